This is an optimization exercise on Yosys and OpenROAD, whose aim is small area, a short achievable clock period and few clock cycles per item, not a production implementation. Where RTL was checked, it was by simulation tests only, not by an equivalence proof against the original. Order is by start time. A run may have started before the one above it ended, and the first run may already hold edits. Some runs may be left out. An edit can pass the tests and still lose a function that they never use. The RTL of runs 2 and 9 to 12 was laid out without a check of its function. The clock cells of runs 15 to 19 come from the design's own scripts or RTL, not from TritonCTS. The clock port is modelled as an ideal driver, which makes a skipped or thinned clock tree look cheaper than it is; a real chip needs a root buffer or a tree.

==> flow/design.v <==
`timescale 1ns / 1ps
module fixedPointSquareroot(
    input [22:0] Y,
    output wire [23:0] result
);
    wire [23:0] Y_new = {1'b1, Y};  
    wire [5:0] Y_cap = Y[22:17];
    reg [8:0] R_LUT [0:63];
    reg [27:0] M_LUT [0:63];
    initial begin
        $readmemb("lutR.mem", R_LUT);
        $readmemb("lutM.mem", M_LUT);
    end
    wire [8:0] R = R_LUT[Y_cap];
    wire [27:0] M = M_LUT[Y_cap];
    wire [31:0] product = R * Y_new;
    wire [23:0] A_raw = product[31:8] - 24'h800000;
    wire [23:0] A = A_raw[23] ? (~A_raw + 1'b1) : A_raw;  
    wire [6:0] A2 = A[15:9];
    wire [6:0] A3 = A[8:2];
    wire [23:0] A2_square = (A2 * A2) >> 5;
    wire [23:0] A2_cube = (A2 * A2 * A2) >> 19;
    wire [23:0] A2_A3_prod = (A2 * A3) >> 12;
    wire [23:0] term1 = 24'h800000;
    wire [23:0] term2 = A_raw[23] ? (A >> 1) : ({2'b0, A[23:1]});
    wire [23:0] term3 = A2_square >> 3;
    wire [23:0] term4 = A2_A3_prod >> 2;
    wire [23:0] term5 = A2_cube >> 4;
    wire [23:0] B = A_raw[23]
        ? (term1 - term2 - term3 - term4 - term5)
        : (term1 + term2 - term3 - term4 + term5);
    wire [50:0] prod = M * B;
    assign result = prod[50:27];
endmodule
`timescale 1ns / 1ps
module SquareRoot(
    input clk,
    input rst,
    input in_valid,
    input [31:0] floating_point_in,
    output out_valid,
    output reg [31:0] result
);
    reg [31:0] x_q;
    reg        v_q;
    always @(posedge clk) begin
        if (rst) v_q <= 1'b0;
        else     v_q <= in_valid;
        x_q <= floating_point_in;
    end
    assign out_valid = v_q;
    wire sign = x_q[31];
    wire [7:0] exponent = x_q[30:23];
    wire [22:0] mantissa = x_q[22:0];
    wire is_nan = (exponent == 8'hFF) && (mantissa != 0);
    wire is_pos_inf = (sign == 1'b0) && (exponent == 8'hFF) && (mantissa == 0);
    wire is_neg_inf = (sign == 1'b1) && (exponent == 8'hFF) && (mantissa == 0);
    wire is_zero = (exponent == 8'h00) && (mantissa == 0);
    wire [8:0] exp_sum = {1'b0, exponent} + 9'd127;
    wire [7:0] sqrt_exponent = exp_sum[8:1];
    wire [23:0] fixed_sqrt_result;
    fixedPointSquareroot sqrt_inst (
        .Y(mantissa),
        .result(fixed_sqrt_result)
    );
    parameter ROOT2 = 24'hB504F3;  
    reg [23:0] sqrt_mantissa;
    reg [46:0] product;
    always @* begin
        sqrt_mantissa = fixed_sqrt_result;
        product = 47'd0;
        if (exponent[0] == 0) begin
            product = (sqrt_mantissa * ROOT2);
            sqrt_mantissa = product[46:23] + 1'b1;
        end
        if (is_nan) begin
            result = 32'h7FC00000;
        end else if (is_pos_inf) begin
            result = 32'h7F800000;
        end else if (is_neg_inf) begin
            result = 32'h7FC00000;
        end else if (is_zero) begin
            result = 32'h00000000;
        end else if (sign == 1) begin
            result = 32'h7FC00000;
        end else begin
            result = {1'b0, sqrt_exponent, sqrt_mantissa[22:0]};
        end
    end
endmodule
==> flow/lutM.mem <==
1000000000000000000000000000
1000000100000011000010100010
1000001000001100010100100100
1000001100011100000110011000
1000010000110010101001010001
1000010100001000001010100100
1000010111100001110001110101
1000011100001010100001101110
1000011111101110001101110111
1000100011010110011101110010
1000100111000011011011010110
1000101010110101010000111001
1000101110101100001001010001
1000110010101000001111110110
1000110101010011010011110010
1000111001011000100010001111
1000111101100011100000001001
1001000000011000110001100110
1001000100101101110010100111
1001000111101001111110010010
1001001010101001000010110010
1001001111001101001110100010
1001010010010011110110010110
1001010101011101101000011110
1001011000101010101010010100
1001011011111011000001100010
1001011111001110110011111110
1001100010100110000111101100
1001100110000001000011000000
1001101001011111101100011110
1001101101000010001010111011
1001110000101000100101011101
1001110100010011000011011101
1001111000000001101100101000
1001111001111010100111111001
1001111101101111110000111111
1010000001101001011001111100
1010000011100111111101001001
1010000111101000100110110001
1010001001101010101111100011
1010001101110010101111001101
1010001111111000101000100111
1010010100001000010101001011
1010010110010010001011000010
1010011010101001111100111100
1010011100110111111011111001
1010100001011000001101010100
1010100011101010100010111010
1010100101111110011000100011
1010101010101010101010101010
1010101101000011001010100100
1010101111011101010001011000
1010110001111001000000111011
1010110100010110011011000110
1010111001010110010110111100
1010111011111000111100100101
1010111110011101010100110011
1011000001000011100001101100
1011000011101011100101011011
1011000110010101100010010000
1011001001000001011010011011
1011001011101111010000010101
1011001110011111000110010111
1011010001010000111111000000
==> flow/lutR.mem <==
100000000
011111100
011111000
011110100
011110000
011101101
011101010
011100110
011100011
011100000
011011101
011011010
011010111
011010100
011010010
011001111
011001100
011001010
011000111
011000101
011000011
011000000
010111110
010111100
010111010
010111000
010110110
010110100
010110010
010110000
010101110
010101100
010101010
010101000
010100111
010100101
010100011
010100010
010100000
010011111
010011101
010011100
010011010
010011001
010010111
010010110
010010100
010010011
010010010
010010000
010001111
010001110
010001101
010001100
010001010
010001001
010001000
010000111
010000110
010000101
010000100
010000011
010000010
010000001
==> flow/run.sh <==
#!/bin/bash
# synth_recipe.tcl (not shown) runs the flow's synth.tcl, then flattens the netlist and writes it again
# the make line also repeats each setting of config.mk as NAME=value (left out here)
make -C /OpenROAD-flow-scripts/flow DESIGN_CONFIG=/design/flow/config.mk WORK_HOME=/design/flow/orfs CLKGATE_MAP_FILE= SYNTH_SCRIPT=/design/flow/synth_recipe.tcl finish
==> flow/config.mk <==
export PLATFORM = sky130hd
export DESIGN_NAME = SquareRoot
export DESIGN_NICKNAME = SquareRoot
export VERILOG_FILES = /design/flow/design.v
export SDC_FILE = /design/flow/constraint.sdc
export NUM_CORES = 4
export LEC_CHECK = 0
export CAP_MARGIN = 20
export CORE_MARGIN = 2
export CORE_UTILIZATION = 40
export SLEW_MARGIN = 20
==> flow/constraint.sdc <==
create_clock -name core_clock -period 35.0 [get_ports {clk}]
set_input_delay 7.0000 -clock core_clock [delete_from_list [all_inputs] [get_ports {clk}]]
set_output_delay 7.0000 -clock core_clock [all_outputs]
set_load 0.01 [all_outputs]
==> notes.md, run 1 <==
PortBufs - 66
H-tree depth - 3
GP Congestion - 0.9483
Hold/Removal Path Class - in2reg
Die H - 346.4 um
clock transition at the registers of the reported paths - 0.07 ns
Detail Route Antenna Nets - 0
DR WL/cell - 19.64 um
clk sinks - 68
Most used DFF post-synth - dfxtp_1
Ys Warns - 2
WHS Endpoint - x_q[4]$_DFF_P_
Slew HR - 0.2662
CP Capture Type - output pin
DR vias/cell - 5.353
crit path time final - 33.80 ns
Final #Nets - 7114
kind of critical path - reg2out
commonest non-fill, non-tap cells in the layout - inv_1, fa_1, nand2_1
num rows - 125
1st-iter DRT viols - 2871
register area - 1415 um^2
Place WS - -0.5907 ns
total stage count of the critical path - 101
Max-cap violations - 0
number of synthesized flops with an enable pin - 0
layout cells sized above 1 - 0.06733
library cells used by synthesis - 99
Core ar. - 116200 um^2
vias post-DR - 38.29k
maximum clock frequency - 29.59 MHz
GR Overflow Total - 0
Slew Limit Fails - 0
synthesized cell area - 46890 um^2
Worst setup SP type - flip-flop
CP max-delay cell - dfxtp_1
Hold Worst Slack - 7.053 ns
min-delay src - floating_point_in[4]
number of global-route vias before repair - 40.07k
endpoints failing setup - 0
Yosys reg bits - 68
Largest delay share family, worst path - adder cells
Overall Global Routing Usage - 0.2379
syn_area_per_cell - 8.313 um^2
Area growth syn-to-layout - 8.394%
critical path arrival - 26.80 ns
Initial Utilization - 0.4036
async set-reset flop share out of synthesis - 0
status - timing/DRC/antenna clean
grt met3 use - 0.03303
Worst Tran Pin Value - 1.099 ns
# IOs - 68
synthesized instance count - 5641
drt total wl - 140.5 mm
Worst path most repeated cell - fa_1
final hold viol count - 0
met1 GRT Util - 0.3480
DRT Pass-1 Iters - 6
commonest non-fill, non-tap cell in the layout - inv_1
GR Util met2 - 0.3700
CP bufs+invs - 21
die area - 120000 um^2
Hold Path Depth - 1
largest net degree at the start of global routing - 87
first-pass GRT wire length - 226.8 mm
Filler cells - 11.57k
Setup TNS Final - 0 ns
critical path data required time - 28.00 ns
busiest layer in global routing - met2
CP Max Fanout - 16
TritonCTS clock tree - done
Final period util - 0.9657
Num CTS Buffers - 9
clock root buffer - clkbuf_16
setup ws final - 1.201 ns
clock tree buffer depth - 2
post-DP HPWL - 114.0 mm
initial antenna violation count - 3
DIE WIDTH - 346.4 um
sequential area share after synthesis - 0.02903
DRC Markers - 0
worst stage delay on the critical path - 0.67 ns
Multi-input gate area - 40740 um^2
-- routing by layer --
metal	wire length, um	part of all wire
met1	65160	0.46
met2	61670	0.44
met3	10270	0.073
met4	3370	0.024
met5	0	0
-- layout make-up --
| class | instances | area share |
|---|---|---|
| Antenna cell | 1 | 0.00004923 |
| Clock buffer | 12 | 0.005046 |
| Clock inverter | 4 | 0.0006400 |
| Inverter | 1224 | 0.09039 |
| Multi-Input combinational cell | 4098 | 0.8014 |
| Sequential cell | 68 | 0.02784 |
| Tap cell | 1524 | 0.03751 |
| Timing Repair Buffer | 223 | 0.03709 |
-- Yosys cell counts (13+ instances only) --
library cell / instances / area, um^2
xnor2_1: 127 / 1112
or2_2: 18 / 112.6
a211oi_1: 50 / 375.4
and3_1: 28 / 175.2
inv_1: 1220 / 4579
clkbuf_1: 219 / 822.0
nor2_1: 243 / 912.1
and2_1: 324 / 2027
nor3_1: 52 / 260.3
mux2i_1: 26 / 260.3
nand3_1: 60 / 300.3
o21bai_1: 28 / 210.2
xor2_1: 86 / 753.2
a221oi_1: 15 / 131.4
fa_1: 881 / 17640
o21a_1: 18 / 135.1
buf_1: 18 / 67.56
nor2b_1: 32 / 200.2
nand4_1: 28 / 175.2
a21o_1: 80 / 600.6
o211ai_1: 27 / 202.7
a21oi_1: 220 / 1101
buf_2: 13 / 65.06
dfxtp_1: 68 / 1361
a31oi_1: 28 / 175.2
ha_1: 574 / 7182
nand2b_1: 31 / 193.9
nand2_1: 712 / 2673
or3_1: 16 / 100.1
o21ai_0: 147 / 735.7
-- per-stage QoR --
stage	instances	area, um^2	util
2_1_floorplan	5641	46900	-
6_report	7154	50830	0.4374
5_1_grt	7153	50830	0.4374
4_1_cts	7124	50010	0.4304
3_5_place_dp	7104	49580	0.4267
3_3_place_gp	7104	49580	0.4267
-- logic make-up after synthesis --
family	Yosys count	synth area share
other	1	0.00007997
flip-flops	68	0.02903
adder cells (fa/ha/maj)	1455	0.5292
AO/OA/AOI/OAI	773	0.1085
XOR/XNOR	215	0.04047
buffers and inverters	1475	0.1185
multiplexers	40	0.009712
AND/OR/NAND/NOR	1614	0.1644
-- worst max-delay path by stage --
stage	start	end	slack [ns]
5_1_grt	sqrt_inst.R[4]$_DFF_P_	result[15]	-0.05
4_1_cts	sqrt_inst.R[2]$_DFF_P_	result[22]	0.06
2_1_floorplan	sqrt_inst.R[0]$_DFF_P_	result[22]	2.17
6_report	x_q[0]$_DFF_P_	result[21]	1.20
3_3_place_gp	sqrt_inst.R[4]$_DFF_P_	result[22]	-0.39
3_5_place_dp	sqrt_inst.R[4]$_DFF_P_	result[22]	-0.59
-- sequential cells by signal, summed over array words and instances (netlist names) --
name         flops
sqrt_inst.M     26
sqrt_inst.R      9
v_q              1
x_q             32
-- what timing repair did --
action                     CTS  global route
gates resized for setup     35           138
hold buffers                 0             0
setup endpoints to repair   16            21
setup buffers                4            28
pin swaps                    5            19
gates cloned                 0             0
Testbench counts, summed over its fixed seeds: cycles 16,008, items 16,000.
Power of run 1 is left out: the tool's default activity adds up to more than one toggle a clock period on the data nets, which glitch-free logic cannot reach.
## Run 2: large edit since run 1, in outline
flow/design.v: 90 -> 2163 lines; modules unchanged: 0
  sqrt_s1: new, 437 lines, not shown
  sqrt_s2: new, 9 lines
  sqrt_s3: new, 1333 lines, shown in part
  sqrt_s4: new, 322 lines, not shown
  SquareRoot: edited, 55 -> 60 lines
  removed: fixedPointSquareroot
==> module sqrt_s2 as of run 2 <==
module sqrt_s2(input [17:0] ar, output [17:0] d);
wire neg = ar[17];
wire [17:0] aabs = neg ? (18'd0 - ar) : ar;
wire [6:0] a2 = aabs[15:9];
wire [13:0] sq = a2 * a2;
wire [5:0] t3 = sq[13:8];
wire [17:0] sd = {ar[17], ar[17:1]} + {17'd0, neg & ar[0]};
assign d = sd - {12'd0, t3};
endmodule
==> module sqrt_s3 as of run 2, first 50 of 1333 lines <==
module sqrt_s3(input [5:0] idx, input [17:0] d, output [21:0] g);
wire [25:0] mp;
wire [63:0] mp_t0 = 64'h759127edc0059950;
assign mp[0] = mp_t0[idx];
wire [63:0] mp_t1 = 64'h55338e8866fee782;
assign mp[1] = mp_t1[idx];
wire [63:0] mp_t2 = 64'h62e45319adc6a5e4;
assign mp[2] = mp_t2[idx];
wire [63:0] mp_t3 = 64'h165ab53fec818888;
assign mp[3] = mp_t3[idx];
wire [63:0] mp_t4 = 64'h7d58f05de5d87f58;
assign mp[4] = mp_t4[idx];
wire [63:0] mp_t5 = 64'h03d7b2de4e366be6;
assign mp[5] = mp_t5[idx];
wire [63:0] mp_t6 = 64'h86286db59e0277d0;
assign mp[6] = mp_t6[idx];
wire [63:0] mp_t7 = 64'hd866a9c55d7ce42a;
assign mp[7] = mp_t7[idx];
wire [63:0] mp_t8 = 64'hc5c055e6a868230c;
assign mp[8] = mp_t8[idx];
wire [63:0] mp_t9 = 64'h90a77bb261a83730;
assign mp[9] = mp_t9[idx];
wire [63:0] mp_t10 = 64'hb1e93438044e4e44;
assign mp[10] = mp_t10[idx];
wire [63:0] mp_t11 = 64'h8e82b3eea5cf80d0;
assign mp[11] = mp_t11[idx];
wire [63:0] mp_t12 = 64'h7f1c303b32fd4c42;
assign mp[12] = mp_t12[idx];
wire [63:0] mp_t13 = 64'h6667a9ad6f414792;
assign mp[13] = mp_t13[idx];
wire [63:0] mp_t14 = 64'h696920282ca41b0c;
assign mp[14] = mp_t14[idx];
wire [63:0] mp_t15 = 64'h659bd6dca7beb1ac;
assign mp[15] = mp_t15[idx];
wire [63:0] mp_t16 = 64'hc9f96b0522c2ca18;
assign mp[16] = mp_t16[idx];
wire [63:0] mp_t17 = 64'h2493b3fc8b1d3950;
assign mp[17] = mp_t17[idx];
wire [63:0] mp_t18 = 64'hb6ddc3fc66a9c740;
assign mp[18] = mp_t18[idx];
wire [63:0] mp_t19 = 64'h6d8a9a601e783f40;
assign mp[19] = mp_t19[idx];
wire [63:0] mp_t20 = 64'h492d2f4954ad55ea;
assign mp[20] = mp_t20[idx];
wire [63:0] mp_t21 = 64'h71ce338e6731998c;
assign mp[21] = mp_t21[idx];
wire [63:0] mp_t22 = 64'h81f03c0f87c1e1f0;
assign mp[22] = mp_t22[idx];
wire [63:0] mp_t23 = 64'h01ffc00ff801fe00;
assign mp[23] = mp_t23[idx];
==> module SquareRoot as of run 2 <==
module SquareRoot(
    input clk,
    input rst,
    input in_valid,
    input [31:0] floating_point_in,
    output out_valid,
    output [31:0] result
);
    reg [0:0] v;
    always @(posedge clk) begin
        if (rst) v <= 1'd0;
        else v <= in_valid;
    end
    assign out_valid = v[0];
    wire [31:0] x_x = floating_point_in;
    reg [31:0] x_x_q;
    always @(posedge clk) begin
        x_x_q <= x_x;
    end
    wire sign = x_x_q[31];
    wire [7:0] expo = x_x_q[30:23];
    wire [22:0] mant = x_x_q[22:0];
    wire e_ff = (expo == 8'hFF);
    wire m_z = (mant == 23'd0);
    wire e_z = (expo == 8'h00);
    wire is_zero = e_z & m_z;
    wire kill = e_ff | is_zero | sign;
    wire qnan = e_ff ? (~m_z | sign) : ~is_zero;
    wire [8:0] exp_sum = {1'b0, expo} + 9'd127;
    wire [7:0] eo = kill ? (is_zero ? 8'h00 : 8'hFF) : exp_sum[8:1];
    wire [17:0] ar0;
    sqrt_s1 u1(.m(mant), .ar(ar0));
    wire [7:0] eo_a = eo;
    wire [0:0] k_a = kill;
    wire [0:0] qn_a = qnan;
    wire [0:0] e0_a = expo[0];
    wire [17:0] ar_a = ar0;
    wire [5:0] ix_a = mant[22:17];
    wire [17:0] d0;
    sqrt_s2 u2(.ar(ar_a), .d(d0));
    wire [7:0] eo_b = eo_a;
    wire [0:0] k_b = k_a;
    wire [0:0] qn_b = qn_a;
    wire [0:0] e0_b = e0_a;
    wire [17:0] d_b = d0;
    wire [5:0] ix_b = ix_a;
    wire [21:0] g0;
    sqrt_s3 u3(.idx(ix_b), .d(d_b), .g(g0));
    wire [7:0] eo_c = eo_b;
    wire [0:0] k_c = k_b;
    wire [0:0] qn_c = qn_b;
    wire [0:0] e0_c = e0_b;
    wire [21:0] g_c = g0;
    wire [22:0] me0;
    sqrt_s4 u4(.g(g_c), .me(me0));
    wire [22:0] mf = e0_c ? {1'b0, g_c} : me0;
    wire [30:0] res0 = {eo_c, k_c ? {qn_c, 22'd0} : mf};
    wire [30:0] res_o = res0;
    assign result = {1'b0, res_o};
endmodule
removed: flow/lutM.mem
removed: flow/lutR.mem
==> run 2 against run 1 <==
  * Global-route usage is 1.5 points higher
  * Non-clock buffer count is 32 lower
  * Sequential share of layout area fell by 0.78 points
  * Synthesized cell count shrank 33%
  * Worst hold slack improved by 0.041 ns
  * Cell count decreased by 32%
  * Still clean
  * Area after synthesis decreased by 34%
  * Critical path depth grew 4
==> notes.md, run 2 <==
CP Capture Type - output pin
synth cell count leaders - inv_1, fa_1, nand2_1
kind of critical path - reg2out
Final period util - 0.9628
Worst setup SP type - flip-flop
# IOs - 68
number of global-route vias before repair - 27.51k
WHS Endpoint - x_x_q[10]$_DFF_P_
H-tree depth - 2
DR vias/cell - 5.425
sequential area share after synthesis - 0.02139
async set-reset flop share out of synthesis - 0
critical path arrival - 26.70 ns
synthesized instance count - 3797
Hold Worst Slack - 7.094 ns
1st-iter DRT viols - 2444
status - timing/DRC/antenna clean
largest net degree at the start of global routing - 57
commonest non-fill, non-tap cells in the layout - inv_1, fa_1, nand2_1
clock transition at the registers of the reported paths - 0.09 ns
Core ar. - 76200 um^2
Final #Nets - 4742
Hold/Removal Path Class - in2reg
CP Max Fanout - 21
placed cell areas - 32990 um^2
synthesized cell area - 30890 um^2
endpoints failing setup - 0
hold_buf cts - 0
Worst Tran Pin Value - 0.9719 ns
Place WS - 0.3660 ns
CP max-delay cell - xnor2_4
Max-cap violations - 0
Initial Utilization - 0.4054
die area - 79460 um^2
Synth area leader - fa_1
clk sinks - 33
worst stage delay on the critical path - 0.68 ns
Most used DFF post-synth - dfxtp_1
TritonCTS clock tree - done
max reg flops - 32
vias post-DR - 26.39k
register with the most flip-flops - x_x_q
post-DP HPWL - 77.80 mm
Multi-input gate area - 26660 um^2
maximum clock frequency - 29.67 MHz
Detail Route Antenna Nets - 0
setup ws final - 1.301 ns
PortBufs - 66
crit path time final - 33.70 ns
Finished Cell Area - 33510 um^2
clock tree buffer depth - 2
library cells used by synthesis - 107
drt total wl - 98.78 mm
num rows - 101
syn_area_per_cell - 8.136 um^2
top post-synthesis cells by area - fa_1, ha_1, inv_1
Filler cells - 7648
GR Overflow Total - 0
Slew Limit Fails - 0
GP Congestion - 0.9972
layout cells sized above 1 - 0.06468
Die H - 281.9 um
Area growth syn-to-layout - 8.485%
Diodes inserted - 0
DIE WIDTH - 281.9 um
Num CTS Buffers - 5
most common cell in the netlist - inv_1
min-delay src - floating_point_in[10]
Synth top area share - 0.4012
Worst path most repeated cell - fa_1
Slew HR - 0.3513
register area - 673.1 um^2
number of synthesized flops with an enable pin - 0
Util after Layout - 0.4398
DRT Pass-1 Iters - 8
first-pass GRT wire length - 155.8 mm
DR WL/cell - 20.31 um
Overall Global Routing Usage - 0.2528
final hold viol count - 0
critical path data required time - 28.00 ns
DRC Markers - 0
Yosys reg bits - 33
Ys Warns - 1
Hold Path Depth - 1
commonest non-fill, non-tap cell in the layout - inv_1
initial antenna violation count - 0
clock root buffer - clkbuf_16
==> run 2: worst max path at each step <==
stage	end	cells after the start	slack [ns]	start
final	result[17]	105	1.30	x_x_q[17]$_DFF_P_
after global routing	result[17]	109	-0.05	x_x_q[17]$_DFF_P_
after CTS	result[22]	110	0.33	x_x_q[18]$_DFF_P_
after detailed placement	result[22]	110	0.37	x_x_q[18]$_DFF_P_
after global placement	result[22]	110	0.73	x_x_q[18]$_DFF_P_
after floorplan	result[17]	103	2.93	x_x_q[19]$_DFF_P_
==> run 2: what timing repair did <==
action	4_1_cts	5_1_grt
endpoints found under the setup margin	2	23
gates resized for setup	1	29
pin swaps	0	3
setup buffers	0	22
==> run 2: routing by layer <==
layer / GRT usage / wire [um] / share of wire
met5: 0 / 0 / 0
met4: 0.09233 / 4287 / 0.043
met2: 0.4055 / 44260 / 0.45
met1: 0.3400 / 41310 / 0.42
met3: 0.04765 / 8918 / 0.090
==> run 2: logic make-up (layout without fill, tap and decap cells) <==
family | after synthesis | in the layout | share of synthesized area
AND/OR/NAND/NOR | 1124 | 1124 | 0.1665
buffers and inverters | 975 | 1012 | 0.1209
adder cells (fa/ha/maj) | 877 | 877 | 0.5054
AO/OA/AOI/OAI | 634 | 634 | 0.1363
XOR/XNOR | 126 | 126 | 0.03840
flip-flops | 33 | 33 | 0.02139
multiplexers | 27 | 27 | 0.01098
other | 1 | 1 | 0.0001214
==> run 2: critical path: cells and delay by family, from the launching register on <==
kind	cells	cell delay [ns]
adders and majority gates	26	10.63
AOI/OAI and AO/OA	33	7.33
buffers and inverters	22	3.58
and+or+nand+nor	19	3.24
xor gates and xnor gates	5	1.26
DFF	1	0.30
==> run 2: area by class of cell <==
cell class                      count  share of cell area
Timing Repair Buffer              191             0.04828
Clock buffer                        5            0.003734
Inverter                          813             0.09173
Clock inverter                      3            0.002053
Multi-Input combinational cell   2789              0.7957
Sequential cell                    33             0.02009
Tap cell                         1030             0.03846
==> run 2: through the flow <==
step	setup TNS (ns)	instances
2_1_floorplan	0	3797
3_3_place_gp	0	4833
3_5_place_dp	0	4833
4_1_cts	0	4841
5_1_grt	-0.05444	4864
6_report	0	4864
Power of run 2 is left out for the same reason.
--- run 3: outline of the changes from run 2 ---
flow/design.v: 2163 -> 2245 lines; modules unchanged: 1
  sqrt_fa: new, 4 lines
  sqrt_ha: new, 4 lines
  sqrt_s1: edited, 437 -> 445 lines, not shown
  sqrt_s3: edited, 1333 -> 1339 lines, shown in part
  sqrt_s4: edited, 322 -> 338 lines, not shown
  SquareRoot: edited, 60 -> 104 lines
==> module sqrt_fa as of run 3 <==
module sqrt_fa(input a, input b, input c, output s, output co);
    assign s = a ^ b ^ c;
    assign co = (a & b) | (a & c) | (b & c);
endmodule
==> module sqrt_ha as of run 3 <==
module sqrt_ha(input a, input b, output s, output co);
    assign s = a ^ b;
    assign co = a & b;
endmodule
==> module sqrt_s3 as of run 3, first 50 of 1339 lines <==
module sqrt_s3(input [5:0] idx, input [17:0] d, output [21:0] g);
wire [25:0] mp;
wire [63:0] mp_t0 = 64'h759127edc0059950;
assign mp[0] = mp_t0[idx];
wire [63:0] mp_t1 = 64'h55338e8866fee782;
assign mp[1] = mp_t1[idx];
wire [63:0] mp_t2 = 64'h62e45319adc6a5e4;
assign mp[2] = mp_t2[idx];
wire [63:0] mp_t3 = 64'h165ab53fec818888;
assign mp[3] = mp_t3[idx];
wire [63:0] mp_t4 = 64'h7d58f05de5d87f58;
assign mp[4] = mp_t4[idx];
wire [63:0] mp_t5 = 64'h03d7b2de4e366be6;
assign mp[5] = mp_t5[idx];
wire [63:0] mp_t6 = 64'h86286db59e0277d0;
assign mp[6] = mp_t6[idx];
wire [63:0] mp_t7 = 64'hd866a9c55d7ce42a;
assign mp[7] = mp_t7[idx];
wire [63:0] mp_t8 = 64'hc5c055e6a868230c;
assign mp[8] = mp_t8[idx];
wire [63:0] mp_t9 = 64'h90a77bb261a83730;
assign mp[9] = mp_t9[idx];
wire [63:0] mp_t10 = 64'hb1e93438044e4e44;
assign mp[10] = mp_t10[idx];
wire [63:0] mp_t11 = 64'h8e82b3eea5cf80d0;
assign mp[11] = mp_t11[idx];
wire [63:0] mp_t12 = 64'h7f1c303b32fd4c42;
assign mp[12] = mp_t12[idx];
wire [63:0] mp_t13 = 64'h6667a9ad6f414792;
assign mp[13] = mp_t13[idx];
wire [63:0] mp_t14 = 64'h696920282ca41b0c;
assign mp[14] = mp_t14[idx];
wire [63:0] mp_t15 = 64'h659bd6dca7beb1ac;
assign mp[15] = mp_t15[idx];
wire [63:0] mp_t16 = 64'hc9f96b0522c2ca18;
assign mp[16] = mp_t16[idx];
wire [63:0] mp_t17 = 64'h2493b3fc8b1d3950;
assign mp[17] = mp_t17[idx];
wire [63:0] mp_t18 = 64'hb6ddc3fc66a9c740;
assign mp[18] = mp_t18[idx];
wire [63:0] mp_t19 = 64'h6d8a9a601e783f40;
assign mp[19] = mp_t19[idx];
wire [63:0] mp_t20 = 64'h492d2f4954ad55ea;
assign mp[20] = mp_t20[idx];
wire [63:0] mp_t21 = 64'h71ce338e6731998c;
assign mp[21] = mp_t21[idx];
wire [63:0] mp_t22 = 64'h81f03c0f87c1e1f0;
assign mp[22] = mp_t22[idx];
wire [63:0] mp_t23 = 64'h01ffc00ff801fe00;
assign mp[23] = mp_t23[idx];
==> module SquareRoot as of run 3 <==
module SquareRoot(
    input clk,
    input rst,
    input in_valid,
    input [31:0] floating_point_in,
    output out_valid,
    output [31:0] result
);
    reg [4:0] v;
    always @(posedge clk) begin
        if (rst) v <= 5'd0;
        else v <= {v[3:0], in_valid};
    end
    assign out_valid = v[4];
    wire [31:0] x_x = floating_point_in;
    reg [31:0] x_x_q;
    always @(posedge clk) begin
        x_x_q <= x_x;
    end
    wire sign = x_x_q[31];
    wire [7:0] expo = x_x_q[30:23];
    wire [22:0] mant = x_x_q[22:0];
    wire e_ff = (expo == 8'hFF);
    wire m_z = (mant == 23'd0);
    wire e_z = (expo == 8'h00);
    wire is_zero = e_z & m_z;
    wire kill = e_ff | is_zero | sign;
    wire qnan = e_ff ? (~m_z | sign) : ~is_zero;
    wire [8:0] exp_sum = {1'b0, expo} + 9'd127;
    wire [7:0] eo = kill ? (is_zero ? 8'h00 : 8'hFF) : exp_sum[8:1];
    wire [17:0] ar0;
    sqrt_s1 u1(.m(mant), .ar(ar0));
    wire [7:0] eo_a = eo;
    wire [0:0] k_a = kill;
    wire [0:0] qn_a = qnan;
    wire [0:0] e0_a = expo[0];
    wire [17:0] ar_a = ar0;
    wire [5:0] ix_a = mant[22:17];
    reg [7:0] eo_a_q;
    reg [0:0] k_a_q;
    reg [0:0] qn_a_q;
    reg [0:0] e0_a_q;
    reg [17:0] ar_a_q;
    reg [5:0] ix_a_q;
    always @(posedge clk) begin
        eo_a_q <= eo_a;
        k_a_q <= k_a;
        qn_a_q <= qn_a;
        e0_a_q <= e0_a;
        ar_a_q <= ar_a;
        ix_a_q <= ix_a;
    end
    wire [17:0] d0;
    sqrt_s2 u2(.ar(ar_a_q), .d(d0));
    wire [7:0] eo_b = eo_a_q;
    wire [0:0] k_b = k_a_q;
    wire [0:0] qn_b = qn_a_q;
    wire [0:0] e0_b = e0_a_q;
    wire [17:0] d_b = d0;
    wire [5:0] ix_b = ix_a_q;
    reg [7:0] eo_b_q;
    reg [0:0] k_b_q;
    reg [0:0] qn_b_q;
    reg [0:0] e0_b_q;
    reg [17:0] d_b_q;
    reg [5:0] ix_b_q;
    always @(posedge clk) begin
        eo_b_q <= eo_b;
        k_b_q <= k_b;
        qn_b_q <= qn_b;
        e0_b_q <= e0_b;
        d_b_q <= d_b;
        ix_b_q <= ix_b;
    end
    wire [21:0] g0;
    sqrt_s3 u3(.idx(ix_b_q), .d(d_b_q), .g(g0));
    wire [7:0] eo_c = eo_b_q;
    wire [0:0] k_c = k_b_q;
    wire [0:0] qn_c = qn_b_q;
    wire [0:0] e0_c = e0_b_q;
    wire [21:0] g_c = g0;
    reg [7:0] eo_c_q;
    reg [0:0] k_c_q;
    reg [0:0] qn_c_q;
    reg [0:0] e0_c_q;
    reg [21:0] g_c_q;
    always @(posedge clk) begin
        eo_c_q <= eo_c;
        k_c_q <= k_c;
        qn_c_q <= qn_c;
        e0_c_q <= e0_c;
        g_c_q <= g_c;
    end
    wire [22:0] me0;
    sqrt_s4 u4(.g(g_c_q), .me(me0));
    wire [22:0] mf = e0_c_q ? {1'b0, g_c_q} : me0;
    wire [30:0] res0 = {eo_c_q, k_c_q ? {qn_c_q, 22'd0} : mf};
    wire [30:0] res_o = res0;
    reg [30:0] res_o_q;
    always @(posedge clk) begin
        res_o_q <= res_o;
    end
    assign result = {1'b0, res_o_q};
endmodule
--- a/flow/config.mk
+++ b/flow/config.mk
@@ -10,2 +10,4 @@
 export CORE_UTILIZATION = 40
 export SLEW_MARGIN = 20
+export SYNTH_HIERARCHICAL = 1
+export SYNTH_MINIMUM_KEEP_SIZE = 0
==> run 3 against run 2 <==
  * Cell area is 0.49% higher
  * Cell count is 10% lower
  * First-iteration DRC count is 27% lower
  * Non-clock buffer count is 64 lower
  * Flip-flop and latch count is 138 higher
  * Area after synthesis is 2.3% higher
  * Worst setup slack better by 18 ns
  * Synthesized cell count is 11% lower
  * Critical path depth is 64 lower
  * Fmax is 120% higher
  * Worst hold slack worse by 6.8 ns
  * Wire length is 13% lower
  * Critical endpoint is now g_c_q[19]$_DFF_P_
==> notes.md, run 3 <==
# IOs - 68
sequential area share after synthesis - 0.1084
initial antenna violation count - 0
register-to-register setup slack - 19.63 ns
GP Congestion - 0.9236
Synth top area share - 0.4144
GR Overflow Total - 0
Max-cap violations - 0
Reg2Reg Depth - 41
CP max-delay cell - ha_1
clock transition at the registers of the reported paths - 0.08 ns
Setup TNS Final - 0 ns
synthesized instance count - 3374
CP endpoint - g_c_q[19]$_DFF_P_
reg-to-reg startpoint - ix_b_q[1]$_DFF_P_
post-DP HPWL - 64.42 mm
num rows - 103
CP Capture Type - flip-flop
Slew HR - 0.3975
Clock Latency Late Sink - 0.49 ns
layout cells sized above 1 - 0.05197
1st-iter DRT viols - 1787
clock tree buffer depth - 2
Worst path most repeated cell - fa_1
Hold/Removal Path Class - reg2reg
Slew Limit Fails - 0
Worst setup SP type - flip-flop
most common cell in the netlist - nand2_1
clock root buffer - clkbuf_16
Diodes inserted - 0
maximum clock frequency - 65.07 MHz
Post-CTS Setup Bufs - 0
Finished Cell Area - 33680 um^2
synthesized cell area - 31590 um^2
number of synthesized flops with an enable pin - 0
Final #Nets - 4246
Detail Route Antenna Nets - 0
commonest non-fill, non-tap cell in the layout - nand2_1
worst reg2reg path endpoint - g_c_q[19]$_DFF_P_
setup repair after global routing missed its margin - false
DR vias/cell - 5.508
syn_area_per_cell - 9.363 um^2
CP Max Fanout - 25
commonest non-fill, non-tap cells in the layout - nand2_1, fa_1, inv_1
top post-synthesis cells by area - fa_1, dfxtp_1, ha_1
critical path data required time - 35.40 ns
Synth area leader - fa_1
Ys Warns - 7
Yosys reg bits - 171
Overall Global Routing Usage - 0.2169
synth cell count leaders - nand2_1, fa_1, inv_1
worst stage delay on the critical path - 0.93 ns
register with the most flip-flops - x_x_q
vias post-DR - 24.12k
Final period util - 0.4391
Die H - 285.0 um
DR WL/cell - 19.54 um
drt total wl - 85.57 mm
Area growth syn-to-layout - 6.606%
PortBufs - 66
Most used DFF post-synth - dfxtp_1
async set-reset flop share out of synthesis - 0
Initial Utilization - 0.4018
die area - 81240 um^2
status - timing/DRC/antenna clean
endpoints failing setup - 0
DRC Markers - 0
Num CTS Buffers - 17
final hold viol count - 0
TritonCTS clock tree - done
largest net degree at the start of global routing - 82
DIE WIDTH - 285.0 um
library cells used by synthesis - 106
max reg flops - 32
number of global-route vias before repair - 25.65k
worst setup path start - ix_b_q[1]$_DFF_P_
H-tree depth - 4
crit path time final - 15.37 ns
Core ar. - 78610 um^2
DRT Pass-1 Iters - 6
# resized after CTS - 0
kind of critical path - reg2reg
placed cell areas - 33110 um^2
critical path arrival - 15.77 ns
Worst Tran Pin Value - 0.9024 ns
first-pass GRT wire length - 140.2 mm
skew final - 0.02513 ns
clk sinks - 171
hold_buf cts - 0
run 3: cell types whose count changed in the layout (fill, tap and decap cells not counted), moves of 12 or more:
cell	change
a21o_1	-53
and2_1	-89
buf_4	-60
clkbuf_16	+12
dfxtp_1	+137
fa_1	+35
ha_1	-16
inv_1	-541
mux2i_1	+13
nand2_1	+256
nor2_1	-147
o21ai_0	-19
xnor2_2	-14
run 3: cells by family (layout without fill, tap and decap cells):
logic type / count (synthesis) / in the layout / share of synthesized area
xor gates and xnor gates: 97 / 97 / 0.02689
buffers and inverters: 456 / 411 / 0.05961
DFF: 171 / 171 / 0.1084
adders and majority gates: 894 / 894 / 0.5094
other: 1 / 1 / 0.0001187
muxes: 36 / 36 / 0.01382
and+or+nand+nor: 1134 / 1134 / 0.1566
AOI/OAI and AO/OA: 585 / 585 / 0.1252
run 3: modules after synthesis, one instance, submodules excluded:
module,copies in the design,cells inside
sqrt_s4,1,341
sqrt_fa,641,1
sqrt_ha,9,1
sqrt_s2,1,261
sqrt_s1,1,587
SquareRoot,1,276
sqrt_s3,1,1259
run 3: worst min-delay path by stage:
| stage | cells past startpoint | from | slack, ns | endpoint |
|---|---|---|---|---|
| 6_report | 0 | qn_b_q$_DFF_P_ | 0.33 | qn_c_q$_DFF_P_ |
| 5_1_grt | 0 | qn_b_q$_DFF_P_ | 0.33 | qn_c_q$_DFF_P_ |
| 4_1_cts | 0 | eo_b_q[1]$_DFF_P_ | 0.32 | eo_c_q[1]$_DFF_P_ |
| 3_5_place_dp | 0 | eo_a_q[3]$_DFF_P_ | 0.31 | eo_b_q[3]$_DFF_P_ |
| 3_3_place_gp | 0 | e0_a_q$_DFF_P_ | 0.31 | e0_b_q$_DFF_P_ |
| 2_1_floorplan | 0 | e0_a_q$_DFF_P_ | 0.31 | e0_b_q$_DFF_P_ |
run 3: per-stage QoR:
step                hold slack, ns  cells    util  setup slack (ns)
CTS                         0.3243   4379  0.4283             19.75
global route                0.3278   4379  0.4284             19.03
global placement            0.3103   4349  0.4212             19.92
floorplan                   0.3096   3374       -             21.13
detailed placement          0.3121   4349  0.4212             19.79
finish                      0.3261   4379  0.4284             19.63
run 3: area by class of cell:
type | count | area [um^2]
fillers | 7696 | 44940
clock buffers | 20 | 456.7
flip-flops and latches | 171 | 3430
inverters | 254 | 953.4
multi-input cells | 2747 | 26300
well taps | 1050 | 1314
repair buffers | 127 | 1119
clock inverters | 10 | 101.3
run 3: worst max-delay path: cells and delay by family, from the launching register on:
family                     cells  cell delay [ns]
adders and majority gates     26            11.16
xor gates and xnor gates       1             0.15
and+or+nand+nor                4             1.11
DFF                            1             0.31
AOI/OAI and AO/OA              6             1.01
buffers and inverters          3             0.72
muxes                          1             0.78
run 3: per-layer routing:
metal  up-vias  routed length, um  global-route usage
met5         -                  0                   0
met3       126               5055             0.03160
met2       840              41880              0.3703
li1      10990                  -                   -
met4         0               2021             0.05929
met1     12170              36610              0.2880
Testbench counts for the RTL of run 3, summed over its fixed seeds: cycles 16,040, items 16,000.
Power of run 3 is left out for the same reason.
## Run 4: large edit since run 3, in outline
flow/design.v: 2245 -> 3006 lines; modules unchanged: 2
  sqrt_gc: new, 3 lines
  sqrt_bc: new, 4 lines
  sqrt_s1: edited, 445 -> 520 lines, not shown
  sqrt_s2: edited, 9 -> 216 lines, not shown
  sqrt_mpt: new, 54 lines
  sqrt_s3: edited, 1339 -> 1507 lines, shown in part
  sqrt_s4: edited, 338 -> 586 lines, not shown
  SquareRoot: edited, 104 -> 106 lines
==> module sqrt_gc as of run 4 <==
module sqrt_gc(input gh, input ph, input gl, output g);
    assign g = gh | (ph & gl);
endmodule
==> module sqrt_bc as of run 4 <==
module sqrt_bc(input gh, input ph, input gl, input pl, output g, output p);
    assign g = gh | (ph & gl);
    assign p = ph & pl;
endmodule
==> module sqrt_mpt as of run 4 <==
module sqrt_mpt(input [5:0] idx, output [25:0] mp);
wire [63:0] mp_t0 = 64'h759127edc0059950;
assign mp[0] = mp_t0[idx];
wire [63:0] mp_t1 = 64'h55338e8866fee782;
assign mp[1] = mp_t1[idx];
wire [63:0] mp_t2 = 64'h62e45319adc6a5e4;
assign mp[2] = mp_t2[idx];
wire [63:0] mp_t3 = 64'h165ab53fec818888;
assign mp[3] = mp_t3[idx];
wire [63:0] mp_t4 = 64'h7d58f05de5d87f58;
assign mp[4] = mp_t4[idx];
wire [63:0] mp_t5 = 64'h03d7b2de4e366be6;
assign mp[5] = mp_t5[idx];
wire [63:0] mp_t6 = 64'h86286db59e0277d0;
assign mp[6] = mp_t6[idx];
wire [63:0] mp_t7 = 64'hd866a9c55d7ce42a;
assign mp[7] = mp_t7[idx];
wire [63:0] mp_t8 = 64'hc5c055e6a868230c;
assign mp[8] = mp_t8[idx];
wire [63:0] mp_t9 = 64'h90a77bb261a83730;
assign mp[9] = mp_t9[idx];
wire [63:0] mp_t10 = 64'hb1e93438044e4e44;
assign mp[10] = mp_t10[idx];
wire [63:0] mp_t11 = 64'h8e82b3eea5cf80d0;
assign mp[11] = mp_t11[idx];
wire [63:0] mp_t12 = 64'h7f1c303b32fd4c42;
assign mp[12] = mp_t12[idx];
wire [63:0] mp_t13 = 64'h6667a9ad6f414792;
assign mp[13] = mp_t13[idx];
wire [63:0] mp_t14 = 64'h696920282ca41b0c;
assign mp[14] = mp_t14[idx];
wire [63:0] mp_t15 = 64'h659bd6dca7beb1ac;
assign mp[15] = mp_t15[idx];
wire [63:0] mp_t16 = 64'hc9f96b0522c2ca18;
assign mp[16] = mp_t16[idx];
wire [63:0] mp_t17 = 64'h2493b3fc8b1d3950;
assign mp[17] = mp_t17[idx];
wire [63:0] mp_t18 = 64'hb6ddc3fc66a9c740;
assign mp[18] = mp_t18[idx];
wire [63:0] mp_t19 = 64'h6d8a9a601e783f40;
assign mp[19] = mp_t19[idx];
wire [63:0] mp_t20 = 64'h492d2f4954ad55ea;
assign mp[20] = mp_t20[idx];
wire [63:0] mp_t21 = 64'h71ce338e6731998c;
assign mp[21] = mp_t21[idx];
wire [63:0] mp_t22 = 64'h81f03c0f87c1e1f0;
assign mp[22] = mp_t22[idx];
wire [63:0] mp_t23 = 64'h01ffc00ff801fe00;
assign mp[23] = mp_t23[idx];
wire [63:0] mp_t24 = 64'hfe00000ffffe0000;
assign mp[24] = mp_t24[idx];
wire [63:0] mp_t25 = 64'hfffffff000000000;
assign mp[25] = mp_t25[idx];
endmodule
==> module sqrt_s3 as of run 4, first 52 of 1507 lines <==
module sqrt_s3(input [25:0] mp, input [17:0] d, output [21:0] g);
wire pp3_0_8 = ~(mp[8] & d[0]);
wire pp3_0_9 = ~(mp[9] & d[0]);
wire pp3_0_10 = ~(mp[10] & d[0]);
wire pp3_0_11 = ~(mp[11] & d[0]);
wire pp3_0_12 = ~(mp[12] & d[0]);
wire pp3_0_13 = ~(mp[13] & d[0]);
wire pp3_0_14 = ~(mp[14] & d[0]);
wire pp3_0_15 = ~(mp[15] & d[0]);
wire pp3_0_16 = ~(mp[16] & d[0]);
wire pp3_0_17 = ~(mp[17] & d[0]);
wire pp3_0_18 = ~(mp[18] & d[0]);
wire pp3_0_19 = ~(mp[19] & d[0]);
wire pp3_0_20 = ~(mp[20] & d[0]);
wire pp3_0_21 = ~(mp[21] & d[0]);
wire pp3_0_22 = ~(mp[22] & d[0]);
wire pp3_0_23 = ~(mp[23] & d[0]);
wire pp3_0_24 = ~(mp[24] & d[0]);
wire pp3_0_25 = ~(mp[25] & d[0]);
wire pp3_1_7 = ~(mp[7] & d[1]);
wire pp3_1_8 = ~(mp[8] & d[1]);
wire pp3_1_9 = ~(mp[9] & d[1]);
wire pp3_1_10 = ~(mp[10] & d[1]);
wire pp3_1_11 = ~(mp[11] & d[1]);
wire pp3_1_12 = ~(mp[12] & d[1]);
wire pp3_1_13 = ~(mp[13] & d[1]);
wire pp3_1_14 = ~(mp[14] & d[1]);
wire pp3_1_15 = ~(mp[15] & d[1]);
wire pp3_1_16 = ~(mp[16] & d[1]);
wire pp3_1_17 = ~(mp[17] & d[1]);
wire pp3_1_18 = ~(mp[18] & d[1]);
wire pp3_1_19 = ~(mp[19] & d[1]);
wire pp3_1_20 = ~(mp[20] & d[1]);
wire pp3_1_21 = ~(mp[21] & d[1]);
wire pp3_1_22 = ~(mp[22] & d[1]);
wire pp3_1_23 = ~(mp[23] & d[1]);
wire pp3_1_24 = ~(mp[24] & d[1]);
wire pp3_1_25 = ~(mp[25] & d[1]);
wire pp3_2_6 = ~(mp[6] & d[2]);
wire pp3_2_7 = ~(mp[7] & d[2]);
wire pp3_2_8 = ~(mp[8] & d[2]);
wire pp3_2_9 = ~(mp[9] & d[2]);
wire pp3_2_10 = ~(mp[10] & d[2]);
wire pp3_2_11 = ~(mp[11] & d[2]);
wire pp3_2_12 = ~(mp[12] & d[2]);
wire pp3_2_13 = ~(mp[13] & d[2]);
wire pp3_2_14 = ~(mp[14] & d[2]);
wire pp3_2_15 = ~(mp[15] & d[2]);
wire pp3_2_16 = ~(mp[16] & d[2]);
wire pp3_2_17 = ~(mp[17] & d[2]);
wire pp3_2_18 = ~(mp[18] & d[2]);
wire pp3_2_19 = ~(mp[19] & d[2]);
==> module SquareRoot, changes in run 4 <==
@@ -53,4 +53,6 @@
     wire [17:0] d0;
     sqrt_s2 u2(.ar(ar_a_q), .d(d0));
+    wire [25:0] mp0;
+    sqrt_mpt ut(.idx(ix_a_q), .mp(mp0));
     wire [7:0] eo_b = eo_a_q;
     wire [0:0] k_b = k_a_q;
@@ -58,5 +60,5 @@
     wire [0:0] e0_b = e0_a_q;
     wire [17:0] d_b = d0;
-    wire [5:0] ix_b = ix_a_q;
+    wire [25:0] mp_b = mp0;
     reg [7:0] eo_b_q;
     reg [0:0] k_b_q;
@@ -64,5 +66,5 @@
     reg [0:0] e0_b_q;
     reg [17:0] d_b_q;
-    reg [5:0] ix_b_q;
+    reg [25:0] mp_b_q;
     always @(posedge clk) begin
         eo_b_q <= eo_b;
@@ -71,8 +73,8 @@
         e0_b_q <= e0_b;
         d_b_q <= d_b;
-        ix_b_q <= ix_b;
+        mp_b_q <= mp_b;
     end
     wire [21:0] g0;
-    sqrt_s3 u3(.idx(ix_b_q), .d(d_b_q), .g(g0));
+    sqrt_s3 u3(.mp(mp_b_q), .d(d_b_q), .g(g0));
     wire [7:0] eo_c = eo_b_q;
     wire [0:0] k_c = k_b_q;
==> run 4 against run 3 <==
  * Still clean
  * Cell count down 5.8%
  * Register-to-register slack better by 7.9 ns
  * Flip-flop and latch count up 20
  * Global-route usage down 1.0 points
  * Core utilization up 0.26 points
  * Synthesized cell count down 7.2%
  * Critical endpoint is now result[27]
  * Largest cell class unchanged
  * Highest routed layer unchanged
==> notes.md, run 4 <==
Synth area leader - fa_1
busiest layer in global routing - met2
worst stage delay on the critical path - 0.54 ns
sequential area share after synthesis - 0.1241
endpoints failing setup - 0
Num CTS Buffers - 17
maximum clock frequency - 119.6 MHz
worst reg2reg path endpoint - ar_a_q[15]$_DFF_P_
CP bufs+invs - 1
Post-CTS Setup Bufs - 0
drt total wl - 78.63 mm
Util after Layout - 0.4310
clock tree buffer depth - 2
number of global-route vias before repair - 23.20k
TritonCTS clock tree - done
first-pass GRT wire length - 128.1 mm
max reg flops - 32
# IOs - 68
number of synthesized flops with an enable pin - 0
register-to-register setup slack - 27.51 ns
synthesized cell area - 30820 um^2
layout cells sized above 1 - 0.03846
setup repair after global routing missed its margin - false
# resized after CTS - 0
Ys Warns - 7
register with the most flip-flops - x_x_q
DRT Pass-1 Iters - 6
Largest delay share family, worst path - buffers and inverters
commonest non-fill, non-tap cell in the layout - fa_1
CP max-delay cell - clkdlybuf4s50_1
Worst Tran Pin Value - 1.146 ns
GP Congestion - 0.8782
CP cell instances - clkdlybuf4s50_1
Final #Nets - 3973
Slew Limit Fails - 0
critical path data required time - 28.00 ns
post-DP HPWL - 56.21 mm
synthesized instance count - 3131
largest net degree at the start of global routing - 78
kind of critical path - reg2out
library cells used by synthesis - 96
Hold Path Depth - 0
Worst setup SP type - flip-flop
Reg2Reg Depth - 19
most common cell in the netlist - fa_1
grt met3 use - 0.03580
final hold viol count - 0
Slew HR - 0.2351
Area growth syn-to-layout - 6.386%
die area - 79280 um^2
Die H - 281.6 um
GR Util met2 - 0.3391
Initial Utilization - 0.4051
async set-reset flop share out of synthesis - 0
Detail Route Antenna Nets - 0
min-delay src - eo_c_q[0]$_DFF_P_
Diodes inserted - 0
top post-synthesis cells by area - fa_1, dfxtp_1, ha_1
Most used DFF post-synth - dfxtp_1
skew final - 0.02289 ns
Final period util - 0.2388
clock transition at the registers of the reported paths - 0.10 ns
Clock Latency Late Sink - 0.49 ns
Yosys reg bits - 191
DR vias/cell - 5.355
DRC Markers - 0
DIE WIDTH - 281.6 um
num rows - 101
1st-iter DRT viols - 1643
syn_area_per_cell - 9.843 um^2
Core ar. - 76080 um^2
H-tree depth - 4
Hold/Removal Path Class - reg2reg
reg-to-reg startpoint - x_x_q[18]$_DFF_P_
Overall Global Routing Usage - 0.2068
hold_buf cts - 0
commonest non-fill, non-tap cells in the layout - fa_1, nand2_1, inv_1
Setup TNS Final - 0 ns
status - timing/DRC/antenna clean
PortBufs - 66
synth cell count leaders - fa_1, nand2_1, inv_1
initial antenna violation count - 0
CP Max Fanout - 1
clk sinks - 191
WHS Endpoint - res_o_q[23]$_DFF_P_
Synth top area share - 0.4105
GR Overflow Total - 0
critical path arrival - 1.36 ns
crit path time final - 8.359 ns
vias post-DR - 22.09k
Max-cap violations - 0
met1 GRT Util - 0.2809
DR WL/cell - 19.07 um
CP Capture Type - output pin
clock root buffer - clkbuf_16
[run 4: cell type report]
type / count / area (um^2)
fillers: 7391 / 43290
multi-input cells: 2437 / 24810
flip-flops and latches: 191 / 3835
well taps: 1030 / 1289
inverters: 323 / 1212
repair buffers: 111 / 998.5
clock buffers: 17 / 425.4
clock inverters: 15 / 217.7
[run 4: layer usage]
layer  wire [um]  part of all wire  up-vias
li1            -                 -     9927
met1       33740              0.43    11170
met2       37870              0.48      844
met3        5065             0.064      144
met4        1948             0.025        0
met5           0                 0        -
[run 4: through the flow]
step | cells | hold WS [ns] | cell area (um^2) | worst slack, ns
2_1_floorplan | 3134 | 0.3096 | 30830 | 27.67
3_3_place_gp | 4092 | 0.3108 | 32140 | 27.17
3_5_place_dp | 4092 | 0.3121 | 32140 | 27.16
4_1_cts | 4124 | 0.3186 | 32780 | 26.58
5_1_grt | 4124 | 0.3336 | 32790 | 26.57
6_report | 4124 | 0.3242 | 32790 | 26.64
[run 4: per-module statistics from Yosys (local to each module, per instance)]
module | area (um^2) | flip-flops and latches | cells | copies in the design
SquareRoot | 4521 | 191 | 296 | 1
sqrt_s3 | 3570 | 0 | 745 | 1
sqrt_s1 | 2587 | 0 | 401 | 1
sqrt_mpt | 2557 | 0 | 394 | 1
sqrt_s4 | 1425 | 0 | 202 | 1
sqrt_s2 | 972.2 | 0 | 124 | 1
sqrt_fa | 20.02 | 0 | 1 | 632
sqrt_bc | 13.76 | 0 | 2 | 105
sqrt_ha | 12.51 | 0 | 1 | 27
sqrt_gc | 7.507 | 0 | 1 | 100
[run 4: worst max-delay path by stage]
stage                                startpoint         end  slack (ns)  depth (start not counted)
final                       res_o_q[27]$_DFF_P_  result[27]       26.64                          1
after global routing        res_o_q[27]$_DFF_P_  result[27]       26.57                          1
after CTS                   res_o_q[27]$_DFF_P_  result[27]       26.58                          1
after detailed placement  res_o_q[9]$_SDFF_PP0_   result[9]       27.16                          1
after global placement      res_o_q[29]$_DFF_P_  result[29]       27.17                          1
after floorplan                 v[4]$_SDFF_PP0_   out_valid       27.67                          0
[run 4: kinds of logic after synthesis]
logic type | synth area share
simple gates | 0.1426
fa+ha+maj | 0.5019
buf+inv | 0.07170
compound gates | 0.1135
flops | 0.1241
xor+xnor | 0.03073
mux | 0.01510
other cells | 0.0003654
Testbench counts for the RTL of run 4, summed over its fixed seeds: cycles 16,040, items 16,000.
Power of run 4 is left out for the same reason.
==> run 5: too many edits to list; what changed since run 4 <==
flow/design.v: 3006 -> 2641 lines; modules unchanged: 5
  sqrt_bp: new, 3 lines
  sqrt_s1: edited, 520 -> 505 lines, not shown
  sqrt_s2: edited, 216 -> 198 lines
  sqrt_s3: edited, 1507 -> 1237 lines, not shown
  sqrt_s4: edited, 586 -> 538 lines, not shown
  SquareRoot: edited, 106 -> 89 lines
==> module sqrt_bp as of run 5 <==
module sqrt_bp(input on, input tw, input ng, input a, input b, output p);
    assign p = ((on & a) | (tw & b)) ^ ng;
endmodule
==> module sqrt_s2 as of run 5 <==
module sqrt_s2(input [17:0] ar, output [17:0] d);
wire neg = ar[17];
wire az = (ar[8:0] == 9'd0);
wire [6:0] a2 = (ar[15:9] ^ {7{neg}}) + {6'd0, neg & az};
wire [5:0] t3;
wire sq_0_1 = a2[0] & a2[1];
wire sq_0_2 = a2[0] & a2[2];
wire sq_0_3 = a2[0] & a2[3];
wire sq_0_4 = a2[0] & a2[4];
wire sq_0_5 = a2[0] & a2[5];
wire sq_0_6 = a2[0] & a2[6];
wire sq_1_2 = a2[1] & a2[2];
wire sq_1_3 = a2[1] & a2[3];
wire sq_1_4 = a2[1] & a2[4];
wire sq_1_5 = a2[1] & a2[5];
wire sq_1_6 = a2[1] & a2[6];
wire sq_2_3 = a2[2] & a2[3];
wire sq_2_4 = a2[2] & a2[4];
wire sq_2_5 = a2[2] & a2[5];
wire sq_2_6 = a2[2] & a2[6];
wire sq_3_4 = a2[3] & a2[4];
wire sq_3_5 = a2[3] & a2[5];
wire sq_3_6 = a2[3] & a2[6];
wire sq_4_5 = a2[4] & a2[5];
wire sq_4_6 = a2[4] & a2[6];
wire sq_5_6 = a2[5] & a2[6];
wire t2q_1, t2q_2;
sqrt_ha t2q_1_c(.a(sq_0_5), .b(sq_1_4), .s(t2q_1), .co(t2q_2));
wire t2q_3, t2q_4;
sqrt_ha t2q_3_c(.a(sq_0_6), .b(sq_1_5), .s(t2q_3), .co(t2q_4));
wire t2q_5, t2q_6;
sqrt_fa t2q_5_c(.a(sq_1_6), .b(sq_2_5), .c(sq_3_4), .s(t2q_5), .co(t2q_6));
wire t2q_7, t2q_8;
sqrt_ha t2q_7_c(.a(sq_0_3), .b(sq_1_2), .s(t2q_7), .co(t2q_8));
wire t2q_9, t2q_10;
sqrt_ha t2q_9_c(.a(sq_0_4), .b(sq_1_3), .s(t2q_9), .co(t2q_10));
wire t2q_11, t2q_12;
sqrt_fa t2q_11_c(.a(sq_2_3), .b(a2[3]), .c(t2q_1), .s(t2q_11), .co(t2q_12));
wire t2q_13, t2q_14;
sqrt_fa t2q_13_c(.a(sq_2_4), .b(t2q_3), .c(t2q_2), .s(t2q_13), .co(t2q_14));
wire t2q_15, t2q_16;
sqrt_fa t2q_15_c(.a(a2[4]), .b(t2q_5), .c(t2q_4), .s(t2q_15), .co(t2q_16));
wire t2q_17, t2q_18;
sqrt_fa t2q_17_c(.a(sq_2_6), .b(sq_3_5), .c(t2q_6), .s(t2q_17), .co(t2q_18));
wire t2q_19, t2q_20;
sqrt_fa t2q_19_c(.a(sq_3_6), .b(sq_4_5), .c(a2[5]), .s(t2q_19), .co(t2q_20));
wire t2q_21 = sq_0_1 & a2[1];
wire t2q_22 = sq_0_1 ^ a2[1];
wire t2q_23 = a2[2] & t2q_7;
wire t2q_24 = a2[2] ^ t2q_7;
wire t2q_25 = t2q_9 & t2q_8;
wire t2q_26 = t2q_9 ^ t2q_8;
wire t2q_27 = t2q_11 & t2q_10;
wire t2q_28 = t2q_11 ^ t2q_10;
wire t2q_29 = t2q_13 & t2q_12;
wire t2q_30 = t2q_13 ^ t2q_12;
wire t2q_31 = t2q_15 & t2q_14;
wire t2q_32 = t2q_15 ^ t2q_14;
wire t2q_33 = t2q_17 & t2q_16;
wire t2q_34 = t2q_17 ^ t2q_16;
wire t2q_35 = t2q_19 & t2q_18;
wire t2q_36 = t2q_19 ^ t2q_18;
wire t2q_37 = sq_4_6 & t2q_20;
wire t2q_38 = sq_4_6 ^ t2q_20;
wire t2q_39 = sq_5_6 & a2[6];
wire t2q_40 = sq_5_6 ^ a2[6];
wire t2q_41 = sq_0_2 & t2q_21;
wire t2q_42 = sq_0_2 & t2q_22;
wire t2q_43, t2q_44;
sqrt_bc t2q_43_c(.gh(t2q_25), .ph(t2q_26), .gl(t2q_23), .pl(t2q_24), .g(t2q_43), .p(t2q_44));
wire t2q_45, t2q_46;
sqrt_bc t2q_45_c(.gh(t2q_29), .ph(t2q_30), .gl(t2q_27), .pl(t2q_28), .g(t2q_45), .p(t2q_46));
wire t2q_47, t2q_48;
sqrt_bc t2q_47_c(.gh(t2q_45), .ph(t2q_46), .gl(t2q_43), .pl(t2q_44), .g(t2q_47), .p(t2q_48));
wire t2q_49;
sqrt_gc t2q_49_c(.gh(t2q_47), .ph(t2q_48), .gl(t2q_41), .g(t2q_49));
wire t2q_50;
sqrt_gc t2q_50_c(.gh(t2q_31), .ph(t2q_32), .gl(t2q_49), .g(t2q_50));
wire t2q_51, t2q_52;
sqrt_bc t2q_51_c(.gh(t2q_35), .ph(t2q_36), .gl(t2q_33), .pl(t2q_34), .g(t2q_51), .p(t2q_52));
wire t2q_53, t2q_54;
sqrt_bc t2q_53_c(.gh(t2q_39), .ph(t2q_40), .gl(t2q_37), .pl(t2q_38), .g(t2q_53), .p(t2q_54));
wire t2q_55;
sqrt_gc t2q_55_c(.gh(t2q_51), .ph(t2q_52), .gl(t2q_50), .g(t2q_55));
wire t2q_56;
sqrt_gc t2q_56_c(.gh(t2q_53), .ph(t2q_54), .gl(t2q_55), .g(t2q_56));
wire t2q_57;
sqrt_gc t2q_57_c(.gh(t2q_33), .ph(t2q_34), .gl(t2q_50), .g(t2q_57));
wire t2q_58;
sqrt_gc t2q_58_c(.gh(t2q_37), .ph(t2q_38), .gl(t2q_55), .g(t2q_58));
assign t3 = {t2q_56, (t2q_40 ^ t2q_58), (t2q_38 ^ t2q_55), (t2q_36 ^ t2q_57), (t2q_34 ^ t2q_50), (t2q_32 ^ t2q_49)};
wire nb = neg & ar[0];
wire t2d_1, t2d_2;
sqrt_ha t2d_1_c(.a(ar[1]), .b(nb), .s(t2d_1), .co(t2d_2));
wire t2d_3, t2d_4;
sqrt_fa t2d_3_c(.a(ar[2]), .b(~t3[1]), .c(t2d_2), .s(t2d_3), .co(t2d_4));
wire t2d_5, t2d_6;
sqrt_ha t2d_5_c(.a(ar[3]), .b(~t3[2]), .s(t2d_5), .co(t2d_6));
wire t2d_7, t2d_8;
sqrt_ha t2d_7_c(.a(ar[4]), .b(~t3[3]), .s(t2d_7), .co(t2d_8));
wire t2d_9, t2d_10;
sqrt_ha t2d_9_c(.a(ar[5]), .b(~t3[4]), .s(t2d_9), .co(t2d_10));
wire t2d_11, t2d_12;
sqrt_ha t2d_11_c(.a(ar[6]), .b(~t3[5]), .s(t2d_11), .co(t2d_12));
wire t2d_13 = t2d_1 & t3[0];
wire t2d_14 = t2d_1 ^ t3[0];
wire t2d_15 = t2d_3 & ~t3[0];
wire t2d_16 = t2d_3 ^ ~t3[0];
wire t2d_17 = t2d_5 & t2d_4;
wire t2d_18 = t2d_5 ^ t2d_4;
wire t2d_19 = t2d_7 & t2d_6;
wire t2d_20 = t2d_7 ^ t2d_6;
wire t2d_21 = t2d_9 & t2d_8;
wire t2d_22 = t2d_9 ^ t2d_8;
wire t2d_23 = t2d_11 & t2d_10;
wire t2d_24 = t2d_11 ^ t2d_10;
wire t2d_25 = ~ar[7] & t2d_12;
wire t2d_26 = ~ar[7] ^ t2d_12;
wire t2d_27 = ~ar[8] & ar[7];
wire t2d_28 = ~ar[8] ^ ar[7];
wire t2d_29 = ~ar[9] & ar[8];
wire t2d_30 = ~ar[9] ^ ar[8];
wire t2d_31 = ~ar[10] & ar[9];
wire t2d_32 = ~ar[10] ^ ar[9];
wire t2d_33 = ~ar[11] & ar[10];
wire t2d_34 = ~ar[11] ^ ar[10];
wire t2d_35 = ~ar[12] & ar[11];
wire t2d_36 = ~ar[12] ^ ar[11];
wire t2d_37 = ~ar[13] & ar[12];
wire t2d_38 = ~ar[13] ^ ar[12];
wire t2d_39 = ~ar[14] & ar[13];
wire t2d_40 = ~ar[14] ^ ar[13];
wire t2d_41 = ~ar[15] & ar[14];
wire t2d_42 = ~ar[15] ^ ar[14];
wire t2d_43 = ~ar[16] & ar[15];
wire t2d_44 = ~ar[16] ^ ar[15];
wire t2d_45 = ~ar[17] & ar[16];
wire t2d_46 = ~ar[17] ^ ar[16];
wire t2d_47 = ~ar[17] & ar[17];
wire t2d_48 = ~ar[17] ^ ar[17];
wire t2d_49, t2d_50;
sqrt_bc t2d_49_c(.gh(t2d_17), .ph(t2d_18), .gl(t2d_15), .pl(t2d_16), .g(t2d_49), .p(t2d_50));
wire t2d_51, t2d_52;
sqrt_bc t2d_51_c(.gh(t2d_21), .ph(t2d_22), .gl(t2d_19), .pl(t2d_20), .g(t2d_51), .p(t2d_52));
wire t2d_53, t2d_54;
sqrt_bc t2d_53_c(.gh(t2d_25), .ph(t2d_26), .gl(t2d_23), .pl(t2d_24), .g(t2d_53), .p(t2d_54));
wire t2d_55, t2d_56;
sqrt_bc t2d_55_c(.gh(t2d_29), .ph(t2d_30), .gl(t2d_27), .pl(t2d_28), .g(t2d_55), .p(t2d_56));
wire t2d_57, t2d_58;
sqrt_bc t2d_57_c(.gh(t2d_33), .ph(t2d_34), .gl(t2d_31), .pl(t2d_32), .g(t2d_57), .p(t2d_58));
wire t2d_59, t2d_60;
sqrt_bc t2d_59_c(.gh(t2d_37), .ph(t2d_38), .gl(t2d_35), .pl(t2d_36), .g(t2d_59), .p(t2d_60));
wire t2d_61, t2d_62;
sqrt_bc t2d_61_c(.gh(t2d_41), .ph(t2d_42), .gl(t2d_39), .pl(t2d_40), .g(t2d_61), .p(t2d_62));
wire t2d_63, t2d_64;
sqrt_bc t2d_63_c(.gh(t2d_45), .ph(t2d_46), .gl(t2d_43), .pl(t2d_44), .g(t2d_63), .p(t2d_64));
wire t2d_65;
sqrt_gc t2d_65_c(.gh(t2d_49), .ph(t2d_50), .gl(t2d_13), .g(t2d_65));
wire t2d_66, t2d_67;
sqrt_bc t2d_66_c(.gh(t2d_53), .ph(t2d_54), .gl(t2d_51), .pl(t2d_52), .g(t2d_66), .p(t2d_67));
wire t2d_68, t2d_69;
sqrt_bc t2d_68_c(.gh(t2d_57), .ph(t2d_58), .gl(t2d_55), .pl(t2d_56), .g(t2d_68), .p(t2d_69));
wire t2d_70, t2d_71;
sqrt_bc t2d_70_c(.gh(t2d_61), .ph(t2d_62), .gl(t2d_59), .pl(t2d_60), .g(t2d_70), .p(t2d_71));
wire t2d_72;
sqrt_gc t2d_72_c(.gh(t2d_66), .ph(t2d_67), .gl(t2d_65), .g(t2d_72));
wire t2d_73, t2d_74;
sqrt_bc t2d_73_c(.gh(t2d_70), .ph(t2d_71), .gl(t2d_68), .pl(t2d_69), .g(t2d_73), .p(t2d_74));
wire t2d_75;
sqrt_gc t2d_75_c(.gh(t2d_73), .ph(t2d_74), .gl(t2d_72), .g(t2d_75));
wire t2d_76;
sqrt_gc t2d_76_c(.gh(t2d_68), .ph(t2d_69), .gl(t2d_72), .g(t2d_76));
wire t2d_77;
sqrt_gc t2d_77_c(.gh(t2d_51), .ph(t2d_52), .gl(t2d_65), .g(t2d_77));
wire t2d_78;
sqrt_gc t2d_78_c(.gh(t2d_55), .ph(t2d_56), .gl(t2d_72), .g(t2d_78));
wire t2d_79;
sqrt_gc t2d_79_c(.gh(t2d_59), .ph(t2d_60), .gl(t2d_76), .g(t2d_79));
wire t2d_80;
sqrt_gc t2d_80_c(.gh(t2d_63), .ph(t2d_64), .gl(t2d_75), .g(t2d_80));
wire t2d_81;
sqrt_gc t2d_81_c(.gh(t2d_15), .ph(t2d_16), .gl(t2d_13), .g(t2d_81));
wire t2d_82;
sqrt_gc t2d_82_c(.gh(t2d_19), .ph(t2d_20), .gl(t2d_65), .g(t2d_82));
wire t2d_83;
sqrt_gc t2d_83_c(.gh(t2d_23), .ph(t2d_24), .gl(t2d_77), .g(t2d_83));
wire t2d_84;
sqrt_gc t2d_84_c(.gh(t2d_27), .ph(t2d_28), .gl(t2d_72), .g(t2d_84));
wire t2d_85;
sqrt_gc t2d_85_c(.gh(t2d_31), .ph(t2d_32), .gl(t2d_78), .g(t2d_85));
wire t2d_86;
sqrt_gc t2d_86_c(.gh(t2d_35), .ph(t2d_36), .gl(t2d_76), .g(t2d_86));
wire t2d_87;
sqrt_gc t2d_87_c(.gh(t2d_39), .ph(t2d_40), .gl(t2d_79), .g(t2d_87));
wire t2d_88;
sqrt_gc t2d_88_c(.gh(t2d_43), .ph(t2d_44), .gl(t2d_75), .g(t2d_88));
assign d = {(t2d_48 ^ t2d_80), (t2d_46 ^ t2d_88), (t2d_44 ^ t2d_75), (t2d_42 ^ t2d_87), (t2d_40 ^ t2d_79), (t2d_38 ^ t2d_86), (t2d_36 ^ t2d_76), (t2d_34 ^ t2d_85), (t2d_32 ^ t2d_78), (t2d_30 ^ t2d_84), (t2d_28 ^ t2d_72), (t2d_26 ^ t2d_83), (t2d_24 ^ t2d_77), (t2d_22 ^ t2d_82), (t2d_20 ^ t2d_65), (t2d_18 ^ t2d_81), (t2d_16 ^ t2d_13), t2d_14};
endmodule
==> module SquareRoot as of run 5 <==
module SquareRoot(
    input clk,
    input rst,
    input in_valid,
    input [31:0] floating_point_in,
    output out_valid,
    output [31:0] result
);
    reg [4:0] v;
    always @(posedge clk) begin
        if (rst) v <= 5'd0;
        else v <= {v[3:0], in_valid};
    end
    assign out_valid = v[4];
    wire [31:0] x_x = floating_point_in;
    reg [31:0] x_x_q;
    always @(posedge clk) begin
        x_x_q <= x_x;
    end
    wire sign = x_x_q[31];
    wire [7:0] expo = x_x_q[30:23];
    wire [22:0] mant = x_x_q[22:0];
    wire e_ff = (expo == 8'hFF);
    wire m_z = (mant == 23'd0);
    wire e_z = (expo == 8'h00);
    wire is_zero = e_z & m_z;
    wire kill = e_ff | is_zero | sign;
    wire qnan = e_ff ? (~m_z | sign) : ~is_zero;
    wire [8:0] exp_sum = {1'b0, expo} + 9'd127;
    wire [7:0] eo = kill ? (is_zero ? 8'h00 : 8'hFF) : exp_sum[8:1];
    wire [17:0] ar0;
    sqrt_s1 u1(.m(mant), .ar(ar0));
    wire [7:0] eo_a = eo;
    wire [0:0] e0_a = kill ? qnan : expo[0];
    wire [17:0] ar_a = ar0;
    wire [5:0] ix_a = mant[22:17];
    reg [7:0] eo_a_q;
    reg [0:0] e0_a_q;
    reg [17:0] ar_a_q;
    reg [5:0] ix_a_q;
    always @(posedge clk) begin
        eo_a_q <= eo_a;
        e0_a_q <= e0_a;
        ar_a_q <= ar_a;
        ix_a_q <= ix_a;
    end
    wire [17:0] d0;
    sqrt_s2 u2(.ar(ar_a_q), .d(d0));
    wire [25:0] mp0;
    sqrt_mpt ut(.idx(ix_a_q), .mp(mp0));
    wire [7:0] eo_b = eo_a_q;
    wire [0:0] e0_b = e0_a_q;
    wire [17:0] d_b = d0;
    wire [25:0] mp_b = mp0;
    reg [7:0] eo_b_q;
    reg [0:0] e0_b_q;
    reg [17:0] d_b_q;
    reg [25:0] mp_b_q;
    always @(posedge clk) begin
        eo_b_q <= eo_b;
        e0_b_q <= e0_b;
        d_b_q <= d_b;
        mp_b_q <= mp_b;
    end
    wire [21:0] g0;
    sqrt_s3 u3(.mp(mp_b_q), .d(d_b_q), .g(g0));
    wire [7:0] eo_c = eo_b_q;
    wire [0:0] e0_c = e0_b_q;
    wire [21:0] g_c = g0;
    reg [7:0] eo_c_q;
    reg [0:0] e0_c_q;
    reg [21:0] g_c_q;
    always @(posedge clk) begin
        eo_c_q <= eo_c;
        e0_c_q <= e0_c;
        g_c_q <= g_c;
    end
    wire [22:0] me0;
    sqrt_s4 u4(.g(g_c_q), .me(me0));
    wire [22:0] mf = e0_c_q ? {1'b0, g_c_q} : me0;
    wire kf = (eo_c_q == 8'h00) | (eo_c_q == 8'hFF);
    wire [30:0] res0 = {eo_c_q, kf ? {e0_c_q, 22'd0} : mf};
    wire [30:0] res_o = res0;
    reg [30:0] res_o_q;
    always @(posedge clk) begin
        res_o_q <= res_o;
    end
    assign result = {1'b0, res_o_q};
endmodule
==> run 5 against run 4 <==
  * Still clean
  * Register-to-register slack got worse by 0.16 ns
  * Cell count decreased by 5.4%
  * First-iteration DRC count decreased by 6.1%
  * Flip-flop and latch count decreased by 6
  * Non-clock buffer count increased by 36
  * Global-route usage increased by 1.2 points
  * Sequential share of layout area decreased by 0.42 points
  * Worst setup slack improved by 0.033 ns
  * Area after synthesis decreased by 2.3%
  * Wire length increased by 6.9%
  * Worst hold slack improved by 0.0016 ns
  * Critical path type unchanged
==> notes.md, run 5 <==
status - timing/DRC/antenna clean
CP Max Fanout - 1
synth cell count leaders - fa_1, xnor2_1, ha_1
Detail Route Antenna Nets - 0
Worst Tran Pin Value - 0.9279 ns
largest net degree at the start of global routing - 76
Ys Warns - 7
# IOs - 68
num rows - 100
crit path time final - 8.326 ns
max reg flops - 32
register-to-register setup slack - 27.35 ns
critical path data required time - 28.00 ns
syn_area_per_cell - 10.65 um^2
kind of critical path - reg2out
DIE WIDTH - 278.3 um
Setup TNS Final - 0 ns
worst stage delay on the critical path - 0.55 ns
Place WS - 26.96 ns
most common cell in the netlist - fa_1
CP Capture Type - output pin
Synth area leader - fa_1
first-pass GRT wire length - 134.6 mm
# resized after CTS - 0
CP cell instances - clkdlybuf4s50_1
Num CTS Buffers - 17
register with the most flip-flops - x_x_q
Diodes inserted - 0
Most used DFF post-synth - dfxtp_1
Hold Worst Slack - 0.3258 ns
initial antenna violation count - 1
vias post-DR - 22.57k
GR Overflow Total - 0
PortBufs - 66
final cell count without fillers - 3900
Overall Global Routing Usage - 0.2190
worst setup path start - res_o_q[22]$_DFF_P_
Reg2Reg Depth - 28
Largest delay share family, worst path - buffers and inverters
sequential area share after synthesis - 0.1230
library cells used by synthesis - 100
clock tree buffer depth - 2
Post-CTS Setup Bufs - 0
Core ar. - 74450 um^2
1st-iter DRT viols - 1542
endpoints failing setup - 0
synthesized instance count - 2827
Die H - 278.3 um
setup repair after global routing missed its margin - false
maximum clock frequency - 120.1 MHz
die area - 77460 um^2
DRC Markers - 0
DR vias/cell - 5.787
async set-reset flop share out of synthesis - 0
hold_buf cts - 0
Final period util - 0.2379
Hold/Removal Path Class - reg2reg
CP max-delay cell - clkdlybuf4s50_1
Clock Latency Late Sink - 0.46 ns
clock transition at the registers of the reported paths - 0.07 ns
TritonCTS clock tree - done
commonest non-fill, non-tap cell in the layout - fa_1
commonest non-fill, non-tap cells in the layout - fa_1, xnor2_1, ha_1
layout cells sized above 1 - 0.1488
H-tree depth - 4
Synth top area share - 0.2980
GP Congestion - 0.8788
final hold viol count - 0
setup ws final - 26.67 ns
drt total wl - 84.03 mm
Worst setup SP type - flip-flop
Yosys reg bits - 185
placed cells - 3865
Final #Nets - 3649
DR WL/cell - 21.54 um
skew final - 0.01417 ns
Initial Utilization - 0.4043
clock root buffer - clkbuf_16
synthesized cell area - 30100 um^2
reg-to-reg startpoint - ar_a_q[17]$_DFF_P_
number of global-route vias before repair - 24.41k
number of synthesized flops with an enable pin - 0
DRT Pass-1 Iters - 6
Hold Path Depth - 0
Max-cap violations - 0
WHS Endpoint - eo_c_q[5]$_DFF_P_
worst reg2reg path endpoint - d_b_q[14]$_DFF_P_
Slew Limit Fails - 0
CP bufs+invs - 1
Filler cells - 6927
Area growth syn-to-layout - 9.635%
Multi-input gate area - 25310 um^2
Slew HR - 0.3790
top post-synthesis cells by area - fa_1, dfxtp_1, ha_1
critical path arrival - 1.33 ns
register area - 3721 um^2
post-DP HPWL - 59.67 mm
min-delay src - eo_b_q[5]$_DFF_P_
clk sinks - 185
run 5: cell count changes after synthesis, moves of 9 or more:
| cell | delta |
|---|---|
| fa_1 | -184 |
| ha_1 | +23 |
| nand2_1 | -421 |
| a21o_1 | -10 |
| and2_1 | -37 |
| o21ai_0 | +16 |
| xnor2_1 | +244 |
| buf_2 | -83 |
| inv_1 | -103 |
| clkbuf_1 | -11 |
| a22oi_2 | +244 |
| o21ai_1 | -10 |
| o31ai_2 | +9 |
run 5: cells by family after synthesis:
kind of cell	share of synthesized area
compound gates	0.2209
fa+ha+maj	0.4010
simple gates	0.08842
xor+xnor	0.1040
buf+inv	0.04635
flops	0.1230
mux	0.01605
other cells	0.0002495
run 5: modules after synthesis, one instance, submodules excluded, a selection:
module	flip-flops and latches	cells	times used
sqrt_bp	0	2	243
sqrt_gc	0	1	93
SquareRoot	185	292	1
sqrt_ha	0	1	47
sqrt_fa	0	1	448
sqrt_s1	0	386	1
sqrt_s3	0	156	1
sqrt_mpt	0	394	1
run 5: area by class of cell:
type                    count  share of cell area
multi-input cells        2346              0.7670
flip-flops and latches    185              0.1128
repair buffers            147             0.04087
well taps                 969             0.03674
inverters                 221             0.02514
clock buffers              18             0.01300
clock inverters            14            0.004512
run 5: worst max path at each step:
stage                              endpoint  cells after the start  slack [ns]
after floorplan           g_c_q[21]$_DFF_P_                     23       25.61
after global placement    g_c_q[21]$_DFF_P_                     23       27.08
after detailed placement  g_c_q[21]$_DFF_P_                     23       26.96
after CTS                         result[0]                      1       26.63
after global routing              result[0]                      1       26.60
final                            result[22]                      1       26.67
run 5: routing by layer:
metal / wire (um) / GRT usage / vias to the layer above
met2: 41180 / 0.3781 / 838
li1: - / - / 10030
met3: 5095 / 0.03643 / 151
met1: 35680 / 0.2827 / 11550
met5: 13 / 0 / -
met4: 2055 / 0.05974 / 2
run 5: per-stage QoR:
| stage | cell area, um^2 | utilization |
|---|---|---|
| CTS | 32920 | 0.4421 |
| floorplan | 30160 | - |
| detailed placement | 32340 | 0.4344 |
| global placement | 32310 | 0.4340 |
| finish | 33000 | 0.4433 |
| global route | 33000 | 0.4433 |
Testbench counts for the RTL of run 5, summed over its fixed seeds: cycles 16,040, items 16,000.
Power of run 5 is left out for the same reason.
==> run 6: changes to the inputs <==
--- a/flow/design.v
+++ b/flow/design.v
@@ -780,12 +780,4 @@
 wire on0 = d[0] ^ 1'b0;
 wire tw0 = (d[1] & ~d[0] & ~1'b0) | (~d[1] & d[0] & 1'b0);
-wire bp0_0;
-sqrt_bp bp0_0_c(.on(on0), .tw(tw0), .ng(ng0), .a(mx[1]), .b(mx[0]), .p(bp0_0));
-wire bp0_1;
-sqrt_bp bp0_1_c(.on(on0), .tw(tw0), .ng(ng0), .a(mx[2]), .b(mx[1]), .p(bp0_1));
-wire bp0_2;
-sqrt_bp bp0_2_c(.on(on0), .tw(tw0), .ng(ng0), .a(mx[3]), .b(mx[2]), .p(bp0_2));
-wire bp0_3;
-sqrt_bp bp0_3_c(.on(on0), .tw(tw0), .ng(ng0), .a(mx[4]), .b(mx[3]), .p(bp0_3));
 wire bp0_4;
 sqrt_bp bp0_4_c(.on(on0), .tw(tw0), .ng(ng0), .a(mx[5]), .b(mx[4]), .p(bp0_4));
@@ -837,8 +829,4 @@
 wire on1 = d[2] ^ d[1];
 wire tw1 = (d[3] & ~d[2] & ~d[1]) | (~d[3] & d[2] & d[1]);
-wire bp1_0;
-sqrt_bp bp1_0_c(.on(on1), .tw(tw1), .ng(ng1), .a(mx[1]), .b(mx[0]), .p(bp1_0));
-wire bp1_1;
-sqrt_bp bp1_1_c(.on(on1), .tw(tw1), .ng(ng1), .a(mx[2]), .b(mx[1]), .p(bp1_1));
 wire bp1_2;
 sqrt_bp bp1_2_c(.on(on1), .tw(tw1), .ng(ng1), .a(mx[3]), .b(mx[2]), .p(bp1_2));
@@ -1627,5 +1615,5 @@
 sqrt_ha t3_329_c(.a(bp0_4), .b(bp1_2), .s(t3_329), .co(t3_330));
 wire t3_331, t3_332;
-sqrt_ha t3_331_c(.a(bp0_5), .b(bp1_3), .s(t3_331), .co(t3_332));
+sqrt_fa t3_331_c(.a(bp0_5), .b(bp1_3), .c(bp2_1), .s(t3_331), .co(t3_332));
 wire t3_333, t3_334;
 sqrt_fa t3_333_c(.a(bp2_2), .b(bp3_0), .c(ng3), .s(t3_333), .co(t3_334));
@@ -1706,309 +1694,293 @@
 sqrt_fa t3_407_c(.a(d[16]), .b(mp[20]), .c(t3_328), .s(t3_407), .co(t3_408));
 wire t3_409, t3_410;
-sqrt_ha t3_409_c(.a(bp0_2), .b(bp1_0), .s(t3_409), .co(t3_410));
+sqrt_ha t3_409_c(.a(bp2_0), .b(ng2), .s(t3_409), .co(t3_410));
 wire t3_411, t3_412;
-sqrt_ha t3_411_c(.a(bp0_3), .b(bp1_1), .s(t3_411), .co(t3_412));
+assign t3_411 = ~t3_331 ^ ~t3_330;
+assign t3_412 = ~t3_331 & ~t3_330;
 wire t3_413, t3_414;
-sqrt_fa t3_413_c(.a(bp2_0), .b(ng2), .c(t3_329), .s(t3_413), .co(t3_414));
+sqrt_fa t3_413_c(.a(t3_191), .b(t3_333), .c(t3_332), .s(t3_413), .co(t3_414));
 wire t3_415, t3_416;
-sqrt_fa t3_415_c(.a(bp2_1), .b(t3_331), .c(t3_330), .s(t3_415), .co(t3_416));
+sqrt_fa t3_415_c(.a(t3_192), .b(t3_335), .c(t3_334), .s(t3_415), .co(t3_416));
 wire t3_417, t3_418;
-sqrt_fa t3_417_c(.a(t3_191), .b(t3_333), .c(t3_332), .s(t3_417), .co(t3_418));
+sqrt_fa t3_417_c(.a(t3_194), .b(t3_337), .c(t3_336), .s(t3_417), .co(t3_418));
 wire t3_419, t3_420;
-sqrt_fa t3_419_c(.a(t3_192), .b(t3_335), .c(t3_334), .s(t3_419), .co(t3_420));
+sqrt_fa t3_419_c(.a(t3_198), .b(t3_339), .c(t3_338), .s(t3_419), .co(t3_420));
 wire t3_421, t3_422;
-sqrt_fa t3_421_c(.a(t3_194), .b(t3_337), .c(t3_336), .s(t3_421), .co(t3_422));
+sqrt_fa t3_421_c(.a(t3_202), .b(t3_341), .c(t3_340), .s(t3_421), .co(t3_422));
 wire t3_423, t3_424;
-sqrt_fa t3_423_c(.a(t3_198), .b(t3_339), .c(t3_338), .s(t3_423), .co(t3_424));
+sqrt_fa t3_423_c(.a(t3_206), .b(t3_343), .c(t3_342), .s(t3_423), .co(t3_424));
 wire t3_425, t3_426;
-sqrt_fa t3_425_c(.a(t3_202), .b(t3_341), .c(t3_340), .s(t3_425), .co(t3_426));
+sqrt_fa t3_425_c(.a(t3_210), .b(t3_345), .c(t3_344), .s(t3_425), .co(t3_426));
 wire t3_427, t3_428;
-sqrt_fa t3_427_c(.a(t3_206), .b(t3_343), .c(t3_342), .s(t3_427), .co(t3_428));
+sqrt_fa t3_427_c(.a(t3_214), .b(t3_347), .c(t3_346), .s(t3_427), .co(t3_428));
 wire t3_429, t3_430;
-sqrt_fa t3_429_c(.a(t3_210), .b(t3_345), .c(t3_344), .s(t3_429), .co(t3_430));
+sqrt_fa t3_429_c(.a(t3_218), .b(t3_349), .c(t3_348), .s(t3_429), .co(t3_430));
 wire t3_431, t3_432;
-sqrt_fa t3_431_c(.a(t3_214), .b(t3_347), .c(t3_346), .s(t3_431), .co(t3_432));
+sqrt_fa t3_431_c(.a(t3_222), .b(t3_351), .c(t3_350), .s(t3_431), .co(t3_432));
 wire t3_433, t3_434;
-sqrt_fa t3_433_c(.a(t3_218), .b(t3_349), .c(t3_348), .s(t3_433), .co(t3_434));
+sqrt_fa t3_433_c(.a(t3_226), .b(t3_353), .c(t3_352), .s(t3_433), .co(t3_434));
 wire t3_435, t3_436;
-sqrt_fa t3_435_c(.a(t3_222), .b(t3_351), .c(t3_350), .s(t3_435), .co(t3_436));
+sqrt_fa t3_435_c(.a(t3_230), .b(t3_355), .c(t3_354), .s(t3_435), .co(t3_436));
 wire t3_437, t3_438;
-sqrt_fa t3_437_c(.a(t3_226), .b(t3_353), .c(t3_352), .s(t3_437), .co(t3_438));
+sqrt_fa t3_437_c(.a(t3_234), .b(t3_357), .c(t3_356), .s(t3_437), .co(t3_438));
 wire t3_439, t3_440;
-sqrt_fa t3_439_c(.a(t3_230), .b(t3_355), .c(t3_354), .s(t3_439), .co(t3_440));
+sqrt_fa t3_439_c(.a(t3_238), .b(t3_359), .c(t3_358), .s(t3_439), .co(t3_440));
 wire t3_441, t3_442;
-sqrt_fa t3_441_c(.a(t3_234), .b(t3_357), .c(t3_356), .s(t3_441), .co(t3_442));
+sqrt_fa t3_441_c(.a(t3_242), .b(t3_361), .c(t3_360), .s(t3_441), .co(t3_442));
 wire t3_443, t3_444;
-sqrt_fa t3_443_c(.a(t3_238), .b(t3_359), .c(t3_358), .s(t3_443), .co(t3_444));
+sqrt_fa t3_443_c(.a(t3_246), .b(t3_363), .c(t3_362), .s(t3_443), .co(t3_444));
 wire t3_445, t3_446;
-sqrt_fa t3_445_c(.a(t3_242), .b(t3_361), .c(t3_360), .s(t3_445), .co(t3_446));
+sqrt_fa t3_445_c(.a(t3_250), .b(t3_365), .c(t3_364), .s(t3_445), .co(t3_446));
 wire t3_447, t3_448;
-sqrt_fa t3_447_c(.a(t3_246), .b(t3_363), .c(t3_362), .s(t3_447), .co(t3_448));
+sqrt_fa t3_447_c(.a(t3_254), .b(t3_367), .c(t3_366), .s(t3_447), .co(t3_448));
 wire t3_449, t3_450;
-sqrt_fa t3_449_c(.a(t3_250), .b(t3_365), .c(t3_364), .s(t3_449), .co(t3_450));
+sqrt_fa t3_449_c(.a(t3_258), .b(t3_369), .c(t3_368), .s(t3_449), .co(t3_450));
 wire t3_451, t3_452;
-sqrt_fa t3_451_c(.a(t3_254), .b(t3_367), .c(t3_366), .s(t3_451), .co(t3_452));
+sqrt_fa t3_451_c(.a(t3_262), .b(t3_371), .c(t3_370), .s(t3_451), .co(t3_452));
 wire t3_453, t3_454;
-sqrt_fa t3_453_c(.a(t3_258), .b(t3_369), .c(t3_368), .s(t3_453), .co(t3_454));
+sqrt_fa t3_453_c(.a(t3_266), .b(t3_373), .c(t3_372), .s(t3_453), .co(t3_454));
 wire t3_455, t3_456;
-sqrt_fa t3_455_c(.a(t3_262), .b(t3_371), .c(t3_370), .s(t3_455), .co(t3_456));
+sqrt_fa t3_455_c(.a(t3_270), .b(t3_375), .c(t3_374), .s(t3_455), .co(t3_456));
 wire t3_457, t3_458;
-sqrt_fa t3_457_c(.a(t3_266), .b(t3_373), .c(t3_372), .s(t3_457), .co(t3_458));
+sqrt_fa t3_457_c(.a(~t3_277), .b(t3_377), .c(t3_376), .s(t3_457), .co(t3_458));
 wire t3_459, t3_460;
-sqrt_fa t3_459_c(.a(t3_270), .b(t3_375), .c(t3_374), .s(t3_459), .co(t3_460));
+sqrt_fa t3_459_c(.a(~t3_278), .b(t3_379), .c(t3_378), .s(t3_459), .co(t3_460));
 wire t3_461, t3_462;
-sqrt_fa t3_461_c(.a(~t3_277), .b(t3_377), .c(t3_376), .s(t3_461), .co(t3_462));
+sqrt_fa t3_461_c(.a(t3_282), .b(t3_381), .c(t3_380), .s(t3_461), .co(t3_462));
 wire t3_463, t3_464;
-sqrt_fa t3_463_c(.a(~t3_278), .b(t3_379), .c(t3_378), .s(t3_463), .co(t3_464));
+sqrt_fa t3_463_c(.a(t3_286), .b(t3_383), .c(t3_382), .s(t3_463), .co(t3_464));
 wire t3_465, t3_466;
-sqrt_fa t3_465_c(.a(t3_282), .b(t3_381), .c(t3_380), .s(t3_465), .co(t3_466));
+sqrt_fa t3_465_c(.a(t3_290), .b(t3_385), .c(t3_384), .s(t3_465), .co(t3_466));
 wire t3_467, t3_468;
-sqrt_fa t3_467_c(.a(t3_286), .b(t3_383), .c(t3_382), .s(t3_467), .co(t3_468));
+sqrt_fa t3_467_c(.a(t3_294), .b(t3_387), .c(t3_386), .s(t3_467), .co(t3_468));
 wire t3_469, t3_470;
-sqrt_fa t3_469_c(.a(t3_290), .b(t3_385), .c(t3_384), .s(t3_469), .co(t3_470));
+sqrt_fa t3_469_c(.a(t3_298), .b(t3_389), .c(t3_388), .s(t3_469), .co(t3_470));
 wire t3_471, t3_472;
-sqrt_fa t3_471_c(.a(t3_294), .b(t3_387), .c(t3_386), .s(t3_471), .co(t3_472));
+sqrt_fa t3_471_c(.a(t3_302), .b(t3_391), .c(t3_390), .s(t3_471), .co(t3_472));
 wire t3_473, t3_474;
-sqrt_fa t3_473_c(.a(t3_298), .b(t3_389), .c(t3_388), .s(t3_473), .co(t3_474));
+sqrt_fa t3_473_c(.a(~t3_307), .b(t3_393), .c(t3_392), .s(t3_473), .co(t3_474));
 wire t3_475, t3_476;
-sqrt_fa t3_475_c(.a(t3_302), .b(t3_391), .c(t3_390), .s(t3_475), .co(t3_476));
+sqrt_fa t3_475_c(.a(~t3_308), .b(t3_395), .c(t3_394), .s(t3_475), .co(t3_476));
 wire t3_477, t3_478;
-sqrt_fa t3_477_c(.a(~t3_307), .b(t3_393), .c(t3_392), .s(t3_477), .co(t3_478));
+sqrt_fa t3_477_c(.a(~t3_317), .b(t3_397), .c(t3_396), .s(t3_477), .co(t3_478));
 wire t3_479, t3_480;
-sqrt_fa t3_479_c(.a(~t3_308), .b(t3_395), .c(t3_394), .s(t3_479), .co(t3_480));
+sqrt_fa t3_479_c(.a(~t3_318), .b(t3_399), .c(t3_398), .s(t3_479), .co(t3_480));
 wire t3_481, t3_482;
-sqrt_fa t3_481_c(.a(~t3_317), .b(t3_397), .c(t3_396), .s(t3_481), .co(t3_482));
+sqrt_fa t3_481_c(.a(~mp[17]), .b(t3_401), .c(t3_400), .s(t3_481), .co(t3_482));
 wire t3_483, t3_484;
-sqrt_fa t3_483_c(.a(~t3_318), .b(t3_399), .c(t3_398), .s(t3_483), .co(t3_484));
+sqrt_fa t3_483_c(.a(~ng7), .b(t3_403), .c(t3_402), .s(t3_483), .co(t3_484));
 wire t3_485, t3_486;
-sqrt_fa t3_485_c(.a(~mp[17]), .b(t3_401), .c(t3_400), .s(t3_485), .co(t3_486));
+sqrt_fa t3_485_c(.a(t3_326), .b(~t3_405), .c(t3_404), .s(t3_485), .co(t3_486));
 wire t3_487, t3_488;
-sqrt_fa t3_487_c(.a(~ng7), .b(t3_403), .c(t3_402), .s(t3_487), .co(t3_488));
+sqrt_fa t3_487_c(.a(ng8), .b(~t3_407), .c(t3_406), .s(t3_487), .co(t3_488));
 wire t3_489, t3_490;
-sqrt_fa t3_489_c(.a(t3_326), .b(~t3_405), .c(t3_404), .s(t3_489), .co(t3_490));
-wire t3_491, t3_492;
-sqrt_fa t3_491_c(.a(ng8), .b(~t3_407), .c(t3_406), .s(t3_491), .co(t3_492));
-wire t3_493, t3_494;
-sqrt_fa t3_493_c(.a(~d[17]), .b(mp[21]), .c(t3_408), .s(t3_493), .co(t3_494));
-wire t3_495 = bp0_0 & ng0;
-wire t3_496 = bp0_0 ^ ng0;
-wire t3_497 = ng1 & t3_409;
-wire t3_498 = ng1 ^ t3_409;
-wire t3_499 = t3_411 & t3_410;
-wire t3_500 = t3_411 ^ t3_410;
-wire t3_501 = t3_413 & t3_412;
-wire t3_502 = t3_413 ^ t3_412;
-wire t3_503 = t3_415 & t3_414;
-wire t3_504 = t3_415 ^ t3_414;
-wire t3_505 = t3_417 & t3_416;
-wire t3_506 = t3_417 ^ t3_416;
-wire t3_507 = t3_419 & t3_418;
-wire t3_508 = t3_419 ^ t3_418;
-wire t3_509 = t3_421 & t3_420;
-wire t3_510 = t3_421 ^ t3_420;
-wire t3_511 = t3_423 & t3_422;
-wire t3_512 = t3_423 ^ t3_422;
-wire t3_513 = t3_425 & t3_424;
-wire t3_514 = t3_425 ^ t3_424;
-wire t3_515 = t3_427 & t3_426;
-wire t3_516 = t3_427 ^ t3_426;
-wire t3_517 = t3_429 & t3_428;
-wire t3_518 = t3_429 ^ t3_428;
-wire t3_519 = t3_431 & t3_430;
-wire t3_520 = t3_431 ^ t3_430;
-wire t3_521 = t3_433 & t3_432;
-wire t3_522 = t3_433 ^ t3_432;
-wire t3_523 = t3_435 & t3_434;
-wire t3_524 = t3_435 ^ t3_434;
-wire t3_525 = t3_437 & t3_436;
-wire t3_526 = t3_437 ^ t3_436;
-wire t3_527 = t3_439 & t3_438;
-wire t3_528 = t3_439 ^ t3_438;
-wire t3_529 = t3_441 & t3_440;
-wire t3_530 = t3_441 ^ t3_440;
-wire t3_531 = t3_443 & t3_442;
-wire t3_532 = t3_443 ^ t3_442;
-wire t3_533 = t3_445 & t3_444;
-wire t3_534 = t3_445 ^ t3_444;
-wire t3_535 = t3_447 & t3_446;
-wire t3_536 = t3_447 ^ t3_446;
-wire t3_537 = t3_449 & t3_448;
-wire t3_538 = t3_449 ^ t3_448;
-wire t3_539 = t3_451 & t3_450;
-wire t3_540 = t3_451 ^ t3_450;
-wire t3_541 = t3_453 & t3_452;
-wire t3_542 = t3_453 ^ t3_452;
-wire t3_543 = t3_455 & t3_454;
-wire t3_544 = t3_455 ^ t3_454;
-wire t3_545 = t3_457 & t3_456;
-wire t3_546 = t3_457 ^ t3_456;
-wire t3_547 = t3_459 & t3_458;
-wire t3_548 = t3_459 ^ t3_458;
-wire t3_549 = t3_461 & t3_460;
-wire t3_550 = t3_461 ^ t3_460;
-wire t3_551 = t3_463 & t3_462;
-wire t3_552 = t3_463 ^ t3_462;
-wire t3_553 = t3_465 & t3_464;
-wire t3_554 = t3_465 ^ t3_464;
-wire t3_555 = t3_467 & t3_466;
-wire t3_556 = t3_467 ^ t3_466;
-wire t3_557 = t3_469 & t3_468;
-wire t3_558 = t3_469 ^ t3_468;
-wire t3_559 = t3_471 & t3_470;
-wire t3_560 = t3_471 ^ t3_470;
-wire t3_561 = t3_473 & t3_472;
-wire t3_562 = t3_473 ^ t3_472;
-wire t3_563 = t3_475 & t3_474;
-wire t3_564 = t3_475 ^ t3_474;
-wire t3_565 = t3_477 & t3_476;
-wire t3_566 = t3_477 ^ t3_476;
-wire t3_567 = t3_479 & t3_478;
-wire t3_568 = t3_479 ^ t3_478;
-wire t3_569 = t3_481 & t3_480;
-wire t3_570 = t3_481 ^ t3_480;
-wire t3_571 = t3_483 & t3_482;
-wire t3_572 = t3_483 ^ t3_482;
-wire t3_573 = t3_485 & t3_484;
-wire t3_574 = t3_485 ^ t3_484;
-wire t3_575 = t3_487 & t3_486;
-wire t3_576 = t3_487 ^ t3_486;
-wire t3_577 = t3_489 & t3_488;
-wire t3_578 = t3_489 ^ t3_488;
-wire t3_579 = ~t3_491 & t3_490;
-wire t3_580 = ~t3_491 ^ t3_490;
-wire t3_581 = t3_493 & ~t3_492;
-wire t3_582 = t3_493 ^ ~t3_492;
-wire t3_583 = ~mp[22] & t3_494;
-wire t3_584 = ~mp[22] ^ t3_494;
-wire t3_585 = ~mp[23] & mp[22];
-wire t3_586 = ~mp[23] ^ mp[22];
-wire t3_587 = ~mp[24] & mp[23];
-wire t3_588 = ~mp[24] ^ mp[23];
-wire t3_589 = ~mp[25] & mp[24];
-wire t3_590 = ~mp[25] ^ mp[24];
-wire t3_591 = bp0_1 & t3_495;
+sqrt_fa t3_489_c(.a(~d[17]), .b(mp[21]), .c(t3_408), .s(t3_489), .co(t3_490));
+wire t3_491 = t3_329 & t3_409;
+wire t3_492 = t3_329 ^ t3_409;
+wire t3_493 = ~t3_411 & t3_410;
+wire t3_494 = ~t3_411 ^ t3_410;
+wire t3_495 = t3_413 & ~t3_412;
+wire t3_496 = t3_413 ^ ~t3_412;
+wire t3_497 = t3_415 & t3_414;
+wire t3_498 = t3_415 ^ t3_414;
+wire t3_499 = t3_417 & t3_416;
+wire t3_500 = t3_417 ^ t3_416;
+wire t3_501 = t3_419 & t3_418;
+wire t3_502 = t3_419 ^ t3_418;
+wire t3_503 = t3_421 & t3_420;
+wire t3_504 = t3_421 ^ t3_420;
+wire t3_505 = t3_423 & t3_422;
+wire t3_506 = t3_423 ^ t3_422;
+wire t3_507 = t3_425 & t3_424;
+wire t3_508 = t3_425 ^ t3_424;
+wire t3_509 = t3_427 & t3_426;
+wire t3_510 = t3_427 ^ t3_426;
+wire t3_511 = t3_429 & t3_428;
+wire t3_512 = t3_429 ^ t3_428;
+wire t3_513 = t3_431 & t3_430;
+wire t3_514 = t3_431 ^ t3_430;
+wire t3_515 = t3_433 & t3_432;
+wire t3_516 = t3_433 ^ t3_432;
+wire t3_517 = t3_435 & t3_434;
+wire t3_518 = t3_435 ^ t3_434;
+wire t3_519 = t3_437 & t3_436;
+wire t3_520 = t3_437 ^ t3_436;
+wire t3_521 = t3_439 & t3_438;
+wire t3_522 = t3_439 ^ t3_438;
+wire t3_523 = t3_441 & t3_440;
+wire t3_524 = t3_441 ^ t3_440;
+wire t3_525 = t3_443 & t3_442;
+wire t3_526 = t3_443 ^ t3_442;
+wire t3_527 = t3_445 & t3_444;
+wire t3_528 = t3_445 ^ t3_444;
+wire t3_529 = t3_447 & t3_446;
+wire t3_530 = t3_447 ^ t3_446;
+wire t3_531 = t3_449 & t3_448;
+wire t3_532 = t3_449 ^ t3_448;
+wire t3_533 = t3_451 & t3_450;
+wire t3_534 = t3_451 ^ t3_450;
+wire t3_535 = t3_453 & t3_452;
+wire t3_536 = t3_453 ^ t3_452;
+wire t3_537 = t3_455 & t3_454;
+wire t3_538 = t3_455 ^ t3_454;
+wire t3_539 = t3_457 & t3_456;
+wire t3_540 = t3_457 ^ t3_456;
+wire t3_541 = t3_459 & t3_458;
+wire t3_542 = t3_459 ^ t3_458;
+wire t3_543 = t3_461 & t3_460;
+wire t3_544 = t3_461 ^ t3_460;
+wire t3_545 = t3_463 & t3_462;
+wire t3_546 = t3_463 ^ t3_462;
+wire t3_547 = t3_465 & t3_464;
+wire t3_548 = t3_465 ^ t3_464;
+wire t3_549 = t3_467 & t3_466;
+wire t3_550 = t3_467 ^ t3_466;
+wire t3_551 = t3_469 & t3_468;
+wire t3_552 = t3_469 ^ t3_468;
+wire t3_553 = t3_471 & t3_470;
+wire t3_554 = t3_471 ^ t3_470;
+wire t3_555 = t3_473 & t3_472;
+wire t3_556 = t3_473 ^ t3_472;
+wire t3_557 = t3_475 & t3_474;
+wire t3_558 = t3_475 ^ t3_474;
+wire t3_559 = t3_477 & t3_476;
+wire t3_560 = t3_477 ^ t3_476;
+wire t3_561 = t3_479 & t3_478;
+wire t3_562 = t3_479 ^ t3_478;
+wire t3_563 = t3_481 & t3_480;
+wire t3_564 = t3_481 ^ t3_480;
+wire t3_565 = t3_483 & t3_482;
+wire t3_566 = t3_483 ^ t3_482;
+wire t3_567 = t3_485 & t3_484;
+wire t3_568 = t3_485 ^ t3_484;
+wire t3_569 = ~t3_487 & t3_486;
+wire t3_570 = ~t3_487 ^ t3_486;
+wire t3_571 = t3_489 & ~t3_488;
+wire t3_572 = t3_489 ^ ~t3_488;
+wire t3_573 = ~mp[22] & t3_490;
+wire t3_574 = ~mp[22] ^ t3_490;
+wire t3_575 = ~mp[23] & mp[22];
+wire t3_576 = ~mp[23] ^ mp[22];
+wire t3_577 = ~mp[24] & mp[23];
+wire t3_578 = ~mp[24] ^ mp[23];
+wire t3_579 = ~mp[25] & mp[24];
+wire t3_580 = ~mp[25] ^ mp[24];
+wire t3_581;
+sqrt_gc t3_581_c(.gh(t3_493), .ph(t3_494), .gl(t3_491), .g(t3_581));
+wire t3_582, t3_583;
+sqrt_bc t3_582_c(.gh(t3_497), .ph(t3_498), .gl(t3_495), .pl(t3_496), .g(t3_582), .p(t3_583));
+wire t3_584, t3_585;
+sqrt_bc t3_584_c(.gh(t3_501), .ph(t3_502), .gl(t3_499), .pl(t3_500), .g(t3_584), .p(t3_585));
+wire t3_586, t3_587;
+sqrt_bc t3_586_c(.gh(t3_505), .ph(t3_506), .gl(t3_503), .pl(t3_504), .g(t3_586), .p(t3_587));
+wire t3_588, t3_589;
+sqrt_bc t3_588_c(.gh(t3_509), .ph(t3_510), .gl(t3_507), .pl(t3_508), .g(t3_588), .p(t3_589));
+wire t3_590, t3_591;
+sqrt_bc t3_590_c(.gh(t3_513), .ph(t3_514), .gl(t3_511), .pl(t3_512), .g(t3_590), .p(t3_591));
 wire t3_592, t3_593;
-sqrt_bc t3_592_c(.gh(t3_499), .ph(t3_500), .gl(t3_497), .pl(t3_498), .g(t3_592), .p(t3_593));
+sqrt_bc t3_592_c(.gh(t3_517), .ph(t3_518), .gl(t3_515), .pl(t3_516), .g(t3_592), .p(t3_593));
 wire t3_594, t3_595;
-sqrt_bc t3_594_c(.gh(t3_503), .ph(t3_504), .gl(t3_501), .pl(t3_502), .g(t3_594), .p(t3_595));
+sqrt_bc t3_594_c(.gh(t3_521), .ph(t3_522), .gl(t3_519), .pl(t3_520), .g(t3_594), .p(t3_595));
 wire t3_596, t3_597;
-sqrt_bc t3_596_c(.gh(t3_507), .ph(t3_508), .gl(t3_505), .pl(t3_506), .g(t3_596), .p(t3_597));
+sqrt_bc t3_596_c(.gh(t3_525), .ph(t3_526), .gl(t3_523), .pl(t3_524), .g(t3_596), .p(t3_597));
 wire t3_598, t3_599;
-sqrt_bc t3_598_c(.gh(t3_511), .ph(t3_512), .gl(t3_509), .pl(t3_510), .g(t3_598), .p(t3_599));
+sqrt_bc t3_598_c(.gh(t3_529), .ph(t3_530), .gl(t3_527), .pl(t3_528), .g(t3_598), .p(t3_599));
 wire t3_600, t3_601;
-sqrt_bc t3_600_c(.gh(t3_515), .ph(t3_516), .gl(t3_513), .pl(t3_514), .g(t3_600), .p(t3_601));
-wire t3_602, t3_603;
-sqrt_bc t3_602_c(.gh(t3_519), .ph(t3_520), .gl(t3_517), .pl(t3_518), .g(t3_602), .p(t3_603));
-wire t3_604, t3_605;
-sqrt_bc t3_604_c(.gh(t3_523), .ph(t3_524), .gl(t3_521), .pl(t3_522), .g(t3_604), .p(t3_605));
-wire t3_606, t3_607;
-sqrt_bc t3_606_c(.gh(t3_527), .ph(t3_528), .gl(t3_525), .pl(t3_526), .g(t3_606), .p(t3_607));
-wire t3_608, t3_609;
-sqrt_bc t3_608_c(.gh(t3_531), .ph(t3_532), .gl(t3_529), .pl(t3_530), .g(t3_608), .p(t3_609));
-wire t3_610, t3_611;
-sqrt_bc t3_610_c(.gh(t3_535), .ph(t3_536), .gl(t3_533), .pl(t3_534), .g(t3_610), .p(t3_611));
-wire t3_612, t3_613;
-sqrt_bc t3_612_c(.gh(t3_539), .ph(t3_540), .gl(t3_537), .pl(t3_538), .g(t3_612), .p(t3_613));
+sqrt_bc t3_600_c(.gh(t3_533), .ph(t3_534), .gl(t3_531), .pl(t3_532), .g(t3_600), .p(t3_601));
+wire t3_602;
+sqrt_gc t3_602_c(.gh(t3_582), .ph(t3_583), .gl(t3_581), .g(t3_602));
+wire t3_603, t3_604;
+sqrt_bc t3_603_c(.gh(t3_586), .ph(t3_587), .gl(t3_584), .pl(t3_585), .g(t3_603), .p(t3_604));
+wire t3_605, t3_606;
+sqrt_bc t3_605_c(.gh(t3_590), .ph(t3_591), .gl(t3_588), .pl(t3_589), .g(t3_605), .p(t3_606));
+wire t3_607, t3_608;
+sqrt_bc t3_607_c(.gh(t3_594), .ph(t3_595), .gl(t3_592), .pl(t3_593), .g(t3_607), .p(t3_608));
+wire t3_609, t3_610;
+sqrt_bc t3_609_c(.gh(t3_598), .ph(t3_599), .gl(t3_596), .pl(t3_597), .g(t3_609), .p(t3_610));
+wire t3_611, t3_612;
+sqrt_bc t3_611_c(.gh(t3_535), .ph(t3_536), .gl(t3_600), .pl(t3_601), .g(t3_611), .p(t3_612));
+wire t3_613;
+sqrt_gc t3_613_c(.gh(t3_603), .ph(t3_604), .gl(t3_602), .g(t3_613));
 wire t3_614, t3_615;
-sqrt_bc t3_614_c(.gh(t3_543), .ph(t3_544), .gl(t3_541), .pl(t3_542), .g(t3_614), .p(t3_615));
-wire t3_616;
-sqrt_gc t3_616_c(.gh(t3_592), .ph(t3_593), .gl(t3_591), .g(t3_616));
-wire t3_617, t3_618;
-sqrt_bc t3_617_c(.gh(t3_596), .ph(t3_597), .gl(t3_594), .pl(t3_595), .g(t3_617), .p(t3_618));
-wire t3_619, t3_620;
-sqrt_bc t3_619_c(.gh(t3_600), .ph(t3_601), .gl(t3_598), .pl(t3_599), .g(t3_619), .p(t3_620));
+sqrt_bc t3_614_c(.gh(t3_607), .ph(t3_608), .gl(t3_605), .pl(t3_606), .g(t3_614), .p(t3_615));
+wire t3_616, t3_617;
+sqrt_bc t3_616_c(.gh(t3_611), .ph(t3_612), .gl(t3_609), .pl(t3_610), .g(t3_616), .p(t3_617));
+wire t3_618;
+sqrt_gc t3_618_c(.gh(t3_614), .ph(t3_615), .gl(t3_613), .g(t3_618));
+wire t3_619;
+sqrt_gc t3_619_c(.gh(t3_616), .ph(t3_617), .gl(t3_618), .g(t3_619));
+wire t3_620;
+sqrt_gc t3_620_c(.gh(t3_537), .ph(t3_538), .gl(t3_619), .g(t3_620));
 wire t3_621, t3_622;
-sqrt_bc t3_621_c(.gh(t3_604), .ph(t3_605), .gl(t3_602), .pl(t3_603), .g(t3_621), .p(t3_622));
+sqrt_bc t3_621_c(.gh(t3_541), .ph(t3_542), .gl(t3_539), .pl(t3_540), .g(t3_621), .p(t3_622));
 wire t3_623, t3_624;
-sqrt_bc t3_623_c(.gh(t3_608), .ph(t3_609), .gl(t3_606), .pl(t3_607), .g(t3_623), .p(t3_624));
+sqrt_bc t3_623_c(.gh(t3_545), .ph(t3_546), .gl(t3_543), .pl(t3_544), .g(t3_623), .p(t3_624));
 wire t3_625, t3_626;
-sqrt_bc t3_625_c(.gh(t3_612), .ph(t3_613), .gl(t3_610), .pl(t3_611), .g(t3_625), .p(t3_626));
+sqrt_bc t3_625_c(.gh(t3_549), .ph(t3_550), .gl(t3_547), .pl(t3_548), .g(t3_625), .p(t3_626));
 wire t3_627, t3_628;
-sqrt_bc t3_627_c(.gh(t3_545), .ph(t3_546), .gl(t3_614), .pl(t3_615), .g(t3_627), .p(t3_628));
-wire t3_629;
-sqrt_gc t3_629_c(.gh(t3_617), .ph(t3_618), .gl(t3_616), .g(t3_629));
-wire t3_630, t3_631;
-sqrt_bc t3_630_c(.gh(t3_621), .ph(t3_622), .gl(t3_619), .pl(t3_620), .g(t3_630), .p(t3_631));
-wire t3_632, t3_633;
-sqrt_bc t3_632_c(.gh(t3_625), .ph(t3_626), .gl(t3_623), .pl(t3_624), .g(t3_632), .p(t3_633));
-wire t3_634;
-sqrt_gc t3_634_c(.gh(t3_630), .ph(t3_631), .gl(t3_629), .g(t3_634));
+sqrt_bc t3_627_c(.gh(t3_553), .ph(t3_554), .gl(t3_551), .pl(t3_552), .g(t3_627), .p(t3_628));
+wire t3_629, t3_630;
+sqrt_bc t3_629_c(.gh(t3_557), .ph(t3_558), .gl(t3_555), .pl(t3_556), .g(t3_629), .p(t3_630));
+wire t3_631, t3_632;
+sqrt_bc t3_631_c(.gh(t3_561), .ph(t3_562), .gl(t3_559), .pl(t3_560), .g(t3_631), .p(t3_632));
+wire t3_633, t3_634;
+sqrt_bc t3_633_c(.gh(t3_565), .ph(t3_566), .gl(t3_563), .pl(t3_564), .g(t3_633), .p(t3_634));
 wire t3_635, t3_636;
-sqrt_bc t3_635_c(.gh(t3_627), .ph(t3_628), .gl(t3_632), .pl(t3_633), .g(t3_635), .p(t3_636));
-wire t3_637;
-sqrt_gc t3_637_c(.gh(t3_635), .ph(t3_636), .gl(t3_634), .g(t3_637));
-wire t3_638;
-sqrt_gc t3_638_c(.gh(t3_547), .ph(t3_548), .gl(t3_637), .g(t3_638));
+sqrt_bc t3_635_c(.gh(t3_569), .ph(t3_570), .gl(t3_567), .pl(t3_568), .g(t3_635), .p(t3_636));
+wire t3_637, t3_638;
+sqrt_bc t3_637_c(.gh(t3_573), .ph(t3_574), .gl(t3_571), .pl(t3_572), .g(t3_637), .p(t3_638));
 wire t3_639, t3_640;
-sqrt_bc t3_639_c(.gh(t3_551), .ph(t3_552), .gl(t3_549), .pl(t3_550), .g(t3_639), .p(t3_640));
-wire t3_641, t3_642;
-sqrt_bc t3_641_c(.gh(t3_555), .ph(t3_556), .gl(t3_553), .pl(t3_554), .g(t3_641), .p(t3_642));
-wire t3_643, t3_644;
-sqrt_bc t3_643_c(.gh(t3_559), .ph(t3_560), .gl(t3_557), .pl(t3_558), .g(t3_643), .p(t3_644));
-wire t3_645, t3_646;
-sqrt_bc t3_645_c(.gh(t3_563), .ph(t3_564), .gl(t3_561), .pl(t3_562), .g(t3_645), .p(t3_646));
-wire t3_647, t3_648;
-sqrt_bc t3_647_c(.gh(t3_567), .ph(t3_568), .gl(t3_565), .pl(t3_566), .g(t3_647), .p(t3_648));
-wire t3_649, t3_650;
-sqrt_bc t3_649_c(.gh(t3_571), .ph(t3_572), .gl(t3_569), .pl(t3_570), .g(t3_649), .p(t3_650));
+sqrt_bc t3_639_c(.gh(t3_577), .ph(t3_578), .gl(t3_575), .pl(t3_576), .g(t3_639), .p(t3_640));
+wire t3_641;
+sqrt_gc t3_641_c(.gh(t3_621), .ph(t3_622), .gl(t3_620), .g(t3_641));
+wire t3_642, t3_643;
+sqrt_bc t3_642_c(.gh(t3_625), .ph(t3_626), .gl(t3_623), .pl(t3_624), .g(t3_642), .p(t3_643));
+wire t3_644, t3_645;
+sqrt_bc t3_644_c(.gh(t3_629), .ph(t3_630), .gl(t3_627), .pl(t3_628), .g(t3_644), .p(t3_645));
+wire t3_646, t3_647;
+sqrt_bc t3_646_c(.gh(t3_633), .ph(t3_634), .gl(t3_631), .pl(t3_632), .g(t3_646), .p(t3_647));
+wire t3_648, t3_649;
+sqrt_bc t3_648_c(.gh(t3_637), .ph(t3_638), .gl(t3_635), .pl(t3_636), .g(t3_648), .p(t3_649));
+wire t3_650;
+sqrt_gc t3_650_c(.gh(t3_642), .ph(t3_643), .gl(t3_641), .g(t3_650));
 wire t3_651, t3_652;
-sqrt_bc t3_651_c(.gh(t3_575), .ph(t3_576), .gl(t3_573), .pl(t3_574), .g(t3_651), .p(t3_652));
-wire t3_653, t3_654;
-sqrt_bc t3_653_c(.gh(t3_579), .ph(t3_580), .gl(t3_577), .pl(t3_578), .g(t3_653), .p(t3_654));
-wire t3_655, t3_656;
-sqrt_bc t3_655_c(.gh(t3_583), .ph(t3_584), .gl(t3_581), .pl(t3_582), .g(t3_655), .p(t3_656));
-wire t3_657, t3_658;
-sqrt_bc t3_657_c(.gh(t3_587), .ph(t3_588), .gl(t3_585), .pl(t3_586), .g(t3_657), .p(t3_658));
+sqrt_bc t3_651_c(.gh(t3_646), .ph(t3_647), .gl(t3_644), .pl(t3_645), .g(t3_651), .p(t3_652));
+wire t3_653;
+sqrt_gc t3_653_c(.gh(t3_651), .ph(t3_652), .gl(t3_650), .g(t3_653));
+wire t3_654;
+sqrt_gc t3_654_c(.gh(t3_644), .ph(t3_645), .gl(t3_650), .g(t3_654));
+wire t3_655;
+sqrt_gc t3_655_c(.gh(t3_648), .ph(t3_649), .gl(t3_653), .g(t3_655));
+wire t3_656;
+sqrt_gc t3_656_c(.gh(t3_623), .ph(t3_624), .gl(t3_641), .g(t3_656));
+wire t3_657;
+sqrt_gc t3_657_c(.gh(t3_627), .ph(t3_628), .gl(t3_650), .g(t3_657));
+wire t3_658;
+sqrt_gc t3_658_c(.gh(t3_631), .ph(t3_632), .gl(t3_654), .g(t3_658));
 wire t3_659;
-sqrt_gc t3_659_c(.gh(t3_639), .ph(t3_640), .gl(t3_638), .g(t3_659));
-wire t3_660, t3_661;
-sqrt_bc t3_660_c(.gh(t3_643), .ph(t3_644), .gl(t3_641), .pl(t3_642), .g(t3_660), .p(t3_661));
-wire t3_662, t3_663;
-sqrt_bc t3_662_c(.gh(t3_647), .ph(t3_648), .gl(t3_645), .pl(t3_646), .g(t3_662), .p(t3_663));
-wire t3_664, t3_665;
-sqrt_bc t3_664_c(.gh(t3_651), .ph(t3_652), .gl(t3_649), .pl(t3_650), .g(t3_664), .p(t3_665));
-wire t3_666, t3_667;
-sqrt_bc t3_666_c(.gh(t3_655), .ph(t3_656), .gl(t3_653), .pl(t3_654), .g(t3_666), .p(t3_667));
+sqrt_gc t3_659_c(.gh(t3_635), .ph(t3_636), .gl(t3_653), .g(t3_659));
+wire t3_660;
+sqrt_gc t3_660_c(.gh(t3_639), .ph(t3_640), .gl(t3_655), .g(t3_660));
+wire t3_661;
+sqrt_gc t3_661_c(.gh(t3_539), .ph(t3_540), .gl(t3_620), .g(t3_661));
+wire t3_662;
+sqrt_gc t3_662_c(.gh(t3_543), .ph(t3_544), .gl(t3_641), .g(t3_662));
+wire t3_663;
+sqrt_gc t3_663_c(.gh(t3_547), .ph(t3_548), .gl(t3_656), .g(t3_663));
+wire t3_664;
+sqrt_gc t3_664_c(.gh(t3_551), .ph(t3_552), .gl(t3_650), .g(t3_664));
+wire t3_665;
+sqrt_gc t3_665_c(.gh(t3_555), .ph(t3_556), .gl(t3_657), .g(t3_665));
+wire t3_666;
+sqrt_gc t3_666_c(.gh(t3_559), .ph(t3_560), .gl(t3_654), .g(t3_666));
+wire t3_667;
+sqrt_gc t3_667_c(.gh(t3_563), .ph(t3_564), .gl(t3_658), .g(t3_667));
 wire t3_668;
-sqrt_gc t3_668_c(.gh(t3_660), .ph(t3_661), .gl(t3_659), .g(t3_668));
-wire t3_669, t3_670;
-sqrt_bc t3_669_c(.gh(t3_664), .ph(t3_665), .gl(t3_662), .pl(t3_663), .g(t3_669), .p(t3_670));
-wire t3_671;
-sqrt_gc t3_671_c(.gh(t3_669), .ph(t3_670), .gl(t3_668), .g(t3_671));
-wire t3_672;
-sqrt_gc t3_672_c(.gh(t3_662), .ph(t3_663), .gl(t3_668), .g(t3_672));
-wire t3_673;
-sqrt_gc t3_673_c(.gh(t3_666), .ph(t3_667), .gl(t3_671), .g(t3_673));
-wire t3_674;
-sqrt_gc t3_674_c(.gh(t3_641), .ph(t3_642), .gl(t3_659), .g(t3_674));
-wire t3_675;
-sqrt_gc t3_675_c(.gh(t3_645), .ph(t3_646), .gl(t3_668), .g(t3_675));
-wire t3_676;
-sqrt_gc t3_676_c(.gh(t3_649), .ph(t3_650), .gl(t3_672), .g(t3_676));
-wire t3_677;
-sqrt_gc t3_677_c(.gh(t3_653), .ph(t3_654), .gl(t3_671), .g(t3_677));
-wire t3_678;
-sqrt_gc t3_678_c(.gh(t3_657), .ph(t3_658), .gl(t3_673), .g(t3_678));
-wire t3_679;
-sqrt_gc t3_679_c(.gh(t3_549), .ph(t3_550), .gl(t3_638), .g(t3_679));
-wire t3_680;
-sqrt_gc t3_680_c(.gh(t3_553), .ph(t3_554), .gl(t3_659), .g(t3_680));
-wire t3_681;
-sqrt_gc t3_681_c(.gh(t3_557), .ph(t3_558), .gl(t3_674), .g(t3_681));
-wire t3_682;
-sqrt_gc t3_682_c(.gh(t3_561), .ph(t3_562), .gl(t3_668), .g(t3_682));
-wire t3_683;
-sqrt_gc t3_683_c(.gh(t3_565), .ph(t3_566), .gl(t3_675), .g(t3_683));
-wire t3_684;
-sqrt_gc t3_684_c(.gh(t3_569), .ph(t3_570), .gl(t3_672), .g(t3_684));
-wire t3_685;
-sqrt_gc t3_685_c(.gh(t3_573), .ph(t3_574), .gl(t3_676), .g(t3_685));
-wire t3_686;
-sqrt_gc t3_686_c(.gh(t3_577), .ph(t3_578), .gl(t3_671), .g(t3_686));
-wire t3_687;
-sqrt_gc t3_687_c(.gh(t3_581), .ph(t3_582), .gl(t3_677), .g(t3_687));
-wire t3_688;
-sqrt_gc t3_688_c(.gh(t3_585), .ph(t3_586), .gl(t3_673), .g(t3_688));
-assign g = {(t3_590 ^ t3_678), (t3_588 ^ t3_688), (t3_586 ^ t3_673), (t3_584 ^ t3_687), (t3_582 ^ t3_677), (t3_580 ^ t3_686), (t3_578 ^ t3_671), (t3_576 ^ t3_685), (t3_574 ^ t3_676), (t3_572 ^ t3_684), (t3_570 ^ t3_672), (t3_568 ^ t3_683), (t3_566 ^ t3_675), (t3_564 ^ t3_682), (t3_562 ^ t3_668), (t3_560 ^ t3_681), (t3_558 ^ t3_674), (t3_556 ^ t3_680), (t3_554 ^ t3_659), (t3_552 ^ t3_679), (t3_550 ^ t3_638), (t3_548 ^ t3_637)};
+sqrt_gc t3_668_c(.gh(t3_567), .ph(t3_568), .gl(t3_653), .g(t3_668));
+wire t3_669;
+sqrt_gc t3_669_c(.gh(t3_571), .ph(t3_572), .gl(t3_659), .g(t3_669));
+wire t3_670;
+sqrt_gc t3_670_c(.gh(t3_575), .ph(t3_576), .gl(t3_655), .g(t3_670));
+assign g = {(t3_580 ^ t3_660), (t3_578 ^ t3_670), (t3_576 ^ t3_655), (t3_574 ^ t3_669), (t3_572 ^ t3_659), (t3_570 ^ t3_668), (t3_568 ^ t3_653), (t3_566 ^ t3_667), (t3_564 ^ t3_658), (t3_562 ^ t3_666), (t3_560 ^ t3_654), (t3_558 ^ t3_665), (t3_556 ^ t3_657), (t3_554 ^ t3_664), (t3_552 ^ t3_650), (t3_550 ^ t3_663), (t3_548 ^ t3_656), (t3_546 ^ t3_662), (t3_544 ^ t3_641), (t3_542 ^ t3_661), (t3_540 ^ t3_620), (t3_538 ^ t3_619)};
 endmodule
 module sqrt_s4(input [21:0] g, output [22:0] me);
==> flow/flow/run.sh (new file) <==
#!/bin/bash
# The standard layout, except that the port buffers use buf_1 instead of the
# clkdlybuf4s50_1 that buffer_ports picks by default (smaller and faster).
set -euo pipefail
export BUFFER_PORTS_ARGS="-buffer_cell sky130_fd_sc_hd__buf_1"
bash standard.sh synth > synth.log 2>&1
bash standard.sh > layout.log 2>&1
==> flow/standard.sh (new file) <==
#!/bin/bash
# synth_recipe.tcl (not shown) runs the flow's synth.tcl, then flattens the netlist and writes it again
# the make line also repeats each setting of config.mk as NAME=value (left out here)
make -C /OpenROAD-flow-scripts/flow DESIGN_CONFIG=/design/flow/config.mk WORK_HOME=/design/flow/orfs CLKGATE_MAP_FILE= SYNTH_SCRIPT=/design/flow/synth_recipe.tcl "${@:-finish}"
removed: flow/run.sh
==> run 6 against run 5 <==
  * Still clean
  * Via count fell by 1.8%
  * Worst setup slack improved by 0.37 ns
  * Register-to-register slack improved by 0.27 ns
  * Clock-buffer cell count fell by 1
  * Fmax up 4.7%
  * Critical endpoint is now result[9]
==> notes.md, run 6 <==
status - timing/DRC/antenna clean
Filler cells - 7032
number of synthesized flops with an enable pin - 0
clock tree buffer depth - 2
Synth area leader - fa_1
critical path arrival - 0.95 ns
synth cell count leaders - fa_1, xnor2_1, ha_1
kind of critical path - reg2out
vias post-DR - 22.16k
worst reg2reg path endpoint - d_b_q[14]$_DFF_P_
async set-reset flop share out of synthesis - 0
register-to-register setup slack - 27.62 ns
CP bufs+invs - 1
synthesized cell area - 29870 um^2
skew final - 0.01720 ns
layout cells sized above 1 - 0.1474
DR vias/cell - 5.723
total stage count of the critical path - 1
H-tree depth - 4
number of global-route vias before repair - 24.42k
max reg flops - 32
die area - 76880 um^2
DIE WIDTH - 277.3 um
TritonCTS clock tree - done
Die H - 277.3 um
Final period util - 0.2272
Diodes inserted - 0
sequential area share after synthesis - 0.1240
first-pass GRT wire length - 135.7 mm
PortBufs - 66
reg-to-reg startpoint - ar_a_q[17]$_DFF_P_
largest net degree at the start of global routing - 76
Area growth syn-to-layout - 8.202%
library cells used by synthesis - 100
post-DP HPWL - 59.60 mm
# IOs - 68
setup repair after global routing missed its margin - false
Ys Warns - 7
Synth top area share - 0.2996
Initial Utilization - 0.4026
Reg2Reg Depth - 28
final hold viol count - 0
endpoints failing setup - 0
crit path time final - 7.954 ns
Final #Nets - 3616
Multi-input gate area - 25040 um^2
clock transition at the registers of the reported paths - 0.08 ns
Detail Route Antenna Nets - 0
DRC Markers - 0
initial antenna violation count - 1
Core ar. - 74200 um^2
synthesized instance count - 2807
register with the most flip-flops - x_x_q
Num CTS Buffers - 17
top post-synthesis cells by area - fa_1, dfxtp_1, ha_1
CP endpoint - result[9]
CP Max Fanout - 1
worst stage delay on the critical path - 0.34 ns
maximum clock frequency - 125.7 MHz
GR Overflow Total - 0
hold_buf cts - 0
CP max-delay cell - dfxtp_1
CP Capture Type - output pin
drt total wl - 83.65 mm
CP cell instances - buf_1
Most used DFF post-synth - dfxtp_1
Slew HR - 0.3845
num rows - 100
1st-iter DRT viols - 1490
commonest non-fill, non-tap cells in the layout - fa_1, xnor2_1, ha_1
clock root buffer - clkbuf_16
DR WL/cell - 21.60 um
Clock Latency Late Sink - 0.47 ns
Slew Limit Fails - 0
commonest non-fill, non-tap cell in the layout - fa_1
Setup TNS Final - 0 ns
clk sinks - 185
GP Congestion - 0.8726
worst setup path start - res_o_q[9]$_SDFF_PP0_
most common cell in the netlist - fa_1
syn_area_per_cell - 10.64 um^2
Yosys reg bits - 185
DRT Pass-1 Iters - 5
Largest delay share family, worst path - flip-flops
Worst Tran Pin Value - 0.9220 ns
Overall Global Routing Usage - 0.2214
Worst setup SP type - flip-flop
critical path data required time - 28.00 ns
Post-CTS Setup Bufs - 0
Max-cap violations - 0
# resized after CTS - 0
Hold/Removal Path Class - reg2reg
register area - 3725 um^2
## run 6: modules after synthesis (local to each module, per instance), a selection
module    cell area [um^2]  cells  copies in the design  flip-flops and latches
sqrt_bp              21.27      2                   237                       0
sqrt_mpt              2557    394                     1                       0
sqrt_s1               2649    386                     1                       0
sqrt_s4               1425    202                     1                       0
sqrt_bc              13.76      2                    97                       0
sqrt_fa              20.02      1                   447                       0
sqrt_s3               1255    158                     1                       0
sqrt_ha              12.51      1                    45                       0
sqrt_gc              7.507      1                    94                       0
sqrt_s2              943.4    121                     1                       0
## run 6: cell families after synthesis
| logic type | share of synthesized area |
|---|---|
| AND/OR/NAND/NOR | 0.08826 |
| multiplexers | 0.01617 |
| XOR/XNOR | 0.1030 |
| buffers and inverters | 0.04721 |
| adder cells (fa/ha/maj) | 0.4018 |
| flip-flops | 0.1240 |
| AO/OA/AOI/OAI | 0.2193 |
| other | 0.0002514 |
## run 6: layout make-up
cell class | count | share of cell area
multi-input combinational | 2320 | 0.7747
sequential | 185 | 0.1152
timing repair buffer | 141 | 0.02632
clock inverter | 15 | 0.006891
clock buffer | 17 | 0.01316
tap | 969 | 0.03751
inverter | 225 | 0.02613
## run 6: worst min path at each step
| stage | end | start | slack [ns] | depth (start not counted) |
|---|---|---|---|---|
| global route | eo_c_q[4]$_DFF_P_ | eo_b_q[4]$_DFF_P_ | 0.33 | 0 |
| detailed placement | eo_b_q[1]$_DFF_P_ | eo_a_q[1]$_DFF_P_ | 0.31 | 0 |
| finish | eo_c_q[1]$_DFF_P_ | eo_b_q[1]$_DFF_P_ | 0.33 | 0 |
| floorplan | e0_b_q$_DFF_P_ | e0_a_q$_DFF_P_ | 0.31 | 0 |
| CTS | eo_b_q[1]$_DFF_P_ | eo_a_q[1]$_DFF_P_ | 0.33 | 0 |
| global placement | e0_c_q$_DFF_P_ | e0_b_q$_DFF_P_ | 0.31 | 0 |
## run 6: metrics by stage
| stage | util | instance area, um^2 | hold WS, ns | cells | setup slack [ns] |
|---|---|---|---|---|---|
| 5_1_grt | 0.4356 | 32320 | 0.3350 | 3872 | 26.99 |
| 3_5_place_dp | 0.4261 | 31610 | 0.3128 | 3838 | 27.29 |
| 6_report | 0.4356 | 32320 | 0.3307 | 3872 | 27.05 |
| 2_1_floorplan | - | 29930 | 0.3096 | 2822 | 25.79 |
| 3_3_place_gp | 0.4261 | 31610 | 0.3096 | 3838 | 27.41 |
| 4_1_cts | 0.4348 | 32260 | 0.3310 | 3870 | 27.01 |
## run 6: routing by layer
metal,up-vias,track usage,share of wire
met2,671,0.3898,0.50
met4,2,0.06480,0.026
met5,-,0,0.00012
met1,11420,0.2817,0.42
met3,150,0.03125,0.050
li1,9922,-,-
Testbench counts for the RTL of run 6, summed over its fixed seeds: cycles 16,040, items 16,000.
Power of run 6 is left out for the same reason.
--- run 7: outline of the changes from run 6 ---
flow/design.v: 2613 -> 2876 lines; modules unchanged: 10
  sqrt_s3: edited, 1209 -> 1472 lines, shown in part
==> module sqrt_s3 as of run 7, first 52 of 1472 lines <==
module sqrt_s3(input [25:0] mp, input [17:0] d, output [21:0] g);
wire pp3_0_8 = ~(mp[8] & d[0]);
wire pp3_0_9 = ~(mp[9] & d[0]);
wire pp3_0_10 = ~(mp[10] & d[0]);
wire pp3_0_11 = ~(mp[11] & d[0]);
wire pp3_0_12 = ~(mp[12] & d[0]);
wire pp3_0_13 = ~(mp[13] & d[0]);
wire pp3_0_14 = ~(mp[14] & d[0]);
wire pp3_0_15 = ~(mp[15] & d[0]);
wire pp3_0_16 = ~(mp[16] & d[0]);
wire pp3_0_17 = ~(mp[17] & d[0]);
wire pp3_0_18 = ~(mp[18] & d[0]);
wire pp3_0_19 = ~(mp[19] & d[0]);
wire pp3_0_20 = ~(mp[20] & d[0]);
wire pp3_0_21 = ~(mp[21] & d[0]);
wire pp3_0_22 = ~(mp[22] & d[0]);
wire pp3_0_23 = ~(mp[23] & d[0]);
wire pp3_0_24 = ~(mp[24] & d[0]);
wire pp3_0_25 = ~(mp[25] & d[0]);
wire pp3_1_7 = ~(mp[7] & d[1]);
wire pp3_1_8 = ~(mp[8] & d[1]);
wire pp3_1_9 = ~(mp[9] & d[1]);
wire pp3_1_10 = ~(mp[10] & d[1]);
wire pp3_1_11 = ~(mp[11] & d[1]);
wire pp3_1_12 = ~(mp[12] & d[1]);
wire pp3_1_13 = ~(mp[13] & d[1]);
wire pp3_1_14 = ~(mp[14] & d[1]);
wire pp3_1_15 = ~(mp[15] & d[1]);
wire pp3_1_16 = ~(mp[16] & d[1]);
wire pp3_1_17 = ~(mp[17] & d[1]);
wire pp3_1_18 = ~(mp[18] & d[1]);
wire pp3_1_19 = ~(mp[19] & d[1]);
wire pp3_1_20 = ~(mp[20] & d[1]);
wire pp3_1_21 = ~(mp[21] & d[1]);
wire pp3_1_22 = ~(mp[22] & d[1]);
wire pp3_1_23 = ~(mp[23] & d[1]);
wire pp3_1_24 = ~(mp[24] & d[1]);
wire pp3_1_25 = ~(mp[25] & d[1]);
wire pp3_2_6 = ~(mp[6] & d[2]);
wire pp3_2_7 = ~(mp[7] & d[2]);
wire pp3_2_8 = ~(mp[8] & d[2]);
wire pp3_2_9 = ~(mp[9] & d[2]);
wire pp3_2_10 = ~(mp[10] & d[2]);
wire pp3_2_11 = ~(mp[11] & d[2]);
wire pp3_2_12 = ~(mp[12] & d[2]);
wire pp3_2_13 = ~(mp[13] & d[2]);
wire pp3_2_14 = ~(mp[14] & d[2]);
wire pp3_2_15 = ~(mp[15] & d[2]);
wire pp3_2_16 = ~(mp[16] & d[2]);
wire pp3_2_17 = ~(mp[17] & d[2]);
wire pp3_2_18 = ~(mp[18] & d[2]);
wire pp3_2_19 = ~(mp[19] & d[2]);
==> run 7 against run 6 <==
  * Critical path type unchanged
  * Global-route usage fell by 1.7 points
  * Flip-flop and latch count unchanged
  * Non-clock buffer count down 19
  * Clock-buffer cell count stayed put
  * First-iteration DRC count is 1.7% higher
  * Still clean on timing, DRC and antenna
==> notes.md, run 7 <==
Synth area leader - fa_1
commonest non-fill, non-tap cell in the layout - fa_1
synth cell count leaders - fa_1, nand2_1, inv_1
# IOs - 68
synthesized cell area - 30590 um^2
number of synthesized flops with an enable pin - 0
Die H - 280.5 um
die area - 78700 um^2
post-DP HPWL - 55.37 mm
Slew Limit Fails - 0
most common cell in the netlist - fa_1
clock transition at the registers of the reported paths - 0.09 ns
Initial Utilization - 0.4034
Diodes inserted - 0
critical path arrival - 0.97 ns
Clock Latency Late Sink - 0.50 ns
kind of critical path - reg2out
endpoints failing setup - 0
DRC Markers - 0
GP Congestion - 0.9053
hold_buf cts - 0
CP cell instances - buf_1
# resized after CTS - 0
Hold/Removal Path Class - reg2reg
critical path data required time - 28.00 ns
CP Capture Type - output pin
Slew HR - 0.2762
sequential area share after synthesis - 0.1211
PortBufs - 66
Post-CTS Setup Bufs - 0
num rows - 101
setup repair after global routing missed its margin - false
Most used DFF post-synth - dfxtp_1
CP Max Fanout - 1
initial antenna violation count - 0
async set-reset flop share out of synthesis - 0
Max-cap violations - 0
DIE WIDTH - 280.5 um
top post-synthesis cells by area - fa_1, dfxtp_1, ha_1
Core ar. - 75820 um^2
min-delay src - eo_b_q[7]$_DFF_P_
number of global-route vias before repair - 23.20k
CP max-delay cell - dfxtp_1
DR vias/cell - 5.435
Synth top area share - 0.4136
register with the most flip-flops - x_x_q
clk sinks - 185
vias post-DR - 21.96k
Final period util - 0.2278
max reg flops - 32
TritonCTS clock tree - done
first-pass GRT wire length - 126.5 mm
skew final - 0.02113 ns
library cells used by synthesis - 98
layout cells sized above 1 - 0.04082
largest net degree at the start of global routing - 84
crit path time final - 7.972 ns
Yosys reg bits - 185
maximum clock frequency - 125.4 MHz
syn_area_per_cell - 9.883 um^2
GR Overflow Total - 0
reg-to-reg startpoint - x_x_q[18]$_DFF_P_
Area growth syn-to-layout - 4.970%
synthesized instance count - 3095
placed cell areas - 31440 um^2
Overall Global Routing Usage - 0.2048
Worst setup SP type - flip-flop
clock tree buffer depth - 2
Final #Nets - 3944
Num CTS Buffers - 17
Ys Warns - 7
Setup TNS Final - 0 ns
drt total wl - 76.90 mm
H-tree depth - 4
worst setup path start - res_o_q[27]$_DFF_P_
DRT Pass-1 Iters - 6
Detail Route Antenna Nets - 0
worst stage delay on the critical path - 0.32 ns
commonest non-fill, non-tap cells in the layout - fa_1, nand2_1, inv_1
CP bufs+invs - 1
final hold viol count - 0
status - timing/DRC/antenna clean
Finished Cell Area - 32110 um^2
1st-iter DRT viols - 1515
DR WL/cell - 19.04 um
Largest delay share family, worst path - flip-flops
clock root buffer - clkbuf_16
Worst Tran Pin Value - 1.084 ns
## run 7: cell types whose count changed in the layout (fill, tap and decap cells not counted), sizes merged, moves of 17 or more
| cell | delta |
|---|---|
| xnor2 | -237 |
| and2 | +28 |
| inv | +100 |
| o211ai | +17 |
| nand2 | +411 |
| buf | -19 |
| a22oi | -237 |
| o21ai | -32 |
| fa | +185 |
## run 7: kinds of logic after synthesis
logic type                 Yosys count  share of synthesized area
and+or+nand+nor                    926                     0.1402
xor gates and xnor gates           104                    0.03096
other                                1                  0.0001226
muxes                               36                    0.01280
buffers and inverters              511                    0.07391
adders and majority gates          860                     0.5069
DFF                                185                     0.1211
AOI/OAI and AO/OA                  472                     0.1140
## run 7: path summary, 6_finish.rpt
check                       endpoint  slack, ns  depth (start not counted)
setup / recovery          result[27]      27.03                          1
hold / removal     eo_c_q[7]$_DFF_P_       0.33                          0
setup reg to reg  ar_a_q[14]$_DFF_P_      27.58                         23
hold reg to reg    eo_c_q[7]$_DFF_P_       0.33                          0
## run 7: final cells by class
class                      instances  area (um^2)
timing repair buffer             122        668.1
clock buffer                      17        425.4
multi-input combinational       2399        24620
fill                            7377        43710
clock inverter                    15        239.0
sequential                       185         3712
inverter                         324         1216
tap                              978         1224
## run 7: per-module statistics from Yosys (local to each module, per instance)
module      flops+latches  cells inside  cell area [um^2]
sqrt_s1                 0           402              2651
SquareRoot            185           292              4447
sqrt_s4                 0           202              1425
sqrt_bc                 0             2             13.76
sqrt_fa                 0             1             20.02
sqrt_ha                 0             1             12.51
sqrt_gc                 0             1             7.507
sqrt_s2                 0           121             962.2
sqrt_mpt                0           394              2557
sqrt_s3                 0           745              3570
## run 7: metrics by stage
stage	hold WS, ns	utilization	std cells	worst slack (ns)
after detailed placement	0.3121	0.4147	4008	27.55
after floorplan	0.3096	-	3095	27.67
after global routing	0.3342	0.4235	4040	26.96
after CTS	0.3281	0.4235	4040	26.98
after global placement	0.3108	0.4147	4008	27.55
final	0.3321	0.4235	4040	27.03
## run 7: per-layer routing
metal,vias to the layer above,share of wire,track usage
met3,138,0.069,0.03672
met1,11160,0.42,0.2690
met2,789,0.49,0.3430
met4,0,0.025,0.06417
li1,9871,-,-
met5,-,0,0
Testbench counts for the RTL of run 7, summed over its fixed seeds: cycles 16,040, items 16,000.
Power of run 7 is left out for the same reason.
## Run 8: large edit since run 7, in outline
flow/design.v: 2876 -> 2764 lines; modules unchanged: 6
  sqrt_s1: edited, 505 -> 498 lines
  sqrt_s2: edited, 198 -> 192 lines, not shown
  sqrt_s3: edited, 1472 -> 1392 lines, shown in part
  sqrt_s4: edited, 538 -> 519 lines, not shown
  SquareRoot: edited, 89 -> 89 lines
==> module sqrt_s1, changes in run 8 <==
@@ -221,10 +221,8 @@
 wire t1_65, t1_66;
 sqrt_fa t1_65_c(.a(pp1_2_3), .b(pp1_3_2), .c(pp1_4_1), .s(t1_65), .co(t1_66));
-wire t1_67, t1_68;
-assign t1_67 = ~pp1_5_0 ^ ~t1_1;
-assign t1_68 = ~pp1_5_0 & ~t1_1;
-wire t1_69, t1_70;
-assign t1_69 = ~pp1_5_1 ^ ~pp1_6_0;
-assign t1_70 = ~pp1_5_1 & ~pp1_6_0;
+wire t1_67 = pp1_5_0 ^ t1_1;
+wire t1_68 = pp1_5_0 | t1_1;
+wire t1_69 = pp1_5_1 ^ pp1_6_0;
+wire t1_70 = pp1_5_1 | pp1_6_0;
 wire t1_71, t1_72;
 sqrt_fa t1_71_c(.a(t1_3), .b(t1_5), .c(t1_2), .s(t1_71), .co(t1_72));
@@ -269,7 +267,6 @@
 wire t1_111, t1_112;
 sqrt_fa t1_111_c(.a(t1_45), .b(t1_40), .c(t1_42), .s(t1_111), .co(t1_112));
-wire t1_113, t1_114;
-assign t1_113 = ~t1_47 ^ ~t1_49;
-assign t1_114 = ~t1_47 & ~t1_49;
+wire t1_113 = t1_47 ^ t1_49;
+wire t1_114 = t1_47 | t1_49;
 wire t1_115, t1_116;
 sqrt_fa t1_115_c(.a(t1_51), .b(t1_44), .c(t1_46), .s(t1_115), .co(t1_116));
@@ -290,16 +287,14 @@
 wire t1_131, t1_132;
 sqrt_ha t1_131_c(.a(pp1_0_2), .b(pp1_1_1), .s(t1_131), .co(t1_132));
-wire t1_133, t1_134;
-assign t1_133 = ~pp1_2_1 ^ ~pp1_3_0;
-assign t1_134 = ~pp1_2_1 & ~pp1_3_0;
-wire t1_135, t1_136;
-assign t1_135 = ~t1_61 ^ ~t1_63;
-assign t1_136 = ~t1_61 & ~t1_63;
+wire t1_133 = pp1_2_1 ^ pp1_3_0;
+wire t1_134 = pp1_2_1 | pp1_3_0;
+wire t1_135 = t1_61 ^ t1_63;
+wire t1_136 = t1_61 | t1_63;
 wire t1_137, t1_138;
 sqrt_fa t1_137_c(.a(t1_65), .b(t1_62), .c(t1_64), .s(t1_137), .co(t1_138));
 wire t1_139, t1_140;
-sqrt_fa t1_139_c(.a(~t1_69), .b(t1_71), .c(t1_66), .s(t1_139), .co(t1_140));
+sqrt_fa t1_139_c(.a(t1_71), .b(t1_66), .c(t1_68), .s(t1_139), .co(t1_140));
 wire t1_141, t1_142;
-sqrt_fa t1_141_c(.a(t1_73), .b(t1_75), .c(t1_72), .s(t1_141), .co(t1_142));
+sqrt_fa t1_141_c(.a(t1_73), .b(t1_75), .c(t1_70), .s(t1_141), .co(t1_142));
 wire t1_143, t1_144;
 sqrt_fa t1_143_c(.a(t1_77), .b(t1_79), .c(t1_74), .s(t1_143), .co(t1_144));
@@ -323,5 +318,5 @@
 sqrt_fa t1_161_c(.a(t1_115), .b(t1_110), .c(t1_112), .s(t1_161), .co(t1_162));
 wire t1_163, t1_164;
-sqrt_fa t1_163_c(.a(t1_117), .b(t1_119), .c(t1_116), .s(t1_163), .co(t1_164));
+sqrt_fa t1_163_c(.a(t1_117), .b(t1_119), .c(t1_114), .s(t1_163), .co(t1_164));
 wire t1_165, t1_166;
 sqrt_fa t1_165_c(.a(t1_121), .b(t1_123), .c(t1_118), .s(t1_165), .co(t1_166));
@@ -334,17 +329,16 @@
 wire t1_173, t1_174;
 sqrt_ha t1_173_c(.a(pp1_0_1), .b(pp1_1_0), .s(t1_173), .co(t1_174));
-wire t1_175, t1_176;
-assign t1_175 = ~pp1_2_0 ^ ~t1_131;
-assign t1_176 = ~pp1_2_0 & ~t1_131;
+wire t1_175 = pp1_2_0 ^ t1_131;
+wire t1_176 = pp1_2_0 | t1_131;
 wire t1_177, t1_178;
 sqrt_fa t1_177_c(.a(t1_59), .b(~t1_133), .c(t1_132), .s(t1_177), .co(t1_178));
 wire t1_179, t1_180;
-sqrt_fa t1_179_c(.a(~t1_60), .b(t1_135), .c(t1_134), .s(t1_179), .co(t1_180));
+sqrt_fa t1_179_c(.a(t1_60), .b(~t1_135), .c(t1_134), .s(t1_179), .co(t1_180));
 wire t1_181, t1_182;
-sqrt_fa t1_181_c(.a(t1_67), .b(~t1_137), .c(t1_136), .s(t1_181), .co(t1_182));
+sqrt_fa t1_181_c(.a(~t1_67), .b(t1_137), .c(t1_136), .s(t1_181), .co(t1_182));
 wire t1_183, t1_184;
-sqrt_fa t1_183_c(.a(~t1_68), .b(t1_139), .c(t1_138), .s(t1_183), .co(t1_184));
+sqrt_fa t1_183_c(.a(~t1_69), .b(t1_139), .c(t1_138), .s(t1_183), .co(t1_184));
 wire t1_185, t1_186;
-sqrt_fa t1_185_c(.a(~t1_70), .b(t1_141), .c(t1_140), .s(t1_185), .co(t1_186));
+sqrt_fa t1_185_c(.a(t1_72), .b(t1_141), .c(t1_140), .s(t1_185), .co(t1_186));
 wire t1_187, t1_188;
 sqrt_fa t1_187_c(.a(t1_76), .b(t1_143), .c(t1_142), .s(t1_187), .co(t1_188));
@@ -368,5 +362,5 @@
 sqrt_fa t1_205_c(.a(~t1_113), .b(t1_161), .c(t1_160), .s(t1_205), .co(t1_206));
 wire t1_207, t1_208;
-sqrt_fa t1_207_c(.a(~t1_114), .b(t1_163), .c(t1_162), .s(t1_207), .co(t1_208));
+sqrt_fa t1_207_c(.a(t1_116), .b(t1_163), .c(t1_162), .s(t1_207), .co(t1_208));
 wire t1_209, t1_210;
 sqrt_fa t1_209_c(.a(t1_120), .b(t1_165), .c(t1_164), .s(t1_209), .co(t1_210));
@@ -379,19 +373,18 @@
 wire t1_217, t1_218;
 sqrt_fa t1_217_c(.a(yl[15]), .b(c1[6]), .c(t1_172), .s(t1_217), .co(t1_218));
-wire t1_219, t1_220;
-assign t1_219 = ~yl[16] ^ ~c1[7];
-assign t1_220 = ~yl[16] & ~c1[7];
+wire t1_219 = yl[16] ^ c1[7];
+wire t1_220 = yl[16] | c1[7];
 wire t1_221 = ~t1_175 & t1_174;
-wire t1_222 = ~t1_175 ^ t1_174;
-wire t1_223 = t1_177 & ~t1_176;
-wire t1_224 = t1_177 ^ ~t1_176;
-wire t1_225 = ~t1_179 & t1_178;
-wire t1_226 = ~t1_179 ^ t1_178;
-wire t1_227 = ~t1_181 & ~t1_180;
-wire t1_228 = ~t1_181 ^ ~t1_180;
-wire t1_229 = t1_183 & ~t1_182;
-wire t1_230 = t1_183 ^ ~t1_182;
+wire t1_222 = ~t1_175 | t1_174;
+wire t1_223 = t1_177 & t1_176;
+wire t1_224 = t1_177 | t1_176;
+wire t1_225 = t1_179 & t1_178;
+wire t1_226 = t1_179 | t1_178;
+wire t1_227 = t1_181 & t1_180;
+wire t1_228 = t1_181 | t1_180;
+wire t1_229 = t1_183 & t1_182;
+wire t1_230 = t1_183 | t1_182;
 wire t1_231 = t1_185 & t1_184;
-wire t1_232 = t1_185 ^ t1_184;
+wire t1_232 = t1_185 | t1_184;
 wire t1_233 = t1_187 & t1_186;
 wire t1_234 = t1_187 ^ t1_186;
@@ -428,6 +421,6 @@
 wire t1_265 = ~t1_219 & t1_218;
 wire t1_266 = ~t1_219 ^ t1_218;
-wire t1_267 = ~c1[8] & ~t1_220;
-wire t1_268 = ~c1[8] ^ ~t1_220;
+wire t1_267 = ~c1[8] & t1_220;
+wire t1_268 = ~c1[8] ^ t1_220;
 wire t1_269;
 sqrt_gc t1_269_c(.gh(t1_173), .ph(~t1_173), .gl(pp1_0_0), .g(t1_269));
==> module sqrt_s3 as of run 8, first 52 of 1392 lines <==
module sqrt_s3(input [25:0] mp, input [16:0] d, output [21:0] g);
wire pp3_0_8 = ~(mp[8] & d[0]);
wire pp3_0_9 = ~(mp[9] & d[0]);
wire pp3_0_10 = ~(mp[10] & d[0]);
wire pp3_0_11 = ~(mp[11] & d[0]);
wire pp3_0_12 = ~(mp[12] & d[0]);
wire pp3_0_13 = ~(mp[13] & d[0]);
wire pp3_0_14 = ~(mp[14] & d[0]);
wire pp3_0_15 = ~(mp[15] & d[0]);
wire pp3_0_16 = ~(mp[16] & d[0]);
wire pp3_0_17 = ~(mp[17] & d[0]);
wire pp3_0_18 = ~(mp[18] & d[0]);
wire pp3_0_19 = ~(mp[19] & d[0]);
wire pp3_0_20 = ~(mp[20] & d[0]);
wire pp3_0_21 = ~(mp[21] & d[0]);
wire pp3_0_22 = ~(mp[22] & d[0]);
wire pp3_0_23 = ~(mp[23] & d[0]);
wire pp3_0_24 = ~(mp[24] & d[0]);
wire pp3_0_25 = ~(mp[25] & d[0]);
wire pp3_1_7 = ~(mp[7] & d[1]);
wire pp3_1_8 = ~(mp[8] & d[1]);
wire pp3_1_9 = ~(mp[9] & d[1]);
wire pp3_1_10 = ~(mp[10] & d[1]);
wire pp3_1_11 = ~(mp[11] & d[1]);
wire pp3_1_12 = ~(mp[12] & d[1]);
wire pp3_1_13 = ~(mp[13] & d[1]);
wire pp3_1_14 = ~(mp[14] & d[1]);
wire pp3_1_15 = ~(mp[15] & d[1]);
wire pp3_1_16 = ~(mp[16] & d[1]);
wire pp3_1_17 = ~(mp[17] & d[1]);
wire pp3_1_18 = ~(mp[18] & d[1]);
wire pp3_1_19 = ~(mp[19] & d[1]);
wire pp3_1_20 = ~(mp[20] & d[1]);
wire pp3_1_21 = ~(mp[21] & d[1]);
wire pp3_1_22 = ~(mp[22] & d[1]);
wire pp3_1_23 = ~(mp[23] & d[1]);
wire pp3_1_24 = ~(mp[24] & d[1]);
wire pp3_1_25 = ~(mp[25] & d[1]);
wire pp3_2_6 = ~(mp[6] & d[2]);
wire pp3_2_7 = ~(mp[7] & d[2]);
wire pp3_2_8 = ~(mp[8] & d[2]);
wire pp3_2_9 = ~(mp[9] & d[2]);
wire pp3_2_10 = ~(mp[10] & d[2]);
wire pp3_2_11 = ~(mp[11] & d[2]);
wire pp3_2_12 = ~(mp[12] & d[2]);
wire pp3_2_13 = ~(mp[13] & d[2]);
wire pp3_2_14 = ~(mp[14] & d[2]);
wire pp3_2_15 = ~(mp[15] & d[2]);
wire pp3_2_16 = ~(mp[16] & d[2]);
wire pp3_2_17 = ~(mp[17] & d[2]);
wire pp3_2_18 = ~(mp[18] & d[2]);
wire pp3_2_19 = ~(mp[19] & d[2]);
==> module SquareRoot, changes in run 8 <==
@@ -45,5 +45,5 @@
         ix_a_q <= ix_a;
     end
-    wire [17:0] d0;
+    wire [16:0] d0;
     sqrt_s2 u2(.ar(ar_a_q), .d(d0));
     wire [25:0] mp0;
@@ -51,9 +51,9 @@
     wire [7:0] eo_b = eo_a_q;
     wire [0:0] e0_b = e0_a_q;
-    wire [17:0] d_b = d0;
+    wire [16:0] d_b = d0;
     wire [25:0] mp_b = mp0;
     reg [7:0] eo_b_q;
     reg [0:0] e0_b_q;
-    reg [17:0] d_b_q;
+    reg [16:0] d_b_q;
     reg [25:0] mp_b_q;
     always @(posedge clk) begin
==> run 8 against run 7 <==
  * Synthesized cell count decreased by 4.2%
  * First-iteration DRC count increased by 16%
  * Sequential share of layout area increased by 0.41 points
  * Cell area decreased by 4.0%
  * Core utilization decreased by 0.094 points
  * Cell count decreased by 3.6%
  * Worst hold slack got worse by 0.0067 ns
  * Area after synthesis decreased by 3.8%
  * Via count decreased by 3.6%
  * Clock skew decreased by 0.0056 ns
  * Critical path depth unchanged
==> notes.md, run 8 <==
synthesized cell area - 29430 um^2
Core ar. - 72960 um^2
Initial Utilization - 0.4034
worst stage delay on the critical path - 0.32 ns
clock tree buffer depth - 2
Area growth syn-to-layout - 4.749%
crit path time final - 7.929 ns
Max-cap violations - 0
DR vias/cell - 5.435
clock root buffer - clkbuf_16
DRC Markers - 0
Yosys reg bits - 184
top post-synthesis cells by area - fa_1, dfxtp_1, ha_1
Filler cells - 7114
Detail Route Antenna Nets - 0
synthesized instance count - 2966
sequential area share after synthesis - 0.1252
Ys Warns - 7
library cells used by synthesis - 103
DR WL/cell - 19.09 um
setup repair after global routing missed its margin - false
TritonCTS clock tree - done
Diodes inserted - 0
CP Max Fanout - 1
critical path data required time - 28.00 ns
min-delay src - eo_a_q[7]$_DFF_P_
drt total wl - 74.36 mm
Slew Limit Fails - 0
maximum clock frequency - 126.1 MHz
worst reg2reg path endpoint - ar_a_q[14]$_DFF_P_
Hold Path Depth - 0
Die H - 275.2 um
clk sinks - 184
Reg2Reg Depth - 23
DIE WIDTH - 275.2 um
Worst setup SP type - flip-flop
async set-reset flop share out of synthesis - 0
GP Congestion - 0.8579
CP bufs+invs - 1
Overall Global Routing Usage - 0.2052
register with the most flip-flops - x_x_q
PortBufs - 66
status - timing/DRC/antenna clean
H-tree depth - 4
DRT Pass-1 Iters - 7
CP max-delay cell - dfxtp_1
max reg flops - 32
Synth area leader - fa_1
Final #Nets - 3741
number of global-route vias before repair - 22.51k
critical path arrival - 0.93 ns
Synth top area share - 0.4122
Final period util - 0.2266
total stage count of the critical path - 1
skew final - 0.01554 ns
commonest non-fill, non-tap cells in the layout - fa_1, nand2_1, inv_1
CP cell instances - buf_1
most common cell in the netlist - fa_1
layout cells sized above 1 - 0.04768
number of synthesized flops with an enable pin - 0
CP Capture Type - output pin
Clock Latency Late Sink - 0.47 ns
WHS Endpoint - eo_b_q[7]$_DFF_P_
# resized after CTS - 0
commonest non-fill, non-tap cell in the layout - fa_1
synth cell count leaders - fa_1, nand2_1, inv_1
largest net degree at the start of global routing - 86
final hold viol count - 0
final cell count without fillers - 3895
register-to-register setup slack - 27.74 ns
syn_area_per_cell - 9.922 um^2
Worst Tran Pin Value - 1.120 ns
Hold/Removal Path Class - reg2reg
Largest delay share family, worst path - flip-flops
Most used DFF post-synth - dfxtp_1
die area - 75760 um^2
Slew HR - 0.2524
# IOs - 68
Num CTS Buffers - 17
initial antenna violation count - 1
post-DP HPWL - 54.78 mm
vias post-DR - 21.17k
placed cells - 3863
first-pass GRT wire length - 121.9 mm
kind of critical path - reg2out
reg-to-reg startpoint - x_x_q[18]$_DFF_P_
Setup TNS Final - 0 ns
hold_buf cts - 0
GR Overflow Total - 0
Post-CTS Setup Bufs - 0
endpoints failing setup - 0
num rows - 99
1st-iter DRT viols - 1755
clock transition at the registers of the reported paths - 0.07 ns
run 8: changes by cell type after synthesis, moves of 10 or more:
cell and change:
nor2b_1 +12, nand2b_1 +10, nand3_2 +10, inv_1 -102, o21ai_1 +12, and2_1 +25, ha_1 -51, or2_1 +18
fa_1 -26, o211ai_1 -14
run 8: per-module statistics from Yosys (local to each module, per instance):
module	copies in the design	cells inside	flip-flops and latches
SquareRoot	1	291	184
sqrt_ha	36	1	0
sqrt_fa	606	1	0
sqrt_bc	92	2	0
sqrt_mpt	1	394	0
sqrt_s4	1	147	0
sqrt_s1	1	386	0
sqrt_gc	93	1	0
sqrt_s3	1	703	0
sqrt_s2	1	126	0
run 8: worst max-delay path by stage:
stage                     startpoint         end  slack [ns]
2_1_floorplan        v[4]$_SDFF_PP0_   out_valid       27.67
3_3_place_gp     res_o_q[28]$_DFF_P_  result[28]       27.56
3_5_place_dp   res_o_q[5]$_SDFF_PP0_   result[5]       27.56
4_1_cts          res_o_q[28]$_DFF_P_  result[28]       27.02
5_1_grt          res_o_q[28]$_DFF_P_  result[28]       26.99
6_report       res_o_q[5]$_SDFF_PP0_   result[5]       27.07
run 8: cell families (layout without fill, tap and decap cells):
family,count (synthesis),count (layout),synth area share
AO/OA/AOI/OAI,461,461,0.1152
XOR/XNOR,105,105,0.03248
adder cells (fa/ha/maj),783,783,0.4875
buffers and inverters,400,370,0.06343
flip-flops,184,184,0.1252
multiplexers,36,36,0.01373
other,1,1,0.0001274
AND/OR/NAND/NOR,996,996,0.1624
run 8: layout make-up:
type	count	area [um^2]	area share
timing repair buffer	113	600.6	0.01948
multi-input combinational	2382	23880	0.7746
clock inverter	14	183.9	0.005966
sequential	184	3690	0.1197
tap	959	1200	0.03892
inverter	225	844.6	0.02740
clock buffer	18	429.2	0.01392
run 8: metrics by stage:
step / cell area (um^2) / utilization / setup WS [ns] / hold slack (ns)
after global routing: 30830 / 0.4225 / 26.99 / 0.3333
after floorplan: 29430 / - / 27.67 / 0.3096
after CTS: 30830 / 0.4225 / 27.02 / 0.3262
after global placement: 30210 / 0.4141 / 27.56 / 0.3105
final: 30830 / 0.4225 / 27.07 / 0.3254
after detailed placement: 30210 / 0.4141 / 27.56 / 0.3121
run 8: layer usage:
layer,global-route usage,up-vias,routed length [um]
met5,0,-,0
met3,0.03497,128,4806
met1,0.2760,10740,31890
li1,-,9503,-
met4,0.05263,0,1575
met2,0.3441,805,36100
Testbench counts for the RTL of run 8, summed over its fixed seeds: cycles 16,040, items 16,000.
Power of run 8 is left out for the same reason.
==> run 9: changes to the inputs <==
--- a/flow/design.v
+++ b/flow/design.v
@@ -240,7 +240,7 @@
 wire t1_65, t1_66;
 sqrt_fa t1_65_c(.a(pp1_2_3), .b(pp1_3_2), .c(pp1_4_1), .s(t1_65), .co(t1_66));
-wire t1_67 = pp1_5_0 ^ t1_1;
+wire t1_67 = ~(pp1_5_0 ^ t1_1);
 wire t1_68 = pp1_5_0 | t1_1;
-wire t1_69 = pp1_5_1 ^ pp1_6_0;
+wire t1_69 = ~(pp1_5_1 ^ pp1_6_0);
 wire t1_70 = pp1_5_1 | pp1_6_0;
 wire t1_71, t1_72;
@@ -286,5 +286,5 @@
 wire t1_111, t1_112;
 sqrt_fa t1_111_c(.a(t1_45), .b(t1_40), .c(t1_42), .s(t1_111), .co(t1_112));
-wire t1_113 = t1_47 ^ t1_49;
+wire t1_113 = ~(t1_47 ^ t1_49);
 wire t1_114 = t1_47 | t1_49;
 wire t1_115, t1_116;
@@ -306,12 +306,12 @@
 wire t1_131, t1_132;
 sqrt_ha t1_131_c(.a(pp1_0_2), .b(pp1_1_1), .s(t1_131), .co(t1_132));
-wire t1_133 = pp1_2_1 ^ pp1_3_0;
+wire t1_133 = ~(pp1_2_1 ^ pp1_3_0);
 wire t1_134 = pp1_2_1 | pp1_3_0;
-wire t1_135 = t1_61 ^ t1_63;
+wire t1_135 = ~(t1_61 ^ t1_63);
 wire t1_136 = t1_61 | t1_63;
 wire t1_137, t1_138;
-sqrt_fa t1_137_c(.a(t1_65), .b(t1_62), .c(t1_64), .s(t1_137), .co(t1_138));
+sqrt_fa t1_137_c(.a(t1_65), .b(t1_67), .c(t1_62), .s(t1_137), .co(t1_138));
 wire t1_139, t1_140;
-sqrt_fa t1_139_c(.a(t1_71), .b(t1_66), .c(t1_68), .s(t1_139), .co(t1_140));
+sqrt_fa t1_139_c(.a(t1_69), .b(t1_71), .c(t1_66), .s(t1_139), .co(t1_140));
 wire t1_141, t1_142;
 sqrt_fa t1_141_c(.a(t1_73), .b(t1_75), .c(t1_70), .s(t1_141), .co(t1_142));
@@ -335,5 +335,5 @@
 sqrt_fa t1_159_c(.a(t1_109), .b(t1_111), .c(t1_106), .s(t1_159), .co(t1_160));
 wire t1_161, t1_162;
-sqrt_fa t1_161_c(.a(t1_115), .b(t1_110), .c(t1_112), .s(t1_161), .co(t1_162));
+sqrt_fa t1_161_c(.a(t1_113), .b(t1_115), .c(t1_110), .s(t1_161), .co(t1_162));
 wire t1_163, t1_164;
 sqrt_fa t1_163_c(.a(t1_117), .b(t1_119), .c(t1_114), .s(t1_163), .co(t1_164));
@@ -348,14 +348,14 @@
 wire t1_173, t1_174;
 sqrt_ha t1_173_c(.a(pp1_0_1), .b(pp1_1_0), .s(t1_173), .co(t1_174));
-wire t1_175 = pp1_2_0 ^ t1_131;
+wire t1_175 = ~(pp1_2_0 ^ t1_131);
 wire t1_176 = pp1_2_0 | t1_131;
 wire t1_177, t1_178;
-sqrt_fa t1_177_c(.a(t1_59), .b(~t1_133), .c(t1_132), .s(t1_177), .co(t1_178));
+sqrt_fa t1_177_c(.a(t1_59), .b(t1_133), .c(t1_132), .s(t1_177), .co(t1_178));
 wire t1_179, t1_180;
-sqrt_fa t1_179_c(.a(t1_60), .b(~t1_135), .c(t1_134), .s(t1_179), .co(t1_180));
+sqrt_fa t1_179_c(.a(t1_60), .b(t1_135), .c(t1_134), .s(t1_179), .co(t1_180));
 wire t1_181, t1_182;
-sqrt_fa t1_181_c(.a(~t1_67), .b(t1_137), .c(t1_136), .s(t1_181), .co(t1_182));
+sqrt_fa t1_181_c(.a(t1_64), .b(t1_137), .c(t1_136), .s(t1_181), .co(t1_182));
 wire t1_183, t1_184;
-sqrt_fa t1_183_c(.a(~t1_69), .b(t1_139), .c(t1_138), .s(t1_183), .co(t1_184));
+sqrt_fa t1_183_c(.a(t1_68), .b(t1_139), .c(t1_138), .s(t1_183), .co(t1_184));
 wire t1_185, t1_186;
 sqrt_fa t1_185_c(.a(t1_72), .b(t1_141), .c(t1_140), .s(t1_185), .co(t1_186));
@@ -379,5 +379,5 @@
 sqrt_fa t1_203_c(.a(t1_108), .b(t1_159), .c(t1_158), .s(t1_203), .co(t1_204));
 wire t1_205, t1_206;
-sqrt_fa t1_205_c(.a(~t1_113), .b(t1_161), .c(t1_160), .s(t1_205), .co(t1_206));
+sqrt_fa t1_205_c(.a(t1_112), .b(t1_161), .c(t1_160), .s(t1_205), .co(t1_206));
 wire t1_207, t1_208;
 sqrt_fa t1_207_c(.a(t1_116), .b(t1_163), .c(t1_162), .s(t1_207), .co(t1_208));
@@ -392,8 +392,8 @@
 wire t1_217, t1_218;
 sqrt_fa t1_217_c(.a(yl[15]), .b(c1[6]), .c(t1_172), .s(t1_217), .co(t1_218));
-wire t1_219 = yl[16] ^ c1[7];
+wire t1_219 = ~(yl[16] ^ c1[7]);
 wire t1_220 = yl[16] | c1[7];
-wire t1_221 = ~t1_175 & t1_174;
-wire t1_222 = ~t1_175 | t1_174;
+wire t1_221 = t1_175 & t1_174;
+wire t1_222 = t1_175 | t1_174;
 wire t1_223 = t1_177 & t1_176;
 wire t1_224 = t1_177 | t1_176;
@@ -438,6 +438,6 @@
 wire t1_263 = t1_217 & t1_216;
 wire t1_264 = t1_217 ^ t1_216;
-wire t1_265 = ~t1_219 & t1_218;
-wire t1_266 = ~t1_219 ^ t1_218;
+wire t1_265 = t1_219 & t1_218;
+wire t1_266 = t1_219 ^ t1_218;
 wire t1_267 = ~c1[8] & t1_220;
 wire t1_268 = ~c1[8] ^ t1_220;
@@ -612,12 +612,12 @@
 wire t2d_3, t2d_4;
 sqrt_fa t2d_3_c(.a(ar[2]), .b(~t3[1]), .c(t2d_2), .s(t2d_3), .co(t2d_4));
-wire t2d_5, t2d_6;
-sqrt_ha t2d_5_c(.a(ar[3]), .b(~t3[2]), .s(t2d_5), .co(t2d_6));
-wire t2d_7, t2d_8;
-sqrt_ha t2d_7_c(.a(ar[4]), .b(~t3[3]), .s(t2d_7), .co(t2d_8));
-wire t2d_9, t2d_10;
-sqrt_ha t2d_9_c(.a(ar[5]), .b(~t3[4]), .s(t2d_9), .co(t2d_10));
-wire t2d_11, t2d_12;
-sqrt_ha t2d_11_c(.a(ar[6]), .b(~t3[5]), .s(t2d_11), .co(t2d_12));
+wire t2d_5 = ar[3] ^ ~t3[2];
+wire t2d_6 = ar[3] & ~t3[2];
+wire t2d_7 = ar[4] ^ ~t3[3];
+wire t2d_8 = ar[4] & ~t3[3];
+wire t2d_9 = ar[5] ^ ~t3[4];
+wire t2d_10 = ar[5] & ~t3[4];
+wire t2d_11 = ar[6] ^ ~t3[5];
+wire t2d_12 = ar[6] & ~t3[5];
 wire t2d_13 = t2d_1 & t3[0];
 wire t2d_14 = t2d_1 ^ t3[0];
@@ -1143,47 +1143,44 @@
 wire pp3_15_24 = ~(mp[24] & d[15]);
 wire pp3_15_25 = ~(mp[25] & d[15]);
-wire pp3_16_0 = ~(mp[0] & d[16]);
-wire pp3_16_1 = ~(mp[1] & d[16]);
-wire pp3_16_2 = ~(mp[2] & d[16]);
-wire pp3_16_3 = ~(mp[3] & d[16]);
-wire pp3_16_4 = ~(mp[4] & d[16]);
-wire pp3_16_5 = ~(mp[5] & d[16]);
-wire pp3_16_6 = ~(mp[6] & d[16]);
-wire pp3_16_7 = ~(mp[7] & d[16]);
-wire pp3_16_8 = ~(mp[8] & d[16]);
-wire pp3_16_9 = ~(mp[9] & d[16]);
-wire pp3_16_10 = ~(mp[10] & d[16]);
-wire pp3_16_11 = ~(mp[11] & d[16]);
-wire pp3_16_12 = ~(mp[12] & d[16]);
-wire pp3_16_13 = ~(mp[13] & d[16]);
-wire pp3_16_14 = ~(mp[14] & d[16]);
-wire pp3_16_15 = ~(mp[15] & d[16]);
-wire pp3_16_16 = ~(mp[16] & d[16]);
-wire pp3_16_17 = ~(mp[17] & d[16]);
-wire pp3_16_18 = ~(mp[18] & d[16]);
-wire pp3_16_19 = ~(mp[19] & d[16]);
-wire pp3_16_20 = ~(mp[20] & d[16]);
-wire pp3_16_21 = ~(mp[21] & d[16]);
-wire pp3_16_22 = ~(mp[22] & d[16]);
-wire pp3_16_23 = ~(mp[23] & d[16]);
-wire pp3_16_24 = ~(mp[24] & d[16]);
-wire pp3_16_25 = ~(mp[25] & d[16]);
-wire t3_1, t3_2;
-assign t3_1 = ~pp3_0_13 ^ ~pp3_1_12;
-assign t3_2 = ~pp3_0_13 & ~pp3_1_12;
+wire pp3_16_0 = mp[0] & d[16];
+wire pp3_16_1 = mp[1] & d[16];
+wire pp3_16_2 = mp[2] & d[16];
+wire pp3_16_3 = mp[3] & d[16];
+wire pp3_16_4 = mp[4] & d[16];
+wire pp3_16_5 = mp[5] & d[16];
+wire pp3_16_6 = mp[6] & d[16];
+wire pp3_16_7 = mp[7] & d[16];
+wire pp3_16_8 = mp[8] & d[16];
+wire pp3_16_9 = mp[9] & d[16];
+wire pp3_16_10 = mp[10] & d[16];
+wire pp3_16_11 = mp[11] & d[16];
+wire pp3_16_12 = mp[12] & d[16];
+wire pp3_16_13 = mp[13] & d[16];
+wire pp3_16_14 = mp[14] & d[16];
+wire pp3_16_15 = mp[15] & d[16];
+wire pp3_16_16 = mp[16] & d[16];
+wire pp3_16_17 = mp[17] & d[16];
+wire pp3_16_18 = mp[18] & d[16];
+wire pp3_16_19 = mp[19] & d[16];
+wire pp3_16_20 = mp[20] & d[16];
+wire pp3_16_21 = mp[21] & d[16];
+wire pp3_16_22 = mp[22] & d[16];
+wire pp3_16_23 = mp[23] & d[16];
+wire pp3_16_24 = mp[24] & d[16];
+wire pp3_16_25 = mp[25] & d[16];
+wire t3_1 = ~(~pp3_0_13 ^ ~pp3_1_12);
+wire t3_2 = ~(~pp3_0_13 & ~pp3_1_12);
 wire t3_3, t3_4;
 sqrt_fa t3_3_c(.a(pp3_0_14), .b(pp3_1_13), .c(pp3_2_12), .s(t3_3), .co(t3_4));
-wire t3_5, t3_6;
-assign t3_5 = ~pp3_3_11 ^ ~pp3_4_10;
-assign t3_6 = ~pp3_3_11 & ~pp3_4_10;
+wire t3_5 = ~(~pp3_3_11 ^ ~pp3_4_10);
+wire t3_6 = ~(~pp3_3_11 & ~pp3_4_10);
 wire t3_7, t3_8;
 sqrt_fa t3_7_c(.a(pp3_0_15), .b(pp3_1_14), .c(pp3_2_13), .s(t3_7), .co(t3_8));
 wire t3_9, t3_10;
 sqrt_fa t3_9_c(.a(pp3_3_12), .b(pp3_4_11), .c(pp3_5_10), .s(t3_9), .co(t3_10));
-wire t3_11, t3_12;
-assign t3_11 = ~pp3_6_9 ^ ~pp3_7_8;
-assign t3_12 = ~pp3_6_9 & ~pp3_7_8;
-wire t3_13, t3_14;
-sqrt_ha t3_13_c(.a(pp3_0_16), .b(pp3_1_15), .s(t3_13), .co(t3_14));
+wire t3_11 = ~(~pp3_6_9 ^ ~pp3_7_8);
+wire t3_12 = ~(~pp3_6_9 & ~pp3_7_8);
+wire t3_13 = ~(pp3_0_16 ^ pp3_1_15);
+wire t3_14 = ~(pp3_0_16 & pp3_1_15);
 wire t3_15, t3_16;
 sqrt_fa t3_15_c(.a(pp3_2_14), .b(pp3_3_13), .c(pp3_4_12), .s(t3_15), .co(t3_16));
@@ -1248,7 +1245,6 @@
 wire t3_75, t3_76;
 sqrt_fa t3_75_c(.a(pp3_9_14), .b(pp3_10_13), .c(pp3_11_12), .s(t3_75), .co(t3_76));
-wire t3_77, t3_78;
-assign t3_77 = ~pp3_12_11 ^ ~pp3_13_10;
-assign t3_78 = ~pp3_12_11 & ~pp3_13_10;
+wire t3_77 = ~(~pp3_12_11 ^ ~pp3_13_10);
+wire t3_78 = ~(~pp3_12_11 & ~pp3_13_10);
 wire t3_79, t3_80;
 sqrt_fa t3_79_c(.a(pp3_0_24), .b(pp3_1_23), .c(pp3_2_22), .s(t3_79), .co(t3_80));
@@ -1279,7 +1275,6 @@
 wire t3_105, t3_106;
 sqrt_fa t3_105_c(.a(pp3_10_16), .b(pp3_11_15), .c(pp3_12_14), .s(t3_105), .co(t3_106));
-wire t3_107, t3_108;
-assign t3_107 = ~pp3_13_13 ^ ~pp3_14_12;
-assign t3_108 = ~pp3_13_13 & ~pp3_14_12;
+wire t3_107 = ~(~pp3_13_13 ^ ~pp3_14_12);
+wire t3_108 = ~(~pp3_13_13 & ~pp3_14_12);
 wire t3_109, t3_110;
 sqrt_fa t3_109_c(.a(pp3_2_25), .b(pp3_3_24), .c(pp3_4_23), .s(t3_109), .co(t3_110));
@@ -1290,7 +1285,6 @@
 wire t3_115, t3_116;
 sqrt_fa t3_115_c(.a(pp3_11_16), .b(pp3_12_15), .c(pp3_13_14), .s(t3_115), .co(t3_116));
-wire t3_117, t3_118;
-assign t3_117 = ~pp3_14_13 ^ ~pp3_15_12;
-assign t3_118 = ~pp3_14_13 & ~pp3_15_12;
+wire t3_117 = ~(~pp3_14_13 ^ ~pp3_15_12);
+wire t3_118 = ~(~pp3_14_13 & ~pp3_15_12);
 wire t3_119, t3_120;
 sqrt_fa t3_119_c(.a(pp3_3_25), .b(pp3_4_24), .c(pp3_5_23), .s(t3_119), .co(t3_120));
@@ -1313,21 +1307,18 @@
 wire t3_137, t3_138;
 sqrt_fa t3_137_c(.a(pp3_6_25), .b(pp3_7_24), .c(pp3_8_23), .s(t3_137), .co(t3_138));
-wire t3_139, t3_140;
-assign t3_139 = ~pp3_0_8 ^ ~pp3_1_7;
-assign t3_140 = ~pp3_0_8 & ~pp3_1_7;
+wire t3_139 = ~(~pp3_0_8 ^ ~pp3_1_7);
+wire t3_140 = ~(~pp3_0_8 & ~pp3_1_7);
 wire t3_141, t3_142;
 sqrt_fa t3_141_c(.a(pp3_0_9), .b(pp3_1_8), .c(pp3_2_7), .s(t3_141), .co(t3_142));
 wire t3_143, t3_144;
 sqrt_fa t3_143_c(.a(pp3_0_10), .b(pp3_1_9), .c(pp3_2_8), .s(t3_143), .co(t3_144));
-wire t3_145, t3_146;
-assign t3_145 = ~pp3_3_7 ^ ~pp3_4_6;
-assign t3_146 = ~pp3_3_7 & ~pp3_4_6;
+wire t3_145 = ~(~pp3_3_7 ^ ~pp3_4_6);
+wire t3_146 = ~(~pp3_3_7 & ~pp3_4_6);
 wire t3_147, t3_148;
 sqrt_fa t3_147_c(.a(pp3_0_11), .b(pp3_1_10), .c(pp3_2_9), .s(t3_147), .co(t3_148));
 wire t3_149, t3_150;
 sqrt_fa t3_149_c(.a(pp3_3_8), .b(pp3_4_7), .c(pp3_5_6), .s(t3_149), .co(t3_150));
-wire t3_151, t3_152;
-assign t3_151 = ~pp3_6_5 ^ ~pp3_7_4;
-assign t3_152 = ~pp3_6_5 & ~pp3_7_4;
+wire t3_151 = ~(~pp3_6_5 ^ ~pp3_7_4);
+wire t3_152 = ~(~pp3_6_5 & ~pp3_7_4);
 wire t3_153, t3_154;
 sqrt_fa t3_153_c(.a(pp3_0_12), .b(pp3_1_11), .c(pp3_2_10), .s(t3_153), .co(t3_154));
@@ -1336,7 +1327,6 @@
 wire t3_157, t3_158;
 sqrt_fa t3_157_c(.a(pp3_6_6), .b(pp3_7_5), .c(pp3_8_4), .s(t3_157), .co(t3_158));
-wire t3_159, t3_160;
-assign t3_159 = ~pp3_9_3 ^ ~pp3_10_2;
-assign t3_160 = ~pp3_9_3 & ~pp3_10_2;
+wire t3_159 = ~(~pp3_9_3 ^ ~pp3_10_2);
+wire t3_160 = ~(~pp3_9_3 & ~pp3_10_2);
 wire t3_161, t3_162;
 sqrt_fa t3_161_c(.a(pp3_2_11), .b(pp3_3_10), .c(pp3_4_9), .s(t3_161), .co(t3_162));
@@ -1354,5 +1344,5 @@
 sqrt_fa t3_173_c(.a(pp3_11_3), .b(pp3_12_2), .c(pp3_13_1), .s(t3_173), .co(t3_174));
 wire t3_175, t3_176;
-sqrt_fa t3_175_c(.a(pp3_14_0), .b(t3_3), .c(~t3_5), .s(t3_175), .co(t3_176));
+sqrt_fa t3_175_c(.a(pp3_14_0), .b(t3_3), .c(t3_5), .s(t3_175), .co(t3_176));
 wire t3_177, t3_178;
 sqrt_fa t3_177_c(.a(pp3_8_7), .b(pp3_9_6), .c(pp3_10_5), .s(t3_177), .co(t3_178));
@@ -1362,19 +1352,19 @@
 sqrt_fa t3_181_c(.a(pp3_14_1), .b(pp3_15_0), .c(t3_7), .s(t3_181), .co(t3_182));
 wire t3_183, t3_184;
-sqrt_fa t3_183_c(.a(t3_9), .b(~t3_11), .c(t3_4), .s(t3_183), .co(t3_184));
+sqrt_fa t3_183_c(.a(t3_9), .b(t3_11), .c(t3_4), .s(t3_183), .co(t3_184));
 wire t3_185, t3_186;
 sqrt_fa t3_185_c(.a(pp3_11_5), .b(pp3_12_4), .c(pp3_13_3), .s(t3_185), .co(t3_186));
 wire t3_187, t3_188;
-sqrt_fa t3_187_c(.a(pp3_14_2), .b(pp3_15_1), .c(t3_13), .s(t3_187), .co(t3_188));
+sqrt_fa t3_187_c(.a(pp3_14_2), .b(pp3_15_1), .c(pp3_16_0), .s(t3_187), .co(t3_188));
 wire t3_189, t3_190;
 sqrt_fa t3_189_c(.a(t3_15), .b(t3_17), .c(t3_19), .s(t3_189), .co(t3_190));
 wire t3_191, t3_192;
-sqrt_fa t3_191_c(.a(~pp3_16_0), .b(t3_8), .c(t3_10), .s(t3_191), .co(t3_192));
+sqrt_fa t3_191_c(.a(t3_8), .b(t3_10), .c(t3_12), .s(t3_191), .co(t3_192));
 wire t3_193, t3_194;
 sqrt_fa t3_193_c(.a(pp3_12_5), .b(pp3_13_4), .c(pp3_14_3), .s(t3_193), .co(t3_194));
 wire t3_195, t3_196;
-sqrt_fa t3_195_c(.a(pp3_15_2), .b(t3_21), .c(t3_23), .s(t3_195), .co(t3_196));
+sqrt_fa t3_195_c(.a(pp3_15_2), .b(pp3_16_1), .c(t3_21), .s(t3_195), .co(t3_196));
 wire t3_197, t3_198;
-sqrt_fa t3_197_c(.a(t3_25), .b(t3_27), .c(t3_14), .s(t3_197), .co(t3_198));
+sqrt_fa t3_197_c(.a(t3_23), .b(t3_25), .c(t3_27), .s(t3_197), .co(t3_198));
 wire t3_199, t3_200;
 sqrt_fa t3_199_c(.a(t3_16), .b(t3_18), .c(t3_20), .s(t3_199), .co(t3_200));
@@ -1382,105 +1372,105 @@
 sqrt_fa t3_201_c(.a(pp3_12_6), .b(pp3_13_5), .c(pp3_14_4), .s(t3_201), .co(t3_202));
 wire t3_203, t3_204;
-sqrt_fa t3_203_c(.a(pp3_15_3), .b(t3_29), .c(t3_31), .s(t3_203), .co(t3_204));
+sqrt_fa t3_203_c(.a(pp3_15_3), .b(pp3_16_2), .c(t3_29), .s(t3_203), .co(t3_204));
 wire t3_205, t3_206;
-sqrt_fa t3_205_c(.a(t3_33), .b(t3_35), .c(t3_22), .s(t3_205), .co(t3_206));
+sqrt_fa t3_205_c(.a(t3_31), .b(t3_33), .c(t3_35), .s(t3_205), .co(t3_206));
 wire t3_207, t3_208;
-sqrt_fa t3_207_c(.a(t3_24), .b(t3_26), .c(t3_28), .s(t3_207), .co(t3_208));
+sqrt_fa t3_207_c(.a(t3_22), .b(t3_24), .c(t3_26), .s(t3_207), .co(t3_208));
 wire t3_209, t3_210;
 sqrt_fa t3_209_c(.a(pp3_12_7), .b(pp3_13_6), .c(pp3_14_5), .s(t3_209), .co(t3_210));
 wire t3_211, t3_212;
-sqrt_fa t3_211_c(.a(pp3_15_4), .b(t3_37), .c(t3_39), .s(t3_211), .co(t3_212));
+sqrt_fa t3_211_c(.a(pp3_15_4), .b(pp3_16_3), .c(t3_37), .s(t3_211), .co(t3_212));
 wire t3_213, t3_214;
-sqrt_fa t3_213_c(.a(t3_41), .b(t3_43), .c(t3_30), .s(t3_213), .co(t3_214));
+sqrt_fa t3_213_c(.a(t3_39), .b(t3_41), .c(t3_43), .s(t3_213), .co(t3_214));
 wire t3_215, t3_216;
-sqrt_fa t3_215_c(.a(t3_32), .b(t3_34), .c(t3_36), .s(t3_215), .co(t3_216));
+sqrt_fa t3_215_c(.a(t3_30), .b(t3_32), .c(t3_34), .s(t3_215), .co(t3_216));
 wire t3_217, t3_218;
 sqrt_fa t3_217_c(.a(pp3_12_8), .b(pp3_13_7), .c(pp3_14_6), .s(t3_217), .co(t3_218));
 wire t3_219, t3_220;
-sqrt_fa t3_219_c(.a(pp3_15_5), .b(t3_45), .c(t3_47), .s(t3_219), .co(t3_220));
+sqrt_fa t3_219_c(.a(pp3_15_5), .b(pp3_16_4), .c(t3_45), .s(t3_219), .co(t3_220));
 wire t3_221, t3_222;
-sqrt_fa t3_221_c(.a(t3_49), .b(t3_51), .c(t3_38), .s(t3_221), .co(t3_222));
+sqrt_fa t3_221_c(.a(t3_47), .b(t3_49), .c(t3_51), .s(t3_221), .co(t3_222));
 wire t3_223, t3_224;
-sqrt_fa t3_223_c(.a(t3_40), .b(t3_42), .c(t3_44), .s(t3_223), .co(t3_224));
+sqrt_fa t3_223_c(.a(t3_38), .b(t3_40), .c(t3_42), .s(t3_223), .co(t3_224));
 wire t3_225, t3_226;
 sqrt_fa t3_225_c(.a(pp3_12_9), .b(pp3_13_8), .c(pp3_14_7), .s(t3_225), .co(t3_226));
 wire t3_227, t3_228;
-sqrt_fa t3_227_c(.a(pp3_15_6), .b(t3_53), .c(t3_55), .s(t3_227), .co(t3_228));
+sqrt_fa t3_227_c(.a(pp3_15_6), .b(pp3_16_5), .c(t3_53), .s(t3_227), .co(t3_228));
 wire t3_229, t3_230;
-sqrt_fa t3_229_c(.a(t3_57), .b(t3_59), .c(t3_46), .s(t3_229), .co(t3_230));
+sqrt_fa t3_229_c(.a(t3_55), .b(t3_57), .c(t3_59), .s(t3_229), .co(t3_230));
 wire t3_231, t3_232;
-sqrt_fa t3_231_c(.a(t3_48), .b(t3_50), .c(t3_52), .s(t3_231), .co(t3_232));
+sqrt_fa t3_231_c(.a(t3_46), .b(t3_48), .c(t3_50), .s(t3_231), .co(t3_232));
 wire t3_233, t3_234;
 sqrt_fa t3_233_c(.a(pp3_12_10), .b(pp3_13_9), .c(pp3_14_8), .s(t3_233), .co(t3_234));
 wire t3_235, t3_236;
-sqrt_fa t3_235_c(.a(pp3_15_7), .b(t3_61), .c(t3_63), .s(t3_235), .co(t3_236));
+sqrt_fa t3_235_c(.a(pp3_15_7), .b(pp3_16_6), .c(t3_61), .s(t3_235), .co(t3_236));
 wire t3_237, t3_238;
-sqrt_fa t3_237_c(.a(t3_65), .b(t3_67), .c(t3_54), .s(t3_237), .co(t3_238));
+sqrt_fa t3_237_c(.a(t3_63), .b(t3_65), .c(t3_67), .s(t3_237), .co(t3_238));
 wire t3_239, t3_240;
-sqrt_fa t3_239_c(.a(t3_56), .b(t3_58), .c(t3_60), .s(t3_239), .co(t3_240));
+sqrt_fa t3_239_c(.a(t3_54), .b(t3_56), .c(t3_58), .s(t3_239), .co(t3_240));
 wire t3_241, t3_242;
-sqrt_fa t3_241_c(.a(pp3_14_9), .b(pp3_15_8), .c(t3_69), .s(t3_241), .co(t3_242));
+sqrt_fa t3_241_c(.a(pp3_14_9), .b(pp3_15_8), .c(pp3_16_7), .s(t3_241), .co(t3_242));
 wire t3_243, t3_244;
-sqrt_fa t3_243_c(.a(t3_71), .b(t3_73), .c(t3_75), .s(t3_243), .co(t3_244));
+sqrt_fa t3_243_c(.a(t3_69), .b(t3_71), .c(t3_73), .s(t3_243), .co(t3_244));
 wire t3_245, t3_246;
-sqrt_fa t3_245_c(.a(pp3_16_7), .b(mp[0]), .c(t3_77), .s(t3_245), .co(t3_246));
+sqrt_fa t3_245_c(.a(t3_75), .b(t3_77), .c(t3_62), .s(t3_245), .co(t3_246));
 wire t3_247, t3_248;
-sqrt_fa t3_247_c(.a(t3_62), .b(t3_64), .c(t3_66), .s(t3_247), .co(t3_248));
+sqrt_fa t3_247_c(.a(t3_64), .b(t3_66), .c(t3_68), .s(t3_247), .co(t3_248));
 wire t3_249, t3_250;
-sqrt_fa t3_249_c(.a(pp3_15_9), .b(t3_79), .c(t3_81), .s(t3_249), .co(t3_250));
+sqrt_fa t3_249_c(.a(pp3_15_9), .b(pp3_16_8), .c(t3_79), .s(t3_249), .co(t3_250));
 wire t3_251, t3_252;
-sqrt_fa t3_251_c(.a(t3_83), .b(t3_85), .c(t3_87), .s(t3_251), .co(t3_252));
+sqrt_fa t3_251_c(.a(t3_81), .b(t3_83), .c(t3_85), .s(t3_251), .co(t3_252));
 wire t3_253, t3_254;
-sqrt_fa t3_253_c(.a(t3_70), .b(t3_72), .c(t3_74), .s(t3_253), .co(t3_254));
+sqrt_fa t3_253_c(.a(t3_87), .b(t3_70), .c(t3_72), .s(t3_253), .co(t3_254));
 wire t3_255, t3_256;
-sqrt_fa t3_255_c(.a(pp3_16_8), .b(mp[1]), .c(t3_78), .s(t3_255), .co(t3_256));
+sqrt_fa t3_255_c(.a(t3_74), .b(t3_76), .c(t3_78), .s(t3_255), .co(t3_256));
 wire t3_257, t3_258;
-sqrt_fa t3_257_c(.a(pp3_15_10), .b(t3_89), .c(t3_91), .s(t3_257), .co(t3_258));
+sqrt_fa t3_257_c(.a(pp3_15_10), .b(pp3_16_9), .c(t3_89), .s(t3_257), .co(t3_258));
 wire t3_259, t3_260;
-sqrt_fa t3_259_c(.a(t3_93), .b(t3_95), .c(t3_97), .s(t3_259), .co(t3_260));
+sqrt_fa t3_259_c(.a(t3_91), .b(t3_93), .c(t3_95), .s(t3_259), .co(t3_260));
 wire t3_261, t3_262;
-sqrt_fa t3_261_c(.a(t3_80), .b(t3_82), .c(t3_84), .s(t3_261), .co(t3_262));
+sqrt_fa t3_261_c(.a(t3_97), .b(t3_80), .c(t3_82), .s(t3_261), .co(t3_262));
 wire t3_263, t3_264;
-sqrt_fa t3_263_c(.a(pp3_16_9), .b(mp[2]), .c(~t3_86), .s(t3_263), .co(t3_264));
+sqrt_fa t3_263_c(.a(t3_84), .b(t3_86), .c(t3_88), .s(t3_263), .co(t3_264));
 wire t3_265, t3_266;
-sqrt_fa t3_265_c(.a(pp3_15_11), .b(t3_99), .c(t3_101), .s(t3_265), .co(t3_266));
+sqrt_fa t3_265_c(.a(pp3_15_11), .b(pp3_16_10), .c(t3_99), .s(t3_265), .co(t3_266));
 wire t3_267, t3_268;
-sqrt_fa t3_267_c(.a(pp3_16_10), .b(mp[3]), .c(t3_107), .s(t3_267), .co(t3_268));
+sqrt_fa t3_267_c(.a(t3_101), .b(t3_103), .c(t3_105), .s(t3_267), .co(t3_268));
 wire t3_269, t3_270;
-sqrt_fa t3_269_c(.a(t3_103), .b(t3_105), .c(t3_90), .s(t3_269), .co(t3_270));
+sqrt_fa t3_269_c(.a(t3_107), .b(t3_90), .c(t3_92), .s(t3_269), .co(t3_270));
 wire t3_271, t3_272;
-sqrt_fa t3_271_c(.a(t3_92), .b(t3_94), .c(t3_96), .s(t3_271), .co(t3_272));
+sqrt_fa t3_271_c(.a(t3_94), .b(t3_96), .c(t3_98), .s(t3_271), .co(t3_272));
 wire t3_273, t3_274;
-sqrt_fa t3_273_c(.a(pp3_16_11), .b(d[0]), .c(mp[4]), .s(t3_273), .co(t3_274));
+sqrt_fa t3_273_c(.a(pp3_16_11), .b(t3_109), .c(t3_111), .s(t3_273), .co(t3_274));
 wire t3_275, t3_276;
-sqrt_fa t3_275_c(.a(t3_109), .b(t3_111), .c(t3_113), .s(t3_275), .co(t3_276));
+sqrt_fa t3_275_c(.a(t3_113), .b(t3_115), .c(t3_117), .s(t3_275), .co(t3_276));
 wire t3_277, t3_278;
-sqrt_fa t3_277_c(.a(t3_115), .b(t3_100), .c(t3_102), .s(t3_277), .co(t3_278));
+sqrt_fa t3_277_c(.a(t3_100), .b(t3_102), .c(t3_104), .s(t3_277), .co(t3_278));
 wire t3_279, t3_280;
-sqrt_fa t3_279_c(.a(~t3_117), .b(t3_104), .c(t3_106), .s(t3_279), .co(t3_280));
+sqrt_fa t3_279_c(.a(d[0]), .b(mp[4]), .c(~t3_106), .s(t3_279), .co(t3_280));
 wire t3_281, t3_282;
-sqrt_fa t3_281_c(.a(pp3_16_12), .b(d[1]), .c(mp[5]), .s(t3_281), .co(t3_282));
+sqrt_fa t3_281_c(.a(pp3_15_13), .b(pp3_16_12), .c(t3_119), .s(t3_281), .co(t3_282));
 wire t3_283, t3_284;
-sqrt_fa t3_283_c(.a(pp3_15_13), .b(t3_119), .c(t3_121), .s(t3_283), .co(t3_284));
+sqrt_fa t3_283_c(.a(t3_121), .b(t3_123), .c(t3_125), .s(t3_283), .co(t3_284));
 wire t3_285, t3_286;
-sqrt_fa t3_285_c(.a(t3_123), .b(t3_125), .c(t3_110), .s(t3_285), .co(t3_286));
+sqrt_fa t3_285_c(.a(t3_110), .b(t3_112), .c(t3_114), .s(t3_285), .co(t3_286));
 wire t3_287, t3_288;
-sqrt_fa t3_287_c(.a(t3_112), .b(t3_114), .c(t3_116), .s(t3_287), .co(t3_288));
+sqrt_fa t3_287_c(.a(d[1]), .b(mp[5]), .c(~t3_116), .s(t3_287), .co(t3_288));
 wire t3_289, t3_290;
 sqrt_fa t3_289_c(.a(pp3_13_16), .b(pp3_14_15), .c(pp3_15_14), .s(t3_289), .co(t3_290));
 wire t3_291, t3_292;
-sqrt_fa t3_291_c(.a(pp3_16_13), .b(d[2]), .c(mp[6]), .s(t3_291), .co(t3_292));
+sqrt_fa t3_291_c(.a(pp3_16_13), .b(t3_127), .c(t3_129), .s(t3_291), .co(t3_292));
 wire t3_293, t3_294;
-sqrt_fa t3_293_c(.a(t3_127), .b(t3_129), .c(t3_131), .s(t3_293), .co(t3_294));
+sqrt_fa t3_293_c(.a(t3_131), .b(t3_120), .c(t3_122), .s(t3_293), .co(t3_294));
 wire t3_295, t3_296;
-sqrt_fa t3_295_c(.a(t3_120), .b(t3_122), .c(t3_124), .s(t3_295), .co(t3_296));
+sqrt_fa t3_295_c(.a(d[2]), .b(mp[6]), .c(~t3_124), .s(t3_295), .co(t3_296));
 wire t3_297, t3_298;
 sqrt_fa t3_297_c(.a(pp3_11_19), .b(pp3_12_18), .c(pp3_13_17), .s(t3_297), .co(t3_298));
 wire t3_299, t3_300;
-sqrt_fa t3_299_c(.a(pp3_16_14), .b(d[3]), .c(mp[7]), .s(t3_299), .co(t3_300));
+sqrt_fa t3_299_c(.a(pp3_14_16), .b(pp3_15_15), .c(pp3_16_14), .s(t3_299), .co(t3_300));
 wire t3_301, t3_302;
-sqrt_fa t3_301_c(.a(pp3_14_16), .b(pp3_15_15), .c(t3_133), .s(t3_301), .co(t3_302));
+sqrt_fa t3_301_c(.a(t3_133), .b(t3_135), .c(t3_128), .s(t3_301), .co(t3_302));
 wire t3_303, t3_304;
-sqrt_fa t3_303_c(.a(t3_135), .b(t3_128), .c(t3_130), .s(t3_303), .co(t3_304));
+sqrt_fa t3_303_c(.a(d[3]), .b(mp[7]), .c(~t3_130), .s(t3_303), .co(t3_304));
 wire t3_305, t3_306;
 sqrt_fa t3_305_c(.a(pp3_9_22), .b(pp3_10_21), .c(pp3_11_20), .s(t3_305), .co(t3_306));
@@ -1488,7 +1478,7 @@
 sqrt_fa t3_307_c(.a(pp3_12_19), .b(pp3_13_18), .c(pp3_14_17), .s(t3_307), .co(t3_308));
 wire t3_309, t3_310;
-sqrt_fa t3_309_c(.a(pp3_16_15), .b(d[4]), .c(mp[8]), .s(t3_309), .co(t3_310));
+sqrt_fa t3_309_c(.a(pp3_15_16), .b(pp3_16_15), .c(t3_137), .s(t3_309), .co(t3_310));
 wire t3_311, t3_312;
-sqrt_fa t3_311_c(.a(pp3_15_16), .b(t3_137), .c(t3_134), .s(t3_311), .co(t3_312));
+sqrt_fa t3_311_c(.a(d[4]), .b(mp[8]), .c(~t3_134), .s(t3_311), .co(t3_312));
 wire t3_313, t3_314;
 sqrt_fa t3_313_c(.a(pp3_7_25), .b(pp3_8_24), .c(pp3_9_23), .s(t3_313), .co(t3_314));
@@ -1498,5 +1488,5 @@
 sqrt_fa t3_317_c(.a(pp3_13_19), .b(pp3_14_18), .c(pp3_15_17), .s(t3_317), .co(t3_318));
 wire t3_319, t3_320;
-sqrt_fa t3_319_c(.a(pp3_16_16), .b(d[5]), .c(mp[9]), .s(t3_319), .co(t3_320));
+sqrt_fa t3_319_c(.a(~pp3_16_16), .b(d[5]), .c(mp[9]), .s(t3_319), .co(t3_320));
 wire t3_321, t3_322;
 sqrt_fa t3_321_c(.a(pp3_8_25), .b(pp3_9_24), .c(pp3_10_23), .s(t3_321), .co(t3_322));
@@ -1504,5 +1494,5 @@
 sqrt_fa t3_323_c(.a(pp3_11_22), .b(pp3_12_21), .c(pp3_13_20), .s(t3_323), .co(t3_324));
 wire t3_325, t3_326;
-sqrt_fa t3_325_c(.a(pp3_16_17), .b(d[6]), .c(mp[10]), .s(t3_325), .co(t3_326));
+sqrt_fa t3_325_c(.a(pp3_14_19), .b(pp3_15_18), .c(pp3_16_17), .s(t3_325), .co(t3_326));
 wire t3_327, t3_328;
 sqrt_fa t3_327_c(.a(pp3_9_25), .b(pp3_10_24), .c(pp3_11_23), .s(t3_327), .co(t3_328));
@@ -1511,16 +1501,14 @@
 wire t3_331, t3_332;
 sqrt_fa t3_331_c(.a(pp3_10_25), .b(pp3_11_24), .c(pp3_12_23), .s(t3_331), .co(t3_332));
-wire t3_333, t3_334;
-sqrt_ha t3_333_c(.a(pp3_2_6), .b(pp3_3_5), .s(t3_333), .co(t3_334));
-wire t3_335, t3_336;
-assign t3_335 = ~pp3_4_4 ^ ~pp3_5_3;
-assign t3_336 = ~pp3_4_4 & ~pp3_5_3;
+wire t3_333 = ~(pp3_2_6 ^ pp3_3_5);
+wire t3_334 = ~(pp3_2_6 & pp3_3_5);
+wire t3_335 = ~(~pp3_4_4 ^ ~pp3_5_3);
+wire t3_336 = ~(~pp3_4_4 & ~pp3_5_3);
 wire t3_337, t3_338;
 sqrt_fa t3_337_c(.a(pp3_3_6), .b(pp3_4_5), .c(pp3_5_4), .s(t3_337), .co(t3_338));
 wire t3_339, t3_340;
 sqrt_fa t3_339_c(.a(pp3_6_3), .b(pp3_7_2), .c(pp3_8_1), .s(t3_339), .co(t3_340));
-wire t3_341, t3_342;
-assign t3_341 = ~pp3_9_0 ^ ~t3_141;
-assign t3_342 = ~pp3_9_0 & ~t3_141;
+wire t3_341 = ~(~pp3_9_0 ^ ~t3_141);
+wire t3_342 = ~(~pp3_9_0 & ~t3_141);
 wire t3_343, t3_344;
 sqrt_fa t3_343_c(.a(pp3_5_5), .b(pp3_6_4), .c(pp3_7_3), .s(t3_343), .co(t3_344));
@@ -1528,5 +1516,5 @@
 sqrt_fa t3_345_c(.a(pp3_8_2), .b(pp3_9_1), .c(pp3_10_0), .s(t3_345), .co(t3_346));
 wire t3_347, t3_348;
-sqrt_fa t3_347_c(.a(t3_143), .b(~t3_145), .c(t3_142), .s(t3_347), .co(t3_348));
+sqrt_fa t3_347_c(.a(t3_143), .b(t3_145), .c(t3_142), .s(t3_347), .co(t3_348));
 wire t3_349, t3_350;
 sqrt_fa t3_349_c(.a(pp3_8_3), .b(pp3_9_2), .c(pp3_10_1), .s(t3_349), .co(t3_350));
@@ -1534,29 +1522,29 @@
 sqrt_fa t3_351_c(.a(pp3_11_0), .b(t3_147), .c(t3_149), .s(t3_351), .co(t3_352));
 wire t3_353, t3_354;
-sqrt_fa t3_353_c(.a(t3_151), .b(~t3_144), .c(t3_146), .s(t3_353), .co(t3_354));
+sqrt_fa t3_353_c(.a(t3_151), .b(t3_144), .c(t3_146), .s(t3_353), .co(t3_354));
 wire t3_355, t3_356;
 sqrt_fa t3_355_c(.a(pp3_11_1), .b(pp3_12_0), .c(t3_153), .s(t3_355), .co(t3_356));
 wire t3_357, t3_358;
-sqrt_fa t3_357_c(.a(t3_155), .b(t3_157), .c(t3_148), .s(t3_357), .co(t3_358));
+sqrt_fa t3_357_c(.a(t3_155), .b(t3_157), .c(t3_159), .s(t3_357), .co(t3_358));
 wire t3_359, t3_360;
-sqrt_fa t3_359_c(.a(t3_159), .b(~t3_150), .c(t3_152), .s(t3_359), .co(t3_360));
+sqrt_fa t3_359_c(.a(t3_148), .b(t3_150), .c(t3_152), .s(t3_359), .co(t3_360));
 wire t3_361, t3_362;
-sqrt_fa t3_361_c(.a(t3_161), .b(t3_163), .c(t3_165), .s(t3_361), .co(t3_362));
+sqrt_fa t3_361_c(.a(t3_1), .b(t3_161), .c(t3_163), .s(t3_361), .co(t3_362));
 wire t3_363, t3_364;
-sqrt_fa t3_363_c(.a(t3_167), .b(t3_154), .c(t3_156), .s(t3_363), .co(t3_364));
+sqrt_fa t3_363_c(.a(t3_165), .b(t3_167), .c(t3_154), .s(t3_363), .co(t3_364));
 wire t3_365, t3_366;
-sqrt_fa t3_365_c(.a(t3_1), .b(~t3_158), .c(t3_160), .s(t3_365), .co(t3_366));
+sqrt_fa t3_365_c(.a(t3_156), .b(t3_158), .c(t3_160), .s(t3_365), .co(t3_366));
 wire t3_367, t3_368;
-sqrt_fa t3_367_c(.a(t3_169), .b(t3_171), .c(t3_173), .s(t3_367), .co(t3_368));
+sqrt_fa t3_367_c(.a(t3_2), .b(t3_169), .c(t3_171), .s(t3_367), .co(t3_368));
 wire t3_369, t3_370;
-sqrt_fa t3_369_c(.a(t3_175), .b(t3_162), .c(t3_164), .s(t3_369), .co(t3_370));
+sqrt_fa t3_369_c(.a(t3_173), .b(t3_175), .c(t3_162), .s(t3_369), .co(t3_370));
 wire t3_371, t3_372;
-sqrt_fa t3_371_c(.a(~t3_2), .b(t3_166), .c(t3_168), .s(t3_371), .co(t3_372));
+sqrt_fa t3_371_c(.a(t3_164), .b(t3_166), .c(t3_168), .s(t3_371), .co(t3_372));
 wire t3_373, t3_374;
-sqrt_fa t3_373_c(.a(t3_177), .b(t3_179), .c(t3_181), .s(t3_373), .co(t3_374));
+sqrt_fa t3_373_c(.a(t3_6), .b(t3_177), .c(t3_179), .s(t3_373), .co(t3_374));
 wire t3_375, t3_376;
-sqrt_fa t3_375_c(.a(t3_183), .b(t3_170), .c(t3_172), .s(t3_375), .co(t3_376));
+sqrt_fa t3_375_c(.a(t3_181), .b(t3_183), .c(t3_170), .s(t3_375), .co(t3_376));
 wire t3_377, t3_378;
-sqrt_fa t3_377_c(.a(~t3_6), .b(t3_174), .c(t3_176), .s(t3_377), .co(t3_378));
+sqrt_fa t3_377_c(.a(t3_172), .b(t3_174), .c(t3_176), .s(t3_377), .co(t3_378));
 wire t3_379, t3_380;
 sqrt_fa t3_379_c(.a(t3_185), .b(t3_187), .c(t3_189), .s(t3_379), .co(t3_380));
@@ -1564,5 +1552,5 @@
 sqrt_fa t3_381_c(.a(t3_191), .b(t3_178), .c(t3_180), .s(t3_381), .co(t3_382));
 wire t3_383, t3_384;
-sqrt_fa t3_383_c(.a(~t3_12), .b(t3_182), .c(t3_184), .s(t3_383), .co(t3_384));
+sqrt_fa t3_383_c(.a(~t3_13), .b(t3_182), .c(t3_184), .s(t3_383), .co(t3_384));
 wire t3_385, t3_386;
 sqrt_fa t3_385_c(.a(t3_193), .b(t3_195), .c(t3_197), .s(t3_385), .co(t3_386));
@@ -1570,89 +1558,89 @@
 sqrt_fa t3_387_c(.a(t3_199), .b(t3_186), .c(t3_188), .s(t3_387), .co(t3_388));
 wire t3_389, t3_390;
-sqrt_fa t3_389_c(.a(~pp3_16_1), .b(t3_190), .c(t3_192), .s(t3_389), .co(t3_390));
+sqrt_fa t3_389_c(.a(~t3_14), .b(t3_190), .c(t3_192), .s(t3_389), .co(t3_390));
 wire t3_391, t3_392;
-sqrt_fa t3_391_c(.a(t3_201), .b(t3_203), .c(t3_205), .s(t3_391), .co(t3_392));
+sqrt_fa t3_391_c(.a(t3_28), .b(t3_201), .c(t3_203), .s(t3_391), .co(t3_392));
 wire t3_393, t3_394;
-sqrt_fa t3_393_c(.a(t3_207), .b(t3_194), .c(t3_196), .s(t3_393), .co(t3_394));
+sqrt_fa t3_393_c(.a(t3_205), .b(t3_207), .c(t3_194), .s(t3_393), .co(t3_394));
 wire t3_395, t3_396;
-sqrt_fa t3_395_c(.a(~pp3_16_2), .b(t3_198), .c(t3_200), .s(t3_395), .co(t3_396));
+sqrt_fa t3_395_c(.a(t3_196), .b(t3_198), .c(t3_200), .s(t3_395), .co(t3_396));
 wire t3_397, t3_398;
-sqrt_fa t3_397_c(.a(t3_209), .b(t3_211), .c(t3_213), .s(t3_397), .co(t3_398));
+sqrt_fa t3_397_c(.a(t3_36), .b(t3_209), .c(t3_211), .s(t3_397), .co(t3_398));
 wire t3_399, t3_400;
-sqrt_fa t3_399_c(.a(t3_215), .b(t3_202), .c(t3_204), .s(t3_399), .co(t3_400));
+sqrt_fa t3_399_c(.a(t3_213), .b(t3_215), .c(t3_202), .s(t3_399), .co(t3_400));
 wire t3_401, t3_402;
-sqrt_fa t3_401_c(.a(~pp3_16_3), .b(t3_206), .c(t3_208), .s(t3_401), .co(t3_402));
+sqrt_fa t3_401_c(.a(t3_204), .b(t3_206), .c(t3_208), .s(t3_401), .co(t3_402));
 wire t3_403, t3_404;
-sqrt_fa t3_403_c(.a(t3_217), .b(t3_219), .c(t3_221), .s(t3_403), .co(t3_404));
+sqrt_fa t3_403_c(.a(t3_44), .b(t3_217), .c(t3_219), .s(t3_403), .co(t3_404));
 wire t3_405, t3_406;
-sqrt_fa t3_405_c(.a(t3_223), .b(t3_210), .c(t3_212), .s(t3_405), .co(t3_406));
+sqrt_fa t3_405_c(.a(t3_221), .b(t3_223), .c(t3_210), .s(t3_405), .co(t3_406));
 wire t3_407, t3_408;
-sqrt_fa t3_407_c(.a(~pp3_16_4), .b(t3_214), .c(t3_216), .s(t3_407), .co(t3_408));
+sqrt_fa t3_407_c(.a(t3_212), .b(t3_214), .c(t3_216), .s(t3_407), .co(t3_408));
 wire t3_409, t3_410;
-sqrt_fa t3_409_c(.a(t3_225), .b(t3_227), .c(t3_229), .s(t3_409), .co(t3_410));
+sqrt_fa t3_409_c(.a(t3_52), .b(t3_225), .c(t3_227), .s(t3_409), .co(t3_410));
 wire t3_411, t3_412;
-sqrt_fa t3_411_c(.a(t3_231), .b(t3_218), .c(t3_220), .s(t3_411), .co(t3_412));
+sqrt_fa t3_411_c(.a(t3_229), .b(t3_231), .c(t3_218), .s(t3_411), .co(t3_412));
 wire t3_413, t3_414;
-sqrt_fa t3_413_c(.a(~pp3_16_5), .b(t3_222), .c(t3_224), .s(t3_413), .co(t3_414));
+sqrt_fa t3_413_c(.a(t3_220), .b(t3_222), .c(t3_224), .s(t3_413), .co(t3_414));
 wire t3_415, t3_416;
-sqrt_fa t3_415_c(.a(t3_233), .b(t3_235), .c(t3_237), .s(t3_415), .co(t3_416));
+sqrt_fa t3_415_c(.a(t3_60), .b(t3_233), .c(t3_235), .s(t3_415), .co(t3_416));
 wire t3_417, t3_418;
-sqrt_fa t3_417_c(.a(t3_239), .b(t3_226), .c(t3_228), .s(t3_417), .co(t3_418));
+sqrt_fa t3_417_c(.a(t3_237), .b(t3_239), .c(t3_226), .s(t3_417), .co(t3_418));
 wire t3_419, t3_420;
-sqrt_fa t3_419_c(.a(~pp3_16_6), .b(t3_230), .c(t3_232), .s(t3_419), .co(t3_420));
+sqrt_fa t3_419_c(.a(t3_228), .b(t3_230), .c(t3_232), .s(t3_419), .co(t3_420));
 wire t3_421, t3_422;
-sqrt_fa t3_421_c(.a(t3_68), .b(t3_241), .c(t3_243), .s(t3_421), .co(t3_422));
+sqrt_fa t3_421_c(.a(t3_241), .b(t3_243), .c(t3_245), .s(t3_421), .co(t3_422));
 wire t3_423, t3_424;
 sqrt_fa t3_423_c(.a(t3_247), .b(t3_234), .c(t3_236), .s(t3_423), .co(t3_424));
 wire t3_425, t3_426;
-sqrt_fa t3_425_c(.a(~t3_245), .b(t3_238), .c(t3_240), .s(t3_425), .co(t3_426));
+sqrt_fa t3_425_c(.a(~mp[0]), .b(t3_238), .c(t3_240), .s(t3_425), .co(t3_426));
 wire t3_427, t3_428;
-sqrt_fa t3_427_c(.a(t3_76), .b(t3_249), .c(t3_251), .s(t3_427), .co(t3_428));
+sqrt_fa t3_427_c(.a(t3_249), .b(t3_251), .c(t3_253), .s(t3_427), .co(t3_428));
 wire t3_429, t3_430;
-sqrt_fa t3_429_c(.a(t3_253), .b(t3_242), .c(t3_244), .s(t3_429), .co(t3_430));
+sqrt_fa t3_429_c(.a(t3_255), .b(t3_242), .c(t3_244), .s(t3_429), .co(t3_430));
 wire t3_431, t3_432;
-sqrt_fa t3_431_c(.a(t3_255), .b(t3_246), .c(~t3_248), .s(t3_431), .co(t3_432));
+sqrt_fa t3_431_c(.a(~mp[1]), .b(t3_246), .c(t3_248), .s(t3_431), .co(t3_432));
 wire t3_433, t3_434;
-sqrt_fa t3_433_c(.a(t3_88), .b(t3_257), .c(t3_259), .s(t3_433), .co(t3_434));
+sqrt_fa t3_433_c(.a(t3_257), .b(t3_259), .c(t3_261), .s(t3_433), .co(t3_434));
 wire t3_435, t3_436;
-sqrt_fa t3_435_c(.a(t3_261), .b(t3_250), .c(t3_252), .s(t3_435), .co(t3_436));
+sqrt_fa t3_435_c(.a(t3_263), .b(t3_250), .c(t3_252), .s(t3_435), .co(t3_436));
 wire t3_437, t3_438;
-sqrt_fa t3_437_c(.a(t3_263), .b(~t3_254), .c(t3_256), .s(t3_437), .co(t3_438));
+sqrt_fa t3_437_c(.a(~mp[2]), .b(t3_254), .c(t3_256), .s(t3_437), .co(t3_438));
 wire t3_439, t3_440;
-sqrt_fa t3_439_c(.a(t3_98), .b(t3_265), .c(t3_269), .s(t3_439), .co(t3_440));
+sqrt_fa t3_439_c(.a(t3_265), .b(t3_267), .c(t3_269), .s(t3_439), .co(t3_440));
 wire t3_441, t3_442;
 sqrt_fa t3_441_c(.a(t3_271), .b(t3_258), .c(t3_260), .s(t3_441), .co(t3_442));
 wire t3_443, t3_444;
-sqrt_fa t3_443_c(.a(t3_267), .b(~t3_262), .c(t3_264), .s(t3_443), .co(t3_444));
+sqrt_fa t3_443_c(.a(~mp[3]), .b(t3_262), .c(t3_264), .s(t3_443), .co(t3_444));
 wire t3_445, t3_446;
-sqrt_fa t3_445_c(.a(t3_275), .b(t3_277), .c(t3_279), .s(t3_445), .co(t3_446));
+sqrt_fa t3_445_c(.a(t3_108), .b(t3_273), .c(t3_275), .s(t3_445), .co(t3_446));
 wire t3_447, t3_448;
-sqrt_fa t3_447_c(.a(t3_108), .b(t3_273), .c(t3_268), .s(t3_447), .co(t3_448));
+sqrt_fa t3_447_c(.a(t3_277), .b(t3_266), .c(t3_268), .s(t3_447), .co(t3_448));
 wire t3_449, t3_450;
-sqrt_fa t3_449_c(.a(t3_266), .b(t3_270), .c(t3_272), .s(t3_449), .co(t3_450));
+sqrt_fa t3_449_c(.a(~t3_279), .b(t3_270), .c(t3_272), .s(t3_449), .co(t3_450));
 wire t3_451, t3_452;
-sqrt_fa t3_451_c(.a(t3_283), .b(t3_285), .c(t3_287), .s(t3_451), .co(t3_452));
+sqrt_fa t3_451_c(.a(t3_118), .b(t3_281), .c(t3_283), .s(t3_451), .co(t3_452));
 wire t3_453, t3_454;
-sqrt_fa t3_453_c(.a(t3_118), .b(t3_281), .c(t3_274), .s(t3_453), .co(t3_454));
+sqrt_fa t3_453_c(.a(t3_285), .b(t3_274), .c(t3_276), .s(t3_453), .co(t3_454));
 wire t3_455, t3_456;
-sqrt_fa t3_455_c(.a(t3_276), .b(t3_278), .c(t3_280), .s(t3_455), .co(t3_456));
+sqrt_fa t3_455_c(.a(t3_287), .b(~t3_278), .c(t3_280), .s(t3_455), .co(t3_456));
 wire t3_457, t3_458;
-sqrt_fa t3_457_c(.a(t3_126), .b(t3_289), .c(t3_293), .s(t3_457), .co(t3_458));
+sqrt_fa t3_457_c(.a(t3_126), .b(t3_289), .c(t3_291), .s(t3_457), .co(t3_458));
 wire t3_459, t3_460;
-sqrt_fa t3_459_c(.a(t3_295), .b(t3_284), .c(t3_286), .s(t3_459), .co(t3_460));
+sqrt_fa t3_459_c(.a(t3_293), .b(t3_282), .c(t3_284), .s(t3_459), .co(t3_460));
 wire t3_461, t3_462;
-sqrt_fa t3_461_c(.a(t3_291), .b(t3_282), .c(~t3_288), .s(t3_461), .co(t3_462));
+sqrt_fa t3_461_c(.a(t3_295), .b(~t3_286), .c(t3_288), .s(t3_461), .co(t3_462));
 wire t3_463, t3_464;
-sqrt_fa t3_463_c(.a(t3_132), .b(t3_297), .c(t3_301), .s(t3_463), .co(t3_464));
+sqrt_fa t3_463_c(.a(t3_132), .b(t3_297), .c(t3_299), .s(t3_463), .co(t3_464));
 wire t3_465, t3_466;
-sqrt_fa t3_465_c(.a(t3_303), .b(t3_290), .c(t3_294), .s(t3_465), .co(t3_466));
+sqrt_fa t3_465_c(.a(t3_301), .b(t3_290), .c(t3_292), .s(t3_465), .co(t3_466));
 wire t3_467, t3_468;
-sqrt_fa t3_467_c(.a(t3_299), .b(t3_292), .c(~t3_296), .s(t3_467), .co(t3_468));
+sqrt_fa t3_467_c(.a(t3_303), .b(~t3_294), .c(t3_296), .s(t3_467), .co(t3_468));
 wire t3_469, t3_470;
 sqrt_fa t3_469_c(.a(t3_136), .b(t3_305), .c(t3_307), .s(t3_469), .co(t3_470));
 wire t3_471, t3_472;
-sqrt_fa t3_471_c(.a(t3_311), .b(t3_298), .c(t3_302), .s(t3_471), .co(t3_472));
+sqrt_fa t3_471_c(.a(t3_309), .b(t3_298), .c(t3_300), .s(t3_471), .co(t3_472));
 wire t3_473, t3_474;
-sqrt_fa t3_473_c(.a(t3_309), .b(t3_300), .c(~t3_304), .s(t3_473), .co(t3_474));
+sqrt_fa t3_473_c(.a(t3_311), .b(~t3_302), .c(t3_304), .s(t3_473), .co(t3_474));
 wire t3_475, t3_476;
 sqrt_fa t3_475_c(.a(t3_138), .b(t3_313), .c(t3_315), .s(t3_475), .co(t3_476));
@@ -1660,33 +1648,33 @@
 sqrt_fa t3_477_c(.a(t3_317), .b(t3_306), .c(t3_308), .s(t3_477), .co(t3_478));
 wire t3_479, t3_480;
-sqrt_fa t3_479_c(.a(t3_319), .b(t3_310), .c(~t3_312), .s(t3_479), .co(t3_480));
+sqrt_fa t3_479_c(.a(t3_319), .b(~t3_310), .c(t3_312), .s(t3_479), .co(t3_480));
 wire t3_481, t3_482;
-sqrt_fa t3_481_c(.a(pp3_14_19), .b(pp3_15_18), .c(t3_321), .s(t3_481), .co(t3_482));
+sqrt_fa t3_481_c(.a(t3_321), .b(t3_323), .c(t3_325), .s(t3_481), .co(t3_482));
 wire t3_483, t3_484;
-sqrt_fa t3_483_c(.a(t3_323), .b(t3_314), .c(t3_316), .s(t3_483), .co(t3_484));
+sqrt_fa t3_483_c(.a(t3_314), .b(t3_316), .c(t3_318), .s(t3_483), .co(t3_484));
 wire t3_485, t3_486;
-sqrt_fa t3_485_c(.a(t3_325), .b(~t3_318), .c(t3_320), .s(t3_485), .co(t3_486));
+sqrt_fa t3_485_c(.a(d[6]), .b(mp[10]), .c(t3_320), .s(t3_485), .co(t3_486));
 wire t3_487, t3_488;
-sqrt_fa t3_487_c(.a(pp3_16_18), .b(d[7]), .c(mp[11]), .s(t3_487), .co(t3_488));
+sqrt_fa t3_487_c(.a(pp3_15_19), .b(pp3_16_18), .c(t3_327), .s(t3_487), .co(t3_488));
 wire t3_489, t3_490;
-sqrt_fa t3_489_c(.a(pp3_15_19), .b(t3_327), .c(t3_329), .s(t3_489), .co(t3_490));
+sqrt_fa t3_489_c(.a(t3_329), .b(t3_322), .c(t3_324), .s(t3_489), .co(t3_490));
 wire t3_491, t3_492;
-sqrt_fa t3_491_c(.a(t3_322), .b(t3_324), .c(~t3_326), .s(t3_491), .co(t3_492));
+sqrt_fa t3_491_c(.a(d[7]), .b(mp[11]), .c(~t3_326), .s(t3_491), .co(t3_492));
 wire t3_493, t3_494;
 sqrt_fa t3_493_c(.a(pp3_13_22), .b(pp3_14_21), .c(pp3_15_20), .s(t3_493), .co(t3_494));
 wire t3_495, t3_496;
-sqrt_fa t3_495_c(.a(pp3_16_19), .b(d[8]), .c(mp[12]), .s(t3_495), .co(t3_496));
+sqrt_fa t3_495_c(.a(pp3_16_19), .b(t3_331), .c(t3_328), .s(t3_495), .co(t3_496));
 wire t3_497, t3_498;
-sqrt_fa t3_497_c(.a(t3_331), .b(t3_328), .c(t3_330), .s(t3_497), .co(t3_498));
+sqrt_fa t3_497_c(.a(d[8]), .b(mp[12]), .c(~t3_330), .s(t3_497), .co(t3_498));
 wire t3_499, t3_500;
 sqrt_fa t3_499_c(.a(pp3_11_25), .b(pp3_12_24), .c(pp3_13_23), .s(t3_499), .co(t3_500));
 wire t3_501, t3_502;
-sqrt_fa t3_501_c(.a(pp3_16_20), .b(d[9]), .c(mp[13]), .s(t3_501), .co(t3_502));
+sqrt_fa t3_501_c(.a(pp3_14_22), .b(pp3_15_21), .c(pp3_16_20), .s(t3_501), .co(t3_502));
 wire t3_503, t3_504;
-sqrt_fa t3_503_c(.a(pp3_14_22), .b(pp3_15_21), .c(t3_332), .s(t3_503), .co(t3_504));
+sqrt_fa t3_503_c(.a(d[9]), .b(mp[13]), .c(~t3_332), .s(t3_503), .co(t3_504));
 wire t3_505, t3_506;
 sqrt_fa t3_505_c(.a(pp3_12_25), .b(pp3_13_24), .c(pp3_14_23), .s(t3_505), .co(t3_506));
 wire t3_507, t3_508;
-sqrt_fa t3_507_c(.a(pp3_16_21), .b(d[10]), .c(mp[14]), .s(t3_507), .co(t3_508));
+sqrt_fa t3_507_c(.a(pp3_15_22), .b(pp3_16_21), .c(~d[10]), .s(t3_507), .co(t3_508));
 wire t3_509, t3_510;
 sqrt_fa t3_509_c(.a(pp3_13_25), .b(pp3_14_24), .c(pp3_15_23), .s(t3_509), .co(t3_510));
@@ -1694,27 +1682,27 @@
 sqrt_fa t3_511_c(.a(pp3_6_2), .b(pp3_7_1), .c(pp3_8_0), .s(t3_511), .co(t3_512));
 wire t3_513, t3_514;
-sqrt_fa t3_513_c(.a(t3_337), .b(t3_339), .c(t3_334), .s(t3_513), .co(t3_514));
-wire t3_515, t3_516;
-sqrt_ha t3_515_c(.a(t3_140), .b(t3_341), .s(t3_515), .co(t3_516));
+sqrt_fa t3_513_c(.a(t3_140), .b(t3_337), .c(t3_339), .s(t3_513), .co(t3_514));
+wire t3_515 = ~(~t3_341 ^ ~t3_336);
+wire t3_516 = ~(~t3_341 & ~t3_336);
 wire t3_517, t3_518;
 sqrt_fa t3_517_c(.a(t3_343), .b(t3_345), .c(t3_347), .s(t3_517), .co(t3_518));
 wire t3_519, t3_520;
-sqrt_fa t3_519_c(.a(t3_338), .b(t3_340), .c(~t3_342), .s(t3_519), .co(t3_520));
+sqrt_fa t3_519_c(.a(t3_338), .b(t3_340), .c(t3_342), .s(t3_519), .co(t3_520));
 wire t3_521, t3_522;
-sqrt_fa t3_521_c(.a(t3_349), .b(t3_351), .c(t3_344), .s(t3_521), .co(t3_522));
+sqrt_fa t3_521_c(.a(t3_349), .b(t3_351), .c(t3_353), .s(t3_521), .co(t3_522));
 wire t3_523, t3_524;
-sqrt_fa t3_523_c(.a(~t3_353), .b(t3_346), .c(t3_348), .s(t3_523), .co(t3_524));
+sqrt_fa t3_523_c(.a(t3_344), .b(t3_346), .c(t3_348), .s(t3_523), .co(t3_524));
 wire t3_525, t3_526;
-sqrt_fa t3_525_c(.a(t3_355), .b(t3_357), .c(t3_350), .s(t3_525), .co(t3_526));
+sqrt_fa t3_525_c(.a(t3_355), .b(t3_357), .c(t3_359), .s(t3_525), .co(t3_526));
 wire t3_527, t3_528;
-sqrt_fa t3_527_c(.a(t3_359), .b(~t3_352), .c(t3_354), .s(t3_527), .co(t3_528));
+sqrt_fa t3_527_c(.a(t3_350), .b(t3_352), .c(t3_354), .s(t3_527), .co(t3_528));
 wire t3_529, t3_530;
-sqrt_fa t3_529_c(.a(t3_361), .b(t3_363), .c(t3_356), .s(t3_529), .co(t3_530));
+sqrt_fa t3_529_c(.a(t3_361), .b(t3_363), .c(t3_365), .s(t3_529), .co(t3_530));
 wire t3_531, t3_532;
-sqrt_fa t3_531_c(.a(t3_365), .b(~t3_358), .c(t3_360), .s(t3_531), .co(t3_532));
+sqrt_fa t3_531_c(.a(t3_356), .b(t3_358), .c(t3_360), .s(t3_531), .co(t3_532));
 wire t3_533, t3_534;
 sqrt_fa t3_533_c(.a(t3_367), .b(t3_369), .c(t3_371), .s(t3_533), .co(t3_534));
 wire t3_535, t3_536;
-sqrt_fa t3_535_c(.a(t3_362), .b(t3_364), .c(~t3_366), .s(t3_535), .co(t3_536));
+sqrt_fa t3_535_c(.a(t3_362), .b(t3_364), .c(t3_366), .s(t3_535), .co(t3_536));
 wire t3_537, t3_538;
 sqrt_fa t3_537_c(.a(t3_373), .b(t3_375), .c(t3_377), .s(t3_537), .co(t3_538));
@@ -1754,27 +1742,27 @@
 sqrt_fa t3_571_c(.a(t3_416), .b(t3_418), .c(t3_420), .s(t3_571), .co(t3_572));
 wire t3_573, t3_574;
-sqrt_fa t3_573_c(.a(t3_427), .b(t3_429), .c(t3_422), .s(t3_573), .co(t3_574));
+sqrt_fa t3_573_c(.a(t3_427), .b(t3_429), .c(t3_431), .s(t3_573), .co(t3_574));
 wire t3_575, t3_576;
-sqrt_fa t3_575_c(.a(~t3_431), .b(t3_424), .c(t3_426), .s(t3_575), .co(t3_576));
+sqrt_fa t3_575_c(.a(t3_422), .b(t3_424), .c(t3_426), .s(t3_575), .co(t3_576));
 wire t3_577, t3_578;
-sqrt_fa t3_577_c(.a(t3_433), .b(t3_435), .c(t3_428), .s(t3_577), .co(t3_578));
+sqrt_fa t3_577_c(.a(t3_433), .b(t3_435), .c(t3_437), .s(t3_577), .co(t3_578));
 wire t3_579, t3_580;
-sqrt_fa t3_579_c(.a(t3_437), .b(~t3_430), .c(t3_432), .s(t3_579), .co(t3_580));
+sqrt_fa t3_579_c(.a(t3_428), .b(t3_430), .c(t3_432), .s(t3_579), .co(t3_580));
 wire t3_581, t3_582;
-sqrt_fa t3_581_c(.a(t3_439), .b(t3_441), .c(t3_434), .s(t3_581), .co(t3_582));
+sqrt_fa t3_581_c(.a(t3_439), .b(t3_441), .c(t3_443), .s(t3_581), .co(t3_582));
 wire t3_583, t3_584;
-sqrt_fa t3_583_c(.a(t3_443), .b(~t3_436), .c(t3_438), .s(t3_583), .co(t3_584));
+sqrt_fa t3_583_c(.a(t3_434), .b(t3_436), .c(t3_438), .s(t3_583), .co(t3_584));
 wire t3_585, t3_586;
-sqrt_fa t3_585_c(.a(t3_445), .b(t3_449), .c(t3_440), .s(t3_585), .co(t3_586));
+sqrt_fa t3_585_c(.a(t3_445), .b(t3_447), .c(t3_449), .s(t3_585), .co(t3_586));
 wire t3_587, t3_588;
-sqrt_fa t3_587_c(.a(t3_447), .b(~t3_442), .c(t3_444), .s(t3_587), .co(t3_588));
+sqrt_fa t3_587_c(.a(t3_440), .b(t3_442), .c(t3_444), .s(t3_587), .co(t3_588));
 wire t3_589, t3_590;
-sqrt_fa t3_589_c(.a(t3_451), .b(t3_455), .c(t3_446), .s(t3_589), .co(t3_590));
+sqrt_fa t3_589_c(.a(t3_451), .b(t3_453), .c(t3_446), .s(t3_589), .co(t3_590));
 wire t3_591, t3_592;
-sqrt_fa t3_591_c(.a(t3_453), .b(t3_448), .c(~t3_450), .s(t3_591), .co(t3_592));
+sqrt_fa t3_591_c(.a(~t3_455), .b(t3_448), .c(t3_450), .s(t3_591), .co(t3_592));
 wire t3_593, t3_594;
 sqrt_fa t3_593_c(.a(t3_457), .b(t3_459), .c(t3_452), .s(t3_593), .co(t3_594));
 wire t3_595, t3_596;
-sqrt_fa t3_595_c(.a(t3_461), .b(t3_454), .c(~t3_456), .s(t3_595), .co(t3_596));
+sqrt_fa t3_595_c(.a(t3_461), .b(~t3_454), .c(t3_456), .s(t3_595), .co(t3_596));
 wire t3_597, t3_598;
 sqrt_fa t3_597_c(.a(t3_463), .b(t3_465), .c(t3_458), .s(t3_597), .co(t3_598));
@@ -1794,33 +1782,33 @@
 sqrt_fa t3_611_c(.a(t3_485), .b(~t3_478), .c(t3_480), .s(t3_611), .co(t3_612));
 wire t3_613, t3_614;
-sqrt_fa t3_613_c(.a(t3_489), .b(t3_491), .c(t3_482), .s(t3_613), .co(t3_614));
+sqrt_fa t3_613_c(.a(t3_487), .b(t3_489), .c(t3_482), .s(t3_613), .co(t3_614));
 wire t3_615, t3_616;
-sqrt_fa t3_615_c(.a(t3_487), .b(~t3_484), .c(t3_486), .s(t3_615), .co(t3_616));
+sqrt_fa t3_615_c(.a(t3_491), .b(~t3_484), .c(t3_486), .s(t3_615), .co(t3_616));
 wire t3_617, t3_618;
-sqrt_fa t3_617_c(.a(t3_493), .b(t3_497), .c(t3_490), .s(t3_617), .co(t3_618));
+sqrt_fa t3_617_c(.a(t3_493), .b(t3_495), .c(t3_488), .s(t3_617), .co(t3_618));
 wire t3_619, t3_620;
-sqrt_fa t3_619_c(.a(t3_495), .b(t3_488), .c(~t3_492), .s(t3_619), .co(t3_620));
+sqrt_fa t3_619_c(.a(t3_497), .b(~t3_490), .c(t3_492), .s(t3_619), .co(t3_620));
 wire t3_621, t3_622;
-sqrt_fa t3_621_c(.a(t3_499), .b(t3_503), .c(t3_494), .s(t3_621), .co(t3_622));
+sqrt_fa t3_621_c(.a(t3_499), .b(t3_501), .c(t3_494), .s(t3_621), .co(t3_622));
 wire t3_623, t3_624;
-sqrt_fa t3_623_c(.a(t3_501), .b(t3_496), .c(~t3_498), .s(t3_623), .co(t3_624));
+sqrt_fa t3_623_c(.a(t3_503), .b(~t3_496), .c(t3_498), .s(t3_623), .co(t3_624));
 wire t3_625, t3_626;
-sqrt_fa t3_625_c(.a(pp3_15_22), .b(t3_505), .c(t3_500), .s(t3_625), .co(t3_626));
+sqrt_fa t3_625_c(.a(t3_505), .b(t3_507), .c(t3_500), .s(t3_625), .co(t3_626));
 wire t3_627, t3_628;
-sqrt_fa t3_627_c(.a(t3_507), .b(t3_502), .c(~t3_504), .s(t3_627), .co(t3_628));
+sqrt_fa t3_627_c(.a(mp[14]), .b(~t3_502), .c(t3_504), .s(t3_627), .co(t3_628));
 wire t3_629, t3_630;
-sqrt_fa t3_629_c(.a(pp3_16_22), .b(d[11]), .c(mp[15]), .s(t3_629), .co(t3_630));
+sqrt_fa t3_629_c(.a(pp3_16_22), .b(t3_509), .c(t3_506), .s(t3_629), .co(t3_630));
 wire t3_631, t3_632;
-sqrt_fa t3_631_c(.a(t3_509), .b(t3_506), .c(~t3_508), .s(t3_631), .co(t3_632));
+sqrt_fa t3_631_c(.a(d[11]), .b(mp[15]), .c(~t3_508), .s(t3_631), .co(t3_632));
 wire t3_633, t3_634;
-sqrt_fa t3_633_c(.a(pp3_16_23), .b(d[12]), .c(mp[16]), .s(t3_633), .co(t3_634));
+sqrt_fa t3_633_c(.a(pp3_14_25), .b(pp3_15_24), .c(pp3_16_23), .s(t3_633), .co(t3_634));
 wire t3_635, t3_636;
-sqrt_fa t3_635_c(.a(pp3_14_25), .b(pp3_15_24), .c(t3_510), .s(t3_635), .co(t3_636));
+sqrt_fa t3_635_c(.a(d[12]), .b(mp[16]), .c(~t3_510), .s(t3_635), .co(t3_636));
 wire t3_637, t3_638;
-sqrt_fa t3_637_c(.a(pp3_16_24), .b(d[13]), .c(mp[17]), .s(t3_637), .co(t3_638));
-wire t3_639, t3_640;
-sqrt_ha t3_639_c(.a(t3_139), .b(t3_335), .s(t3_639), .co(t3_640));
+sqrt_fa t3_637_c(.a(pp3_15_25), .b(pp3_16_24), .c(~d[13]), .s(t3_637), .co(t3_638));
+wire t3_639 = ~(~t3_139 ^ ~t3_335);
+wire t3_640 = ~(~t3_139 & ~t3_335);
 wire t3_641, t3_642;
-sqrt_fa t3_641_c(.a(t3_336), .b(~t3_513), .c(t3_515), .s(t3_641), .co(t3_642));
+sqrt_fa t3_641_c(.a(t3_513), .b(t3_515), .c(t3_512), .s(t3_641), .co(t3_642));
 wire t3_643, t3_644;
 sqrt_fa t3_643_c(.a(t3_517), .b(t3_519), .c(t3_514), .s(t3_643), .co(t3_644));
@@ -1828,7 +1816,7 @@
 sqrt_fa t3_645_c(.a(t3_521), .b(t3_523), .c(t3_518), .s(t3_645), .co(t3_646));
 wire t3_647, t3_648;
-sqrt_fa t3_647_c(.a(t3_525), .b(t3_522), .c(t3_524), .s(t3_647), .co(t3_648));
+sqrt_fa t3_647_c(.a(t3_525), .b(t3_527), .c(t3_522), .s(t3_647), .co(t3_648));
 wire t3_649, t3_650;
-sqrt_fa t3_649_c(.a(t3_529), .b(~t3_531), .c(t3_526), .s(t3_649), .co(t3_650));
+sqrt_fa t3_649_c(.a(t3_529), .b(t3_531), .c(t3_526), .s(t3_649), .co(t3_650));
 wire t3_651, t3_652;
 sqrt_fa t3_651_c(.a(t3_533), .b(t3_535), .c(t3_530), .s(t3_651), .co(t3_652));
@@ -1854,13 +1842,13 @@
 sqrt_fa t3_671_c(.a(t3_573), .b(t3_575), .c(t3_570), .s(t3_671), .co(t3_672));
 wire t3_673, t3_674;
-sqrt_fa t3_673_c(.a(t3_577), .b(t3_574), .c(t3_576), .s(t3_673), .co(t3_674));
+sqrt_fa t3_673_c(.a(t3_577), .b(t3_579), .c(t3_574), .s(t3_673), .co(t3_674));
 wire t3_675, t3_676;
-sqrt_fa t3_675_c(.a(t3_581), .b(~t3_583), .c(t3_578), .s(t3_675), .co(t3_676));
+sqrt_fa t3_675_c(.a(t3_581), .b(t3_583), .c(t3_578), .s(t3_675), .co(t3_676));
 wire t3_677, t3_678;
-sqrt_fa t3_677_c(.a(t3_585), .b(~t3_587), .c(t3_582), .s(t3_677), .co(t3_678));
+sqrt_fa t3_677_c(.a(t3_585), .b(t3_587), .c(t3_582), .s(t3_677), .co(t3_678));
 wire t3_679, t3_680;
-sqrt_fa t3_679_c(.a(t3_589), .b(~t3_591), .c(t3_586), .s(t3_679), .co(t3_680));
+sqrt_fa t3_679_c(.a(t3_589), .b(t3_591), .c(t3_586), .s(t3_679), .co(t3_680));
 wire t3_681, t3_682;
-sqrt_fa t3_681_c(.a(t3_593), .b(~t3_595), .c(t3_590), .s(t3_681), .co(t3_682));
+sqrt_fa t3_681_c(.a(t3_593), .b(t3_590), .c(t3_592), .s(t3_681), .co(t3_682));
 wire t3_683, t3_684;
 sqrt_fa t3_683_c(.a(t3_597), .b(~t3_599), .c(t3_594), .s(t3_683), .co(t3_684));
@@ -1880,28 +1868,27 @@
 sqrt_fa t3_697_c(.a(t3_625), .b(~t3_627), .c(t3_622), .s(t3_697), .co(t3_698));
 wire t3_699, t3_700;
-sqrt_fa t3_699_c(.a(~t3_629), .b(t3_631), .c(t3_626), .s(t3_699), .co(t3_700));
+sqrt_fa t3_699_c(.a(t3_629), .b(~t3_631), .c(t3_626), .s(t3_699), .co(t3_700));
 wire t3_701, t3_702;
 sqrt_fa t3_701_c(.a(t3_633), .b(~t3_635), .c(t3_630), .s(t3_701), .co(t3_702));
 wire t3_703, t3_704;
-sqrt_fa t3_703_c(.a(~pp3_15_25), .b(t3_637), .c(t3_634), .s(t3_703), .co(t3_704));
+sqrt_fa t3_703_c(.a(~mp[17]), .b(t3_637), .c(t3_634), .s(t3_703), .co(t3_704));
 wire t3_705, t3_706;
-sqrt_fa t3_705_c(.a(pp3_16_25), .b(d[14]), .c(mp[18]), .s(t3_705), .co(t3_706));
-wire t3_707, t3_708;
-sqrt_ha t3_707_c(.a(d[15]), .b(mp[19]), .s(t3_707), .co(t3_708));
-wire t3_709, t3_710;
-assign t3_709 = ~t3_333 ^ ~t3_511;
-assign t3_710 = ~t3_333 & ~t3_511;
+sqrt_fa t3_705_c(.a(~pp3_16_25), .b(d[14]), .c(mp[18]), .s(t3_705), .co(t3_706));
+wire t3_707 = ~(d[15] ^ mp[19]);
+wire t3_708 = ~(d[15] & mp[19]);
+wire t3_709 = ~(~t3_511 ^ ~t3_639);
+wire t3_710 = ~(~t3_511 & ~t3_639);
 wire t3_711, t3_712;
-sqrt_fa t3_711_c(.a(~t3_512), .b(t3_641), .c(t3_640), .s(t3_711), .co(t3_712));
+sqrt_fa t3_711_c(.a(~t3_334), .b(t3_641), .c(t3_640), .s(t3_711), .co(t3_712));
 wire t3_713, t3_714;
-sqrt_fa t3_713_c(.a(t3_516), .b(~t3_643), .c(t3_642), .s(t3_713), .co(t3_714));
+sqrt_fa t3_713_c(.a(t3_516), .b(t3_643), .c(t3_642), .s(t3_713), .co(t3_714));
 wire t3_715, t3_716;
 sqrt_fa t3_715_c(.a(t3_520), .b(t3_645), .c(t3_644), .s(t3_715), .co(t3_716));
 wire t3_717, t3_718;
-sqrt_fa t3_717_c(.a(~t3_527), .b(t3_647), .c(t3_646), .s(t3_717), .co(t3_718));
+sqrt_fa t3_717_c(.a(t3_524), .b(t3_647), .c(t3_646), .s(t3_717), .co(t3_718));
 wire t3_719, t3_720;
-sqrt_fa t3_719_c(.a(~t3_528), .b(t3_649), .c(t3_648), .s(t3_719), .co(t3_720));
+sqrt_fa t3_719_c(.a(t3_528), .b(t3_649), .c(t3_648), .s(t3_719), .co(t3_720));
 wire t3_721, t3_722;
-sqrt_fa t3_721_c(.a(~t3_532), .b(t3_651), .c(t3_650), .s(t3_721), .co(t3_722));
+sqrt_fa t3_721_c(.a(t3_532), .b(t3_651), .c(t3_650), .s(t3_721), .co(t3_722));
 wire t3_723, t3_724;
 sqrt_fa t3_723_c(.a(t3_536), .b(t3_653), .c(t3_652), .s(t3_723), .co(t3_724));
@@ -1925,13 +1912,13 @@
 sqrt_fa t3_741_c(.a(t3_572), .b(t3_671), .c(t3_670), .s(t3_741), .co(t3_742));
 wire t3_743, t3_744;
-sqrt_fa t3_743_c(.a(~t3_579), .b(t3_673), .c(t3_672), .s(t3_743), .co(t3_744));
+sqrt_fa t3_743_c(.a(t3_576), .b(t3_673), .c(t3_672), .s(t3_743), .co(t3_744));
 wire t3_745, t3_746;
-sqrt_fa t3_745_c(.a(~t3_580), .b(t3_675), .c(t3_674), .s(t3_745), .co(t3_746));
+sqrt_fa t3_745_c(.a(t3_580), .b(t3_675), .c(t3_674), .s(t3_745), .co(t3_746));
 wire t3_747, t3_748;
-sqrt_fa t3_747_c(.a(~t3_584), .b(t3_677), .c(t3_676), .s(t3_747), .co(t3_748));
+sqrt_fa t3_747_c(.a(t3_584), .b(t3_677), .c(t3_676), .s(t3_747), .co(t3_748));
 wire t3_749, t3_750;
-sqrt_fa t3_749_c(.a(~t3_588), .b(t3_679), .c(t3_678), .s(t3_749), .co(t3_750));
+sqrt_fa t3_749_c(.a(t3_588), .b(t3_679), .c(t3_678), .s(t3_749), .co(t3_750));
 wire t3_751, t3_752;
-sqrt_fa t3_751_c(.a(~t3_592), .b(t3_681), .c(t3_680), .s(t3_751), .co(t3_752));
+sqrt_fa t3_751_c(.a(~t3_595), .b(t3_681), .c(t3_680), .s(t3_751), .co(t3_752));
 wire t3_753, t3_754;
 sqrt_fa t3_753_c(.a(~t3_596), .b(t3_683), .c(t3_682), .s(t3_753), .co(t3_754));
@@ -1953,21 +1940,21 @@
 sqrt_fa t3_769_c(.a(~t3_628), .b(t3_699), .c(t3_698), .s(t3_769), .co(t3_770));
 wire t3_771, t3_772;
-sqrt_fa t3_771_c(.a(t3_632), .b(~t3_701), .c(t3_700), .s(t3_771), .co(t3_772));
+sqrt_fa t3_771_c(.a(~t3_632), .b(t3_701), .c(t3_700), .s(t3_771), .co(t3_772));
 wire t3_773, t3_774;
 sqrt_fa t3_773_c(.a(~t3_636), .b(t3_703), .c(t3_702), .s(t3_773), .co(t3_774));
 wire t3_775, t3_776;
-sqrt_fa t3_775_c(.a(t3_638), .b(t3_705), .c(t3_704), .s(t3_775), .co(t3_776));
-wire t3_777 = t3_707 ^ t3_706;
-wire t3_778 = t3_707 | t3_706;
+sqrt_fa t3_775_c(.a(t3_638), .b(~t3_705), .c(t3_704), .s(t3_775), .co(t3_776));
+wire t3_777 = ~(~(~t3_707 ^ t3_706));
+wire t3_778 = ~(~t3_707 | t3_706);
 wire t3_779, t3_780;
-sqrt_fa t3_779_c(.a(~d[16]), .b(mp[20]), .c(t3_708), .s(t3_779), .co(t3_780));
-wire t3_781 = t3_639 & t3_709;
-wire t3_782 = t3_639 | t3_709;
-wire t3_783 = t3_711 & t3_710;
-wire t3_784 = t3_711 | t3_710;
-wire t3_785 = t3_713 & t3_712;
-wire t3_786 = t3_713 | t3_712;
-wire t3_787 = ~t3_715 & t3_714;
-wire t3_788 = ~t3_715 | t3_714;
+sqrt_fa t3_779_c(.a(d[16]), .b(~mp[20]), .c(t3_708), .s(t3_779), .co(t3_780));
+wire t3_781 = t3_333 & ~t3_709;
+wire t3_782 = t3_333 | ~t3_709;
+wire t3_783 = ~t3_711 & ~t3_710;
+wire t3_784 = ~t3_711 | ~t3_710;
+wire t3_785 = ~t3_713 & ~t3_712;
+wire t3_786 = ~t3_713 | ~t3_712;
+wire t3_787 = ~t3_715 & ~t3_714;
+wire t3_788 = ~t3_715 | ~t3_714;
 wire t3_789 = ~t3_717 & ~t3_716;
 wire t3_790 = ~t3_717 | ~t3_716;
@@ -2026,14 +2013,14 @@
 wire t3_843 = ~t3_771 & ~t3_770;
 wire t3_844 = ~t3_771 ^ ~t3_770;
-wire t3_845 = t3_773 & ~t3_772;
-wire t3_846 = t3_773 ^ ~t3_772;
-wire t3_847 = t3_775 & t3_774;
-wire t3_848 = t3_775 ^ t3_774;
-wire t3_849 = ~t3_777 & t3_776;
-wire t3_850 = ~t3_777 ^ t3_776;
-wire t3_851 = t3_779 & t3_778;
-wire t3_852 = t3_779 ^ t3_778;
-wire t3_853 = ~mp[21] & t3_780;
-wire t3_854 = ~mp[21] ^ t3_780;
+wire t3_845 = ~t3_773 & ~t3_772;
+wire t3_846 = ~t3_773 ^ ~t3_772;
+wire t3_847 = ~t3_775 & ~t3_774;
+wire t3_848 = ~t3_775 ^ ~t3_774;
+wire t3_849 = ~t3_777 & ~t3_776;
+wire t3_850 = ~t3_777 ^ ~t3_776;
+wire t3_851 = ~t3_779 & ~t3_778;
+wire t3_852 = ~t3_779 ^ ~t3_778;
+wire t3_853 = ~mp[21] & ~t3_780;
+wire t3_854 = ~mp[21] ^ ~t3_780;
 wire t3_855 = ~mp[22] & mp[21];
 wire t3_856 = ~mp[22] ^ mp[21];
@@ -2236,5 +2223,5 @@
 wire t4_79, t4_80;
 sqrt_fa t4_79_c(.a(g[1]), .b(t4_3), .c(t4_2), .s(t4_79), .co(t4_80));
-wire t4_81 = g[2] ^ gn[0];
+wire t4_81 = ~(g[2] ^ gn[0]);
 wire t4_82 = g[2] | gn[0];
 wire t4_83, t4_84;
@@ -2256,5 +2243,5 @@
 wire t4_99, t4_100;
 sqrt_fa t4_99_c(.a(t4_23), .b(t4_18), .c(t4_20), .s(t4_99), .co(t4_100));
-wire t4_101 = t4_25 ^ t4_27;
+wire t4_101 = ~(t4_25 ^ t4_27);
 wire t4_102 = t4_25 | t4_27;
 wire t4_103, t4_104;
@@ -2268,13 +2255,13 @@
 wire t4_111, t4_112;
 sqrt_fa t4_111_c(.a(t4_32), .b(t4_34), .c(g[2]), .s(t4_111), .co(t4_112));
-wire t4_113 = g[4] ^ t4_39;
+wire t4_113 = ~(g[4] ^ t4_39);
 wire t4_114 = g[4] | t4_39;
 wire t4_115, t4_116;
 sqrt_fa t4_115_c(.a(t4_41), .b(t4_36), .c(t4_38), .s(t4_115), .co(t4_116));
-wire t4_117 = g[5] ^ t4_43;
+wire t4_117 = ~(g[5] ^ t4_43);
 wire t4_118 = g[5] | t4_43;
 wire t4_119, t4_120;
 sqrt_fa t4_119_c(.a(t4_45), .b(t4_40), .c(t4_42), .s(t4_119), .co(t4_120));
-wire t4_121 = g[6] ^ t4_47;
+wire t4_121 = ~(g[6] ^ t4_47);
 wire t4_122 = g[6] | t4_47;
 wire t4_123, t4_124;
@@ -2290,5 +2277,5 @@
 wire t4_133, t4_134;
 sqrt_fa t4_133_c(.a(g[17]), .b(g[15]), .c(gn[13]), .s(t4_133), .co(t4_134));
-wire t4_135 = gn[11] ^ g[9];
+wire t4_135 = ~(gn[11] ^ g[9]);
 wire t4_136 = gn[11] | g[9];
 wire t4_137, t4_138;
@@ -2345,5 +2332,5 @@
 sqrt_fa t4_187_c(.a(t4_77), .b(t4_79), .c(t4_74), .s(t4_187), .co(t4_188));
 wire t4_189, t4_190;
-sqrt_fa t4_189_c(.a(t4_83), .b(t4_78), .c(t4_80), .s(t4_189), .co(t4_190));
+sqrt_fa t4_189_c(.a(t4_81), .b(t4_83), .c(t4_78), .s(t4_189), .co(t4_190));
 wire t4_191, t4_192;
 sqrt_fa t4_191_c(.a(t4_85), .b(t4_87), .c(t4_82), .s(t4_191), .co(t4_192));
@@ -2355,5 +2342,5 @@
 sqrt_fa t4_197_c(.a(t4_97), .b(t4_99), .c(t4_94), .s(t4_197), .co(t4_198));
 wire t4_199, t4_200;
-sqrt_fa t4_199_c(.a(t4_103), .b(t4_98), .c(t4_100), .s(t4_199), .co(t4_200));
+sqrt_fa t4_199_c(.a(t4_101), .b(t4_103), .c(t4_98), .s(t4_199), .co(t4_200));
 wire t4_201, t4_202;
 sqrt_fa t4_201_c(.a(t4_105), .b(t4_107), .c(t4_102), .s(t4_201), .co(t4_202));
@@ -2361,9 +2348,9 @@
 sqrt_fa t4_203_c(.a(t4_109), .b(t4_111), .c(t4_106), .s(t4_203), .co(t4_204));
 wire t4_205, t4_206;
-sqrt_fa t4_205_c(.a(t4_115), .b(t4_110), .c(t4_112), .s(t4_205), .co(t4_206));
+sqrt_fa t4_205_c(.a(t4_113), .b(t4_115), .c(t4_110), .s(t4_205), .co(t4_206));
 wire t4_207, t4_208;
-sqrt_fa t4_207_c(.a(t4_119), .b(t4_114), .c(t4_116), .s(t4_207), .co(t4_208));
+sqrt_fa t4_207_c(.a(t4_117), .b(t4_119), .c(t4_114), .s(t4_207), .co(t4_208));
 wire t4_209, t4_210;
-sqrt_fa t4_209_c(.a(t4_123), .b(t4_118), .c(t4_120), .s(t4_209), .co(t4_210));
+sqrt_fa t4_209_c(.a(t4_121), .b(t4_123), .c(t4_118), .s(t4_209), .co(t4_210));
 wire t4_211, t4_212;
 sqrt_fa t4_211_c(.a(t4_125), .b(t4_127), .c(t4_122), .s(t4_211), .co(t4_212));
@@ -2371,5 +2358,5 @@
 sqrt_fa t4_213_c(.a(t4_129), .b(t4_131), .c(t4_126), .s(t4_213), .co(t4_214));
 wire t4_215, t4_216;
-sqrt_fa t4_215_c(.a(t4_133), .b(t4_130), .c(t4_132), .s(t4_215), .co(t4_216));
+sqrt_fa t4_215_c(.a(t4_133), .b(t4_135), .c(t4_130), .s(t4_215), .co(t4_216));
 wire t4_217, t4_218;
 sqrt_fa t4_217_c(.a(t4_137), .b(t4_139), .c(t4_134), .s(t4_217), .co(t4_218));
@@ -2382,5 +2369,5 @@
 wire t4_225, t4_226;
 sqrt_fa t4_225_c(.a(g[14]), .b(t4_153), .c(t4_150), .s(t4_225), .co(t4_226));
-wire t4_227 = g[15] ^ t4_155;
+wire t4_227 = ~(g[15] ^ t4_155);
 wire t4_228 = g[15] | t4_155;
 wire t4_229, t4_230;
@@ -2421,5 +2408,5 @@
 sqrt_fa t4_263_c(.a(t4_76), .b(t4_187), .c(t4_186), .s(t4_263), .co(t4_264));
 wire t4_265, t4_266;
-sqrt_fa t4_265_c(.a(~t4_81), .b(t4_189), .c(t4_188), .s(t4_265), .co(t4_266));
+sqrt_fa t4_265_c(.a(t4_80), .b(t4_189), .c(t4_188), .s(t4_265), .co(t4_266));
 wire t4_267, t4_268;
 sqrt_fa t4_267_c(.a(t4_84), .b(t4_191), .c(t4_190), .s(t4_267), .co(t4_268));
@@ -2431,5 +2418,5 @@
 sqrt_fa t4_273_c(.a(t4_96), .b(t4_197), .c(t4_196), .s(t4_273), .co(t4_274));
 wire t4_275, t4_276;
-sqrt_fa t4_275_c(.a(~t4_101), .b(t4_199), .c(t4_198), .s(t4_275), .co(t4_276));
+sqrt_fa t4_275_c(.a(t4_100), .b(t4_199), .c(t4_198), .s(t4_275), .co(t4_276));
 wire t4_277, t4_278;
 sqrt_fa t4_277_c(.a(t4_104), .b(t4_201), .c(t4_200), .s(t4_277), .co(t4_278));
@@ -2437,9 +2424,9 @@
 sqrt_fa t4_279_c(.a(t4_108), .b(t4_203), .c(t4_202), .s(t4_279), .co(t4_280));
 wire t4_281, t4_282;
-sqrt_fa t4_281_c(.a(~t4_113), .b(t4_205), .c(t4_204), .s(t4_281), .co(t4_282));
+sqrt_fa t4_281_c(.a(t4_112), .b(t4_205), .c(t4_204), .s(t4_281), .co(t4_282));
 wire t4_283, t4_284;
-sqrt_fa t4_283_c(.a(~t4_117), .b(t4_207), .c(t4_206), .s(t4_283), .co(t4_284));
+sqrt_fa t4_283_c(.a(t4_116), .b(t4_207), .c(t4_206), .s(t4_283), .co(t4_284));
 wire t4_285, t4_286;
-sqrt_fa t4_285_c(.a(~t4_121), .b(t4_209), .c(t4_208), .s(t4_285), .co(t4_286));
+sqrt_fa t4_285_c(.a(t4_120), .b(t4_209), .c(t4_208), .s(t4_285), .co(t4_286));
 wire t4_287, t4_288;
 sqrt_fa t4_287_c(.a(t4_124), .b(t4_211), .c(t4_210), .s(t4_287), .co(t4_288));
@@ -2447,5 +2434,5 @@
 sqrt_fa t4_289_c(.a(t4_128), .b(t4_213), .c(t4_212), .s(t4_289), .co(t4_290));
 wire t4_291, t4_292;
-sqrt_fa t4_291_c(.a(~t4_135), .b(t4_215), .c(t4_214), .s(t4_291), .co(t4_292));
+sqrt_fa t4_291_c(.a(t4_132), .b(t4_215), .c(t4_214), .s(t4_291), .co(t4_292));
 wire t4_293, t4_294;
 sqrt_fa t4_293_c(.a(t4_136), .b(t4_217), .c(t4_216), .s(t4_293), .co(t4_294));
@@ -2459,10 +2446,10 @@
 sqrt_fa t4_301_c(.a(t4_152), .b(t4_225), .c(t4_224), .s(t4_301), .co(t4_302));
 wire t4_303, t4_304;
-sqrt_fa t4_303_c(.a(t4_154), .b(~t4_227), .c(t4_226), .s(t4_303), .co(t4_304));
+sqrt_fa t4_303_c(.a(t4_154), .b(t4_227), .c(t4_226), .s(t4_303), .co(t4_304));
 wire t4_305, t4_306;
 sqrt_fa t4_305_c(.a(t4_156), .b(t4_229), .c(t4_228), .s(t4_305), .co(t4_306));
-wire t4_307 = t4_231 ^ t4_230;
+wire t4_307 = ~(t4_231 ^ t4_230);
 wire t4_308 = t4_231 | t4_230;
-wire t4_309 = t4_233 ^ t4_232;
+wire t4_309 = ~(t4_233 ^ t4_232);
 wire t4_310 = t4_233 | t4_232;
 wire t4_311, t4_312;
@@ -2546,8 +2533,8 @@
 wire t4_389 = t4_305 & t4_304;
 wire t4_390 = t4_305 ^ t4_304;
-wire t4_391 = ~t4_307 & t4_306;
-wire t4_392 = ~t4_307 ^ t4_306;
-wire t4_393 = ~t4_309 & t4_308;
-wire t4_394 = ~t4_309 ^ t4_308;
+wire t4_391 = t4_307 & t4_306;
+wire t4_392 = t4_307 ^ t4_306;
+wire t4_393 = t4_309 & t4_308;
+wire t4_394 = t4_309 ^ t4_308;
 wire t4_395 = t4_311 & t4_310;
 wire t4_396 = t4_311 ^ t4_310;
--- a/flow/config.mk
+++ b/flow/config.mk
@@ -8,5 +8,7 @@
 export CAP_MARGIN = 20
 export CORE_MARGIN = 2
-export CORE_UTILIZATION = 40
+export CORE_UTILIZATION = 65
+export CTS_CLUSTER_DIAMETER = 100
+export CTS_CLUSTER_SIZE = 30
 export SLEW_MARGIN = 20
 export SYNTH_HIERARCHICAL = 1
==> run 9 against run 8 <==
  * Via count is 4.0% higher
  * Area after synthesis is 0.20% lower
  * Worst setup slack lost 0.037 ns
  * Flip-flop and latch count is the same
==> notes.md, run 9 <==
Clock Latency Late Sink - 0.49 ns
final hold viol count - 0
clk sinks - 184
register-to-register setup slack - 27.42 ns
largest net degree at the start of global routing - 103
worst setup path start - res_o_q[0]$_SDFF_PP0_
Initial Utilization - 0.6613
die area - 46900 um^2
synthesized cell area - 29370 um^2
Ys Warns - 7
synth cell count leaders - fa_1, nand2_1, inv_1
Slew Limit Fails - 0
CP bufs+invs - 1
vias post-DR - 22.01k
clock root buffer - clkbuf_16
Setup TNS Final - 0 ns
TritonCTS clock tree - done
most common cell in the netlist - fa_1
setup repair after global routing missed its margin - false
min-delay src - eo_b_q[2]$_DFF_P_
Yosys reg bits - 184
number of global-route vias before repair - 23.97k
DRT Pass-1 Iters - 5
DR WL/cell - 22.02 um
kind of critical path - reg2out
Hold/Removal Path Class - reg2reg
skew final - 0.01333 ns
drt total wl - 77.50 mm
# resized after CTS - 0
reg-to-reg startpoint - x_x_q[18]$_DFF_P_
DRC Markers - 0
Multi-input gate area - 23840 um^2
Diodes inserted - 0
Synth area leader - fa_1
Worst setup SP type - flip-flop
CP cell instances - buf_1
# IOs - 68
post-DP HPWL - 55.80 mm
CP max-delay cell - dfxtp_1
critical path data required time - 28.00 ns
Slew HR - 0.1883
crit path time final - 7.966 ns
top post-synthesis cells by area - fa_1, dfxtp_1, ha_1
clock transition at the registers of the reported paths - 0.08 ns
Overall Global Routing Usage - 0.3467
max reg flops - 32
critical path arrival - 0.97 ns
Detail Route Antenna Nets - 0
initial antenna violation count - 0
Final #Nets - 3733
1st-iter DRT viols - 2096
Core ar. - 44410 um^2
library cells used by synthesis - 106
worst reg2reg path endpoint - ar_a_q[14]$_DFF_P_
CP Max Fanout - 1
Synth top area share - 0.4130
Most used DFF post-synth - dfxtp_1
CP Capture Type - output pin
maximum clock frequency - 125.5 MHz
number of synthesized flops with an enable pin - 0
GR Overflow Total - 0
Area growth syn-to-layout - 3.191%
DR vias/cell - 6.253
layout cells sized above 1 - 0.04406
Filler cells - 3524
worst stage delay on the critical path - 0.33 ns
DIE WIDTH - 216.6 um
sequential area share after synthesis - 0.1254
synthesized instance count - 2961
CP endpoint - result[0]
num rows - 77
H-tree depth - 4
register area - 3689 um^2
syn_area_per_cell - 9.920 um^2
hold_buf cts - 0
Die H - 216.6 um
first-pass GRT wire length - 126.3 mm
Final period util - 0.2276
Reg2Reg Depth - 21
Post-CTS Setup Bufs - 0
commonest non-fill, non-tap cell in the layout - fa_1
PortBufs - 66
commonest non-fill, non-tap cells in the layout - fa_1, nand2_1, inv_1
register with the most flip-flops - x_x_q
clock tree buffer depth - 2
status - timing/DRC/antenna clean
total stage count of the critical path - 1
endpoints failing setup - 0
Worst Tran Pin Value - 1.216 ns
async set-reset flop share out of synthesis - 0
GP Congestion - 0.9216
Largest delay share family, worst path - flip-flops
Max-cap violations - 0
Num CTS Buffers - 17
==> run 9: logic make-up (layout without fill, tap and decap cells) <==
group	after synthesis	count (layout)	share of synthesized area
DFF	184	184	0.1254
buffers and inverters	399	366	0.06305
muxes	39	39	0.01538
adders and majority gates	783	783	0.4884
AOI/OAI and AO/OA	464	464	0.1154
xor gates and xnor gates	104	104	0.03246
other	1	1	0.0001277
and+or+nand+nor	987	987	0.1597
==> run 9: modules after synthesis, one instance, submodules excluded <==
module / cell area, um^2 / cells
sqrt_ha: 12.51 / 1
sqrt_mpt: 2557 / 394
sqrt_s2: 982.2 / 127
sqrt_fa: 20.02 / 1
sqrt_s3: 3362 / 709
sqrt_gc: 7.507 / 1
sqrt_s1: 2561 / 383
sqrt_s4: 1049 / 147
sqrt_bc: 13.76 / 2
SquareRoot: 4427 / 291
==> run 9: worst min path at each step <==
stage                             end  cells after the start  slack [ns]
floorplan              e0_b_q$_DFF_P_                      0        0.31
global placement    eo_c_q[4]$_DFF_P_                      0        0.31
detailed placement  eo_b_q[0]$_DFF_P_                      0        0.31
CTS                 eo_c_q[6]$_DFF_P_                      0        0.33
global route        eo_c_q[2]$_DFF_P_                      0        0.34
finish              eo_c_q[2]$_DFF_P_                      0        0.33
==> run 9: metrics by stage <==
step                      cells  hold WS, ns  setup WS [ns]    util  area (um^2)
final                      3520       0.3306          27.03  0.6824        30310
after global routing       3520       0.3351          26.98  0.6824        30310
after CTS                  3520       0.3316          26.99  0.6824        30310
after detailed placement   3488       0.3121          27.52  0.6679        29660
after global placement     3488       0.3123          27.56  0.6679        29660
after floorplan            2961       0.3096          27.67       -        29370
==> run 9: cell type report <==
cell class              count  area share
clock buffers              17     0.01404
clock inverters            15    0.007224
inverters                 230     0.02857
multi-input cells        2378      0.7865
flip-flops and latches    184      0.1217
well taps                 592     0.02444
repair buffers            104     0.01759
==> run 9: metal layers <==
layer  track usage  part of all wire  up-vias
li1              -                 -     9497
met1        0.4713              0.40    11120
met2        0.5600              0.47     1202
met3       0.06919             0.092      194
met4        0.1194             0.029        0
met5             0                 0        -
Power of run 9 is left out for the same reason.
==> run 10: changes to the inputs <==
--- a/flow/config.mk
+++ b/flow/config.mk
@@ -9,6 +9,4 @@
 export CORE_MARGIN = 2
 export CORE_UTILIZATION = 65
-export CTS_CLUSTER_DIAMETER = 100
-export CTS_CLUSTER_SIZE = 30
 export SLEW_MARGIN = 20
 export SYNTH_HIERARCHICAL = 1
==> run 10 against run 9 <==
  * Register-to-register slack about the same
  * Clock skew unchanged
  * First-iteration DRC count is the same
  * Via count unchanged
  * Core utilization unchanged
  * Sequential share of layout area unchanged
  * Global-route usage stayed put
  * Largest cell class unchanged
==> notes.md, run 10 <==
final hold viol count - 0
DR WL/cell - 22.02 um
met2 wire length - 36.80 mm
max reg flops - 32
top post-synthesis cells by area - fa_1, dfxtp_1, ha_1
M1 WL - 31.31 mm
Area growth syn-to-layout - 3.191%
number of global-route vias before repair - 23.97k
PortBufs - 66
Hold/Removal Path Class - reg2reg
Most used DFF post-synth - dfxtp_1
initial antenna violation count - 0
DRT Pass-1 Iters - 5
DRC Markers - 0
DR vias/cell - 6.253
Worst setup SP type - flip-flop
Synth top area share - 0.4130
# IOs - 68
crit path time final - 7.966 ns
Max-cap violations - 0
H-tree depth - 4
met3 wire length - 7.154 mm
clock transition at the registers of the reported paths - 0.08 ns
CP Capture Type - output pin
layout cells sized above 1 - 0.04406
most common cell in the netlist - fa_1
num rows - 77
library cells used by synthesis - 106
status - timing/DRC/antenna clean
sequential area share after synthesis - 0.1254
Die H - 216.6 um
maximum clock frequency - 125.5 MHz
Final period util - 0.2276
GR Overflow Total - 0
Largest delay share family, worst path - flip-flops
Synth area leader - fa_1
largest net degree at the start of global routing - 103
Post-CTS Setup Bufs - 0
critical path arrival - 0.97 ns
Yosys reg bits - 184
synth cell count leaders - fa_1, nand2_1, inv_1
kind of critical path - reg2out
GP Congestion - 0.9216
Worst Tran Pin Value - 1.216 ns
1st-iter DRT viols - 2096
syn_area_per_cell - 9.920 um^2
clk sinks - 184
TritonCTS clock tree - done
drt total wl - 77.50 mm
vias post-DR - 22.01k
Filler cells - 3524
Clock Latency Late Sink - 0.49 ns
commonest non-fill, non-tap cells in the layout - fa_1, nand2_1, inv_1
# resized after CTS - 0
clock root buffer - clkbuf_16
setup repair after global routing missed its margin - false
Detail Route Antenna Nets - 0
Slew Limit Fails - 0
Ys Warns - 7
Slew HR - 0.1883
Overall Global Routing Usage - 0.3467
synthesized cell area - 29370 um^2
clock tree buffer depth - 2
DIE WIDTH - 216.6 um
die area - 46900 um^2
first-pass GRT wire length - 126.3 mm
async set-reset flop share out of synthesis - 0
synthesized instance count - 2961
setup ws final - 27.03 ns
critical path data required time - 28.00 ns
Initial Utilization - 0.6613
CP bufs+invs - 1
endpoints failing setup - 0
hold_buf cts - 0
Num CTS Buffers - 17
Diodes inserted - 0
Final #Nets - 3733
Place WS - 27.52 ns
CP Max Fanout - 1
number of synthesized flops with an enable pin - 0
skew final - 0.01333 ns
CP max-delay cell - dfxtp_1
commonest non-fill, non-tap cell in the layout - fa_1
register with the most flip-flops - x_x_q
CP cell instances - buf_1
Top Layer Used - met4
worst stage delay on the critical path - 0.33 ns
Core ar. - 44410 um^2
post-DP HPWL - 55.80 mm
Setup TNS Final - 0 ns
run 10: metal layers:
layer  GRT usage  vias up
met4      0.1194        0
li1            -     9497
met2      0.5600     1202
met3     0.06919      194
met5           0        -
met1      0.4713    11120
run 10: cells by family (layout without fill, tap and decap cells):
kind of cell	Yosys count	in the layout	synth area share
other cells	1	1	0.0001277
mux	39	39	0.01538
fa+ha+maj	783	783	0.4884
buf+inv	399	366	0.06305
compound gates	464	464	0.1154
flops	184	184	0.1254
simple gates	987	987	0.1597
xor+xnor	104	104	0.03246
run 10: per-module statistics from Yosys, one instance, submodules excluded, a selection:
module      flip-flops and latches  cells inside  area [um^2]
SquareRoot                     184           291         4427
sqrt_s3                          0           709         3362
sqrt_s1                          0           383         2561
sqrt_mpt                         0           394         2557
sqrt_s4                          0           147         1049
sqrt_s2                          0           127        982.2
sqrt_fa                          0             1        20.02
sqrt_ha                          0             1        12.51
sqrt_gc                          0             1        7.507
run 10: final timing paths:
path / to / slack [ns] / cells past startpoint / start
max: result[0] / 27.03 / 1 / res_o_q[0]$_SDFF_PP0_
min: eo_c_q[2]$_DFF_P_ / 0.33 / 0 / eo_b_q[2]$_DFF_P_
max reg2reg: ar_a_q[14]$_DFF_P_ / 27.42 / 21 / x_x_q[18]$_DFF_P_
min reg2reg: eo_c_q[2]$_DFF_P_ / 0.33 / 0 / eo_b_q[2]$_DFF_P_
run 10: layout make-up:
class / instances / area, um^2 / area share
Clock buffer: 17 / 425.4 / 0.01404
Timing Repair Buffer: 104 / 533.0 / 0.01759
Multi-Input combinational cell: 2378 / 23840 / 0.7865
Tap cell: 592 / 740.7 / 0.02444
Inverter: 230 / 865.8 / 0.02857
Clock inverter: 15 / 219.0 / 0.007224
Sequential cell: 184 / 3689 / 0.1217
run 10: stage by stage:
stage / hold WS [ns] / area [um^2] / cells / utilization
floorplan: 0.3096 / 29370 / 2961 / -
CTS: 0.3316 / 30310 / 3520 / 0.6824
detailed placement: 0.3121 / 29660 / 3488 / 0.6679
finish: 0.3306 / 30310 / 3520 / 0.6824
global route: 0.3351 / 30310 / 3520 / 0.6824
global placement: 0.3123 / 29660 / 3488 / 0.6679
Power of run 10 is left out for the same reason.
==> run 11: changes to the inputs <==
--- a/flow/config.mk
+++ b/flow/config.mk
@@ -6,8 +6,8 @@
 export NUM_CORES = 4
 export LEC_CHECK = 0
-export CAP_MARGIN = 20
+export CAP_MARGIN = 0
 export CORE_MARGIN = 2
-export CORE_UTILIZATION = 65
-export SLEW_MARGIN = 20
+export CORE_UTILIZATION = 40
+export SLEW_MARGIN = 0
 export SYNTH_HIERARCHICAL = 1
 export SYNTH_MINIMUM_KEEP_SIZE = 0
==> run 11 against run 10 <==
  * Cell area grew 1.6%
  * Clock skew grew 0.0095 ns
  * Highest routed layer is now met5
  * Critical path depth is the same
  * Sequential share of layout area shrank 0.18 points
  * Die area grew 61%
  * Worst setup slack gained 0.024 ns
  * Still clean
==> notes.md, run 11 <==
register with the most flip-flops - x_x_q
Core ar. - 72830 um^2
maximum clock frequency - 125.9 MHz
Area growth syn-to-layout - 4.826%
busiest layer in global routing - met2
1st-iter DRT viols - 1470
placed cells - 3863
Slew HR - 0.1898
clock transition at the registers of the reported paths - 0.09 ns
Detail Route Antenna Nets - 0
total stage count of the critical path - 1
crit path time final - 7.942 ns
CP bufs+invs - 1
layout cells sized above 1 - 0.04666
number of synthesized flops with an enable pin - 0
largest net degree at the start of global routing - 86
grt met3 use - 0.03823
Clock Latency Late Sink - 0.48 ns
clk sinks - 184
CP Max Fanout - 1
reg-to-reg startpoint - ar_a_q[17]$_DFF_P_
CP cell instances - buf_1
Slew Limit Fails - 0
CP max-delay cell - dfxtp_1
final hold viol count - 0
async set-reset flop share out of synthesis - 0
vias post-DR - 21.04k
commonest non-fill, non-tap cell in the layout - fa_1
# IOs - 68
Overall Global Routing Usage - 0.2050
# resized after CTS - 0
Yosys reg bits - 184
DRC Markers - 0
Multi-input gate area - 23840 um^2
num rows - 99
kind of critical path - reg2out
Ys Warns - 7
Most used DFF post-synth - dfxtp_1
Reg2Reg Depth - 28
most common cell in the netlist - fa_1
PortBufs - 66
critical path data required time - 28.00 ns
setup ws final - 27.06 ns
drt total wl - 74.26 mm
Initial Utilization - 0.4033
clock tree buffer depth - 2
synth cell count leaders - fa_1, nand2_1, inv_1
met1 GRT Util - 0.2741
Filler cells - 7161
GP Congestion - 0.9135
hold_buf cts - 0
Post-CTS Setup Bufs - 0
min-delay src - eo_b_q[1]$_DFF_P_
TritonCTS clock tree - done
worst reg2reg path endpoint - d_b_q[14]$_DFF_P_
top post-synthesis cells by area - fa_1, dfxtp_1, ha_1
Hold/Removal Path Class - reg2reg
syn_area_per_cell - 9.920 um^2
GR Util met2 - 0.3399
Die H - 275.0 um
Largest delay share family, worst path - flip-flops
DIE WIDTH - 275.0 um
synthesized cell area - 29370 um^2
library cells used by synthesis - 106
DR WL/cell - 19.07 um
Final period util - 0.2269
DR vias/cell - 5.402
status - timing/DRC/antenna clean
register-to-register setup slack - 27.67 ns
Final #Nets - 3741
GR Overflow Total - 0
sequential area share after synthesis - 0.1254
final cell count without fillers - 3895
Worst setup SP type - flip-flop
setup repair after global routing missed its margin - false
initial antenna violation count - 1
Hold Path Depth - 0
Setup TNS Final - 0 ns
synthesized instance count - 2961
Num CTS Buffers - 17
WHS Endpoint - eo_c_q[1]$_DFF_P_
worst setup path start - v[4]$_SDFF_PP0_
die area - 75610 um^2
CP Capture Type - output pin
first-pass GRT wire length - 121.9 mm
Util after Layout - 0.4227
skew final - 0.02287 ns
Synth area leader - fa_1
clock root buffer - clkbuf_16
Max-cap violations - 0
Place WS - 27.54 ns
H-tree depth - 4
critical path arrival - 0.94 ns
Diodes inserted - 0
number of global-route vias before repair - 22.69k
DRT Pass-1 Iters - 5
Worst Tran Pin Value - 1.214 ns
post-DP HPWL - 54.54 mm
max reg flops - 32
worst stage delay on the critical path - 0.32 ns
commonest non-fill, non-tap cells in the layout - fa_1, nand2_1, inv_1
Synth top area share - 0.4130
register area - 3691 um^2
endpoints failing setup - 0
run 11: cell counts after synthesis:
Identical to the previous run, type by type.
run 11: routing by layer:
layer	up-vias	wire length, um
met1	10600	31930
met4	2	1730
li1	9503	-
met3	124	5074
met2	810	35510
met5	-	9
run 11: modules after synthesis, one instance, submodules excluded:
module / cells inside / cell area [um^2] / copies in the design / flops+latches
sqrt_s2: 127 / 982.2 / 1 / 0
sqrt_s3: 709 / 3362 / 1 / 0
sqrt_ha: 1 / 12.51 / 27 / 0
sqrt_fa: 1 / 20.02 / 606 / 0
sqrt_gc: 1 / 7.507 / 93 / 0
sqrt_mpt: 394 / 2557 / 1 / 0
sqrt_s4: 147 / 1049 / 1 / 0
sqrt_s1: 383 / 2561 / 1 / 0
sqrt_bc: 2 / 13.76 / 92 / 0
SquareRoot: 291 / 4427 / 1 / 184
run 11: cells by family after synthesis:
logic type	count (synthesis)	synth area share
simple gates	987	0.1597
fa+ha+maj	783	0.4884
compound gates	464	0.1154
buf+inv	399	0.06305
flops	184	0.1254
xor+xnor	104	0.03246
mux	39	0.01538
other cells	1	0.0001277
run 11: worst max-delay path by stage:
stage                 end  slack [ns]
6_report        out_valid       27.06
5_1_grt        result[20]       26.99
4_1_cts         out_valid       27.00
3_5_place_dp    out_valid       27.54
3_3_place_gp    out_valid       27.55
2_1_floorplan   out_valid       27.67
run 11: area by class of cell:
cell class / instances / area share
multi-input combinational: 2378 / 0.7743
sequential: 184 / 0.1199
tap: 959 / 0.03897
inverter: 230 / 0.02812
timing repair buffer: 112 / 0.01926
clock buffer: 18 / 0.01394
clock inverter: 14 / 0.005527
run 11: through the flow:
stage / hold WS [ns] / area [um^2]
3_5_place_dp: 0.3121 / 30190
3_3_place_gp: 0.3099 / 30190
4_1_cts: 0.3199 / 30790
2_1_floorplan: 0.3096 / 29370
5_1_grt: 0.3276 / 30790
6_report: 0.3169 / 30790
Power of run 11 is left out for the same reason.
==> run 12: changes to the inputs <==
--- a/flow/config.mk
+++ b/flow/config.mk
@@ -9,4 +9,5 @@
 export CORE_MARGIN = 2
 export CORE_UTILIZATION = 40
+export GPL_TIMING_DRIVEN = 0
 export SLEW_MARGIN = 0
 export SYNTH_HIERARCHICAL = 1
==> run 12 against run 11 <==
  * Still clean
  * Clock skew is 0.0033 ns lower
  * Critical path depth stayed put
  * Sequential share of layout area is 0.27 points lower
  * Via count is 4.2% higher
  * Synthesized cell count stayed put
  * Cell area is 2.1% higher
  * Non-clock buffer count is 123 higher
  * Largest cell class unchanged
  * Highest routed layer is now met4
==> notes.md, run 12 <==
DR vias/cell - 5.459
Final period util - 0.2264
top post-synthesis cells by area - fa_1, dfxtp_1, ha_1
GP Congestion - 0.9703
clock transition at the registers of the reported paths - 0.08 ns
largest family of logic cells by synthesized area - adder cells
maximum clock frequency - 126.2 MHz
num rows - 99
register with the most flip-flops - x_x_q
CP Capture Type - output pin
Most used DFF post-synth - dfxtp_1
met1 GRT Util - 0.3190
die area - 75610 um^2
Overall Global Routing Usage - 0.2319
Slew HR - 0.3991
H-tree depth - 4
async set-reset flop share out of synthesis - 0
Compound-Gate Fraction of Synth Area - 0.1154
busiest layer in global routing - met2
hold_buf cts - 0
Num CTS Buffers - 17
first-pass GRT wire length - 134.3 mm
CP Max Fanout - 1
Post-CTS Setup Bufs - 0
layout cells sized above 1 - 0.07486
# IOs - 68
commonest non-fill, non-tap cell in the layout - fa_1
clk sinks - 184
critical path data required time - 28.00 ns
TritonCTS clock tree - done
max reg flops - 32
Clock Latency Late Sink - 0.46 ns
DRT Pass-1 Iters - 6
Diodes inserted - 0
Slew Limit Fails - 0
commonest non-fill, non-tap cells in the layout - fa_1, nand2_1, inv_1
GR Util met2 - 0.3709
DIE WIDTH - 275.0 um
clock tree buffer depth - 2
Worst setup SP type - flip-flop
Post-Synth XOR/XNOR Area - 0.03246
status - timing/DRC/antenna clean
Largest delay share family, worst path - flip-flops
Synth area leader - fa_1
library cells used by synthesis - 106
kind of critical path - reg2out
Die H - 275.0 um
final hold viol count - 0
Core ar. - 72830 um^2
skew final - 0.01954 ns
vias post-DR - 21.94k
number of synthesized flops with an enable pin - 0
Final #Nets - 3864
setup repair after global routing missed its margin - false
worst stage delay on the critical path - 0.32 ns
Max-cap violations - 0
Area growth syn-to-layout - 7.029%
1st-iter DRT viols - 1804
synthesized instance count - 2961
proportion of synthesized area in mux cells - 0.01538
DRC Markers - 0
number of global-route vias before repair - 23.18k
critical path arrival - 0.92 ns
DR WL/cell - 21.06 um
Worst Tran Pin Value - 0.9013 ns
sequential area share after synthesis - 0.1254
Synth Area in Simple Gates - 0.1597
grt met3 use - 0.04609
adder-cell share of the synthesized area - 0.4884
clock root buffer - clkbuf_16
# resized after CTS - 0
PortBufs - 66
CP cell instances - buf_1
post-DP HPWL - 67.94 mm
synthesized cell area - 29370 um^2
Yosys reg bits - 184
Synth top area share - 0.4130
Initial Utilization - 0.4033
initial antenna violation count - 0
crit path time final - 7.924 ns
Detail Route Antenna Nets - 0
syn_area_per_cell - 9.920 um^2
drt total wl - 84.61 mm
Ys Warns - 7
Filler cells - 7225
synth cell count leaders - fa_1, nand2_1, inv_1
endpoints failing setup - 0
Setup TNS Final - 0 ns
largest net degree at the start of global routing - 20
CP bufs+invs - 1
Hold/Removal Path Class - reg2reg
GR Overflow Total - 0
most common cell in the netlist - fa_1
CP max-delay cell - dfxtp_1
[run 12: cell counts after synthesis]
Identical to the previous run, type by type.
[run 12: cell families (layout without fill, tap and decap cells)]
family,after synthesis,in the layout
AND/OR/NAND/NOR,987,987
adder cells (fa/ha/maj),783,783
AO/OA/AOI/OAI,464,464
buffers and inverters,399,497
flip-flops,184,184
XOR/XNOR,104,104
multiplexers,39,39
other,1,1
[run 12: final cells by class]
type                       instances  area (um^2)  area share
clock buffer                      18        439.2     0.01397
tap                              959         1200     0.03817
sequential                       184         3684      0.1172
multi-input combinational       2378        23840      0.7582
clock inverter                    14        177.7    0.005652
timing repair buffer              66        247.7    0.007881
buffer                           169        985.9     0.03136
inverter                         230        865.8     0.02754
[run 12: path summary, 6_finish.rpt]
kind	start	end	slack, ns	cells past startpoint
max	res_o_q[15]$_SDFF_PP0_	result[15]	27.08	1
min	e0_b_q$_DFF_P_	e0_c_q$_DFF_P_	0.33	0
max reg2reg	x_x_q[17]$_DFF_P_	ar_a_q[14]$_DFF_P_	27.63	24
min reg2reg	e0_b_q$_DFF_P_	e0_c_q$_DFF_P_	0.33	0
[run 12: metal layers]
metal,routed length [um],share of wire,vias to the layer above
met4,2448,0.029,0
met1,36140,0.43,11010
met2,39070,0.46,997
met3,6947,0.082,179
li1,-,-,9749
met5,0,0,-
[run 12: per-module statistics from Yosys, one instance, submodules excluded]
| module | area [um^2] | cells | times used |
|---|---|---|---|
| sqrt_s1 | 2561 | 383 | 1 |
| sqrt_gc | 7.507 | 1 | 93 |
| sqrt_bc | 13.76 | 2 | 92 |
| sqrt_fa | 20.02 | 1 | 606 |
| sqrt_s4 | 1049 | 147 | 1 |
| sqrt_ha | 12.51 | 1 | 27 |
| sqrt_s2 | 982.2 | 127 | 1 |
| sqrt_s3 | 3362 | 709 | 1 |
| SquareRoot | 4427 | 291 | 1 |
| sqrt_mpt | 2557 | 394 | 1 |
[run 12: metrics by stage]
step                cell area, um^2  hold slack, ns    util  std cells  setup WS [ns]
global route                  31440          0.3339  0.4316       4018          27.00
floorplan                     29370          0.3096       -       2961          27.67
global placement              30820          0.3105  0.4231       3986          27.55
finish                        31440          0.3267  0.4316       4018          27.08
detailed placement            30820          0.3121  0.4231       3986          27.55
CTS                           31440          0.3258  0.4316       4018          27.04
Power of run 12 is left out for the same reason.
==> run 13: changes to the inputs <==
--- a/flow/design.v
+++ b/flow/design.v
@@ -18,4 +18,19 @@
     assign p = ph & pl;
 endmodule
+module sqrt_g2_1(input a, input b, output y);
+    assign y = (~a & ~b);
+endmodule
+module sqrt_g2_2(input a, input b, output y);
+    assign y = (~a & b);
+endmodule
+module sqrt_g2_4(input a, input b, output y);
+    assign y = (a & ~b);
+endmodule
+module sqrt_g2_7(input a, input b, output y);
+    assign y = (~a & ~b) | (~a & b) | (a & ~b);
+endmodule
+module sqrt_g2_e(input a, input b, output y);
+    assign y = (~a & b) | (a & ~b) | (a & b);
+endmodule
 module sqrt_s1(input [22:0] m, output [17:0] ar);
 wire [5:0] idx = m[22:17];
@@ -241,7 +256,9 @@
 sqrt_fa t1_65_c(.a(pp1_2_3), .b(pp1_3_2), .c(pp1_4_1), .s(t1_65), .co(t1_66));
 wire t1_67 = ~(pp1_5_0 ^ t1_1);
-wire t1_68 = pp1_5_0 | t1_1;
+wire t1_68;
+sqrt_g2_e t1_68_c(.a(pp1_5_0), .b(t1_1), .y(t1_68));
 wire t1_69 = ~(pp1_5_1 ^ pp1_6_0);
-wire t1_70 = pp1_5_1 | pp1_6_0;
+wire t1_70;
+sqrt_g2_e t1_70_c(.a(pp1_5_1), .b(pp1_6_0), .y(t1_70));
 wire t1_71, t1_72;
 sqrt_fa t1_71_c(.a(t1_3), .b(t1_5), .c(t1_2), .s(t1_71), .co(t1_72));
@@ -287,5 +304,6 @@
 sqrt_fa t1_111_c(.a(t1_45), .b(t1_40), .c(t1_42), .s(t1_111), .co(t1_112));
 wire t1_113 = ~(t1_47 ^ t1_49);
-wire t1_114 = t1_47 | t1_49;
+wire t1_114;
+sqrt_g2_e t1_114_c(.a(t1_47), .b(t1_49), .y(t1_114));
 wire t1_115, t1_116;
 sqrt_fa t1_115_c(.a(t1_51), .b(t1_44), .c(t1_46), .s(t1_115), .co(t1_116));
@@ -307,7 +325,9 @@
 sqrt_ha t1_131_c(.a(pp1_0_2), .b(pp1_1_1), .s(t1_131), .co(t1_132));
 wire t1_133 = ~(pp1_2_1 ^ pp1_3_0);
-wire t1_134 = pp1_2_1 | pp1_3_0;
+wire t1_134;
+sqrt_g2_e t1_134_c(.a(pp1_2_1), .b(pp1_3_0), .y(t1_134));
 wire t1_135 = ~(t1_61 ^ t1_63);
-wire t1_136 = t1_61 | t1_63;
+wire t1_136;
+sqrt_g2_e t1_136_c(.a(t1_61), .b(t1_63), .y(t1_136));
 wire t1_137, t1_138;
 sqrt_fa t1_137_c(.a(t1_65), .b(t1_67), .c(t1_62), .s(t1_137), .co(t1_138));
@@ -349,5 +369,6 @@
 sqrt_ha t1_173_c(.a(pp1_0_1), .b(pp1_1_0), .s(t1_173), .co(t1_174));
 wire t1_175 = ~(pp1_2_0 ^ t1_131);
-wire t1_176 = pp1_2_0 | t1_131;
+wire t1_176;
+sqrt_g2_e t1_176_c(.a(pp1_2_0), .b(t1_131), .y(t1_176));
 wire t1_177, t1_178;
 sqrt_fa t1_177_c(.a(t1_59), .b(t1_133), .c(t1_132), .s(t1_177), .co(t1_178));
@@ -393,5 +414,6 @@
 sqrt_fa t1_217_c(.a(yl[15]), .b(c1[6]), .c(t1_172), .s(t1_217), .co(t1_218));
 wire t1_219 = ~(yl[16] ^ c1[7]);
-wire t1_220 = yl[16] | c1[7];
+wire t1_220;
+sqrt_g2_e t1_220_c(.a(yl[16]), .b(c1[7]), .y(t1_220));
 wire t1_221 = t1_175 & t1_174;
 wire t1_222 = t1_175 | t1_174;
@@ -440,6 +462,7 @@
 wire t1_265 = t1_219 & t1_218;
 wire t1_266 = t1_219 ^ t1_218;
-wire t1_267 = ~c1[8] & t1_220;
-wire t1_268 = ~c1[8] ^ t1_220;
+wire t1_267;
+sqrt_g2_2 t1_267_c(.a(c1[8]), .b(t1_220), .y(t1_267));
+wire t1_268 = ~(c1[8] ^ t1_220);
 wire t1_269;
 sqrt_gc t1_269_c(.gh(t1_173), .ph(~t1_173), .gl(pp1_0_0), .g(t1_269));
@@ -612,16 +635,21 @@
 wire t2d_3, t2d_4;
 sqrt_fa t2d_3_c(.a(ar[2]), .b(~t3[1]), .c(t2d_2), .s(t2d_3), .co(t2d_4));
-wire t2d_5 = ar[3] ^ ~t3[2];
-wire t2d_6 = ar[3] & ~t3[2];
-wire t2d_7 = ar[4] ^ ~t3[3];
-wire t2d_8 = ar[4] & ~t3[3];
-wire t2d_9 = ar[5] ^ ~t3[4];
-wire t2d_10 = ar[5] & ~t3[4];
-wire t2d_11 = ar[6] ^ ~t3[5];
-wire t2d_12 = ar[6] & ~t3[5];
+wire t2d_5 = ~(ar[3] ^ t3[2]);
+wire t2d_6;
+sqrt_g2_4 t2d_6_c(.a(ar[3]), .b(t3[2]), .y(t2d_6));
+wire t2d_7 = ~(ar[4] ^ t3[3]);
+wire t2d_8;
+sqrt_g2_4 t2d_8_c(.a(ar[4]), .b(t3[3]), .y(t2d_8));
+wire t2d_9 = ~(ar[5] ^ t3[4]);
+wire t2d_10;
+sqrt_g2_4 t2d_10_c(.a(ar[5]), .b(t3[4]), .y(t2d_10));
+wire t2d_11 = ~(ar[6] ^ t3[5]);
+wire t2d_12;
+sqrt_g2_4 t2d_12_c(.a(ar[6]), .b(t3[5]), .y(t2d_12));
 wire t2d_13 = t2d_1 & t3[0];
 wire t2d_14 = t2d_1 ^ t3[0];
-wire t2d_15 = t2d_3 & ~t3[0];
-wire t2d_16 = t2d_3 ^ ~t3[0];
+wire t2d_15;
+sqrt_g2_4 t2d_15_c(.a(t2d_3), .b(t3[0]), .y(t2d_15));
+wire t2d_16 = ~(t2d_3 ^ t3[0]);
 wire t2d_17 = t2d_5 & t2d_4;
 wire t2d_18 = t2d_5 ^ t2d_4;
@@ -632,26 +660,37 @@
 wire t2d_23 = t2d_11 & t2d_10;
 wire t2d_24 = t2d_11 ^ t2d_10;
-wire t2d_25 = ~ar[7] & t2d_12;
-wire t2d_26 = ~ar[7] ^ t2d_12;
-wire t2d_27 = ~ar[8] & ar[7];
-wire t2d_28 = ~ar[8] ^ ar[7];
-wire t2d_29 = ~ar[9] & ar[8];
-wire t2d_30 = ~ar[9] ^ ar[8];
-wire t2d_31 = ~ar[10] & ar[9];
-wire t2d_32 = ~ar[10] ^ ar[9];
-wire t2d_33 = ~ar[11] & ar[10];
-wire t2d_34 = ~ar[11] ^ ar[10];
-wire t2d_35 = ~ar[12] & ar[11];
-wire t2d_36 = ~ar[12] ^ ar[11];
-wire t2d_37 = ~ar[13] & ar[12];
-wire t2d_38 = ~ar[13] ^ ar[12];
-wire t2d_39 = ~ar[14] & ar[13];
-wire t2d_40 = ~ar[14] ^ ar[13];
-wire t2d_41 = ~ar[15] & ar[14];
-wire t2d_42 = ~ar[15] ^ ar[14];
-wire t2d_43 = ~ar[16] & ar[15];
-wire t2d_44 = ~ar[16] ^ ar[15];
-wire t2d_45 = ~ar[17] & ar[16];
-wire t2d_46 = ~ar[17] ^ ar[16];
+wire t2d_25;
+sqrt_g2_2 t2d_25_c(.a(ar[7]), .b(t2d_12), .y(t2d_25));
+wire t2d_26 = ~(ar[7] ^ t2d_12);
+wire t2d_27;
+sqrt_g2_2 t2d_27_c(.a(ar[8]), .b(ar[7]), .y(t2d_27));
+wire t2d_28 = ~(ar[8] ^ ar[7]);
+wire t2d_29;
+sqrt_g2_2 t2d_29_c(.a(ar[9]), .b(ar[8]), .y(t2d_29));
+wire t2d_30 = ~(ar[9] ^ ar[8]);
+wire t2d_31;
+sqrt_g2_2 t2d_31_c(.a(ar[10]), .b(ar[9]), .y(t2d_31));
+wire t2d_32 = ~(ar[10] ^ ar[9]);
+wire t2d_33;
+sqrt_g2_2 t2d_33_c(.a(ar[11]), .b(ar[10]), .y(t2d_33));
+wire t2d_34 = ~(ar[11] ^ ar[10]);
+wire t2d_35;
+sqrt_g2_2 t2d_35_c(.a(ar[12]), .b(ar[11]), .y(t2d_35));
+wire t2d_36 = ~(ar[12] ^ ar[11]);
+wire t2d_37;
+sqrt_g2_2 t2d_37_c(.a(ar[13]), .b(ar[12]), .y(t2d_37));
+wire t2d_38 = ~(ar[13] ^ ar[12]);
+wire t2d_39;
+sqrt_g2_2 t2d_39_c(.a(ar[14]), .b(ar[13]), .y(t2d_39));
+wire t2d_40 = ~(ar[14] ^ ar[13]);
+wire t2d_41;
+sqrt_g2_2 t2d_41_c(.a(ar[15]), .b(ar[14]), .y(t2d_41));
+wire t2d_42 = ~(ar[15] ^ ar[14]);
+wire t2d_43;
+sqrt_g2_2 t2d_43_c(.a(ar[16]), .b(ar[15]), .y(t2d_43));
+wire t2d_44 = ~(ar[16] ^ ar[15]);
+wire t2d_45;
+sqrt_g2_2 t2d_45_c(.a(ar[17]), .b(ar[16]), .y(t2d_45));
+wire t2d_46 = ~(ar[17] ^ ar[16]);
 wire t2d_47, t2d_48;
 sqrt_bc t2d_47_c(.gh(t2d_17), .ph(t2d_18), .gl(t2d_15), .pl(t2d_16), .g(t2d_47), .p(t2d_48));
@@ -1169,18 +1208,22 @@
 wire pp3_16_24 = mp[24] & d[16];
 wire pp3_16_25 = mp[25] & d[16];
-wire t3_1 = ~(~pp3_0_13 ^ ~pp3_1_12);
-wire t3_2 = ~(~pp3_0_13 & ~pp3_1_12);
+wire t3_1 = ~(pp3_0_13 ^ pp3_1_12);
+wire t3_2;
+sqrt_g2_e t3_2_c(.a(pp3_0_13), .b(pp3_1_12), .y(t3_2));
 wire t3_3, t3_4;
 sqrt_fa t3_3_c(.a(pp3_0_14), .b(pp3_1_13), .c(pp3_2_12), .s(t3_3), .co(t3_4));
-wire t3_5 = ~(~pp3_3_11 ^ ~pp3_4_10);
-wire t3_6 = ~(~pp3_3_11 & ~pp3_4_10);
+wire t3_5 = ~(pp3_3_11 ^ pp3_4_10);
+wire t3_6;
+sqrt_g2_e t3_6_c(.a(pp3_3_11), .b(pp3_4_10), .y(t3_6));
 wire t3_7, t3_8;
 sqrt_fa t3_7_c(.a(pp3_0_15), .b(pp3_1_14), .c(pp3_2_13), .s(t3_7), .co(t3_8));
 wire t3_9, t3_10;
 sqrt_fa t3_9_c(.a(pp3_3_12), .b(pp3_4_11), .c(pp3_5_10), .s(t3_9), .co(t3_10));
-wire t3_11 = ~(~pp3_6_9 ^ ~pp3_7_8);
-wire t3_12 = ~(~pp3_6_9 & ~pp3_7_8);
+wire t3_11 = ~(pp3_6_9 ^ pp3_7_8);
+wire t3_12;
+sqrt_g2_e t3_12_c(.a(pp3_6_9), .b(pp3_7_8), .y(t3_12));
 wire t3_13 = ~(pp3_0_16 ^ pp3_1_15);
-wire t3_14 = ~(pp3_0_16 & pp3_1_15);
+wire t3_14;
+sqrt_g2_7 t3_14_c(.a(pp3_0_16), .b(pp3_1_15), .y(t3_14));
 wire t3_15, t3_16;
 sqrt_fa t3_15_c(.a(pp3_2_14), .b(pp3_3_13), .c(pp3_4_12), .s(t3_15), .co(t3_16));
@@ -1245,6 +1288,7 @@
 wire t3_75, t3_76;
 sqrt_fa t3_75_c(.a(pp3_9_14), .b(pp3_10_13), .c(pp3_11_12), .s(t3_75), .co(t3_76));
-wire t3_77 = ~(~pp3_12_11 ^ ~pp3_13_10);
-wire t3_78 = ~(~pp3_12_11 & ~pp3_13_10);
+wire t3_77 = ~(pp3_12_11 ^ pp3_13_10);
+wire t3_78;
+sqrt_g2_e t3_78_c(.a(pp3_12_11), .b(pp3_13_10), .y(t3_78));
 wire t3_79, t3_80;
 sqrt_fa t3_79_c(.a(pp3_0_24), .b(pp3_1_23), .c(pp3_2_22), .s(t3_79), .co(t3_80));
@@ -1275,6 +1319,7 @@
 wire t3_105, t3_106;
 sqrt_fa t3_105_c(.a(pp3_10_16), .b(pp3_11_15), .c(pp3_12_14), .s(t3_105), .co(t3_106));
-wire t3_107 = ~(~pp3_13_13 ^ ~pp3_14_12);
-wire t3_108 = ~(~pp3_13_13 & ~pp3_14_12);
+wire t3_107 = ~(pp3_13_13 ^ pp3_14_12);
+wire t3_108;
+sqrt_g2_e t3_108_c(.a(pp3_13_13), .b(pp3_14_12), .y(t3_108));
 wire t3_109, t3_110;
 sqrt_fa t3_109_c(.a(pp3_2_25), .b(pp3_3_24), .c(pp3_4_23), .s(t3_109), .co(t3_110));
@@ -1285,6 +1330,7 @@
 wire t3_115, t3_116;
 sqrt_fa t3_115_c(.a(pp3_11_16), .b(pp3_12_15), .c(pp3_13_14), .s(t3_115), .co(t3_116));
-wire t3_117 = ~(~pp3_14_13 ^ ~pp3_15_12);
-wire t3_118 = ~(~pp3_14_13 & ~pp3_15_12);
+wire t3_117 = ~(pp3_14_13 ^ pp3_15_12);
+wire t3_118;
+sqrt_g2_e t3_118_c(.a(pp3_14_13), .b(pp3_15_12), .y(t3_118));
 wire t3_119, t3_120;
 sqrt_fa t3_119_c(.a(pp3_3_25), .b(pp3_4_24), .c(pp3_5_23), .s(t3_119), .co(t3_120));
@@ -1307,18 +1353,21 @@
 wire t3_137, t3_138;
 sqrt_fa t3_137_c(.a(pp3_6_25), .b(pp3_7_24), .c(pp3_8_23), .s(t3_137), .co(t3_138));
-wire t3_139 = ~(~pp3_0_8 ^ ~pp3_1_7);
-wire t3_140 = ~(~pp3_0_8 & ~pp3_1_7);
+wire t3_139 = ~(pp3_0_8 ^ pp3_1_7);
+wire t3_140;
+sqrt_g2_e t3_140_c(.a(pp3_0_8), .b(pp3_1_7), .y(t3_140));
 wire t3_141, t3_142;
 sqrt_fa t3_141_c(.a(pp3_0_9), .b(pp3_1_8), .c(pp3_2_7), .s(t3_141), .co(t3_142));
 wire t3_143, t3_144;
 sqrt_fa t3_143_c(.a(pp3_0_10), .b(pp3_1_9), .c(pp3_2_8), .s(t3_143), .co(t3_144));
-wire t3_145 = ~(~pp3_3_7 ^ ~pp3_4_6);
-wire t3_146 = ~(~pp3_3_7 & ~pp3_4_6);
+wire t3_145 = ~(pp3_3_7 ^ pp3_4_6);
+wire t3_146;
+sqrt_g2_e t3_146_c(.a(pp3_3_7), .b(pp3_4_6), .y(t3_146));
 wire t3_147, t3_148;
 sqrt_fa t3_147_c(.a(pp3_0_11), .b(pp3_1_10), .c(pp3_2_9), .s(t3_147), .co(t3_148));
 wire t3_149, t3_150;
 sqrt_fa t3_149_c(.a(pp3_3_8), .b(pp3_4_7), .c(pp3_5_6), .s(t3_149), .co(t3_150));
-wire t3_151 = ~(~pp3_6_5 ^ ~pp3_7_4);
-wire t3_152 = ~(~pp3_6_5 & ~pp3_7_4);
+wire t3_151 = ~(pp3_6_5 ^ pp3_7_4);
+wire t3_152;
+sqrt_g2_e t3_152_c(.a(pp3_6_5), .b(pp3_7_4), .y(t3_152));
 wire t3_153, t3_154;
 sqrt_fa t3_153_c(.a(pp3_0_12), .b(pp3_1_11), .c(pp3_2_10), .s(t3_153), .co(t3_154));
@@ -1327,6 +1376,7 @@
 wire t3_157, t3_158;
 sqrt_fa t3_157_c(.a(pp3_6_6), .b(pp3_7_5), .c(pp3_8_4), .s(t3_157), .co(t3_158));
-wire t3_159 = ~(~pp3_9_3 ^ ~pp3_10_2);
-wire t3_160 = ~(~pp3_9_3 & ~pp3_10_2);
+wire t3_159 = ~(pp3_9_3 ^ pp3_10_2);
+wire t3_160;
+sqrt_g2_e t3_160_c(.a(pp3_9_3), .b(pp3_10_2), .y(t3_160));
 wire t3_161, t3_162;
 sqrt_fa t3_161_c(.a(pp3_2_11), .b(pp3_3_10), .c(pp3_4_9), .s(t3_161), .co(t3_162));
@@ -1502,13 +1552,16 @@
 sqrt_fa t3_331_c(.a(pp3_10_25), .b(pp3_11_24), .c(pp3_12_23), .s(t3_331), .co(t3_332));
 wire t3_333 = ~(pp3_2_6 ^ pp3_3_5);
-wire t3_334 = ~(pp3_2_6 & pp3_3_5);
-wire t3_335 = ~(~pp3_4_4 ^ ~pp3_5_3);
-wire t3_336 = ~(~pp3_4_4 & ~pp3_5_3);
+wire t3_334;
+sqrt_g2_7 t3_334_c(.a(pp3_2_6), .b(pp3_3_5), .y(t3_334));
+wire t3_335 = ~(pp3_4_4 ^ pp3_5_3);
+wire t3_336;
+sqrt_g2_e t3_336_c(.a(pp3_4_4), .b(pp3_5_3), .y(t3_336));
 wire t3_337, t3_338;
 sqrt_fa t3_337_c(.a(pp3_3_6), .b(pp3_4_5), .c(pp3_5_4), .s(t3_337), .co(t3_338));
 wire t3_339, t3_340;
 sqrt_fa t3_339_c(.a(pp3_6_3), .b(pp3_7_2), .c(pp3_8_1), .s(t3_339), .co(t3_340));
-wire t3_341 = ~(~pp3_9_0 ^ ~t3_141);
-wire t3_342 = ~(~pp3_9_0 & ~t3_141);
+wire t3_341 = ~(pp3_9_0 ^ t3_141);
+wire t3_342;
+sqrt_g2_e t3_342_c(.a(pp3_9_0), .b(t3_141), .y(t3_342));
 wire t3_343, t3_344;
 sqrt_fa t3_343_c(.a(pp3_5_5), .b(pp3_6_4), .c(pp3_7_3), .s(t3_343), .co(t3_344));
@@ -1683,6 +1736,7 @@
 wire t3_513, t3_514;
 sqrt_fa t3_513_c(.a(t3_140), .b(t3_337), .c(t3_339), .s(t3_513), .co(t3_514));
-wire t3_515 = ~(~t3_341 ^ ~t3_336);
-wire t3_516 = ~(~t3_341 & ~t3_336);
+wire t3_515 = ~(t3_341 ^ t3_336);
+wire t3_516;
+sqrt_g2_e t3_516_c(.a(t3_341), .b(t3_336), .y(t3_516));
 wire t3_517, t3_518;
 sqrt_fa t3_517_c(.a(t3_343), .b(t3_345), .c(t3_347), .s(t3_517), .co(t3_518));
@@ -1807,6 +1861,7 @@
 wire t3_637, t3_638;
 sqrt_fa t3_637_c(.a(pp3_15_25), .b(pp3_16_24), .c(~d[13]), .s(t3_637), .co(t3_638));
-wire t3_639 = ~(~t3_139 ^ ~t3_335);
-wire t3_640 = ~(~t3_139 & ~t3_335);
+wire t3_639 = ~(t3_139 ^ t3_335);
+wire t3_640;
+sqrt_g2_e t3_640_c(.a(t3_139), .b(t3_335), .y(t3_640));
 wire t3_641, t3_642;
 sqrt_fa t3_641_c(.a(t3_513), .b(t3_515), .c(t3_512), .s(t3_641), .co(t3_642));
@@ -1876,7 +1931,9 @@
 sqrt_fa t3_705_c(.a(~pp3_16_25), .b(d[14]), .c(mp[18]), .s(t3_705), .co(t3_706));
 wire t3_707 = ~(d[15] ^ mp[19]);
-wire t3_708 = ~(d[15] & mp[19]);
-wire t3_709 = ~(~t3_511 ^ ~t3_639);
-wire t3_710 = ~(~t3_511 & ~t3_639);
+wire t3_708;
+sqrt_g2_7 t3_708_c(.a(d[15]), .b(mp[19]), .y(t3_708));
+wire t3_709 = ~(t3_511 ^ t3_639);
+wire t3_710;
+sqrt_g2_e t3_710_c(.a(t3_511), .b(t3_639), .y(t3_710));
 wire t3_711, t3_712;
 sqrt_fa t3_711_c(.a(~t3_334), .b(t3_641), .c(t3_640), .s(t3_711), .co(t3_712));
@@ -1945,6 +2002,7 @@
 wire t3_775, t3_776;
 sqrt_fa t3_775_c(.a(t3_638), .b(~t3_705), .c(t3_704), .s(t3_775), .co(t3_776));
-wire t3_777 = ~(~(~t3_707 ^ t3_706));
-wire t3_778 = ~(~t3_707 | t3_706);
+wire t3_777 = ~(t3_707 ^ t3_706);
+wire t3_778;
+sqrt_g2_4 t3_778_c(.a(t3_707), .b(t3_706), .y(t3_778));
 wire t3_779, t3_780;
 sqrt_fa t3_779_c(.a(d[16]), .b(~mp[20]), .c(t3_708), .s(t3_779), .co(t3_780));
@@ -1987,48 +2045,70 @@
 wire t3_817 = ~t3_745 & ~t3_744;
 wire t3_818 = ~t3_745 | ~t3_744;
-wire t3_819 = ~t3_747 & ~t3_746;
-wire t3_820 = ~t3_747 ^ ~t3_746;
-wire t3_821 = ~t3_749 & ~t3_748;
-wire t3_822 = ~t3_749 ^ ~t3_748;
-wire t3_823 = ~t3_751 & ~t3_750;
-wire t3_824 = ~t3_751 ^ ~t3_750;
-wire t3_825 = ~t3_753 & ~t3_752;
-wire t3_826 = ~t3_753 ^ ~t3_752;
-wire t3_827 = ~t3_755 & ~t3_754;
-wire t3_828 = ~t3_755 ^ ~t3_754;
-wire t3_829 = ~t3_757 & ~t3_756;
-wire t3_830 = ~t3_757 ^ ~t3_756;
-wire t3_831 = ~t3_759 & ~t3_758;
-wire t3_832 = ~t3_759 ^ ~t3_758;
-wire t3_833 = ~t3_761 & ~t3_760;
-wire t3_834 = ~t3_761 ^ ~t3_760;
-wire t3_835 = ~t3_763 & ~t3_762;
-wire t3_836 = ~t3_763 ^ ~t3_762;
-wire t3_837 = ~t3_765 & ~t3_764;
-wire t3_838 = ~t3_765 ^ ~t3_764;
-wire t3_839 = ~t3_767 & ~t3_766;
-wire t3_840 = ~t3_767 ^ ~t3_766;
-wire t3_841 = ~t3_769 & ~t3_768;
-wire t3_842 = ~t3_769 ^ ~t3_768;
-wire t3_843 = ~t3_771 & ~t3_770;
-wire t3_844 = ~t3_771 ^ ~t3_770;
-wire t3_845 = ~t3_773 & ~t3_772;
-wire t3_846 = ~t3_773 ^ ~t3_772;
-wire t3_847 = ~t3_775 & ~t3_774;
-wire t3_848 = ~t3_775 ^ ~t3_774;
-wire t3_849 = ~t3_777 & ~t3_776;
-wire t3_850 = ~t3_777 ^ ~t3_776;
-wire t3_851 = ~t3_779 & ~t3_778;
-wire t3_852 = ~t3_779 ^ ~t3_778;
-wire t3_853 = ~mp[21] & ~t3_780;
-wire t3_854 = ~mp[21] ^ ~t3_780;
-wire t3_855 = ~mp[22] & mp[21];
-wire t3_856 = ~mp[22] ^ mp[21];
-wire t3_857 = ~mp[23] & mp[22];
-wire t3_858 = ~mp[23] ^ mp[22];
-wire t3_859 = ~mp[24] & mp[23];
-wire t3_860 = ~mp[24] ^ mp[23];
-wire t3_861 = ~mp[25] & mp[24];
-wire t3_862 = ~mp[25] ^ mp[24];
+wire t3_819;
+sqrt_g2_1 t3_819_c(.a(t3_747), .b(t3_746), .y(t3_819));
+wire t3_820 = t3_747 ^ t3_746;
+wire t3_821;
+sqrt_g2_1 t3_821_c(.a(t3_749), .b(t3_748), .y(t3_821));
+wire t3_822 = t3_749 ^ t3_748;
+wire t3_823;
+sqrt_g2_1 t3_823_c(.a(t3_751), .b(t3_750), .y(t3_823));
+wire t3_824 = t3_751 ^ t3_750;
+wire t3_825;
+sqrt_g2_1 t3_825_c(.a(t3_753), .b(t3_752), .y(t3_825));
+wire t3_826 = t3_753 ^ t3_752;
+wire t3_827;
+sqrt_g2_1 t3_827_c(.a(t3_755), .b(t3_754), .y(t3_827));
+wire t3_828 = t3_755 ^ t3_754;
+wire t3_829;
+sqrt_g2_1 t3_829_c(.a(t3_757), .b(t3_756), .y(t3_829));
+wire t3_830 = t3_757 ^ t3_756;
+wire t3_831;
+sqrt_g2_1 t3_831_c(.a(t3_759), .b(t3_758), .y(t3_831));
+wire t3_832 = t3_759 ^ t3_758;
+wire t3_833;
+sqrt_g2_1 t3_833_c(.a(t3_761), .b(t3_760), .y(t3_833));
+wire t3_834 = t3_761 ^ t3_760;
+wire t3_835;
+sqrt_g2_1 t3_835_c(.a(t3_763), .b(t3_762), .y(t3_835));
+wire t3_836 = t3_763 ^ t3_762;
+wire t3_837;
+sqrt_g2_1 t3_837_c(.a(t3_765), .b(t3_764), .y(t3_837));
+wire t3_838 = t3_765 ^ t3_764;
+wire t3_839;
+sqrt_g2_1 t3_839_c(.a(t3_767), .b(t3_766), .y(t3_839));
+wire t3_840 = t3_767 ^ t3_766;
+wire t3_841;
+sqrt_g2_1 t3_841_c(.a(t3_769), .b(t3_768), .y(t3_841));
+wire t3_842 = t3_769 ^ t3_768;
+wire t3_843;
+sqrt_g2_1 t3_843_c(.a(t3_771), .b(t3_770), .y(t3_843));
+wire t3_844 = t3_771 ^ t3_770;
+wire t3_845;
+sqrt_g2_1 t3_845_c(.a(t3_773), .b(t3_772), .y(t3_845));
+wire t3_846 = t3_773 ^ t3_772;
+wire t3_847;
+sqrt_g2_1 t3_847_c(.a(t3_775), .b(t3_774), .y(t3_847));
+wire t3_848 = t3_775 ^ t3_774;
+wire t3_849;
+sqrt_g2_1 t3_849_c(.a(t3_777), .b(t3_776), .y(t3_849));
+wire t3_850 = t3_777 ^ t3_776;
+wire t3_851;
+sqrt_g2_1 t3_851_c(.a(t3_779), .b(t3_778), .y(t3_851));
+wire t3_852 = t3_779 ^ t3_778;
+wire t3_853;
+sqrt_g2_1 t3_853_c(.a(mp[21]), .b(t3_780), .y(t3_853));
+wire t3_854 = mp[21] ^ t3_780;
+wire t3_855;
+sqrt_g2_2 t3_855_c(.a(mp[22]), .b(mp[21]), .y(t3_855));
+wire t3_856 = ~(mp[22] ^ mp[21]);
+wire t3_857;
+sqrt_g2_2 t3_857_c(.a(mp[23]), .b(mp[22]), .y(t3_857));
+wire t3_858 = ~(mp[23] ^ mp[22]);
+wire t3_859;
+sqrt_g2_2 t3_859_c(.a(mp[24]), .b(mp[23]), .y(t3_859));
+wire t3_860 = ~(mp[24] ^ mp[23]);
+wire t3_861;
+sqrt_g2_2 t3_861_c(.a(mp[25]), .b(mp[24]), .y(t3_861));
+wire t3_862 = ~(mp[25] ^ mp[24]);
 wire t3_863;
 sqrt_gc t3_863_c(.gh(t3_783), .ph(t3_784), .gl(t3_781), .g(t3_863));
@@ -2224,5 +2304,6 @@
 sqrt_fa t4_79_c(.a(g[1]), .b(t4_3), .c(t4_2), .s(t4_79), .co(t4_80));
 wire t4_81 = ~(g[2] ^ gn[0]);
-wire t4_82 = g[2] | gn[0];
+wire t4_82;
+sqrt_g2_e t4_82_c(.a(g[2]), .b(gn[0]), .y(t4_82));
 wire t4_83, t4_84;
 sqrt_fa t4_83_c(.a(t4_5), .b(t4_7), .c(t4_4), .s(t4_83), .co(t4_84));
@@ -2244,5 +2325,6 @@
 sqrt_fa t4_99_c(.a(t4_23), .b(t4_18), .c(t4_20), .s(t4_99), .co(t4_100));
 wire t4_101 = ~(t4_25 ^ t4_27);
-wire t4_102 = t4_25 | t4_27;
+wire t4_102;
+sqrt_g2_e t4_102_c(.a(t4_25), .b(t4_27), .y(t4_102));
 wire t4_103, t4_104;
 sqrt_fa t4_103_c(.a(t4_29), .b(t4_22), .c(t4_24), .s(t4_103), .co(t4_104));
@@ -2256,13 +2338,16 @@
 sqrt_fa t4_111_c(.a(t4_32), .b(t4_34), .c(g[2]), .s(t4_111), .co(t4_112));
 wire t4_113 = ~(g[4] ^ t4_39);
-wire t4_114 = g[4] | t4_39;
+wire t4_114;
+sqrt_g2_e t4_114_c(.a(g[4]), .b(t4_39), .y(t4_114));
 wire t4_115, t4_116;
 sqrt_fa t4_115_c(.a(t4_41), .b(t4_36), .c(t4_38), .s(t4_115), .co(t4_116));
 wire t4_117 = ~(g[5] ^ t4_43);
-wire t4_118 = g[5] | t4_43;
+wire t4_118;
+sqrt_g2_e t4_118_c(.a(g[5]), .b(t4_43), .y(t4_118));
 wire t4_119, t4_120;
 sqrt_fa t4_119_c(.a(t4_45), .b(t4_40), .c(t4_42), .s(t4_119), .co(t4_120));
 wire t4_121 = ~(g[6] ^ t4_47);
-wire t4_122 = g[6] | t4_47;
+wire t4_122;
+sqrt_g2_e t4_122_c(.a(g[6]), .b(t4_47), .y(t4_122));
 wire t4_123, t4_124;
 sqrt_fa t4_123_c(.a(t4_49), .b(t4_44), .c(t4_46), .s(t4_123), .co(t4_124));
@@ -2278,5 +2363,6 @@
 sqrt_fa t4_133_c(.a(g[17]), .b(g[15]), .c(gn[13]), .s(t4_133), .co(t4_134));
 wire t4_135 = ~(gn[11] ^ g[9]);
-wire t4_136 = gn[11] | g[9];
+wire t4_136;
+sqrt_g2_e t4_136_c(.a(gn[11]), .b(g[9]), .y(t4_136));
 wire t4_137, t4_138;
 sqrt_fa t4_137_c(.a(g[18]), .b(g[16]), .c(gn[14]), .s(t4_137), .co(t4_138));
@@ -2370,5 +2456,6 @@
 sqrt_fa t4_225_c(.a(g[14]), .b(t4_153), .c(t4_150), .s(t4_225), .co(t4_226));
 wire t4_227 = ~(g[15] ^ t4_155);
-wire t4_228 = g[15] | t4_155;
+wire t4_228;
+sqrt_g2_e t4_228_c(.a(g[15]), .b(t4_155), .y(t4_228));
 wire t4_229, t4_230;
 sqrt_fa t4_229_c(.a(gn[20]), .b(gn[18]), .c(g[16]), .s(t4_229), .co(t4_230));
@@ -2450,7 +2537,9 @@
 sqrt_fa t4_305_c(.a(t4_156), .b(t4_229), .c(t4_228), .s(t4_305), .co(t4_306));
 wire t4_307 = ~(t4_231 ^ t4_230);
-wire t4_308 = t4_231 | t4_230;
+wire t4_308;
+sqrt_g2_e t4_308_c(.a(t4_231), .b(t4_230), .y(t4_308));
 wire t4_309 = ~(t4_233 ^ t4_232);
-wire t4_310 = t4_233 | t4_232;
+wire t4_310;
+sqrt_g2_e t4_310_c(.a(t4_233), .b(t4_232), .y(t4_310));
 wire t4_311, t4_312;
 sqrt_fa t4_311_c(.a(gn[21]), .b(g[19]), .c(t4_234), .s(t4_311), .co(t4_312));
--- a/flow/config.mk
+++ b/flow/config.mk
@@ -6,9 +6,8 @@
 export NUM_CORES = 4
 export LEC_CHECK = 0
-export CAP_MARGIN = 0
+export CAP_MARGIN = 20
 export CORE_MARGIN = 2
 export CORE_UTILIZATION = 40
-export GPL_TIMING_DRIVEN = 0
-export SLEW_MARGIN = 0
+export SLEW_MARGIN = 20
 export SYNTH_HIERARCHICAL = 1
 export SYNTH_MINIMUM_KEEP_SIZE = 0
==> run 13 against run 12 <==
  * Still clean
  * First-iteration DRC count shrank 8.5%
  * Die area down 1.0%
  * Wire length is 8.3% lower
  * Non-clock buffer count decreased by 128
  * Flip-flop and latch count unchanged
  * Register-to-register slack worse by 0.05 ns
  * Critical path depth stayed put
  * Cell area is 2.9% lower
  * Clock skew increased by 0.0094 ns
  * Highest routed layer is now met5
==> notes.md, run 13 <==
GR Util met2 - 0.3662
Slew HR - 0.2058
layout cells sized above 1 - 0.05036
maximum clock frequency - 125.8 MHz
TritonCTS clock tree - done
endpoints failing setup - 0
DR vias/cell - 5.521
Synth area leader - fa_1
synthesized instance count - 2940
sequential area share after synthesis - 0.1267
proportion of synthesized area in mux cells - 0.02049
crit path time final - 7.951 ns
CP max-delay cell - dfxtp_1
busiest layer in global routing - met2
max reg flops - 32
Core ar. - 71730 um^2
skew final - 0.02894 ns
Post-CTS Setup Bufs - 0
worst stage delay on the critical path - 0.32 ns
CP bufs+invs - 1
DR WL/cell - 20.16 um
async set-reset flop share out of synthesis - 0
adder-cell share of the synthesized area - 0.4638
most common cell in the netlist - fa_1
Yosys reg bits - 184
kind of critical path - reg2out
top post-synthesis cells by area - fa_1, dfxtp_1, nand2_1
register with the most flip-flops - x_x_q
vias post-DR - 21.26k
Slew Limit Fails - 0
clock root buffer - clkbuf_16
Compound-Gate Fraction of Synth Area - 0.1085
Overall Global Routing Usage - 0.2154
Worst Tran Pin Value - 1.190 ns
largest family of logic cells by synthesized area - adder cells
CP Max Fanout - 1
Hold Path Depth - 0
Worst setup SP type - flip-flop
largest net degree at the start of global routing - 71
total stage count of the critical path - 1
DIE WIDTH - 273.6 um
critical path arrival - 0.95 ns
Most used DFF post-synth - dfxtp_1
GR Overflow Total - 0
Hold/Removal Path Class - reg2reg
Largest delay share family, worst path - flip-flops
setup repair after global routing missed its margin - false
# IOs - 68
Max-cap violations - 0
Initial Utilization - 0.4053
CP cell instances - buf_1
hold_buf cts - 0
grt met3 use - 0.04368
post-DP HPWL - 56.72 mm
Synth top area share - 0.4173
initial antenna violation count - 2
synthesized cell area - 29070 um^2
Clock Latency Late Sink - 0.48 ns
num rows - 98
GP Congestion - 0.9012
1st-iter DRT viols - 1650
library cells used by synthesis - 96
Synth Area in Simple Gates - 0.1790
register-to-register setup slack - 27.58 ns
drt total wl - 77.62 mm
syn_area_per_cell - 9.888 um^2
clock tree buffer depth - 2
Final period util - 0.2272
Final #Nets - 3635
met1 GRT Util - 0.2766
die area - 74850 um^2
critical path data required time - 28.00 ns
H-tree depth - 4
Area growth syn-to-layout - 4.997%
commonest non-fill, non-tap cell in the layout - fa_1
synth cell count leaders - fa_1, nand2_1, a21o_1
clk sinks - 184
first-pass GRT wire length - 127.0 mm
final hold viol count - 0
status - timing/DRC/antenna clean
CP Capture Type - output pin
# resized after CTS - 0
Detail Route Antenna Nets - 0
number of synthesized flops with an enable pin - 0
commonest non-fill, non-tap cells in the layout - fa_1, nand2_1, a21o_1
Setup TNS Final - 0 ns
Reg2Reg Depth - 23
PortBufs - 66
clock transition at the registers of the reported paths - 0.07 ns
Die H - 273.6 um
Num CTS Buffers - 17
Ys Warns - 7
DRT Pass-1 Iters - 5
Post-Synth XOR/XNOR Area - 0.05414
number of global-route vias before repair - 23.37k
DRC Markers - 0
run 13: cell types whose count changed in the layout (fill, tap and decap cells not counted), moves of 24 or more:
cell      delta
clkbuf_1    -25
inv_1      -112
xnor2_1     +43
and2_1      -24
buf_4       +25
xor2_1      +28
buf_2      -104
nand2_1     +97
ha_1        -69
nand3_1     -49
or2_1       +32
run 13: cells by family (layout without fill, tap and decap cells):
logic type / after synthesis / after routing
AO/OA/AOI/OAI: 443 / 443
XOR/XNOR: 175 / 175
adder cells (fa/ha/maj): 714 / 714
buffers and inverters: 295 / 254
flip-flops: 184 / 184
multiplexers: 49 / 49
other: 1 / 2
AND/OR/NAND/NOR: 1079 / 1079
run 13: final timing paths:
path | start | endpoint
worst max-delay path | res_o_q[28]$_DFF_P_ | result[28]
worst min-delay path | eo_b_q[5]$_DFF_P_ | eo_c_q[5]$_DFF_P_
worst max register to register | x_x_q[17]$_DFF_P_ | ar_a_q[14]$_DFF_P_
worst min register to register | eo_b_q[5]$_DFF_P_ | eo_c_q[5]$_DFF_P_
run 13: layout make-up:
type	instances	area, um^2
Antenna cell	1	2.502
Clock inverter	14	202.7
Fill cell	6927	41210
Timing Repair Buffer	107	555.5
Multi-Input combinational cell	2461	24010
Tap cell	950	1189
Inverter	115	431.7
Sequential cell	184	3690
Clock buffer	18	439.2
run 13: per-layer routing:
metal  vias up  wire length (um)
li1       9375                 -
met5         -                24
met1     10840             31820
met3       152              5627
met2       883             38320
met4         4              1823
run 13: per-module statistics from Yosys, one instance, submodules excluded, a selection:
module / times used / flip-flops and latches / cell area (um^2) / cells
SquareRoot: 1 / 184 / 4427 / 291
sqrt_g2_7: 3 / 0 / 3.754 / 1
sqrt_g2_e: 31 / 0 / 6.256 / 1
sqrt_gc: 93 / 0 / 7.507 / 1
sqrt_ha: 27 / 0 / 12.51 / 1
sqrt_mpt: 1 / 0 / 2557 / 394
sqrt_s1: 1 / 0 / 2409 / 384
sqrt_s2: 1 / 0 / 905.9 / 117
sqrt_s3: 1 / 0 / 2889 / 653
sqrt_s4: 1 / 0 / 915.9 / 120
run 13: stage by stage:
stage          area, um^2  setup WS, ns  hold WS [ns]  std cells    util
2_1_floorplan       29070         27.67        0.3096       2940       -
6_report            30520         27.05        0.3256       3850  0.4255
4_1_cts             30520         27.00        0.3271       3849  0.4255
3_5_place_dp        29880         27.54        0.3121       3817  0.4165
5_1_grt             30520         26.99        0.3324       3849  0.4255
3_3_place_gp        29880         27.56        0.3107       3817  0.4165
Testbench counts for the RTL of run 13, summed over its fixed seeds: cycles 16,040, items 16,000.
Power of run 13 is left out for the same reason.
==> run 14: changes to the inputs <==
==> flow/flow/run.sh (replaced) <==
#!/bin/bash
# The standard layout, except: port buffers use buf_1 instead of the clkdlybuf4s50_1
# that buffer_ports picks by default (smaller and faster), and clock tree synthesis uses
# larger sink clusters (fewer, more heavily loaded leaf buffers) for a shorter insertion delay.
set -euo pipefail
export BUFFER_PORTS_ARGS="-buffer_cell sky130_fd_sc_hd__buf_1"
export CTS_ARGS="-sink_clustering_enable -repair_clock_nets -sink_clustering_size 64 -sink_clustering_max_diameter 300 -sink_buffer_max_cap_derate 1.0 -root_buf sky130_fd_sc_hd__clkbuf_16 -buf_list sky130_fd_sc_hd__clkbuf_16"
bash standard.sh synth > synth.log 2>&1
bash standard.sh > layout.log 2>&1
==> run 14 against run 13 <==
  * First-iteration DRC count down 1.6%
  * Clock skew down 0.0012 ns
  * Flip-flop and latch count unchanged
  * Via count down 0.14%
  * Clock-buffer cell count down 1
  * Non-clock buffer count unchanged
  * Die area unchanged
  * Core utilization about the same
  * Worst setup slack worse by 0.0011 ns
  * Fmax about the same
  * Area after synthesis unchanged
  * Cell count unchanged
  * Highest routed layer unchanged
==> notes.md, run 14 <==
status - timing/DRC/antenna clean
largest net degree at the start of global routing - 71
sequential area share after synthesis - 0.1267
TritonCTS clock tree - done
Max-cap violations - 0
maximum clock frequency - 125.8 MHz
Yosys reg bits - 184
CP cell instances - buf_1
Num CTS Buffers - 17
Finished Cell Area - 30510 um^2
Die H - 273.6 um
num rows - 98
hold_buf cts - 0
syn_area_per_cell - 9.888 um^2
Post-CTS Setup Bufs - 0
1st-iter DRT viols - 1624
skew final - 0.02769 ns
register-to-register setup slack - 27.61 ns
Filler cells - 6923
max reg flops - 32
clk sinks - 184
Slew Limit Fails - 0
post-DP HPWL - 56.72 mm
CP Max Fanout - 1
# IOs - 68
number of global-route vias before repair - 23.35k
DIE WIDTH - 273.6 um
placed cell areas - 29880 um^2
endpoints failing setup - 0
Final period util - 0.2272
number of synthesized flops with an enable pin - 0
library cells used by synthesis - 96
final hold viol count - 0
commonest non-fill, non-tap cells in the layout - fa_1, nand2_1, a21o_1
CP max-delay cell - dfxtp_1
Clock Latency Late Sink - 0.48 ns
clock tree buffer depth - 2
Setup TNS Final - 0 ns
clock transition at the registers of the reported paths - 0.07 ns
GR Overflow Total - 0
H-tree depth - 4
Detail Route Antenna Nets - 0
min-delay src - eo_b_q[5]$_DFF_P_
WHS Endpoint - eo_c_q[5]$_DFF_P_
initial antenna violation count - 2
Initial Utilization - 0.4053
commonest non-fill, non-tap cell in the layout - fa_1
DR WL/cell - 20.20 um
Synth area leader - fa_1
Synth top area share - 0.4173
synthesized cell area - 29070 um^2
Worst setup SP type - flip-flop
GP Congestion - 0.9012
critical path arrival - 0.95 ns
Hold/Removal Path Class - reg2reg
final cell count without fillers - 3850
Core ar. - 71730 um^2
PortBufs - 66
Final #Nets - 3635
CP bufs+invs - 1
# resized after CTS - 0
layout cells sized above 1 - 0.05002
synthesized instance count - 2940
worst reg2reg path endpoint - ar_a_q[14]$_DFF_P_
top post-synthesis cells by area - fa_1, dfxtp_1, nand2_1
DR vias/cell - 5.513
crit path time final - 7.952 ns
reg-to-reg startpoint - x_x_q[17]$_DFF_P_
Area growth syn-to-layout - 4.962%
die area - 74850 um^2
register with the most flip-flops - x_x_q
DRT Pass-1 Iters - 11
vias post-DR - 21.23k
drt total wl - 77.77 mm
placed cells - 3817
Worst Tran Pin Value - 1.204 ns
Largest delay share family, worst path - flip-flops
Slew HR - 0.1959
Hold Path Depth - 0
Reg2Reg Depth - 23
setup repair after global routing missed its margin - false
clock root buffer - clkbuf_16
critical path data required time - 28.00 ns
kind of critical path - reg2out
DRC Markers - 0
worst stage delay on the critical path - 0.32 ns
first-pass GRT wire length - 126.9 mm
Overall Global Routing Usage - 0.2153
synth cell count leaders - fa_1, nand2_1, a21o_1
async set-reset flop share out of synthesis - 0
CP Capture Type - output pin
Most used DFF post-synth - dfxtp_1
most common cell in the netlist - fa_1
Ys Warns - 7
setup ws final - 27.05 ns
Place WS - 27.54 ns
run 14: cell counts after synthesis:
No cell type changed its count.
run 14: how the worst max path moves through the flow:
| stage | startpoint | to | slack, ns | cells past startpoint |
|---|---|---|---|---|
| 3_3_place_gp | res_o_q[16]$_SDFF_PP0_ | result[16] | 27.56 | 1 |
| 5_1_grt | res_o_q[24]$_DFF_P_ | result[24] | 26.99 | 1 |
| 4_1_cts | res_o_q[12]$_SDFF_PP0_ | result[12] | 27.00 | 1 |
| 3_5_place_dp | res_o_q[26]$_DFF_P_ | result[26] | 27.54 | 1 |
| 6_report | res_o_q[28]$_DFF_P_ | result[28] | 27.05 | 1 |
| 2_1_floorplan | v[4]$_SDFF_PP0_ | out_valid | 27.67 | 0 |
run 14: worst register-to-register path: stages (launching register included):
cell and delay [ns]:
dfxtp_1 0.73, inv_1 0.23, ha_1 0.50, inv_1 0.13, ha_1 0.31, mux4_2 0.52
nor2_2 0.12, or2_1 0.46, nand2_1 0.15, fa_1 0.52, fa_1 0.44, fa_1 0.57
fa_1 0.42, or2_2 0.30, and2_1 0.17, and2_1 0.15, a21o_1 0.19, a21o_1 0.20
a21o_1 0.22, a21o_1 0.25, a21o_1 0.22, a21o_1 0.18, a21o_1 0.16, xor2_1 0.13
run 14: kinds of logic after synthesis:
logic type / synth area share
fa+ha+maj: 0.4638
xor+xnor: 0.05414
simple gates: 0.1790
compound gates: 0.1085
other cells: 0.0001290
buf+inv: 0.04726
mux: 0.02049
flops: 0.1267
run 14: final cells by class:
class,count,area (um^2),share of cell area
timing repair buffer,107,555.5,0.01821
antenna,1,2.502,0.00008201
clock buffer,17,425.4,0.01394
inverter,115,431.7,0.01415
multi-input combinational,2461,24010,0.7870
sequential,184,3690,0.1209
tap,950,1189,0.03895
clock inverter,15,206.4,0.006766
run 14: Yosys stat by module, one instance, submodules excluded, excerpt:
| module | times used | cells inside |
|---|---|---|
| SquareRoot | 1 | 291 |
| sqrt_s3 | 1 | 653 |
| sqrt_s1 | 1 | 384 |
| sqrt_s4 | 1 | 120 |
| sqrt_s2 | 1 | 117 |
| sqrt_fa | 606 | 1 |
| sqrt_bc | 92 | 2 |
| sqrt_g2_4 | 6 | 1 |
| sqrt_ha | 27 | 1 |
| sqrt_g2_e | 31 | 1 |
| sqrt_g2_1 | 18 | 1 |
run 14: metrics by stage:
stage               utilization  hold slack (ns)
floorplan                     -           0.3096
global placement         0.4165           0.3107
detailed placement       0.4165           0.3121
CTS                      0.4253           0.3271
global route             0.4254           0.3324
finish                   0.4254           0.3255
run 14: layer usage:
metal,wire [um],share of wire,global-route usage
met4,2094,0.027,0.06414
met1,31710,0.41,0.2768
met5,24,0.00031,0
met2,38190,0.49,0.3659
met3,5749,0.074,0.04351
Power of run 14 is left out for the same reason.
==> run 15: changes to the inputs <==
==> flow/flow/run.sh (replaced) <==
#!/bin/bash
# The standard layout, except:
#  - port buffers use buf_1 instead of the clkdlybuf4s50_1 that buffer_ports picks by default;
#  - the clock tree has two levels: the clock port drives four clkbuf_16, which drive sixteen
#    leaf clkbuf_16 near the register clusters (flow/mycts.tcl, sourced as ORFS's PRE_CTS_TCL hook,
#    stands in for TritonCTS). The rest of ORFS's CTS step (legalisation, repair) runs as usual.
set -euo pipefail
export BUFFER_PORTS_ARGS="-buffer_cell sky130_fd_sc_hd__buf_1"
export PRE_CTS_TCL="$(pwd)/flow/mycts.tcl"
bash standard.sh synth > synth.log 2>&1
bash standard.sh > layout.log 2>&1
==> flow/flow/mycts.tcl (new file) <==
# PRE_CTS hook: replaces TritonCTS with a two-level clock tree. The clock port drives four
# clkbuf_16; each drives the leaf clkbuf_16 of nearby register clusters (k-means on the placed
# register positions), so no single buffer has to span the die.
proc mycts_kmeans {xs ys k} {
  set n [llength $xs]
  set order [lsort -real -indices $xs]
  set cx {}; set cy {}
  for {set j 0} {$j < $k} {incr j} {
    set i [lindex $order [expr {int(($j + 0.5) * $n / $k)}]]
    lappend cx [lindex $xs $i]; lappend cy [lindex $ys $i]
  }
  set asg [lrepeat $n 0]
  for {set iter 0} {$iter < 100} {incr iter} {
    for {set i 0} {$i < $n} {incr i} {
      set best 0; set bd 1e30
      for {set j 0} {$j < $k} {incr j} {
        set d [expr {abs([lindex $xs $i] - [lindex $cx $j]) + abs([lindex $ys $i] - [lindex $cy $j])}]
        if {$d < $bd} { set bd $d; set best $j }
      }
      lset asg $i $best
    }
    for {set j 0} {$j < $k} {incr j} {
      set sx 0; set sy 0; set c 0
      for {set i 0} {$i < $n} {incr i} {
        if {[lindex $asg $i] == $j} { set sx [expr {$sx + [lindex $xs $i]}]; set sy [expr {$sy + [lindex $ys $i]}]; incr c }
      }
      if {$c > 0} { lset cx $j [expr {$sx / $c}]; lset cy $j [expr {$sy / $c}] }
    }
  }
  return [list $asg $cx $cy]
}

proc mycts_buffer {block master name innet x y} {
  set inst [odb::dbInst_create $block $master $name]
  set net [odb::dbNet_create $block "net_$name"]
  $net setSigType CLOCK
  [$inst findITerm A] connect $innet
  [$inst findITerm X] connect $net
  $inst setLocation [expr {int($x)}] [expr {int($y)}]
  $inst setPlacementStatus PLACED
  return $net
}

proc clock_tree_synthesis {args} {
  set n1 4
  set n2 16
  set block [ord::get_db_block]
  set clk [$block findNet clk]
  $clk setSigType CLOCK
  set master [[ord::get_db] findMaster sky130_fd_sc_hd__clkbuf_16]
  set sinks {}
  foreach it [$clk getITerms] {
    if {[$it isInputSignal]} { lappend sinks $it }
  }
  set xs {}; set ys {}
  foreach it $sinks {
    set bb [[$it getInst] getBBox]
    lappend xs [expr {([$bb xMin] + [$bb xMax]) / 2.0}]
    lappend ys [expr {([$bb yMin] + [$bb yMax]) / 2.0}]
  }
  lassign [mycts_kmeans $xs $ys $n2] asg2 cx2 cy2
  lassign [mycts_kmeans $cx2 $cy2 $n1] asg1 cx1 cy1
  puts "mycts: [llength $sinks] clock sinks, $n1 + $n2 buffers"
  for {set a 0} {$a < $n1} {incr a} {
    set net1 [mycts_buffer $block $master "clkbuf_my1_$a" $clk [lindex $cx1 $a] [lindex $cy1 $a]]
    for {set b 0} {$b < $n2} {incr b} {
      if {[lindex $asg1 $b] != $a} continue
      set net2 [mycts_buffer $block $master "clkbuf_my2_$b" $net1 [lindex $cx2 $b] [lindex $cy2 $b]]
      set c 0
      for {set i 0} {$i < [llength $sinks]} {incr i} {
        if {[lindex $asg2 $i] == $b} {
          set it [lindex $sinks $i]
          $it disconnect
          $it connect $net2
          incr c
        }
      }
      puts "mycts: leaf $b under $a drives $c sinks"
    }
  }
}
==> run 15 against run 14 <==
  * Area after synthesis is the same
  * Flip-flop and latch count is the same
  * Wire length shrank 0.40%
  * Sequential share of layout area grew 0.053 points
  * Cell area shrank 0.44%
  * Core utilization shrank 0.19 points
==> notes.md, run 15 <==
status - timing/DRC/antenna clean
DR vias/cell - 5.495
Ys Warns - 7
Worst setup SP type - flip-flop
register with the most flip-flops - x_x_q
num rows - 98
Die H - 273.6 um
most common cell in the netlist - fa_1
Diodes inserted - 0
Final #Nets - 3638
skew final - 0.05243 ns
commonest non-fill, non-tap cells in the layout - fa_1, nand2_1, a21o_1
Detail Route Antenna Nets - 0
largest net degree at the start of global routing - 71
first-pass GRT wire length - 126.5 mm
Initial Utilization - 0.4053
initial antenna violation count - 1
met3 wire length - 5.810 mm
critical path arrival - 0.81 ns
WHS Endpoint - eo_b_q[5]$_DFF_P_
Core ar. - 71730 um^2
CP max-delay cell - dfxtp_1
Final period util - 0.2231
Slew Limit Fails - 0
1st-iter DRT viols - 1634
Area growth syn-to-layout - 4.502%
final cell count without fillers - 3837
Reg2Reg Depth - 23
reg-to-reg startpoint - x_x_q[17]$_DFF_P_
drt total wl - 77.46 mm
CP Max Fanout - 1
number of global-route vias before repair - 23.36k
PortBufs - 66
register area - 3690 um^2
async set-reset flop share out of synthesis - 0
# resized after CTS - 0
sequential area share after synthesis - 0.1267
Largest delay share family, worst path - flip-flops
maximum clock frequency - 128.1 MHz
min-delay src - eo_a_q[5]$_DFF_P_
Hold/Removal Path Class - reg2reg
Top Layer Used - met5
number of synthesized flops with an enable pin - 0
die area - 74850 um^2
Slew HR - 0.1918
Setup TNS Final - 0 ns
Filler cells - 6931
Most used DFF post-synth - dfxtp_1
worst reg2reg path endpoint - ar_a_q[14]$_DFF_P_
endpoints failing setup - 0
worst stage delay on the critical path - 0.33 ns
GR Overflow Total - 0
layout cells sized above 1 - 0.04641
crit path time final - 7.808 ns
Yosys reg bits - 184
post-DP HPWL - 56.72 mm
DRC Markers - 0
clock transition at the registers of the reported paths - 0.07 ns
Hold Path Depth - 0
hold_buf cts - 0
Clock Latency Late Sink - 0.33 ns
library cells used by synthesis - 96
critical path data required time - 28.00 ns
Worst Tran Pin Value - 1.211 ns
Synth top area share - 0.4173
# IOs - 68
placed cells - 3817
max reg flops - 32
Post-CTS Setup Bufs - 0
final hold viol count - 0
GP Congestion - 0.9012
register-to-register setup slack - 27.65 ns
Max-cap violations - 0
Overall Global Routing Usage - 0.2104
commonest non-fill, non-tap cell in the layout - fa_1
CP Capture Type - output pin
CP cell instances - buf_1
top post-synthesis cells by area - fa_1, dfxtp_1, nand2_1
DIE WIDTH - 273.6 um
kind of critical path - reg2out
synthesized instance count - 2940
Multi-input gate area - 24010 um^2
synthesized cell area - 29070 um^2
setup repair after global routing missed its margin - false
M1 WL - 31.48 mm
met2 wire length - 38.10 mm
CP bufs+invs - 1
syn_area_per_cell - 9.888 um^2
DR WL/cell - 20.19 um
vias post-DR - 21.08k
DRT Pass-1 Iters - 6
Synth area leader - fa_1
synth cell count leaders - fa_1, nand2_1, a21o_1
-- run 15: cell types whose count changed in the layout (fill, tap and decap cells not counted), sizes merged --
| cell | change |
|---|---|
| inv | -7 |
| diode | -1 |
| clkbuf | +3 |
| bufinv | -2 |
| clkinv | -6 |
-- run 15: per-module statistics from Yosys, one instance, submodules excluded, a selection --
module      copies in the design  flip-flops and latches
SquareRoot                     1                     184
sqrt_s3                        1                       0
sqrt_mpt                       1                       0
sqrt_s1                        1                       0
sqrt_s4                        1                       0
sqrt_s2                        1                       0
sqrt_fa                      606                       0
sqrt_g2_2                     13                       0
sqrt_g2_4                      6                       0
sqrt_bc                       92                       0
sqrt_ha                       27                       0
sqrt_gc                       93                       0
sqrt_g2_e                     31                       0
sqrt_g2_1                     18                       0
-- run 15: worst max-delay path by stage --
stage	start	endpoint	slack, ns	cells after the start
after CTS	res_o_q[12]$_SDFF_PP0_	result[12]	27.53	1
final	res_o_q[28]$_DFF_P_	result[28]	27.19	1
after floorplan	v[4]$_SDFF_PP0_	out_valid	27.67	0
after global placement	res_o_q[16]$_SDFF_PP0_	result[16]	27.56	1
after detailed placement	res_o_q[26]$_DFF_P_	result[26]	27.54	1
after global routing	res_o_q[24]$_DFF_P_	result[24]	27.15	1
-- run 15: routing by layer --
metal,vias up,GRT usage
met5,-,0
met4,2,0.05177
met3,142,0.03368
met2,856,0.3637
met1,10720,0.2751
li1,9360,-
-- run 15: final cells by class --
type / instances / share of cell area
sequential: 184 / 0.1215
buffer: 20 / 0.01647
timing repair buffer: 107 / 0.01829
multi-input combinational: 2461 / 0.7905
inverter: 115 / 0.01421
tap: 950 / 0.03913
-- run 15: metrics by stage --
step	utilization	area, um^2	hold slack [ns]	worst slack [ns]
finish	0.4235	30380	0.3002	27.19
global route	0.4235	30380	0.3125	27.15
CTS	0.4235	30380	0.3121	27.53
detailed placement	0.4165	29880	0.3121	27.54
global placement	0.4165	29880	0.3107	27.56
floorplan	-	29070	0.3096	27.67
-- run 15: cells by family after synthesis --
family                     after synthesis  synth area share
and+or+nand+nor                       1079            0.1790
adders and majority gates              714            0.4638
AOI/OAI and AO/OA                      443            0.1085
buffers and inverters                  295           0.04726
DFF                                    184            0.1267
xor gates and xnor gates               175           0.05414
muxes                                   49           0.02049
other                                    1         0.0001290
Power of run 15 is left out for the same reason.
==> run 16: changes to the inputs <==
--- a/flow/flow/run.sh
+++ b/flow/flow/run.sh
@@ -1,5 +1,6 @@
 #!/bin/bash
 # The standard layout, except:
-#  - port buffers use buf_1 instead of the clkdlybuf4s50_1 that buffer_ports picks by default;
+#  - port buffers use buf_1 instead of the clkdlybuf4s50_1 that buffer_ports picks by default,
+#    and the output port buffers are then swapped to buf_2 (in flow/mycts.tcl);
 #  - the clock tree has two levels: the clock port drives four clkbuf_16, which drive sixteen
 #    leaf clkbuf_16 near the register clusters (flow/mycts.tcl, sourced as ORFS's PRE_CTS_TCL hook,
--- a/flow/flow/mycts.tcl
+++ b/flow/flow/mycts.tcl
@@ -43,4 +43,11 @@
 
 proc clock_tree_synthesis {args} {
+  # output port buffers: buf_2 instead of buf_1 (0.01 pF port load)
+  set b2 [[ord::get_db] findMaster sky130_fd_sc_hd__buf_2]
+  foreach inst [[ord::get_db_block] getInsts] {
+    if {[string match "output*" [$inst getName]] && [[$inst getMaster] getName] eq "sky130_fd_sc_hd__buf_1"} {
+      $inst swapMaster $b2
+    }
+  }
   set n1 4
   set n2 16
==> run 16 against run 15 <==
  * Die area is the same
  * Core utilization grew 0.056 points
  * Clock skew is essentially flat
  * Cell count is the same
  * Critical path depth is the same
  * Worst hold slack is essentially flat
  * Worst setup slack gained 0.033 ns
==> notes.md, run 16 <==
Post-CTS Setup Bufs - 0
PortBufs - 66
placed cells - 3817
final hold viol count - 0
Core ar. - 71730 um^2
register area - 3690 um^2
top post-synthesis cells by area - fa_1, dfxtp_1, nand2_1
Final period util - 0.2221
drt total wl - 77.45 mm
# resized after CTS - 0
Most used DFF post-synth - dfxtp_1
Final #Nets - 3638
critical path data required time - 28.00 ns
Setup TNS Final - 0 ns
async set-reset flop share out of synthesis - 0
DR WL/cell - 20.18 um
DRT Pass-1 Iters - 6
worst stage delay on the critical path - 0.32 ns
DIE WIDTH - 273.6 um
library cells used by synthesis - 96
initial antenna violation count - 1
commonest non-fill, non-tap cell in the layout - fa_1
CP max-delay cell - dfxtp_1
Diodes inserted - 0
Hold Worst Slack - 0.3003 ns
synthesized cell area - 29070 um^2
synthesized instance count - 2940
Overall Global Routing Usage - 0.2104
hold_buf cts - 0
layout cells sized above 1 - 0.05750
num rows - 98
Hold/Removal Path Class - reg2reg
crit path time final - 7.775 ns
DRC Markers - 0
CP cell instances - buf_2
number of synthesized flops with an enable pin - 0
DR vias/cell - 5.524
CP bufs+invs - 1
total stage count of the critical path - 1
final cell count without fillers - 3837
register with the most flip-flops - x_x_q
die area - 74850 um^2
CP Capture Type - output pin
Ys Warns - 7
endpoints failing setup - 0
Clock Latency Late Sink - 0.33 ns
Worst setup SP type - flip-flop
Area growth syn-to-layout - 4.639%
CP Max Fanout - 1
GR Overflow Total - 0
GP Congestion - 0.9012
vias post-DR - 21.20k
status - timing/DRC/antenna clean
first-pass GRT wire length - 126.6 mm
Reg2Reg Depth - 23
max reg flops - 32
kind of critical path - reg2out
maximum clock frequency - 128.6 MHz
Largest delay share family, worst path - flip-flops
largest net degree at the start of global routing - 71
Synth area leader - fa_1
sequential area share after synthesis - 0.1267
placed cell areas - 29880 um^2
most common cell in the netlist - fa_1
Max-cap violations - 0
Finished Cell Area - 30420 um^2
Slew HR - 0.1891
# IOs - 68
commonest non-fill, non-tap cells in the layout - fa_1, nand2_1, a21o_1
number of global-route vias before repair - 23.36k
Initial Utilization - 0.4053
Die H - 273.6 um
skew final - 0.05219 ns
Detail Route Antenna Nets - 0
post-DP HPWL - 56.72 mm
Synth top area share - 0.4173
1st-iter DRT viols - 1640
clock transition at the registers of the reported paths - 0.07 ns
Worst Tran Pin Value - 1.215 ns
syn_area_per_cell - 9.888 um^2
setup repair after global routing missed its margin - false
Hold Path Depth - 0
synth cell count leaders - fa_1, nand2_1, a21o_1
Slew Limit Fails - 0
Filler cells - 6929
Yosys reg bits - 184
Multi-input gate area - 24010 um^2
critical path arrival - 0.78 ns
## run 16: cell counts after synthesis
Identical to the previous run, type by type.
## run 16: metal layers
metal / up-vias / global-route usage / part of all wire
li1: 9350 / - / -
met1: 10780 / 0.2752 / 0.40
met2: 916 / 0.3638 / 0.49
met3: 146 / 0.03368 / 0.076
met4: 2 / 0.05177 / 0.026
met5: - / 0 / 0.00014
## run 16: cell type report
| type | instances | share of cell area |
|---|---|---|
| Buffer | 20 | 0.01645 |
| Inverter | 115 | 0.01419 |
| Multi-Input combinational cell | 2461 | 0.7894 |
| Sequential cell | 184 | 0.1213 |
| Tap cell | 950 | 0.03907 |
| Timing Repair Buffer | 107 | 0.01958 |
## run 16: worst paths after layout
kind / to / slack [ns] / from
max: result[28] / 27.22 / res_o_q[28]$_DFF_P_
min: eo_b_q[5]$_DFF_P_ / 0.30 / eo_a_q[5]$_DFF_P_
max reg2reg: ar_a_q[14]$_DFF_P_ / 27.65 / x_x_q[17]$_DFF_P_
min reg2reg: eo_b_q[5]$_DFF_P_ / 0.30 / eo_a_q[5]$_DFF_P_
## run 16: Yosys stat by module (local to each module, per instance)
module	cells inside	flip-flops and latches	copies in the design
SquareRoot	291	184	1
sqrt_bc	2	0	92
sqrt_fa	1	0	606
sqrt_g2_1	1	0	18
sqrt_g2_2	1	0	13
sqrt_g2_4	1	0	6
sqrt_g2_7	1	0	3
sqrt_g2_e	1	0	31
sqrt_gc	1	0	93
sqrt_ha	1	0	27
sqrt_mpt	394	0	1
sqrt_s1	384	0	1
sqrt_s2	117	0	1
sqrt_s3	653	0	1
sqrt_s4	120	0	1
## run 16: cells by family after synthesis
| group | synth area share |
|---|---|
| flops | 0.1267 |
| fa+ha+maj | 0.4638 |
| mux | 0.02049 |
| xor+xnor | 0.05414 |
| other cells | 0.0001290 |
| simple gates | 0.1790 |
| buf+inv | 0.04726 |
| compound gates | 0.1085 |
## run 16: metrics by stage
stage / setup slack, ns / utilization
2_1_floorplan: 27.67 / -
3_3_place_gp: 27.56 / 0.4165
3_5_place_dp: 27.54 / 0.4165
4_1_cts: 27.57 / 0.4241
5_1_grt: 27.18 / 0.4241
6_report: 27.22 / 0.4241
Power of run 16 is left out for the same reason.
==> run 17: changes to the inputs <==
--- a/flow/flow/run.sh
+++ b/flow/flow/run.sh
@@ -3,5 +3,5 @@
 #  - port buffers use buf_1 instead of the clkdlybuf4s50_1 that buffer_ports picks by default,
 #    and the output port buffers are then swapped to buf_2 (in flow/mycts.tcl);
-#  - the clock tree has two levels: the clock port drives four clkbuf_16, which drive sixteen
+#  - the clock tree has two levels: the clock port drives four clkbuf_16, which drive twelve
 #    leaf clkbuf_16 near the register clusters (flow/mycts.tcl, sourced as ORFS's PRE_CTS_TCL hook,
 #    stands in for TritonCTS). The rest of ORFS's CTS step (legalisation, repair) runs as usual.
--- a/flow/flow/mycts.tcl
+++ b/flow/flow/mycts.tcl
@@ -51,5 +51,5 @@
   }
   set n1 4
-  set n2 16
+  set n2 12
   set block [ord::get_db_block]
   set clk [$block findNet clk]
==> run 17 against run 16 <==
  * Synthesized cell count did not move
  * Sequential share of layout area hardly changed
  * First-iteration DRC count is 6.6% lower
  * Clock skew is 0.036 ns higher
  * Largest cell class unchanged
  * Global-route usage about the same
  * Area after synthesis is the same
  * Via count is 0.30% lower
  * Worst hold slack got worse by 0.025 ns
==> notes.md, run 17 <==
Core ar. - 71730 um^2
CP Capture Type - output pin
number of global-route vias before repair - 23.28k
num rows - 98
commonest non-fill, non-tap cell in the layout - fa_1
layout cells sized above 1 - 0.05619
Max-cap violations - 0
crit path time final - 7.811 ns
status - timing/DRC/antenna clean
Worst Tran Pin Value - 1.199 ns
Overall Global Routing Usage - 0.2103
Largest delay share family, worst path - flip-flops
Worst setup SP type - flip-flop
Final period util - 0.2232
critical path data required time - 28.00 ns
critical path arrival - 0.81 ns
M1 WL - 31.24 mm
number of synthesized flops with an enable pin - 0
setup repair after global routing missed its margin - false
register area - 3690 um^2
Post-CTS Setup Bufs - 0
# IOs - 68
top post-synthesis cells by area - fa_1, dfxtp_1, nand2_1
die area - 74850 um^2
Setup TNS Final - 0 ns
PortBufs - 66
first-pass GRT wire length - 126.5 mm
most common cell in the netlist - fa_1
GP Congestion - 0.9012
DIE WIDTH - 273.6 um
async set-reset flop share out of synthesis - 0
GR Overflow Total - 0
initial antenna violation count - 1
Synth area leader - fa_1
Most used DFF post-synth - dfxtp_1
Detail Route Antenna Nets - 0
skew final - 0.08807 ns
Ys Warns - 7
Synth top area share - 0.4173
Top Layer Used - met5
synthesized instance count - 2940
Final #Nets - 3634
largest family of logic cells by synthesized area - adder cells
Yosys reg bits - 184
Compound-Gate Fraction of Synth Area - 0.1085
CP max-delay cell - dfxtp_1
Area growth syn-to-layout - 4.295%
clock transition at the registers of the reported paths - 0.12 ns
worst stage delay on the critical path - 0.34 ns
endpoints failing setup - 0
max reg flops - 32
register with the most flip-flops - x_x_q
DRC Markers - 0
adder-cell share of the synthesized area - 0.4638
Post-Synth XOR/XNOR Area - 0.05414
Synth Area in Simple Gates - 0.1790
Multi-input gate area - 24010 um^2
Slew Limit Fails - 0
post-DP HPWL - 56.72 mm
proportion of synthesized area in mux cells - 0.02049
synth cell count leaders - fa_1, nand2_1, a21o_1
1st-iter DRT viols - 1531
# resized after CTS - 0
maximum clock frequency - 128.0 MHz
kind of critical path - reg2out
final hold viol count - 0
CP cell instances - buf_2
DR WL/cell - 20.14 um
met2 wire length - 38.14 mm
sequential area share after synthesis - 0.1267
Initial Utilization - 0.4053
syn_area_per_cell - 9.888 um^2
Clock Latency Late Sink - 0.34 ns
largest net degree at the start of global routing - 71
Diodes inserted - 0
vias post-DR - 21.13k
Hold/Removal Path Class - reg2reg
met3 wire length - 5.923 mm
synthesized cell area - 29070 um^2
Die H - 273.6 um
Filler cells - 6936
DRT Pass-1 Iters - 6
DR vias/cell - 5.513
Slew HR - 0.1995
commonest non-fill, non-tap cells in the layout - fa_1, nand2_1, a21o_1
drt total wl - 77.21 mm
CP bufs+invs - 1
CP Max Fanout - 1
library cells used by synthesis - 96
hold_buf cts - 0
[run 17: cell counts after synthesis]
No cell type changed its count.
[run 17: kinds of logic after synthesis]
| kind of cell | Yosys count |
|---|---|
| mux | 49 |
| xor+xnor | 175 |
| flops | 184 |
| compound gates | 443 |
| fa+ha+maj | 714 |
| simple gates | 1079 |
| other cells | 1 |
| buf+inv | 295 |
[run 17: worst paths after layout]
path                        from                 end  slack [ns]  cells after the start
min            eo_a_q[5]$_DFF_P_   eo_b_q[5]$_DFF_P_        0.28                      0
min reg2reg    eo_a_q[5]$_DFF_P_   eo_b_q[5]$_DFF_P_        0.28                      0
max          res_o_q[28]$_DFF_P_          result[28]       27.19                      1
max reg2reg    x_x_q[17]$_DFF_P_  ar_a_q[14]$_DFF_P_       27.61                     23
[run 17: routing by layer]
layer / track usage / vias to the layer above
li1: - / 9355
met1: 0.2755 / 10720
met2: 0.3640 / 910
met3: 0.03421 / 147
met4: 0.04832 / 2
met5: 0 / -
[run 17: Yosys stat by module, one instance, submodules excluded, a selection]
module,cell area (um^2),cells inside
SquareRoot,4427,291
sqrt_s3,2889,653
sqrt_mpt,2557,394
sqrt_s4,915.9,120
sqrt_s2,905.9,117
sqrt_bc,13.76,2
sqrt_g2_2,13.76,1
sqrt_g2_4,13.76,1
sqrt_ha,12.51,1
sqrt_gc,7.507,1
sqrt_g2_e,6.256,1
sqrt_g2_7,3.754,1
sqrt_g2_1,3.754,1
[run 17: layout make-up]
| cell class | count | area share |
|---|---|---|
| Multi-Input combinational cell | 2461 | 0.7920 |
| Sequential cell | 184 | 0.1217 |
| Buffer | 16 | 0.01321 |
| Tap cell | 950 | 0.03920 |
| Timing Repair Buffer | 107 | 0.01964 |
| Inverter | 115 | 0.01424 |
[run 17: per-stage QoR]
step                cells  utilization  cell area [um^2]  hold WS [ns]  setup slack [ns]
global placement     3817       0.4165             29880        0.3107             27.56
floorplan            2940            -             29070        0.3096             27.67
finish               3833       0.4227             30320        0.2758             27.19
global route         3833       0.4227             30320        0.2870             27.15
detailed placement   3817       0.4165             29880        0.3121             27.54
CTS                  3833       0.4227             30320        0.3121             27.57
Power of run 17 is left out for the same reason.
==> run 18: changes to the inputs <==
--- a/flow/flow/run.sh
+++ b/flow/flow/run.sh
@@ -3,5 +3,5 @@
 #  - port buffers use buf_1 instead of the clkdlybuf4s50_1 that buffer_ports picks by default,
 #    and the output port buffers are then swapped to buf_2 (in flow/mycts.tcl);
-#  - the clock tree has two levels: the clock port drives four clkbuf_16, which drive twelve
+#  - the clock tree has two levels: the clock port drives four clkbuf_16, which drive sixteen
 #    leaf clkbuf_16 near the register clusters (flow/mycts.tcl, sourced as ORFS's PRE_CTS_TCL hook,
 #    stands in for TritonCTS). The rest of ORFS's CTS step (legalisation, repair) runs as usual.
--- a/flow/flow/mycts.tcl
+++ b/flow/flow/mycts.tcl
@@ -51,5 +51,5 @@
   }
   set n1 4
-  set n2 12
+  set n2 16
   set block [ord::get_db_block]
   set clk [$block findNet clk]
--- a/flow/config.mk
+++ b/flow/config.mk
@@ -9,4 +9,5 @@
 export CORE_MARGIN = 2
 export CORE_UTILIZATION = 40
+export PLACE_DENSITY = 0.75
 export SLEW_MARGIN = 20
 export SYNTH_HIERARCHICAL = 1
==> run 18 against run 17 <==
  * Still clean
  * Flip-flop and latch count did not move
  * First-iteration DRC count up 29%
  * Wire length is 7.5% lower
  * Worst setup slack better by 0.029 ns
  * Cell count barely moved
  * Via count is 0.96% higher
  * Area after synthesis did not move
  * Clock skew fell by 0.037 ns
  * Critical path depth unchanged
  * Fmax increased by 0.37%
  * Largest cell class unchanged
==> notes.md, run 18 <==
status - timing/DRC/antenna clean
die area - 74850 um^2
layout cells sized above 1 - 0.05583
Slew Limit Fails - 0
CP Capture Type - output pin
sequential area share after synthesis - 0.1267
critical path arrival - 0.78 ns
max reg flops - 32
synthesized cell area - 29070 um^2
Final #Nets - 3635
Die H - 273.6 um
clock transition at the registers of the reported paths - 0.11 ns
Setup TNS Final - 0 ns
Synth top area share - 0.4173
Multi-input gate area - 24010 um^2
number of synthesized flops with an enable pin - 0
DR WL/cell - 18.62 um
Initial Utilization - 0.4053
GR Overflow Total - 0
Ys Warns - 7
Core ar. - 71730 um^2
commonest non-fill, non-tap cell in the layout - fa_1
Worst setup SP type - flip-flop
register with the most flip-flops - x_x_q
drt total wl - 71.40 mm
DRT Pass-1 Iters - 5
initial antenna violation count - 1
CP Max Fanout - 1
Largest delay share family, worst path - flip-flops
library cells used by synthesis - 96
Hold/Removal Path Class - reg2reg
first-pass GRT wire length - 116.8 mm
num rows - 98
Yosys reg bits - 184
endpoints failing setup - 0
register area - 3687 um^2
Most used DFF post-synth - dfxtp_1
skew final - 0.05143 ns
CP max-delay cell - dfxtp_1
Diodes inserted - 0
worst stage delay on the critical path - 0.33 ns
maximum clock frequency - 128.5 MHz
syn_area_per_cell - 9.888 um^2
DR vias/cell - 5.565
1st-iter DRT viols - 1970
PortBufs - 66
Place WS - 27.48 ns
# resized after CTS - 0
largest net degree at the start of global routing - 86
Slew HR - 0.2470
Final period util - 0.2224
critical path data required time - 28.00 ns
number of global-route vias before repair - 22.46k
Synth area leader - fa_1
setup repair after global routing missed its margin - false
setup ws final - 27.22 ns
DRC Markers - 0
Post-CTS Setup Bufs - 0
Finished Cell Area - 30400 um^2
Area growth syn-to-layout - 4.553%
post-DP HPWL - 52.22 mm
async set-reset flop share out of synthesis - 0
CP cell instances - buf_2
most common cell in the netlist - fa_1
synth cell count leaders - fa_1, nand2_1, a21o_1
commonest non-fill, non-tap cells in the layout - fa_1, nand2_1, a21o_1
final hold viol count - 0
Overall Global Routing Usage - 0.1911
placed cell areas - 29850 um^2
Max-cap violations - 0
DIE WIDTH - 273.6 um
crit path time final - 7.783 ns
kind of critical path - reg2out
vias post-DR - 21.34k
hold_buf cts - 0
top post-synthesis cells by area - fa_1, dfxtp_1, nand2_1
Worst Tran Pin Value - 1.128 ns
Detail Route Antenna Nets - 0
Clock Latency Late Sink - 0.33 ns
Filler cells - 6743
Hold Worst Slack - 0.2830 ns
synthesized instance count - 2940
CP bufs+invs - 1
# IOs - 68
GP Congestion - 0.9387
[run 18: routing by layer]
| metal | global-route usage | wire, um | up-vias | part of all wire |
|---|---|---|---|---|
| met5 | 0 | 8 | - | 0.00011 |
| met1 | 0.2505 | 28200 | 10620 | 0.39 |
| met4 | 0.05781 | 2387 | 2 | 0.033 |
| met3 | 0.03395 | 6481 | 209 | 0.091 |
| met2 | 0.3222 | 34320 | 1139 | 0.48 |
| li1 | - | - | 9364 | - |
[run 18: cell type report]
type / instances / area share
Tap cell: 950 / 0.03911
Sequential cell: 184 / 0.1213
Timing Repair Buffer: 104 / 0.01885
Inverter: 115 / 0.01420
Buffer: 20 / 0.01647
Multi-Input combinational cell: 2461 / 0.7901
[run 18: final timing paths]
path,slack (ns),start,depth (start not counted),end
worst max-delay path,27.22,res_o_q[25]$_DFF_P_,1,result[25]
worst min-delay path,0.28,eo_a_q[1]$_DFF_P_,0,eo_b_q[1]$_DFF_P_
worst max register to register,27.46,x_x_q[18]$_DFF_P_,23,ar_a_q[14]$_DFF_P_
worst min register to register,0.28,eo_a_q[1]$_DFF_P_,0,eo_b_q[1]$_DFF_P_
[run 18: per-stage QoR]
stage | util | std cells
floorplan | - | 2940
global placement | 0.4162 | 3814
detailed placement | 0.4162 | 3814
CTS | 0.4237 | 3834
global route | 0.4237 | 3834
finish | 0.4237 | 3834
[run 18: cells by family (layout without fill, tap and decap cells)]
kind of cell	count (synthesis)	after routing	share of synthesized area
buffers and inverters	295	239	0.04726
AO/OA/AOI/OAI	443	443	0.1085
multiplexers	49	49	0.02049
other	1	1	0.0001290
flip-flops	184	184	0.1267
adder cells (fa/ha/maj)	714	714	0.4638
XOR/XNOR	175	175	0.05414
AND/OR/NAND/NOR	1079	1079	0.1790
[run 18: per-module statistics from Yosys, one instance, submodules excluded, a selection]
| module | area [um^2] | times used |
|---|---|---|
| sqrt_s3 | 2889 | 1 |
| sqrt_gc | 7.507 | 93 |
| sqrt_g2_7 | 3.754 | 3 |
| sqrt_g2_e | 6.256 | 31 |
| sqrt_g2_4 | 13.76 | 6 |
| sqrt_s2 | 905.9 | 1 |
| SquareRoot | 4427 | 1 |
| sqrt_bc | 13.76 | 92 |
Power of run 18 is left out for the same reason.
==> run 19: changes to the inputs <==
--- a/flow/config.mk
+++ b/flow/config.mk
@@ -8,6 +8,5 @@
 export CAP_MARGIN = 20
 export CORE_MARGIN = 2
-export CORE_UTILIZATION = 40
-export PLACE_DENSITY = 0.75
+export CORE_UTILIZATION = 60
 export SLEW_MARGIN = 20
 export SYNTH_HIERARCHICAL = 1
==> run 19 against run 18 <==
  * Via count decreased by 0.13%
  * Fmax is 0.53% higher
  * First-iteration DRC count fell by 1.3%
  * Register-to-register slack worse by 0.07 ns
  * Global-route usage is 12 points higher
  * Synthesized cell count unchanged
  * Critical endpoint is now result[23]
  * Highest routed layer is now met4
  * Critical path type unchanged
  * Wire length is 7.9% higher
  * Critical path depth is the same
  * Still clean
  * Sequential share of layout area grew 0.17 points
  * Area after synthesis unchanged
  * Worst hold slack improved by 0.026 ns
==> notes.md, run 19 <==
critical path data required time - 28.00 ns
Ys Warns - 7
GP Congestion - 0.9306
Reg2Reg Depth - 23
Worst Tran Pin Value - 1.197 ns
max reg flops - 32
Most used DFF post-synth - dfxtp_1
synthesized instance count - 2940
PortBufs - 66
Initial Utilization - 0.6089
DRC Markers - 0
kind of critical path - reg2out
vias post-DR - 21.31k
Place WS - 27.47 ns
Detail Route Antenna Nets - 0
CP max-delay cell - dfxtp_1
Post-Synth XOR/XNOR Area - 0.05414
endpoints failing setup - 0
Slew Limit Fails - 0
number of synthesized flops with an enable pin - 0
Hold Path Depth - 0
Hold Worst Slack - 0.3087 ns
largest net degree at the start of global routing - 115
met3 wire length - 6.035 mm
worst stage delay on the critical path - 0.32 ns
Clock Latency Late Sink - 0.31 ns
reg-to-reg startpoint - x_x_q[18]$_DFF_P_
syn_area_per_cell - 9.888 um^2
status - timing/DRC/antenna clean
Synth area leader - fa_1
Worst setup SP type - flip-flop
proportion of synthesized area in mux cells - 0.02049
Final #Nets - 3636
Largest delay share family, worst path - flip-flops
setup ws final - 27.26 ns
clock transition at the registers of the reported paths - 0.06 ns
setup repair after global routing missed its margin - false
M1 WL - 30.43 mm
adder-cell share of the synthesized area - 0.4638
async set-reset flop share out of synthesis - 0
min-delay src - eo_a_q[7]$_DFF_P_
worst reg2reg path endpoint - ar_a_q[14]$_DFF_P_
CP cell instances - buf_2
crit path time final - 7.742 ns
Filler cells - 4024
# IOs - 68
critical path arrival - 0.74 ns
Compound-Gate Fraction of Synth Area - 0.1085
met2 wire length - 37.76 mm
Max-cap violations - 0
synth cell count leaders - fa_1, nand2_1, a21o_1
# resized after CTS - 0
Yosys reg bits - 184
DR vias/cell - 6.086
DRT Pass-1 Iters - 6
first-pass GRT wire length - 124.5 mm
commonest non-fill, non-tap cell in the layout - fa_1
Area growth syn-to-layout - 3.155%
Top Layer Used - met4
sequential area share after synthesis - 0.1267
Final period util - 0.2212
initial antenna violation count - 0
Hold/Removal Path Class - reg2reg
DIE WIDTH - 224.1 um
Core ar. - 47750 um^2
final hold viol count - 0
largest family of logic cells by synthesized area - adder cells
DR WL/cell - 22.01 um
library cells used by synthesis - 96
number of global-route vias before repair - 23.32k
die area - 50230 um^2
drt total wl - 77.06 mm
post-DP HPWL - 55.88 mm
maximum clock frequency - 129.2 MHz
skew final - 0.03112 ns
1st-iter DRT viols - 1945
CP Capture Type - output pin
Overall Global Routing Usage - 0.3156
synthesized cell area - 29070 um^2
Setup TNS Final - 0 ns
Synth Area in Simple Gates - 0.1790
Slew HR - 0.2011
Util after Layout - 0.6281
register-to-register setup slack - 27.39 ns
CP bufs+invs - 1
commonest non-fill, non-tap cells in the layout - fa_1, nand2_1, a21o_1
num rows - 80
Synth top area share - 0.4173
CP Max Fanout - 1
most common cell in the netlist - fa_1
hold_buf cts - 0
layout cells sized above 1 - 0.05685
top post-synthesis cells by area - fa_1, dfxtp_1, nand2_1
Die H - 224.1 um
Post-CTS Setup Bufs - 0
WHS Endpoint - eo_b_q[7]$_DFF_P_
register with the most flip-flops - x_x_q
GR Overflow Total - 0
[run 19: final cells by class]
| cell class | instances | area (um^2) | share of cell area |
|---|---|---|---|
| multi-input cells | 2461 | 24010 | 0.8008 |
| flip-flops and latches | 184 | 3690 | 0.1230 |
| plain buffers | 20 | 500.5 | 0.01669 |
| repair buffers | 105 | 580.6 | 0.01936 |
| diodes | 1 | 2.502 | 0.00008344 |
| inverters | 115 | 431.7 | 0.01439 |
| well taps | 615 | 769.5 | 0.02566 |
[run 19: how the worst max path moves through the flow]
stage | startpoint | end | depth (start not counted)
floorplan | v[4]$_SDFF_PP0_ | out_valid | 0
global placement | v[4]$_SDFF_PP0_ | out_valid | 1
detailed placement | x_x_q[18]$_DFF_P_ | ar_a_q[14]$_DFF_P_ | 23
CTS | x_x_q[18]$_DFF_P_ | ar_a_q[14]$_DFF_P_ | 23
global route | x_x_q[18]$_DFF_P_ | ar_a_q[17]$_DFF_P_ | 23
finish | res_o_q[23]$_DFF_P_ | result[23] | 1
[run 19: layer usage]
| metal | vias to the layer above | GRT usage |
|---|---|---|
| met2 | 961 | 0.5419 |
| met3 | 195 | 0.05470 |
| met4 | 0 | 0.1077 |
| li1 | 9357 | - |
| met1 | 10800 | 0.4057 |
| met5 | - | 0 |
[run 19: modules after synthesis (local to each module, per instance)]
module	copies in the design	flops+latches	cell area [um^2]
sqrt_bc	92	0	13.76
sqrt_g2_1	18	0	3.754
sqrt_fa	606	0	20.02
SquareRoot	1	184	4427
sqrt_mpt	1	0	2557
sqrt_g2_2	13	0	13.76
sqrt_s3	1	0	2889
sqrt_g2_4	6	0	13.76
sqrt_g2_e	31	0	6.256
sqrt_ha	27	0	12.51
sqrt_s1	1	0	2409
sqrt_g2_7	3	0	3.754
sqrt_s2	1	0	905.9
sqrt_gc	93	0	7.507
sqrt_s4	1	0	915.9
[run 19: kinds of logic after synthesis]
group / count (synthesis)
AOI/OAI and AO/OA: 443
buffers and inverters: 295
DFF: 184
muxes: 49
xor gates and xnor gates: 175
and+or+nand+nor: 1079
adders and majority gates: 714
other: 1
[run 19: through the flow]
stage          std cells  cell area (um^2)
2_1_floorplan       2940             29070
3_3_place_gp        3480             29450
3_5_place_dp        3480             29450
4_1_cts             3500             29990
5_1_grt             3500             29990
6_report            3501             29990
Power of run 19 is left out for the same reason.

-- re-timing with driven ports --
How much do the figures lean on ideal ports? The routed layouts below were timed once more, with nothing changed but the port constraints.
Step 1, drivers: a clkbuf_16 drives clk and a buf_2 each remaining input, both assumed.
Step 2 adds t to the input delays and takes it off the output delays; t is the mean of the earliest and latest rising clock arrival at the registers after step 1. Input paths then give back, and output paths get back, about the clock's delay inside the block.
Three values: no drivers, after step 1, after step 2; two values: the first two.
| run | t, ns | setup slack, ns | worst register clock-pin slew, ns |
|---|---|---|---|
| run 1 | 0.418 | 1.201 / 1.153 / 1.571 | 0.08 / 0.08 |
| run 2 | 0.385 | 1.301 / 1.247 / 1.632 | 0.09 / 0.09 |
| run 3 | 0.548 | 19.631 / 19.631 / 19.631 | 0.08 / 0.08 |
| run 4 | 0.544 | 26.641 / 26.578 / 27.123 | 0.10 / 0.10 |
| run 5 | 0.513 | 26.674 / 26.614 / 27.127 | 0.08 / 0.08 |
| run 6 | 0.515 | 27.046 / 26.990 / 27.505 | 0.08 / 0.08 |
| run 7 | 0.550 | 27.028 / 26.966 / 27.516 | 0.09 / 0.09 |
| run 8 | 0.522 | 27.071 / 27.008 / 27.530 | 0.08 / 0.08 |
| run 9 | 0.545 | 27.034 / 26.975 / 27.419 | 0.09 / 0.09 |
| run 10 | 0.545 | 27.034 / 26.975 / 27.419 | 0.09 / 0.09 |
| run 11 | 0.530 | 27.058 / 26.997 / 27.527 | 0.09 / 0.09 |
| run 12 | 0.518 | 27.076 / 27.014 / 27.531 | 0.09 / 0.09 |
| run 13 | 0.524 | 27.049 / 26.994 / 27.519 | 0.09 / 0.09 |
| run 14 | 0.526 | 27.048 / 26.993 / 27.519 | 0.09 / 0.09 |
| run 15 | 0.418 | 27.192 / 27.071 / 27.489 | 0.09 / 0.09 |
| run 16 | 0.418 | 27.225 / 27.104 / 27.523 | 0.08 / 0.08 |
| run 17 | 0.412 | 27.189 / 27.071 / 27.484 | 0.12 / 0.12 |
| run 18 | 0.419 | 27.217 / 27.099 / 27.459 | 0.11 / 0.11 |
| run 19 | 0.411 | 27.258 / 27.138 / 27.389 | 0.08 / 0.08 |
After both steps setup and hold are still met in every run listed.
